Context: an optimization exercise on an open-source flow, tuned for small area and a short achievable clock period. The choices shown serve that exercise and are no tape-out recipe.
At most, simulation tests tie the RTL to the original design; equivalence was not proved.
Runs are listed by start time; runs that overlapped did not see each other's results, and the first one shown may already differ from the original design.
The series may have gaps, and a smaller design here may also do less where the tests do not look.
Function not checked in runs 2 to 4, 6, 9 to 12, 14 to 21, 34, 35, 38, 39 and 43: the RTL went through the layout flow alone.
The clock port is modelled as an ideal driver, which makes a skipped or thinned clock tree look cheaper than it is; a real chip needs a root buffer or a tree.
Power and IR drop assume default switching activity.

--- constraint.sdc ---
create_clock -name core_clock -period 5.0 [get_ports {clk}]
set_input_delay 1.0000 -clock core_clock [delete_from_list [all_inputs] [get_ports {clk}]]
set_output_delay 1.0000 -clock core_clock [all_outputs]
set_load 0.01 [all_outputs]
--- run.sh ---
#!/bin/bash
# synth_recipe.tcl (not shown) runs the flow's synth.tcl, then flattens the netlist and writes it again
# the make line also repeats each setting of config.mk as NAME=value (left out here)
make -C /OpenROAD-flow-scripts/flow DESIGN_CONFIG=/design/flow/config.mk WORK_HOME=/design/flow/orfs CLKGATE_MAP_FILE= SYNTH_SCRIPT=/design/flow/synth_recipe.tcl finish
--- design.v ---
module unpack(
    input [31:0] A,
    input [31:0] B,
    output sign_A,          
    output sign_B,
    output [7:0] exp_A,     
    output [7:0] exp_B,
    output [23:0] mant_A,   
    output [23:0] mant_B
);
    assign sign_A = A[31];
    assign sign_B = B[31];
    assign exp_A = A[30:23];
    assign exp_B = B[30:23];
    assign mant_A = {1'b1, A[22:0]};
    assign mant_B = {1'b1, B[22:0]};
endmodule
module alignment(
    input sign_A,
    input sign_B,
    input [7:0] exp_A,     
    input [7:0] exp_B,
    input [23:0] mant_A,   
    input [23:0] mant_B,
    output [24:0] mant_A_align,
    output [24:0] mant_B_align,
    output [7:0] exp_common,
    output round_bit
);
    wire [7:0] exp_diff = (exp_A > exp_B) ? (exp_A - exp_B) : (exp_B - exp_A);
    assign round_bit = (exp_A > exp_B) ? mant_B[exp_diff-1] : mant_A[exp_diff-1];
    wire [23:0] mant_A_shifted = (exp_A > exp_B) ? mant_A : (mant_A >> exp_diff);
    wire [23:0] mant_B_shifted = (exp_A > exp_B) ? (mant_B >> exp_diff) : mant_B;
    assign mant_A_align = (sign_A) ? -mant_A_shifted : mant_A_shifted;  
    assign mant_B_align = (sign_B) ? -mant_B_shifted : mant_B_shifted;
    assign exp_common = (exp_A > exp_B) ? exp_A : exp_B;
endmodule
module addition(
    input sign_A,
    input sign_B,
    input [24:0] mant_A_align,
    input [24:0] mant_B_align,
    output [24:0] mant_sum
);
    assign mant_sum = mant_A_align + mant_B_align;
endmodule
module conversion(
    input [24:0] mant_sum,
    output [23:0] mant_conv,
    output sign_norm
);
    assign sign_norm = mant_sum[24];
    assign mant_conv = (mant_sum[24]) ? (-mant_sum[23:0]) : (mant_sum[23:0]);
endmodule
module normalization(
    input [23:0] mant_conv,
    input [7:0] exp_common,
    output reg [23:0] mant_norm,
    output reg [7:0] exp_norm
);
    always @(*) begin
        if (mant_conv[23] == 1) begin
            mant_norm = mant_conv;  
            exp_norm = exp_common;
        end else begin
            mant_norm = mant_conv << 1;
            exp_norm = exp_common - 1;
        end
    end
endmodule
module rounding(
    input [23:0] mant_norm,
    input round_bit,
    output [23:0] mant_rounded
);
    assign mant_rounded = (round_bit === 1) ? mant_norm + 1 : mant_norm;
endmodule
module packing(
    input sign_norm,
    input [7:0] exp_norm,
    input [23:0] mant_rounded,
    output [31:0] sum
);
    assign sum = {sign_norm, exp_norm, mant_rounded[22:0]};
endmodule
module FLP_adder(
    input [31:0] A,
    input [31:0] B,
    output [31:0] sum
);
    wire sign_A, sign_B;
    wire [7:0] exp_A, exp_B, exp_common, exp_norm;
    wire [23:0] mant_A, mant_B;
    wire [24:0] mant_A_align, mant_B_align;
    wire [24:0] mant_sum;
    wire [23:0] mant_conv, mant_rounded;
    wire round_bit, sign_norm;
    unpack unpackAB(
        .A(A), .B(B), .sign_A(sign_A), .sign_B(sign_B), .exp_A(exp_A), .exp_B(exp_B), .mant_A(mant_A), .mant_B(mant_B)
    );
    alignment alignAB(
        .sign_A(sign_A), .sign_B(sign_B), .exp_A(exp_A), .exp_B(exp_B), .mant_A(mant_A), .mant_B(mant_B),
        .mant_A_align(mant_A_align), .mant_B_align(mant_B_align), .exp_common(exp_common), .round_bit(round_bit)
    );
    addition addAB(
        .sign_A(sign_A), .sign_B(sign_B), .mant_A_align(mant_A_align), .mant_B_align(mant_B_align), .mant_sum(mant_sum)
    );
    conversion conv(
        .mant_sum(mant_sum), .mant_conv(mant_conv), .sign_norm(sign_norm)
    );
    wire [23:0] mant_norm;
    normalization normAB(
        .mant_conv(mant_conv), .exp_common(exp_common), .mant_norm(mant_norm), .exp_norm(exp_norm)
    );
    wire [23:0] mant_result = mant_norm;
    wire [7:0] exp_result = exp_norm;
    rounding roundAB(
        .mant_norm(mant_result), .round_bit(round_bit), .mant_rounded(mant_rounded)
    );
    packing packAB(
        .sign_norm(sign_norm), .exp_norm(exp_result), .mant_rounded(mant_rounded), .sum(sum)
    );
endmodule
module D_FF_unpack(
    input sign_A,          
    input sign_B,
    input [7:0] exp_A,     
    input [7:0] exp_B,
    input [23:0] mant_A,   
    input [23:0] mant_B,
    input clk,
    output reg sign_A_out,          
    output reg sign_B_out,
    output reg [7:0] exp_A_out,     
    output reg [7:0] exp_B_out,
    output reg [23:0] mant_A_out,   
    output reg [23:0] mant_B_out
);
    always @( posedge clk) begin
        sign_A_out <= sign_A;
        sign_B_out <= sign_B;
        mant_A_out <= mant_A;
        mant_B_out <= mant_B;
        exp_A_out <= exp_A;
        exp_B_out <= exp_B;
    end
endmodule
module D_FF_align(
    input sign_A,          
    input sign_B,
    input [7:0] exp_common,     
    input [24:0] mant_A_align,   
    input [24:0] mant_B_align,
    input clk,
    output reg sign_A_out,          
    output reg sign_B_out,
    output reg [7:0] exp_common_out,     
    output reg [24:0] mant_A_align_out,   
    output reg [24:0] mant_B_align_out
);
    always @( posedge clk ) begin
        sign_A_out <= sign_A;
        sign_B_out <= sign_B;
        exp_common_out <= exp_common;
        mant_A_align_out <= mant_A_align;
        mant_B_align_out <= mant_B_align;
    end
endmodule
module D_FF_add(
    input sign_A,          
    input sign_B,
    input [7:0] exp_common,     
    input [24:0] mant_sum,   
    input clk,
    output reg sign_A_out,          
    output reg sign_B_out,
    output reg [7:0] exp_common_out,     
    output reg [24:0] mant_sum_out
);
    always @( posedge clk ) begin
        sign_A_out <= sign_A;
        sign_B_out <= sign_B;
        exp_common_out <= exp_common;
        mant_sum_out <= mant_sum;
    end
endmodule
module D_FF_conv (
    input sign_norm,
    input [23:0] mant_conv,
    input [7:0] exp_common,
    input clk,
    output reg sign_norm_out,
    output reg [23:0] mant_conv_out,
    output reg [7:0] exp_common_out
);
    always @( posedge clk ) begin
        sign_norm_out <= sign_norm;
        exp_common_out <= exp_common;
        mant_conv_out <= mant_conv;
    end
endmodule
module D_FF_norm(
    input [23:0] mant_norm,
    input [7:0] exp_norm,
    input sign_norm,
    input clk,
    output reg [23:0] mant_norm_out,
    output reg [7:0] exp_norm_out,
    output reg sign_norm_out
);
    always @( posedge clk ) begin
        mant_norm_out <= mant_norm;
        sign_norm_out <= sign_norm;
        exp_norm_out <= exp_norm;
    end
endmodule
module D_FF_rounding(
    input [23:0] mant_rounded,
    input [7:0] exp_norm,
    input sign_norm,
    input clk,
    output reg [23:0] mant_rounded_out,
    output reg [7:0] exp_norm_out,
    output reg sign_norm_out
);
    always @( posedge clk ) begin
        mant_rounded_out <= mant_rounded;
        sign_norm_out <= sign_norm;
        exp_norm_out <= exp_norm;
    end
endmodule
module FLP_adder_7(
    input [31:0] A,
    input [31:0] B,
    input rst,
    input clk,
    output [31:0] sum
);
    wire sign_A, sign_B;
    wire [7:0] exp_A, exp_B, exp_common, exp_norm, exp_A_out, exp_B_out;
    wire [23:0] mant_A, mant_B;
    wire [24:0] mant_A_align, mant_B_align;
    wire [24:0] mant_sum;
    wire [23:0] mant_conv, mant_rounded, mant_rounded_out;
    wire round_bit, sign_norm;
    wire sign_A_out, sign_B_out;
    wire [23:0] mant_A_out, mant_B_out;
    wire [7:0] exp_common_out, exp_norm_out, exp_common_out_2, exp_common_out_3, exp_norm_out_2;
    wire [24:0] mant_A_align_out, mant_B_align_out;
    wire [23:0] mant_conv_out, mant_norm_out;
    wire sign_norm_out, sign_norm_out_2, sign_norm_out_3;
    wire [24:0] mant_sum_out;
    unpack unpackAB(
        .A(A), .B(B), 
        .sign_A(sign_A), .sign_B(sign_B), .exp_A(exp_A), .exp_B(exp_B), .mant_A(mant_A), .mant_B(mant_B)
    );
    D_FF_unpack pipe1(.sign_A(sign_A), .sign_B(sign_B), .exp_A(exp_A), .exp_B(exp_B), .mant_A(mant_A), .mant_B(mant_B),.clk(clk),
        .sign_A_out(sign_A_out), .sign_B_out(sign_B_out), .exp_A_out(exp_A_out), .exp_B_out(exp_B_out), .mant_A_out(mant_A_out), .mant_B_out(mant_B_out)
    );
    alignment alignAB(
        .sign_A(sign_A_out), .sign_B(sign_B_out), .exp_A(exp_A_out), .exp_B(exp_B_out), .mant_A(mant_A_out), .mant_B(mant_B_out),
        .mant_A_align(mant_A_align), .mant_B_align(mant_B_align), .exp_common(exp_common)
    );
    wire sign_A_out_2, sign_B_out_2;
    D_FF_align pipe2(
        .sign_A(sign_A_out), .sign_B(sign_B_out), .exp_common(exp_common), .mant_A_align(mant_A_align), .mant_B_align(mant_B_align),.clk(clk),
        .sign_A_out(sign_A_out_2), .sign_B_out(sign_B_out_2), .exp_common_out(exp_common_out), .mant_A_align_out(mant_A_align_out), .mant_B_align_out(mant_B_align_out)
    );
    addition addAB(
        .sign_A(sign_A_out_2), .sign_B(sign_B_out_2), .mant_A_align(mant_A_align_out), .mant_B_align(mant_B_align_out), 
        .mant_sum(mant_sum)
    );
    wire sign_A_out_3, sign_B_out_3;
    D_FF_add pipe3(
        .sign_A(sign_A_out_2), .sign_B(sign_B_out_2),.exp_common(exp_common_out),.mant_sum(mant_sum), .clk(clk),
        .sign_A_out(sign_A_out_3), .sign_B_out(sign_B_out_3), .exp_common_out(exp_common_out_2), .mant_sum_out(mant_sum_out)
    );
    conversion conv(
        .mant_sum(mant_sum_out), 
        .mant_conv(mant_conv), .sign_norm(sign_norm)
    );
    wire [23:0] mant_norm;
    D_FF_conv pipe4(
        .sign_norm(sign_norm), .mant_conv(mant_conv), .exp_common(exp_common_out_2), .clk(clk),
        .sign_norm_out(sign_norm_out), .mant_conv_out(mant_conv_out), .exp_common_out(exp_common_out_3)
    );
    normalization normAB(
        .mant_conv(mant_conv_out), .exp_common(exp_common_out_3), 
        .mant_norm(mant_norm), .exp_norm(exp_norm)
    );
    D_FF_norm pipe5(
        .mant_norm(mant_norm), .exp_norm(exp_norm), .sign_norm(sign_norm_out), .clk(clk),
        .mant_norm_out( mant_norm_out), .exp_norm_out(exp_norm_out), .sign_norm_out(sign_norm_out_2)
    );
    wire [23:0] mant_result = mant_norm_out;
    wire [7:0] exp_result = exp_norm_out;
    rounding roundAB(
        .mant_norm(mant_result), .round_bit(1'b0),
        .mant_rounded(mant_rounded)
    );
    D_FF_rounding pipe6(
        .mant_rounded(mant_rounded), .exp_norm(exp_norm_out), .sign_norm(sign_norm_out_2), .clk(clk),
        .mant_rounded_out(mant_rounded_out), .exp_norm_out(exp_norm_out_2), .sign_norm_out(sign_norm_out_3)
    );
    packing packAB(
        .sign_norm(sign_norm_out_3), .exp_norm(exp_norm_out_2), .mant_rounded(mant_rounded_out), 
        .sum(sum)
    );
endmodule
--- config.mk ---
export PLATFORM = sky130hd
export DESIGN_NAME = FLP_adder_7
export DESIGN_NICKNAME = FLP_adder_7
export VERILOG_FILES = /design/flow/design.v
export SDC_FILE = /design/flow/constraint.sdc
export NUM_CORES = 4
export LEC_CHECK = 0
export CAP_MARGIN = 20
export CORE_MARGIN = 2
export CORE_UTILIZATION = 40
export SETUP_SLACK_MARGIN = 3.0
export SLEW_MARGIN = 20
==> results of run 1 <==
registers in the layout (all words and copies together), names as in the netlist, 8 cells and up:
| name | cells |
|---|---|
| pipe2.mant_A_align_out | 25 |
| pipe2.mant_B_align_out | 25 |
| pipe3.mant_sum_out | 25 |
| pipe4.mant_conv_out | 24 |
| pipe1.mant_A_out | 23 |
| pipe1.mant_B_out | 23 |
| pipe5.mant_norm_out | 23 |
| pipe6.mant_rounded_out | 23 |
| pipe1.exp_A_out | 8 |
| pipe1.exp_B_out | 8 |
| pipe2.exp_common_out | 8 |
| pipe3.exp_common_out | 8 |
| pipe4.exp_common_out | 8 |
| pipe5.exp_norm_out | 8 |
| pipe6.exp_norm_out | 8 |
final timing paths:
kind                             startpoint                                     to  slack [ns]  cells after the start
min reg2reg  pipe5.mant_norm_out[2]$_DFF_P_      pipe6.mant_rounded_out[2]$_DFF_P_        0.32                      0
max              pipe1.exp_A_out[0]$_DFF_P_  pipe2.mant_A_align_out[24]$_SDFF_PN0_        0.34                     20
min          pipe5.mant_norm_out[2]$_DFF_P_      pipe6.mant_rounded_out[2]$_DFF_P_        0.32                      0
max reg2reg      pipe1.exp_A_out[0]$_DFF_P_  pipe2.mant_A_align_out[24]$_SDFF_PN0_        0.34                     20
power groups by stage:
stage | sequential (mW) | clock, mW | combinational [mW]
2_1_floorplan | 2.95 | 0 | 2.05
3_3_place_gp | 3.00 | 0 | 2.93
3_5_place_dp | 3.02 | 0 | 2.96
4_1_cts | 2.98 | 2.14 | 3.39
5_1_grt | 3.08 | 2.22 | 4.04
6_report | 3.01 | 2.08 | 3.79
layout make-up:
class                      instances  area (um2)  share of cell area (%)
multi-input combinational       1001        9089                   48.69
clock buffer                      28       658.1                   3.526
timing repair buffer             320        2890                   15.48
tap                              402       503.0                   2.695
inverter                          45       171.4                  0.9184
sequential                       252        5070                   27.16
antenna                            1       2.502                 0.01341
clock inverter                    20       281.5                   1.508
cells in the final DEF, fill, tap and decap left out, types with 25 or more instances in the layout:
| cell | n |
|---|---|
| buf_6 | 62 |
| nor2_1 | 53 |
| clkdlybuf4s50_1 | 64 |
| ha_1 | 32 |
| dfxtp_1 | 232 |
| clkbuf_16 | 26 |
| inv_1 | 36 |
| mux2_2 | 39 |
| mux2i_1 | 50 |
| xnor2_1 | 61 |
| a21oi_1 | 25 |
| nor3_1 | 29 |
| nand2_1 | 110 |
| buf_4 | 151 |
| o21ai_0 | 48 |
| nand3_1 | 41 |
worst max-delay path: cells and delay by family (launching register included):
family          cells  cell delay (ns)
fa+ha+maj           3             0.64
simple gates        3             0.85
flops               1             0.33
buf+inv             4             0.38
compound gates     10             2.35
routing by layer:
metal  GRT usage [%]  part of all wire (%)  vias up
met5               0                     0        -
met1           30.31                    42     5661
li1                -                     -     5591
met4           9.677                   4.3        0
met3           2.934                   6.1      125
met2           38.80                    47      462
metrics by stage:
stage | setup WS (ns) | hold WS (ns) | cells | TNS, ns
after global routing | 0.2166 | 0.3280 | 2068 | 0
after floorplan | 0.4743 | 0.3096 | 1364 | 0
after detailed placement | -0.004683 | 0.3121 | 1890 | -0.004683
after global placement | 0.07124 | 0.3100 | 1890 | 0
final | 0.3408 | 0.3241 | 2069 | 0
after CTS | 0.3340 | 0.3261 | 2003 | 0
kinds of logic after synthesis:
family	after synthesis	synth area share, %
AOI/OAI and AO/OA	360	19.84
muxes	113	10.17
DFF	252	39.50
adders and majority gates	46	4.683
and+or+nand+nor	383	15.34
xor gates and xnor gates	98	6.720
buffers and inverters	112	3.752
repair_timing:
action / CTS / global route
hold buffers: 0 / 0
pin swaps: 67 / 108
gates resized for setup: 197 / 288
endpoints found under the setup margin: 111 / 116
gates cloned: 3 / 0
setup buffers: 62 / 65
==> impl_metrics.env, run 1 <==
export IMPL_status="complete, no violations"
export IMPL_power_per_cell_area_nw_per_um2=476.2
export IMPL_ys_flop_type="dfxtp_1"
export IMPL_max_vdd_ir_drop_mv=0.2939
export IMPL_vias=11840
export IMPL_die_w_um=182.7
export IMPL_rsz0062_at_grt="yes"
export IMPL_avgSynthCellArea_um2=9.364
export IMPL_grt_use_total_pct=23.22
export IMPL_tritoncts="built"
export IMPL_tightest_slew_ns=1.062
export IMPL_route_detailed_drc=0
export IMPL_slew_headroom_pct=29.13
export IMPL_hold_path_class="flop to flop"
export IMPL_num_fill_cells=2606
export IMPL_comb_power_share_pct=42.7
export IMPL_clock_path_buffers=3
export IMPL_io_pins=98
export IMPL_p_switching_mw=3.085
export IMPL_drv_cap=0
export IMPL_rows=65
export IMPL_critPathSlowestCell="or4_4"
export IMPL_p_seq_share_pct=33.9
export IMPL_nets=1758
export IMPL_numCtsBuffers=26
export IMPL_core_area_um2=31470
export IMPL_drt_total_wl_mm=41.26
export IMPL_avgRoutedWirePerCell_um=19.94
export IMPL_clock_power_share_pct=23.4
export IMPL_io_buffers=96
export IMPL_setup_violations_final=0
export IMPL_synth_edf_count=0
export IMPL_placed_area_um2=15060
export IMPL_slew_viol_final=0
export IMPL_synthTopCellsByArea="dfxtp_1 (39%), xnor2_1 (4.9%), mux2i_1 (4.7%)"
export IMPL_fin_skew_ns=0.01112
export IMPL_yosysSeqAreaShare_pct=39.50
export IMPL_period_share_pct=93.18
export IMPL_htree_num_levels=1
export IMPL_clk_pin_slew_worst_paths_ns=0.07
export IMPL_clock_root_buffer="clkbuf_16"
export IMPL_grt_max_degree=33
export IMPL_critical_path_class="flop to flop"
export IMPL_synth_top_area_share_pct=39.50
export IMPL_yosys_warnings=7
export IMPL_cpPeakStageDelay_ns=0.44
export IMPL_synthDistinctLibCells=96
export IMPL_crit_path_cell_trace="inv_2, ha_4, fa_2, nand2b_4, a211o_4, a21oi_4, buf_12, a21oi_4, buf_4, o21ai_4, a31oi_4, o32ai_2, o21a_2, ha_4, inv_2, a221o_1, a211o_1, or4_4, nand3b_4, o41a_1"
export IMPL_crit_path_end_kind="flop"
export IMPL_hpwl_mm=29.01
export IMPL_yosysMostFrequentCell="dfxtp_1"
export IMPL_clock_sinks=252
export IMPL_utilization_pct=59.30
export IMPL_async_flop_share_pct=0
export IMPL_worstPathRequired_ns=5.43
export IMPL_viasPerCell=5.722
export IMPL_die_area_um2=33380
export IMPL_synth_common_cells="dfxtp_1 (252), nand2_1 (122), o21ai_0 (88), xnor2_1 (72), nor2_1 (64)"
export IMPL_dieHeight_um=182.7
export IMPL_grt_pass1_wl_mm=61.08
export IMPL_hold_viol_final=0
export IMPL_timing_fmax_mhz=214.6
export IMPL_grt_pass1_vias=11040
export IMPL_synth_top_cell_by_area="dfxtp_1"
export IMPL_drt_iter0_markers=909
export IMPL_area_delta_synth_final_pct=46.14
export IMPL_synth_seq_cells=252
export IMPL_grt_overflow_total=0
export IMPL_final_area_um2=18670
export IMPL_switching_share_pct=34.71
export IMPL_power_internal_mw=5.803
export IMPL_fin_crit_ns=4.659
export IMPL_drt_first_pass_iters=6
export IMPL_power_total_mw=8.888
export IMPL_antenna_left=0
export IMPL_initial_core_util_pct=40.58
export IMPL_postSynthCellCount=1364
export IMPL_antenna_found_initial=0
export IMPL_drive_above_1_share_pct=39.20
export IMPL_power_leakage_nw=7.524
export IMPL_gp_congestion=0.9561
export IMPL_clock_latency_ns=0.54
export IMPL_crit_path_max_fanout=7
export IMPL_arrival_ns=5.09
export IMPL_cp_start_kind="flop"
export IMPL_netlist_area_um2=12770
export IMPL_synth_fp_nets=1476
==> run 2, diff against run 1 <==
==> design.v (replaced) <==
module FLP_adder(
    input  [31:0] A,
    input  [31:0] B,
    output [31:0] sum
);
    wire        gt   = A[30:23] > B[30:23];
    wire [7:0]  d    = gt ? A[30:23] - B[30:23] : B[30:23] - A[30:23];
    wire [23:0] big  = gt ? {1'b1, A[22:0]} : {1'b1, B[22:0]};
    wire [23:0] sml  = gt ? {1'b1, B[22:0]} : {1'b1, A[22:0]};
    wire        sbig = gt ? A[31] : B[31];
    wire        sub  = A[31] ^ B[31];
    wire [7:0]  ec   = gt ? A[30:23] : B[30:23];
    wire [23:0] shd  = (d > 8'd23) ? 24'd0 : (sml >> d[4:0]);
    wire [24:0] X    = {1'b0, big} + ({1'b0, shd} ^ {25{sub}}) + {24'd0, sub};
    wire        nz   = |X[23:0];
    wire        sgn  = sbig ? (sub ? (~X[24] & nz) : ~(X[24] & nz)) : X[24];
    wire [23:0] C    = X[24] ? (24'd0 - X[23:0]) : X[23:0];
    wire [22:0] M    = C[23] ? C[22:0] : {C[21:0], 1'b0};
    wire [7:0]  e    = C[23] ? ec : ec - 8'd1;
    assign sum = {sgn, e, M};
endmodule
module FLP_adder_7(
    input  [31:0] A,
    input  [31:0] B,
    input         rst,
    input         clk,
    output [31:0] sum
);
    reg [31:0] a1, b1;
    always @(posedge clk) begin
        a1 <= A;
        b1 <= B;
    end
    wire        gt   = a1[30:23] > b1[30:23];
    wire [7:0]  d    = gt ? a1[30:23] - b1[30:23] : b1[30:23] - a1[30:23];
    wire [23:0] sml  = gt ? {1'b1, b1[22:0]} : {1'b1, a1[22:0]};
    wire [23:0] shd  = (d > 8'd23) ? 24'd0 : (sml >> d[4:0]);
    reg [22:0] big2;
    reg [23:0] shd2;
    reg        sbig2, sub2;
    reg [7:0]  ec2;
    always @(posedge clk) begin
        big2  <= gt ? a1[22:0] : b1[22:0];
        shd2  <= shd;
        sbig2 <= gt ? a1[31] : b1[31];
        sub2  <= a1[31] ^ b1[31];
        ec2   <= gt ? a1[30:23] : b1[30:23];
    end
    wire [24:0] X   = {2'b01, big2} + ({1'b0, shd2} ^ {25{sub2}}) + {24'd0, sub2};
    wire        nz  = |X[23:0];
    wire        sgn = sbig2 ? (sub2 ? (~X[24] & nz) : ~(X[24] & nz)) : X[24];
    wire [23:0] C   = X[24] ? (24'd0 - X[23:0]) : X[23:0];
    wire [22:0] M   = C[23] ? C[22:0] : {C[21:0], 1'b0};
    wire [7:0]  e   = C[23] ? ec2 : ec2 - 8'd1;
    reg [31:0] r3, r4, r5, r6;
    always @(posedge clk) begin
        r3 <= {sgn, e, M};
        r4 <= r3;
        r5 <= r4;
        r6 <= r5;
    end
    assign sum = r6;
endmodule
==> run 2 against run 1 <==
Effect of this change: synthesized cell count decreased by 24%; hold slack got worse by 0.0037 ns; count of clock-buffer cells in the layout increased by 9; total power decreased by 9.3%; fmax increased by 17%; non-clock buffer count decreased by 108; largest power group unchanged; highest routed layer unchanged.
==> impl_metrics.env, run 2 <==
export IMPL_status="complete, no violations"
export IMPL_synth_mux_area_share_pct=12.19
export IMPL_postSynthCellCount=1034
export IMPL_period_share_pct=79.75
export IMPL_timing_rr_start="sub2$_DFF_P_"
export IMPL_hold_viol_final=0
export IMPL_gp_congestion=0.8926
export IMPL_clock_latency_ns=0.52
export IMPL_yosysSeqAreaShare_pct=46.46
export IMPL_grt_max_degree=21
export IMPL_synth_compound_area_share_pct=13.29
export IMPL_yosysMostFrequentCell="dfxtp_1"
export IMPL_drv_cap=0
export IMPL_holdWs_ns=0.3204
export IMPL_crit_path_cell_trace="buf_12, xor2_2, ha_2, o21ai_0, a211oi_2, o21a_1, buf_4, o21ai_0, o211ai_1, nand4bb_4, or4b_4, buf_6, a21oi_4, buf_6, nor3_2, a211oi_2, o21ai_1"
export IMPL_drt_total_wl_mm=26.18
export IMPL_yosys_warnings=1
export IMPL_core_area_um2=26210
export IMPL_clk_pin_slew_worst_paths_ns=0.06
export IMPL_io_buffers=96
export IMPL_synth_edf_count=0
export IMPL_grt_pass1_vias=7905
export IMPL_power_per_cell_area_nw_per_um2=521.4
export IMPL_synth_top_area_share_pct=46.46
export IMPL_numCtsBuffers=25
export IMPL_antenna_found_initial=0
export IMPL_grt_use_total_pct=17.54
export IMPL_dp_slack_ns=0.6040
export IMPL_drt_iter0_markers=526
export IMPL_route_detailed_drc=0
export IMPL_arrival_ns=4.38
export IMPL_synth_seq_cells=249
export IMPL_die_w_um=167.8
export IMPL_fin_skew_ns=0.01652
export IMPL_synth_top_cell_by_area="dfxtp_1"
export IMPL_tightest_slew_ns=0.8669
export IMPL_crit_path_max_fanout=7
export IMPL_synthXorXnorAreaFrac_pct=5.865
export IMPL_yosys_area_share_adder_pct=5.224
export IMPL_clock_root_buffer="clkbuf_16"
export IMPL_utilization_pct=58.97
export IMPL_tritoncts="built"
export IMPL_crit_start="sub2$_DFF_P_"
export IMPL_netlist_area_um2=10730
export IMPL_antenna_left=0
export IMPL_die_area_um2=28150
export IMPL_area_delta_synth_final_pct=44.03
export IMPL_critical_path_class="flop to flop"
export IMPL_cpPeakStageDelay_ns=0.60
export IMPL_ff2ff_path_depth=17
export IMPL_nets=1337
export IMPL_synthTopCellsByArea="dfxtp_1 (46%), mux2i_1 (6.6%), ha_1 (4.7%)"
export IMPL_power_leakage_nw=6.182
export IMPL_vias=8044
export IMPL_clock_sinks=249
export IMPL_fin_crit_ns=3.988
export IMPL_busiest_layer="met2"
export IMPL_synth_common_cells="dfxtp_1 (249), nand2_1 (85), mux2i_1 (71), nor2_1 (63), a21oi_1 (49)"
export IMPL_cp_start_kind="flop"
export IMPL_use_met3_pct=2.539
export IMPL_n_antenna_cell=0
export IMPL_grt_overflow_total=0
export IMPL_power_total_mw=8.058
export IMPL_yosys_area_share_simple_pct=13.20
export IMPL_crit_path_end_kind="flop"
export IMPL_layout_cells_most_common="dfxtp_1"
export IMPL_worstPathRequired_ns=5.39
export IMPL_rows=59
export IMPL_hpwl_mm=16.68
export IMPL_viasPerCell=5.088
export IMPL_critPathSlowestCell="or4b_4"
export IMPL_fin_tns_setup_ns=0
export IMPL_layout_common_cells="dfxtp_1 (244), nand2_1 (75), clkdlybuf4s50_1 (64), buf_4 (64), nor2_1 (54)"
export IMPL_synth_fp_nets=1143
export IMPL_slew_viol_final=0
export IMPL_max_vdd_ir_drop_mv=0.2896
export IMPL_met1_usage_pct=21.60
export IMPL_setup_violations_final=0
export IMPL_htree_num_levels=1
export IMPL_hold_depth=0
export IMPL_slew_headroom_pct=42.01
export IMPL_multi_input_area_um2=6915
export IMPL_ys_flop_type="dfxtp_1"
export IMPL_avgRoutedWirePerCell_um=16.56
export IMPL_grt_pass1_wl_mm=40.28
export IMPL_seq_area_um2=4994
export IMPL_drt_first_pass_iters=5
export IMPL_synthDistinctLibCells=96
export IMPL_timing_final_ws_setup_ns=1.012
export IMPL_hold_path_class="flop to flop"
export IMPL_rsz0062_at_grt="yes"
export IMPL_met2_usage_pct=31.32
export IMPL_async_flop_share_pct=0
export IMPL_synth_top_family_by_area="compound AO/OA/AOI/OAI gates"
export IMPL_min_from="r3[20]$_DFF_P_"
export IMPL_timing_fmax_mhz=250.8
export IMPL_clock_path_buffers=3
export IMPL_initial_core_util_pct=40.95
export IMPL_io_pins=98
export IMPL_num_fill_cells=2141
export IMPL_drive_above_1_share_pct=38.28
export IMPL_dieHeight_um=167.8
export IMPL_avgSynthCellArea_um2=10.38
run 2: power by group:
group / switching (mW) / internal (mW)
logic: 1.84 / 1.61
registers: 0.142 / 2.55
clock network: 0.732 / 1.19
total: 2.71 / 5.35
run 2: worst paths after layout:
check | end | slack, ns
hold reg to reg | r4[20]$_DFF_P_ | 0.32
setup / recovery | r3[8]$_DFF_P_ | 1.01
setup reg to reg | r3[8]$_DFF_P_ | 1.01
hold / removal | r4[20]$_DFF_P_ | 0.32
run 2: cells by family after synthesis:
family	Yosys count
adders and majority gates	43
muxes	112
DFF	249
xor gates and xnor gates	71
buffers and inverters	83
and+or+nand+nor	271
AOI/OAI and AO/OA	205
run 2: cell type report:
type	count	area share [%]
inverter	35	0.8501
clock inverter	8	0.8096
timing repair buffer	212	13.71
clock buffer	37	4.858
multi-input combinational	705	44.75
sequential	249	32.31
tap	335	2.712
run 2: timing repair:
action                                  in CTS  in global routing
endpoints found under the hold margin        0                  0
pin swaps                                   57                 66
cloned                                      10                  4
hold buffers                                 0                  0
endpoints found under the setup margin     120                 89
resized for setup                          323                114
setup buffers                               67                 23
run 2: worst max-delay path, delay by kind of cell, from the launching register on:
kind,cells,cell delay (ns)
compound gates,8,1.51
simple gates,3,0.81
buf+inv,4,0.59
fa+ha+maj,1,0.40
flops,1,0.38
xor+xnor,1,0.18
run 2: through the flow:
stage,area [um2],cells
final,15450,1581
after CTS,14610,1554
after global placement,12220,1432
after detailed placement,12220,1432
after floorplan,11140,1034
after global routing,15450,1581
run 2: metal layers:
layer / share of wire (%) / vias up / wire length, um
li1: - / 4062 / -
met4: 3.6 / 0 / 940
met1: 43 / 3720 / 11240
met2: 50 / 202 / 13020
met3: 3.8 / 60 / 982
met5: 0 / - / 0
==> run 3, diff against run 2 <==
--- a/design.v
+++ b/design.v
@@ -27,13 +27,20 @@
     output [31:0] sum
 );
-    reg [31:0] a1, b1;
+    wire        gt = A[30:23] > B[30:23];
+    wire [7:0]  d  = gt ? A[30:23] - B[30:23] : B[30:23] - A[30:23];
+    reg [22:0] big1, sml1;
+    reg [4:0]  sh1;
+    reg        z1, sbig1, sub1;
+    reg [7:0]  ec1;
     always @(posedge clk) begin
-        a1 <= A;
-        b1 <= B;
+        big1  <= gt ? A[22:0] : B[22:0];
+        sml1  <= gt ? B[22:0] : A[22:0];
+        sh1   <= d[4:0];
+        z1    <= d > 8'd23;
+        sbig1 <= gt ? A[31] : B[31];
+        sub1  <= A[31] ^ B[31];
+        ec1   <= gt ? A[30:23] : B[30:23];
     end
-    wire        gt   = a1[30:23] > b1[30:23];
-    wire [7:0]  d    = gt ? a1[30:23] - b1[30:23] : b1[30:23] - a1[30:23];
-    wire [23:0] sml  = gt ? {1'b1, b1[22:0]} : {1'b1, a1[22:0]};
-    wire [23:0] shd  = (d > 8'd23) ? 24'd0 : (sml >> d[4:0]);
+    wire [23:0] shd = z1 ? 24'd0 : ({1'b1, sml1} >> sh1);
     reg [22:0] big2;
     reg [23:0] shd2;
@@ -41,20 +48,28 @@
     reg [7:0]  ec2;
     always @(posedge clk) begin
-        big2  <= gt ? a1[22:0] : b1[22:0];
+        big2  <= big1;
         shd2  <= shd;
-        sbig2 <= gt ? a1[31] : b1[31];
-        sub2  <= a1[31] ^ b1[31];
-        ec2   <= gt ? a1[30:23] : b1[30:23];
+        sbig2 <= sbig1;
+        sub2  <= sub1;
+        ec2   <= ec1;
     end
-    wire [24:0] X   = {2'b01, big2} + ({1'b0, shd2} ^ {25{sub2}}) + {24'd0, sub2};
-    wire        nz  = |X[23:0];
-    wire        sgn = sbig2 ? (sub2 ? (~X[24] & nz) : ~(X[24] & nz)) : X[24];
-    wire [23:0] C   = X[24] ? (24'd0 - X[23:0]) : X[23:0];
+    wire [24:0] X = {2'b01, big2} + ({1'b0, shd2} ^ {25{sub2}}) + {24'd0, sub2};
+    reg [24:0] X3;
+    reg        sbig3, sub3;
+    reg [7:0]  ec3;
+    always @(posedge clk) begin
+        X3    <= X;
+        sbig3 <= sbig2;
+        sub3  <= sub2;
+        ec3   <= ec2;
+    end
+    wire        nz  = |X3[23:0];
+    wire        sgn = sbig3 ? (sub3 ? (~X3[24] & nz) : ~(X3[24] & nz)) : X3[24];
+    wire [23:0] C   = X3[24] ? (24'd0 - X3[23:0]) : X3[23:0];
     wire [22:0] M   = C[23] ? C[22:0] : {C[21:0], 1'b0};
-    wire [7:0]  e   = C[23] ? ec2 : ec2 - 8'd1;
-    reg [31:0] r3, r4, r5, r6;
+    wire [7:0]  e   = C[23] ? ec3 : ec3 - 8'd1;
+    reg [31:0] r4, r5, r6;
     always @(posedge clk) begin
-        r3 <= {sgn, e, M};
-        r4 <= r3;
+        r4 <= {sgn, e, M};
         r5 <= r4;
         r6 <= r5;
--- a/config.mk
+++ b/config.mk
@@ -9,4 +9,4 @@
 export CORE_MARGIN = 2
 export CORE_UTILIZATION = 40
-export SETUP_SLACK_MARGIN = 3.0
+export SETUP_SLACK_MARGIN = 0
 export SLEW_MARGIN = 20
==> run 3 against run 2 <==
Effect of this change: critical path depth shrank 7; combinational power is 46% lower; count of clock-buffer cells in the layout is 5 lower; design area decreased by 21%; register-to-register slack improved by 0.66 ns; sequential share of layout area rose by 8.8 points; non-clock buffer count down 108; die area is 5.2% lower; setup slack gained 0.42 ns; global-route usage fell by 3.5 points; sequential power increased by 9.3%; via count decreased by 17%; largest cell class is now sequential cells.
==> impl_metrics.env, run 3 <==
export IMPL_cts_resized=0
export IMPL_arrival_ns=3.98
export IMPL_grt_use_total_pct=14.01
export IMPL_grt_pass1_vias=6393
export IMPL_clock_root_buffer="clkbuf_16"
export IMPL_die_w_um=163.4
export IMPL_yosys_warnings=1
export IMPL_io_pins=98
export IMPL_hold_viol_final=0
export IMPL_drt_first_pass_iters=4
export IMPL_worstPathRequired_ns=5.40
export IMPL_drt_total_wl_mm=18.39
export IMPL_nets=1153
export IMPL_vias=6693
export IMPL_ys_flop_type="dfxtp_1"
export IMPL_synth_top_area_share_pct=49.27
export IMPL_viasPerCell=4.808
export IMPL_tritoncts="built"
export IMPL_drt_iter0_markers=335
export IMPL_yosysSeqAreaShare_pct=49.27
export IMPL_synthTopCellsByArea="dfxtp_1 (49%), mux2_2 (6.1%), ha_1 (4.8%)"
export IMPL_setup_violations_final=0
export IMPL_period_share_pct=71.41
export IMPL_antenna_found_initial=0
export IMPL_route_detailed_drc=0
export IMPL_area_delta_synth_final_pct=19.76
export IMPL_fin_tns_setup_ns=0
export IMPL_utilization_pct=48.59
export IMPL_seq_area_um2=5006
export IMPL_drv_cap=0
export IMPL_clock_path_buffers=3
export IMPL_slew_headroom_pct=42.60
export IMPL_n_antenna_cell=0
export IMPL_reg_largest_list="r4 x32, r5 x32, r6 x32"
export IMPL_layout_common_cells="dfxtp_1 (249), clkdlybuf4s50_1 (96), nand2_1 (70)"
export IMPL_drive_above_1_share_pct=12.62
export IMPL_antenna_left=0
export IMPL_grt_overflow_total=0
export IMPL_critical_path_class="primary input to flop"
export IMPL_placed_area_um2=11370
export IMPL_rsz0062_at_grt="no"
export IMPL_yosysMostFrequentCell="dfxtp_1"
export IMPL_numCtsBuffers=25
export IMPL_synthDistinctLibCells=66
export IMPL_clk_pin_slew_worst_paths_ns=0.06
export IMPL_hpwl_mm=13.71
export IMPL_fin_skew_ns=0.01919
export IMPL_cp_start_kind="primary input"
export IMPL_synth_common_cells="dfxtp_1 (250), nand2_1 (70), a21oi_1 (63), mux2_2 (55), nor2_1 (50)"
export IMPL_fin_cells=1392
export IMPL_gp_congestion=0.8364
export IMPL_layout_cells_most_common="dfxtp_1"
export IMPL_initial_core_util_pct=40.57
export IMPL_num_fill_cells=2359
export IMPL_power_total_mw=6.552
export IMPL_core_area_um2=25040
export IMPL_clock_sinks=250
export IMPL_crit_path_end_kind="flop"
export IMPL_grt_pass1_wl_mm=30.85
export IMPL_synth_top_cell_by_area="dfxtp_1"
export IMPL_power_leakage_nw=5.002
export IMPL_slew_viol_final=0
export IMPL_fin_crit_ns=3.571
export IMPL_die_area_um2=26680
export IMPL_async_flop_share_pct=0
export IMPL_power_per_cell_area_nw_per_um2=538.6
export IMPL_grt_max_degree=47
export IMPL_synth_edf_count=0
export IMPL_max_vdd_ir_drop_mv=0.2700
export IMPL_final_area_um2=12160
export IMPL_cts_setup_buffers=0
export IMPL_rrSetupSlack_ns=1.67
export IMPL_multi_input_area_um2=4805
export IMPL_ctsHoldBuffers=0
export IMPL_dp_cells=1348
export IMPL_netlist_area_um2=10160
export IMPL_postSynthCellCount=973
export IMPL_status="complete, no violations"
export IMPL_synth_fp_nets=1081
export IMPL_dieHeight_um=163.4
export IMPL_avgRoutedWirePerCell_um=13.21
export IMPL_io_buffers=96
export IMPL_tightest_slew_ns=0.8599
export IMPL_synth_seq_cells=250
export IMPL_htree_num_levels=1
export IMPL_avgSynthCellArea_um2=10.44
export IMPL_clock_latency_ns=0.53
export IMPL_hold_path_class="flop to flop"
export IMPL_timing_fmax_mhz=280.1
export IMPL_rows=58
export IMPL_crit_path_max_fanout=25
-- run 3: cell count changes after synthesis, moves of 12 or more --
cell,change
nor2_1,-13
clkbuf_1,+12
mux2_2,+26
mux2i_1,-37
nor3_1,-21
nand2_1,-15
a21oi_1,+14
a211oi_1,+25
-- run 3: kinds of logic (layout without fill, tap and decap cells) --
family,after synthesis,count (layout),share of synthesized area (%)
adder cells (fa/ha/maj),42,42,5.395
flip-flops,250,250,49.27
AND/OR/NAND/NOR,201,201,9.731
AO/OA/AOI/OAI,210,210,13.35
buffers and inverters,93,182,3.720
multiplexers,100,100,11.81
XOR/XNOR,77,77,6.714
-- run 3: area by class of cell --
type	instances	area share, %
clock buffers	32	5.770
clock inverters	12	0.6377
inverters	34	1.049
multi-input cells	630	39.50
flip-flops and latches	250	41.15
well taps	330	3.394
repair buffers	104	8.496
-- run 3: metal layers --
layer	wire [um]	share of wire, %	global-route usage [%]
met4	459	2.5	4.706
met3	831	4.5	2.285
met2	8164	44	22.75
met1	8936	49	18.98
met5	0	0	0
-- run 3: per-stage QoR --
stage	hold slack [ns]	setup WS (ns)
floorplan	0.3096	1.807
global placement	0.3099	0.9211
detailed placement	0.3121	0.9246
CTS	0.3218	1.449
global route	0.3276	1.210
finish	0.3107	1.429
-- run 3: path summary, 6_finish.rpt --
check	to	depth (start not counted)	startpoint
max	z1$_DFF_P_	10	A[28]
min	r6[15]$_DFF_P_	0	r5[15]$_DFF_P_
max reg2reg	X3[22]$_DFF_P_	9	sub2$_DFF_P_
min reg2reg	r6[15]$_DFF_P_	0	r5[15]$_DFF_P_
-- run 3: worst max-delay path, cell delays in order --
cell             delay (ns)
clkdlybuf4s50_1        0.48
inv_1                  0.06
ha_1                   0.44
a21oi_1                0.13
o21ai_0                0.51
o21ai_4                0.32
a2111oi_0              0.44
a21oi_1                0.11
xor2_1                 0.20
a211o_1                0.27
-- run 3: power by group --
group          total, mW  internal (mW)  switching [mW]  leakage, nW
clock               1.74          0.994           0.743        0.392
combinational       1.88          0.947           0.929         2.51
sequential          2.94           2.59           0.347         2.10
total               6.55           4.53            2.02         5.00
==> run 4, diff against run 3 <==
--- a/config.mk
+++ b/config.mk
@@ -9,4 +9,4 @@
 export CORE_MARGIN = 2
 export CORE_UTILIZATION = 40
-export SETUP_SLACK_MARGIN = 0
+export SETUP_SLACK_MARGIN = 3.0
 export SLEW_MARGIN = 20
==> run 4 against run 3 <==
Effect of this change: total power rose by 18%; design area rose by 19%; largest cell class is now multi-input gates; setup slack improved by 0.86 ns; still clean on timing, DRC and antenna; combinational power rose by 47%; highest routed layer unchanged.
==> impl_metrics.env, run 4 <==
export IMPL_async_flop_share_pct=0
export IMPL_fin_cells=1507
export IMPL_drive_above_1_share_pct=36.62
export IMPL_dp_cells=1345
export IMPL_yosysMostFrequentCell="dfxtp_1"
export IMPL_crit_path_max_fanout=4
export IMPL_tritoncts="built"
export IMPL_synth_top_area_share_pct=49.27
export IMPL_fin_skew_ns=0.01353
export IMPL_crit_path_cell_trace="buf_12, mux2_4, fa_2, a211o_1, buf_6, a211oi_4, o221ai_2, a31oi_2, o21ai_2, buf_4, xor2_1"
export IMPL_worstPathRequired_ns=5.41
export IMPL_clock_sinks=250
export IMPL_period_share_pct=54.30
export IMPL_io_buffers=96
export IMPL_placed_area_um2=11740
export IMPL_status="complete, no violations"
export IMPL_grt_pass1_wl_mm=34.34
export IMPL_synth_common_cells="dfxtp_1 (250), nand2_1 (70), a21oi_1 (63), mux2_2 (55), nor2_1 (50)"
export IMPL_postSynthCellCount=973
export IMPL_yosysSeqAreaShare_pct=49.27
export IMPL_ctsHoldBuffers=0
export IMPL_drt_first_pass_iters=5
export IMPL_rows=58
export IMPL_power_per_cell_area_nw_per_um2=534.6
export IMPL_timing_fmax_mhz=368.3
export IMPL_crit_path_end_kind="flop"
export IMPL_crit_family="compound AO/OA/AOI/OAI gates"
export IMPL_layout_common_cells="dfxtp_1 (231), buf_4 (62), nand2_1 (60)"
export IMPL_vias=7344
export IMPL_clock_root_buffer="clkbuf_16"
export IMPL_avgSynthCellArea_um2=10.44
export IMPL_antenna_left=0
export IMPL_utilization_pct=57.94
export IMPL_timing_final_ws_setup_ns=2.285
export IMPL_netlist_area_um2=10160
export IMPL_num_fill_cells=2077
export IMPL_met1Wirelength_mm=9.654
export IMPL_clock_path_buffers=3
export IMPL_slew_viol_final=0
export IMPL_yosys_warnings=1
export IMPL_hold_path_class="flop to flop"
export IMPL_hold_viol_final=0
export IMPL_clk_pin_slew_worst_paths_ns=0.06
export IMPL_final_area_um2=14510
export IMPL_synthDistinctLibCells=66
export IMPL_max_vdd_ir_drop_mv=0.2893
export IMPL_initial_core_util_pct=40.57
export IMPL_synth_fp_nets=1081
export IMPL_die_area_um2=26680
export IMPL_setup_violations_final=0
export IMPL_avgRoutedWirePerCell_um=14.59
export IMPL_grt_use_total_pct=15.69
export IMPL_crit_buf_inv=3
export IMPL_dieHeight_um=163.4
export IMPL_fin_tns_setup_ns=0
export IMPL_area_delta_synth_final_pct=42.82
export IMPL_rsz0062_at_grt="yes"
export IMPL_power_leakage_nw=6.157
export IMPL_nets=1269
export IMPL_drt_iter0_markers=289
export IMPL_synth_seq_cells=250
export IMPL_top_layer="met4"
export IMPL_clock_latency_ns=0.52
export IMPL_hpwl_mm=13.53
export IMPL_gp_congestion=0.8611
export IMPL_tightest_slew_ns=0.7959
export IMPL_grt_overflow_total=0
export IMPL_grt_max_degree=42
export IMPL_cpPeakStageDelay_ns=0.35
export IMPL_die_w_um=163.4
export IMPL_fin_crit_ns=2.715
export IMPL_dp_slack_ns=1.184
export IMPL_n_antenna_cell=0
export IMPL_met2_wirelength_mm=10.92
export IMPL_slew_headroom_pct=46.94
export IMPL_reg_largest_list="r4 x32, r5 x32, r6 x32"
export IMPL_core_area_um2=25040
export IMPL_numCtsBuffers=27
export IMPL_route_detailed_drc=0
export IMPL_viasPerCell=4.873
export IMPL_route_met3_wl_um=830
export IMPL_synthTopCellsByArea="dfxtp_1 (49%), mux2_2 (6.1%), ha_1 (4.8%)"
export IMPL_arrival_ns=3.12
export IMPL_io_pins=98
export IMPL_cp_start_kind="flop"
export IMPL_synth_edf_count=0
export IMPL_htree_num_levels=1
export IMPL_drv_cap=0
export IMPL_ys_flop_type="dfxtp_1"
export IMPL_drt_total_wl_mm=21.99
export IMPL_antenna_found_initial=0
export IMPL_synth_top_cell_by_area="dfxtp_1"
export IMPL_grt_pass1_vias=6970
export IMPL_layout_cells_most_common="dfxtp_1"
export IMPL_critPathSlowestCell="dfxtp_4"
export IMPL_critical_path_class="flop to flop"
## run 4: changes by cell type in the layout (fill, tap and decap cells not counted), moves of 17 or more
cell             change
buf_6               +40
a21oi_1             -20
mux2_2              -50
clkdlybuf4s50_1     -48
buf_4               +55
dfxtp_1             -18
o21ai_0             -20
mux2_4              +50
buf_2               +34
ha_1                -17
## run 4: per-stage QoR
stage | total power [mW] | hold WS [ns]
after floorplan | 4.405 | 0.3096
after global placement | 4.938 | 0.3096
after detailed placement | 4.963 | 0.3121
after CTS | 7.463 | 0.3098
after global routing | 8.186 | 0.3208
final | 7.755 | 0.3187
## run 4: cell type report
cell class	count	area, um2	area share (%)
Multi-Input combinational cell	633	5822	40.13
Inverter	34	171.4	1.182
Tap cell	330	412.9	2.846
Sequential cell	250	5056	34.85
Timing Repair Buffer	215	2143	14.77
Clock inverter	13	186.4	1.285
Clock buffer	32	714.4	4.925
## run 4: power by group
part / internal [mW] / switching, mW
Clock: 1.22 / 0.755
Sequential: 2.62 / 0.387
Combinational: 1.48 / 1.29
## run 4: worst paths after layout
check | start | end | slack (ns) | cells past startpoint
min | ec1[2]$_DFF_P_ | ec2[2]$_DFF_P_ | 0.32 | 0
max reg2reg | sub2$_DFF_P_ | X3[18]$_DFF_P_ | 2.28 | 11
min reg2reg | ec1[2]$_DFF_P_ | ec2[2]$_DFF_P_ | 0.32 | 0
max | sub2$_DFF_P_ | X3[18]$_DFF_P_ | 2.28 | 11
## run 4: logic make-up after synthesis
group / after synthesis / synth area share [%]
adder cells (fa/ha/maj): 42 / 5.395
buffers and inverters: 93 / 3.720
AO/OA/AOI/OAI: 210 / 13.35
XOR/XNOR: 77 / 6.714
AND/OR/NAND/NOR: 201 / 9.731
flip-flops: 250 / 49.27
multiplexers: 100 / 11.81
## run 4: metal layers
layer  GRT usage, %  vias to the layer above
met5              0                        -
li1               -                     3792
met1          19.59                     3355
met4          4.787                        0
met3          2.387                       44
met2          27.83                      153
## run 4: timing repair
action,in CTS,in global routing
endpoints found under the setup margin,164,122
setup buffers,70,34
pin swaps,65,55
gates resized for setup,321,122
gates cloned,12,1
==> run 5, diff against run 4 <==
--- a/design.v
+++ b/design.v
@@ -29,30 +29,33 @@
     wire        gt = A[30:23] > B[30:23];
     wire [7:0]  d  = gt ? A[30:23] - B[30:23] : B[30:23] - A[30:23];
-    reg [22:0] big1, sml1;
+    reg [22:0] ma1, mb1;
+    reg        sa1, sb1, gt1, z1;
     reg [4:0]  sh1;
-    reg        z1, sbig1, sub1;
     reg [7:0]  ec1;
     always @(posedge clk) begin
-        big1  <= gt ? A[22:0] : B[22:0];
-        sml1  <= gt ? B[22:0] : A[22:0];
-        sh1   <= d[4:0];
-        z1    <= d > 8'd23;
-        sbig1 <= gt ? A[31] : B[31];
-        sub1  <= A[31] ^ B[31];
-        ec1   <= gt ? A[30:23] : B[30:23];
+        ma1 <= A[22:0];
+        mb1 <= B[22:0];
+        sa1 <= A[31];
+        sb1 <= B[31];
+        gt1 <= gt;
+        z1  <= d > 8'd23;
+        sh1 <= d[4:0];
+        ec1 <= gt ? A[30:23] : B[30:23];
     end
-    wire [23:0] shd = z1 ? 24'd0 : ({1'b1, sml1} >> sh1);
+    wire        sub = sa1 ^ sb1;
+    wire [23:0] sml = gt1 ? {1'b1, mb1} : {1'b1, ma1};
+    wire [23:0] shd = z1 ? 24'd0 : (sml >> sh1);
     reg [22:0] big2;
-    reg [23:0] shd2;
+    reg [23:0] shx2;
     reg        sbig2, sub2;
     reg [7:0]  ec2;
     always @(posedge clk) begin
-        big2  <= big1;
-        shd2  <= shd;
-        sbig2 <= sbig1;
-        sub2  <= sub1;
+        big2  <= gt1 ? ma1 : mb1;
+        shx2  <= shd ^ {24{sub}};
+        sbig2 <= gt1 ? sa1 : sb1;
+        sub2  <= sub;
         ec2   <= ec1;
     end
-    wire [24:0] X = {2'b01, big2} + ({1'b0, shd2} ^ {25{sub2}}) + {24'd0, sub2};
+    wire [24:0] X = {2'b01, big2} + {sub2, shx2} + {24'd0, sub2};
     reg [24:0] X3;
     reg        sbig3, sub3;
--- a/config.mk
+++ b/config.mk
@@ -6,4 +6,5 @@
 export NUM_CORES = 4
 export LEC_CHECK = 0
+export ABC_CLOCK_PERIOD_IN_PS = 1400
 export CAP_MARGIN = 20
 export CORE_MARGIN = 2
==> run 5 against run 4 <==
Effect of this change: sequential share of layout area is 0.43 points lower; via count is 6.3% higher; design area is 1.3% higher; sequential power is 2% lower; largest power group is now combinational logic.
==> impl_metrics.env, run 5 <==
export IMPL_n_antenna_cell=0
export IMPL_crit_path_cell_trace="or4_4, or3_4, o31ai_4, buf_12, xor2_4, buf_12, or3_1, a21oi_2, a211oi_1"
export IMPL_avgRoutedWirePerCell_um=16.05
export IMPL_netlist_area_um2=10490
export IMPL_slew_viol_final=0
export IMPL_die_area_um2=27540
export IMPL_die_w_um=166.0
export IMPL_io_pins=98
export IMPL_vias=7808
export IMPL_synth_fp_nets=1104
export IMPL_dieHeight_um=166.0
export IMPL_crit_path_end_kind="flop"
export IMPL_holdWs_ns=0.3179
export IMPL_route_detailed_drc=0
export IMPL_tritoncts="built"
export IMPL_rsz0062_at_grt="yes"
export IMPL_clock_root_buffer="clkbuf_16"
export IMPL_core_area_um2=25910
export IMPL_crit_path_max_fanout=5
export IMPL_synth_top_area_share_pct=47.90
export IMPL_postSynthCellCount=995
export IMPL_dp_slack_ns=1.321
export IMPL_slew_headroom_pct=56.00
export IMPL_critical_path_class="flop to flop"
export IMPL_power_per_cell_area_nw_per_um2=545.1
export IMPL_reg_largest_list="r4 x32, r5 x32, r6 x32"
export IMPL_num_fill_cells=2156
export IMPL_layout_common_cells="dfxtp_1 (237), buf_4 (68), nand2_1 (67)"
export IMPL_final_area_um2=14700
export IMPL_antenna_left=0
export IMPL_synth_top_cell_by_area="dfxtp_1"
export IMPL_critPathSlowestCell="or4_4"
export IMPL_synth_seq_cells=251
export IMPL_numCtsBuffers=26
export IMPL_dp_cells=1375
export IMPL_fin_crit_ns=2.570
export IMPL_power_total_mw=8.013
export IMPL_drt_total_wl_mm=24.58
export IMPL_met1Wirelength_mm=10.78
export IMPL_status="complete, no violations"
export IMPL_timing_final_ws_setup_ns=2.430
export IMPL_area_delta_synth_final_pct=40.11
export IMPL_top_layer="met4"
export IMPL_antenna_found_initial=0
export IMPL_clk_pin_slew_worst_paths_ns=0.06
export IMPL_nets=1285
export IMPL_hpwl_mm=14.99
export IMPL_clock_path_buffers=3
export IMPL_avgSynthCellArea_um2=10.54
export IMPL_drive_above_1_share_pct=38.88
export IMPL_timing_fmax_mhz=389.1
export IMPL_grt_pass1_wl_mm=38.12
export IMPL_fin_skew_ns=0.01497
export IMPL_synth_common_cells="dfxtp_1 (251), nand2_1 (73), a21oi_1 (67), o21ai_0 (49), nor2_1 (47)"
export IMPL_rows=59
export IMPL_io_buffers=96
export IMPL_initial_core_util_pct=40.49
export IMPL_max_vdd_ir_drop_mv=0.3205
export IMPL_fin_cells=1531
export IMPL_cpMostUsedCell="buf_12"
export IMPL_hold_path_class="flop to flop"
export IMPL_cp_start_kind="flop"
export IMPL_clock_latency_ns=0.53
export IMPL_gp_congestion=0.8657
export IMPL_yosysMostFrequentCell="dfxtp_1"
export IMPL_synthDistinctLibCells=64
export IMPL_grt_max_degree=39
export IMPL_grt_overflow_total=0
export IMPL_synth_edf_count=0
export IMPL_drt_iter0_markers=468
export IMPL_hold_viol_final=0
export IMPL_ctsHoldBuffers=0
export IMPL_async_flop_share_pct=0
export IMPL_cpPeakStageDelay_ns=0.54
export IMPL_setup_violations_final=0
export IMPL_grt_pass1_vias=7497
export IMPL_worstPathRequired_ns=5.38
export IMPL_ys_flop_type="dfxtp_1"
export IMPL_htree_num_levels=1
export IMPL_synthTopCellsByArea="dfxtp_1 (48%), mux4_2 (7.3%), ha_1 (4.7%)"
export IMPL_tightest_slew_ns=0.6530
export IMPL_power_leakage_nw=5.945
export IMPL_fin_tns_setup_ns=0
export IMPL_route_met3_wl_mm=1.070
export IMPL_viasPerCell=5.100
export IMPL_placed_area_um2=11980
export IMPL_drt_first_pass_iters=5
export IMPL_clock_sinks=251
export IMPL_drv_cap=0
export IMPL_arrival_ns=2.95
export IMPL_yosys_warnings=1
export IMPL_utilization_pct=56.73
export IMPL_period_share_pct=51.40
export IMPL_grt_use_total_pct=16.64
export IMPL_yosysSeqAreaShare_pct=47.90
export IMPL_met2_wirelength_mm=11.78
export IMPL_layout_cells_most_common="dfxtp_1"
-- run 5: metal layers --
layer,vias to the layer above,GRT usage [%]
li1,3898,-
met1,3591,21.44
met2,250,28.43
met3,69,2.431
met4,0,6.087
met5,-,0
-- run 5: critical path, delay by kind of cell, from the launching register on --
family	cells	cell delay, ns
DFF	1	0.32
buffers and inverters	2	0.33
xor gates and xnor gates	1	0.09
and+or+nand+nor	3	1.24
AOI/OAI and AO/OA	3	0.46
-- run 5: path summary, 6_finish.rpt --
| path | startpoint | endpoint | slack (ns) | cells past startpoint |
|---|---|---|---|---|
| max | X3[13]$_DFF_P_ | r4[11]$_DFF_P_ | 2.43 | 9 |
| min | r5[27]$_DFF_P_ | r6[27]$_DFF_P_ | 0.32 | 0 |
| max reg2reg | X3[13]$_DFF_P_ | r4[11]$_DFF_P_ | 2.43 | 9 |
| min reg2reg | r5[27]$_DFF_P_ | r6[27]$_DFF_P_ | 0.32 | 0 |
-- run 5: logic make-up (layout without fill, tap and decap cells) --
logic type               Yosys count  in the layout  share of synthesized area, %
flip-flops                       251            251                         47.90
AO/OA/AOI/OAI                    215            217                         12.69
AND/OR/NAND/NOR                  214            214                         9.934
multiplexers                     104            104                         14.48
buffers and inverters             97            296                         3.590
XOR/XNOR                          71             71                         5.999
adder cells (fa/ha/maj)           43             43                         5.414
-- run 5: timing repair --
item / 4_1_cts / 5_1_grt
resized for setup: 361 / 95
buffers inserted: 81 / 19
pin swaps: 71 / 60
gates cloned: 7 / 1
setup endpoints to repair: 118 / 86
-- run 5: power breakdown --
| group | leakage [nW] | internal, mW | switching [mW] |
|---|---|---|---|
| Combinational | 3.38 | 1.58 | 1.49 |
| Clock | 0.441 | 1.23 | 0.766 |
| Sequential | 2.12 | 2.62 | 0.329 |
-- run 5: area by class of cell --
class                   instances  area, um2  share of cell area (%)
multi-input cells             649       6068                   41.28
flip-flops and latches        251       5060                   34.42
repair buffers                211       2073                   14.10
clock buffers                  33      718.2                   4.886
well taps                     335      419.2                   2.852
clock inverters                15      193.9                   1.319
inverters                      37      166.4                   1.132
==> run 6, diff against run 5 <==
--- a/design.v
+++ b/design.v
@@ -1,2 +1,32 @@
+module pfx_add #(parameter W = 25) (
+    input  [W-1:0] a,
+    input  [W-1:0] b,
+    input          cin,
+    output [W-1:0] s,
+    output         cout
+);
+    localparam L = $clog2(W + 1);
+    wire [W:0] g [0:L];
+    wire [W:0] p [0:L];
+    assign g[0] = {a & b, cin};
+    assign p[0] = {a ^ b, 1'b0};
+    genvar l, i;
+    generate
+        for (l = 0; l < L; l = l + 1) begin : lvl
+            for (i = 0; i <= W; i = i + 1) begin : bt
+                if ((i >> l) & 1) begin : comb
+                    localparam integer J = ((i >> l) << l) - 1;
+                    assign g[l+1][i] = g[l][i] | (p[l][i] & g[l][J]);
+                    assign p[l+1][i] = p[l][i] & p[l][J];
+                end else begin : pass
+                    assign g[l+1][i] = g[l][i];
+                    assign p[l+1][i] = p[l][i];
+                end
+            end
+        end
+    endgenerate
+    assign s    = p[0][W:1] ^ g[L][W-1:0];
+    assign cout = g[L][W];
+endmodule
 module FLP_adder(
     input  [31:0] A,
@@ -27,6 +57,10 @@
     output [31:0] sum
 );
-    wire        gt = A[30:23] > B[30:23];
-    wire [7:0]  d  = gt ? A[30:23] - B[30:23] : B[30:23] - A[30:23];
+    wire [7:0] dab, dba;
+    wire       ge, le;    
+    pfx_add #(8) sab (.a(A[30:23]), .b(~B[30:23]), .cin(1'b1), .s(dab), .cout(ge));
+    pfx_add #(8) sba (.a(B[30:23]), .b(~A[30:23]), .cin(1'b1), .s(dba), .cout(le));
+    wire       gt = ~le;
+    wire [7:0] d  = gt ? dab : dba;
     reg [22:0] ma1, mb1;
     reg        sa1, sb1, gt1, z1;
@@ -39,5 +73,5 @@
         sb1 <= B[31];
         gt1 <= gt;
-        z1  <= d > 8'd23;
+        z1  <= (|d[7:5]) | (d[4] & d[3]);
         sh1 <= d[4:0];
         ec1 <= gt ? A[30:23] : B[30:23];
@@ -57,5 +91,6 @@
         ec2   <= ec1;
     end
-    wire [24:0] X = {2'b01, big2} + {sub2, shx2} + {24'd0, sub2};
+    wire [24:0] X;
+    pfx_add #(25) add (.a({2'b01, big2}), .b({sub2, shx2}), .cin(sub2), .s(X), .cout());
     reg [24:0] X3;
     reg        sbig3, sub3;
@@ -67,7 +102,15 @@
         ec3   <= ec2;
     end
-    wire        nz  = |X3[23:0];
+    wire [23:0] lo;       
+    assign lo[0] = 1'b0;
+    genvar i;
+    generate
+        for (i = 1; i < 24; i = i + 1) begin : orl
+            assign lo[i] = |X3[i-1:0];
+        end
+    endgenerate
+    wire        nz  = lo[23] | X3[23];
     wire        sgn = sbig3 ? (sub3 ? (~X3[24] & nz) : ~(X3[24] & nz)) : X3[24];
-    wire [23:0] C   = X3[24] ? (24'd0 - X3[23:0]) : X3[23:0];
+    wire [23:0] C   = X3[23:0] ^ (lo & {24{X3[24]}});
     wire [22:0] M   = C[23] ? C[22:0] : {C[21:0], 1'b0};
     wire [7:0]  e   = C[23] ? ec3 : ec3 - 8'd1;
--- a/config.mk
+++ b/config.mk
@@ -6,5 +6,4 @@
 export NUM_CORES = 4
 export LEC_CHECK = 0
-export ABC_CLOCK_PERIOD_IN_PS = 1400
 export CAP_MARGIN = 20
 export CORE_MARGIN = 2
==> run 6 against run 5 <==
Effect of this change: still clean on timing, DRC and antenna; critical path depth up 5; flip-flop and latch count unchanged; first-iteration DRC count down 36%; count of clock-buffer cells in the layout up 3; wire length down 11%; combinational power down about 20%; synthesized area down 3.4%; setup slack worse by 0.36 ns; cell count down 1.4%; critical path type is now primary input to flop; critical endpoint is now z1$_DFF_P_; largest power group is now sequential cells.
==> impl_metrics.env, run 6 <==
export IMPL_synthTopCellsByArea="dfxtp_1 (50%), mux4_2 (5.6%), ha_1 (4.7%)"
export IMPL_io_pins=98
export IMPL_holdWs_ns=0.3227
export IMPL_r2r_end="r4[28]$_DFF_P_"
export IMPL_crit_path_end_kind="flop"
export IMPL_avgRoutedWirePerCell_um=14.43
export IMPL_nets=1274
export IMPL_fin_crit_ns=2.931
export IMPL_drt_total_wl_mm=21.78
export IMPL_ff2ff_path_depth=9
export IMPL_placed_area_um2=11680
export IMPL_die_area_um2=26640
export IMPL_yosysMostFrequentCell="dfxtp_1"
export IMPL_slew_viol_final=0
export IMPL_setup_violations_final=0
export IMPL_grt_pass1_wl_mm=34.24
export IMPL_reg_largest_list="r4 x32, r5 x32, r6 x32"
export IMPL_utilization_pct=56.89
export IMPL_drv_cap=0
export IMPL_power_total_mw=7.327
export IMPL_p_switching_mw=2.363
export IMPL_slew_headroom_pct=45.74
export IMPL_vias=7470
export IMPL_grt_max_degree=54
export IMPL_fin_cells=1509
export IMPL_tritoncts="built"
export IMPL_path_depth=14
export IMPL_period_share_pct=58.63
export IMPL_power_leakage_nw=5.935
export IMPL_numCtsBuffers=26
export IMPL_critical_path_class="primary input to flop"
export IMPL_crit_path_cell_trace="clkdlybuf4s50_1, ha_4, o21ai_2, buf_4, buf_4, buf_4, buf_4, buf_4, buf_4, buf_4, buf_4, a32oi_1, mux2i_1, o211ai_1"
export IMPL_timing_fmax_mhz=341.1
export IMPL_clk_pin_slew_worst_paths_ns=0.06
export IMPL_ys_flop_type="dfxtp_1"
export IMPL_hold_viol_final=0
export IMPL_clock_path_buffers=3
export IMPL_dp_cells=1346
export IMPL_clock_sinks=251
export IMPL_crit_buf_inv=9
export IMPL_grt_overflow_total=0
export IMPL_synth_top_cell_by_area="dfxtp_1"
export IMPL_async_flop_share_pct=0
export IMPL_p_seq_share_pct=40.5
export IMPL_min_from="r4[3]$_DFF_P_"
export IMPL_met1Wirelength_mm=9.899
export IMPL_layout_common_cells="dfxtp_1 (235), buf_4 (75), nand2_1 (59)"
export IMPL_grt_pass1_vias=6927
export IMPL_comb_power_share_pct=33.7
export IMPL_grt_use_total_pct=15.80
export IMPL_hpwl_mm=14.09
export IMPL_critPathSlowestCell="clkdlybuf4s50_1"
export IMPL_rrSetupSlack_ns=2.72
export IMPL_layout_cells_most_common="dfxtp_1"
export IMPL_dieHeight_um=163.2
export IMPL_io_buffers=96
export IMPL_synth_common_cells="dfxtp_1 (251), nand2_1 (86), o21ai_0 (53), nor2_1 (50), inv_1 (43)"
export IMPL_cp_start_kind="primary input"
export IMPL_rows=58
export IMPL_cpPeakStageDelay_ns=0.47
export IMPL_drt_first_pass_iters=4
export IMPL_synth_top_area_share_pct=49.56
export IMPL_yosys_warnings=3
export IMPL_status="complete, no violations"
export IMPL_dp_slack_ns=0.5675
export IMPL_drive_above_1_share_pct=37.91
export IMPL_crit_family="buffers and inverters"
export IMPL_power_per_cell_area_nw_per_um2=514.4
export IMPL_route_detailed_drc=0
export IMPL_switching_share_pct=32.25
export IMPL_postSynthCellCount=956
export IMPL_antenna_left=0
export IMPL_n_antenna_cell=0
export IMPL_crit_start="B[27]"
export IMPL_fin_tns_setup_ns=0
export IMPL_viasPerCell=4.950
export IMPL_endpoint="z1$_DFF_P_"
export IMPL_synth_fp_nets=1069
export IMPL_met2_wirelength_mm=10.41
export IMPL_crit_path_max_fanout=2
export IMPL_netlist_area_um2=10140
export IMPL_hold_path_class="flop to flop"
export IMPL_drt_iter0_markers=299
export IMPL_initial_core_util_pct=40.49
export IMPL_fin_skew_ns=0.01085
export IMPL_arrival_ns=3.33
export IMPL_core_area_um2=25040
export IMPL_clock_power_share_pct=25.8
export IMPL_gp_congestion=0.8518
export IMPL_tightest_slew_ns=0.8109
export IMPL_avgSynthCellArea_um2=10.61
export IMPL_area_delta_synth_final_pct=40.49
export IMPL_clock_root_buffer="clkbuf_16"
export IMPL_yosysSeqAreaShare_pct=49.56
export IMPL_timing_rr_start="X3[19]$_DFF_P_"
export IMPL_final_area_um2=14240
export IMPL_htree_num_levels=1
export IMPL_die_w_um=163.2
export IMPL_timing_final_ws_setup_ns=2.069
export IMPL_max_vdd_ir_drop_mv=0.2645
export IMPL_cpMostUsedCell="buf_4"
export IMPL_clock_latency_ns=0.52
export IMPL_synthDistinctLibCells=66
export IMPL_top_layer="met4"
export IMPL_route_met3_wl_mm=1.013
export IMPL_antenna_found_initial=0
export IMPL_worstPathRequired_ns=5.40
export IMPL_rsz0062_at_grt="yes"
export IMPL_power_internal_mw=4.964
export IMPL_synth_seq_cells=251
export IMPL_synth_edf_count=0
run 6: changes by cell type in the layout (fill, tap and decap cells not counted), sizes merged, moves of 8 or more:
cell    before  now
or3         12    3
o21ai       61   53
a21oi       67   37
nand2       73   86
nor2b        5   14
mux4        34   25
mux2        42   33
xor2        33   25
a21o        16    7
a211oi       8   19
run 6: per-layer routing:
layer | vias up | track usage, %
li1 | 3792 | -
met1 | 3476 | 20.93
met2 | 164 | 26.52
met3 | 38 | 2.616
met4 | 0 | 4.666
met5 | - | 0
run 6: final cells by class:
| class | count | area [um2] |
|---|---|---|
| Clock buffer | 36 | 770.7 |
| Clock inverter | 10 | 91.34 |
| Fill cell | 2133 | 10790 |
| Inverter | 45 | 190.2 |
| Multi-Input combinational cell | 613 | 5707 |
| Sequential cell | 251 | 5057 |
| Tap cell | 330 | 412.9 |
| Timing Repair Buffer | 223 | 2007 |
| Timing Repair inverter | 1 | 7.507 |
run 6: cells by family after synthesis:
group,share of synthesized area [%]
AO/OA/AOI/OAI,12.06
XOR/XNOR,4.838
adder cells (fa/ha/maj),6.467
buffers and inverters,3.591
flip-flops,49.56
multiplexers,12.58
AND/OR/NAND/NOR,10.91
run 6: what timing repair did:
item | CTS | global route
buffers inserted | 85 | 30
gates cloned | 2 | 0
hold buffers | 0 | 0
setup endpoints to repair | 111 | 80
pin swaps | 59 | 62
resized for setup | 297 | 107
run 6: worst min path at each step:
stage | to | slack [ns] | depth (start not counted)
after floorplan | ec2[0]$_DFF_P_ | 0.31 | 0
after global placement | ec2[7]$_DFF_P_ | 0.31 | 0
after detailed placement | ec2[6]$_DFF_P_ | 0.31 | 0
after CTS | r6[9]$_DFF_P_ | 0.32 | 0
after global routing | ec3[5]$_DFF_P_ | 0.33 | 0
final | r5[3]$_DFF_P_ | 0.32 | 0
run 6: power groups by stage:
stage / logic, mW / registers (mW) / clock network, mW
finish: 2.47 / 2.97 / 1.89
global route: 2.70 / 3.04 / 2.03
CTS: 2.22 / 2.96 / 1.95
detailed placement: 1.97 / 3.01 / 0
global placement: 1.95 / 3.00 / 0
floorplan: 1.44 / 2.91 / 0
==> run 7, diff against run 6 <==
==> design.v: back to that of run 5 <==
--- a/config.mk
+++ b/config.mk
@@ -6,4 +6,5 @@
 export NUM_CORES = 4
 export LEC_CHECK = 0
+export ABC_CLOCK_PERIOD_IN_PS = 2000
 export CAP_MARGIN = 20
 export CORE_MARGIN = 2
==> run 7 against run 6 <==
Effect of this change: register-to-register slack worse by 0.29 ns; critical path type is now flop to flop; sequential share of layout area is 1.1 points lower; synthesized cell count is 4.1% higher; total power is 9.4% higher; cell count is 1.5% higher; flip-flop and latch count stayed put; critical endpoint is now r4[11]$_DFF_P_; largest power group is now combinational logic; still clean; via count is 4.5% higher.
==> impl_metrics.env, run 7 <==
export IMPL_status="complete, no violations"
export IMPL_hpwl_mm=14.99
export IMPL_power_leakage_nw=5.945
export IMPL_hold_path_class="flop to flop"
export IMPL_crit_family="simple AND/OR/NAND/NOR gates"
export IMPL_utilization_pct=56.73
export IMPL_critical_path_class="flop to flop"
export IMPL_antenna_left=0
export IMPL_placed_area_um2=11980
export IMPL_viasPerCell=5.100
export IMPL_n_antenna_cell=0
export IMPL_die_area_um2=27540
export IMPL_tightest_slew_ns=0.6530
export IMPL_tritoncts="built"
export IMPL_avgSynthCellArea_um2=10.54
export IMPL_dieHeight_um=166.0
export IMPL_crit_path_end_kind="flop"
export IMPL_layout_cells_most_common="dfxtp_1"
export IMPL_gp_congestion=0.8657
export IMPL_crit_path_max_fanout=5
export IMPL_avgRoutedWirePerCell_um=16.05
export IMPL_period_share_pct=51.40
export IMPL_io_pins=98
export IMPL_reg_largest_list="r4 x32, r5 x32, r6 x32"
export IMPL_timing_fmax_mhz=389.1
export IMPL_initial_core_util_pct=40.49
export IMPL_synth_seq_cells=251
export IMPL_layout_common_cells="dfxtp_1 (237), buf_4 (68), nand2_1 (67)"
export IMPL_ys_flop_type="dfxtp_1"
export IMPL_dp_slack_ns=1.321
export IMPL_numCtsBuffers=26
export IMPL_synthDistinctLibCells=64
export IMPL_grt_max_degree=39
export IMPL_nets=1285
export IMPL_slew_headroom_pct=56.00
export IMPL_grt_pass1_wl_mm=38.12
export IMPL_crit_buf_inv=2
export IMPL_clock_latency_ns=0.53
export IMPL_drt_total_wl_mm=24.58
export IMPL_drive_above_1_share_pct=38.88
export IMPL_crit_path_cell_trace="or4_4, or3_4, o31ai_4, buf_12, xor2_4, buf_12, or3_1, a21oi_2, a211oi_1"
export IMPL_setup_violations_final=0
export IMPL_synth_top_area_share_pct=47.90
export IMPL_slew_viol_final=0
export IMPL_timing_final_ws_setup_ns=2.430
export IMPL_worstPathRequired_ns=5.38
export IMPL_synth_fp_nets=1104
export IMPL_rows=59
export IMPL_hold_viol_final=0
export IMPL_core_area_um2=25910
export IMPL_rsz0062_at_grt="yes"
export IMPL_cpPeakStageDelay_ns=0.54
export IMPL_die_w_um=166.0
export IMPL_yosysSeqAreaShare_pct=47.90
export IMPL_clk_pin_slew_worst_paths_ns=0.06
export IMPL_critPathSlowestCell="or4_4"
export IMPL_clock_sinks=251
export IMPL_arrival_ns=2.95
export IMPL_async_flop_share_pct=0
export IMPL_fin_crit_ns=2.570
export IMPL_htree_num_levels=1
export IMPL_max_vdd_ir_drop_mv=0.3205
export IMPL_drt_first_pass_iters=5
export IMPL_clock_root_buffer="clkbuf_16"
export IMPL_ctsHoldBuffers=0
export IMPL_fin_tns_setup_ns=0
export IMPL_yosysMostFrequentCell="dfxtp_1"
export IMPL_grt_pass1_vias=7497
export IMPL_grt_overflow_total=0
export IMPL_synthTopCellsByArea="dfxtp_1 (48%), mux4_2 (7.3%), ha_1 (4.7%)"
export IMPL_rrSetupSlack_ns=2.43
export IMPL_synth_common_cells="dfxtp_1 (251), nand2_1 (73), a21oi_1 (67), o21ai_0 (49), nor2_1 (47)"
export IMPL_yosys_warnings=1
export IMPL_netlist_area_um2=10490
export IMPL_route_detailed_drc=0
export IMPL_antenna_found_initial=0
export IMPL_power_per_cell_area_nw_per_um2=545.1
export IMPL_drv_cap=0
export IMPL_cp_start_kind="flop"
export IMPL_vias=7808
export IMPL_drt_iter0_markers=468
export IMPL_clock_path_buffers=3
export IMPL_io_buffers=96
export IMPL_area_delta_synth_final_pct=40.11
export IMPL_cpMostUsedCell="buf_12"
export IMPL_grt_use_total_pct=16.64
export IMPL_postSynthCellCount=995
export IMPL_synth_edf_count=0
export IMPL_final_area_um2=14700
export IMPL_synth_top_cell_by_area="dfxtp_1"
export IMPL_fin_skew_ns=0.01497
-- run 7: cell count changes in the layout (fill, tap and decap cells not counted), moves of 8 or more --
cell / change
inv_1: -20
a21o_1: +9
a211oi_1: -10
a21oi_1: +21
nand2_1: +8
buf_6: -8
nand2_2: -15
ha_1: -8
nor2b_1: -8
inv_2: +9
mux4_2: +9
-- run 7: metrics by stage --
stage          total power [mW]  instances  hold slack, ns
4_1_cts                   7.774       1511          0.3176
6_report                  8.013       1531          0.3179
3_3_place_gp              5.184       1375          0.3097
2_1_floorplan             4.603        995          0.3096
3_5_place_dp              5.210       1375          0.3121
5_1_grt                   8.447       1531          0.3249
-- run 7: what timing repair did --
item,CTS,global route
cloned,7,1
pin swaps,71,60
endpoints found under the setup margin,118,86
buffers inserted,81,19
resized for setup,361,95
-- run 7: final cells by class --
cell class                      instances  area, um2
Fill cell                            2156      11210
Multi-Input combinational cell        649       6068
Tap cell                              335      419.2
Sequential cell                       251       5060
Clock buffer                           33      718.2
Inverter                               37      166.4
Timing Repair Buffer                  211       2073
Clock inverter                         15      193.9
-- run 7: logic make-up after synthesis --
family | after synthesis | synth area share (%)
AO/OA/AOI/OAI | 215 | 12.69
XOR/XNOR | 71 | 5.999
adder cells (fa/ha/maj) | 43 | 5.414
buffers and inverters | 97 | 3.590
flip-flops | 251 | 47.90
multiplexers | 104 | 14.48
AND/OR/NAND/NOR | 214 | 9.934
-- run 7: final timing paths --
| check | startpoint | to | depth (start not counted) |
|---|---|---|---|
| max | X3[13]$_DFF_P_ | r4[11]$_DFF_P_ | 9 |
| min | r5[27]$_DFF_P_ | r6[27]$_DFF_P_ | 0 |
| max reg2reg | X3[13]$_DFF_P_ | r4[11]$_DFF_P_ | 9 |
| min reg2reg | r5[27]$_DFF_P_ | r6[27]$_DFF_P_ | 0 |
-- run 7: routing by layer --
metal | global-route usage [%] | up-vias | routed length (um)
met5 | 0 | - | 0
met4 | 6.087 | 0 | 955
met3 | 2.431 | 69 | 1070
met2 | 28.43 | 250 | 11780
met1 | 21.44 | 3591 | 10780
li1 | - | 3898 | -
-- run 7: power by group --
group | switching (mW) | internal [mW] | leakage (nW)
logic | 1.49 | 1.58 | 3.38
registers | 0.329 | 2.62 | 2.12
clock network | 0.766 | 1.23 | 0.441
total | 2.58 | 5.43 | 5.95
==> run 8, diff against run 7 <==
--- a/config.mk
+++ b/config.mk
@@ -6,5 +6,4 @@
 export NUM_CORES = 4
 export LEC_CHECK = 0
-export ABC_CLOCK_PERIOD_IN_PS = 2000
 export CAP_MARGIN = 20
 export CORE_MARGIN = 2
@@ -12,2 +11,3 @@
 export SETUP_SLACK_MARGIN = 3.0
 export SLEW_MARGIN = 20
+export TNS_END_PERCENT = 10
==> run 8 against run 7 <==
Effect of this change: setup slack better by 0.035 ns; count of clock-buffer cells in the layout up 2; die area unchanged; still clean on timing, DRC and antenna; flip-flop and latch count unchanged; largest power group is now sequential cells; cell count down 2.4%; combinational power down 11%; highest routed layer unchanged; synthesized area unchanged; synthesized cell count unchanged; design area down 6.1%.
==> impl_metrics.env, run 8 <==
export IMPL_yosysMostFrequentCell="dfxtp_1"
export IMPL_multi_input_area_um2=5584
export IMPL_initial_core_util_pct=40.49
export IMPL_max_vdd_ir_drop_mv=0.3590
export IMPL_status="complete, no violations"
export IMPL_num_fill_cells=2311
export IMPL_grt_overflow_total=0
export IMPL_clock_latency_ns=0.52
export IMPL_timing_fmax_mhz=394.5
export IMPL_p_switching_mw=2.376
export IMPL_drt_iter0_markers=452
export IMPL_die_w_um=166.0
export IMPL_period_share_pct=50.70
export IMPL_avgRoutedWirePerCell_um=14.78
export IMPL_nets=1249
export IMPL_final_area_um2=13800
export IMPL_seq_area_um2=5047
export IMPL_layout_common_cells="dfxtp_1 (241), clkdlybuf4s50_1 (80), nand2_1 (72)"
export IMPL_fin_skew_ns=0.009565
export IMPL_crit_path_end_kind="flop"
export IMPL_viasPerCell=5.017
export IMPL_antenna_left=0
export IMPL_htree_num_levels=1
export IMPL_clock_sinks=251
export IMPL_rsz0062_at_grt="yes"
export IMPL_n_antenna_cell=0
export IMPL_fin_tns_setup_ns=0
export IMPL_netlist_area_um2=10490
export IMPL_clock_path_buffers=3
export IMPL_synth_top_cell_by_area="dfxtp_1"
export IMPL_route_detailed_drc=0
export IMPL_synthTopCellsByArea="dfxtp_1 (48%), mux4_2 (7.3%), ha_1 (4.7%)"
export IMPL_io_buffers=96
export IMPL_slew_headroom_pct=49.20
export IMPL_setup_violations_final=0
export IMPL_postSynthCellCount=995
export IMPL_ys_flop_type="dfxtp_1"
export IMPL_switching_share_pct=31.51
export IMPL_worstPathRequired_ns=5.39
export IMPL_synth_fp_nets=1104
export IMPL_antenna_found_initial=0
export IMPL_layout_cells_most_common="dfxtp_1"
export IMPL_crit_path_max_fanout=5
export IMPL_rows=59
export IMPL_clock_root_buffer="clkbuf_16"
export IMPL_power_internal_mw=5.166
export IMPL_grt_pass1_wl_mm=34.97
export IMPL_hpwl_mm=14.70
export IMPL_numCtsBuffers=26
export IMPL_power_per_cell_area_nw_per_um2=546.6
export IMPL_yosysSeqAreaShare_pct=47.90
export IMPL_hold_viol_final=0
export IMPL_grt_use_total_pct=15.21
export IMPL_clk_pin_slew_worst_paths_ns=0.06
export IMPL_synth_seq_cells=251
export IMPL_slew_viol_final=0
export IMPL_drt_first_pass_iters=5
export IMPL_synthDistinctLibCells=64
export IMPL_synth_edf_count=0
export IMPL_io_pins=98
export IMPL_async_flop_share_pct=0
export IMPL_vias=7500
export IMPL_dieHeight_um=166.0
export IMPL_comb_power_share_pct=36.0
export IMPL_avgSynthCellArea_um2=10.54
export IMPL_critical_path_class="flop to flop"
export IMPL_grt_max_degree=45
export IMPL_drv_cap=0
export IMPL_gp_congestion=0.8789
export IMPL_yosys_warnings=1
export IMPL_arrival_ns=2.92
export IMPL_fin_crit_ns=2.535
export IMPL_drive_above_1_share_pct=26.55
export IMPL_clock_power_share_pct=24.9
export IMPL_core_area_um2=25910
export IMPL_hold_depth=0
export IMPL_tritoncts="built"
export IMPL_grt_pass1_vias=7058
export IMPL_cp_start_kind="flop"
export IMPL_drt_total_wl_mm=22.09
export IMPL_ctsHoldBuffers=0
export IMPL_p_seq_share_pct=39.1
export IMPL_hold_path_class="flop to flop"
export IMPL_placed_area_um2=11820
export IMPL_die_area_um2=27540
export IMPL_synth_common_cells="dfxtp_1 (251), nand2_1 (73), a21oi_1 (67), o21ai_0 (49), nor2_1 (47)"
export IMPL_tightest_slew_ns=0.7592
export IMPL_reg_largest_list="r4 x32, r5 x32, r6 x32"
export IMPL_ff2ff_path_depth=10
export IMPL_area_delta_synth_final_pct=31.52
export IMPL_power_leakage_nw=5.548
export IMPL_synth_top_area_share_pct=47.90
==> run 8: logic make-up after synthesis <==
family                   count (synthesis)  share of synthesized area [%]
AO/OA/AOI/OAI                          215                          12.69
XOR/XNOR                                71                          5.999
adder cells (fa/ha/maj)                 43                          5.414
buffers and inverters                   97                          3.590
flip-flops                             251                          47.90
multiplexers                           104                          14.48
AND/OR/NAND/NOR                        214                          9.934
==> run 8: layer usage <==
| metal | track usage (%) | routed length, um | up-vias | share of wire, % |
|---|---|---|---|---|
| li1 | - | - | 3821 | - |
| met1 | 20.57 | 10330 | 3392 | 47 |
| met2 | 24.17 | 9908 | 226 | 45 |
| met3 | 2.526 | 991 | 61 | 4.5 |
| met4 | 6.503 | 864 | 0 | 3.9 |
| met5 | 0 | 0 | - | 0 |
==> run 8: layout make-up <==
type,count,area share (%)
inverters,37,1.133
repair buffers,176,12.49
well taps,335,3.038
flip-flops and latches,251,36.58
multi-input cells,648,40.47
clock inverters,13,0.8161
clock buffers,35,5.477
==> run 8: critical path: stages, from the launching register on <==
cell      delay (ns)
dfxtp_4         0.34
or4_4           0.53
or3_4           0.36
o31ai_4         0.22
buf_6           0.15
xnor2_4         0.10
buf_8           0.18
buf_6           0.11
or2_1           0.21
a21oi_2         0.12
a211oi_1        0.06
==> run 8: power by group through the flow <==
stage | clock, mW | combinational [mW] | sequential [mW]
4_1_cts | 1.93 | 2.56 | 2.93
3_3_place_gp | 0 | 2.10 | 2.97
5_1_grt | 2.01 | 2.95 | 3.03
2_1_floorplan | 0 | 1.55 | 2.89
6_report | 1.88 | 2.72 | 2.95
3_5_place_dp | 0 | 2.12 | 2.98
==> run 8: timing repair <==
action | 4_1_cts | 5_1_grt
gates resized for setup | 146 | 50
pin swaps | 38 | 20
setup endpoints to repair | 119 | 117
gates cloned | 4 | 0
buffers inserted | 54 | 12
==> run 8: metrics by stage <==
stage          power [mW]  util [%]  instances  hold WS (ns)  setup slack, ns
2_1_floorplan       4.437         -        995        0.3096            2.293
3_3_place_gp        5.069     45.60       1377        0.3096            1.353
3_5_place_dp        5.100     45.60       1377        0.3121            1.347
4_1_cts             7.420     52.10       1483        0.3207            2.408
5_1_grt             7.982     53.25       1495        0.3275            2.382
6_report            7.543     53.25       1495        0.3231            2.465
==> run 8: path summary, 6_finish.rpt <==
check                   endpoint  slack, ns           start
setup / recovery  r4[11]$_DFF_P_       2.47  X3[11]$_DFF_P_
hold / removal    r6[27]$_DFF_P_       0.32  r5[27]$_DFF_P_
setup reg to reg  r4[11]$_DFF_P_       2.47  X3[11]$_DFF_P_
hold reg to reg   r6[27]$_DFF_P_       0.32  r5[27]$_DFF_P_
==> run 9, diff against run 8 <==
==> design.v (replaced) <==
module pfx_add #(parameter W = 25) (
    input  [W-1:0] a,
    input  [W-1:0] b,
    input          cin,
    output [W-1:0] s,
    output         cout
);
    localparam L = $clog2(W + 1);
    wire [W:0] g [0:L];
    wire [W:0] p [0:L];
    assign g[0] = {a & b, cin};
    assign p[0] = {a ^ b, 1'b0};
    genvar l, i;
    generate
        for (l = 0; l < L; l = l + 1) begin : lvl
            for (i = 0; i <= W; i = i + 1) begin : bt
                if ((i >> l) & 1) begin : comb
                    localparam integer J = ((i >> l) << l) - 1;
                    assign g[l+1][i] = g[l][i] | (p[l][i] & g[l][J]);
                    assign p[l+1][i] = p[l][i] & p[l][J];
                end else begin : pass
                    assign g[l+1][i] = g[l][i];
                    assign p[l+1][i] = p[l][i];
                end
            end
        end
    endgenerate
    assign s    = p[0][W:1] ^ g[L][W-1:0];
    assign cout = g[L][W];
endmodule
module FLP_adder(
    input  [31:0] A,
    input  [31:0] B,
    output [31:0] sum
);
    wire        gt   = A[30:23] > B[30:23];
    wire [7:0]  d    = gt ? A[30:23] - B[30:23] : B[30:23] - A[30:23];
    wire [23:0] big  = gt ? {1'b1, A[22:0]} : {1'b1, B[22:0]};
    wire [23:0] sml  = gt ? {1'b1, B[22:0]} : {1'b1, A[22:0]};
    wire        sbig = gt ? A[31] : B[31];
    wire        sub  = A[31] ^ B[31];
    wire [7:0]  ec   = gt ? A[30:23] : B[30:23];
    wire [23:0] shd  = (d > 8'd23) ? 24'd0 : (sml >> d[4:0]);
    wire [24:0] X    = {1'b0, big} + ({1'b0, shd} ^ {25{sub}}) + {24'd0, sub};
    wire        nz   = |X[23:0];
    wire        sgn  = sbig ? (sub ? (~X[24] & nz) : ~(X[24] & nz)) : X[24];
    wire [23:0] C    = X[24] ? (24'd0 - X[23:0]) : X[23:0];
    wire [22:0] M    = C[23] ? C[22:0] : {C[21:0], 1'b0};
    wire [7:0]  e    = C[23] ? ec : ec - 8'd1;
    assign sum = {sgn, e, M};
endmodule
module FLP_adder_7(
    input  [31:0] A,
    input  [31:0] B,
    input         rst,
    input         clk,
    output [31:0] sum
);
    reg [31:0] a1, b1;
    reg        ge1;
    always @(posedge clk) begin
        a1  <= A;
        b1  <= B;
        ge1 <= A[30:23] >= B[30:23];
    end
    wire [7:0] ebig = ge1 ? a1[30:23] : b1[30:23];
    wire [7:0] esml = ge1 ? b1[30:23] : a1[30:23];
    wire [7:0] d    = ebig - esml;
    reg [22:0] big2, sml2;
    reg [7:0]  d2;
    reg        sbig2, sub2;
    reg [7:0]  ec2;
    always @(posedge clk) begin
        big2  <= ge1 ? a1[22:0] : b1[22:0];
        sml2  <= ge1 ? b1[22:0] : a1[22:0];
        d2    <= d;
        sbig2 <= ge1 ? a1[31] : b1[31];
        sub2  <= a1[31] ^ b1[31];
        ec2   <= ebig;
    end
    wire        z2  = (|d2[7:5]) | (d2[4] & d2[3]);
    wire [23:0] shd = z2 ? 24'd0 : ({1'b1, sml2} >> d2[4:0]);
    reg [22:0] big3;
    reg [23:0] shx3;
    reg        sbig3, sub3;
    reg [7:0]  ec3;
    always @(posedge clk) begin
        big3  <= big2;
        shx3  <= shd ^ {24{sub2}};
        sbig3 <= sbig2;
        sub3  <= sub2;
        ec3   <= ec2;
    end
    wire [24:0] X;
    pfx_add #(25) add (.a({2'b01, big3}), .b({sub3, shx3}), .cin(sub3), .s(X), .cout());
    reg [24:0] X4;
    reg        sbig4, sub4;
    reg [7:0]  ec4;
    always @(posedge clk) begin
        X4    <= X;
        sbig4 <= sbig3;
        sub4  <= sub3;
        ec4   <= ec3;
    end
    wire [23:0] lo;       
    assign lo[0] = 1'b0;
    genvar i;
    generate
        for (i = 1; i < 24; i = i + 1) begin : orl
            assign lo[i] = |X4[i-1:0];
        end
    endgenerate
    wire        nz  = lo[23] | X4[23];
    wire        sgn = sbig4 ? (sub4 ? (~X4[24] & nz) : ~(X4[24] & nz)) : X4[24];
    wire [23:0] C   = X4[23:0] ^ (lo & {24{X4[24]}});
    wire [22:0] M   = C[23] ? C[22:0] : {C[21:0], 1'b0};
    wire [7:0]  e   = C[23] ? ec4 : ec4 - 8'd1;
    reg [31:0] r5, r6;
    always @(posedge clk) begin
        r5 <= {sgn, e, M};
        r6 <= r5;
    end
    assign sum = r6;
endmodule
==> run 9 against run 8 <==
Effect of this change: still clean on timing, DRC and antenna; non-clock buffer count down 39; fmax fell by 2.8%; flip-flop and latch count up 34; sequential power increased by 9.2%; critical path depth is 1 lower; total power increased by 3.4%; sequential share of layout area grew 6.3 points; wire length is 12% lower; setup slack worse by 0.074 ns; first-iteration DRC count is 33% lower; count of clock-buffer cells in the layout grew 3; highest routed layer unchanged.
==> impl_metrics.env, run 9 <==
export IMPL_power_per_cell_area_nw_per_um2=584.4
export IMPL_vias=6799
export IMPL_viasPerCell=4.725
export IMPL_dp_slack_ns=1.980
export IMPL_hold_path_class="flop to flop"
export IMPL_io_buffers=96
export IMPL_rows=59
export IMPL_fin_skew_ns=0.01666
export IMPL_numCtsBuffers=28
export IMPL_tritoncts="built"
export IMPL_synth_seq_cells=285
export IMPL_core_area_um2=25910
export IMPL_p_switching_mw=2.380
export IMPL_dieHeight_um=165.9
export IMPL_worstPathRequired_ns=5.43
export IMPL_drive_above_1_share_pct=19.38
export IMPL_drt_total_wl_mm=19.35
export IMPL_synthTopCellsByArea="dfxtp_1 (54%), mux2_2 (7.2%), ha_1 (4.5%)"
export IMPL_antenna_left=0
export IMPL_route_detailed_drc=0
export IMPL_yosysMostFrequentCell="dfxtp_1"
export IMPL_avgSynthCellArea_um2=10.88
export IMPL_die_area_um2=27510
export IMPL_ctsHoldBuffers=0
export IMPL_grt_pass1_wl_mm=31.28
export IMPL_timing_fmax_mhz=383.3
export IMPL_nets=1193
export IMPL_n_antenna_cell=0
export IMPL_grt_use_total_pct=13.57
export IMPL_clock_path_buffers=3
export IMPL_clock_root_buffer="clkbuf_16"
export IMPL_comb_power_share_pct=30.2
export IMPL_antenna_found_initial=0
export IMPL_synth_fp_nets=1072
export IMPL_arrival_ns=3.04
export IMPL_clock_latency_ns=0.54
export IMPL_slew_viol_final=0
export IMPL_initial_core_util_pct=40.44
export IMPL_synth_top_area_share_pct=54.45
export IMPL_grt_overflow_total=0
export IMPL_cpMostUsedCell="or4_4"
export IMPL_period_share_pct=52.18
export IMPL_clock_sinks=285
export IMPL_netlist_area_um2=10480
export IMPL_critPathSlowestCell="or4_4"
export IMPL_fin_tns_setup_ns=0
export IMPL_hold_viol_final=0
export IMPL_synth_top_cell_by_area="dfxtp_1"
export IMPL_p_seq_share_pct=41.3
export IMPL_yosysSeqAreaShare_pct=54.45
export IMPL_clk_pin_slew_worst_paths_ns=0.07
export IMPL_fin_crit_ns=2.609
export IMPL_htree_num_levels=1
export IMPL_crit_path_end_kind="flop"
export IMPL_synthDistinctLibCells=57
export IMPL_crit_family="simple AND/OR/NAND/NOR gates"
export IMPL_crit_buf_inv=1
export IMPL_power_leakage_nw=5.453
export IMPL_timing_final_ws_setup_ns=2.391
export IMPL_hpwl_mm=13.03
export IMPL_die_w_um=165.9
export IMPL_power_internal_mw=5.416
export IMPL_yosys_warnings=2
export IMPL_drt_first_pass_iters=5
export IMPL_clock_power_share_pct=28.4
export IMPL_tightest_slew_ns=0.8872
export IMPL_cp_start_kind="flop"
export IMPL_crit_path_cell_trace="or4_4, or4_4, o31ai_4, xnor2_2, buf_6, or3_4, nor3_4, nand2_1, xnor2_1"
export IMPL_slew_headroom_pct=40.74
export IMPL_status="complete, no violations"
export IMPL_drv_cap=0
export IMPL_max_vdd_ir_drop_mv=0.2892
export IMPL_setup_violations_final=0
export IMPL_rsz0062_at_grt="yes"
export IMPL_grt_max_degree=49
export IMPL_critical_path_class="flop to flop"
export IMPL_synth_edf_count=0
export IMPL_layout_common_cells="dfxtp_1 (277), clkdlybuf4s50_1 (96), mux2_2 (66)"
export IMPL_crit_path_max_fanout=3
export IMPL_layout_cells_most_common="dfxtp_1"
export IMPL_switching_share_pct=30.53
export IMPL_drt_iter0_markers=305
export IMPL_area_delta_synth_final_pct=27.31
export IMPL_grt_pass1_vias=6404
export IMPL_async_flop_share_pct=0
export IMPL_avgRoutedWirePerCell_um=13.45
export IMPL_gp_congestion=0.8715
export IMPL_rrSetupSlack_ns=2.39
export IMPL_io_pins=98
export IMPL_cpPeakStageDelay_ns=0.53
export IMPL_postSynthCellCount=963
export IMPL_synth_common_cells="dfxtp_1 (285), nand2_1 (68), mux2_2 (67), o21ai_0 (57), nor2_1 (52)"
export IMPL_ys_flop_type="dfxtp_1"
## run 9: cell types whose count changed in the layout (fill, tap and decap cells not counted), moves of 11 or more
| cell | change |
|---|---|
| a211oi_1 | +15 |
| a21oi_1 | -18 |
| buf_4 | -28 |
| clkdlybuf4s50_1 | +16 |
| dfxtp_1 | +36 |
| inv_1 | +12 |
| mux2_2 | +26 |
| mux4_2 | -27 |
| o22ai_1 | +11 |
| xor2_1 | -13 |
## run 9: metrics by stage
stage / hold WS (ns) / instance area [um2] / utilization, % / std cells / power [mW]
floorplan: 0.3096 / 10590 / - / 963 / 4.732
global placement: 0.3109 / 11790 / 45.51 / 1356 / 5.360
detailed placement: 0.3121 / 11790 / 45.51 / 1356 / 5.386
CTS: 0.3235 / 13190 / 50.91 / 1430 / 7.784
global route: 0.3258 / 13340 / 51.48 / 1439 / 8.275
finish: 0.3212 / 13340 / 51.48 / 1439 / 7.797
## run 9: path summary, 6_finish.rpt
check / from / end / depth (start not counted)
setup / recovery: X4[17]$_DFF_P_ / r5[30]$_DFF_P_ / 9
hold / removal: big2[10]$_DFF_P_ / big3[10]$_DFF_P_ / 0
setup reg to reg: X4[17]$_DFF_P_ / r5[30]$_DFF_P_ / 9
hold reg to reg: big2[10]$_DFF_P_ / big3[10]$_DFF_P_ / 0
## run 9: logic make-up (layout without fill, tap and decap cells)
family                   after synthesis  in the layout  synth area share, %
multiplexers                         108            108                11.95
flip-flops                           285            285                54.45
XOR/XNOR                              59             59                4.931
buffers and inverters                 83            224                3.033
adder cells (fa/ha/maj)               43             43                5.493
AND/OR/NAND/NOR                      197            197                8.955
AO/OA/AOI/OAI                        188            188                11.19
## run 9: power groups by stage
stage | registers [mW] | logic (mW) | clock network (mW)
6_report | 3.22 | 2.36 | 2.22
3_5_place_dp | 3.27 | 2.12 | 0
3_3_place_gp | 3.26 | 2.11 | 0
4_1_cts | 3.22 | 2.29 | 2.28
5_1_grt | 3.30 | 2.60 | 2.38
2_1_floorplan | 3.12 | 1.61 | 0
## run 9: what timing repair did
item / 4_1_cts / 5_1_grt
buffers inserted: 22 / 9
resized for setup: 36 / 23
cloned: 2 / 0
setup endpoints to repair: 100 / 103
pin swaps: 18 / 15
## run 9: per-layer routing
| layer | track usage (%) | routed length (um) |
|---|---|---|
| met4 | 4.612 | 518 |
| met1 | 17.51 | 8854 |
| met5 | 0 | 0 |
| met3 | 2.169 | 881 |
| met2 | 23.16 | 9100 |
## run 9: layout make-up
cell class                      count  area, um2
Multi-Input combinational cell    595       4690
Sequential cell                   285       5720
Clock inverter                     12      197.7
Inverter                           37      138.9
Timing Repair Buffer              137       1375
Tap cell                          335      419.2
Fill cell                        2321      12570
Clock buffer                       38      799.5
==> run 10, diff against run 9 <==
==> flow/run.sh (new file) <==
#!/bin/bash
# Standard ORFS layout with smaller input-port buffers and a clock tree
# without dummy loads. Each tool's output goes to its own log under
# orfs/logs; make's output goes to make.log.
set -euo pipefail
here=$(pwd)
bash standard.sh \
  POST_GLOBAL_PLACE_TCL="$here/flow/inbuf.tcl" \
  CTS_ARGS="-sink_clustering_enable -repair_clock_nets -dont_use_dummy_load -sink_clustering_size 24 -sink_clustering_max_diameter 100" \
  finish > make.log 2>&1
==> flow/inbuf.tcl (new file) <==
# After global placement: drive each input port through the smallest buffer.
foreach inst [get_cells input*] {
  replace_cell $inst sky130_fd_sc_hd__buf_1
}
==> standard.sh (new file) <==
#!/bin/bash
# synth_recipe.tcl (not shown) runs the flow's synth.tcl, then flattens the netlist and writes it again
# the make line also repeats each setting of config.mk as NAME=value (left out here)
make -C /OpenROAD-flow-scripts/flow DESIGN_CONFIG=/design/flow/config.mk WORK_HOME=/design/flow/orfs CLKGATE_MAP_FILE= SYNTH_SCRIPT=/design/flow/synth_recipe.tcl "${@:-finish}"
removed: run.sh
==> run 10 against run 9 <==
Effect of this change: still clean on timing, DRC and antenna; global-route usage decreased by 0.31 points; total power decreased by 14%; non-clock buffer count decreased by 2; sequential power about the same; critical path depth unchanged; first-iteration DRC count decreased by 16%; setup slack got worse by 0.0037 ns; hold slack got worse by 0.011 ns; via count decreased by 2.6%; count of clock-buffer cells in the layout decreased by 23; sequential share of layout area increased by 3.9 points; combinational power decreased by 3%; largest power group unchanged.
==> impl_metrics.env, run 10 <==
export IMPL_status="complete, no violations"
export IMPL_synth_common_cells="dfxtp_1 (285), nand2_1 (68), mux2_2 (67), o21ai_0 (57), nor2_1 (52)"
export IMPL_setup_violations_final=0
export IMPL_clock_power_share_pct=17.8
export IMPL_dieHeight_um=165.9
export IMPL_die_area_um2=27510
export IMPL_initial_core_util_pct=40.44
export IMPL_tritoncts="built"
export IMPL_critical_path_class="flop to flop"
export IMPL_hold_path_class="flop to flop"
export IMPL_slew_viol_final=0
export IMPL_synthTopCellsByArea="dfxtp_1 (54%), mux2_2 (7.2%), ha_1 (4.5%)"
export IMPL_utilization_pct=47.16
export IMPL_timing_fmax_mhz=382.7
export IMPL_area_delta_synth_final_pct=16.62
export IMPL_ys_flop_type="dfxtp_1"
export IMPL_rsz0062_at_grt="yes"
export IMPL_grt_overflow_total=0
export IMPL_clock_sinks=285
export IMPL_clock_root_buffer="clkbuf_16"
export IMPL_yosysMostFrequentCell="dfxtp_1"
export IMPL_yosys_warnings=2
export IMPL_slew_headroom_pct=37.62
export IMPL_netlist_area_um2=10480
export IMPL_io_buffers=96
export IMPL_hold_viol_final=0
export IMPL_drt_iter0_markers=256
export IMPL_postSynthCellCount=963
export IMPL_ctsHoldBuffers=0
export IMPL_core_area_um2=25910
export IMPL_tightest_slew_ns=0.9339
export IMPL_synth_top_area_share_pct=54.45
export IMPL_switching_share_pct=32.22
export IMPL_fin_skew_ns=0.02047
export IMPL_fin_crit_ns=2.613
export IMPL_avgSynthCellArea_um2=10.88
export IMPL_viasPerCell=4.722
export IMPL_nets=1178
export IMPL_fin_tns_setup_ns=0
export IMPL_grt_use_total_pct=13.26
export IMPL_worstPathRequired_ns=5.36
export IMPL_synth_fp_nets=1072
export IMPL_num_fill_cells=2437
export IMPL_clock_path_buffers=3
export IMPL_yosysSeqAreaShare_pct=54.45
export IMPL_crit_path_max_fanout=3
export IMPL_antenna_left=0
export IMPL_die_w_um=165.9
export IMPL_period_share_pct=52.26
export IMPL_synthDistinctLibCells=57
export IMPL_power_per_cell_area_nw_per_um2=545.5
export IMPL_clk_pin_slew_worst_paths_ns=0.09
export IMPL_synth_top_cell_by_area="dfxtp_1"
export IMPL_crit_path_end_kind="flop"
export IMPL_p_seq_share_pct=48.0
export IMPL_max_vdd_ir_drop_mv=0.2805
export IMPL_power_internal_mw=4.518
export IMPL_rows=59
export IMPL_cp_start_kind="flop"
export IMPL_synth_seq_cells=285
export IMPL_drive_above_1_share_pct=16.03
export IMPL_antenna_found_initial=0
export IMPL_io_pins=98
export IMPL_htree_num_levels=1
export IMPL_grt_pass1_wl_mm=30.66
export IMPL_comb_power_share_pct=34.1
export IMPL_grt_max_degree=49
export IMPL_drt_total_wl_mm=18.53
export IMPL_drt_first_pass_iters=4
export IMPL_power_leakage_nw=4.957
export IMPL_grt_pass1_vias=6227
export IMPL_route_detailed_drc=0
export IMPL_n_antenna_cell=0
export IMPL_synth_edf_count=0
export IMPL_numCtsBuffers=15
export IMPL_layout_cells_most_common="dfxtp_1"
export IMPL_async_flop_share_pct=0
export IMPL_vias=6620
export IMPL_layout_common_cells="dfxtp_1 (278), mux2_2 (66), nand2_1 (65)"
export IMPL_p_switching_mw=2.148
export IMPL_drv_cap=0
export IMPL_arrival_ns=2.97
export IMPL_avgRoutedWirePerCell_um=13.22
export IMPL_hpwl_mm=13.09
export IMPL_clock_latency_ns=0.48
==> run 10: power by group through the flow <==
| stage | Combinational, mW | Sequential [mW] | Clock, mW |
|---|---|---|---|
| after global placement | 2.11 | 3.26 | 0 |
| after floorplan | 1.61 | 3.12 | 0 |
| after global routing | 2.53 | 3.28 | 1.33 |
| after detailed placement | 2.09 | 3.27 | 0 |
| final | 2.28 | 3.20 | 1.19 |
| after CTS | 2.22 | 3.21 | 1.25 |
==> run 10: cell type report <==
type / instances / area [um2] / area share [%]
clock buffer: 15 / 375.4 / 3.072
timing repair buffer: 135 / 923.4 / 7.556
sequential: 285 / 5719 / 46.80
inverter: 37 / 138.9 / 1.136
tap: 335 / 419.2 / 3.430
multi-input combinational: 595 / 4644 / 38.01
==> run 10: routing by layer <==
metal / track usage [%] / up-vias / share of wire [%]
li1: - / 3526 / -
met1: 17.82 / 2929 / 47
met2: 22.03 / 140 / 46
met3: 2.050 / 25 / 4.4
met4: 4.159 / 0 / 2.3
met5: 0 / - / 0
==> run 10: per-stage QoR <==
step / instance area (um2) / setup WS, ns / hold WS, ns / std cells / total power [mW]
finish: 12220 / 2.387 / 0.3099 / 1402 / 6.666
global route: 12220 / 2.289 / 0.3127 / 1402 / 7.138
CTS: 12100 / 2.267 / 0.3063 / 1395 / 6.680
detailed placement: 11390 / 2.068 / 0.3121 / 1356 / 5.358
global placement: 11790 / 1.940 / 0.3109 / 1356 / 5.360
floorplan: 10590 / 2.476 / 0.3096 / 963 / 4.732
==> run 10: final timing paths <==
kind	from	end	slack (ns)	cells past startpoint
worst min register to register	big2[18]$_DFF_P_	big3[18]$_DFF_P_	0.31	0
worst max register to register	X4[16]$_DFF_P_	r5[30]$_DFF_P_	2.39	9
worst max-delay path	X4[16]$_DFF_P_	r5[30]$_DFF_P_	2.39	9
worst min-delay path	big2[18]$_DFF_P_	big3[18]$_DFF_P_	0.31	0
==> run 10: critical path, cell delays in order, from the launching register on <==
cell	delay, ns
dfxtp_4	0.35
or4_4	0.51
or4_4	0.46
o31ai_4	0.22
xnor2_2	0.11
buf_6	0.15
or3_4	0.36
nor3_4	0.13
nand2_1	0.09
xnor2_1	0.12
==> run 10: logic make-up (layout without fill, tap and decap cells) <==
group	after synthesis	count (layout)	share of synthesized area [%]
fa+ha+maj	43	43	5.493
compound gates	188	188	11.19
buf+inv	83	187	3.033
simple gates	197	197	8.955
mux	108	108	11.95
xor+xnor	59	59	4.931
flops	285	285	54.45
==> run 10: what timing repair did <==
item	CTS	global route
resized for setup	23	20
endpoints found under the setup margin	99	105
gates cloned	2	0
pin swaps	12	11
buffers inserted	22	7
==> run 11, diff against run 10 <==
--- a/design.v
+++ b/design.v
@@ -65,6 +65,7 @@
     end
     wire [7:0] ebig = ge1 ? a1[30:23] : b1[30:23];
-    wire [7:0] esml = ge1 ? b1[30:23] : a1[30:23];
-    wire [7:0] d    = ebig - esml;
+    wire [7:0] dab  = a1[30:23] - b1[30:23];
+    wire [7:0] dba  = b1[30:23] - a1[30:23];
+    wire [7:0] d    = ge1 ? dab : dba;
     reg [22:0] big2, sml2;
     reg [7:0]  d2;
@@ -114,10 +115,17 @@
     wire        sgn = sbig4 ? (sub4 ? (~X4[24] & nz) : ~(X4[24] & nz)) : X4[24];
     wire [23:0] C   = X4[23:0] ^ (lo & {24{X4[24]}});
-    wire [22:0] M   = C[23] ? C[22:0] : {C[21:0], 1'b0};
-    wire [7:0]  e   = C[23] ? ec4 : ec4 - 8'd1;
-    reg [31:0] r5, r6;
+    reg        sgn5;
+    reg [23:0] C5;
+    reg [7:0]  ec5;
     always @(posedge clk) begin
-        r5 <= {sgn, e, M};
-        r6 <= r5;
+        sgn5 <= sgn;
+        C5   <= C;
+        ec5  <= ec4;
+    end
+    wire [22:0] M = C5[23] ? C5[22:0] : {C5[21:0], 1'b0};
+    wire [7:0]  e = C5[23] ? ec5 : ec5 - 8'd1;
+    reg [31:0] r6;
+    always @(posedge clk) begin
+        r6 <= {sgn5, e, M};
     end
     assign sum = r6;
==> run.sh (new file) <==
#!/bin/bash
# synth_recipe.tcl (not shown) runs the flow's synth.tcl, then flattens the netlist and writes it again
# the make line also repeats each setting of config.mk as NAME=value (left out here)
make -C /OpenROAD-flow-scripts/flow DESIGN_CONFIG=/design/flow/config.mk WORK_HOME=/design/flow/orfs CLKGATE_MAP_FILE= SYNTH_SCRIPT=/design/flow/synth_recipe.tcl finish
removed: flow/run.sh
removed: flow/inbuf.tcl
removed: standard.sh
==> run 11 against run 10 <==
Effect of this change: utilization rose by 3.5 points; still clean on timing, DRC and antenna; critical path type unchanged; total power rose by 4.4%; non-clock buffer count fell by 24; largest power group unchanged; first-iteration DRC count rose by 29%; clock power rose by 85%.
==> impl_metrics.env, run 11 <==
export IMPL_critical_path_class="flop to flop"
export IMPL_crit_path_end_kind="flop"
export IMPL_n_antenna_cell=0
export IMPL_power_leakage_nw=5.357
export IMPL_holdPathEnd="big3[2]$_DFF_P_"
export IMPL_grt_use_total_pct=13.50
export IMPL_layout_cells_most_common="dfxtp_1"
export IMPL_hpwl_mm=12.93
export IMPL_cpPeakStageDelay_ns=0.57
export IMPL_drv_cap=0
export IMPL_slew_headroom_pct=50.55
export IMPL_crit_buf_inv=0
export IMPL_drt_iter0_markers=331
export IMPL_synth_common_cells="dfxtp_1 (286), mux2_2 (82), xnor2_1 (54), nand2_1 (53), ha_1 (45)"
export IMPL_power_per_cell_area_nw_per_um2=544.1
export IMPL_postSynthCellCount=871
export IMPL_grt_pass1_vias=6037
export IMPL_antenna_left=0
export IMPL_yosysSeqAreaShare_pct=55.64
export IMPL_htree_num_levels=1
export IMPL_initial_core_util_pct=40.75
export IMPL_netlist_area_um2=10290
export IMPL_numCtsBuffers=30
export IMPL_clock_root_buffer="clkbuf_16"
export IMPL_layout_common_cells="dfxtp_1 (280), mux2_2 (82), clkdlybuf4s50_1 (64)"
export IMPL_drive_above_1_share_pct=19.54
export IMPL_grt_overflow_total=0
export IMPL_arrival_ns=2.76
export IMPL_crit_path_max_fanout=7
export IMPL_critPathSlowestCell="or4_1"
export IMPL_ctsHoldBuffers=0
export IMPL_fin_skew_ns=0.01297
export IMPL_synth_top_area_share_pct=55.64
export IMPL_yosys_warnings=2
export IMPL_synth_fp_nets=989
export IMPL_clock_path_buffers=3
export IMPL_async_flop_share_pct=0
export IMPL_clk_pin_slew_worst_paths_ns=0.06
export IMPL_final_area_um2=12780
export IMPL_fin_tns_setup_ns=0
export IMPL_avgSynthCellArea_um2=11.82
export IMPL_die_w_um=164.4
export IMPL_clock_latency_ns=0.54
export IMPL_area_delta_synth_final_pct=24.23
export IMPL_top_layer="met4"
export IMPL_synth_top_cell_by_area="dfxtp_1"
export IMPL_timing_fmax_mhz=434.4
export IMPL_hold_path_class="flop to flop"
export IMPL_crit_path_cell_trace="or4_1, nor4_2, nand3b_1, or3_4, or3_4, o21ai_2, xnor2_1"
export IMPL_status="complete, no violations"
export IMPL_met2_wirelength_mm=8.304
export IMPL_clock_sinks=286
export IMPL_tightest_slew_ns=0.7408
export IMPL_drt_first_pass_iters=5
export IMPL_setup_violations_final=0
export IMPL_placed_area_um2=11580
export IMPL_fin_crit_ns=2.302
export IMPL_grt_max_degree=50
export IMPL_crit_family="simple AND/OR/NAND/NOR gates"
export IMPL_r2r_end="C5[20]$_DFF_P_"
export IMPL_gp_congestion=0.8942
export IMPL_synth_seq_cells=286
export IMPL_drt_total_wl_mm=18.02
export IMPL_slew_viol_final=0
export IMPL_min_from="big2[2]$_DFF_P_"
export IMPL_rrSetupSlack_ns=2.70
export IMPL_hold_viol_final=0
export IMPL_yosysMostFrequentCell="dfxtp_1"
export IMPL_route_met3_wl_um=764
export IMPL_synth_edf_count=0
export IMPL_period_share_pct=46.04
export IMPL_tritoncts="built"
export IMPL_timing_rr_start="X4[8]$_DFF_P_"
export IMPL_rows=58
export IMPL_route_detailed_drc=0
export IMPL_grt_pass1_wl_mm=29.27
export IMPL_nets=1097
export IMPL_worstPathRequired_ns=5.46
export IMPL_synthDistinctLibCells=53
export IMPL_cp_start_kind="flop"
export IMPL_io_buffers=96
export IMPL_avgRoutedWirePerCell_um=13.52
export IMPL_die_area_um2=27030
export IMPL_max_vdd_ir_drop_mv=0.3342
export IMPL_ff2ff_path_depth=7
export IMPL_holdWs_ns=0.3253
export IMPL_hold_depth=0
export IMPL_synthTopCellsByArea="dfxtp_1 (56%), mux2_2 (9.0%), ha_1 (5.5%)"
export IMPL_vias=6121
export IMPL_dieHeight_um=164.4
export IMPL_viasPerCell=4.592
export IMPL_cpMostUsedCell="or3_4"
export IMPL_reg_largest_list="a1 x32, b1 x32, r6 x32"
export IMPL_ys_flop_type="dfxtp_1"
export IMPL_rsz0062_at_grt="yes"
export IMPL_antenna_found_initial=0
export IMPL_io_pins=98
export IMPL_core_area_um2=25250
export IMPL_met1Wirelength_mm=8.553
run 11: metrics by stage:
| stage | power, mW | cells | setup slack [ns] | util [%] |
|---|---|---|---|---|
| after detailed placement | 4.827 | 1267 | 2.114 | 45.87 |
| after CTS | 6.992 | 1329 | 2.677 | 50.16 |
| after floorplan | 4.265 | 871 | 2.781 | - |
| after global routing | 7.387 | 1333 | 2.592 | 50.62 |
| after global placement | 4.818 | 1267 | 2.137 | 45.87 |
| final | 6.956 | 1333 | 2.698 | 50.62 |
run 11: final cells by class:
type	instances	area, um2
repair buffers	111	1045
multi-input cells	509	4400
fillers	2303	12470
flip-flops and latches	286	5741
clock buffers	41	883.3
clock inverters	15	141.4
well taps	330	412.9
inverters	41	161.4
run 11: power by group:
part | total (mW) | internal (mW) | switching [mW]
registers | 3.14 | 2.82 | 0.318
clock network | 2.20 | 1.34 | 0.856
logic | 1.62 | 0.881 | 0.740
total | 6.96 | 5.04 | 1.91
run 11: worst max path at each step:
stage | from | endpoint | cells after the start
after floorplan | X4[9]$_DFF_P_ | C5[20]$_DFF_P_ | 8
after global placement | d2[0]$_DFF_P_ | shx3[0]$_DFF_P_ | 7
after detailed placement | d2[0]$_DFF_P_ | shx3[4]$_DFF_P_ | 7
after CTS | X4[8]$_DFF_P_ | C5[20]$_DFF_P_ | 7
after global routing | X4[0]$_DFF_P_ | C5[20]$_DFF_P_ | 7
final | X4[8]$_DFF_P_ | C5[20]$_DFF_P_ | 7
run 11: repair_timing:
| item | CTS | global route |
|---|---|---|
| setup buffers | 6 | 4 |
| setup endpoints to repair | 83 | 80 |
| endpoints found under the hold margin | 0 | 0 |
| pin swaps | 1 | 9 |
| gates resized for setup | 47 | 26 |
run 11: cells by family after synthesis:
logic type,share of synthesized area (%)
compound gates,8.219
xor+xnor,6.808
fa+ha+maj,6.833
buf+inv,2.796
flops,55.64
mux,13.35
simple gates,6.359
run 11: worst register-to-register path: cells and delay by family (launching register included):
kind	cells	cell delay (ns)
AND/OR/NAND/NOR	5	1.64
flip-flops	1	0.35
AO/OA/AOI/OAI	1	0.13
XOR/XNOR	1	0.12
run 11: metal layers:
layer | vias up | track usage, %
met4 | 0 | 4.585
li1 | 3209 | -
met2 | 121 | 22.65
met3 | 31 | 2.260
met5 | - | 0
met1 | 2760 | 17.69
==> run 12, diff against run 11 <==
==> flow/run.sh (new file) <==
#!/bin/bash
# Standard ORFS layout with smaller input-port buffers and a clock tree
# without dummy loads. Each tool's output goes to its own log under
# orfs/logs; make's output goes to make.log.
set -euo pipefail
here=$(pwd)
bash standard.sh \
  POST_GLOBAL_PLACE_TCL="$here/flow/inbuf.tcl" \
  CTS_ARGS="-sink_clustering_enable -repair_clock_nets -dont_use_dummy_load -sink_clustering_size 24 -sink_clustering_max_diameter 100" \
  finish > make.log 2>&1
==> flow/inbuf.tcl (new file) <==
# After global placement: drive each input port through the smallest
# buffer, and each output port through a buf_2.
foreach inst [get_cells input*] {
  replace_cell $inst sky130_fd_sc_hd__buf_1
}
foreach inst [get_cells output*] {
  replace_cell $inst sky130_fd_sc_hd__buf_2
}
==> standard.sh (new file) <==
#!/bin/bash
# synth_recipe.tcl (not shown) runs the flow's synth.tcl, then flattens the netlist and writes it again
# the make line also repeats each setting of config.mk as NAME=value (left out here)
make -C /OpenROAD-flow-scripts/flow DESIGN_CONFIG=/design/flow/config.mk WORK_HOME=/design/flow/orfs CLKGATE_MAP_FILE= SYNTH_SCRIPT=/design/flow/synth_recipe.tcl "${@:-finish}"
removed: run.sh
==> run 12 against run 11 <==
Effect of this change: wire length shrank 1.9%; via count shrank 2.9%; count of clock-buffer cells in the layout shrank 26; flip-flop and latch count is the same; synthesized area is the same; sequential power is essentially flat; largest power group unchanged.
==> impl_metrics.env, run 12 <==
export IMPL_hpwl_mm=12.96
export IMPL_fin_skew_ns=0.01532
export IMPL_timing_final_ws_setup_ns=2.690
export IMPL_critical_path_class="flop to flop"
export IMPL_tightest_slew_ns=0.7389
export IMPL_synth_common_cells="dfxtp_1 (286), mux2_2 (82), xnor2_1 (54), nand2_1 (53), ha_1 (45)"
export IMPL_worstPathRequired_ns=5.42
export IMPL_rrSetupSlack_ns=2.69
export IMPL_slew_headroom_pct=50.67
export IMPL_slew_viol_final=0
export IMPL_seq_area_um2=5739
export IMPL_synth_top_cell_by_area="dfxtp_1"
export IMPL_synthTopCellsByArea="dfxtp_1 (56%), mux2_2 (9.0%), ha_1 (5.5%)"
export IMPL_viasPerCell=4.586
export IMPL_grt_use_total_pct=13.22
export IMPL_power_total_mw=5.900
export IMPL_cp_start_kind="flop"
export IMPL_p_seq_share_pct=53.2
export IMPL_vias=5943
export IMPL_grt_pass1_wl_mm=28.63
export IMPL_period_share_pct=46.19
export IMPL_power_internal_mw=4.184
export IMPL_htree_num_levels=1
export IMPL_hold_viol_final=0
export IMPL_utilization_pct=46.12
export IMPL_switching_share_pct=29.09
export IMPL_drt_first_pass_iters=5
export IMPL_reg_largest_list="a1 x32, b1 x32, r6 x32"
export IMPL_io_buffers=96
export IMPL_nets=1086
export IMPL_yosys_warnings=2
export IMPL_power_leakage_nw=4.835
export IMPL_n_antenna_cell=0
export IMPL_clock_path_buffers=3
export IMPL_timing_fmax_mhz=433.0
export IMPL_layout_cells_most_common="dfxtp_1"
export IMPL_layout_common_cells="dfxtp_1 (279), mux2_2 (82), buf_1 (64)"
export IMPL_crit_path_max_fanout=7
export IMPL_status="complete, no violations"
export IMPL_drt_iter0_markers=387
export IMPL_die_w_um=164.4
export IMPL_setup_violations_final=0
export IMPL_avgSynthCellArea_um2=11.82
export IMPL_hold_path_class="flop to flop"
export IMPL_async_flop_share_pct=0
export IMPL_num_fill_cells=2351
export IMPL_ctsHoldBuffers=0
export IMPL_multi_input_area_um2=4407
export IMPL_fin_tns_setup_ns=0
export IMPL_clock_root_buffer="clkbuf_16"
export IMPL_dp_cells=1267
export IMPL_drive_above_1_share_pct=20.19
export IMPL_core_area_um2=25250
export IMPL_synth_seq_cells=286
export IMPL_avgRoutedWirePerCell_um=13.63
export IMPL_comb_power_share_pct=26.6
export IMPL_numCtsBuffers=15
export IMPL_synth_top_area_share_pct=55.64
export IMPL_drv_cap=0
export IMPL_grt_max_degree=50
export IMPL_area_delta_synth_final_pct=13.17
export IMPL_grt_pass1_vias=5724
export IMPL_crit_path_end_kind="flop"
export IMPL_holdWs_ns=0.3177
export IMPL_rows=58
export IMPL_drt_total_wl_mm=17.67
export IMPL_power_per_cell_area_nw_per_um2=506.6
export IMPL_synthDistinctLibCells=53
export IMPL_yosysSeqAreaShare_pct=55.64
export IMPL_clk_pin_slew_worst_paths_ns=0.09
export IMPL_clock_power_share_pct=20.2
export IMPL_max_vdd_ir_drop_mv=0.2190
export IMPL_p_switching_mw=1.716
export IMPL_rsz0062_at_grt="yes"
export IMPL_grt_overflow_total=0
export IMPL_clock_sinks=286
export IMPL_dieHeight_um=164.4
export IMPL_final_area_um2=11650
export IMPL_placed_area_um2=11020
export IMPL_dp_slack_ns=2.147
export IMPL_route_detailed_drc=0
export IMPL_antenna_found_initial=0
export IMPL_netlist_area_um2=10290
export IMPL_io_pins=98
export IMPL_synth_edf_count=0
export IMPL_synth_fp_nets=989
export IMPL_fin_crit_ns=2.310
export IMPL_tritoncts="built"
export IMPL_die_area_um2=27030
export IMPL_ys_flop_type="dfxtp_1"
export IMPL_postSynthCellCount=871
export IMPL_clock_latency_ns=0.49
export IMPL_yosysMostFrequentCell="dfxtp_1"
export IMPL_initial_core_util_pct=40.75
export IMPL_fin_cells=1296
export IMPL_arrival_ns=2.73
export IMPL_antenna_left=0
==> run 12: what timing repair did <==
| action | in CTS | in global routing |
|---|---|---|
| pin swaps | 2 | 14 |
| gates resized for setup | 13 | 26 |
| buffers inserted | 6 | 8 |
| setup endpoints to repair | 49 | 47 |
==> run 12: worst paths after layout <==
check	cells after the start	end	startpoint
max	7	C5[20]$_DFF_P_	X4[2]$_DFF_P_
max reg2reg	7	C5[20]$_DFF_P_	X4[2]$_DFF_P_
min	0	sbig3$_DFF_P_	sbig2$_DFF_P_
min reg2reg	0	sbig3$_DFF_P_	sbig2$_DFF_P_
==> run 12: metal layers <==
metal | track usage, % | routed length [um] | up-vias
met4 | 3.755 | 361 | 0
li1 | - | - | 3148
met5 | 0 | 0 | -
met3 | 1.984 | 788 | 24
met1 | 18.05 | 8426 | 2645
met2 | 21.85 | 8093 | 126
==> run 12: cell families (layout without fill, tap and decap cells) <==
kind of cell	after synthesis	count (layout)	synth area share (%)
fa+ha+maj	52	52	6.833
xor+xnor	80	80	6.808
compound gates	132	132	8.219
buf+inv	76	171	2.796
mux	112	112	13.35
simple gates	133	133	6.359
flops	286	286	55.64
==> run 12: critical path, cell delays in order (launching register included) <==
cell      delay, ns
dfxtp_1        0.34
or4_4          0.58
nor4_4         0.18
nand3b_1       0.15
or3_4          0.39
or3_4          0.35
o21ai_2        0.13
xnor2_1        0.12
==> run 12: cell type report <==
type                       count  share of cell area (%)
multi-input combinational    509                   37.84
timing repair buffer         115                   4.727
inverter                      41                   1.386
sequential                   286                   49.28
clock buffer                  15                   3.223
tap                          330                   3.545
==> run 12: power groups by stage <==
stage          Clock (mW)  Combinational, mW  Sequential (mW)
6_report             1.19               1.57             3.14
5_1_grt              1.33               1.76             3.21
4_1_cts              1.24               1.52             3.14
3_5_place_dp            0               1.48             3.20
3_3_place_gp            0               1.63             3.19
2_1_floorplan           0               1.14             3.13
==> run 13, diff against run 12 <==
--- a/design.v
+++ b/design.v
@@ -1,3 +1,3 @@
-module pfx_add #(parameter W = 25) (
+module pfx_add #(parameter W = 25, parameter L = 5) (
     input  [W-1:0] a,
     input  [W-1:0] b,
@@ -6,5 +6,4 @@
     output         cout
 );
-    localparam L = $clog2(W + 1);
     wire [W:0] g [0:L];
     wire [W:0] p [0:L];
==> run 13 against run 12 <==
Effect of this change: critical path depth stayed put; count of clock-buffer cells in the layout stayed put; setup slack stayed put; first-iteration DRC count stayed put; still clean; utilization stayed put; non-clock buffer count stayed put.
==> impl_metrics.env, run 13 <==
export IMPL_vias=5943
export IMPL_fin_tns_setup_ns=0
export IMPL_met1_usage_pct=18.05
export IMPL_io_buffers=96
export IMPL_antenna_left=0
export IMPL_grt_max_degree=50
export IMPL_grt_overflow_total=0
export IMPL_status="complete, no violations"
export IMPL_synth_seq_cells=286
export IMPL_antenna_found_initial=0
export IMPL_reg_largest_list="a1 x32, b1 x32, r6 x32"
export IMPL_fin_cells=1296
export IMPL_dieHeight_um=164.4
export IMPL_initial_core_util_pct=40.75
export IMPL_drt_total_wl_mm=17.67
export IMPL_nets=1086
export IMPL_crit_path_end_kind="flop"
export IMPL_grt_pass1_wl_mm=28.63
export IMPL_rsz0062_at_grt="yes"
export IMPL_synth_edf_count=0
export IMPL_synthTopCellsByArea="dfxtp_1 (56%), mux2_2 (9.0%), ha_1 (5.5%)"
export IMPL_hold_viol_final=0
export IMPL_die_area_um2=27030
export IMPL_tightest_slew_ns=0.7389
export IMPL_die_w_um=164.4
export IMPL_n_antenna_cell=0
export IMPL_postSynthCellCount=871
export IMPL_power_leakage_nw=4.835
export IMPL_synth_top_area_share_pct=55.64
export IMPL_rows=58
export IMPL_core_area_um2=25250
export IMPL_synthDistinctLibCells=53
export IMPL_hold_path_class="flop to flop"
export IMPL_drv_cap=0
export IMPL_crit_path_cell_trace="or4_4, nor4_4, nand3b_1, or3_4, or3_4, o21ai_2, xnor2_1"
export IMPL_fin_skew_ns=0.01532
export IMPL_timing_fmax_mhz=433.0
export IMPL_critPathSlowestCell="or4_4"
export IMPL_yosysMostFrequentCell="dfxtp_1"
export IMPL_cpPeakStageDelay_ns=0.58
export IMPL_fin_crit_ns=2.310
export IMPL_netlist_area_um2=10290
export IMPL_slew_viol_final=0
export IMPL_grt_pass1_vias=5724
export IMPL_hpwl_mm=12.96
export IMPL_crit_family="simple AND/OR/NAND/NOR gates"
export IMPL_busiest_layer="met2"
export IMPL_dp_cells=1267
export IMPL_crit_path_max_fanout=7
export IMPL_slew_headroom_pct=50.67
export IMPL_cp_start_kind="flop"
export IMPL_yosys_warnings=2
export IMPL_avgSynthCellArea_um2=11.82
export IMPL_route_detailed_drc=0
export IMPL_clk_pin_slew_worst_paths_ns=0.09
export IMPL_layout_common_cells="dfxtp_1 (279), mux2_2 (82), buf_1 (64)"
export IMPL_critical_path_class="flop to flop"
export IMPL_io_pins=98
export IMPL_clock_sinks=286
export IMPL_drt_iter0_markers=387
export IMPL_power_per_cell_area_nw_per_um2=506.6
export IMPL_async_flop_share_pct=0
export IMPL_numCtsBuffers=15
export IMPL_htree_num_levels=1
export IMPL_drive_above_1_share_pct=20.19
export IMPL_drt_first_pass_iters=5
export IMPL_power_total_mw=5.900
export IMPL_synth_top_cell_by_area="dfxtp_1"
export IMPL_synth_common_cells="dfxtp_1 (286), mux2_2 (82), xnor2_1 (54), nand2_1 (53), ha_1 (45)"
export IMPL_layout_cells_most_common="dfxtp_1"
export IMPL_area_delta_synth_final_pct=13.17
export IMPL_grt_use_total_pct=13.22
export IMPL_clock_latency_ns=0.49
export IMPL_clock_path_buffers=3
export IMPL_viasPerCell=4.586
export IMPL_met2_usage_pct=21.85
export IMPL_max_vdd_ir_drop_mv=0.2190
export IMPL_period_share_pct=46.19
export IMPL_synth_fp_nets=989
export IMPL_yosysSeqAreaShare_pct=55.64
export IMPL_use_met3_pct=1.984
export IMPL_arrival_ns=2.73
export IMPL_setup_violations_final=0
export IMPL_avgRoutedWirePerCell_um=13.63
export IMPL_cpMostUsedCell="or3_4"
export IMPL_ys_flop_type="dfxtp_1"
export IMPL_crit_buf_inv=0
export IMPL_worstPathRequired_ns=5.42
export IMPL_clock_root_buffer="clkbuf_16"
export IMPL_tritoncts="built"
run 13: cell counts after synthesis:
No cell type changed its count.
run 13: path summary, 6_finish.rpt:
kind	cells past startpoint	slack [ns]	start	end
min	0	0.32	sbig2$_DFF_P_	sbig3$_DFF_P_
min reg2reg	0	0.32	sbig2$_DFF_P_	sbig3$_DFF_P_
max reg2reg	7	2.69	X4[2]$_DFF_P_	C5[20]$_DFF_P_
max	7	2.69	X4[2]$_DFF_P_	C5[20]$_DFF_P_
run 13: cell type report:
type	count	area, um2
Timing Repair Buffer	115	550.5
Sequential cell	286	5739
Clock buffer	15	375.4
Tap cell	330	412.9
Inverter	41	161.4
Fill cell	2351	13610
Multi-Input combinational cell	509	4407
run 13: cells by family (layout without fill, tap and decap cells):
kind of cell | count (synthesis) | in the layout | share of synthesized area [%]
DFF | 286 | 286 | 55.64
and+or+nand+nor | 133 | 133 | 6.359
AOI/OAI and AO/OA | 132 | 132 | 8.219
muxes | 112 | 112 | 13.35
xor gates and xnor gates | 80 | 80 | 6.808
buffers and inverters | 76 | 171 | 2.796
adders and majority gates | 52 | 52 | 6.833
run 13: stage by stage:
step / cell area [um2] / util [%] / hold slack [ns] / setup WS [ns]
2_1_floorplan: 10310 / - / 0.3096 / 2.781
3_3_place_gp: 11580 / 45.87 / 0.3099 / 2.137
3_5_place_dp: 11020 / 43.65 / 0.3121 / 2.147
4_1_cts: 11490 / 45.48 / 0.3155 / 2.649
5_1_grt: 11650 / 46.12 / 0.3210 / 2.598
6_report: 11650 / 46.12 / 0.3177 / 2.690
run 13: what timing repair did:
| action | CTS | global route |
|---|---|---|
| cloned | 0 | 0 |
| endpoints found under the setup margin | 49 | 47 |
| pin swaps | 2 | 14 |
| hold buffers | 0 | 0 |
| resized for setup | 13 | 26 |
| buffers inserted | 6 | 8 |
run 13: power breakdown:
group          switching (mW)  leakage (nW)  internal (mW)
Combinational           0.741          2.24          0.828
Clock                   0.651         0.185          0.539
Sequential              0.324          2.41           2.82
run 13: routing by layer:
layer	part of all wire, %	vias to the layer above	wire, um
met1	48	2645	8426
met4	2.0	0	361
met3	4.5	24	788
met2	46	126	8093
met5	0	-	0
li1	-	3148	-
run 13: worst register-to-register path, stage by stage, from the launching register on:
cell,delay [ns]
dfxtp_1,0.34
or4_4,0.58
nor4_4,0.18
nand3b_1,0.15
or3_4,0.39
or3_4,0.35
o21ai_2,0.13
xnor2_1,0.12
==> run 14, diff against run 13 <==
--- a/design.v
+++ b/design.v
@@ -27,4 +27,30 @@
     assign s    = p[0][W:1] ^ g[L][W-1:0];
     assign cout = g[L][W];
+endmodule
+module pfx_gp #(parameter W = 25, parameter L = 5) (
+    input  [W-1:0] g,
+    input  [W-1:0] p,
+    output [W-1:0] s
+);
+    wire [W-1:0] gg [0:L];
+    wire [W-1:0] pp [0:L];
+    assign gg[0] = g;
+    assign pp[0] = p;
+    genvar l, i;
+    generate
+        for (l = 0; l < L; l = l + 1) begin : lvl
+            for (i = 0; i < W; i = i + 1) begin : bt
+                if ((i >> l) & 1) begin : comb
+                    localparam integer J = ((i >> l) << l) - 1;
+                    assign gg[l+1][i] = gg[l][i] | (pp[l][i] & gg[l][J]);
+                    assign pp[l+1][i] = pp[l][i] & pp[l][J];
+                end else begin : pass
+                    assign gg[l+1][i] = gg[l][i];
+                    assign pp[l+1][i] = pp[l][i];
+                end
+            end
+        end
+    endgenerate
+    assign s = p ^ {gg[L][W-2:0], 1'b0};
 endmodule
 module FLP_adder(
@@ -81,26 +107,27 @@
     wire        z2  = (|d2[7:5]) | (d2[4] & d2[3]);
     wire [23:0] shd = z2 ? 24'd0 : ({1'b1, sml2} >> d2[4:0]);
-    reg [22:0] big3;
-    reg [23:0] shx3;
-    reg        sbig3, sub3;
-    reg [7:0]  ec3;
+    wire [23:0] ax = {~sub2, big2 ^ {23{sub2}}};
+    reg  [23:0] g3, p3;
+    reg         sbig3, sub3;
+    reg  [7:0]  ec3;
     always @(posedge clk) begin
-        big3  <= big2;
-        shx3  <= shd ^ {24{sub2}};
+        g3    <= ax & shd;
+        p3    <= ax ^ shd;
         sbig3 <= sbig2;
         sub3  <= sub2;
         ec3   <= ec2;
     end
-    wire [24:0] X;
-    pfx_add #(25) add (.a({2'b01, big3}), .b({sub3, shx3}), .cin(sub3), .s(X), .cout());
-    reg [24:0] X4;
+    wire [24:0] Y;
+    pfx_gp #(25) add (.g({1'b0, g3}), .p({sub3, p3}), .s(Y));
+    reg [24:0] Y4;
     reg        sbig4, sub4;
     reg [7:0]  ec4;
     always @(posedge clk) begin
-        X4    <= X;
+        Y4    <= Y;
         sbig4 <= sbig3;
         sub4  <= sub3;
         ec4   <= ec3;
     end
+    wire [24:0] X4 = Y4 ^ {25{sub4}};
     wire [23:0] lo;       
     assign lo[0] = 1'b0;
--- a/config.mk
+++ b/config.mk
@@ -6,4 +6,5 @@
 export NUM_CORES = 4
 export LEC_CHECK = 0
+export ABC_AREA = 1
 export CAP_MARGIN = 20
 export CORE_MARGIN = 2
==> run 14 against run 13 <==
Effect of this change: sequential power decreased by 2%; via count is 28% higher; hold slack better by 0.014 ns; critical path depth rose by 4; die area up 6.7%; design area up 4.9%; wire length increased by 12%; utilization shrank 0.80 points; total power down 0.79%; critical path type unchanged; critical endpoint is now p3[0]$_DFF_P_; largest cell class unchanged; largest power group unchanged; highest routed layer unchanged.
==> impl_metrics.env, run 14 <==
export IMPL_status="complete, no violations"
export IMPL_clock_root_buffer="clkbuf_16"
export IMPL_hold_viol_final=0
export IMPL_period_share_pct=38.96
export IMPL_grt_pass1_vias=7064
export IMPL_nets=1500
export IMPL_comb_power_share_pct=27.0
export IMPL_drt_total_wl_mm=19.81
export IMPL_die_w_um=169.8
export IMPL_clock_path_buffers=3
export IMPL_layout_common_cells="nand2_1 (328), dfxtp_1 (281), inv_1 (123)"
export IMPL_crit_path_end_kind="flop"
export IMPL_clock_sinks=287
export IMPL_tightest_slew_ns=0.4400
export IMPL_avgRoutedWirePerCell_um=11.52
export IMPL_utilization_pct=45.31
export IMPL_cpPeakStageDelay_ns=0.37
export IMPL_antenna_left=0
export IMPL_clk_pin_slew_worst_paths_ns=0.09
export IMPL_timing_fmax_mhz=513.4
export IMPL_async_flop_share_pct=0
export IMPL_drt_first_pass_iters=4
export IMPL_rsz0062_at_grt="yes"
export IMPL_synth_edf_count=0
export IMPL_arrival_ns=2.31
export IMPL_power_per_cell_area_nw_per_um2=479.3
export IMPL_viasPerCell=4.429
export IMPL_cp_start_kind="flop"
export IMPL_power_leakage_nw=5.864
export IMPL_fin_cells=1719
export IMPL_htree_num_levels=1
export IMPL_crit_path_max_fanout=6
export IMPL_antenna_found_initial=0
export IMPL_route_detailed_drc=0
export IMPL_fin_skew_ns=0.01750
export IMPL_p_switching_mw=1.866
export IMPL_numCtsBuffers=15
export IMPL_crit_family="simple AND/OR/NAND/NOR gates"
export IMPL_dieHeight_um=169.8
export IMPL_ys_flop_type="dfxtp_1"
export IMPL_ctsHoldBuffers=0
export IMPL_slew_headroom_pct=70.36
export IMPL_worstPathRequired_ns=5.36
export IMPL_drt_iter0_markers=497
export IMPL_reg_largest_list="a1 x32, b1 x32, r6 x32"
export IMPL_die_area_um2=28830
export IMPL_critPathSlowestCell="dfxtp_4"
export IMPL_grt_overflow_total=0
export IMPL_tritoncts="built"
export IMPL_hold_path_class="flop to flop"
export IMPL_synth_common_cells="nand2_1 (329), dfxtp_1 (287), inv_1 (127), o21ai_0 (111), nor2_1 (68)"
export IMPL_switching_share_pct=31.87
export IMPL_cpMostUsedCell="nor2_1"
export IMPL_power_internal_mw=3.988
export IMPL_synth_top_area_share_pct=52.26
export IMPL_area_delta_synth_final_pct=11.09
export IMPL_io_buffers=96
export IMPL_max_vdd_ir_drop_mv=0.2667
export IMPL_clock_latency_ns=0.49
export IMPL_multi_input_area_um2=4526
export IMPL_fin_crit_ns=1.948
export IMPL_rows=60
export IMPL_drive_above_1_share_pct=9.289
export IMPL_yosysMostFrequentCell="nand2_1"
export IMPL_fin_tns_setup_ns=0
export IMPL_num_fill_cells=2693
export IMPL_netlist_area_um2=10990
export IMPL_p_seq_share_pct=52.8
export IMPL_critical_path_class="flop to flop"
export IMPL_grt_pass1_wl_mm=32.87
export IMPL_clock_power_share_pct=20.2
export IMPL_postSynthCellCount=1289
export IMPL_drv_cap=0
export IMPL_synth_top_cell_by_area="dfxtp_1"
export IMPL_n_antenna_cell=0
export IMPL_seq_area_um2=5763
export IMPL_grt_max_degree=70
export IMPL_crit_buf_inv=1
export IMPL_synthTopCellsByArea="dfxtp_1 (52%), nand2_1 (11%), ha_1 (5.9%)"
export IMPL_synth_fp_nets=1409
export IMPL_slew_viol_final=0
export IMPL_yosys_warnings=2
export IMPL_io_pins=98
export IMPL_crit_path_cell_trace="buf_4, or2_2, o21ai_1, nand2_1, o21ai_0, nand2_1, o21ai_2, nor2_1, nor2_1, nor2_1, ha_1"
export IMPL_avgSynthCellArea_um2=8.528
export IMPL_vias=7613
export IMPL_initial_core_util_pct=40.79
export IMPL_layout_cells_most_common="nand2_1"
export IMPL_yosysSeqAreaShare_pct=52.26
export IMPL_hpwl_mm=14.85
export IMPL_synth_seq_cells=287
export IMPL_synthDistinctLibCells=46
export IMPL_grt_use_total_pct=13.75
export IMPL_setup_violations_final=0
export IMPL_core_area_um2=26950
export IMPL_dp_cells=1683
==> run 14: logic make-up after synthesis <==
kind of cell               share of synthesized area (%)
DFF                                                52.26
buffers and inverters                              6.749
adders and majority gates                          6.283
and+or+nand+nor                                    19.18
muxes                                             0.1821
AOI/OAI and AO/OA                                  9.117
xor gates and xnor gates                           6.226
==> run 14: what timing repair did <==
action	CTS	global route
gates cloned	4	2
setup buffers	3	12
resized for setup	15	34
pin swaps	0	4
endpoints found under the hold margin	0	0
setup endpoints to repair	47	45
==> run 14: final timing paths <==
path                                      from        endpoint  slack [ns]  depth (start not counted)
worst min register to register  ec3[3]$_DFF_P_  ec4[3]$_DFF_P_        0.33                          0
worst max-delay path             d2[0]$_DFF_P_   p3[0]$_DFF_P_        3.05                         11
worst max register to register   d2[0]$_DFF_P_   p3[0]$_DFF_P_        3.05                         11
worst min-delay path            ec3[3]$_DFF_P_  ec4[3]$_DFF_P_        0.33                          0
==> run 14: per-layer routing <==
| layer | vias up | track usage, % | part of all wire, % | wire length [um] |
|---|---|---|---|---|
| met3 | 30 | 1.982 | 3.5 | 702 |
| met1 | 3228 | 18.76 | 50 | 9876 |
| met5 | - | 0 | 0 | 0 |
| li1 | 4227 | - | - | - |
| met4 | 0 | 3.642 | 2.3 | 461 |
| met2 | 128 | 22.86 | 44 | 8771 |
==> run 14: stage by stage <==
| step | cell area (um2) | setup slack [ns] | hold WS [ns] | power [mW] |
|---|---|---|---|---|
| finish | 12210 | 3.052 | 0.3320 | 5.853 |
| global route | 12210 | 2.949 | 0.3387 | 6.302 |
| CTS | 12070 | 2.900 | 0.3329 | 5.886 |
| detailed placement | 11620 | 2.143 | 0.3121 | 4.666 |
| global placement | 12180 | 2.164 | 0.3104 | 4.785 |
| floorplan | 10990 | 3.198 | 0.3096 | 4.248 |
==> run 14: final cells by class <==
type	count	share of cell area (%)
clock buffers	15	3.074
repair buffers	117	4.652
flip-flops and latches	287	47.19
multi-input cells	823	37.06
well taps	341	3.494
inverters	130	4.180
repair inverters	6	0.3484
==> run 14: power by group through the flow <==
stage	Combinational, mW	Clock (mW)	Sequential, mW
3_5_place_dp	1.52	0	3.15
6_report	1.58	1.18	3.09
2_1_floorplan	1.13	0	3.12
5_1_grt	1.82	1.33	3.16
4_1_cts	1.54	1.24	3.10
3_3_place_gp	1.64	0	3.15
==> run 15, diff against run 14 <==
--- a/config.mk
+++ b/config.mk
@@ -6,5 +6,4 @@
 export NUM_CORES = 4
 export LEC_CHECK = 0
-export ABC_AREA = 1
 export CAP_MARGIN = 20
 export CORE_MARGIN = 2
==> run 15 against run 14 <==
Effect of this change: fmax decreased by 11%; via count fell by 12%; setup slack got worse by 0.24 ns; synthesized area is 1.1% lower; register-to-register slack lost 0.24 ns; count of clock-buffer cells in the layout stayed put; utilization increased by 1.3 points; clock power is essentially flat; design area increased by 2.2%; non-clock buffer count increased by 11; combinational power decreased by 13%; critical endpoint is now sgn5$_DFF_P_; largest cell class unchanged.
==> impl_metrics.env, run 15 <==
export IMPL_reg_largest_list="a1 x32, b1 x32, r6 x32"
export IMPL_grt_pass1_wl_mm=30.57
export IMPL_route_detailed_drc=0
export IMPL_layout_cells_most_common="dfxtp_1"
export IMPL_crit_buf_inv=1
export IMPL_crit_family="compound AO/OA/AOI/OAI gates"
export IMPL_synthDistinctLibCells=70
export IMPL_viasPerCell=4.768
export IMPL_tritoncts="built"
export IMPL_crit_path_end_kind="flop"
export IMPL_dieHeight_um=168.9
export IMPL_async_flop_share_pct=0
export IMPL_ys_flop_type="dfxtp_1"
export IMPL_clock_path_buffers=3
export IMPL_ctsHoldBuffers=0
export IMPL_final_area_um2=12490
export IMPL_timing_fmax_mhz=457.2
export IMPL_netlist_area_um2=10870
export IMPL_yosys_warnings=2
export IMPL_met2_wirelength_mm=8.250
export IMPL_power_per_cell_area_nw_per_um2=461.4
export IMPL_timing_rr_start="sub4$_DFF_P_"
export IMPL_htree_num_levels=1
export IMPL_cp_start_kind="flop"
export IMPL_slew_viol_final=0
export IMPL_core_area_um2=26800
export IMPL_io_buffers=96
export IMPL_clock_latency_ns=0.49
export IMPL_postSynthCellCount=953
export IMPL_antenna_left=0
export IMPL_clock_root_buffer="clkbuf_16"
export IMPL_holdPathEnd="Y4[0]$_DFF_P_"
export IMPL_ff2ff_path_depth=7
export IMPL_avgSynthCellArea_um2=11.41
export IMPL_top_layer="met4"
export IMPL_critical_path_class="flop to flop"
export IMPL_met1Wirelength_mm=9.338
export IMPL_grt_pass1_vias=6453
export IMPL_grt_overflow_total=0
export IMPL_placed_area_um2=11610
export IMPL_die_area_um2=28520
export IMPL_synth_edf_count=0
export IMPL_status="complete, no violations"
export IMPL_synth_top_cell_by_area="dfxtp_1"
export IMPL_initial_core_util_pct=40.57
export IMPL_crit_start="sub4$_DFF_P_"
export IMPL_max_vdd_ir_drop_mv=0.2674
export IMPL_worstPathRequired_ns=5.38
export IMPL_grt_max_degree=58
export IMPL_nets=1179
export IMPL_synthTopCellsByArea="dfxtp_1 (53%), mux2_2 (7.6%), ha_1 (6.0%)"
export IMPL_synth_common_cells="dfxtp_1 (287), mux2_2 (73), ha_1 (52), nor2_1 (46), inv_1 (43)"
export IMPL_drive_above_1_share_pct=20.25
export IMPL_dp_slack_ns=2.218
export IMPL_hold_path_class="flop to flop"
export IMPL_hold_viol_final=0
export IMPL_io_pins=98
export IMPL_drt_first_pass_iters=4
export IMPL_rrSetupSlack_ns=2.81
export IMPL_r2r_end="sgn5$_DFF_P_"
export IMPL_cpPeakStageDelay_ns=0.43
export IMPL_rows=60
export IMPL_die_w_um=168.9
export IMPL_rsz0062_at_grt="yes"
export IMPL_synth_fp_nets=1073
export IMPL_arrival_ns=2.57
export IMPL_fin_tns_setup_ns=0
export IMPL_synth_top_area_share_pct=52.84
export IMPL_area_delta_synth_final_pct=14.83
export IMPL_tightest_slew_ns=1.093
export IMPL_hold_depth=0
export IMPL_n_antenna_cell=0
export IMPL_critPathSlowestCell="or4_4"
export IMPL_yosysSeqAreaShare_pct=52.84
export IMPL_numCtsBuffers=15
export IMPL_clk_pin_slew_worst_paths_ns=0.09
export IMPL_clock_sinks=287
export IMPL_avgRoutedWirePerCell_um=13.39
export IMPL_grt_use_total_pct=12.83
export IMPL_drv_cap=0
export IMPL_drt_total_wl_mm=18.71
export IMPL_timing_final_ws_setup_ns=2.813
export IMPL_slew_headroom_pct=27.01
export IMPL_layout_common_cells="dfxtp_1 (279), mux2_2 (73), buf_1 (64)"
export IMPL_power_leakage_nw=5.164
export IMPL_antenna_found_initial=0
export IMPL_yosysMostFrequentCell="dfxtp_1"
export IMPL_setup_violations_final=0
export IMPL_hpwl_mm=13.11
export IMPL_synth_seq_cells=287
export IMPL_route_met3_wl_um=718
export IMPL_min_from="p3[0]$_DFF_P_"
export IMPL_vias=6665
export IMPL_period_share_pct=43.74
export IMPL_crit_path_cell_trace="buf_12, or4_4, o22ai_4, o211ai_4, nor3_4, mux2_4, a31o_1"
export IMPL_fin_crit_ns=2.187
export IMPL_fin_skew_ns=0.01182
export IMPL_drt_iter0_markers=309
export IMPL_crit_path_max_fanout=8
run 15: stage by stage:
step | total power [mW] | hold slack (ns) | util [%] | cells
3_3_place_gp | 4.609 | 0.3105 | 45.41 | 1356
5_1_grt | 6.107 | 0.3371 | 46.59 | 1398
4_1_cts | 5.776 | 0.3259 | 45.73 | 1386
2_1_floorplan | 4.104 | 0.3096 | - | 953
3_5_place_dp | 4.483 | 0.3121 | 43.31 | 1356
6_report | 5.761 | 0.3238 | 46.59 | 1398
run 15: logic make-up after synthesis:
| logic type | share of synthesized area (%) |
|---|---|
| fa+ha+maj | 6.444 |
| compound gates | 9.862 |
| flops | 52.84 |
| xor+xnor | 6.202 |
| buf+inv | 3.061 |
| mux | 13.21 |
| simple gates | 8.378 |
run 15: what timing repair did:
item	in CTS	in global routing
buffers inserted	14	9
cloned	1	3
setup endpoints to repair	70	60
pin swaps	11	11
gates resized for setup	30	21
hold endpoints to repair	0	0
run 15: layout make-up:
type	count	area [um2]
fill	2450	14320
timing repair buffer	128	790.8
clock buffer	15	375.4
sequential	287	5763
tap	341	426.7
multi-input combinational	583	4960
inverter	44	170.2
run 15: worst register-to-register path: cells and delay by family, from the launching register on:
family	cells	cell delay [ns]
DFF	1	0.36
buffers and inverters	1	0.13
AOI/OAI and AO/OA	3	0.67
and+or+nand+nor	2	0.63
muxes	1	0.31
run 15: worst max path at each step:
stage | endpoint | slack, ns | cells past startpoint
2_1_floorplan | ge1$_DFF_P_ | 2.84 | 7
3_3_place_gp | ge1$_DFF_P_ | 2.12 | 9
3_5_place_dp | p3[1]$_DFF_P_ | 2.22 | 5
4_1_cts | sgn5$_DFF_P_ | 2.79 | 7
5_1_grt | d2[7]$_DFF_P_ | 2.71 | 8
6_report | sgn5$_DFF_P_ | 2.81 | 7
run 15: per-layer routing:
layer	global-route usage, %	vias up
met2	20.92	117
met1	17.83	2998
met4	3.336	0
li1	-	3527
met3	1.987	23
met5	0	-
run 15: where the power goes:
part | leakage, nW | internal (mW) | switching (mW)
Sequential | 2.41 | 2.79 | 0.396
Clock | 0.185 | 0.539 | 0.665
Combinational | 2.57 | 0.741 | 0.634
Total | 5.16 | 4.07 | 1.69
==> run 16, diff against run 15 <==
--- a/design.v
+++ b/design.v
@@ -82,27 +82,25 @@
     output [31:0] sum
 );
-    reg [31:0] a1, b1;
-    reg        ge1;
+    wire       ge  = A[30:23] >= B[30:23];
+    wire [7:0] dab = A[30:23] - B[30:23];
+    wire [7:0] dba = B[30:23] - A[30:23];
+    reg [22:0] ma1, mb1;
+    reg        sa1, sb1, ge1;
+    reg [7:0]  d1, ec1;
     always @(posedge clk) begin
-        a1  <= A;
-        b1  <= B;
-        ge1 <= A[30:23] >= B[30:23];
+        ma1 <= A[22:0];
+        mb1 <= B[22:0];
+        sa1 <= A[31];
+        sb1 <= B[31];
+        ge1 <= ge;
+        d1  <= ge ? dab : dba;
+        ec1 <= ge ? A[30:23] : B[30:23];
     end
-    wire [7:0] ebig = ge1 ? a1[30:23] : b1[30:23];
-    wire [7:0] dab  = a1[30:23] - b1[30:23];
-    wire [7:0] dba  = b1[30:23] - a1[30:23];
-    wire [7:0] d    = ge1 ? dab : dba;
-    reg [22:0] big2, sml2;
-    reg [7:0]  d2;
-    reg        sbig2, sub2;
-    reg [7:0]  ec2;
-    always @(posedge clk) begin
-        big2  <= ge1 ? a1[22:0] : b1[22:0];
-        sml2  <= ge1 ? b1[22:0] : a1[22:0];
-        d2    <= d;
-        sbig2 <= ge1 ? a1[31] : b1[31];
-        sub2  <= a1[31] ^ b1[31];
-        ec2   <= ebig;
-    end
+    wire [22:0] big2 = ge1 ? ma1 : mb1;
+    wire [22:0] sml2 = ge1 ? mb1 : ma1;
+    wire        sbig2 = ge1 ? sa1 : sb1;
+    wire        sub2  = sa1 ^ sb1;
+    wire [7:0]  d2    = d1;
+    wire [7:0]  ec2   = ec1;
     wire        z2  = (|d2[7:5]) | (d2[4] & d2[3]);
     wire [23:0] shd = z2 ? 24'd0 : ({1'b1, sml2} >> d2[4:0]);
@@ -151,7 +149,8 @@
     wire [22:0] M = C5[23] ? C5[22:0] : {C5[21:0], 1'b0};
     wire [7:0]  e = C5[23] ? ec5 : ec5 - 8'd1;
-    reg [31:0] r6;
+    reg [31:0] r5, r6;
     always @(posedge clk) begin
-        r6 <= {sgn5, e, M};
+        r5 <= {sgn5, e, M};
+        r6 <= r5;
     end
     assign sum = r6;
--- a/config.mk
+++ b/config.mk
@@ -6,4 +6,5 @@
 export NUM_CORES = 4
 export LEC_CHECK = 0
+export ABC_AREA = 1
 export CAP_MARGIN = 20
 export CORE_MARGIN = 2
==> run 16 against run 15 <==
Effect of this change: still clean; register-to-register slack better by 0.16 ns; sequential power shrank 8.5%; critical path depth increased by 3; cell count grew 20%; flip-flop and latch count shrank 32; non-clock buffer count up 5; first-iteration DRC count up 46%; clock skew up 0.012 ns; fmax increased by 6.7%; global-route usage grew 2.1 points; hold slack improved by 0.0024 ns; combinational power rose by 36%.
==> impl_metrics.env, run 16 <==
export IMPL_grt_pass1_wl_mm=33.04
export IMPL_fin_tns_setup_ns=0
export IMPL_io_buffers=96
export IMPL_grt_use_total_pct=14.91
export IMPL_holdPathEnd="r6[6]$_DFF_P_"
export IMPL_yosys_area_share_adder_pct=5.843
export IMPL_fin_cells=1681
export IMPL_max_vdd_ir_drop_mv=0.2622
export IMPL_rsz0062_at_grt="yes"
export IMPL_rrSetupSlack_ns=2.97
export IMPL_crit_path_cell_trace="buf_2, ha_4, fa_2, o21ai_2, o21ai_2, nand2_4, buf_4, nand2_1, nand2_1, xnor2_1"
export IMPL_synthXorXnorAreaFrac_pct=6.983
export IMPL_core_area_um2=25250
export IMPL_power_per_cell_area_nw_per_um2=484.4
export IMPL_grt_max_degree=63
export IMPL_clock_root_buffer="clkbuf_16"
export IMPL_initial_core_util_pct=40.87
export IMPL_hold_path_class="flop to flop"
export IMPL_vias=7906
export IMPL_critPathSlowestCell="fa_2"
export IMPL_synth_compound_area_share_pct=6.910
export IMPL_nets=1466
export IMPL_arrival_ns=2.44
export IMPL_timing_fmax_mhz=488.1
export IMPL_clock_path_buffers=3
export IMPL_met2_usage_pct=24.53
export IMPL_antenna_found_initial=0
export IMPL_synth_top_cell_by_area="dfxtp_1"
export IMPL_n_antenna_cell=0
export IMPL_power_total_mw=5.865
export IMPL_synthTopCellsByArea="dfxtp_1 (49%), nand2_1 (12%), nand3_1 (7.0%)"
export IMPL_setup_violations_final=0
export IMPL_synth_edf_count=0
export IMPL_crit_path_max_fanout=5
export IMPL_yosysSeqAreaShare_pct=49.46
export IMPL_grt_overflow_total=0
export IMPL_synth_fp_nets=1352
export IMPL_synthDistinctLibCells=40
export IMPL_rows=58
export IMPL_worstPathRequired_ns=5.40
export IMPL_tightest_slew_ns=0.5262
export IMPL_met1_usage_pct=20.22
export IMPL_min_from="r5[6]$_DFF_P_"
export IMPL_drt_total_wl_mm=21.71
export IMPL_avgSynthCellArea_um2=8.330
export IMPL_drive_above_1_share_pct=15.40
export IMPL_numCtsBuffers=14
export IMPL_dieHeight_um=164.6
export IMPL_route_detailed_drc=0
export IMPL_layout_cells_most_common="nand2_1"
export IMPL_use_met3_pct=2.285
export IMPL_io_pins=98
export IMPL_hold_viol_final=0
export IMPL_netlist_area_um2=10320
export IMPL_utilization_pct=47.94
export IMPL_avgRoutedWirePerCell_um=12.92
export IMPL_drv_cap=0
export IMPL_status="complete, no violations"
export IMPL_cp_start_kind="primary input"
export IMPL_clock_latency_ns=0.48
export IMPL_period_share_pct=40.98
export IMPL_die_w_um=164.6
export IMPL_yosysMostFrequentCell="nand2_1"
export IMPL_r2r_end="p3[5]$_DFF_P_"
export IMPL_drt_first_pass_iters=5
export IMPL_htree_num_levels=1
export IMPL_ctsHoldBuffers=0
export IMPL_timing_rr_start="ge1$_DFF_P_"
export IMPL_ys_flop_type="dfxtp_1"
export IMPL_reg_largest_list="r5 x32, r6 x32, Y4 x25"
export IMPL_postSynthCellCount=1239
export IMPL_yosys_warnings=2
export IMPL_slew_headroom_pct=64.92
export IMPL_cpPeakStageDelay_ns=0.41
export IMPL_dp_cells=1624
export IMPL_drt_iter0_markers=450
export IMPL_fin_skew_ns=0.02427
export IMPL_synth_seq_cells=255
export IMPL_viasPerCell=4.703
export IMPL_synth_top_area_share_pct=49.46
export IMPL_crit_path_end_kind="flop"
export IMPL_antenna_left=0
export IMPL_yosys_area_share_simple_pct=24.61
export IMPL_power_leakage_nw=5.694
export IMPL_clk_pin_slew_worst_paths_ns=0.09
export IMPL_hold_depth=0
export IMPL_synth_mux_area_share_pct=0.09698
export IMPL_layout_common_cells="nand2_1 (329), dfxtp_1 (249), nand3_1 (116)"
export IMPL_synth_top_family_by_area="simple AND/OR/NAND/NOR gates"
export IMPL_synth_common_cells="nand2_1 (335), dfxtp_1 (255), nand3_1 (145), inv_1 (99), nor2_1 (53)"
export IMPL_clock_sinks=255
export IMPL_grt_pass1_vias=7013
export IMPL_fin_crit_ns=2.049
export IMPL_slew_viol_final=0
export IMPL_area_delta_synth_final_pct=17.31
export IMPL_async_flop_share_pct=0
export IMPL_critical_path_class="primary input to flop"
export IMPL_ff2ff_path_depth=12
export IMPL_hpwl_mm=14.55
export IMPL_tritoncts="built"
export IMPL_busiest_layer="met2"
export IMPL_die_area_um2=27100
## run 16: cell types whose count changed in the layout (fill, tap and decap cells not counted), moves of 13 or more
cell        previous run  this run
nand2_1               39       329
nand3_1               11       116
mux2_2                73         0
inv_1                 42        91
dfxtp_1              279       249
nand3_2                0        29
nand2_2                0        23
mux4_2                17         0
mux2i_1               17         1
o211ai_1               5        20
clkinvlp_4             0        13
nor2b_1               13         0
## run 16: worst max-delay path by stage
stage	slack, ns	start	cells past startpoint	end
2_1_floorplan	2.69	A[23]	10	d1[4]$_DFF_P_
3_3_place_gp	1.34	A[23]	11	d1[4]$_DFF_P_
3_5_place_dp	1.72	A[23]	11	d1[4]$_DFF_P_
4_1_cts	2.92	d1[0]$_DFF_P_	10	p3[2]$_DFF_P_
5_1_grt	2.88	A[27]	11	d1[3]$_DFF_P_
6_report	2.95	B[23]	10	d1[2]$_DFF_P_
## run 16: repair_timing
item | in CTS | in global routing
gates resized for setup | 36 | 63
setup endpoints to repair | 88 | 68
pin swaps | 5 | 35
hold endpoints to repair | 0 | 0
cloned | 8 | 11
setup buffers | 6 | 18
## run 16: cells by family after synthesis
kind of cell,Yosys count
flops,255
compound gates,126
buf+inv,149
simple gates,583
xor+xnor,78
fa+ha+maj,47
mux,1
## run 16: area by class of cell
type	count	area, um2
fill	2533	13150
sequential	255	5120
multi-input combinational	836	4872
timing repair buffer	133	860.8
inverter	102	416.7
tap	330	412.9
clock buffer	14	350.3
timing repair inverter	11	75.07
## run 16: layer usage
layer  routed length [um]  vias up
met5                    0        -
met4                  706        0
met3                 1202       54
met2                 9838      207
met1                 9964     3462
li1                     -     4183
## run 16: metrics by stage
stage | hold WS, ns | area (um2) | setup slack [ns]
2_1_floorplan | 0.3096 | 10370 | 2.686
3_3_place_gp | 0.3107 | 11540 | 1.337
3_5_place_dp | 0.3121 | 10980 | 1.718
4_1_cts | 0.3268 | 11540 | 2.917
5_1_grt | 0.3197 | 12110 | 2.883
6_report | 0.3262 | 12110 | 2.951
## run 16: where the power goes
| group | switching [mW] | total (mW) | internal [mW] |
|---|---|---|---|
| combinational | 1.12 | 1.86 | 0.739 |
| sequential | 0.274 | 2.91 | 2.64 |
| clock | 0.591 | 1.09 | 0.503 |
| total | 1.99 | 5.87 | 3.88 |
## run 16: critical path, delay by kind of cell
family / cells / cell delay, ns
buffers and inverters: 2 / 0.26
AOI/OAI and AO/OA: 2 / 0.27
and+or+nand+nor: 3 / 0.23
xor gates and xnor gates: 1 / 0.11
adders and majority gates: 2 / 0.57
==> run 17, diff against run 16 <==
--- a/design.v
+++ b/design.v
@@ -105,11 +105,10 @@
     wire        z2  = (|d2[7:5]) | (d2[4] & d2[3]);
     wire [23:0] shd = z2 ? 24'd0 : ({1'b1, sml2} >> d2[4:0]);
-    wire [23:0] ax = {~sub2, big2 ^ {23{sub2}}};
-    reg  [23:0] g3, p3;
+    reg  [23:0] ax3, shd3;
     reg         sbig3, sub3;
     reg  [7:0]  ec3;
     always @(posedge clk) begin
-        g3    <= ax & shd;
-        p3    <= ax ^ shd;
+        ax3   <= {~sub2, big2 ^ {23{sub2}}};
+        shd3  <= shd;
         sbig3 <= sbig2;
         sub3  <= sub2;
@@ -117,5 +116,5 @@
     end
     wire [24:0] Y;
-    pfx_gp #(25) add (.g({1'b0, g3}), .p({sub3, p3}), .s(Y));
+    pfx_gp #(25) add (.g({1'b0, ax3 & shd3}), .p({sub3, ax3 ^ shd3}), .s(Y));
     reg [24:0] Y4;
     reg        sbig4, sub4;
==> run 17 against run 16 <==
Effect of this change: total power shrank 3.0%; hold slack worse by 0.0029 ns; largest power group unchanged; design area decreased by 2.9%; critical path depth is 1 higher; via count shrank 4.8%; sequential share of layout area grew 1.1 points; global-route usage up 0.070 points; count of clock-buffer cells in the layout did not move; sequential power decreased by 3%; combinational power is 4% lower; non-clock buffer count decreased by 15; synthesized cell count decreased by 0.16%.
==> impl_metrics.env, run 17 <==
export IMPL_async_flop_share_pct=0
export IMPL_slew_viol_final=0
export IMPL_yosys_area_share_simple_pct=23.42
export IMPL_grt_pass1_wl_mm=33.01
export IMPL_cpPeakStageDelay_ns=0.39
export IMPL_drt_first_pass_iters=5
export IMPL_core_area_um2=25330
export IMPL_antenna_left=0
export IMPL_route_detailed_drc=0
export IMPL_crit_path_max_fanout=8
export IMPL_period_share_pct=40.26
export IMPL_synth_edf_count=0
export IMPL_synth_common_cells="nand2_1 (300), dfxtp_1 (255), nand3_1 (159), inv_1 (118), a21oi_1 (56)"
export IMPL_synthTopCellsByArea="dfxtp_1 (49%), nand2_1 (11%), nand3_1 (7.7%)"
export IMPL_power_per_cell_area_nw_per_um2=483.6
export IMPL_nets=1440
export IMPL_htree_num_levels=1
export IMPL_power_leakage_nw=5.570
export IMPL_critPathSlowestCell="fa_2"
export IMPL_slew_headroom_pct=46.88
export IMPL_ctsHoldBuffers=0
export IMPL_critical_path_class="primary input to flop"
export IMPL_postSynthCellCount=1237
export IMPL_rows=58
export IMPL_yosysMostFrequentCell="nand2_1"
export IMPL_worstPathRequired_ns=5.35
export IMPL_die_w_um=165.0
export IMPL_io_buffers=96
export IMPL_status="complete, no violations"
export IMPL_fin_tns_setup_ns=0
export IMPL_clock_root_buffer="clkbuf_16"
export IMPL_clock_sinks=255
export IMPL_io_pins=98
export IMPL_max_vdd_ir_drop_mv=0.2853
export IMPL_synth_seq_cells=255
export IMPL_cp_start_kind="primary input"
export IMPL_antenna_found_initial=0
export IMPL_hold_path_class="flop to flop"
export IMPL_synth_top_area_share_pct=49.26
export IMPL_placed_area_um2=11040
export IMPL_final_area_um2=11760
export IMPL_synth_top_family_by_area="simple AND/OR/NAND/NOR gates"
export IMPL_dieHeight_um=165.0
export IMPL_drt_iter0_markers=568
export IMPL_grt_max_degree=60
export IMPL_avgRoutedWirePerCell_um=12.22
export IMPL_synthDistinctLibCells=42
export IMPL_tritoncts="built"
export IMPL_crit_path_cell_trace="buf_8, inv_8, ha_4, fa_2, o21ai_4, o21ai_4, nand2_4, inv_6, nand2_4, nand2_2, xnor2_2"
export IMPL_yosys_warnings=2
export IMPL_layout_cells_most_common="nand2_1"
export IMPL_viasPerCell=4.545
export IMPL_ys_flop_type="dfxtp_1"
export IMPL_fin_skew_ns=0.02477
export IMPL_avgSynthCellArea_um2=8.377
export IMPL_synth_mux_area_share_pct=0.09660
export IMPL_drive_above_1_share_pct=12.22
export IMPL_numCtsBuffers=14
export IMPL_hpwl_mm=15.03
export IMPL_rsz0062_at_grt="yes"
export IMPL_die_area_um2=27210
export IMPL_fin_crit_ns=2.013
export IMPL_clock_latency_ns=0.48
export IMPL_drv_cap=0
export IMPL_arrival_ns=2.36
export IMPL_grt_use_total_pct=14.98
export IMPL_clk_pin_slew_worst_paths_ns=0.09
export IMPL_synth_fp_nets=1349
export IMPL_area_delta_synth_final_pct=13.50
export IMPL_reg_largest_list="r5 x32, r6 x32, Y4 x25"
export IMPL_yosysSeqAreaShare_pct=49.26
export IMPL_hold_viol_final=0
export IMPL_initial_core_util_pct=40.91
export IMPL_yosys_area_share_adder_pct=6.061
export IMPL_vias=7526
export IMPL_grt_overflow_total=0
export IMPL_synthXorXnorAreaFrac_pct=6.955
export IMPL_layout_common_cells="nand2_1 (291), dfxtp_1 (254), nand3_1 (159)"
export IMPL_setup_violations_final=0
export IMPL_synth_compound_area_share_pct=7.281
export IMPL_synth_top_cell_by_area="dfxtp_1"
export IMPL_timing_fmax_mhz=496.8
export IMPL_clock_path_buffers=3
export IMPL_tightest_slew_ns=0.7924
export IMPL_n_antenna_cell=0
export IMPL_grt_pass1_vias=6835
export IMPL_netlist_area_um2=10360
export IMPL_drt_total_wl_mm=20.24
export IMPL_crit_path_end_kind="flop"
run 17: cell count changes after synthesis, sizes merged, moves of 6 or more:
cell | before | now
a21oi | 50 | 56
ha | 45 | 39
inv | 102 | 123
nand2 | 358 | 322
nand3 | 145 | 159
nor2 | 59 | 51
run 17: cell families (layout without fill, tap and decap cells):
kind of cell               Yosys count  in the layout
muxes                                1              1
xor gates and xnor gates            78             78
and+or+nand+nor                    549            551
AOI/OAI and AO/OA                  135            135
buffers and inverters              173            260
adders and majority gates           46             46
DFF                                255            255
run 17: final timing paths:
kind                                startpoint        endpoint  slack (ns)  cells past startpoint
worst min-delay path            ec1[3]$_DFF_P_  ec3[3]$_DFF_P_        0.32                      0
worst max-delay path                     A[23]   d1[2]$_DFF_P_        2.99                     11
worst min register to register  ec1[3]$_DFF_P_  ec3[3]$_DFF_P_        0.32                      0
worst max register to register  ax3[0]$_DFF_P_  Y4[16]$_DFF_P_        3.02                     11
run 17: power breakdown:
part           switching [mW]  internal (mW)  total, mW
logic                    1.09          0.688       1.78
clock network           0.587          0.502       1.09
registers               0.200           2.62       2.82
total                    1.88           3.81       5.69
run 17: through the flow:
step,instances,worst slack [ns],hold WS (ns),total power [mW],utilization (%)
floorplan,1237,2.686,0.3096,4.164,-
finish,1656,2.987,0.3233,5.688,46.44
global placement,1621,1.350,0.3105,4.720,45.81
global route,1656,2.928,0.3359,6.153,46.44
detailed placement,1621,1.684,0.3121,4.597,43.59
CTS,1643,2.918,0.3288,5.726,45.75
run 17: what timing repair did:
item	CTS	global route
setup buffers	6	9
pin swaps	6	14
gates cloned	2	4
gates resized for setup	37	30
endpoints found under the hold margin	0	0
setup endpoints to repair	47	51
run 17: layout make-up:
type,count,area [um2]
Timing Repair Buffer,118,603.1
Clock buffer,14,350.3
Timing Repair inverter,4,27.53
Multi-Input combinational cell,811,4766
Inverter,124,495.5
Tap cell,330,412.9
Fill cell,2500,13570
Sequential cell,255,5106
run 17: worst max-delay path, delay by kind of cell:
family          cells  cell delay (ns)
xor+xnor            1             0.13
buf+inv             3             0.18
fa+ha+maj           2             0.54
simple gates        3             0.23
compound gates      2             0.27
run 17: per-layer routing:
metal / vias to the layer above / share of wire [%] / GRT usage, %
li1: 4113 / - / -
met1: 3238 / 50 / 21.49
met2: 153 / 43 / 23.81
met3: 22 / 4.2 / 2.160
met4: 0 / 1.9 / 3.557
met5: - / 0 / 0
==> run 18, diff against run 17 <==
--- a/design.v
+++ b/design.v
@@ -82,33 +82,36 @@
     output [31:0] sum
 );
-    wire       ge  = A[30:23] >= B[30:23];
-    wire [7:0] dab = A[30:23] - B[30:23];
-    wire [7:0] dba = B[30:23] - A[30:23];
-    reg [22:0] ma1, mb1;
-    reg        sa1, sb1, ge1;
-    reg [7:0]  d1, ec1;
+    reg [31:0] a1, b1;
+    reg        ge1;
     always @(posedge clk) begin
-        ma1 <= A[22:0];
-        mb1 <= B[22:0];
-        sa1 <= A[31];
-        sb1 <= B[31];
-        ge1 <= ge;
-        d1  <= ge ? dab : dba;
-        ec1 <= ge ? A[30:23] : B[30:23];
+        a1  <= A;
+        b1  <= B;
+        ge1 <= A[30:23] >= B[30:23];
     end
-    wire [22:0] big2 = ge1 ? ma1 : mb1;
-    wire [22:0] sml2 = ge1 ? mb1 : ma1;
-    wire        sbig2 = ge1 ? sa1 : sb1;
-    wire        sub2  = sa1 ^ sb1;
-    wire [7:0]  d2    = d1;
-    wire [7:0]  ec2   = ec1;
+    wire [7:0] ebig = ge1 ? a1[30:23] : b1[30:23];
+    wire [7:0] dab  = a1[30:23] - b1[30:23];
+    wire [7:0] dba  = b1[30:23] - a1[30:23];
+    wire [7:0] d    = ge1 ? dab : dba;
+    reg [22:0] big2, sml2;
+    reg [7:0]  d2;
+    reg        sbig2, sub2;
+    reg [7:0]  ec2;
+    always @(posedge clk) begin
+        big2  <= ge1 ? a1[22:0] : b1[22:0];
+        sml2  <= ge1 ? b1[22:0] : a1[22:0];
+        d2    <= d;
+        sbig2 <= ge1 ? a1[31] : b1[31];
+        sub2  <= a1[31] ^ b1[31];
+        ec2   <= ebig;
+    end
     wire        z2  = (|d2[7:5]) | (d2[4] & d2[3]);
     wire [23:0] shd = z2 ? 24'd0 : ({1'b1, sml2} >> d2[4:0]);
-    reg  [23:0] ax3, shd3;
+    wire [23:0] ax = {~sub2, big2 ^ {23{sub2}}};
+    reg  [23:0] g3, p3;
     reg         sbig3, sub3;
     reg  [7:0]  ec3;
     always @(posedge clk) begin
-        ax3   <= {~sub2, big2 ^ {23{sub2}}};
-        shd3  <= shd;
+        g3    <= ax & shd;
+        p3    <= ax ^ shd;
         sbig3 <= sbig2;
         sub3  <= sub2;
@@ -116,5 +119,5 @@
     end
     wire [24:0] Y;
-    pfx_gp #(25) add (.g({1'b0, ax3 & shd3}), .p({sub3, ax3 ^ shd3}), .s(Y));
+    pfx_gp #(25) add (.g({1'b0, g3}), .p({sub3, p3}), .s(Y));
     reg [24:0] Y4;
     reg        sbig4, sub4;
@@ -148,8 +151,7 @@
     wire [22:0] M = C5[23] ? C5[22:0] : {C5[21:0], 1'b0};
     wire [7:0]  e = C5[23] ? ec5 : ec5 - 8'd1;
-    reg [31:0] r5, r6;
+    reg [31:0] r6;
     always @(posedge clk) begin
-        r5 <= {sgn5, e, M};
-        r6 <= r5;
+        r6 <= {sgn5, e, M};
     end
     assign sum = r6;
==> flow/run.sh (replaced) <==
#!/bin/bash
# Standard ORFS layout with smaller input-port buffers and a two-level
# clock tree (root buffers, leaf buffers) without dummy loads. Each tool's output goes to its own log under
# orfs/logs; make's output goes to make.log.
set -euo pipefail
here=$(pwd)
bash standard.sh \
  POST_GLOBAL_PLACE_TCL="$here/flow/inbuf.tcl" \
  POST_CTS_TCL="$here/flow/clk_tree.tcl" \
  CTS_ARGS="-sink_clustering_enable -repair_clock_nets -dont_use_dummy_load -sink_clustering_size 24 -sink_clustering_max_diameter 100" \
  finish > make.log 2>&1
==> flow/clk_tree.tcl (new file) <==
# After CTS: make the clock tree two buffers deep. The leaf clock buffers
# are driven straight from root buffers (the intermediate level is removed),
# and the root is split into up to four copies, each driving the leaf
# buffers nearest to it. Every register still sees root buffer + leaf buffer.
set block [ord::get_db_block]
set root_net [$block findNet clknet_0_clk]
set nroots 4
if { $root_net != "NULL" } {
  # 1. remove the intermediate level
  set mids {}
  foreach it [$root_net getITerms] {
    if { [$it isInputSignal] } {
      set inst [$it getInst]
      if { [string match "sky130_fd_sc_hd__clkbuf*" [[$inst getMaster] getName]] } {
        lappend mids $inst
      }
    }
  }
  foreach inst $mids {
    set onet [[$inst findITerm X] getNet]
    set leaves {}
    set ok 1
    foreach it [$onet getITerms] {
      if { [$it isInputSignal] } {
        lappend leaves $it
        if { ![string match "sky130_fd_sc_hd__clkbuf*" [[[$it getInst] getMaster] getName]] } { set ok 0 }
      }
    }
    if { !$ok } { continue }
    foreach it $leaves {
      $it disconnect
      $it connect $root_net
    }
    puts "clk_tree: removed [$inst getName], [llength $leaves] leaf buffers now on clknet_0_clk"
    [$inst findITerm A] disconnect
    [$inst findITerm X] disconnect
    odb::dbInst_destroy $inst
    odb::dbNet_destroy $onet
  }

  # 2. split the root buffer: group the leaf buffers by angle around their
  # centre, one root buffer per group
  set root_it [lindex [$root_net getITerms] 0]
  set root {}
  set leaves {}
  foreach it [$root_net getITerms] {
    if { [$it isOutputSignal] } { set root [$it getInst] } else { lappend leaves $it }
  }
  set clk_net [[$root findITerm A] getNet]
  set n [llength $leaves]
  set cx 0; set cy 0
  foreach it $leaves {
    set b [[$it getInst] getBBox]
    set cx [expr {$cx + ([$b xMin] + [$b xMax]) / 2.0}]
    set cy [expr {$cy + ([$b yMin] + [$b yMax]) / 2.0}]
  }
  set cx [expr {$cx / $n}]; set cy [expr {$cy / $n}]
  set keyed {}
  foreach it $leaves {
    set b [[$it getInst] getBBox]
    set x [expr {([$b xMin] + [$b xMax]) / 2.0 - $cx}]
    set y [expr {([$b yMin] + [$b yMax]) / 2.0 - $cy}]
    lappend keyed [list [expr {atan2($y, $x)}] $it $x $y]
  }
  set keyed [lsort -real -index 0 $keyed]
  set k [expr {min($nroots, $n)}]
  set master [[$root getMaster] getName]
  set lib_master [$root getMaster]
  for {set g 0} {$g < $k} {incr g} {
    set lo [expr {($g * $n) / $k}]
    set hi [expr {(($g + 1) * $n) / $k - 1}]
    set grp [lrange $keyed $lo $hi]
    set gx 0; set gy 0
    foreach e $grp { set gx [expr {$gx + [lindex $e 2]}]; set gy [expr {$gy + [lindex $e 3]}] }
    set gx [expr {int($cx + $gx / [llength $grp] / 2.0)}]
    set gy [expr {int($cy + $gy / [llength $grp] / 2.0)}]
    if { $g == 0 } {
      set inst $root
      set net $root_net
    } else {
      set inst [odb::dbInst_create $block $lib_master "clkbuf_root_${g}_clk"]
      set net [odb::dbNet_create $block "clknet_root_${g}_clk"]
      $net setSigType CLOCK
      [$inst findITerm A] connect $clk_net
      [$inst findITerm X] connect $net
      foreach e $grp {
        set it [lindex $e 1]
        $it disconnect
        $it connect $net
      }
    }
    $inst setLocation $gx $gy
    $inst setPlacementStatus PLACED
    puts "clk_tree: [$inst getName] drives [llength $grp] leaf buffers"
  }
}
--- a/config.mk
+++ b/config.mk
@@ -10,5 +10,5 @@
 export CORE_MARGIN = 2
 export CORE_UTILIZATION = 40
-export SETUP_SLACK_MARGIN = 3.0
+export SETUP_SLACK_MARGIN = 3.2
 export SLEW_MARGIN = 20
 export TNS_END_PERCENT = 10
==> run 18 against run 17 <==
Effect of this change: the flow now stops in global routing; synthesized cell count grew 4.2%; synthesized area grew 6.1%.
==> impl_metrics.env, run 18 <==
export IMPL_status="stopped before the end"
export IMPL_haltStage="global routing"
export IMPL_error="[ERROR DRT-0073] No access point for clkbuf_0_clk/A (sky130_fd_sc_hd__clkbuf_16)."
export IMPL_die_w_um=169.8
export IMPL_synth_edf_count=0
export IMPL_yosysSeqAreaShare_pct=52.26
export IMPL_dieHeight_um=169.8
export IMPL_synthTopCellsByArea="dfxtp_1 (52%), nand2_1 (11%), ha_1 (5.9%)"
export IMPL_synth_top_family_by_area="simple AND/OR/NAND/NOR gates"
export IMPL_postSynthCellCount=1289
export IMPL_netlist_area_um2=10990
export IMPL_avgSynthCellArea_um2=8.528
export IMPL_yosys_warnings=2
export IMPL_yosys_area_share_adder_pct=6.283
export IMPL_synth_common_cells="nand2_1 (329), dfxtp_1 (287), inv_1 (127), o21ai_0 (111), nor2_1 (68)"
export IMPL_hpwl_mm=14.98
export IMPL_synth_top_area_share_pct=52.26
export IMPL_synth_top_cell_by_area="dfxtp_1"
export IMPL_clock_sinks=287
export IMPL_synth_fp_nets=1409
export IMPL_initial_core_util_pct=40.79
export IMPL_synth_compound_area_share_pct=9.117
export IMPL_ys_flop_type="dfxtp_1"
export IMPL_yosys_area_share_simple_pct=19.18
export IMPL_synthDistinctLibCells=46
export IMPL_synth_mux_area_share_pct=0.1821
export IMPL_async_flop_share_pct=0
export IMPL_yosysMostFrequentCell="nand2_1"
export IMPL_synth_seq_cells=287
export IMPL_synthXorXnorAreaFrac_pct=6.226
export IMPL_rows=60
export IMPL_io_buffers=96
export IMPL_io_pins=98
run 18: cell types whose count changed after synthesis, sizes merged, moves of 7 or more:
cell | before | now
dfxtp | 255 | 287
ha | 39 | 52
nand2 | 322 | 349
nand3 | 159 | 56
nand4 | 8 | 1
nor2 | 51 | 72
o211ai | 17 | 5
o21ai | 51 | 114
or2 | 1 | 10
xnor2 | 41 | 18
xor2 | 37 | 58
run 18: cell families after synthesis:
family                     count (synthesis)
adders and majority gates                 54
muxes                                      2
DFF                                      287
AOI/OAI and AO/OA                        188
and+or+nand+nor                          503
xor gates and xnor gates                  76
buffers and inverters                    179
run 18: through the flow:
stage | std cells | area [um2] | worst slack (ns) | util, %
after floorplan | 1289 | 10990 | 3.206 | -
after global placement | 1683 | 12180 | 2.183 | 45.19
after detailed placement | 1683 | 11620 | 2.162 | 43.11
run 18: worst max path at each step:
stage / from / end / slack (ns) / cells past startpoint
global placement: d2[0]$_DFF_P_ / p3[0]$_DFF_P_ / 2.18 / 10
detailed placement: d2[0]$_DFF_P_ / p3[0]$_DFF_P_ / 2.16 / 10
floorplan: B[24] / ge1$_DFF_P_ / 3.21 / 6
run 18: power groups by stage:
stage	sequential [mW]	combinational [mW]	clock [mW]
detailed placement	3.15	1.52	0
global placement	3.15	1.64	0
floorplan	3.12	1.13	0
==> run 19, diff against run 18 <==
--- a/config.mk
+++ b/config.mk
@@ -10,5 +10,5 @@
 export CORE_MARGIN = 2
 export CORE_UTILIZATION = 40
-export SETUP_SLACK_MARGIN = 3.2
+export SETUP_SLACK_MARGIN = 3.0
 export SLEW_MARGIN = 20
 export TNS_END_PERCENT = 10
==> run 19 against run 18 <==
Effect of this change: the run again fails in global routing; synthesized cell count unchanged; synthesized area stayed put.
==> impl_metrics.env, run 19 <==
export IMPL_haltStage="global routing"
export IMPL_status="stopped before the end"
export IMPL_io_pins=98
export IMPL_yosysSeqAreaShare_pct=52.26
export IMPL_postSynthCellCount=1289
export IMPL_error="[ERROR DRT-0073] No access point for clkbuf_0_clk/A (sky130_fd_sc_hd__clkbuf_16)."
export IMPL_avgSynthCellArea_um2=8.528
export IMPL_io_buffers=96
export IMPL_dieHeight_um=169.8
export IMPL_initial_core_util_pct=40.79
export IMPL_ys_flop_type="dfxtp_1"
export IMPL_yosysMostFrequentCell="nand2_1"
export IMPL_hpwl_mm=14.85
export IMPL_async_flop_share_pct=0
export IMPL_clock_sinks=287
export IMPL_synth_top_cell_by_area="dfxtp_1"
export IMPL_synth_top_area_share_pct=52.26
export IMPL_synth_edf_count=0
export IMPL_netlist_area_um2=10990
export IMPL_synth_common_cells="nand2_1 (329), dfxtp_1 (287), inv_1 (127), o21ai_0 (111), nor2_1 (68)"
export IMPL_placed_area_um2=11620
export IMPL_rows=60
export IMPL_synthTopCellsByArea="dfxtp_1 (52%), nand2_1 (11%), ha_1 (5.9%)"
export IMPL_synth_fp_nets=1409
export IMPL_synth_seq_cells=287
export IMPL_die_w_um=169.8
export IMPL_synthDistinctLibCells=46
export IMPL_yosys_warnings=2
## run 19: cell counts after synthesis
No cell type changed its count.
## run 19: power by group through the flow
stage	logic, mW	registers (mW)	clock network [mW]
after floorplan	1.13	3.12	0
after detailed placement	1.52	3.15	0
after global placement	1.64	3.15	0
## run 19: cells by family after synthesis
| family | after synthesis | synth area share, % |
|---|---|---|
| xor gates and xnor gates | 76 | 6.226 |
| muxes | 2 | 0.1821 |
| DFF | 287 | 52.26 |
| AOI/OAI and AO/OA | 188 | 9.117 |
| and+or+nand+nor | 503 | 19.18 |
| buffers and inverters | 179 | 6.749 |
| adders and majority gates | 54 | 6.283 |
## run 19: how the worst max path moves through the flow
stage / end / slack, ns / cells past startpoint
after floorplan: ge1$_DFF_P_ / 3.20 / 6
after global placement: p3[0]$_DFF_P_ / 2.16 / 10
after detailed placement: p3[8]$_DFF_P_ / 2.14 / 8
## run 19: through the flow
stage               instances  setup slack (ns)
global placement         1683             2.164
floorplan                1289             3.198
detailed placement       1683             2.143
==> run 20, diff against run 19 <==
--- a/flow/clk_tree.tcl
+++ b/flow/clk_tree.tcl
@@ -95,2 +95,7 @@
   }
 }
+
+# legalise the moved and added buffers
+detailed_placement
+check_placement -verbose
+estimate_parasitics -placement
--- a/config.mk
+++ b/config.mk
@@ -10,5 +10,5 @@
 export CORE_MARGIN = 2
 export CORE_UTILIZATION = 40
-export SETUP_SLACK_MARGIN = 3.0
+export SETUP_SLACK_MARGIN = 3.2
 export SLEW_MARGIN = 20
 export TNS_END_PERCENT = 10
==> run 20 against run 19 <==
Effect of this change: the run now finishes clean; synthesized area stayed put; synthesized cell count stayed put.
==> impl_metrics.env, run 20 <==
export IMPL_synth_top_cell_by_area="dfxtp_1"
export IMPL_met1_usage_pct=19.22
export IMPL_drive_above_1_share_pct=11.95
export IMPL_hpwl_mm=14.98
export IMPL_io_buffers=96
export IMPL_cp_start_kind="flop"
export IMPL_grt_overflow_total=0
export IMPL_synth_common_cells="nand2_1 (329), dfxtp_1 (287), inv_1 (127), o21ai_0 (111), nor2_1 (68)"
export IMPL_busiest_layer="met2"
export IMPL_hold_viol_final=0
export IMPL_nets=1503
export IMPL_rrSetupSlack_ns=3.07
export IMPL_worstPathRequired_ns=5.19
export IMPL_postSynthCellCount=1289
export IMPL_clock_latency_ns=0.31
export IMPL_clock_sinks=287
export IMPL_grt_use_total_pct=14.41
export IMPL_crit_path_max_fanout=6
export IMPL_antenna_left=0
export IMPL_hold_path_class="flop to flop"
export IMPL_rsz0062_at_grt="yes"
export IMPL_reg_largest_list="a1 x32, b1 x32, r6 x32"
export IMPL_drv_cap=0
export IMPL_yosysMostFrequentCell="nand2_1"
export IMPL_grt_pass1_wl_mm=33.84
export IMPL_synthDistinctLibCells=46
export IMPL_arrival_ns=2.12
export IMPL_ys_flop_type="dfxtp_1"
export IMPL_max_vdd_ir_drop_mv=0.2647
export IMPL_synth_edf_count=0
export IMPL_n_antenna_cell=0
export IMPL_core_area_um2=26950
export IMPL_utilization_pct=46.20
export IMPL_route_detailed_drc=0
export IMPL_period_share_pct=38.53
export IMPL_timing_final_ws_setup_ns=3.074
export IMPL_clk_pin_slew_worst_paths_ns=0.09
export IMPL_grt_pass1_vias=7227
export IMPL_rows=60
export IMPL_critical_path_class="flop to flop"
export IMPL_status="complete, no violations"
export IMPL_drt_first_pass_iters=6
export IMPL_tightest_slew_ns=0.4833
export IMPL_cpPeakStageDelay_ns=0.38
export IMPL_placed_area_um2=11620
export IMPL_dieHeight_um=169.8
export IMPL_fin_tns_setup_ns=0
export IMPL_area_delta_synth_final_pct=13.27
export IMPL_layout_cells_most_common="nand2_1"
export IMPL_slew_headroom_pct=67.78
export IMPL_drt_total_wl_mm=20.34
export IMPL_die_area_um2=28830
export IMPL_setup_violations_final=0
export IMPL_crit_buf_inv=2
export IMPL_yosys_warnings=2
export IMPL_timing_fmax_mhz=519.1
export IMPL_grt_max_degree=70
export IMPL_synthTopCellsByArea="dfxtp_1 (52%), nand2_1 (11%), ha_1 (5.9%)"
export IMPL_cpMostUsedCell="nor2_1"
export IMPL_avgSynthCellArea_um2=8.528
export IMPL_async_flop_share_pct=0
export IMPL_antenna_found_initial=0
export IMPL_dp_slack_ns=2.162
export IMPL_use_met3_pct=2.472
export IMPL_layout_common_cells="nand2_1 (316), dfxtp_1 (279), inv_1 (122)"
export IMPL_crit_path_cell_trace="buf_12, clkinvlp_4, nand2_1, nand2_1, o21a_1, o21ai_2, nor2_1, nor2_1, nor2_1, ha_1"
export IMPL_vias=7689
export IMPL_synth_fp_nets=1409
export IMPL_crit_path_end_kind="flop"
export IMPL_synth_seq_cells=287
export IMPL_power_per_cell_area_nw_per_um2=478.8
export IMPL_yosysSeqAreaShare_pct=52.26
export IMPL_num_fill_cells=2655
export IMPL_fin_skew_ns=0.01311
export IMPL_synth_top_area_share_pct=52.26
export IMPL_critPathSlowestCell="dfxtp_4"
export IMPL_initial_core_util_pct=40.79
export IMPL_slew_viol_final=0
export IMPL_drt_iter0_markers=423
export IMPL_crit_family="simple AND/OR/NAND/NOR gates"
export IMPL_fin_crit_ns=1.926
export IMPL_met2_usage_pct=24.10
export IMPL_avgRoutedWirePerCell_um=11.81
export IMPL_viasPerCell=4.465
export IMPL_netlist_area_um2=10990
export IMPL_final_area_um2=12450
export IMPL_power_leakage_nw=5.929
export IMPL_io_pins=98
export IMPL_die_w_um=169.8
export IMPL_power_total_mw=5.962
## run 20: final cells by class, without the clock buffers
| cell class | instances | area, um2 | area share (%) |
|---|---|---|---|
| flip-flops and latches | 287 | 5766 | 46.30 |
| repair buffers | 118 | 658.1 | 5.285 |
| plain buffers | 3 | 75.07 | 0.6029 |
| repair inverters | 7 | 50.05 | 0.4019 |
| multi-input cells | 823 | 4636 | 37.23 |
| inverters | 130 | 515.5 | 4.140 |
| well taps | 341 | 426.7 | 3.426 |
## run 20: final timing paths
check	startpoint	endpoint	cells past startpoint
worst max-delay path	d2[0]$_DFF_P_	p3[0]$_DFF_P_	10
worst min-delay path	ec3[3]$_DFF_P_	ec4[3]$_DFF_P_	0
worst min register to register	ec3[3]$_DFF_P_	ec4[3]$_DFF_P_	0
worst max register to register	d2[0]$_DFF_P_	p3[0]$_DFF_P_	10
## run 20: kinds of logic (layout without fill, tap and decap cells)
group                    after synthesis  in the layout  share of synthesized area, %
flip-flops                           287            287                         52.26
buffers and inverters                179            271                         6.749
multiplexers                           2              2                        0.1821
AO/OA/AOI/OAI                        188            188                         9.117
AND/OR/NAND/NOR                      503            503                         19.18
XOR/XNOR                              76             76                         6.226
adder cells (fa/ha/maj)               54             54                         6.283
## run 20: power breakdown
group	total (mW)	switching [mW]	internal, mW
registers	3.10	0.272	2.83
logic	1.65	0.990	0.662
clock network	1.21	0.636	0.576
total	5.96	1.90	4.06
## run 20: worst register-to-register path, delay by kind of cell (launching register included)
family	cells	cell delay, ns
simple gates	5	0.43
buf+inv	2	0.30
flops	1	0.38
compound gates	2	0.39
fa+ha+maj	1	0.30
## run 20: routing by layer
metal	share of wire (%)	up-vias
li1	-	4215
met1	49	3335
met2	45	115
met3	3.6	24
met4	1.9	0
met5	0	-
## run 20: stage by stage
step           std cells  hold slack [ns]
6_report            1722           0.3301
5_1_grt             1722           0.3383
3_5_place_dp        1683           0.3121
3_3_place_gp        1683           0.3097
2_1_floorplan       1289           0.3096
==> run 21, diff against run 20 <==
--- a/config.mk
+++ b/config.mk
@@ -10,5 +10,5 @@
 export CORE_MARGIN = 2
 export CORE_UTILIZATION = 40
-export SETUP_SLACK_MARGIN = 3.2
+export SETUP_SLACK_MARGIN = 3.0
 export SLEW_MARGIN = 20
 export TNS_END_PERCENT = 10
==> run 21 against run 20 <==
Effect of this change: design area down 1.8%; hold slack better by 0.0020 ns; global-route usage down 0.50 points; setup slack worse by 0.018 ns; register-to-register slack worse by 0.02 ns; clock power about the same; wire length down 3.0%; sequential share of layout area up 0.82 points; die area unchanged; clock skew down 0.0015 ns; largest cell class unchanged.
==> impl_metrics.env, run 21 <==
export IMPL_setup_violations_final=0
export IMPL_max_vdd_ir_drop_mv=0.2768
export IMPL_clock_latency_ns=0.31
export IMPL_num_fill_cells=2690
export IMPL_clock_sinks=287
export IMPL_synth_edf_count=0
export IMPL_antenna_left=0
export IMPL_slew_headroom_pct=69.49
export IMPL_cpPeakStageDelay_ns=0.37
export IMPL_hpwl_mm=14.85
export IMPL_min_from="ec3[3]$_DFF_P_"
export IMPL_power_total_mw=5.868
export IMPL_reg_largest_list="a1 x32, b1 x32, r6 x32"
export IMPL_drv_cap=0
export IMPL_fin_crit_ns=1.944
export IMPL_fin_tns_setup_ns=0
export IMPL_status="complete, no violations"
export IMPL_synth_top_area_share_pct=52.26
export IMPL_grt_overflow_total=0
export IMPL_avgSynthCellArea_um2=8.528
export IMPL_power_leakage_nw=5.873
export IMPL_synth_top_cell_by_area="dfxtp_1"
export IMPL_avgRoutedWirePerCell_um=11.47
export IMPL_synth_fp_nets=1409
export IMPL_vias=7669
export IMPL_arrival_ns=2.14
export IMPL_layout_common_cells="nand2_1 (328), dfxtp_1 (281), inv_1 (123)"
export IMPL_hold_path_class="flop to flop"
export IMPL_synthDistinctLibCells=46
export IMPL_rows=60
export IMPL_rsz0062_at_grt="yes"
export IMPL_netlist_area_um2=10990
export IMPL_async_flop_share_pct=0
export IMPL_hold_viol_final=0
export IMPL_clk_pin_slew_worst_paths_ns=0.09
export IMPL_die_w_um=169.8
export IMPL_fin_skew_ns=0.01162
export IMPL_tightest_slew_ns=0.4577
export IMPL_initial_core_util_pct=40.79
export IMPL_timing_fmax_mhz=514.3
export IMPL_grt_pass1_vias=7067
export IMPL_yosysMostFrequentCell="nand2_1"
export IMPL_dieHeight_um=169.8
export IMPL_io_pins=98
export IMPL_crit_path_cell_trace="clkbuf_4, or2_2, o21ai_1, nand2_1, o21ai_0, o21ai_0, nand2_1, nand2_1, nand2_1, nor2_1, ha_1"
export IMPL_route_detailed_drc=0
export IMPL_layout_cells_most_common="nand2_1"
export IMPL_grt_use_total_pct=13.91
export IMPL_worstPathRequired_ns=5.19
export IMPL_die_area_um2=28830
export IMPL_crit_path_max_fanout=6
export IMPL_viasPerCell=4.459
export IMPL_synth_seq_cells=287
export IMPL_synth_common_cells="nand2_1 (329), dfxtp_1 (287), inv_1 (127), o21ai_0 (111), nor2_1 (68)"
export IMPL_antenna_found_initial=0
export IMPL_yosysSeqAreaShare_pct=52.26
export IMPL_cpMostUsedCell="nand2_1"
export IMPL_nets=1501
export IMPL_area_delta_synth_final_pct=11.24
export IMPL_crit_path_end_kind="flop"
export IMPL_crit_start="d2[0]$_DFF_P_"
export IMPL_timing_rr_start="d2[0]$_DFF_P_"
export IMPL_critPathSlowestCell="dfxtp_4"
export IMPL_drt_total_wl_mm=19.73
export IMPL_yosys_warnings=2
export IMPL_core_area_um2=26950
export IMPL_drt_first_pass_iters=5
export IMPL_cp_start_kind="flop"
export IMPL_synthTopCellsByArea="dfxtp_1 (52%), nand2_1 (11%), ha_1 (5.9%)"
export IMPL_n_antenna_cell=0
export IMPL_io_buffers=96
export IMPL_power_per_cell_area_nw_per_um2=479.8
export IMPL_critical_path_class="flop to flop"
export IMPL_grt_pass1_wl_mm=32.75
export IMPL_grt_max_degree=70
export IMPL_period_share_pct=38.89
export IMPL_drt_iter0_markers=451
export IMPL_drive_above_1_share_pct=9.282
export IMPL_postSynthCellCount=1289
export IMPL_slew_viol_final=0
export IMPL_ys_flop_type="dfxtp_1"
==> run 21: path summary, 6_finish.rpt <==
kind / end / cells after the start / slack (ns)
max: p3[2]$_DFF_P_ / 11 / 3.06
min: ec4[3]$_DFF_P_ / 0 / 0.33
max reg2reg: p3[2]$_DFF_P_ / 11 / 3.06
min reg2reg: ec4[3]$_DFF_P_ / 0 / 0.33
==> run 21: metrics by stage <==
| step | instance area [um2] | cells | hold slack [ns] | util (%) | worst slack, ns |
|---|---|---|---|---|---|
| 5_1_grt | 12230 | 1720 | 0.3387 | 45.38 | 2.940 |
| 2_1_floorplan | 10990 | 1289 | 0.3096 | - | 3.198 |
| 3_5_place_dp | 11620 | 1683 | 0.3121 | 43.11 | 2.143 |
| 3_3_place_gp | 12180 | 1683 | 0.3104 | 45.19 | 2.164 |
| 6_report | 12230 | 1720 | 0.3320 | 45.38 | 3.056 |
==> run 21: critical path, delay by kind of cell (launching register included) <==
kind,cells,cell delay (ns)
fa+ha+maj,1,0.28
flops,1,0.37
buf+inv,1,0.17
simple gates,6,0.66
compound gates,3,0.37
==> run 21: cells by family (layout without fill, tap and decap cells) <==
kind of cell | after synthesis | count (layout) | share of synthesized area [%]
muxes | 2 | 2 | 0.1821
buffers and inverters | 179 | 269 | 6.749
xor gates and xnor gates | 76 | 76 | 6.226
adders and majority gates | 54 | 54 | 6.283
AOI/OAI and AO/OA | 188 | 188 | 9.117
and+or+nand+nor | 503 | 503 | 19.18
DFF | 287 | 287 | 52.26
==> run 21: where the power goes <==
group          leakage [nW]  switching [mW]  internal [mW]
logic                  3.26           0.956          0.623
registers              2.41           0.265           2.82
clock network         0.197           0.622          0.576
total                  5.87            1.84           4.02
==> run 21: layout make-up, without the clock buffers <==
cell class	count	area (um2)	area share [%]
buffer	3	75.07	0.6139
sequential	287	5763	47.13
multi-input combinational	823	4522	36.98
timing repair buffer	117	564.3	4.614
timing repair inverter	6	42.54	0.3479
tap	341	426.7	3.489
inverter	130	510.5	4.174
==> run 21: metal layers <==
| metal | wire (um) | part of all wire (%) | track usage [%] | up-vias |
|---|---|---|---|---|
| met5 | 0 | 0 | 0 | - |
| met4 | 372 | 1.9 | 4.348 | 0 |
| met3 | 817 | 4.1 | 2.355 | 31 |
| met2 | 8785 | 45 | 22.80 | 157 |
| met1 | 9752 | 49 | 18.76 | 3256 |
| li1 | - | - | - | 4225 |
==> run 22, diff against run 21 <==
--- a/design.v
+++ b/design.v
@@ -28,8 +28,8 @@
     assign cout = g[L][W];
 endmodule
-module pfx_gp #(parameter W = 25, parameter L = 5) (
+module pfx_carry #(parameter W = 25, parameter L = 5) (
     input  [W-1:0] g,
     input  [W-1:0] p,
-    output [W-1:0] s
+    output [W-1:0] c
 );
     wire [W-1:0] gg [0:L];
@@ -52,5 +52,5 @@
         end
     endgenerate
-    assign s = p ^ {gg[L][W-2:0], 1'b0};
+    assign c = {gg[L][W-2:0], 1'b0};
 endmodule
 module FLP_adder(
@@ -93,12 +93,14 @@
     wire [7:0] dba  = b1[30:23] - a1[30:23];
     wire [7:0] d    = ge1 ? dab : dba;
-    reg [22:0] big2, sml2;
-    reg [7:0]  d2;
+    wire [23:0] sml = ge1 ? {1'b1, b1[22:0]} : {1'b1, a1[22:0]};
+    reg [22:0] big2;
+    reg [23:0] sml2;
+    reg [7:2]  d2;
     reg        sbig2, sub2;
     reg [7:0]  ec2;
     always @(posedge clk) begin
         big2  <= ge1 ? a1[22:0] : b1[22:0];
-        sml2  <= ge1 ? b1[22:0] : a1[22:0];
-        d2    <= d;
+        sml2  <= sml >> d[1:0];
+        d2    <= d[7:2];
         sbig2 <= ge1 ? a1[31] : b1[31];
         sub2  <= a1[31] ^ b1[31];
@@ -106,5 +108,5 @@
     end
     wire        z2  = (|d2[7:5]) | (d2[4] & d2[3]);
-    wire [23:0] shd = z2 ? 24'd0 : ({1'b1, sml2} >> d2[4:0]);
+    wire [23:0] shd = z2 ? 24'd0 : (sml2 >> {d2[4:2], 2'b00});
     wire [23:0] ax = {~sub2, big2 ^ {23{sub2}}};
     reg  [23:0] g3, p3;
@@ -118,16 +120,16 @@
         ec3   <= ec2;
     end
-    wire [24:0] Y;
-    pfx_gp #(25) add (.g({1'b0, g3}), .p({sub3, p3}), .s(Y));
-    reg [24:0] Y4;
+    wire [24:0] c;
+    pfx_carry #(25) add (.g({1'b0, g3}), .p({sub3, p3}), .c(c));
+    wire [24:0] X = {c[24], (p3 ^ {24{sub3}}) ^ c[23:0]};
+    reg [24:0] X4;
     reg        sbig4, sub4;
     reg [7:0]  ec4;
     always @(posedge clk) begin
-        Y4    <= Y;
+        X4    <= X;
         sbig4 <= sbig3;
         sub4  <= sub3;
         ec4   <= ec3;
     end
-    wire [24:0] X4 = Y4 ^ {25{sub4}};
     wire [23:0] lo;       
     assign lo[0] = 1'b0;
--- a/config.mk
+++ b/config.mk
@@ -10,5 +10,5 @@
 export CORE_MARGIN = 2
 export CORE_UTILIZATION = 40
-export SETUP_SLACK_MARGIN = 3.0
+export SETUP_SLACK_MARGIN = 3.25
 export SLEW_MARGIN = 20
-export TNS_END_PERCENT = 10
+export TNS_END_PERCENT = 30
==> run 22 against run 21 <==
Effect of this change: still clean; fmax rose by 2.0%; utilization rose by 0.77 points; first-iteration DRC count rose by 4.4%; largest cell class unchanged; sequential share of layout area fell by 0.82 points.
==> impl_metrics.env, run 22 <==
export IMPL_fin_tns_setup_ns=0
export IMPL_power_total_mw=5.956
export IMPL_crit_buf_inv=6
export IMPL_ys_flop_type="dfxtp_1"
export IMPL_crit_path_end_kind="flop"
export IMPL_period_share_pct=38.13
export IMPL_synth_fp_nets=1356
export IMPL_comb_power_share_pct=25.8
export IMPL_grt_max_degree=52
export IMPL_antenna_found_initial=0
export IMPL_p_seq_share_pct=53.5
export IMPL_clock_sinks=286
export IMPL_hpwl_mm=14.28
export IMPL_switching_share_pct=31.37
export IMPL_netlist_area_um2=10930
export IMPL_hold_path_class="flop to flop"
export IMPL_nets=1453
export IMPL_die_w_um=169.3
export IMPL_drt_iter0_markers=471
export IMPL_yosys_warnings=2
export IMPL_route_detailed_drc=0
export IMPL_holdPathEnd="sbig4$_DFF_P_"
export IMPL_arrival_ns=2.11
export IMPL_cpPeakStageDelay_ns=0.48
export IMPL_grt_use_total_pct=14.05
export IMPL_clk_pin_slew_worst_paths_ns=0.09
export IMPL_power_per_cell_area_nw_per_um2=480.3
export IMPL_setup_violations_final=0
export IMPL_synth_top_area_share_pct=52.37
export IMPL_rsz0062_at_grt="yes"
export IMPL_postSynthCellCount=1241
export IMPL_clock_latency_ns=0.31
export IMPL_antenna_left=0
export IMPL_timing_rr_start="b1[23]$_DFF_P_"
export IMPL_reg_largest_list="a1 x32, b1 x32, r6 x32"
export IMPL_fin_skew_ns=0.01520
export IMPL_slew_viol_final=0
export IMPL_ff2ff_path_depth=10
export IMPL_yosysSeqAreaShare_pct=52.37
export IMPL_io_buffers=96
export IMPL_yosysMostFrequentCell="nand2_1"
export IMPL_power_internal_mw=4.088
export IMPL_avgSynthCellArea_um2=8.809
export IMPL_fin_crit_ns=1.907
export IMPL_crit_start="b1[23]$_DFF_P_"
export IMPL_cp_start_kind="flop"
export IMPL_drive_above_1_share_pct=11.38
export IMPL_slew_headroom_pct=55.63
export IMPL_layout_common_cells="nand2_1 (295), dfxtp_1 (280), inv_1 (112)"
export IMPL_synth_common_cells="nand2_1 (303), dfxtp_1 (286), inv_1 (121), xor2_1 (69), o21ai_0 (59)"
export IMPL_hold_viol_final=0
export IMPL_crit_family="adder cells"
export IMPL_core_area_um2=26880
export IMPL_crit_path_max_fanout=6
export IMPL_dieHeight_um=169.3
export IMPL_synthDistinctLibCells=47
export IMPL_synth_seq_cells=286
export IMPL_synthTopCellsByArea="dfxtp_1 (52%), nand2_1 (10%), xor2_1 (5.5%)"
export IMPL_cpMostUsedCell="inv_2"
export IMPL_viasPerCell=4.483
export IMPL_crit_path_cell_trace="inv_2, ha_4, inv_2, fa_1, inv_2, buf_4, buf_6, o21ai_4, clkbuf_16, o21ai_0"
export IMPL_min_from="sbig3$_DFF_P_"
export IMPL_clock_power_share_pct=20.7
export IMPL_die_area_um2=28670
export IMPL_status="complete, no violations"
export IMPL_synth_edf_count=0
export IMPL_layout_cells_most_common="nand2_1"
export IMPL_hold_depth=0
export IMPL_critical_path_class="flop to flop"
export IMPL_area_delta_synth_final_pct=13.45
export IMPL_timing_fmax_mhz=524.5
export IMPL_avgRoutedWirePerCell_um=11.88
export IMPL_n_antenna_cell=0
export IMPL_r2r_end="sml2[20]$_DFF_P_"
export IMPL_async_flop_share_pct=0
export IMPL_grt_pass1_vias=6951
export IMPL_grt_overflow_total=0
export IMPL_utilization_pct=46.15
export IMPL_tightest_slew_ns=0.6646
export IMPL_rows=60
export IMPL_initial_core_util_pct=40.68
export IMPL_io_pins=98
export IMPL_drv_cap=0
export IMPL_synth_top_cell_by_area="dfxtp_1"
export IMPL_worstPathRequired_ns=5.20
export IMPL_critPathSlowestCell="fa_1"
export IMPL_grt_pass1_wl_mm=32.95
export IMPL_rrSetupSlack_ns=3.09
export IMPL_power_leakage_nw=5.801
export IMPL_drt_total_wl_mm=19.92
export IMPL_p_switching_mw=1.869
export IMPL_vias=7518
export IMPL_max_vdd_ir_drop_mv=0.2457
export IMPL_drt_first_pass_iters=5
==> run 22: power by group through the flow <==
stage	clock [mW]	sequential [mW]	combinational [mW]
2_1_floorplan	0	3.19	1.06
3_3_place_gp	0	3.24	1.52
3_5_place_dp	0	3.25	1.40
5_1_grt	1.36	3.27	1.75
6_report	1.23	3.19	1.54
==> run 22: logic make-up (layout without fill, tap and decap cells) <==
kind of cell	after synthesis	count (layout)	share of synthesized area, %
flip-flops	286	286	52.37
AND/OR/NAND/NOR	457	457	18.13
AO/OA/AOI/OAI	170	171	8.561
adder cells (fa/ha/maj)	49	49	5.746
XOR/XNOR	101	101	8.092
multiplexers	10	10	0.9157
buffers and inverters	168	262	6.181
==> run 22: worst reg2reg max path, delay by kind of cell, from the launching register on <==
| kind | cells | cell delay, ns |
|---|---|---|
| adders and majority gates | 2 | 0.61 |
| DFF | 1 | 0.33 |
| AOI/OAI and AO/OA | 2 | 0.28 |
| buffers and inverters | 6 | 0.59 |
==> run 22: worst max path at each step <==
stage / endpoint / slack, ns / cells past startpoint
2_1_floorplan: ge1$_DFF_P_ / 3.25 / 6
3_3_place_gp: p3[2]$_DFF_P_ / 2.41 / 6
3_5_place_dp: p3[2]$_DFF_P_ / 2.42 / 6
5_1_grt: sml2[2]$_DFF_P_ / 3.03 / 11
6_report: sml2[20]$_DFF_P_ / 3.09 / 10
==> run 22: through the flow <==
step	hold slack, ns	instances	setup WS [ns]	instance area [um2]
2_1_floorplan	0.3096	1241	3.247	10940
5_1_grt	0.3359	1677	3.029	12400
3_3_place_gp	0.3098	1637	2.406	12140
3_5_place_dp	0.3121	1637	2.421	11580
6_report	0.3312	1677	3.093	12400
==> run 22: layout make-up, without the clock buffers <==
cell class | count | area (um2)
Timing Repair inverter | 4 | 30.03
Tap cell | 341 | 426.7
Timing Repair Buffer | 119 | 670.6
Fill cell | 2665 | 14470
Sequential cell | 286 | 5743
Inverter | 123 | 475.5
Buffer | 3 | 75.07
Multi-Input combinational cell | 788 | 4656
==> run 22: per-layer routing <==
metal / vias to the layer above / track usage, % / part of all wire, %
met2: 151 / 22.36 / 43
met5: - / 0 / 0
li1: 4082 / - / -
met3: 38 / 2.752 / 4.7
met1: 3247 / 19.04 / 49
met4: 0 / 5.091 / 2.7
==> run 23, diff against run 22 <==
--- a/config.mk
+++ b/config.mk
@@ -10,5 +10,5 @@
 export CORE_MARGIN = 2
 export CORE_UTILIZATION = 40
-export SETUP_SLACK_MARGIN = 3.25
+export SETUP_SLACK_MARGIN = 3.2
 export SLEW_MARGIN = 20
-export TNS_END_PERCENT = 30
+export TNS_END_PERCENT = 10
==> run 23 against run 22 <==
Effect of this change: hold slack about the same; sequential share of layout area is 0.68 points higher; clock skew grew 0.0014 ns; via count down 1.8%; setup slack improved by 0.019 ns; wire length decreased by 3.0%; clock power is essentially flat; first-iteration DRC count shrank 8.5%; total power decreased by 1.4%; die area is the same; synthesized area is the same; critical path depth is 1 lower; critical endpoint is now sml2[9]$_DFF_P_.
==> impl_metrics.env, run 23 <==
export IMPL_drt_iter0_markers=431
export IMPL_tightest_slew_ns=0.8162
export IMPL_min_from="ec2[5]$_DFF_P_"
export IMPL_antenna_found_initial=0
export IMPL_hold_depth=0
export IMPL_critPathSlowestCell="fa_1"
export IMPL_switching_share_pct=31.05
export IMPL_rows=60
export IMPL_synth_common_cells="nand2_1 (303), dfxtp_1 (286), inv_1 (121), xor2_1 (69), o21ai_0 (59)"
export IMPL_hpwl_mm=14.27
export IMPL_cp_start_kind="flop"
export IMPL_synthTopCellsByArea="dfxtp_1 (52%), nand2_1 (10%), xor2_1 (5.5%)"
export IMPL_synth_fp_nets=1356
export IMPL_clock_power_share_pct=20.7
export IMPL_placed_area_um2=11580
export IMPL_grt_pass1_vias=6696
export IMPL_area_delta_synth_final_pct=11.80
export IMPL_max_vdd_ir_drop_mv=0.2086
export IMPL_power_leakage_nw=5.721
export IMPL_status="complete, no violations"
export IMPL_p_seq_share_pct=54.5
export IMPL_antenna_left=0
export IMPL_synth_edf_count=0
export IMPL_synthDistinctLibCells=47
export IMPL_n_antenna_cell=0
export IMPL_fin_crit_ns=1.888
export IMPL_slew_viol_final=0
export IMPL_p_switching_mw=1.824
export IMPL_clk_pin_slew_worst_paths_ns=0.09
export IMPL_timing_rr_start="b1[23]$_DFF_P_"
export IMPL_die_w_um=169.3
export IMPL_rrSetupSlack_ns=3.11
export IMPL_ff2ff_path_depth=9
export IMPL_vias=7384
export IMPL_hold_viol_final=0
export IMPL_setup_violations_final=0
export IMPL_netlist_area_um2=10930
export IMPL_ys_flop_type="dfxtp_1"
export IMPL_critical_path_class="flop to flop"
export IMPL_route_detailed_drc=0
export IMPL_nets=1444
export IMPL_yosysSeqAreaShare_pct=52.37
export IMPL_postSynthCellCount=1241
export IMPL_die_area_um2=28670
export IMPL_synth_seq_cells=286
export IMPL_initial_core_util_pct=40.68
export IMPL_timing_final_ws_setup_ns=3.112
export IMPL_clock_latency_ns=0.31
export IMPL_drt_first_pass_iters=5
export IMPL_timing_fmax_mhz=529.8
export IMPL_reg_largest_list="a1 x32, b1 x32, r6 x32"
export IMPL_grt_max_degree=50
export IMPL_num_fill_cells=2671
export IMPL_crit_start="b1[23]$_DFF_P_"
export IMPL_dieHeight_um=169.3
export IMPL_crit_path_end_kind="flop"
export IMPL_io_pins=98
export IMPL_cpMostUsedCell="inv_2"
export IMPL_drv_cap=0
export IMPL_yosys_warnings=2
export IMPL_avgSynthCellArea_um2=8.809
export IMPL_core_area_um2=26880
export IMPL_hold_path_class="flop to flop"
export IMPL_clock_sinks=286
export IMPL_async_flop_share_pct=0
export IMPL_drive_above_1_share_pct=9.570
export IMPL_yosysMostFrequentCell="nand2_1"
export IMPL_io_buffers=96
export IMPL_grt_use_total_pct=13.83
export IMPL_drt_total_wl_mm=19.32
export IMPL_rsz0062_at_grt="yes"
export IMPL_synth_top_cell_by_area="dfxtp_1"
export IMPL_layout_cells_most_common="nand2_1"
export IMPL_crit_path_max_fanout=5
export IMPL_layout_common_cells="nand2_1 (301), dfxtp_1 (280), inv_1 (114)"
export IMPL_period_share_pct=37.75
export IMPL_power_internal_mw=4.050
export IMPL_cpPeakStageDelay_ns=0.49
export IMPL_avgRoutedWirePerCell_um=11.58
export IMPL_comb_power_share_pct=24.8
export IMPL_viasPerCell=4.427
export IMPL_power_per_cell_area_nw_per_um2=480.7
export IMPL_fin_skew_ns=0.01660
export IMPL_final_area_um2=12220
export IMPL_worstPathRequired_ns=5.23
export IMPL_synth_top_area_share_pct=52.37
export IMPL_crit_path_cell_trace="inv_2, ha_4, inv_2, fa_1, inv_2, o21ai_4, buf_12, clkinvlp_4, o21ai_0"
export IMPL_grt_overflow_total=0
export IMPL_arrival_ns=2.12
export IMPL_dp_slack_ns=2.353
export IMPL_slew_headroom_pct=45.51
export IMPL_grt_pass1_wl_mm=32.11
export IMPL_fin_tns_setup_ns=0
==> run 23: cell count changes in the layout (fill, tap and decap cells not counted), moves of 4 or more <==
| cell | before | now |
|---|---|---|
| o21ai_0 | 40 | 55 |
| o21ai_1 | 46 | 36 |
| nand2_1 | 295 | 301 |
| nand2_2 | 18 | 13 |
| buf_4 | 13 | 9 |
| o21ai_2 | 6 | 2 |
==> run 23: worst paths after layout <==
kind | endpoint
worst min register to register | ec3[5]$_DFF_P_
worst max register to register | sml2[9]$_DFF_P_
worst max-delay path | sml2[9]$_DFF_P_
worst min-delay path | ec3[5]$_DFF_P_
==> run 23: logic make-up (layout without fill, tap and decap cells) <==
kind of cell / Yosys count / count (layout) / synth area share [%]
AOI/OAI and AO/OA: 170 / 171 / 8.561
xor gates and xnor gates: 101 / 101 / 8.092
adders and majority gates: 49 / 49 / 5.746
buffers and inverters: 168 / 253 / 6.181
DFF: 286 / 286 / 52.37
muxes: 10 / 10 / 0.9157
and+or+nand+nor: 457 / 457 / 18.13
==> run 23: worst max-delay path: cells and delay by family (launching register included) <==
family	cells	cell delay (ns)
DFF	1	0.33
adders and majority gates	2	0.61
buffers and inverters	5	0.48
AOI/OAI and AO/OA	2	0.40
==> run 23: power by group through the flow <==
stage | Clock [mW] | Sequential [mW] | Combinational, mW
finish | 1.22 | 3.20 | 1.46
global route | 1.35 | 3.28 | 1.67
detailed placement | 0 | 3.26 | 1.39
global placement | 0 | 3.26 | 1.50
floorplan | 0 | 3.19 | 1.06
==> run 23: cell type report, without the clock buffers <==
| type | instances | area, um2 | share of cell area (%) |
|---|---|---|---|
| Buffer | 3 | 75.07 | 0.6143 |
| Tap cell | 341 | 426.7 | 3.491 |
| Sequential cell | 286 | 5743 | 46.99 |
| Timing Repair inverter | 4 | 30.03 | 0.2457 |
| Multi-Input combinational cell | 788 | 4593 | 37.58 |
| Inverter | 123 | 475.5 | 3.890 |
| Timing Repair Buffer | 110 | 553.0 | 4.525 |
==> run 23: per-layer routing <==
| metal | GRT usage (%) | part of all wire, % | vias up | wire [um] |
|---|---|---|---|---|
| met2 | 21.81 | 43 | 159 | 8391 |
| li1 | - | - | 4061 | - |
| met1 | 19.45 | 50 | 3140 | 9598 |
| met5 | 0 | 0 | - | 0 |
| met3 | 2.892 | 5.3 | 24 | 1030 |
| met4 | 3.307 | 1.5 | 0 | 297 |
==> run 23: through the flow <==
step                utilization (%)  total power [mW]  hold slack [ns]  cells
detailed placement            43.10             4.649           0.3121   1637
floorplan                         -             4.252           0.3096   1241
finish                        45.47             5.875           0.3314   1668
global route                  45.47             6.305           0.3353   1668
global placement              45.19             4.761           0.3100   1637
==> run 24, diff against run 23 <==
--- a/config.mk
+++ b/config.mk
@@ -9,5 +9,6 @@
 export CAP_MARGIN = 20
 export CORE_MARGIN = 2
-export CORE_UTILIZATION = 40
+export CORE_UTILIZATION = 65
+export PLACE_DENSITY = 0.75
 export SETUP_SLACK_MARGIN = 3.2
 export SLEW_MARGIN = 20
==> run 24 against run 23 <==
Effect of this change: clock skew shrank 0.0041 ns; setup slack worse by 0.048 ns; first-iteration DRC count decreased by 13%; cell count shrank 7.0%; global-route usage up 7.8 points; design area decreased by 0.92%; critical endpoint is now sml2[19]$_DFF_P_; largest cell class unchanged; largest power group unchanged.
==> impl_metrics.env, run 24 <==
export IMPL_status="complete, no violations"
export IMPL_fin_tns_setup_ns=0
export IMPL_tightest_slew_ns=0.6352
export IMPL_busiest_layer="met2"
export IMPL_crit_start="a1[23]$_DFF_P_"
export IMPL_yosysMostFrequentCell="nand2_1"
export IMPL_crit_path_max_fanout=6
export IMPL_synth_fp_nets=1356
export IMPL_avgRoutedWirePerCell_um=12.22
export IMPL_postSynthCellCount=1241
export IMPL_use_met3_pct=3.805
export IMPL_synth_common_cells="nand2_1 (303), dfxtp_1 (286), inv_1 (121), xor2_1 (69), o21ai_0 (59)"
export IMPL_fin_crit_ns=1.936
export IMPL_antenna_found_initial=0
export IMPL_cpPeakStageDelay_ns=0.51
export IMPL_clk_pin_slew_worst_paths_ns=0.09
export IMPL_grt_overflow_total=0
export IMPL_die_w_um=133.7
export IMPL_crit_path_cell_trace="inv_2, ha_4, inv_4, fa_1, nand2_2, o21ai_4, buf_6, buf_8, mux2i_1"
export IMPL_final_area_um2=12110
export IMPL_placed_area_um2=11430
export IMPL_n_antenna_cell=0
export IMPL_drv_cap=0
export IMPL_worstPathRequired_ns=5.22
export IMPL_min_from="ec3[7]$_DFF_P_"
export IMPL_antenna_left=0
export IMPL_grt_pass1_wl_mm=31.33
export IMPL_netlist_area_um2=10930
export IMPL_reg_largest_list="a1 x32, b1 x32, r6 x32"
export IMPL_cp_start_kind="flop"
export IMPL_vias=7568
export IMPL_met2_usage_pct=37.31
export IMPL_hpwl_mm=13.63
export IMPL_synth_top_cell_by_area="dfxtp_1"
export IMPL_dieHeight_um=133.7
export IMPL_dp_slack_ns=2.376
export IMPL_power_total_mw=5.879
export IMPL_clock_sinks=286
export IMPL_io_buffers=96
export IMPL_synthDistinctLibCells=47
export IMPL_synth_top_area_share_pct=52.37
export IMPL_ys_flop_type="dfxtp_1"
export IMPL_drt_iter0_markers=377
export IMPL_initial_core_util_pct=66.15
export IMPL_slew_headroom_pct=57.60
export IMPL_synth_seq_cells=286
export IMPL_drt_total_wl_mm=18.95
export IMPL_fin_skew_ns=0.01253
export IMPL_crit_path_end_kind="flop"
export IMPL_grt_use_total_pct=21.60
export IMPL_arrival_ns=2.16
export IMPL_viasPerCell=4.879
export IMPL_period_share_pct=38.71
export IMPL_route_detailed_drc=0
export IMPL_setup_violations_final=0
export IMPL_timing_fmax_mhz=516.7
export IMPL_rows=47
export IMPL_synthTopCellsByArea="dfxtp_1 (52%), nand2_1 (10%), xor2_1 (5.5%)"
export IMPL_io_pins=98
export IMPL_die_area_um2=17870
export IMPL_avgSynthCellArea_um2=8.809
export IMPL_clock_latency_ns=0.31
export IMPL_critPathSlowestCell="fa_1"
export IMPL_hold_path_class="flop to flop"
export IMPL_max_vdd_ir_drop_mv=0.3636
export IMPL_drt_first_pass_iters=5
export IMPL_grt_max_degree=77
export IMPL_layout_cells_most_common="nand2_1"
export IMPL_timing_rr_start="a1[23]$_DFF_P_"
export IMPL_synth_edf_count=0
export IMPL_yosys_warnings=2
export IMPL_yosysSeqAreaShare_pct=52.37
export IMPL_async_flop_share_pct=0
export IMPL_utilization_pct=73.28
export IMPL_power_per_cell_area_nw_per_um2=485.5
export IMPL_core_area_um2=16520
export IMPL_met1_usage_pct=27.70
export IMPL_nets=1448
export IMPL_drive_above_1_share_pct=10.07
export IMPL_area_delta_synth_final_pct=10.77
export IMPL_layout_common_cells="nand2_1 (301), dfxtp_1 (280), inv_1 (113)"
export IMPL_hold_viol_final=0
export IMPL_rsz0062_at_grt="yes"
export IMPL_critical_path_class="flop to flop"
export IMPL_timing_final_ws_setup_ns=3.064
export IMPL_power_leakage_nw=5.744
export IMPL_slew_viol_final=0
export IMPL_grt_pass1_vias=6932
[run 24: layer usage]
metal	wire length, um	vias to the layer above
li1	-	4090
met1	8726	3271
met2	8913	176
met3	905	31
met4	406	0
met5	0	-
[run 24: cell families after synthesis]
logic type	after synthesis	share of synthesized area, %
AO/OA/AOI/OAI	170	8.561
XOR/XNOR	101	8.092
adder cells (fa/ha/maj)	49	5.746
buffers and inverters	168	6.181
flip-flops	286	52.37
multiplexers	10	0.9157
AND/OR/NAND/NOR	457	18.13
[run 24: path summary, 6_finish.rpt]
kind | endpoint | slack (ns) | depth (start not counted)
max reg2reg | sml2[19]$_DFF_P_ | 3.06 | 9
max | sml2[19]$_DFF_P_ | 3.06 | 9
min reg2reg | ec4[7]$_DFF_P_ | 0.33 | 0
min | ec4[7]$_DFF_P_ | 0.33 | 0
[run 24: cell type report, without the clock buffers]
class	count	area, um2
Buffer	3	75.07
Fill cell	1303	4415
Inverter	123	478.0
Multi-Input combinational cell	789	4614
Sequential cell	286	5741
Tap cell	220	275.3
Timing Repair Buffer	113	570.5
Timing Repair inverter	4	30.03
[run 24: worst max-delay path: cells and delay by family, from the launching register on]
| kind | cells | cell delay [ns] |
|---|---|---|
| AOI/OAI and AO/OA | 1 | 0.11 |
| adders and majority gates | 2 | 0.65 |
| buffers and inverters | 4 | 0.42 |
| DFF | 1 | 0.37 |
| muxes | 1 | 0.21 |
| and+or+nand+nor | 1 | 0.08 |
[run 24: power by group]
part,internal (mW),switching (mW),leakage (nW),total [mW]
clock network,0.576,0.624,0.197,1.20
logic,0.626,0.877,3.14,1.50
registers,2.85,0.322,2.40,3.18
[run 24: stage by stage]
stage                     instances  hold slack (ns)
final                          1551           0.3317
after global placement         1516           0.3099
after floorplan                1241           0.3096
after detailed placement       1516           0.3121
after global routing           1551           0.3383
==> run 25, diff against run 24 <==
--- a/design.v
+++ b/design.v
@@ -96,11 +96,11 @@
     reg [22:0] big2;
     reg [23:0] sml2;
-    reg [7:2]  d2;
+    reg [7:1]  d2;
     reg        sbig2, sub2;
     reg [7:0]  ec2;
     always @(posedge clk) begin
         big2  <= ge1 ? a1[22:0] : b1[22:0];
-        sml2  <= sml >> d[1:0];
-        d2    <= d[7:2];
+        sml2  <= sml >> d[0];
+        d2    <= d[7:1];
         sbig2 <= ge1 ? a1[31] : b1[31];
         sub2  <= a1[31] ^ b1[31];
@@ -108,16 +108,17 @@
     end
     wire        z2  = (|d2[7:5]) | (d2[4] & d2[3]);
-    wire [23:0] shd = z2 ? 24'd0 : (sml2 >> {d2[4:2], 2'b00});
-    wire [23:0] ax = {~sub2, big2 ^ {23{sub2}}};
-    reg  [23:0] g3, p3;
+    wire [23:0] shd = z2 ? 24'd0 : (sml2 >> {d2[4:1], 1'b0});
+    reg  [23:0] ax3, shd3;
     reg         sbig3, sub3;
     reg  [7:0]  ec3;
     always @(posedge clk) begin
-        g3    <= ax & shd;
-        p3    <= ax ^ shd;
+        ax3   <= {~sub2, big2 ^ {23{sub2}}};
+        shd3  <= shd;
         sbig3 <= sbig2;
         sub3  <= sub2;
         ec3   <= ec2;
     end
+    wire [23:0] g3 = ax3 & shd3;
+    wire [23:0] p3 = ax3 ^ shd3;
     wire [24:0] c;
     pfx_carry #(25) add (.g({1'b0, g3}), .p({sub3, p3}), .c(c));
--- a/config.mk
+++ b/config.mk
@@ -9,6 +9,5 @@
 export CAP_MARGIN = 20
 export CORE_MARGIN = 2
-export CORE_UTILIZATION = 65
-export PLACE_DENSITY = 0.75
+export CORE_UTILIZATION = 40
 export SETUP_SLACK_MARGIN = 3.2
 export SLEW_MARGIN = 20
==> run 25 against run 24 <==
Effect of this change: via count is 4.5% lower; fmax is 6.4% higher; synthesized area is 0.31% higher; design area is 0.79% lower; hold slack worse by 0.0042 ns; still clean; die area is 61% higher.
==> impl_metrics.env, run 25 <==
export IMPL_multi_input_area_um2=4424
export IMPL_fin_skew_ns=0.04817
export IMPL_synth_edf_count=0
export IMPL_crit_family="flip-flops"
export IMPL_tightest_slew_ns=0.7748
export IMPL_grt_pass1_wl_mm=30.55
export IMPL_max_vdd_ir_drop_mv=0.2127
export IMPL_hold_viol_final=0
export IMPL_timing_fmax_mhz=549.8
export IMPL_rows=60
export IMPL_grt_max_degree=62
export IMPL_io_buffers=96
export IMPL_min_from="ec3[1]$_DFF_P_"
export IMPL_die_w_um=169.6
export IMPL_core_area_um2=26950
export IMPL_yosysSeqAreaShare_pct=52.40
export IMPL_num_fill_cells=2692
export IMPL_ys_flop_type="dfxtp_1"
export IMPL_reg_largest_list="a1 x32, b1 x32, r6 x32"
export IMPL_area_delta_synth_final_pct=9.562
export IMPL_async_flop_share_pct=0
export IMPL_cp_start_kind="flop"
export IMPL_status="complete, no violations"
export IMPL_crit_path_max_fanout=31
export IMPL_drt_first_pass_iters=5
export IMPL_yosysMostFrequentCell="dfxtp_1"
export IMPL_grt_pass1_vias=6454
export IMPL_arrival_ns=2.02
export IMPL_layout_cells_most_common="dfxtp_1"
export IMPL_seq_area_um2=5756
export IMPL_slew_headroom_pct=48.28
export IMPL_holdPathEnd="ec4[1]$_DFF_P_"
export IMPL_die_area_um2=28750
export IMPL_layout_common_cells="dfxtp_1 (283), nand2_1 (273), inv_1 (138)"
export IMPL_power_per_cell_area_nw_per_um2=477.2
export IMPL_netlist_area_um2=10970
export IMPL_hpwl_mm=14.42
export IMPL_critical_path_class="flop to flop"
export IMPL_rrSetupSlack_ns=3.18
export IMPL_drive_above_1_share_pct=8.207
export IMPL_setup_violations_final=0
export IMPL_clk_pin_slew_worst_paths_ns=0.09
export IMPL_synth_top_cell_by_area="dfxtp_1"
export IMPL_drt_iter0_markers=366
export IMPL_antenna_left=0
export IMPL_clock_sinks=287
export IMPL_synthDistinctLibCells=43
export IMPL_synthTopCellsByArea="dfxtp_1 (52%), nand2_1 (9.3%), xor2_1 (5.5%)"
export IMPL_vias=7224
export IMPL_fin_tns_setup_ns=0
export IMPL_drv_cap=0
export IMPL_fin_crit_ns=1.819
export IMPL_avgSynthCellArea_um2=8.815
export IMPL_hold_path_class="flop to flop"
export IMPL_nets=1433
export IMPL_route_detailed_drc=0
export IMPL_holdWs_ns=0.3275
export IMPL_slew_viol_final=0
export IMPL_rsz0062_at_grt="yes"
export IMPL_synth_seq_cells=287
export IMPL_drt_total_wl_mm=18.46
export IMPL_timing_rr_start="C5[23]$_DFF_P_"
export IMPL_antenna_found_initial=0
export IMPL_grt_use_total_pct=13.10
export IMPL_ff2ff_path_depth=6
export IMPL_cpPeakStageDelay_ns=0.83
export IMPL_initial_core_util_pct=40.69
export IMPL_crit_buf_inv=1
export IMPL_r2r_end="r6[30]$_DFF_P_"
export IMPL_period_share_pct=36.38
export IMPL_clock_latency_ns=0.31
export IMPL_worstPathRequired_ns=5.20
export IMPL_synth_fp_nets=1359
export IMPL_n_antenna_cell=0
export IMPL_synth_common_cells="dfxtp_1 (287), nand2_1 (273), inv_1 (138), o21ai_0 (108), xor2_1 (69)"
export IMPL_critPathSlowestCell="dfxtp_1"
export IMPL_hold_depth=0
export IMPL_viasPerCell=4.360
export IMPL_postSynthCellCount=1244
export IMPL_power_leakage_nw=5.618
export IMPL_io_pins=98
export IMPL_crit_path_cell_trace="buf_4, nor2_1, nand2_1, nor3_2, nor3b_2, xor2_1"
export IMPL_crit_path_end_kind="flop"
export IMPL_avgRoutedWirePerCell_um=11.14
export IMPL_synth_top_area_share_pct=52.40
export IMPL_dieHeight_um=169.6
export IMPL_grt_overflow_total=0
export IMPL_yosys_warnings=2
[run 25: changes by cell type in the layout (fill, tap and decap cells not counted), moves of 7 or more]
cell        previous run  this run
o21ai_0               48       108
o21ai_1               40        11
nand2_1              301       273
inv_1                113       138
nand3_1               51        37
a21oi_1               48        55
buf_4                 12         5
clkinvlp_4             7         0
mux2i_1               10         3
[run 25: worst max path at each step]
stage	start	to	slack, ns	cells past startpoint
3_5_place_dp	d2[1]$_DFF_P_	shd3[3]$_SDFF_PP0_	2.83	7
6_report	C5[23]$_DFF_P_	r6[30]$_DFF_P_	3.18	6
3_3_place_gp	B[24]	ge1$_DFF_P_	2.66	7
5_1_grt	C5[23]$_DFF_P_	r6[30]$_DFF_P_	2.99	6
2_1_floorplan	B[26]	ge1$_DFF_P_	3.24	6
[run 25: power breakdown]
| part | total [mW] | internal (mW) | switching (mW) |
|---|---|---|---|
| logic | 1.39 | 0.564 | 0.830 |
| clock network | 1.24 | 0.610 | 0.633 |
| registers | 3.10 | 2.82 | 0.278 |
| total | 5.73 | 3.99 | 1.74 |
[run 25: routing by layer]
layer  GRT usage [%]  up-vias  share of wire [%]
met5               0        -                  0
met1           18.43     3046                 52
met2           20.37      122                 42
met3           2.519       28                4.0
met4           4.051        0                2.0
li1                -     4028                  -
[run 25: metrics by stage]
step,setup WS [ns],instance area (um2),power (mW),std cells,utilization (%)
floorplan,3.243,10970,4.187,1244,-
finish,3.181,12010,5.733,1657,44.58
global placement,2.657,12140,4.682,1640,45.05
global route,2.987,12010,6.157,1657,44.58
detailed placement,2.835,11580,4.561,1640,42.97
[run 25: cell families after synthesis]
| group | Yosys count | synth area share (%) |
|---|---|---|
| fa+ha+maj | 49 | 5.728 |
| xor+xnor | 101 | 8.067 |
| mux | 3 | 0.2739 |
| simple gates | 408 | 16.10 |
| buf+inv | 191 | 7.257 |
| flops | 287 | 52.40 |
| compound gates | 205 | 10.18 |
[run 25: cell type report, without the clock buffers]
type | instances | area share [%]
Inverter | 145 | 4.530
Timing Repair Buffer | 101 | 3.645
Multi-Input combinational cell | 766 | 36.83
Sequential cell | 287 | 47.91
Tap cell | 341 | 3.551
Buffer | 3 | 0.6249
==> run 26, diff against run 25 <==
--- a/design.v
+++ b/design.v
@@ -83,9 +83,10 @@
 );
     reg [31:0] a1, b1;
-    reg        ge1;
+    reg        ge1, lt1;    
     always @(posedge clk) begin
         a1  <= A;
         b1  <= B;
         ge1 <= A[30:23] >= B[30:23];
+        lt1 <= A[30:23] <  B[30:23];
     end
     wire [7:0] ebig = ge1 ? a1[30:23] : b1[30:23];
@@ -93,5 +94,5 @@
     wire [7:0] dba  = b1[30:23] - a1[30:23];
     wire [7:0] d    = ge1 ? dab : dba;
-    wire [23:0] sml = ge1 ? {1'b1, b1[22:0]} : {1'b1, a1[22:0]};
+    wire [23:0] sml = lt1 ? {1'b1, a1[22:0]} : {1'b1, b1[22:0]};
     reg [22:0] big2;
     reg [23:0] sml2;
@@ -146,12 +147,14 @@
     reg        sgn5;
     reg [23:0] C5;
+    reg        lz5;       
     reg [7:0]  ec5;
     always @(posedge clk) begin
         sgn5 <= sgn;
         C5   <= C;
+        lz5  <= ~C[23];
         ec5  <= ec4;
     end
     wire [22:0] M = C5[23] ? C5[22:0] : {C5[21:0], 1'b0};
-    wire [7:0]  e = C5[23] ? ec5 : ec5 - 8'd1;
+    wire [7:0]  e = lz5 ? ec5 - 8'd1 : ec5;
     reg [31:0] r6;
     always @(posedge clk) begin
==> run 26 against run 25 <==
Effect of this change: cell count unchanged; clock skew up 0.0094 ns; critical path type is now primary input to flop; combinational power about the same; sequential share of layout area about the same; sequential power about the same; global-route usage about the same; fmax up 1.3%; critical path depth up 3; synthesized cell count about the same; utilization up 0.31 points; still clean on timing, DRC and antenna; largest power group unchanged; flip-flop and latch count up 2; via count up 0.55%.
==> impl_metrics.env, run 26 <==
export IMPL_status="complete, no violations"
export IMPL_die_area_um2=28810
export IMPL_synth_seq_cells=289
export IMPL_met1_usage_pct=18.27
export IMPL_drt_first_pass_iters=5
export IMPL_dieHeight_um=169.7
export IMPL_power_leakage_nw=5.709
export IMPL_tightest_slew_ns=0.7567
export IMPL_hold_viol_final=0
export IMPL_layout_common_cells="dfxtp_1 (285), nand2_1 (269), inv_1 (137)"
export IMPL_hold_path_class="flop to flop"
export IMPL_grt_max_degree=51
export IMPL_antenna_found_initial=0
export IMPL_route_detailed_drc=0
export IMPL_drv_cap=0
export IMPL_fin_crit_ns=1.796
export IMPL_drive_above_1_share_pct=8.359
export IMPL_antenna_left=0
export IMPL_rows=60
export IMPL_dp_slack_ns=2.742
export IMPL_synth_common_cells="dfxtp_1 (289), nand2_1 (269), inv_1 (139), o21ai_0 (94), xor2_1 (69)"
export IMPL_netlist_area_um2=10990
export IMPL_synth_edf_count=0
export IMPL_postSynthCellCount=1243
export IMPL_yosysMostFrequentCell="dfxtp_1"
export IMPL_setup_violations_final=0
export IMPL_timing_fmax_mhz=556.7
export IMPL_busiest_layer="met2"
export IMPL_reg_largest_list="a1 x32, b1 x32, r6 x32"
export IMPL_synth_top_area_share_pct=52.65
export IMPL_yosys_warnings=2
export IMPL_layout_cells_most_common="dfxtp_1"
export IMPL_final_area_um2=12100
export IMPL_die_w_um=169.7
export IMPL_period_share_pct=35.93
export IMPL_slew_headroom_pct=49.49
export IMPL_clock_sinks=289
export IMPL_avgRoutedWirePerCell_um=10.98
export IMPL_worstPathRequired_ns=5.21
export IMPL_ys_flop_type="dfxtp_1"
export IMPL_hpwl_mm=13.98
export IMPL_power_total_mw=5.775
export IMPL_async_flop_share_pct=0
export IMPL_synthDistinctLibCells=45
export IMPL_vias=7264
export IMPL_rsz0062_at_grt="yes"
export IMPL_synth_top_cell_by_area="dfxtp_1"
export IMPL_viasPerCell=4.384
export IMPL_n_antenna_cell=0
export IMPL_clock_latency_ns=0.33
export IMPL_io_buffers=96
export IMPL_core_area_um2=26950
export IMPL_max_vdd_ir_drop_mv=0.2464
export IMPL_avgSynthCellArea_um2=8.840
export IMPL_synthTopCellsByArea="dfxtp_1 (53%), nand2_1 (9.2%), xor2_1 (5.5%)"
export IMPL_drt_iter0_markers=398
export IMPL_critical_path_class="primary input to flop"
export IMPL_grt_pass1_vias=6759
export IMPL_fin_skew_ns=0.05758
export IMPL_placed_area_um2=11660
export IMPL_grt_overflow_total=0
export IMPL_grt_use_total_pct=13.10
export IMPL_fin_tns_setup_ns=0
export IMPL_nets=1433
export IMPL_crit_path_end_kind="flop"
export IMPL_clk_pin_slew_worst_paths_ns=0.09
export IMPL_power_per_cell_area_nw_per_um2=477.4
export IMPL_use_met3_pct=2.192
export IMPL_arrival_ns=2.00
export IMPL_met2_usage_pct=20.75
export IMPL_slew_viol_final=0
export IMPL_synth_fp_nets=1358
export IMPL_grt_pass1_wl_mm=31.37
export IMPL_drt_total_wl_mm=18.19
export IMPL_io_pins=98
export IMPL_area_delta_synth_final_pct=10.09
export IMPL_cp_start_kind="primary input"
export IMPL_yosysSeqAreaShare_pct=52.65
export IMPL_crit_path_max_fanout=2
export IMPL_initial_core_util_pct=40.77
export IMPL_timing_final_ws_setup_ns=3.204
==> run 26: cell types whose count changed in the layout (fill, tap and decap cells not counted), moves of 4 or more <==
cell     change
nand2_1      -4
or2_2        -6
o21ai_0     -16
nand3_1      +8
nor2_1       -4
mux2i_1      +4
o21ai_1     +17
==> run 26: critical path, stage by stage <==
cell and delay (ns):
buf_1 0.09, inv_1 0.05, ha_1 0.29, nand2_1 0.09, nor2_1 0.18, nand2_1 0.08
o211ai_1 0.08, inv_1 0.08, o21ai_1 0.07
==> run 26: stage by stage <==
| step | util [%] | std cells | hold WS (ns) |
|---|---|---|---|
| 5_1_grt | 44.88 | 1657 | 0.3375 |
| 3_3_place_gp | 45.33 | 1640 | 0.3098 |
| 2_1_floorplan | - | 1243 | 0.3096 |
| 6_report | 44.88 | 1657 | 0.3285 |
| 3_5_place_dp | 43.25 | 1640 | 0.3121 |
==> run 26: layer usage <==
metal	vias up	wire length, um	share of wire [%]
met1	3072	9316	51
li1	4037	-	-
met5	-	0	0
met2	130	7693	42
met4	0	400	2.2
met3	25	775	4.3
==> run 26: final timing paths <==
path | from | endpoint | slack (ns) | cells after the start
setup / recovery | B[30] | ge1$_DFF_P_ | 3.20 | 9
hold / removal | sbig2$_DFF_P_ | sbig3$_DFF_P_ | 0.33 | 0
setup reg to reg | a1[23]$_DFF_P_ | sml2[9]$_DFF_P_ | 3.29 | 5
hold reg to reg | sbig2$_DFF_P_ | sbig3$_DFF_P_ | 0.33 | 0
==> run 26: layout make-up, without the clock buffers <==
type | instances | area [um2]
buffer | 3 | 75.07
fill | 2585 | 14850
inverter | 147 | 556.8
multi-input combinational | 763 | 4464
sequential | 289 | 5793
tap | 341 | 426.7
timing repair buffer | 100 | 430.4
==> run 26: power breakdown <==
group	total (mW)	switching [mW]	internal, mW
Clock	1.26	0.653	0.611
Sequential	3.12	0.282	2.84
Combinational	1.39	0.828	0.563
Total	5.78	1.76	4.01
==> run 26: logic make-up after synthesis <==
family | Yosys count | share of synthesized area, %
AO/OA/AOI/OAI | 202 | 9.895
XOR/XNOR | 100 | 7.971
adder cells (fa/ha/maj) | 49 | 5.716
flip-flops | 289 | 52.65
multiplexers | 7 | 0.6377
AND/OR/NAND/NOR | 405 | 16.16
buffers and inverters | 191 | 6.969
==> run 27, diff against run 26 <==
--- a/config.mk
+++ b/config.mk
@@ -10,5 +10,5 @@
 export CORE_MARGIN = 2
 export CORE_UTILIZATION = 40
-export SETUP_SLACK_MARGIN = 3.2
+export SETUP_SLACK_MARGIN = 3.3
 export SLEW_MARGIN = 20
-export TNS_END_PERCENT = 10
+export TNS_END_PERCENT = 20
==> run 27 against run 26 <==
Effect of this change: fmax is 3.2% higher; design area is 2.8% higher; global-route usage down 0.11 points; hold slack is essentially flat; synthesized cell count unchanged; synthesized area did not move; flip-flop and latch count unchanged; clock power about the same; largest power group unchanged; utilization rose by 1.3 points; still clean; largest cell class unchanged.
==> impl_metrics.env, run 27 <==
export IMPL_status="complete, no violations"
export IMPL_yosys_area_share_adder_pct=5.716
export IMPL_synth_top_area_share_pct=52.65
export IMPL_crit_path_end_kind="output port"
export IMPL_utilization_pct=46.14
export IMPL_nets=1437
export IMPL_fin_skew_ns=0.06545
export IMPL_clock_sinks=289
export IMPL_clock_latency_ns=0.31
export IMPL_clock_power_share_pct=21.4
export IMPL_slew_viol_final=0
export IMPL_p_switching_mw=1.792
export IMPL_netlist_area_um2=10990
export IMPL_avgSynthCellArea_um2=8.840
export IMPL_grt_max_degree=51
export IMPL_drt_iter0_markers=459
export IMPL_drt_total_wl_mm=18.64
export IMPL_fin_tns_setup_ns=0
export IMPL_dp_cells=1639
export IMPL_antenna_found_initial=0
export IMPL_synthDistinctLibCells=45
export IMPL_max_vdd_ir_drop_mv=0.2085
export IMPL_postSynthCellCount=1243
export IMPL_async_flop_share_pct=0
export IMPL_synth_edf_count=0
export IMPL_grt_use_total_pct=12.99
export IMPL_crit_buf_inv=1
export IMPL_synth_fp_nets=1358
export IMPL_drive_above_1_share_pct=11.67
export IMPL_power_internal_mw=4.063
export IMPL_crit_path_cell_trace="buf_2"
export IMPL_num_fill_cells=2592
export IMPL_cp_start_kind="flop"
export IMPL_die_area_um2=28810
export IMPL_synth_compound_area_share_pct=9.895
export IMPL_power_per_cell_area_nw_per_um2=470.9
export IMPL_power_total_mw=5.855
export IMPL_area_delta_synth_final_pct=13.16
export IMPL_crit_path_max_fanout=1
export IMPL_route_detailed_drc=0
export IMPL_period_share_pct=34.81
export IMPL_cpPeakStageDelay_ns=0.32
export IMPL_grt_overflow_total=0
export IMPL_p_seq_share_pct=53.8
export IMPL_yosysMostFrequentCell="dfxtp_1"
export IMPL_timing_fmax_mhz=574.6
export IMPL_avgRoutedWirePerCell_um=11.22
export IMPL_yosysSeqAreaShare_pct=52.65
export IMPL_yosys_area_share_simple_pct=16.16
export IMPL_synth_mux_area_share_pct=0.6377
export IMPL_synthXorXnorAreaFrac_pct=7.971
export IMPL_layout_common_cells="dfxtp_1 (281), nand2_1 (266), inv_1 (133)"
export IMPL_critical_path_class="flop to output port"
export IMPL_clk_pin_slew_worst_paths_ns=0.09
export IMPL_synthTopCellsByArea="dfxtp_1 (53%), nand2_1 (9.2%), xor2_1 (5.5%)"
export IMPL_grt_pass1_wl_mm=30.99
export IMPL_synth_seq_cells=289
export IMPL_tightest_slew_ns=0.7341
export IMPL_layout_cells_most_common="dfxtp_1"
export IMPL_antenna_left=0
export IMPL_synth_top_cell_by_area="dfxtp_1"
export IMPL_fin_cells=1661
export IMPL_crit_family="flip-flops"
export IMPL_synth_top_family_by_area="simple AND/OR/NAND/NOR gates"
export IMPL_io_buffers=96
export IMPL_viasPerCell=4.435
export IMPL_slew_headroom_pct=51.00
export IMPL_drv_cap=0
export IMPL_rows=60
export IMPL_setup_violations_final=0
export IMPL_comb_power_share_pct=24.7
export IMPL_power_leakage_nw=5.768
export IMPL_switching_share_pct=30.60
export IMPL_worstPathRequired_ns=4.00
export IMPL_n_antenna_cell=0
export IMPL_reg_largest_list="a1 x32, b1 x32, r6 x32"
export IMPL_ys_flop_type="dfxtp_1"
export IMPL_io_pins=98
export IMPL_hold_viol_final=0
export IMPL_grt_pass1_vias=6701
export IMPL_dieHeight_um=169.7
export IMPL_yosys_warnings=2
export IMPL_hpwl_mm=14.03
export IMPL_core_area_um2=26950
export IMPL_initial_core_util_pct=40.77
export IMPL_drt_first_pass_iters=5
export IMPL_vias=7367
export IMPL_die_w_um=169.7
export IMPL_arrival_ns=0.74
export IMPL_fin_crit_ns=1.740
export IMPL_critPathSlowestCell="dfxtp_1"
export IMPL_rsz0062_at_grt="yes"
export IMPL_synth_common_cells="dfxtp_1 (289), nand2_1 (269), inv_1 (139), o21ai_0 (94), xor2_1 (69)"
export IMPL_hold_path_class="flop to flop"
## run 27: power by group through the flow
stage | Clock, mW | Sequential [mW] | Combinational [mW]
global placement | 0 | 3.18 | 1.51
floorplan | 0 | 3.13 | 1.08
detailed placement | 0 | 3.19 | 1.40
global route | 1.40 | 3.22 | 1.66
finish | 1.25 | 3.15 | 1.45
## run 27: metal layers
layer | track usage (%) | up-vias | wire (um) | share of wire, %
li1 | - | 4046 | - | -
met1 | 18.14 | 3183 | 9484 | 51
met2 | 20.60 | 112 | 8096 | 43
met3 | 2.285 | 26 | 704 | 3.8
met4 | 3.865 | 0 | 357 | 1.9
met5 | 0 | - | 0 | 0
## run 27: area by class of cell, without the clock buffers
type                            count  area (um2)  share of cell area (%)
Tap cell                          341       426.7                   3.431
Multi-Input combinational cell    763        4733                   38.07
Sequential cell                   289        5801                   46.65
Timing Repair inverter              1       7.507                 0.06037
Timing Repair Buffer              103       466.7                   3.753
Buffer                              3       75.07                  0.6037
Inverter                          147       574.3                   4.619
## run 27: logic make-up after synthesis
kind of cell	Yosys count
adders and majority gates	49
AOI/OAI and AO/OA	202
muxes	7
buffers and inverters	191
and+or+nand+nor	405
DFF	289
xor gates and xnor gates	100
## run 27: path summary, 6_finish.rpt
kind	from	endpoint	slack [ns]	cells past startpoint
setup / recovery	r6[21]$_DFF_P_	sum[21]	3.26	1
hold / removal	sbig3$_DFF_P_	sbig4$_DFF_P_	0.33	0
setup reg to reg	X4[24]$_DFF_P_	C5[9]$_DFF_P_	3.33	4
hold reg to reg	sbig3$_DFF_P_	sbig4$_DFF_P_	0.33	0
## run 27: per-stage QoR
| stage | area, um2 | worst slack [ns] | hold slack, ns |
|---|---|---|---|
| 5_1_grt | 12430 | 3.192 | 0.3364 |
| 3_5_place_dp | 11700 | 2.778 | 0.3121 |
| 2_1_floorplan | 11060 | 3.248 | 0.3096 |
| 6_report | 12430 | 3.260 | 0.3281 |
| 3_3_place_gp | 12260 | 2.479 | 0.3099 |
==> run 28, diff against run 27 <==
--- a/config.mk
+++ b/config.mk
@@ -10,5 +10,5 @@
 export CORE_MARGIN = 2
 export CORE_UTILIZATION = 40
-export SETUP_SLACK_MARGIN = 3.3
+export SETUP_SLACK_MARGIN = 3.27
 export SLEW_MARGIN = 20
 export TNS_END_PERCENT = 20
==> run 28 against run 27 <==
Effect of this change: utilization decreased by 0.17 points; global-route usage unchanged; register-to-register slack about the same; total power decreased by 0.24%; fmax about the same; via count decreased by 0.15%; design area decreased by 0.37%; first-iteration DRC count decreased by 2.0%; wire length decreased by 0.40%; highest routed layer unchanged.
==> impl_metrics.env, run 28 <==
export IMPL_io_buffers=96
export IMPL_power_total_mw=5.841
export IMPL_worstPathRequired_ns=4.00
export IMPL_critical_path_class="flop to output port"
export IMPL_crit_path_end_kind="output port"
export IMPL_crit_path_cell_trace="buf_2"
export IMPL_yosysSeqAreaShare_pct=52.65
export IMPL_hold_path_class="flop to flop"
export IMPL_die_area_um2=28810
export IMPL_endpoint="sum[21]"
export IMPL_synth_seq_cells=289
export IMPL_rows=60
export IMPL_yosysMostFrequentCell="dfxtp_1"
export IMPL_drv_cap=0
export IMPL_r2r_end="C5[9]$_DFF_P_"
export IMPL_core_area_um2=26950
export IMPL_clock_latency_ns=0.31
export IMPL_slew_viol_final=0
export IMPL_synthTopCellsByArea="dfxtp_1 (53%), nand2_1 (9.2%), xor2_1 (5.5%)"
export IMPL_hold_depth=0
export IMPL_timing_rr_start="X4[24]$_DFF_P_"
export IMPL_vias=7356
export IMPL_fin_tns_setup_ns=0
export IMPL_max_vdd_ir_drop_mv=0.2086
export IMPL_grt_pass1_wl_mm=30.99
export IMPL_synthDistinctLibCells=45
export IMPL_postSynthCellCount=1243
export IMPL_viasPerCell=4.431
export IMPL_p_switching_mw=1.786
export IMPL_antenna_found_initial=0
export IMPL_antenna_left=0
export IMPL_clock_power_share_pct=21.5
export IMPL_die_w_um=169.7
export IMPL_crit_family="flip-flops"
export IMPL_crit_path_max_fanout=1
export IMPL_hpwl_mm=14.03
export IMPL_synth_top_cell_by_area="dfxtp_1"
export IMPL_comb_power_share_pct=24.7
export IMPL_crit_buf_inv=1
export IMPL_fin_skew_ns=0.06591
export IMPL_layout_cells_most_common="dfxtp_1"
export IMPL_io_pins=98
export IMPL_power_per_cell_area_nw_per_um2=471.5
export IMPL_arrival_ns=0.74
export IMPL_timing_fmax_mhz=574.6
export IMPL_setup_violations_final=0
export IMPL_rsz0062_at_grt="yes"
export IMPL_drive_above_1_share_pct=11.14
export IMPL_switching_share_pct=30.58
export IMPL_synth_top_area_share_pct=52.65
export IMPL_num_fill_cells=2599
export IMPL_synth_fp_nets=1358
export IMPL_clk_pin_slew_worst_paths_ns=0.09
export IMPL_grt_overflow_total=0
export IMPL_netlist_area_um2=10990
export IMPL_reg_largest_list="a1 x32, b1 x32, r6 x32"
export IMPL_yosys_warnings=2
export IMPL_grt_use_total_pct=12.99
export IMPL_layout_common_cells="dfxtp_1 (282), nand2_1 (267), inv_1 (134)"
export IMPL_fin_crit_ns=1.740
export IMPL_synth_edf_count=0
export IMPL_crit_start="r6[21]$_DFF_P_"
export IMPL_power_leakage_nw=5.748
export IMPL_synth_common_cells="dfxtp_1 (289), nand2_1 (269), inv_1 (139), o21ai_0 (94), xor2_1 (69)"
export IMPL_grt_pass1_vias=6701
export IMPL_drt_first_pass_iters=5
export IMPL_hold_viol_final=0
export IMPL_slew_headroom_pct=49.99
export IMPL_ys_flop_type="dfxtp_1"
export IMPL_nets=1436
export IMPL_n_antenna_cell=0
export IMPL_avgSynthCellArea_um2=8.840
export IMPL_avgRoutedWirePerCell_um=11.19
export IMPL_status="complete, no violations"
export IMPL_drt_total_wl_mm=18.57
export IMPL_initial_core_util_pct=40.77
export IMPL_cpPeakStageDelay_ns=0.32
export IMPL_path_depth=1
export IMPL_dieHeight_um=169.7
export IMPL_tightest_slew_ns=0.7491
export IMPL_rrSetupSlack_ns=3.32
export IMPL_route_detailed_drc=0
export IMPL_power_internal_mw=4.055
export IMPL_ff2ff_path_depth=4
export IMPL_critPathSlowestCell="dfxtp_1"
export IMPL_cp_start_kind="flop"
export IMPL_grt_max_degree=51
export IMPL_period_share_pct=34.81
export IMPL_async_flop_share_pct=0
export IMPL_area_delta_synth_final_pct=12.74
export IMPL_clock_sinks=289
export IMPL_drt_iter0_markers=450
export IMPL_p_seq_share_pct=53.9
## run 28: cell counts after synthesis
Identical to the previous run, type by type.
## run 28: final cells by class, without the clock buffers
class                      instances  area [um2]  share of cell area, %
tap                              341       426.7                  3.444
sequential                       289        5799                  46.81
buffer                             3       75.07                 0.6060
inverter                         147       574.3                  4.636
timing repair buffer             102       454.2                  3.666
timing repair inverter             1       7.507                0.06060
multi-input combinational        763        4701                  37.95
## run 28: stage by stage
step / hold slack (ns) / setup WS (ns) / cell area [um2] / cells / utilization [%]
after global routing: 0.3364 / 3.192 / 12390 / 1660 / 45.97
after global placement: 0.3099 / 2.479 / 12260 / 1639 / 45.48
final: 0.3275 / 3.260 / 12390 / 1660 / 45.97
after floorplan: 0.3096 / 3.248 / 11060 / 1243 / -
after detailed placement: 0.3121 / 2.778 / 11700 / 1639 / 43.40
## run 28: kinds of logic after synthesis
group	synth area share (%)
mux	0.6377
xor+xnor	7.971
simple gates	16.16
compound gates	9.895
buf+inv	6.969
fa+ha+maj	5.716
flops	52.65
## run 28: power groups by stage
stage | clock (mW) | sequential, mW | combinational, mW
after floorplan | 0 | 3.13 | 1.08
after global placement | 0 | 3.18 | 1.51
after detailed placement | 0 | 3.19 | 1.40
after global routing | 1.40 | 3.21 | 1.65
final | 1.25 | 3.15 | 1.44
## run 28: worst min path at each step
| stage | start | endpoint | slack, ns |
|---|---|---|---|
| global route | ec4[5]$_DFF_P_ | ec5[5]$_DFF_P_ | 0.34 |
| finish | sbig3$_DFF_P_ | sbig4$_DFF_P_ | 0.33 |
| detailed placement | ec4[5]$_DFF_P_ | ec5[5]$_DFF_P_ | 0.31 |
| global placement | ec4[7]$_DFF_P_ | ec5[7]$_DFF_P_ | 0.31 |
| floorplan | ec2[0]$_DFF_P_ | ec3[0]$_DFF_P_ | 0.31 |
## run 28: routing by layer
layer | vias to the layer above | global-route usage, % | part of all wire [%] | wire length, um
met2 | 127 | 20.60 | 43 | 8046
met5 | - | 0 | 0 | 0
met1 | 3159 | 18.14 | 51 | 9425
li1 | 4044 | - | - | -
met4 | 0 | 3.865 | 1.9 | 360
met3 | 26 | 2.285 | 4.0 | 735
==> run 29, diff against run 28 <==
--- a/config.mk
+++ b/config.mk
@@ -12,3 +12,3 @@
 export SETUP_SLACK_MARGIN = 3.27
 export SLEW_MARGIN = 20
-export TNS_END_PERCENT = 20
+export TNS_END_PERCENT = 0
==> run 29 against run 28 <==
Effect of this change: still clean on timing, DRC and antenna; critical path depth is 8 higher; fmax is 5.3% lower; first-iteration DRC count is 12% lower; synthesized cell count stayed put; register-to-register slack worse by 0.04 ns; via count is 0.69% lower; sequential power hardly changed.
==> impl_metrics.env, run 29 <==
export IMPL_viasPerCell=4.411
export IMPL_reg_largest_list="a1 x32, b1 x32, r6 x32"
export IMPL_tightest_slew_ns=0.7342
export IMPL_dieHeight_um=169.7
export IMPL_layout_cells_most_common="dfxtp_1"
export IMPL_antenna_found_initial=0
export IMPL_die_w_um=169.7
export IMPL_status="complete, no violations"
export IMPL_clock_latency_ns=0.31
export IMPL_die_area_um2=28810
export IMPL_drive_above_1_share_pct=8.821
export IMPL_cpMostUsedCell="o21ai_1"
export IMPL_utilization_pct=45.03
export IMPL_dp_slack_ns=2.778
export IMPL_crit_path_end_kind="flop"
export IMPL_drv_cap=0
export IMPL_power_total_mw=5.765
export IMPL_synth_top_area_share_pct=52.65
export IMPL_async_flop_share_pct=0
export IMPL_drt_first_pass_iters=7
export IMPL_slew_viol_final=0
export IMPL_fin_tns_setup_ns=0
export IMPL_postSynthCellCount=1243
export IMPL_seq_area_um2=5794
export IMPL_max_vdd_ir_drop_mv=0.2061
export IMPL_arrival_ns=2.03
export IMPL_yosys_warnings=2
export IMPL_period_share_pct=36.75
export IMPL_n_antenna_cell=0
export IMPL_multi_input_area_um2=4497
export IMPL_synth_seq_cells=289
export IMPL_crit_path_max_fanout=2
export IMPL_holdWs_ns=0.3279
export IMPL_io_pins=98
export IMPL_core_area_um2=26950
export IMPL_area_delta_synth_final_pct=10.45
export IMPL_grt_pass1_wl_mm=30.99
export IMPL_grt_pass1_vias=6701
export IMPL_clock_sinks=289
export IMPL_initial_core_util_pct=40.77
export IMPL_hold_viol_final=0
export IMPL_avgSynthCellArea_um2=8.840
export IMPL_rsz0062_at_grt="yes"
export IMPL_route_detailed_drc=0
export IMPL_yosysSeqAreaShare_pct=52.65
export IMPL_vias=7305
export IMPL_drt_iter0_markers=394
export IMPL_timing_final_ws_setup_ns=3.162
export IMPL_antenna_left=0
export IMPL_grt_overflow_total=0
export IMPL_io_buffers=96
export IMPL_synth_fp_nets=1358
export IMPL_fin_crit_ns=1.838
export IMPL_critical_path_class="primary input to flop"
export IMPL_fin_skew_ns=0.06561
export IMPL_synth_top_cell_by_area="dfxtp_1"
export IMPL_cpPeakStageDelay_ns=0.28
export IMPL_setup_violations_final=0
export IMPL_timing_fmax_mhz=544.2
export IMPL_synth_edf_count=0
export IMPL_hold_path_class="flop to flop"
export IMPL_ys_flop_type="dfxtp_1"
export IMPL_crit_path_cell_trace="buf_1, inv_12, ha_4, a21oi_2, o21ai_1, nand2_1, o211ai_1, inv_1, o21ai_1"
export IMPL_num_fill_cells=2623
export IMPL_netlist_area_um2=10990
export IMPL_cp_start_kind="primary input"
export IMPL_rows=60
export IMPL_synth_common_cells="dfxtp_1 (289), nand2_1 (269), inv_1 (139), o21ai_0 (94), xor2_1 (69)"
export IMPL_yosysMostFrequentCell="dfxtp_1"
export IMPL_power_leakage_nw=5.706
export IMPL_avgRoutedWirePerCell_um=10.98
export IMPL_clk_pin_slew_worst_paths_ns=0.09
export IMPL_critPathSlowestCell="buf_1"
export IMPL_synthDistinctLibCells=45
export IMPL_worstPathRequired_ns=5.20
export IMPL_power_per_cell_area_nw_per_um2=475.0
export IMPL_grt_use_total_pct=12.99
export IMPL_hpwl_mm=14.03
export IMPL_grt_max_degree=51
export IMPL_nets=1432
export IMPL_layout_common_cells="dfxtp_1 (284), nand2_1 (269), inv_1 (135)"
export IMPL_drt_total_wl_mm=18.18
export IMPL_slew_headroom_pct=50.99
export IMPL_synthTopCellsByArea="dfxtp_1 (53%), nand2_1 (9.2%), xor2_1 (5.5%)"
## run 29: path summary, 6_finish.rpt
kind                                      from               to  slack [ns]  depth (start not counted)
worst max-delay path                     B[24]      ge1$_DFF_P_        3.16                          9
worst min-delay path             sbig3$_DFF_P_    sbig4$_DFF_P_        0.33                          0
worst max register to register  a1[23]$_DFF_P_  sml2[9]$_DFF_P_        3.28                          5
worst min register to register   sbig3$_DFF_P_    sbig4$_DFF_P_        0.33                          0
## run 29: layer usage
| metal | track usage [%] | share of wire (%) |
|---|---|---|
| met1 | 18.14 | 51 |
| met2 | 20.60 | 43 |
| met3 | 2.285 | 4.2 |
| met4 | 3.865 | 2.0 |
| met5 | 0 | 0 |
## run 29: cells by family after synthesis
group,Yosys count,share of synthesized area (%)
xor gates and xnor gates,100,7.971
and+or+nand+nor,405,16.16
buffers and inverters,191,6.969
adders and majority gates,49,5.716
AOI/OAI and AO/OA,202,9.895
DFF,289,52.65
muxes,7,0.6377
## run 29: critical path: cells and delay by family
kind | cells | cell delay [ns]
adder cells (fa/ha/maj) | 1 | 0.24
buffers and inverters | 3 | 0.39
AO/OA/AOI/OAI | 4 | 0.33
AND/OR/NAND/NOR | 1 | 0.07
## run 29: power breakdown
group          switching [mW]  internal, mW
registers               0.290          2.84
logic                   0.822         0.563
clock network           0.641         0.609
## run 29: cell type report, without the clock buffers
cell class	count	share of cell area, %
plain buffers	3	0.6186
inverters	147	4.701
multi-input cells	763	37.05
flip-flops and latches	289	47.74
well taps	341	3.515
repair buffers	99	3.485
## run 29: stage by stage
stage               instance area, um2  cells
floorplan                        11060   1243
global placement                 12260   1639
detailed placement               11700   1639
global route                     12140   1656
finish                           12140   1656
==> run 30, diff against run 29 <==
--- a/config.mk
+++ b/config.mk
@@ -12,3 +12,3 @@
 export SETUP_SLACK_MARGIN = 3.27
 export SLEW_MARGIN = 20
-export TNS_END_PERCENT = 0
+export TNS_END_PERCENT = 2
==> run 30 against run 29 <==
Effect of this change: total power did not move; register-to-register slack hardly changed; die area stayed put; design area stayed put; flip-flop and latch count stayed put; wire length unchanged; clock skew stayed put; combinational power barely moved.
==> impl_metrics.env, run 30 <==
export IMPL_status="complete, no violations"
export IMPL_hold_path_class="flop to flop"
export IMPL_grt_use_total_pct=12.99
export IMPL_postSynthCellCount=1243
export IMPL_met1Wirelength_mm=9.256
export IMPL_crit_path_max_fanout=2
export IMPL_power_leakage_nw=5.706
export IMPL_drt_iter0_markers=394
export IMPL_io_pins=98
export IMPL_timing_fmax_mhz=544.2
export IMPL_p_seq_share_pct=54.3
export IMPL_synth_fp_nets=1358
export IMPL_grt_pass1_wl_mm=30.99
export IMPL_synthDistinctLibCells=45
export IMPL_power_total_mw=5.765
export IMPL_avgRoutedWirePerCell_um=10.98
export IMPL_holdWs_ns=0.3279
export IMPL_top_layer="met4"
export IMPL_layout_common_cells="dfxtp_1 (284), nand2_1 (269), inv_1 (135)"
export IMPL_synth_top_area_share_pct=52.65
export IMPL_grt_pass1_vias=6701
export IMPL_tightest_slew_ns=0.7342
export IMPL_area_delta_synth_final_pct=10.45
export IMPL_yosysSeqAreaShare_pct=52.65
export IMPL_drive_above_1_share_pct=8.821
export IMPL_synth_common_cells="dfxtp_1 (289), nand2_1 (269), inv_1 (139), o21ai_0 (94), xor2_1 (69)"
export IMPL_ff2ff_path_depth=5
export IMPL_antenna_found_initial=0
export IMPL_met2_wirelength_mm=7.799
export IMPL_drt_first_pass_iters=7
export IMPL_n_antenna_cell=0
export IMPL_grt_overflow_total=0
export IMPL_r2r_end="sml2[9]$_DFF_P_"
export IMPL_dp_cells=1639
export IMPL_setup_violations_final=0
export IMPL_rows=60
export IMPL_slew_viol_final=0
export IMPL_viasPerCell=4.411
export IMPL_synth_seq_cells=289
export IMPL_dp_slack_ns=2.778
export IMPL_fin_cells=1656
export IMPL_yosysMostFrequentCell="dfxtp_1"
export IMPL_fin_crit_ns=1.838
export IMPL_avgSynthCellArea_um2=8.840
export IMPL_vias=7305
export IMPL_clock_sinks=289
export IMPL_drv_cap=0
export IMPL_async_flop_share_pct=0
export IMPL_io_buffers=96
export IMPL_synthTopCellsByArea="dfxtp_1 (53%), nand2_1 (9.2%), xor2_1 (5.5%)"
export IMPL_antenna_left=0
export IMPL_p_switching_mw=1.753
export IMPL_grt_max_degree=51
export IMPL_dieHeight_um=169.7
export IMPL_min_from="sbig3$_DFF_P_"
export IMPL_rrSetupSlack_ns=3.28
export IMPL_hold_viol_final=0
export IMPL_switching_share_pct=30.41
export IMPL_drt_total_wl_mm=18.18
export IMPL_fin_tns_setup_ns=0
export IMPL_timing_final_ws_setup_ns=3.162
export IMPL_worstPathRequired_ns=5.20
export IMPL_route_detailed_drc=0
export IMPL_critical_path_class="primary input to flop"
export IMPL_slew_headroom_pct=50.99
export IMPL_power_per_cell_area_nw_per_um2=475.0
export IMPL_holdPathEnd="sbig4$_DFF_P_"
export IMPL_ys_flop_type="dfxtp_1"
export IMPL_arrival_ns=2.03
export IMPL_clock_power_share_pct=21.7
export IMPL_hpwl_mm=14.03
export IMPL_core_area_um2=26950
export IMPL_yosys_warnings=2
export IMPL_rsz0062_at_grt="yes"
export IMPL_initial_core_util_pct=40.77
export IMPL_power_internal_mw=4.012
export IMPL_die_area_um2=28810
export IMPL_num_fill_cells=2623
export IMPL_crit_path_end_kind="flop"
export IMPL_die_w_um=169.7
export IMPL_reg_largest_list="a1 x32, b1 x32, r6 x32"
export IMPL_fin_skew_ns=0.06561
export IMPL_max_vdd_ir_drop_mv=0.2061
export IMPL_netlist_area_um2=10990
export IMPL_cp_start_kind="primary input"
export IMPL_clock_latency_ns=0.31
export IMPL_period_share_pct=36.75
export IMPL_timing_rr_start="a1[23]$_DFF_P_"
export IMPL_comb_power_share_pct=24.0
export IMPL_synth_edf_count=0
export IMPL_clk_pin_slew_worst_paths_ns=0.09
export IMPL_layout_cells_most_common="dfxtp_1"
export IMPL_nets=1432
export IMPL_route_met3_wl_um=764
export IMPL_hold_depth=0
export IMPL_synth_top_cell_by_area="dfxtp_1"
-- run 30: cell counts in the layout (fill, tap and decap cells not counted) --
Identical to the previous run, type by type.
-- run 30: per-layer routing --
layer	vias to the layer above	global-route usage (%)
met3	26	2.285
li1	4037	-
met2	126	20.60
met1	3116	18.14
met5	-	0
met4	0	3.865
-- run 30: metrics by stage --
| stage | utilization (%) | area (um2) |
|---|---|---|
| 5_1_grt | 45.03 | 12140 |
| 3_3_place_gp | 45.48 | 12260 |
| 3_5_place_dp | 43.40 | 11700 |
| 6_report | 45.03 | 12140 |
| 2_1_floorplan | - | 11060 |
-- run 30: power groups by stage --
stage               registers (mW)  logic (mW)  clock network [mW]
detailed placement            3.19        1.40                   0
floorplan                     3.13        1.08                   0
global placement              3.18        1.51                   0
global route                  3.19        1.59                1.40
finish                        3.13        1.39                1.25
-- run 30: area by class of cell, without the clock buffers --
class                      count  area (um2)  share of cell area (%)
inverter                     147       570.5                   4.701
buffer                         3       75.07                  0.6186
multi-input combinational    763        4497                   37.05
sequential                   289        5794                   47.74
timing repair buffer          99       422.9                   3.485
tap                          341       426.7                   3.515
-- run 30: how the worst max path moves through the flow --
stage | from | end | slack (ns) | cells past startpoint
floorplan | B[24] | ge1$_DFF_P_ | 3.25 | 8
global placement | B[24] | ge1$_DFF_P_ | 2.48 | 9
detailed placement | d2[1]$_DFF_P_ | shd3[0]$_SDFF_PP0_ | 2.78 | 7
global route | a1[23]$_DFF_P_ | sml2[17]$_DFF_P_ | 3.08 | 5
finish | B[24] | ge1$_DFF_P_ | 3.16 | 9
-- run 30: kinds of logic (layout without fill, tap and decap cells) --
family,count (synthesis),count (layout),share of synthesized area [%]
AOI/OAI and AO/OA,202,202,9.895
adders and majority gates,49,49,5.716
DFF,289,289,52.65
xor gates and xnor gates,100,100,7.971
muxes,7,7,0.6377
buffers and inverters,191,263,6.969
and+or+nand+nor,405,405,16.16
-- run 30: critical path: stages --
cell      delay, ns
buf_1          0.28
inv_12         0.03
ha_4           0.24
a21oi_2        0.11
o21ai_1        0.08
nand2_1        0.07
o211ai_1       0.08
inv_1          0.08
o21ai_1        0.06
==> run 31, diff against run 30 <==
==> flow/run.sh (replaced) <==
#!/bin/bash
# Standard ORFS layout with: ABC mapping from flow/abc.script (registers as
# in the standard synthesis), smaller input-port buffers, and a two-level
# clock tree (root buffers, leaf buffers) without dummy loads. Each tool's
# output goes to its own log under orfs/logs; make's output to make.log.
set -euo pipefail
here=$(pwd)
export FLOW_ABC_SCRIPT="$here/flow/abc.script"
bash standard.sh \
  SYNTH_SCRIPT="$here/flow/synth.tcl" \
  POST_GLOBAL_PLACE_TCL="$here/flow/inbuf.tcl" \
  POST_CTS_TCL="$here/flow/clk_tree.tcl" \
  CTS_ARGS="-sink_clustering_enable -repair_clock_nets -dont_use_dummy_load -sink_clustering_size 24 -sink_clustering_max_diameter 100" \
  finish > make.log 2>&1
==> flow/abc.script (new file) <==
strash
dch
map -B 0.7
topo
stime -c
buffer -c
upsize -c
dnsize -c
==> flow/synth.tcl (new file) <==
# The standard synthesis (synth_recipe.tcl), with ABC's technology
# mapping run from flow/abc.script instead of ORFS's abc_area.script.
proc synth {args} { yosys synth -nofsm -noshare {*}$args }
proc abc {args} {
  set i [lsearch -exact $args -script]
  if { $i >= 0 } { lset args [expr {$i + 1}] $::env(FLOW_ABC_SCRIPT) }
  yosys abc {*}$args
}
source $::env(SCRIPTS_DIR)/synth.tcl
# left out here: clear keep_hierarchy, flatten, clean up, hide names made inside functions, write 1_2_yosys.v
--- a/config.mk
+++ b/config.mk
@@ -12,3 +12,3 @@
 export SETUP_SLACK_MARGIN = 3.27
 export SLEW_MARGIN = 20
-export TNS_END_PERCENT = 2
+export TNS_END_PERCENT = 5
==> run 31 against run 30 <==
Effect of this change: still clean; flip-flop and latch count unchanged; utilization grew 0.45 points; wire length is 4.1% higher; setup slack gained 0.014 ns; sequential share of layout area fell by 0.23 points; first-iteration DRC count is 13% lower; die area shrank 1.2%.
==> impl_metrics.env, run 31 <==
export IMPL_die_w_um=168.7
export IMPL_synth_common_cells="dfxtp_1 (289), nand2_1 (259), inv_1 (127), o21ai_0 (100)"
export IMPL_drt_first_pass_iters=5
export IMPL_hold_path_class="flop to flop"
export IMPL_netlist_area_um2=10850
export IMPL_hold_viol_final=0
export IMPL_num_fill_cells=2650
export IMPL_dp_slack_ns=2.844
export IMPL_io_pins=98
export IMPL_yosysSeqAreaShare_pct=53.31
export IMPL_power_per_cell_area_nw_per_um2=473.5
export IMPL_r2r_end="shd3[16]$_SDFF_PP0_"
export IMPL_period_share_pct=36.48
export IMPL_arrival_ns=1.99
export IMPL_clk_pin_slew_worst_paths_ns=0.06
export IMPL_cp_start_kind="primary input"
export IMPL_synth_seq_cells=289
export IMPL_grt_pass1_vias=6660
export IMPL_antenna_found_initial=0
export IMPL_critPathSlowestCell="buf_1"
export IMPL_p_seq_share_pct=54.0
export IMPL_rrSetupSlack_ns=3.21
export IMPL_synth_mux_area_share_pct=0.4611
export IMPL_async_flop_share_pct=0
export IMPL_synthTopCellsByArea="dfxtp_1 (53%), nand2_1 (9.0%), ha_1 (5.4%)"
export IMPL_nets=1431
export IMPL_yosys_area_share_adder_pct=5.787
export IMPL_drv_cap=0
export IMPL_synth_fp_nets=1348
export IMPL_synth_top_family_by_area="simple AND/OR/NAND/NOR gates"
export IMPL_layout_common_cells="dfxtp_1 (284), nand2_1 (256), inv_1 (121)"
export IMPL_drt_total_wl_mm=18.92
export IMPL_critical_path_class="primary input to flop"
export IMPL_clock_latency_ns=0.32
export IMPL_slew_headroom_pct=54.43
export IMPL_yosys_warnings=2
export IMPL_route_detailed_drc=0
export IMPL_timing_rr_start="d2[3]$_DFF_P_"
export IMPL_die_area_um2=28470
export IMPL_min_from="sgn5$_DFF_P_"
export IMPL_crit_path_end_kind="flop"
export IMPL_p_switching_mw=1.755
export IMPL_core_area_um2=26800
export IMPL_multi_input_area_um2=4526
export IMPL_tightest_slew_ns=0.6825
export IMPL_rows=60
export IMPL_dieHeight_um=168.7
export IMPL_switching_share_pct=30.40
export IMPL_initial_core_util_pct=40.49
export IMPL_reg_largest_list="a1 x32, b1 x32, r6 x32"
export IMPL_n_antenna_cell=0
export IMPL_holdPathEnd="r6[31]$_DFF_P_"
export IMPL_power_internal_mw=4.017
export IMPL_slew_viol_final=0
export IMPL_hpwl_mm=13.96
export IMPL_ys_flop_type="dfxtp_1"
export IMPL_seq_area_um2=5792
export IMPL_worstPathRequired_ns=5.16
export IMPL_avgSynthCellArea_um2=8.802
export IMPL_grt_pass1_wl_mm=30.64
export IMPL_grt_overflow_total=0
export IMPL_fin_skew_ns=0.04655
export IMPL_rsz0062_at_grt="yes"
export IMPL_clock_sinks=289
export IMPL_cpPeakStageDelay_ns=0.28
export IMPL_comb_power_share_pct=24.0
export IMPL_hold_depth=0
export IMPL_fin_tns_setup_ns=0
export IMPL_crit_family="compound AO/OA/AOI/OAI gates"
export IMPL_viasPerCell=4.450
export IMPL_synthXorXnorAreaFrac_pct=7.909
export IMPL_max_vdd_ir_drop_mv=0.2348
export IMPL_crit_path_max_fanout=2
export IMPL_crit_buf_inv=2
export IMPL_ff2ff_path_depth=5
export IMPL_synth_edf_count=0
export IMPL_timing_fmax_mhz=548.3
export IMPL_drt_iter0_markers=344
export IMPL_layout_cells_most_common="dfxtp_1"
export IMPL_setup_violations_final=0
export IMPL_yosys_area_share_simple_pct=15.43
export IMPL_io_buffers=96
export IMPL_clock_power_share_pct=22.0
export IMPL_area_delta_synth_final_pct=12.31
export IMPL_synth_top_area_share_pct=53.31
export IMPL_postSynthCellCount=1233
export IMPL_power_leakage_nw=5.568
export IMPL_synth_top_cell_by_area="dfxtp_1"
export IMPL_antenna_left=0
export IMPL_yosysMostFrequentCell="dfxtp_1"
export IMPL_synth_compound_area_share_pct=10.59
export IMPL_avgRoutedWirePerCell_um=11.43
export IMPL_status="complete, no violations"
export IMPL_cpMostUsedCell="o21ai_1"
export IMPL_grt_max_degree=50
export IMPL_grt_use_total_pct=13.13
export IMPL_timing_final_ws_setup_ns=3.176
export IMPL_drive_above_1_share_pct=8.980
export IMPL_fin_crit_ns=1.824
export IMPL_synthDistinctLibCells=44
export IMPL_vias=7364
export IMPL_crit_path_cell_trace="buf_1, inv_12, ha_4, a21oi_2, o21ai_1, a21oi_1, o21ai_1"
==> run 31: changes by cell type in the layout (fill, tap and decap cells not counted), moves of 5 or more <==
cell	change
nand3b_1	+10
inv_1	-14
nor2_1	+19
nand3_1	-15
ha_4	+5
buf_4	+8
nand2_1	-13
o21ai_1	+11
a21oi_1	+6
==> run 31: cell type report, without the clock buffers <==
class	count	area share (%)
Sequential cell	289	47.52
Multi-Input combinational cell	766	37.13
Inverter	133	4.301
Timing Repair Buffer	107	3.962
Tap cell	341	3.500
Buffer	3	0.6159
Timing Repair inverter	2	0.1026
==> run 31: logic make-up (layout without fill, tap and decap cells) <==
kind of cell,after synthesis,in the layout
AO/OA/AOI/OAI,220,220
XOR/XNOR,98,98
adder cells (fa/ha/maj),49,49
flip-flops,289,289
AND/OR/NAND/NOR,394,394
buffers and inverters,178,259
multiplexers,5,5
==> run 31: routing by layer <==
metal / vias to the layer above / GRT usage [%] / part of all wire (%)
met2: 153 / 20.79 / 44
met3: 26 / 2.993 / 4.7
met4: 0 / 4.085 / 2.0
met1: 3143 / 17.86 / 49
li1: 4042 / - / -
met5: - / 0 / 0
==> run 31: how the worst max path moves through the flow <==
stage	from	to	slack [ns]	cells after the start
6_report	B[24]	ge1$_DFF_P_	3.18	7
2_1_floorplan	B[24]	ge1$_DFF_P_	3.26	6
3_5_place_dp	d2[3]$_DFF_P_	shd3[13]$_SDFF_PP0_	2.84	5
3_3_place_gp	B[24]	ge1$_DFF_P_	2.54	7
5_1_grt	d2[3]$_DFF_P_	shd3[16]$_SDFF_PP0_	3.10	5
==> run 31: metrics by stage <==
step,power [mW],util [%],instance area [um2],hold slack (ns),std cells
floorplan,4.139,-,10930,0.3096,1233
global placement,4.621,45.33,12150,0.3100,1630
detailed placement,4.513,43.24,11590,0.3121,1630
global route,6.165,45.48,12190,0.3363,1655
finish,5.772,45.48,12190,0.3309,1655
==> run 31: worst register-to-register path, cell delays in order (launching register included) <==
cell and delay (ns):
dfxtp_2 0.58, clkinvlp_4 0.40, o21ai_4 0.38, nor2_4 0.10, inv_2 0.14, nor3_1 0.06
==> run 31: power by group through the flow <==
stage          registers, mW  logic [mW]  clock network [mW]
6_report                3.12        1.38                1.27
2_1_floorplan           3.12        1.02                   0
3_3_place_gp            3.16        1.46                   0
5_1_grt                 3.18        1.58                1.40
3_5_place_dp            3.17        1.34                   0
==> run 32, diff against run 31 <==
==> flow/abc.script (replaced) <==
strash
dch
map -B 0.5
topo
stime -c
buffer -c
upsize -c
dnsize -c
==> run 32 against run 31 <==
Effect of this change: synthesized area fell by 0.36%; first-iteration DRC count rose by 24%; sequential power barely moved; utilization fell by 0.36 points; via count fell by 1.0%; flip-flop and latch count did not move; critical path depth did not move; global-route usage barely moved; total power fell by 0.28%; critical path type unchanged; largest power group unchanged; highest routed layer unchanged.
==> impl_metrics.env, run 32 <==
export IMPL_status="complete, no violations"
export IMPL_n_antenna_cell=0
export IMPL_clock_sinks=289
export IMPL_hold_viol_final=0
export IMPL_cpPeakStageDelay_ns=0.28
export IMPL_slew_headroom_pct=59.29
export IMPL_ys_flop_type="dfxtp_1"
export IMPL_clk_pin_slew_worst_paths_ns=0.08
export IMPL_fin_tns_setup_ns=0
export IMPL_power_per_cell_area_nw_per_um2=477.4
export IMPL_critical_path_class="primary input to flop"
export IMPL_grt_pass1_vias=6615
export IMPL_layout_cells_most_common="dfxtp_1"
export IMPL_synthDistinctLibCells=43
export IMPL_yosysSeqAreaShare_pct=53.50
export IMPL_nets=1420
export IMPL_route_detailed_drc=0
export IMPL_reg_largest_list="a1 x32, b1 x32, r6 x32"
export IMPL_grt_max_degree=51
export IMPL_clock_latency_ns=0.32
export IMPL_synth_top_area_share_pct=53.50
export IMPL_crit_buf_inv=2
export IMPL_rows=60
export IMPL_critPathSlowestCell="buf_1"
export IMPL_io_pins=98
export IMPL_antenna_left=0
export IMPL_arrival_ns=1.98
export IMPL_synthXorXnorAreaFrac_pct=7.370
export IMPL_grt_pass1_wl_mm=30.95
export IMPL_core_area_um2=26730
export IMPL_grt_overflow_total=0
export IMPL_cp_start_kind="primary input"
export IMPL_viasPerCell=4.434
export IMPL_synth_top_family_by_area="simple AND/OR/NAND/NOR gates"
export IMPL_synth_edf_count=0
export IMPL_synth_fp_nets=1340
export IMPL_grt_use_total_pct=13.15
export IMPL_io_buffers=96
export IMPL_antenna_found_initial=0
export IMPL_async_flop_share_pct=0
export IMPL_num_fill_cells=2635
export IMPL_die_w_um=168.4
export IMPL_vias=7289
export IMPL_netlist_area_um2=10810
export IMPL_slew_viol_final=0
export IMPL_area_delta_synth_final_pct=11.50
export IMPL_synth_compound_area_share_pct=10.61
export IMPL_yosysMostFrequentCell="dfxtp_1"
export IMPL_power_leakage_nw=5.561
export IMPL_drt_iter0_markers=428
export IMPL_fin_crit_ns=1.814
export IMPL_rrSetupSlack_ns=3.23
export IMPL_yosys_warnings=2
export IMPL_initial_core_util_pct=40.46
export IMPL_crit_path_max_fanout=2
export IMPL_synth_top_cell_by_area="dfxtp_1"
export IMPL_die_area_um2=28370
export IMPL_synth_mux_area_share_pct=0.8330
export IMPL_avgSynthCellArea_um2=8.828
export IMPL_avgRoutedWirePerCell_um=11.19
export IMPL_utilization_pct=45.12
export IMPL_worstPathRequired_ns=5.17
export IMPL_fin_cells=1644
export IMPL_yosys_area_share_simple_pct=15.48
export IMPL_dieHeight_um=168.4
export IMPL_timing_fmax_mhz=551.3
export IMPL_synth_common_cells="dfxtp_1 (289), nand2_1 (276), inv_1 (128), o21ai_0 (124), a21oi_1 (65)"
export IMPL_layout_common_cells="dfxtp_1 (282), nand2_1 (276), inv_1 (120)"
export IMPL_yosys_area_share_adder_pct=5.808
export IMPL_drt_first_pass_iters=6
export IMPL_drive_above_1_share_pct=8.058
export IMPL_synthTopCellsByArea="dfxtp_1 (53%), nand2_1 (9.6%), o21ai_0 (5.7%)"
export IMPL_drt_total_wl_mm=18.39
export IMPL_fin_skew_ns=0.03699
export IMPL_synth_seq_cells=289
export IMPL_crit_path_cell_trace="buf_1, inv_12, ha_4, a21oi_2, o21ai_1, a21oi_1, o21ai_1"
export IMPL_crit_family="compound AO/OA/AOI/OAI gates"
export IMPL_drv_cap=0
export IMPL_dp_cells=1622
export IMPL_cpMostUsedCell="o21ai_1"
export IMPL_postSynthCellCount=1225
export IMPL_tightest_slew_ns=0.6099
export IMPL_max_vdd_ir_drop_mv=0.2366
export IMPL_crit_path_end_kind="flop"
export IMPL_period_share_pct=36.28
export IMPL_rsz0062_at_grt="yes"
export IMPL_hold_path_class="flop to flop"
export IMPL_setup_violations_final=0
export IMPL_hpwl_mm=13.91
==> run 32: final timing paths <==
kind | startpoint | to | cells after the start
hold reg to reg | ec4[6]$_DFF_P_ | ec5[6]$_DFF_P_ | 0
setup reg to reg | b1[23]$_DFF_P_ | d2[4]$_DFF_P_ | 7
setup / recovery | B[24] | ge1$_DFF_P_ | 7
hold / removal | ec4[6]$_DFF_P_ | ec5[6]$_DFF_P_ | 0
==> run 32: power by group <==
part           total [mW]  internal, mW  switching [mW]
sequential           3.13          2.84           0.292
clock                1.26         0.610           0.646
combinational        1.37         0.564           0.802
==> run 32: cell families after synthesis <==
family	after synthesis
compound gates	216
xor+xnor	91
flops	289
simple gates	395
fa+ha+maj	49
buf+inv	176
mux	9
==> run 32: per-layer routing <==
layer  up-vias  GRT usage [%]  part of all wire (%)
li1       4031              -                     -
met1      3088          18.59                    52
met2       143          20.76                    42
met3        27          2.304                   4.3
met4         0          3.598                   1.6
met5         -              0                     0
==> run 32: layout make-up, without the clock buffers <==
class                           count  area, um2  area share (%)
Sequential cell                   289       5802           48.12
Multi-Input combinational cell    760       4418           36.64
Buffer                              3      75.07          0.6226
Timing Repair Buffer              103      452.9           3.756
Tap cell                          341      426.7           3.538
Timing Repair inverter              2      15.01          0.1245
Inverter                          132      518.0           4.296
==> run 32: per-stage QoR <==
stage | cell area, um2 | hold WS, ns | setup slack [ns] | power, mW
floorplan | 10890 | 0.3096 | 3.260 | 4.160
global placement | 12110 | 0.3107 | 2.540 | 4.651
global route | 12060 | 0.3324 | 3.103 | 6.168
detailed placement | 11550 | 0.3121 | 2.612 | 4.543
finish | 12060 | 0.3312 | 3.186 | 5.756
==> run 33, diff against run 32 <==
==> flow/run.sh (replaced) <==
#!/bin/bash
# Standard ORFS layout with smaller input-port buffers and a two-level
# clock tree (root buffers, leaf buffers) without dummy loads. Each tool's output goes to its own log under
# orfs/logs; make's output goes to make.log.
set -euo pipefail
here=$(pwd)
bash standard.sh \
  POST_GLOBAL_PLACE_TCL="$here/flow/inbuf.tcl" \
  POST_CTS_TCL="$here/flow/clk_tree.tcl" \
  CTS_ARGS="-sink_clustering_enable -repair_clock_nets -dont_use_dummy_load -sink_clustering_size 24 -sink_clustering_max_diameter 100" \
  finish > make.log 2>&1
removed: flow/abc.script
removed: flow/synth.tcl
==> run 33 against run 32 <==
Effect of this change: die area up 1.6%; flip-flop and latch count unchanged; hold slack worse by 0.0035 ns; critical endpoint is now sum[21].
==> impl_metrics.env, run 33 <==
export IMPL_status="complete, no violations"
export IMPL_crit_path_end_kind="output port"
export IMPL_antenna_left=0
export IMPL_crit_buf_inv=1
export IMPL_setup_violations_final=0
export IMPL_core_area_um2=26950
export IMPL_synth_edf_count=0
export IMPL_period_share_pct=34.81
export IMPL_synth_fp_nets=1358
export IMPL_cpPeakStageDelay_ns=0.32
export IMPL_drv_cap=0
export IMPL_critPathSlowestCell="dfxtp_1"
export IMPL_avgSynthCellArea_um2=8.840
export IMPL_synth_top_area_share_pct=52.65
export IMPL_grt_overflow_total=0
export IMPL_crit_start="r6[21]$_DFF_P_"
export IMPL_dieHeight_um=169.7
export IMPL_vias=7301
export IMPL_drt_iter0_markers=394
export IMPL_use_met3_pct=2.285
export IMPL_crit_path_cell_trace="buf_2"
export IMPL_fin_tns_setup_ns=0
export IMPL_crit_path_max_fanout=1
export IMPL_clk_pin_slew_worst_paths_ns=0.09
export IMPL_synth_common_cells="dfxtp_1 (289), nand2_1 (269), inv_1 (139), o21ai_0 (94), xor2_1 (69)"
export IMPL_busiest_layer="met2"
export IMPL_fin_crit_ns=1.741
export IMPL_critical_path_class="flop to output port"
export IMPL_power_total_mw=5.772
export IMPL_slew_headroom_pct=50.99
export IMPL_area_delta_synth_final_pct=10.74
export IMPL_synthTopCellsByArea="dfxtp_1 (53%), nand2_1 (9.2%), xor2_1 (5.5%)"
export IMPL_die_area_um2=28810
export IMPL_met1_usage_pct=18.14
export IMPL_yosysMostFrequentCell="dfxtp_1"
export IMPL_layout_cells_most_common="dfxtp_1"
export IMPL_tightest_slew_ns=0.7342
export IMPL_power_leakage_nw=5.704
export IMPL_met2_usage_pct=20.60
export IMPL_hpwl_mm=14.03
export IMPL_io_pins=98
export IMPL_min_from="sbig3$_DFF_P_"
export IMPL_drt_total_wl_mm=18.28
export IMPL_clock_latency_ns=0.31
export IMPL_grt_pass1_vias=6701
export IMPL_clock_sinks=289
export IMPL_arrival_ns=0.74
export IMPL_netlist_area_um2=10990
export IMPL_drive_above_1_share_pct=9.195
export IMPL_ys_flop_type="dfxtp_1"
export IMPL_die_w_um=169.7
export IMPL_timing_fmax_mhz=574.5
export IMPL_layout_common_cells="dfxtp_1 (284), nand2_1 (269), inv_1 (134)"
export IMPL_route_detailed_drc=0
export IMPL_grt_pass1_wl_mm=30.99
export IMPL_cp_start_kind="flop"
export IMPL_rows=60
export IMPL_slew_viol_final=0
export IMPL_drt_first_pass_iters=5
export IMPL_synthDistinctLibCells=45
export IMPL_postSynthCellCount=1243
export IMPL_reg_largest_list="a1 x32, b1 x32, r6 x32"
export IMPL_worstPathRequired_ns=4.00
export IMPL_yosysSeqAreaShare_pct=52.65
export IMPL_io_buffers=96
export IMPL_synth_seq_cells=289
export IMPL_utilization_pct=45.15
export IMPL_avgRoutedWirePerCell_um=11.03
export IMPL_hold_path_class="flop to flop"
export IMPL_antenna_found_initial=0
export IMPL_nets=1433
export IMPL_yosys_warnings=2
export IMPL_rsz0062_at_grt="yes"
export IMPL_power_per_cell_area_nw_per_um2=474.4
export IMPL_timing_rr_start="X4[24]$_DFF_P_"
export IMPL_initial_core_util_pct=40.77
export IMPL_grt_use_total_pct=12.99
export IMPL_grt_max_degree=51
export IMPL_fin_skew_ns=0.06545
export IMPL_viasPerCell=4.406
export IMPL_crit_family="flip-flops"
export IMPL_async_flop_share_pct=0
export IMPL_n_antenna_cell=0
export IMPL_synth_top_cell_by_area="dfxtp_1"
export IMPL_max_vdd_ir_drop_mv=0.2085
export IMPL_hold_viol_final=0
export IMPL_holdWs_ns=0.3277
==> run 33: cell types whose count changed in the layout (fill, tap and decap cells not counted), sizes merged, moves of 4 or more <==
cell / change
nand3: +31
buf: -5
inv: +17
a21oi: -7
xor2: +6
nand3b: -13
nor2: -8
o21bai: +4
==> run 33: kinds of logic after synthesis <==
logic type,synth area share (%)
buffers and inverters,6.969
flip-flops,52.65
AND/OR/NAND/NOR,16.16
multiplexers,0.6377
XOR/XNOR,7.971
adder cells (fa/ha/maj),5.716
AO/OA/AOI/OAI,9.895
==> run 33: worst paths after layout <==
kind | end | slack, ns | cells after the start
setup / recovery | sum[21] | 3.26 | 1
hold / removal | sbig4$_DFF_P_ | 0.33 | 0
setup reg to reg | C5[9]$_DFF_P_ | 3.32 | 4
hold reg to reg | sbig4$_DFF_P_ | 0.33 | 0
==> run 33: per-stage QoR <==
step	setup slack [ns]	cells	cell area, um2
floorplan	3.248	1243	11060
global placement	2.479	1639	12260
detailed placement	2.778	1639	11700
global route	3.136	1657	12170
finish	3.260	1657	12170
==> run 33: final cells by class, without the clock buffers <==
class,count,area [um2]
fill,2619,14780
sequential,289,5797
multi-input combinational,763,4513
inverter,147,574.3
tap,341,426.7
timing repair buffer,99,424.2
buffer,3,75.07
timing repair inverter,1,7.507
==> run 33: report_power, final <==
| part | total [mW] | switching [mW] | internal [mW] |
|---|---|---|---|
| logic | 1.39 | 0.824 | 0.566 |
| registers | 3.13 | 0.290 | 2.84 |
| clock network | 1.25 | 0.643 | 0.609 |
==> run 33: per-layer routing <==
| layer | wire [um] | up-vias |
|---|---|---|
| li1 | - | 4040 |
| met5 | 0 | - |
| met1 | 9386 | 3113 |
| met3 | 719 | 26 |
| met4 | 358 | 0 |
| met2 | 7811 | 122 |
==> run 34, diff against run 33 <==
--- a/design.v
+++ b/design.v
@@ -110,9 +110,10 @@
     wire        z2  = (|d2[7:5]) | (d2[4] & d2[3]);
     wire [23:0] shd = z2 ? 24'd0 : (sml2 >> {d2[4:1], 1'b0});
-    reg  [23:0] ax3, shd3;
+    reg  [22:0] ax3;
+    reg  [23:0] shd3;
     reg         sbig3, sub3;
     reg  [7:0]  ec3;
     always @(posedge clk) begin
-        ax3   <= {~sub2, big2 ^ {23{sub2}}};
+        ax3   <= big2 ^ {23{sub2}};
         shd3  <= shd;
         sbig3 <= sbig2;
@@ -120,6 +121,7 @@
         ec3   <= ec2;
     end
-    wire [23:0] g3 = ax3 & shd3;
-    wire [23:0] p3 = ax3 ^ shd3;
+    wire [23:0] a3 = {~sub3, ax3};    
+    wire [23:0] g3 = a3 & shd3;
+    wire [23:0] p3 = a3 ^ shd3;
     wire [24:0] c;
     pfx_carry #(25) add (.g({1'b0, g3}), .p({sub3, p3}), .c(c));
==> run 34 against run 33 <==
Effect of this change: still clean on timing, DRC and antenna; cell count is 0.18% higher; fmax hardly changed; synthesized area is 1.1% lower; clock power hardly changed; die area is 1.1% lower; hold slack worse by 0.0049 ns; register-to-register slack worse by 0.02 ns; first-iteration DRC count is 12% lower; largest cell class unchanged.
==> impl_metrics.env, run 34 <==
export IMPL_crit_path_cell_trace="buf_2"
export IMPL_antenna_found_initial=0
export IMPL_synth_common_cells="dfxtp_1 (288), nand2_1 (283), inv_1 (141), o21ai_0 (109), xor2_1 (70)"
export IMPL_layout_common_cells="dfxtp_1 (282), nand2_1 (280), inv_1 (133)"
export IMPL_clock_sinks=288
export IMPL_rsz0062_at_grt="yes"
export IMPL_clock_latency_ns=0.32
export IMPL_drive_above_1_share_pct=9.553
export IMPL_core_area_um2=26800
export IMPL_max_vdd_ir_drop_mv=0.2483
export IMPL_drt_first_pass_iters=5
export IMPL_n_antenna_cell=0
export IMPL_grt_overflow_total=0
export IMPL_postSynthCellCount=1245
export IMPL_power_leakage_nw=5.718
export IMPL_die_area_um2=28490
export IMPL_reg_largest_list="a1 x32, b1 x32, r6 x32"
export IMPL_hold_viol_final=0
export IMPL_synth_seq_cells=288
export IMPL_io_buffers=96
export IMPL_grt_pass1_vias=6687
export IMPL_fin_tns_setup_ns=0
export IMPL_synth_edf_count=0
export IMPL_slew_headroom_pct=58.89
export IMPL_hold_path_class="flop to flop"
export IMPL_worstPathRequired_ns=4.00
export IMPL_fin_cells=1660
export IMPL_power_total_mw=5.760
export IMPL_netlist_area_um2=10860
export IMPL_synthDistinctLibCells=40
export IMPL_drt_total_wl_mm=19.03
export IMPL_dieHeight_um=168.8
export IMPL_viasPerCell=4.392
export IMPL_period_share_pct=34.82
export IMPL_synthTopCellsByArea="dfxtp_1 (53%), nand2_1 (9.8%), xor2_1 (5.6%)"
export IMPL_async_flop_share_pct=0
export IMPL_yosys_warnings=2
export IMPL_synth_top_area_share_pct=53.08
export IMPL_io_pins=98
export IMPL_avgSynthCellArea_um2=8.725
export IMPL_setup_violations_final=0
export IMPL_grt_use_total_pct=13.51
export IMPL_tightest_slew_ns=0.6167
export IMPL_crit_path_max_fanout=1
export IMPL_vias=7291
export IMPL_critPathSlowestCell="dfxtp_1"
export IMPL_area_delta_synth_final_pct=12.23
export IMPL_yosysMostFrequentCell="dfxtp_1"
export IMPL_status="complete, no violations"
export IMPL_grt_pass1_wl_mm=31.57
export IMPL_route_detailed_drc=0
export IMPL_initial_core_util_pct=40.53
export IMPL_avgRoutedWirePerCell_um=11.46
export IMPL_dp_cells=1639
export IMPL_drv_cap=0
export IMPL_synth_top_cell_by_area="dfxtp_1"
export IMPL_timing_fmax_mhz=574.4
export IMPL_arrival_ns=0.74
export IMPL_ys_flop_type="dfxtp_1"
export IMPL_die_w_um=168.8
export IMPL_hpwl_mm=14.63
export IMPL_grt_max_degree=51
export IMPL_cp_start_kind="flop"
export IMPL_yosysSeqAreaShare_pct=53.08
export IMPL_cpPeakStageDelay_ns=0.32
export IMPL_power_per_cell_area_nw_per_um2=472.5
export IMPL_rows=60
export IMPL_layout_cells_most_common="dfxtp_1"
export IMPL_fin_crit_ns=1.741
export IMPL_drt_iter0_markers=345
export IMPL_critical_path_class="flop to output port"
export IMPL_slew_viol_final=0
export IMPL_nets=1436
export IMPL_antenna_left=0
export IMPL_crit_family="flip-flops"
export IMPL_fin_skew_ns=0.05153
export IMPL_synth_fp_nets=1360
export IMPL_clk_pin_slew_worst_paths_ns=0.09
export IMPL_crit_buf_inv=1
export IMPL_crit_path_end_kind="output port"
-- run 34: cell types whose count changed after synthesis, sizes merged, moves of 4 or more --
cell   previous run  this run
buf              21        25
nand3            46        40
nor2             53        48
o21ai           124       129
-- run 34: power breakdown --
part | leakage, nW | switching, mW | internal (mW)
Sequential | 2.42 | 0.280 | 2.83
Combinational | 3.09 | 0.822 | 0.575
Clock | 0.209 | 0.642 | 0.610
-- run 34: cell families (layout without fill, tap and decap cells) --
logic type,after synthesis,count (layout),synth area share (%)
AO/OA/AOI/OAI,207,207,9.963
XOR/XNOR,100,100,8.063
adder cells (fa/ha/maj),49,49,5.782
buffers and inverters,194,268,7.153
flip-flops,288,288,53.08
multiplexers,5,5,0.4607
AND/OR/NAND/NOR,402,402,15.50
-- run 34: per-layer routing --
metal | vias to the layer above | GRT usage, % | wire length, um
met5 | - | 0 | 0
met4 | 0 | 4.235 | 331
met3 | 24 | 2.174 | 726
met2 | 123 | 21.77 | 8325
met1 | 3106 | 18.62 | 9642
li1 | 4038 | - | -
-- run 34: worst paths after layout --
kind	start	end	slack (ns)	depth (start not counted)
max	r6[16]$_DFF_P_	sum[16]	3.26	1
min	ec4[0]$_DFF_P_	ec5[0]$_DFF_P_	0.32	0
max reg2reg	shd3[9]$_SDFF_PP0_	X4[24]$_DFF_P_	3.30	11
min reg2reg	ec4[0]$_DFF_P_	ec5[0]$_DFF_P_	0.32	0
-- run 34: layout make-up, without the clock buffers --
type	instances	area [um2]
buffer	3	75.07
multi-input combinational	763	4459
tap	341	426.7
timing repair inverter	1	7.507
inverter	147	570.5
timing repair buffer	103	524.3
sequential	288	5778
fill	2674	14610
-- run 34: metrics by stage --
step	hold slack (ns)	instance area, um2	util, %	setup slack [ns]
after floorplan	0.3096	10940	-	3.248
after global placement	0.3106	12130	45.25	2.475
after detailed placement	0.3121	11570	43.16	2.823
after global routing	0.3260	12190	45.49	3.140
final	0.3228	12190	45.49	3.259
==> run 35, diff against run 34 <==
--- a/config.mk
+++ b/config.mk
@@ -6,5 +6,5 @@
 export NUM_CORES = 4
 export LEC_CHECK = 0
-export ABC_AREA = 1
+export ABC_AREA = 0
 export CAP_MARGIN = 20
 export CORE_MARGIN = 2
==> run 35 against run 34 <==
Effect of this change: total power shrank 1.5%; still clean on timing, DRC and antenna; design area fell by 4.0%; die area shrank 3.5%; combinational power fell by 6%.
==> impl_metrics.env, run 35 <==
export IMPL_status="complete, no violations"
export IMPL_slew_viol_final=0
export IMPL_grt_use_total_pct=12.93
export IMPL_final_area_um2=11700
export IMPL_dp_cells=1279
export IMPL_grt_max_degree=52
export IMPL_worstPathRequired_ns=5.19
export IMPL_critPathSlowestCell="or4_4"
export IMPL_setup_violations_final=0
export IMPL_avgRoutedWirePerCell_um=13.60
export IMPL_viasPerCell=4.616
export IMPL_area_delta_synth_final_pct=11.72
export IMPL_synth_seq_cells=288
export IMPL_crit_path_end_kind="flop"
export IMPL_dp_slack_ns=2.259
export IMPL_route_detailed_drc=0
export IMPL_core_area_um2=25910
export IMPL_rsz0062_at_grt="yes"
export IMPL_yosys_warnings=2
export IMPL_die_w_um=165.8
export IMPL_layout_common_cells="dfxtp_1 (284), buf_1 (64), xnor2_1 (57)"
export IMPL_fin_cells=1301
export IMPL_crit_path_cell_trace="or4_4, or4_4, or4_4, or4_4, nand3_2, o221ai_2"
export IMPL_min_from="ec4[1]$_DFF_P_"
export IMPL_drive_above_1_share_pct=16.87
export IMPL_cpMostUsedCell="or4_4"
export IMPL_clk_pin_slew_worst_paths_ns=0.09
export IMPL_fin_crit_ns=2.499
export IMPL_tightest_slew_ns=0.9629
export IMPL_synth_fp_nets=991
export IMPL_max_vdd_ir_drop_mv=0.3143
export IMPL_holdPathEnd="ec5[1]$_DFF_P_"
export IMPL_drv_cap=0
export IMPL_ys_flop_type="dfxtp_1"
export IMPL_power_leakage_nw=4.855
export IMPL_grt_pass1_vias=5849
export IMPL_placed_area_um2=11210
export IMPL_num_fill_cells=2411
export IMPL_crit_buf_inv=0
export IMPL_io_buffers=96
export IMPL_clock_sinks=288
export IMPL_power_per_cell_area_nw_per_um2=484.6
export IMPL_period_share_pct=49.99
export IMPL_slew_headroom_pct=35.81
export IMPL_synth_common_cells="dfxtp_1 (288), xnor2_1 (57), mux2_2 (56), xor2_1 (49), ha_1 (47)"
export IMPL_async_flop_share_pct=0
export IMPL_rrSetupSlack_ns=2.50
export IMPL_drt_iter0_markers=298
export IMPL_synth_edf_count=0
export IMPL_r2r_end="sgn5$_DFF_P_"
export IMPL_postSynthCellCount=876
export IMPL_cpPeakStageDelay_ns=0.53
export IMPL_synth_top_area_share_pct=55.04
export IMPL_timing_final_ws_setup_ns=2.501
export IMPL_cp_start_kind="flop"
export IMPL_synthDistinctLibCells=50
export IMPL_grt_overflow_total=0
export IMPL_yosysMostFrequentCell="dfxtp_1"
export IMPL_grt_pass1_wl_mm=29.23
export IMPL_crit_family="simple AND/OR/NAND/NOR gates"
export IMPL_n_antenna_cell=0
export IMPL_synthTopCellsByArea="dfxtp_1 (55%), mux2_2 (6.0%), ha_1 (5.6%)"
export IMPL_timing_rr_start="X4[3]$_DFF_P_"
export IMPL_antenna_found_initial=0
export IMPL_fin_tns_setup_ns=0
export IMPL_synth_top_cell_by_area="dfxtp_1"
export IMPL_hold_viol_final=0
export IMPL_drt_first_pass_iters=4
export IMPL_timing_fmax_mhz=400.1
export IMPL_critical_path_class="flop to flop"
export IMPL_antenna_left=0
export IMPL_hpwl_mm=13.22
export IMPL_fin_skew_ns=0.01231
export IMPL_dieHeight_um=165.8
export IMPL_ff2ff_path_depth=6
export IMPL_power_total_mw=5.671
export IMPL_utilization_pct=45.16
export IMPL_yosysSeqAreaShare_pct=55.04
export IMPL_holdWs_ns=0.3292
export IMPL_rows=59
export IMPL_vias=6005
export IMPL_avgSynthCellArea_um2=11.96
export IMPL_layout_cells_most_common="dfxtp_1"
export IMPL_arrival_ns=2.69
export IMPL_die_area_um2=27500
export IMPL_initial_core_util_pct=40.43
export IMPL_clock_latency_ns=0.31
export IMPL_nets=1083
export IMPL_reg_largest_list="a1 x32, b1 x32, r6 x32"
export IMPL_crit_path_max_fanout=6
export IMPL_drt_total_wl_mm=17.69
export IMPL_hold_depth=0
export IMPL_io_pins=98
export IMPL_netlist_area_um2=10480
export IMPL_hold_path_class="flop to flop"
[run 35: final cells by class, without the clock buffers]
cell class              instances  area [um2]  share of cell area (%)
plain buffers                   3       75.07                  0.6415
inverters                      31       116.4                  0.9943
multi-input cells             524        4509                   38.53
flip-flops and latches        288        5771                   49.31
well taps                     335       419.2                   3.582
repair buffers                107       486.7                   4.159
[run 35: kinds of logic (layout without fill, tap and decap cells)]
logic type      count (synthesis)  in the layout  synth area share (%)
flops                         288            288                 55.04
simple gates                  143            143                 6.856
compound gates                121            121                 7.131
mux                           105            105                 13.81
fa+ha+maj                      49             49                 5.996
buf+inv                        64            154                 2.305
xor+xnor                      106            106                 8.863
[run 35: how the worst max path moves through the flow]
stage / startpoint / endpoint / slack [ns] / cells past startpoint
floorplan: X4[3]$_DFF_P_ / sgn5$_DFF_P_ / 2.39 / 7
global placement: X4[0]$_DFF_P_ / sgn5$_DFF_P_ / 2.28 / 6
detailed placement: X4[0]$_DFF_P_ / sgn5$_DFF_P_ / 2.26 / 6
global route: X4[3]$_DFF_P_ / sgn5$_DFF_P_ / 2.45 / 6
finish: X4[3]$_DFF_P_ / sgn5$_DFF_P_ / 2.50 / 6
[run 35: layer usage]
layer / part of all wire [%] / GRT usage (%) / up-vias
met5: 0 / 0 / -
met4: 2.0 / 4.083 / 0
met3: 3.8 / 2.526 / 24
met2: 44 / 20.49 / 97
met1: 50 / 17.88 / 2701
li1: - / - / 3183
[run 35: power by group]
| group | leakage, nW | switching (mW) | internal, mW |
|---|---|---|---|
| clock | 0.197 | 0.634 | 0.576 |
| combinational | 2.24 | 0.607 | 0.707 |
| sequential | 2.42 | 0.331 | 2.82 |
==> run 36, diff against run 35 <==
--- a/design.v
+++ b/design.v
@@ -110,10 +110,9 @@
     wire        z2  = (|d2[7:5]) | (d2[4] & d2[3]);
     wire [23:0] shd = z2 ? 24'd0 : (sml2 >> {d2[4:1], 1'b0});
-    reg  [22:0] ax3;
-    reg  [23:0] shd3;
+    reg  [23:0] ax3, shd3;
     reg         sbig3, sub3;
     reg  [7:0]  ec3;
     always @(posedge clk) begin
-        ax3   <= big2 ^ {23{sub2}};
+        ax3   <= {~sub2, big2 ^ {23{sub2}}};
         shd3  <= shd;
         sbig3 <= sbig2;
@@ -121,7 +120,6 @@
         ec3   <= ec2;
     end
-    wire [23:0] a3 = {~sub3, ax3};    
-    wire [23:0] g3 = a3 & shd3;
-    wire [23:0] p3 = a3 ^ shd3;
+    wire [23:0] g3 = ax3 & shd3;
+    wire [23:0] p3 = ax3 ^ shd3;
     wire [24:0] c;
     pfx_carry #(25) add (.g({1'b0, g3}), .p({sub3, p3}), .c(c));
--- a/config.mk
+++ b/config.mk
@@ -6,8 +6,8 @@
 export NUM_CORES = 4
 export LEC_CHECK = 0
-export ABC_AREA = 0
+export ABC_AREA = 1
 export CAP_MARGIN = 20
 export CORE_MARGIN = 2
-export CORE_UTILIZATION = 40
+export CORE_UTILIZATION = 50
 export SETUP_SLACK_MARGIN = 3.27
 export SLEW_MARGIN = 20
==> run 36 against run 35 <==
Effect of this change: clock power grew 3%; wire length rose by 4.1%; flip-flop and latch count rose by 1; cell count is 23% higher; register-to-register slack improved by 0.78 ns; hold slack better by 0.00079 ns; sequential power hardly changed; still clean on timing, DRC and antenna.
==> impl_metrics.env, run 36 <==
export IMPL_grt_overflow_total=0
export IMPL_clock_sinks=289
export IMPL_rsz0062_at_grt="yes"
export IMPL_die_w_um=152.2
export IMPL_crit_buf_inv=1
export IMPL_final_area_um2=12120
export IMPL_setup_violations_final=0
export IMPL_synth_top_cell_by_area="dfxtp_1"
export IMPL_yosys_warnings=2
export IMPL_timing_rr_start="X4[24]$_DFF_P_"
export IMPL_timing_fmax_mhz=572.9
export IMPL_dp_slack_ns=2.728
export IMPL_ys_flop_type="dfxtp_1"
export IMPL_postSynthCellCount=1243
export IMPL_core_area_um2=21690
export IMPL_synth_seq_cells=289
export IMPL_crit_path_cell_trace="buf_2"
export IMPL_drt_first_pass_iters=5
export IMPL_synth_common_cells="dfxtp_1 (289), nand2_1 (269), inv_1 (139), o21ai_0 (94), xor2_1 (69)"
export IMPL_synth_fp_nets=1358
export IMPL_n_antenna_cell=0
export IMPL_synth_edf_count=0
export IMPL_critPathSlowestCell="dfxtp_1"
export IMPL_route_detailed_drc=0
export IMPL_io_pins=98
export IMPL_fin_crit_ns=1.746
export IMPL_rows=54
export IMPL_drt_total_wl_mm=18.42
export IMPL_tightest_slew_ns=0.7729
export IMPL_arrival_ns=0.75
export IMPL_placed_area_um2=11630
export IMPL_holdWs_ns=0.3300
export IMPL_cp_start_kind="flop"
export IMPL_synthTopCellsByArea="dfxtp_1 (53%), nand2_1 (9.2%), xor2_1 (5.5%)"
export IMPL_yosysSeqAreaShare_pct=52.65
export IMPL_nets=1435
export IMPL_antenna_found_initial=1
export IMPL_layout_common_cells="dfxtp_1 (284), nand2_1 (267), inv_1 (134)"
export IMPL_hold_viol_final=0
export IMPL_fin_skew_ns=0.05583
export IMPL_utilization_pct=55.87
export IMPL_avgRoutedWirePerCell_um=11.53
export IMPL_synthDistinctLibCells=45
export IMPL_hold_path_class="flop to flop"
export IMPL_crit_path_end_kind="output port"
export IMPL_critical_path_class="flop to output port"
export IMPL_crit_family="flip-flops"
export IMPL_slew_viol_final=0
export IMPL_min_from="ec2[0]$_DFF_P_"
export IMPL_async_flop_share_pct=0
export IMPL_fin_tns_setup_ns=0
export IMPL_status="complete, no violations"
export IMPL_grt_pass1_vias=6589
export IMPL_slew_headroom_pct=48.40
export IMPL_cpPeakStageDelay_ns=0.30
export IMPL_drv_cap=0
export IMPL_hpwl_mm=13.89
export IMPL_worstPathRequired_ns=4.00
export IMPL_antenna_left=0
export IMPL_power_per_cell_area_nw_per_um2=476.2
export IMPL_dieHeight_um=152.2
export IMPL_clk_pin_slew_worst_paths_ns=0.09
export IMPL_initial_core_util_pct=50.66
export IMPL_grt_use_total_pct=16.06
export IMPL_clock_latency_ns=0.30
export IMPL_die_area_um2=23180
export IMPL_drt_iter0_markers=332
export IMPL_crit_path_max_fanout=1
export IMPL_avgSynthCellArea_um2=8.840
export IMPL_grt_max_degree=51
export IMPL_max_vdd_ir_drop_mv=0.2743
export IMPL_reg_largest_list="a1 x32, b1 x32, r6 x32"
export IMPL_grt_pass1_wl_mm=31.19
export IMPL_io_buffers=96
export IMPL_netlist_area_um2=10990
export IMPL_power_leakage_nw=5.728
export IMPL_viasPerCell=4.544
export IMPL_layout_cells_most_common="dfxtp_1"
export IMPL_timing_final_ws_setup_ns=3.254
export IMPL_crit_start="r6[7]$_DFF_P_"
export IMPL_vias=7262
export IMPL_period_share_pct=34.91
export IMPL_yosysMostFrequentCell="dfxtp_1"
export IMPL_area_delta_synth_final_pct=10.28
export IMPL_synth_top_area_share_pct=52.65
export IMPL_drive_above_1_share_pct=9.636
## run 36: through the flow
| step | total power, mW | instances |
|---|---|---|
| final | 5.771 | 1598 |
| after global routing | 6.192 | 1598 |
| after detailed placement | 4.573 | 1579 |
| after global placement | 4.698 | 1579 |
| after floorplan | 4.207 | 1243 |
## run 36: where the power goes
group | internal (mW) | leakage (nW) | switching [mW]
clock network | 0.609 | 0.209 | 0.641
registers | 2.84 | 2.43 | 0.278
logic | 0.572 | 3.09 | 0.832
## run 36: path summary, 6_finish.rpt
path | cells past startpoint | end | slack [ns]
worst min register to register | 0 | ec3[0]$_DFF_P_ | 0.33
worst max-delay path | 1 | sum[7] | 3.25
worst max register to register | 4 | C5[9]$_DFF_P_ | 3.28
worst min-delay path | 0 | ec3[0]$_DFF_P_ | 0.33
## run 36: kinds of logic after synthesis
| family | count (synthesis) | share of synthesized area, % |
|---|---|---|
| multiplexers | 7 | 0.6377 |
| AO/OA/AOI/OAI | 202 | 9.895 |
| buffers and inverters | 191 | 6.969 |
| XOR/XNOR | 100 | 7.971 |
| flip-flops | 289 | 52.65 |
| adder cells (fa/ha/maj) | 49 | 5.716 |
| AND/OR/NAND/NOR | 405 | 16.16 |
## run 36: final cells by class, without the clock buffers
class | count | area, um2
Buffer | 3 | 75.07
Inverter | 147 | 574.3
Multi-Input combinational cell | 763 | 4514
Timing Repair Buffer | 101 | 451.7
Fill cell | 1989 | 9570
Timing Repair inverter | 1 | 7.507
Tap cell | 280 | 350.3
Sequential cell | 289 | 5794
## run 36: metal layers
layer | GRT usage, % | vias to the layer above | share of wire (%)
li1 | - | 4044 | -
met1 | 22.98 | 3058 | 51
met2 | 25.18 | 141 | 43
met3 | 2.730 | 19 | 4.4
met4 | 4.495 | 0 | 1.7
met5 | 0 | - | 0
==> run 37, diff against run 36 <==
--- a/flow/run.sh
+++ b/flow/run.sh
@@ -8,4 +8,4 @@
   POST_GLOBAL_PLACE_TCL="$here/flow/inbuf.tcl" \
   POST_CTS_TCL="$here/flow/clk_tree.tcl" \
-  CTS_ARGS="-sink_clustering_enable -repair_clock_nets -dont_use_dummy_load -sink_clustering_size 24 -sink_clustering_max_diameter 100" \
+  CTS_ARGS="-sink_clustering_enable -repair_clock_nets -dont_use_dummy_load -sink_clustering_size 30 -sink_clustering_max_diameter 100" \
   finish > make.log 2>&1
--- a/config.mk
+++ b/config.mk
@@ -9,5 +9,5 @@
 export CAP_MARGIN = 20
 export CORE_MARGIN = 2
-export CORE_UTILIZATION = 50
+export CORE_UTILIZATION = 40
 export SETUP_SLACK_MARGIN = 3.27
 export SLEW_MARGIN = 20
==> run 37 against run 36 <==
Effect of this change: sequential share of layout area shrank 0.19 points; combinational power is essentially flat; setup slack lost 0.015 ns; register-to-register slack gained 0.05 ns; sequential power is essentially flat; hold slack lost 0.026 ns; via count grew 0.69%; design area grew 0.39%; wire length shrank 1.0%; first-iteration DRC count grew 40%; synthesized area is the same; synthesized cell count is the same; largest cell class unchanged.
==> impl_metrics.env, run 37 <==
export IMPL_status="complete, no violations"
export IMPL_drive_above_1_share_pct=9.665
export IMPL_power_leakage_nw=5.701
export IMPL_yosysMostFrequentCell="dfxtp_1"
export IMPL_num_fill_cells=2622
export IMPL_holdWs_ns=0.3039
export IMPL_cpPeakStageDelay_ns=0.33
export IMPL_rows=60
export IMPL_initial_core_util_pct=40.77
export IMPL_async_flop_share_pct=0
export IMPL_crit_buf_inv=1
export IMPL_clock_sinks=289
export IMPL_hpwl_mm=14.03
export IMPL_netlist_area_um2=10990
export IMPL_synth_fp_nets=1358
export IMPL_slew_headroom_pct=51.20
export IMPL_ys_flop_type="dfxtp_1"
export IMPL_avgSynthCellArea_um2=8.840
export IMPL_viasPerCell=4.418
export IMPL_met1_usage_pct=18.11
export IMPL_dp_slack_ns=2.778
export IMPL_synthDistinctLibCells=45
export IMPL_antenna_found_initial=0
export IMPL_period_share_pct=35.21
export IMPL_postSynthCellCount=1243
export IMPL_fin_crit_ns=1.760
export IMPL_crit_family="flip-flops"
export IMPL_fin_cells=1655
export IMPL_clock_latency_ns=0.32
export IMPL_vias=7312
export IMPL_rsz0062_at_grt="yes"
export IMPL_grt_overflow_total=0
export IMPL_slew_viol_final=0
export IMPL_multi_input_area_um2=4552
export IMPL_busiest_layer="met2"
export IMPL_synth_seq_cells=289
export IMPL_arrival_ns=0.76
export IMPL_drt_total_wl_mm=18.24
export IMPL_nets=1431
export IMPL_hold_path_class="flop to flop"
export IMPL_synthTopCellsByArea="dfxtp_1 (53%), nand2_1 (9.2%), xor2_1 (5.5%)"
export IMPL_dp_cells=1639
export IMPL_clk_pin_slew_worst_paths_ns=0.11
export IMPL_fin_skew_ns=0.06267
export IMPL_final_area_um2=12170
export IMPL_use_met3_pct=2.099
export IMPL_n_antenna_cell=0
export IMPL_power_total_mw=5.696
export IMPL_critical_path_class="flop to output port"
export IMPL_area_delta_synth_final_pct=10.71
export IMPL_power_per_cell_area_nw_per_um2=468.2
export IMPL_synth_top_cell_by_area="dfxtp_1"
export IMPL_dieHeight_um=169.7
export IMPL_layout_cells_most_common="dfxtp_1"
export IMPL_critPathSlowestCell="dfxtp_1"
export IMPL_io_buffers=96
export IMPL_crit_path_cell_trace="buf_2"
export IMPL_die_w_um=169.7
export IMPL_cp_start_kind="flop"
export IMPL_layout_common_cells="dfxtp_1 (284), nand2_1 (268), inv_1 (134)"
export IMPL_grt_pass1_wl_mm=30.93
export IMPL_drt_first_pass_iters=5
export IMPL_fin_tns_setup_ns=0
export IMPL_reg_largest_list="a1 x32, b1 x32, r6 x32"
export IMPL_timing_fmax_mhz=568.1
export IMPL_crit_path_max_fanout=1
export IMPL_route_detailed_drc=0
export IMPL_tightest_slew_ns=0.7310
export IMPL_hold_viol_final=0
export IMPL_worstPathRequired_ns=4.00
export IMPL_core_area_um2=26950
export IMPL_timing_final_ws_setup_ns=3.240
export IMPL_antenna_left=0
export IMPL_setup_violations_final=0
export IMPL_placed_area_um2=11700
export IMPL_yosysSeqAreaShare_pct=52.65
export IMPL_grt_use_total_pct=12.93
export IMPL_crit_path_end_kind="output port"
export IMPL_synth_edf_count=0
export IMPL_synth_common_cells="dfxtp_1 (289), nand2_1 (269), inv_1 (139), o21ai_0 (94), xor2_1 (69)"
export IMPL_seq_area_um2=5794
export IMPL_grt_pass1_vias=6686
export IMPL_utilization_pct=45.14
export IMPL_synth_top_area_share_pct=52.65
export IMPL_avgRoutedWirePerCell_um=11.02
export IMPL_drv_cap=0
export IMPL_die_area_um2=28810
export IMPL_yosys_warnings=2
export IMPL_drt_iter0_markers=464
export IMPL_io_pins=98
export IMPL_met2_usage_pct=20.73
export IMPL_grt_max_degree=51
export IMPL_max_vdd_ir_drop_mv=0.2593
==> run 37: cell type report, without the clock buffers <==
type	instances	share of cell area [%]
Buffer	3	0.6171
Inverter	147	4.721
Multi-Input combinational cell	763	37.42
Sequential cell	289	47.63
Tap cell	341	3.507
Timing Repair Buffer	99	3.579
Timing Repair inverter	1	0.06171
==> run 37: cells by family (layout without fill, tap and decap cells) <==
family	count (synthesis)	after routing	share of synthesized area, %
and+or+nand+nor	405	405	16.16
adders and majority gates	49	49	5.716
DFF	289	289	52.65
muxes	7	7	0.6377
buffers and inverters	191	262	6.969
xor gates and xnor gates	100	100	7.971
AOI/OAI and AO/OA	202	202	9.895
==> run 37: final timing paths <==
| kind | cells past startpoint | slack [ns] | start | end |
|---|---|---|---|---|
| worst max-delay path | 1 | 3.24 | r6[24]$_DFF_P_ | sum[24] |
| worst min-delay path | 0 | 0.30 | ec2[7]$_DFF_P_ | ec3[7]$_DFF_P_ |
| worst max register to register | 4 | 3.33 | X4[24]$_DFF_P_ | C5[9]$_DFF_P_ |
| worst min register to register | 0 | 0.30 | ec2[7]$_DFF_P_ | ec3[7]$_DFF_P_ |
==> run 37: report_power, final <==
group	internal (mW)	switching [mW]	total [mW]
Sequential	2.84	0.289	3.13
Combinational	0.570	0.827	1.40
Clock	0.542	0.629	1.17
==> run 37: metal layers <==
metal	share of wire, %	wire, um
met1	50	9164
met2	43	7909
met3	4.8	870
met4	1.6	296
met5	0	0
==> run 38, diff against run 37 <==
--- a/design.v
+++ b/design.v
@@ -1,30 +1,124 @@
-module pfx_add #(parameter W = 25, parameter L = 5) (
-    input  [W-1:0] a,
-    input  [W-1:0] b,
-    input          cin,
-    output [W-1:0] s,
-    output         cout
-);
-    wire [W:0] g [0:L];
-    wire [W:0] p [0:L];
-    assign g[0] = {a & b, cin};
-    assign p[0] = {a ^ b, 1'b0};
-    genvar l, i;
-    generate
-        for (l = 0; l < L; l = l + 1) begin : lvl
-            for (i = 0; i <= W; i = i + 1) begin : bt
-                if ((i >> l) & 1) begin : comb
-                    localparam integer J = ((i >> l) << l) - 1;
-                    assign g[l+1][i] = g[l][i] | (p[l][i] & g[l][J]);
-                    assign p[l+1][i] = p[l][i] & p[l][J];
-                end else begin : pass
-                    assign g[l+1][i] = g[l][i];
-                    assign p[l+1][i] = p[l][i];
-                end
-            end
+module unpack(
+    input [31:0] A,
+    input [31:0] B,
+    output sign_A,          
+    output sign_B,
+    output [7:0] exp_A,     
+    output [7:0] exp_B,
+    output [23:0] mant_A,   
+    output [23:0] mant_B
+);
+    assign sign_A = A[31];
+    assign sign_B = B[31];
+    assign exp_A = A[30:23];
+    assign exp_B = B[30:23];
+    assign mant_A = {1'b1, A[22:0]};
+    assign mant_B = {1'b1, B[22:0]};
+endmodule
+module alignment(
+    input sign_A,
+    input sign_B,
+    input [7:0] exp_A,     
+    input [7:0] exp_B,
+    input [23:0] mant_A,   
+    input [23:0] mant_B,
+    output [24:0] mant_A_align,
+    output [24:0] mant_B_align,
+    output [7:0] exp_common,
+    output round_bit
+);
+    wire [7:0] exp_diff = (exp_A > exp_B) ? (exp_A - exp_B) : (exp_B - exp_A);
+    assign round_bit = (exp_A > exp_B) ? mant_B[exp_diff-1] : mant_A[exp_diff-1];
+    wire [23:0] mant_A_shifted = (exp_A > exp_B) ? mant_A : (mant_A >> exp_diff);
+    wire [23:0] mant_B_shifted = (exp_A > exp_B) ? (mant_B >> exp_diff) : mant_B;
+    assign mant_A_align = (sign_A) ? -mant_A_shifted : mant_A_shifted;  
+    assign mant_B_align = (sign_B) ? -mant_B_shifted : mant_B_shifted;
+    assign exp_common = (exp_A > exp_B) ? exp_A : exp_B;
+endmodule
+module addition(
+    input sign_A,
+    input sign_B,
+    input [24:0] mant_A_align,
+    input [24:0] mant_B_align,
+    output [24:0] mant_sum
+);
+    assign mant_sum = mant_A_align + mant_B_align;
+endmodule
+module conversion(
+    input [24:0] mant_sum,
+    output [23:0] mant_conv,
+    output sign_norm
+);
+    assign sign_norm = mant_sum[24];
+    assign mant_conv = (mant_sum[24]) ? (-mant_sum[23:0]) : (mant_sum[23:0]);
+endmodule
+module normalization(
+    input [23:0] mant_conv,
+    input [7:0] exp_common,
+    output reg [23:0] mant_norm,
+    output reg [7:0] exp_norm
+);
+    always @(*) begin
+        if (mant_conv[23] == 1) begin
+            mant_norm = mant_conv;  
+            exp_norm = exp_common;
+        end else begin
+            mant_norm = mant_conv << 1;
+            exp_norm = exp_common - 1;
         end
-    endgenerate
-    assign s    = p[0][W:1] ^ g[L][W-1:0];
-    assign cout = g[L][W];
+    end
+endmodule
+module rounding(
+    input [23:0] mant_norm,
+    input round_bit,
+    output [23:0] mant_rounded
+);
+    assign mant_rounded = (round_bit === 1) ? mant_norm + 1 : mant_norm;
+endmodule
+module packing(
+    input sign_norm,
+    input [7:0] exp_norm,
+    input [23:0] mant_rounded,
+    output [31:0] sum
+);
+    assign sum = {sign_norm, exp_norm, mant_rounded[22:0]};
+endmodule
+module FLP_adder(
+    input [31:0] A,
+    input [31:0] B,
+    output [31:0] sum
+);
+    wire sign_A, sign_B;
+    wire [7:0] exp_A, exp_B, exp_common, exp_norm;
+    wire [23:0] mant_A, mant_B;
+    wire [24:0] mant_A_align, mant_B_align;
+    wire [24:0] mant_sum;
+    wire [23:0] mant_conv, mant_rounded;
+    wire round_bit, sign_norm;
+    unpack unpackAB(
+        .A(A), .B(B), .sign_A(sign_A), .sign_B(sign_B), .exp_A(exp_A), .exp_B(exp_B), .mant_A(mant_A), .mant_B(mant_B)
+    );
+    alignment alignAB(
+        .sign_A(sign_A), .sign_B(sign_B), .exp_A(exp_A), .exp_B(exp_B), .mant_A(mant_A), .mant_B(mant_B),
+        .mant_A_align(mant_A_align), .mant_B_align(mant_B_align), .exp_common(exp_common), .round_bit(round_bit)
+    );
+    addition addAB(
+        .sign_A(sign_A), .sign_B(sign_B), .mant_A_align(mant_A_align), .mant_B_align(mant_B_align), .mant_sum(mant_sum)
+    );
+    conversion conv(
+        .mant_sum(mant_sum), .mant_conv(mant_conv), .sign_norm(sign_norm)
+    );
+    wire [23:0] mant_norm;
+    normalization normAB(
+        .mant_conv(mant_conv), .exp_common(exp_common), .mant_norm(mant_norm), .exp_norm(exp_norm)
+    );
+    wire [23:0] mant_result = mant_norm;
+    wire [7:0] exp_result = exp_norm;
+    rounding roundAB(
+        .mant_norm(mant_result), .round_bit(round_bit), .mant_rounded(mant_rounded)
+    );
+    packing packAB(
+        .sign_norm(sign_norm), .exp_norm(exp_result), .mant_rounded(mant_rounded), .sum(sum)
+    );
 endmodule
 module pfx_carry #(parameter W = 25, parameter L = 5) (
@@ -54,25 +148,4 @@
     assign c = {gg[L][W-2:0], 1'b0};
 endmodule
-module FLP_adder(
-    input  [31:0] A,
-    input  [31:0] B,
-    output [31:0] sum
-);
-    wire        gt   = A[30:23] > B[30:23];
-    wire [7:0]  d    = gt ? A[30:23] - B[30:23] : B[30:23] - A[30:23];
-    wire [23:0] big  = gt ? {1'b1, A[22:0]} : {1'b1, B[22:0]};
-    wire [23:0] sml  = gt ? {1'b1, B[22:0]} : {1'b1, A[22:0]};
-    wire        sbig = gt ? A[31] : B[31];
-    wire        sub  = A[31] ^ B[31];
-    wire [7:0]  ec   = gt ? A[30:23] : B[30:23];
-    wire [23:0] shd  = (d > 8'd23) ? 24'd0 : (sml >> d[4:0]);
-    wire [24:0] X    = {1'b0, big} + ({1'b0, shd} ^ {25{sub}}) + {24'd0, sub};
-    wire        nz   = |X[23:0];
-    wire        sgn  = sbig ? (sub ? (~X[24] & nz) : ~(X[24] & nz)) : X[24];
-    wire [23:0] C    = X[24] ? (24'd0 - X[23:0]) : X[23:0];
-    wire [22:0] M    = C[23] ? C[22:0] : {C[21:0], 1'b0};
-    wire [7:0]  e    = C[23] ? ec : ec - 8'd1;
-    assign sum = {sgn, e, M};
-endmodule
 module FLP_adder_7(
     input  [31:0] A,
@@ -83,10 +156,9 @@
 );
     reg [31:0] a1, b1;
-    reg        ge1, lt1;    
+    reg        ge1;
     always @(posedge clk) begin
         a1  <= A;
         b1  <= B;
         ge1 <= A[30:23] >= B[30:23];
-        lt1 <= A[30:23] <  B[30:23];
     end
     wire [7:0] ebig = ge1 ? a1[30:23] : b1[30:23];
@@ -94,5 +166,5 @@
     wire [7:0] dba  = b1[30:23] - a1[30:23];
     wire [7:0] d    = ge1 ? dab : dba;
-    wire [23:0] sml = lt1 ? {1'b1, a1[22:0]} : {1'b1, b1[22:0]};
+    wire [23:0] sml = ge1 ? {1'b1, b1[22:0]} : {1'b1, a1[22:0]};
     reg [22:0] big2;
     reg [23:0] sml2;
@@ -147,14 +219,12 @@
     reg        sgn5;
     reg [23:0] C5;
-    reg        lz5;       
     reg [7:0]  ec5;
     always @(posedge clk) begin
         sgn5 <= sgn;
         C5   <= C;
-        lz5  <= ~C[23];
         ec5  <= ec4;
     end
     wire [22:0] M = C5[23] ? C5[22:0] : {C5[21:0], 1'b0};
-    wire [7:0]  e = lz5 ? ec5 - 8'd1 : ec5;
+    wire [7:0]  e = C5[23] ? ec5 : ec5 - 8'd1;
     reg [31:0] r6;
     always @(posedge clk) begin
--- a/flow/run.sh
+++ b/flow/run.sh
@@ -8,4 +8,4 @@
   POST_GLOBAL_PLACE_TCL="$here/flow/inbuf.tcl" \
   POST_CTS_TCL="$here/flow/clk_tree.tcl" \
-  CTS_ARGS="-sink_clustering_enable -repair_clock_nets -dont_use_dummy_load -sink_clustering_size 30 -sink_clustering_max_diameter 100" \
+  CTS_ARGS="-sink_clustering_enable -repair_clock_nets -dont_use_dummy_load -sink_clustering_size 24 -sink_clustering_max_diameter 100" \
   finish > make.log 2>&1
==> run 38 against run 37 <==
Effect of this change: clock power rose by 3%; flip-flop and latch count is 2 lower; wire length grew 2.4%; register-to-register slack worse by 0.06 ns; critical endpoint is now sum[22]; largest power group unchanged.
==> impl_metrics.env, run 38 <==
export IMPL_status="complete, no violations"
export IMPL_hold_viol_final=0
export IMPL_grt_pass1_wl_mm=30.71
export IMPL_power_leakage_nw=5.597
export IMPL_grt_use_total_pct=13.31
export IMPL_core_area_um2=26800
export IMPL_drt_total_wl_mm=18.67
export IMPL_synth_fp_nets=1358
export IMPL_avgRoutedWirePerCell_um=11.27
export IMPL_ff2ff_path_depth=7
export IMPL_rrSetupSlack_ns=3.27
export IMPL_crit_path_end_kind="output port"
export IMPL_reg_largest_list="a1 x32, b1 x32, r6 x32"
export IMPL_fin_crit_ns=1.731
export IMPL_fin_skew_ns=0.01638
export IMPL_max_vdd_ir_drop_mv=0.2284
export IMPL_crit_buf_inv=1
export IMPL_viasPerCell=4.345
export IMPL_r2r_end="shd3[14]$_SDFF_PP0_"
export IMPL_timing_rr_start="d2[4]$_DFF_P_"
export IMPL_crit_family="flip-flops"
export IMPL_drive_above_1_share_pct=7.447
export IMPL_final_area_um2=11970
export IMPL_hold_depth=0
export IMPL_layout_cells_most_common="nand2_1"
export IMPL_grt_overflow_total=0
export IMPL_min_from="ec4[3]$_DFF_P_"
export IMPL_n_antenna_cell=0
export IMPL_synth_seq_cells=287
export IMPL_clk_pin_slew_worst_paths_ns=0.09
export IMPL_cp_start_kind="flop"
export IMPL_route_detailed_drc=0
export IMPL_synthTopCellsByArea="dfxtp_1 (53%), nand2_1 (9.9%), xor2_1 (5.6%)"
export IMPL_netlist_area_um2=10880
export IMPL_hpwl_mm=14.32
export IMPL_arrival_ns=0.73
export IMPL_vias=7199
export IMPL_setup_violations_final=0
export IMPL_power_total_mw=5.687
export IMPL_fin_tns_setup_ns=0
export IMPL_timing_fmax_mhz=577.8
export IMPL_drt_first_pass_iters=5
export IMPL_drt_iter0_markers=330
export IMPL_synth_common_cells="dfxtp_1 (287), nand2_1 (286), inv_1 (140), o21ai_0 (106), xor2_1 (69)"
export IMPL_cpPeakStageDelay_ns=0.30
export IMPL_postSynthCellCount=1243
export IMPL_yosys_warnings=2
export IMPL_avgSynthCellArea_um2=8.751
export IMPL_dieHeight_um=168.9
export IMPL_power_per_cell_area_nw_per_um2=475.1
export IMPL_synth_top_cell_by_area="dfxtp_1"
export IMPL_synthDistinctLibCells=41
export IMPL_layout_common_cells="nand2_1 (286), dfxtp_1 (282), inv_1 (138)"
export IMPL_hold_path_class="flop to flop"
export IMPL_io_buffers=96
export IMPL_rows=60
export IMPL_placed_area_um2=11520
export IMPL_worstPathRequired_ns=4.00
export IMPL_period_share_pct=34.61
export IMPL_clock_sinks=287
export IMPL_synth_top_area_share_pct=52.82
export IMPL_drv_cap=0
export IMPL_yosysSeqAreaShare_pct=52.82
export IMPL_crit_path_max_fanout=1
export IMPL_initial_core_util_pct=40.59
export IMPL_tightest_slew_ns=0.7179
export IMPL_antenna_found_initial=0
export IMPL_crit_path_cell_trace="buf_2"
export IMPL_slew_viol_final=0
export IMPL_clock_latency_ns=0.31
export IMPL_holdPathEnd="ec5[3]$_DFF_P_"
export IMPL_io_pins=98
export IMPL_die_area_um2=28530
export IMPL_yosysMostFrequentCell="dfxtp_1"
export IMPL_grt_pass1_vias=6479
export IMPL_grt_max_degree=102
export IMPL_async_flop_share_pct=0
export IMPL_ys_flop_type="dfxtp_1"
export IMPL_slew_headroom_pct=52.07
export IMPL_area_delta_synth_final_pct=10.04
export IMPL_antenna_left=0
export IMPL_critical_path_class="flop to output port"
export IMPL_rsz0062_at_grt="yes"
export IMPL_synth_edf_count=0
export IMPL_critPathSlowestCell="dfxtp_1"
export IMPL_nets=1433
export IMPL_die_w_um=168.9
-- run 38: changes by cell type in the layout (fill, tap and decap cells not counted), moves of 6 or more --
cell	delta
o21ai_0	+13
nand3_1	-7
ha_1	+6
o21ai_1	-9
nand2_1	+18
-- run 38: layout make-up, without the clock buffers --
class                   count  area, um2
multi-input cells         766       4375
well taps                 341      426.7
repair buffers            101      451.7
plain buffers               3      75.07
inverters                 144      544.3
repair inverters            2      15.01
flip-flops and latches    287       5757
fillers                  2705      14830
-- run 38: worst max-delay path by stage --
stage,from,end,slack (ns),cells past startpoint
after floorplan,B[26],ge1$_DFF_P_,3.27,6
after global placement,B[30],ge1$_DFF_P_,2.68,7
after detailed placement,d2[1]$_DFF_P_,shd3[2]$_SDFF_PP0_,2.71,7
after global routing,d2[4]$_DFF_P_,shd3[14]$_SDFF_PP0_,3.10,7
final,r6[22]$_DFF_P_,sum[22],3.27,1
-- run 38: worst reg2reg max path, cell delays in order (launching register included) --
cell      delay, ns
dfxtp_1        0.54
nand2_1        0.09
nand2_1        0.19
inv_1          0.11
nand2_1        0.28
inv_1          0.18
o211ai_1       0.16
inv_1          0.06
-- run 38: stage by stage --
step	hold slack [ns]	std cells	setup WS, ns	util [%]
final	0.3305	1657	3.269	44.66
after global routing	0.3356	1657	3.099	44.66
after detailed placement	0.3121	1639	2.705	42.98
after global placement	0.3111	1639	2.679	45.07
after floorplan	0.3096	1243	3.273	-
-- run 38: power by group --
part / internal (mW) / switching, mW
clock: 0.576 / 0.631
combinational: 0.561 / 0.838
sequential: 2.82 / 0.261
total: 3.96 / 1.73
-- run 38: cells by family after synthesis --
logic type / share of synthesized area (%)
AOI/OAI and AO/OA: 9.926
xor gates and xnor gates: 8.132
adders and majority gates: 5.774
buffers and inverters: 7.143
DFF: 52.82
muxes: 0.3681
and+or+nand+nor: 15.84
-- run 38: per-layer routing --
metal | up-vias | global-route usage, % | wire length [um] | share of wire (%)
met5 | - | 0 | 0 | 0
met4 | 0 | 3.861 | 327 | 1.8
met3 | 22 | 2.455 | 756 | 4.0
met2 | 121 | 20.97 | 7955 | 43
met1 | 3019 | 18.65 | 9632 | 52
li1 | 4037 | - | - | -
==> run 39, diff against run 38 <==
--- a/design.v
+++ b/design.v
@@ -156,9 +156,10 @@
 );
     reg [31:0] a1, b1;
-    reg        ge1;
+    reg        ge1, lt1;    
     always @(posedge clk) begin
         a1  <= A;
         b1  <= B;
         ge1 <= A[30:23] >= B[30:23];
+        lt1 <= A[30:23] <  B[30:23];
     end
     wire [7:0] ebig = ge1 ? a1[30:23] : b1[30:23];
@@ -166,5 +167,5 @@
     wire [7:0] dba  = b1[30:23] - a1[30:23];
     wire [7:0] d    = ge1 ? dab : dba;
-    wire [23:0] sml = ge1 ? {1'b1, b1[22:0]} : {1'b1, a1[22:0]};
+    wire [23:0] sml = lt1 ? {1'b1, a1[22:0]} : {1'b1, b1[22:0]};
     reg [22:0] big2;
     reg [23:0] sml2;
@@ -219,12 +220,14 @@
     reg        sgn5;
     reg [23:0] C5;
+    reg        lz5;       
     reg [7:0]  ec5;
     always @(posedge clk) begin
         sgn5 <= sgn;
         C5   <= C;
+        lz5  <= ~C[23];
         ec5  <= ec4;
     end
     wire [22:0] M = C5[23] ? C5[22:0] : {C5[21:0], 1'b0};
-    wire [7:0]  e = C5[23] ? ec5 : ec5 - 8'd1;
+    wire [7:0]  e = lz5 ? ec5 - 8'd1 : ec5;
     reg [31:0] r6;
     always @(posedge clk) begin
==> run 39 against run 38 <==
Effect of this change: fmax is 1.7% lower; register-to-register slack lost 0.03 ns; design area is 1.4% higher; critical path type is now flop to flop; highest routed layer unchanged; utilization is 0.39 points higher; largest power group unchanged; critical path depth up 6.
==> impl_metrics.env, run 39 <==
export IMPL_reg_largest_list="a1 x32, b1 x32, r6 x32"
export IMPL_crit_path_max_fanout=27
export IMPL_drv_cap=0
export IMPL_max_vdd_ir_drop_mv=0.2278
export IMPL_postSynthCellCount=1246
export IMPL_worstPathRequired_ns=5.21
export IMPL_arrival_ns=1.97
export IMPL_synth_common_cells="dfxtp_1 (289), nand2_1 (269), inv_1 (145), o21ai_0 (111), xor2_1 (69)"
export IMPL_synthTopCellsByArea="dfxtp_1 (53%), nand2_1 (9.2%), xor2_1 (5.5%)"
export IMPL_slew_headroom_pct=49.07
export IMPL_hpwl_mm=13.98
export IMPL_synth_top_area_share_pct=52.67
export IMPL_n_antenna_cell=0
export IMPL_power_per_cell_area_nw_per_um2=475.5
export IMPL_antenna_found_initial=0
export IMPL_io_pins=98
export IMPL_yosysMostFrequentCell="dfxtp_1"
export IMPL_avgSynthCellArea_um2=8.816
export IMPL_grt_pass1_wl_mm=31.30
export IMPL_grt_max_degree=50
export IMPL_grt_use_total_pct=13.21
export IMPL_antenna_left=0
export IMPL_timing_fmax_mhz=567.7
export IMPL_die_w_um=169.7
export IMPL_timing_rr_start="d2[1]$_DFF_P_"
export IMPL_cpPeakStageDelay_ns=0.62
export IMPL_synth_edf_count=0
export IMPL_min_from="ec4[4]$_DFF_P_"
export IMPL_area_delta_synth_final_pct=10.55
export IMPL_synthDistinctLibCells=40
export IMPL_ys_flop_type="dfxtp_1"
export IMPL_layout_cells_most_common="dfxtp_1"
export IMPL_dp_cells=1643
export IMPL_synth_seq_cells=289
export IMPL_grt_overflow_total=0
export IMPL_crit_path_cell_trace="inv_2, nand2_1, nand2_1, o21ai_0, nor2_1, a31oi_1, a21oi_1"
export IMPL_drt_iter0_markers=359
export IMPL_hold_viol_final=0
export IMPL_drt_total_wl_mm=18.38
export IMPL_cpMostUsedCell="nand2_1"
export IMPL_fin_tns_setup_ns=0
export IMPL_fin_crit_ns=1.761
export IMPL_viasPerCell=4.389
export IMPL_io_buffers=96
export IMPL_grt_pass1_vias=6644
export IMPL_clk_pin_slew_worst_paths_ns=0.09
export IMPL_status="complete, no violations"
export IMPL_rsz0062_at_grt="yes"
export IMPL_vias=7290
export IMPL_initial_core_util_pct=40.76
export IMPL_critical_path_class="flop to flop"
export IMPL_yosysSeqAreaShare_pct=52.67
export IMPL_synth_top_cell_by_area="dfxtp_1"
export IMPL_crit_path_end_kind="flop"
export IMPL_async_flop_share_pct=0
export IMPL_netlist_area_um2=10980
export IMPL_clock_sinks=289
export IMPL_critPathSlowestCell="dfxtp_2"
export IMPL_route_detailed_drc=0
export IMPL_yosys_warnings=2
export IMPL_clock_latency_ns=0.32
export IMPL_rows=60
export IMPL_setup_violations_final=0
export IMPL_slew_viol_final=0
export IMPL_fin_cells=1661
export IMPL_drive_above_1_share_pct=8.712
export IMPL_tightest_slew_ns=0.7629
export IMPL_utilization_pct=45.06
export IMPL_cp_start_kind="flop"
export IMPL_fin_skew_ns=0.04309
export IMPL_synth_fp_nets=1361
export IMPL_nets=1437
export IMPL_hold_path_class="flop to flop"
export IMPL_drt_first_pass_iters=5
export IMPL_dieHeight_um=169.7
export IMPL_period_share_pct=35.23
export IMPL_crit_start="d2[1]$_DFF_P_"
export IMPL_power_leakage_nw=5.716
export IMPL_layout_common_cells="dfxtp_1 (284), nand2_1 (269), inv_1 (140)"
export IMPL_avgRoutedWirePerCell_um=11.07
export IMPL_die_area_um2=28800
export IMPL_core_area_um2=26950
export IMPL_holdWs_ns=0.3315
-- run 39: worst paths after layout --
kind / end / slack [ns] / depth (start not counted)
worst max register to register: shd3[1]$_SDFF_PP0_ / 3.24 / 7
worst min register to register: ec5[4]$_DFF_P_ / 0.33 / 0
worst min-delay path: ec5[4]$_DFF_P_ / 0.33 / 0
worst max-delay path: shd3[1]$_SDFF_PP0_ / 3.24 / 7
-- run 39: critical path, delay by kind of cell (launching register included) --
kind	cells	cell delay [ns]
flops	1	0.62
compound gates	3	0.54
simple gates	3	0.26
buf+inv	1	0.23
-- run 39: per-layer routing --
metal | routed length (um) | track usage (%) | vias up
met2 | 7853 | 20.30 | 132
li1 | - | - | 4042
met3 | 821 | 2.542 | 28
met5 | 0 | 0 | -
met4 | 423 | 4.311 | 0
met1 | 9284 | 18.69 | 3088
-- run 39: power breakdown --
part / internal, mW / switching [mW] / leakage [nW]
Combinational: 0.564 / 0.819 / 3.08
Clock: 0.611 / 0.652 / 0.209
Sequential: 2.84 / 0.289 / 2.43
Total: 4.01 / 1.76 / 5.72
-- run 39: cells by family after synthesis --
group | Yosys count | share of synthesized area [%]
AND/OR/NAND/NOR | 407 | 16.05
flip-flops | 289 | 52.67
AO/OA/AOI/OAI | 203 | 9.910
buffers and inverters | 192 | 7.131
XOR/XNOR | 100 | 7.974
adder cells (fa/ha/maj) | 49 | 5.718
multiplexers | 6 | 0.5468
-- run 39: cell type report, without the clock buffers --
| class | instances | area [um2] |
|---|---|---|
| plain buffers | 3 | 75.07 |
| fillers | 2650 | 14810 |
| inverters | 148 | 574.3 |
| multi-input cells | 765 | 4486 |
| flip-flops and latches | 289 | 5792 |
| well taps | 341 | 426.7 |
| repair buffers | 100 | 431.7 |
| repair inverters | 1 | 7.507 |
-- run 39: metrics by stage --
step	cell area, um2	setup slack (ns)	total power, mW
floorplan	11060	3.248	4.200
global placement	12250	2.477	4.683
detailed placement	11690	2.837	4.576
global route	12140	3.108	6.197
finish	12140	3.239	5.774
==> run 40, diff against run 39 <==
==> design.v: back to that of run 26 <==
--- a/flow/clk_tree.tcl
+++ b/flow/clk_tree.tcl
@@ -96,4 +96,13 @@
 }
 
+# 3. use buf_12 for the root and leaf buffers: lower insertion delay than
+# clkbuf_16 at these loads, with flip-flop clock slew well inside the limit
+foreach inst [$block getInsts] {
+  set name [$inst getName]
+  if { [string match "clkbuf_*_clk" $name] } {
+    replace_cell [get_cells $name] sky130_fd_sc_hd__buf_12
+  }
+}
+
 # legalise the moved and added buffers
 detailed_placement
--- a/config.mk
+++ b/config.mk
@@ -10,5 +10,5 @@
 export CORE_MARGIN = 2
 export CORE_UTILIZATION = 40
-export SETUP_SLACK_MARGIN = 3.27
+export SETUP_SLACK_MARGIN = 3.31
 export SLEW_MARGIN = 20
 export TNS_END_PERCENT = 5
==> run 40 against run 39 <==
Effect of this change: via count increased by 0.53%; synthesized cell count decreased by 0.24%; flip-flop and latch count unchanged; fmax increased by 3.5%; synthesized area about the same; design area decreased by 0.24%; still clean; critical endpoint is now ge1$_DFF_P_; hold slack got worse by 0.0045 ns; wire length decreased by 0.69%; register-to-register slack improved by 0.09 ns; largest cell class unchanged; die area about the same; utilization decreased by 0.11 points; clock power decreased by 6%.
==> impl_metrics.env, run 40 <==
export IMPL_status="complete, no violations"
export IMPL_viasPerCell=4.423
export IMPL_power_per_cell_area_nw_per_um2=472.1
export IMPL_die_area_um2=28810
export IMPL_timing_fmax_mhz=587.6
export IMPL_cp_start_kind="primary input"
export IMPL_grt_pass1_wl_mm=31.03
export IMPL_reg_largest_list="a1 x32, b1 x32, r6 x32"
export IMPL_tightest_slew_ns=0.7339
export IMPL_initial_core_util_pct=40.77
export IMPL_utilization_pct=44.95
export IMPL_drt_total_wl_mm=18.26
export IMPL_die_w_um=169.7
export IMPL_grt_overflow_total=0
export IMPL_synthTopCellsByArea="dfxtp_1 (53%), nand2_1 (9.2%), xor2_1 (5.5%)"
export IMPL_synth_mux_area_share_pct=0.6377
export IMPL_period_share_pct=34.04
export IMPL_clock_latency_ns=0.27
export IMPL_nets=1433
export IMPL_layout_cells_most_common="dfxtp_1"
export IMPL_rsz0062_at_grt="yes"
export IMPL_crit_path_end_kind="flop"
export IMPL_yosys_area_share_simple_pct=16.16
export IMPL_power_leakage_nw=5.676
export IMPL_grt_use_total_pct=12.99
export IMPL_setup_violations_final=0
export IMPL_synth_edf_count=0
export IMPL_hold_path_class="flop to flop"
export IMPL_grt_max_degree=51
export IMPL_dp_cells=1639
export IMPL_max_vdd_ir_drop_mv=0.2117
export IMPL_postSynthCellCount=1243
export IMPL_fin_skew_ns=0.07281
export IMPL_power_total_mw=5.719
export IMPL_drive_above_1_share_pct=9.726
export IMPL_n_antenna_cell=0
export IMPL_fin_tns_setup_ns=0
export IMPL_critPathSlowestCell="ha_4"
export IMPL_slew_viol_final=0
export IMPL_area_delta_synth_final_pct=10.25
export IMPL_synth_top_area_share_pct=52.65
export IMPL_netlist_area_um2=10990
export IMPL_crit_path_max_fanout=2
export IMPL_yosysSeqAreaShare_pct=52.65
export IMPL_avgSynthCellArea_um2=8.840
export IMPL_synth_seq_cells=289
export IMPL_rows=60
export IMPL_synthXorXnorAreaFrac_pct=7.971
export IMPL_cpMostUsedCell="o21ai_1"
export IMPL_fin_crit_ns=1.702
export IMPL_crit_buf_inv=2
export IMPL_layout_common_cells="dfxtp_1 (284), nand2_1 (268), inv_1 (133)"
export IMPL_crit_family="compound AO/OA/AOI/OAI gates"
export IMPL_clk_pin_slew_worst_paths_ns=0.09
export IMPL_arrival_ns=1.85
export IMPL_drt_first_pass_iters=6
export IMPL_yosysMostFrequentCell="dfxtp_1"
export IMPL_slew_headroom_pct=51.00
export IMPL_drv_cap=0
export IMPL_worstPathRequired_ns=5.15
export IMPL_synth_fp_nets=1358
export IMPL_hold_viol_final=0
export IMPL_synth_top_family_by_area="simple AND/OR/NAND/NOR gates"
export IMPL_synth_common_cells="dfxtp_1 (289), nand2_1 (269), inv_1 (139), o21ai_0 (94), xor2_1 (69)"
export IMPL_ys_flop_type="dfxtp_1"
export IMPL_yosys_warnings=2
export IMPL_crit_path_cell_trace="buf_1, ha_4, a21oi_2, o21ai_1, nand2_1, o211ai_1, inv_1, o21ai_1"
export IMPL_critical_path_class="primary input to flop"
export IMPL_route_detailed_drc=0
export IMPL_avgRoutedWirePerCell_um=11.02
export IMPL_antenna_left=0
export IMPL_hpwl_mm=14.03
export IMPL_drt_iter0_markers=440
export IMPL_antenna_found_initial=0
export IMPL_dieHeight_um=169.7
export IMPL_core_area_um2=26950
export IMPL_clock_sinks=289
export IMPL_fin_cells=1657
export IMPL_synth_compound_area_share_pct=9.895
export IMPL_cpPeakStageDelay_ns=0.23
export IMPL_synth_top_cell_by_area="dfxtp_1"
export IMPL_io_buffers=96
export IMPL_async_flop_share_pct=0
export IMPL_yosys_area_share_adder_pct=5.716
export IMPL_synthDistinctLibCells=45
export IMPL_grt_pass1_vias=6723
export IMPL_io_pins=98
export IMPL_vias=7329
run 40: cell types whose count changed after synthesis, sizes merged, moves of 2 or more:
cell	change
buf	-3
clkbuf	+3
inv	-2
nand3	+3
nor2	-4
run 40: area by class of cell, without the clock buffers:
| cell class | count | area (um2) |
|---|---|---|
| Fill cell | 2625 | 14840 |
| Sequential cell | 289 | 5794 |
| Multi-Input combinational cell | 763 | 4534 |
| Inverter | 147 | 574.3 |
| Timing Repair Buffer | 99 | 436.7 |
| Tap cell | 341 | 426.7 |
| Buffer | 3 | 60.06 |
| Timing Repair inverter | 1 | 7.507 |
run 40: metrics by stage:
step                      worst slack [ns]  instance area [um2]  hold WS, ns
after floorplan                      3.248                11060       0.3096
after global placement               2.479                12260       0.3099
after detailed placement             2.778                11700       0.3121
after global routing                 3.134                12110       0.3372
final                                3.298                12110       0.3270
run 40: per-layer routing:
layer | GRT usage [%] | routed length [um] | vias to the layer above | part of all wire [%]
met3 | 2.169 | 687 | 25 | 3.8
met2 | 20.66 | 7854 | 126 | 43
li1 | - | - | 4040 | -
met4 | 3.902 | 368 | 0 | 2.0
met1 | 18.16 | 9347 | 3138 | 51
met5 | 0 | 0 | - | 0
run 40: worst register-to-register path, cell delays in order, from the launching register on:
cell,delay [ns]
dfxtp_1,0.80
inv_1,0.31
nor2_1,0.23
a21oi_1,0.07
xnor2_1,0.15
run 40: worst paths after layout:
| kind | from | end | slack, ns | depth (start not counted) |
|---|---|---|---|---|
| max | A[26] | ge1$_DFF_P_ | 3.30 | 8 |
| min | sbig3$_DFF_P_ | sbig4$_DFF_P_ | 0.33 | 0 |
| max reg2reg | X4[24]$_DFF_P_ | C5[9]$_DFF_P_ | 3.33 | 4 |
| min reg2reg | sbig3$_DFF_P_ | sbig4$_DFF_P_ | 0.33 | 0 |
run 40: report_power, final:
part	switching (mW)	internal [mW]	total, mW
clock network	0.651	0.539	1.19
registers	0.291	2.84	3.13
logic	0.827	0.568	1.40
run 40: cells by family after synthesis:
family,after synthesis
simple gates,405
flops,289
compound gates,202
buf+inv,191
xor+xnor,100
fa+ha+maj,49
mux,7
==> run 41, diff against run 40 <==
--- a/config.mk
+++ b/config.mk
@@ -10,5 +10,5 @@
 export CORE_MARGIN = 2
 export CORE_UTILIZATION = 40
-export SETUP_SLACK_MARGIN = 3.31
+export SETUP_SLACK_MARGIN = 3.27
 export SLEW_MARGIN = 20
 export TNS_END_PERCENT = 5
==> run 41 against run 40 <==
Effect of this change: synthesized area did not move; sequential power barely moved; sequential share of layout area rose by 0.16 points; highest routed layer unchanged; combinational power barely moved; total power fell by 0.11%; cell count did not move; design area fell by 0.33%; critical path type unchanged; largest cell class unchanged; die area did not move; critical endpoint unchanged.
==> impl_metrics.env, run 41 <==
export IMPL_layout_common_cells="dfxtp_1 (284), nand2_1 (269), inv_1 (134)"
export IMPL_power_total_mw=5.712
export IMPL_reg_largest_list="a1 x32, b1 x32, r6 x32"
export IMPL_antenna_left=0
export IMPL_drt_first_pass_iters=5
export IMPL_postSynthCellCount=1243
export IMPL_async_flop_share_pct=0
export IMPL_yosysMostFrequentCell="dfxtp_1"
export IMPL_synth_top_area_share_pct=52.65
export IMPL_slew_headroom_pct=49.95
export IMPL_seq_area_um2=5794
export IMPL_core_area_um2=26950
export IMPL_power_leakage_nw=5.655
export IMPL_io_pins=98
export IMPL_drive_above_1_share_pct=9.043
export IMPL_vias=7326
export IMPL_netlist_area_um2=10990
export IMPL_synth_edf_count=0
export IMPL_avgRoutedWirePerCell_um=11.01
export IMPL_period_share_pct=35.50
export IMPL_multi_input_area_um2=4507
export IMPL_layout_cells_most_common="dfxtp_1"
export IMPL_status="complete, no violations"
export IMPL_cp_start_kind="primary input"
export IMPL_grt_pass1_wl_mm=31.03
export IMPL_fin_tns_setup_ns=0
export IMPL_timing_fmax_mhz=563.3
export IMPL_synth_top_cell_by_area="dfxtp_1"
export IMPL_hold_depth=0
export IMPL_initial_core_util_pct=40.77
export IMPL_max_vdd_ir_drop_mv=0.2116
export IMPL_holdWs_ns=0.3278
export IMPL_synth_seq_cells=289
export IMPL_yosysSeqAreaShare_pct=52.65
export IMPL_clk_pin_slew_worst_paths_ns=0.09
export IMPL_die_w_um=169.7
export IMPL_num_fill_cells=2632
export IMPL_crit_path_max_fanout=2
export IMPL_setup_violations_final=0
export IMPL_avgSynthCellArea_um2=8.840
export IMPL_grt_pass1_vias=6723
export IMPL_synth_fp_nets=1358
export IMPL_holdPathEnd="sbig4$_DFF_P_"
export IMPL_worstPathRequired_ns=5.15
export IMPL_drt_iter0_markers=413
export IMPL_viasPerCell=4.421
export IMPL_ys_flop_type="dfxtp_1"
export IMPL_fin_crit_ns=1.775
export IMPL_arrival_ns=1.92
export IMPL_drt_total_wl_mm=18.24
export IMPL_dp_slack_ns=2.778
export IMPL_timing_rr_start="X4[24]$_DFF_P_"
export IMPL_clock_sinks=289
export IMPL_min_from="sbig3$_DFF_P_"
export IMPL_area_delta_synth_final_pct=9.884
export IMPL_grt_use_total_pct=12.99
export IMPL_rows=60
export IMPL_clock_latency_ns=0.27
export IMPL_hold_path_class="flop to flop"
export IMPL_grt_overflow_total=0
export IMPL_antenna_found_initial=0
export IMPL_synth_common_cells="dfxtp_1 (289), nand2_1 (269), inv_1 (139), o21ai_0 (94), xor2_1 (69)"
export IMPL_dieHeight_um=169.7
export IMPL_nets=1433
export IMPL_timing_final_ws_setup_ns=3.225
export IMPL_synthDistinctLibCells=45
export IMPL_r2r_end="C5[9]$_DFF_P_"
export IMPL_io_buffers=96
export IMPL_route_detailed_drc=0
export IMPL_hpwl_mm=14.03
export IMPL_grt_max_degree=51
export IMPL_tightest_slew_ns=0.7497
export IMPL_die_area_um2=28810
export IMPL_hold_viol_final=0
export IMPL_rrSetupSlack_ns=3.31
export IMPL_slew_viol_final=0
export IMPL_crit_path_end_kind="flop"
export IMPL_synthTopCellsByArea="dfxtp_1 (53%), nand2_1 (9.2%), xor2_1 (5.5%)"
export IMPL_rsz0062_at_grt="yes"
export IMPL_power_per_cell_area_nw_per_um2=473.1
export IMPL_fin_skew_ns=0.07281
export IMPL_n_antenna_cell=0
export IMPL_ff2ff_path_depth=4
export IMPL_drv_cap=0
export IMPL_critical_path_class="primary input to flop"
export IMPL_yosys_warnings=2
## run 41: cell counts after synthesis
No cell type changed its count.
## run 41: final cells by class, without the clock buffers
| class | count | share of cell area, % |
|---|---|---|
| multi-input cells | 763 | 37.33 |
| well taps | 341 | 3.534 |
| flip-flops and latches | 289 | 47.99 |
| inverters | 147 | 4.756 |
| repair buffers | 99 | 3.513 |
| plain buffers | 3 | 0.4974 |
| repair inverters | 1 | 0.06218 |
## run 41: worst max-delay path by stage
stage | cells past startpoint | slack (ns) | start | end
floorplan | 8 | 3.25 | B[24] | ge1$_DFF_P_
global placement | 9 | 2.48 | B[24] | ge1$_DFF_P_
detailed placement | 7 | 2.78 | d2[1]$_DFF_P_ | shd3[0]$_SDFF_PP0_
global route | 9 | 3.13 | ax3[11]$_DFF_P_ | X4[21]$_DFF_P_
finish | 9 | 3.22 | B[24] | ge1$_DFF_P_
## run 41: metal layers
metal	share of wire (%)	vias up	global-route usage (%)
li1	-	4041	-
met1	51	3127	18.16
met2	43	133	20.66
met3	4.0	25	2.169
met4	2.0	0	3.902
met5	0	-	0
## run 41: cells by family after synthesis
| kind of cell | share of synthesized area (%) |
|---|---|
| compound gates | 9.895 |
| buf+inv | 6.969 |
| flops | 52.65 |
| simple gates | 16.16 |
| xor+xnor | 7.971 |
| fa+ha+maj | 5.716 |
| mux | 0.6377 |
## run 41: power breakdown
part           switching (mW)  leakage [nW]  total [mW]  internal (mW)
sequential              0.291          2.43        3.13           2.84
combinational           0.825          3.07        1.39          0.565
clock                   0.651         0.160        1.19          0.539
total                    1.77          5.66        5.71           3.95
## run 41: critical path, stage by stage
cell      delay [ns]
clkbuf_2        0.18
inv_12          0.03
ha_4            0.24
a21oi_2         0.11
o21ai_1         0.08
nand2_1         0.07
o211ai_1        0.08
inv_1           0.08
o21ai_1         0.06
## run 41: per-stage QoR
step,area [um2],utilization [%],std cells
after global routing,12070,44.80,1657
after global placement,12260,45.48,1639
after floorplan,11060,-,1243
after detailed placement,11700,43.40,1639
final,12070,44.80,1657
==> run 42, diff against run 41 <==
--- a/flow/run.sh
+++ b/flow/run.sh
@@ -1,5 +1,6 @@
 #!/bin/bash
 # Standard ORFS layout with smaller input-port buffers and a two-level
-# clock tree (root buffers, leaf buffers) without dummy loads. Each tool's output goes to its own log under
+# clock tree (root buffers, leaf buffers, see clk_tree.tcl) without dummy
+# loads. Each tool's output goes to its own log under
 # orfs/logs; make's output goes to make.log.
 set -euo pipefail
--- a/flow/clk_tree.tcl
+++ b/flow/clk_tree.tcl
@@ -3,4 +3,5 @@
 # and the root is split into up to four copies, each driving the leaf
 # buffers nearest to it. Every register still sees root buffer + leaf buffer.
+# Root and leaf buffers are then buf_12 cells.
 set block [ord::get_db_block]
 set root_net [$block findNet clknet_0_clk]
--- a/config.mk
+++ b/config.mk
@@ -10,5 +10,5 @@
 export CORE_MARGIN = 2
 export CORE_UTILIZATION = 40
-export SETUP_SLACK_MARGIN = 3.27
+export SETUP_SLACK_MARGIN = 3.31
 export SLEW_MARGIN = 20
 export TNS_END_PERCENT = 5
==> run 42 against run 41 <==
Effect of this change: still clean on timing, DRC and antenna; design area rose by 0.33%; first-iteration DRC count rose by 6.5%; via count is essentially flat; hold slack worse by 0.00076 ns; fmax is 4.3% higher; cell count stayed put; flip-flop and latch count unchanged; setup slack improved by 0.073 ns; die area is the same.
==> impl_metrics.env, run 42 <==
export IMPL_yosys_warnings=2
export IMPL_crit_path_max_fanout=2
export IMPL_timing_rr_start="X4[24]$_DFF_P_"
export IMPL_hold_viol_final=0
export IMPL_synth_common_cells="dfxtp_1 (289), nand2_1 (269), inv_1 (139), o21ai_0 (94), xor2_1 (69)"
export IMPL_viasPerCell=4.423
export IMPL_power_per_cell_area_nw_per_um2=472.1
export IMPL_endpoint="ge1$_DFF_P_"
export IMPL_worstPathRequired_ns=5.15
export IMPL_status="complete, no violations"
export IMPL_clk_pin_slew_worst_paths_ns=0.09
export IMPL_async_flop_share_pct=0
export IMPL_slew_headroom_pct=51.00
export IMPL_rrSetupSlack_ns=3.33
export IMPL_avgSynthCellArea_um2=8.840
export IMPL_setup_violations_final=0
export IMPL_drt_iter0_markers=440
export IMPL_route_detailed_drc=0
export IMPL_die_w_um=169.7
export IMPL_area_delta_synth_final_pct=10.25
export IMPL_synth_top_area_share_pct=52.65
export IMPL_synth_edf_count=0
export IMPL_vias=7329
export IMPL_core_area_um2=26950
export IMPL_clock_latency_ns=0.27
export IMPL_netlist_area_um2=10990
export IMPL_timing_fmax_mhz=587.6
export IMPL_synth_seq_cells=289
export IMPL_clock_sinks=289
export IMPL_antenna_found_initial=0
export IMPL_ff2ff_path_depth=4
export IMPL_avgRoutedWirePerCell_um=11.02
export IMPL_grt_pass1_wl_mm=31.03
export IMPL_grt_overflow_total=0
export IMPL_io_pins=98
export IMPL_layout_common_cells="dfxtp_1 (284), nand2_1 (268), inv_1 (133)"
export IMPL_hpwl_mm=14.03
export IMPL_die_area_um2=28810
export IMPL_crit_path_end_kind="flop"
export IMPL_critical_path_class="primary input to flop"
export IMPL_postSynthCellCount=1243
export IMPL_yosysSeqAreaShare_pct=52.65
export IMPL_antenna_left=0
export IMPL_r2r_end="C5[9]$_DFF_P_"
export IMPL_drv_cap=0
export IMPL_period_share_pct=34.04
export IMPL_power_leakage_nw=5.676
export IMPL_fin_crit_ns=1.702
export IMPL_synth_fp_nets=1358
export IMPL_hold_path_class="flop to flop"
export IMPL_cp_start_kind="primary input"
export IMPL_nets=1433
export IMPL_yosysMostFrequentCell="dfxtp_1"
export IMPL_fin_tns_setup_ns=0
export IMPL_tightest_slew_ns=0.7339
export IMPL_io_buffers=96
export IMPL_grt_use_total_pct=12.99
export IMPL_dieHeight_um=169.7
export IMPL_drt_total_wl_mm=18.26
export IMPL_dp_cells=1639
export IMPL_synthDistinctLibCells=45
export IMPL_max_vdd_ir_drop_mv=0.2117
export IMPL_fin_skew_ns=0.07281
export IMPL_grt_pass1_vias=6723
export IMPL_n_antenna_cell=0
export IMPL_arrival_ns=1.85
export IMPL_synthTopCellsByArea="dfxtp_1 (53%), nand2_1 (9.2%), xor2_1 (5.5%)"
export IMPL_drt_first_pass_iters=6
export IMPL_drive_above_1_share_pct=9.726
export IMPL_synth_top_cell_by_area="dfxtp_1"
export IMPL_ys_flop_type="dfxtp_1"
export IMPL_initial_core_util_pct=40.77
export IMPL_layout_cells_most_common="dfxtp_1"
export IMPL_reg_largest_list="a1 x32, b1 x32, r6 x32"
export IMPL_rsz0062_at_grt="yes"
export IMPL_rows=60
export IMPL_slew_viol_final=0
export IMPL_grt_max_degree=51
export IMPL_fin_cells=1657
export IMPL_crit_start="A[26]"
## run 42: cell counts after synthesis
Identical to the previous run, type by type.
## run 42: cell families (layout without fill, tap and decap cells)
family / Yosys count / after routing / share of synthesized area (%)
AND/OR/NAND/NOR: 405 / 405 / 16.16
flip-flops: 289 / 289 / 52.65
AO/OA/AOI/OAI: 202 / 202 / 9.895
buffers and inverters: 191 / 264 / 6.969
XOR/XNOR: 100 / 100 / 7.971
adder cells (fa/ha/maj): 49 / 49 / 5.716
multiplexers: 7 / 7 / 0.6377
## run 42: final cells by class, without the clock buffers
class / instances / area, um2
Buffer: 3 / 60.06
Timing Repair Buffer: 99 / 436.7
Timing Repair inverter: 1 / 7.507
Fill cell: 2625 / 14840
Sequential cell: 289 / 5794
Multi-Input combinational cell: 763 / 4534
Inverter: 147 / 574.3
Tap cell: 341 / 426.7
## run 42: worst min path at each step
stage | start | to | slack, ns | depth (start not counted)
6_report | sbig3$_DFF_P_ | sbig4$_DFF_P_ | 0.33 | 0
3_3_place_gp | ec4[7]$_DFF_P_ | ec5[7]$_DFF_P_ | 0.31 | 0
3_5_place_dp | ec4[5]$_DFF_P_ | ec5[5]$_DFF_P_ | 0.31 | 0
2_1_floorplan | ec2[0]$_DFF_P_ | ec3[0]$_DFF_P_ | 0.31 | 0
5_1_grt | ec4[5]$_DFF_P_ | ec5[5]$_DFF_P_ | 0.34 | 0
## run 42: per-layer routing
metal	vias to the layer above	share of wire (%)	routed length (um)	track usage (%)
met4	0	2.0	368	3.902
met5	-	0	0	0
met2	126	43	7854	20.66
li1	4040	-	-	-
met3	25	3.8	687	2.169
met1	3138	51	9347	18.16
## run 42: metrics by stage
stage	instance area, um2	hold slack (ns)	setup WS, ns	util [%]	power [mW]
final	12110	0.3270	3.298	44.95	5.719
after global routing	12110	0.3372	3.134	44.95	6.130
after detailed placement	11700	0.3121	2.778	43.40	4.583
after global placement	12260	0.3099	2.479	45.48	4.697
after floorplan	11060	0.3096	3.248	-	4.207
## run 42: power by group
part,switching (mW),leakage (nW),internal [mW]
clock network,0.651,0.160,0.539
logic,0.827,3.09,0.568
registers,0.291,2.43,2.84
total,1.77,5.68,3.95
## run 42: worst max-delay path, cell delays in order
cell	delay, ns
buf_1	0.16
ha_4	0.23
a21oi_2	0.10
o21ai_1	0.07
nand2_1	0.07
o211ai_1	0.08
inv_1	0.08
o21ai_1	0.06
==> run 43, diff against run 42 <==
--- a/design.v
+++ b/design.v
@@ -110,9 +110,10 @@
     wire        z2  = (|d2[7:5]) | (d2[4] & d2[3]);
     wire [23:0] shd = z2 ? 24'd0 : (sml2 >> {d2[4:1], 1'b0});
-    reg  [23:0] ax3, shd3;
+    reg  [22:0] ax3;
+    reg  [23:0] shd3;
     reg         sbig3, sub3;
     reg  [7:0]  ec3;
     always @(posedge clk) begin
-        ax3   <= {~sub2, big2 ^ {23{sub2}}};
+        ax3   <= big2 ^ {23{sub2}};
         shd3  <= shd;
         sbig3 <= sbig2;
@@ -120,6 +121,7 @@
         ec3   <= ec2;
     end
-    wire [23:0] g3 = ax3 & shd3;
-    wire [23:0] p3 = ax3 ^ shd3;
+    wire [23:0] a3 = {~sub3, ax3};    
+    wire [23:0] g3 = a3 & shd3;
+    wire [23:0] p3 = a3 ^ shd3;
     wire [24:0] c;
     pfx_carry #(25) add (.g({1'b0, g3}), .p({sub3, p3}), .c(c));
==> run 43 against run 42 <==
Effect of this change: largest power group unchanged; sequential share of layout area fell by 1.2 points; combinational power rose by 5%; hold slack got worse by 0.0063 ns; fmax fell by 1.6%; clock skew fell by 0.012 ns; highest routed layer unchanged; design area rose by 2.5%; flip-flop and latch count fell by 1.
==> impl_metrics.env, run 43 <==
export IMPL_tightest_slew_ns=0.6133
export IMPL_dp_slack_ns=2.823
export IMPL_synthXorXnorAreaFrac_pct=8.063
export IMPL_drt_total_wl_mm=19.25
export IMPL_fin_skew_ns=0.06037
export IMPL_reg_largest_list="a1 x32, b1 x32, r6 x32"
export IMPL_avgSynthCellArea_um2=8.725
export IMPL_synthTopCellsByArea="dfxtp_1 (53%), nand2_1 (9.8%), xor2_1 (5.6%)"
export IMPL_drive_above_1_share_pct=12.08
export IMPL_ys_flop_type="dfxtp_1"
export IMPL_grt_pass1_vias=6687
export IMPL_hold_viol_final=0
export IMPL_clock_sinks=288
export IMPL_avgRoutedWirePerCell_um=11.55
export IMPL_comb_power_share_pct=25.4
export IMPL_hpwl_mm=14.63
export IMPL_timing_fmax_mhz=578.3
export IMPL_hold_path_class="flop to flop"
export IMPL_synth_top_cell_by_area="dfxtp_1"
export IMPL_synth_edf_count=0
export IMPL_grt_pass1_wl_mm=31.57
export IMPL_synthDistinctLibCells=40
export IMPL_synth_seq_cells=288
export IMPL_route_detailed_drc=0
export IMPL_synth_top_area_share_pct=53.08
export IMPL_io_buffers=96
export IMPL_synth_fp_nets=1360
export IMPL_nets=1442
export IMPL_dieHeight_um=168.8
export IMPL_postSynthCellCount=1245
export IMPL_holdWs_ns=0.3207
export IMPL_drt_first_pass_iters=4
export IMPL_power_per_cell_area_nw_per_um2=468.0
export IMPL_yosysSeqAreaShare_pct=53.08
export IMPL_synth_compound_area_share_pct=9.963
export IMPL_crit_path_end_kind="flop"
export IMPL_p_seq_share_pct=54.0
export IMPL_n_antenna_cell=0
export IMPL_layout_common_cells="nand2_1 (276), dfxtp_1 (272), inv_1 (134)"
export IMPL_worstPathRequired_ns=5.11
export IMPL_critPathSlowestCell="ha_4"
export IMPL_max_vdd_ir_drop_mv=0.2412
export IMPL_crit_path_max_fanout=2
export IMPL_rsz0062_at_grt="yes"
export IMPL_grt_overflow_total=0
export IMPL_async_flop_share_pct=0
export IMPL_crit_buf_inv=2
export IMPL_synth_top_family_by_area="simple AND/OR/NAND/NOR gates"
export IMPL_critical_path_class="primary input to flop"
export IMPL_fin_crit_ns=1.729
export IMPL_fin_tns_setup_ns=0
export IMPL_synth_mux_area_share_pct=0.4607
export IMPL_power_internal_mw=4.014
export IMPL_clock_power_share_pct=20.6
export IMPL_viasPerCell=4.430
export IMPL_yosysMostFrequentCell="dfxtp_1"
export IMPL_core_area_um2=26800
export IMPL_yosys_area_share_simple_pct=15.50
export IMPL_status="complete, no violations"
export IMPL_vias=7380
export IMPL_cpPeakStageDelay_ns=0.24
export IMPL_period_share_pct=34.59
export IMPL_fin_cells=1666
export IMPL_crit_path_cell_trace="buf_1, ha_4, a21oi_1, o211ai_1, inv_1, o21ai_1"
export IMPL_switching_share_pct=30.92
export IMPL_clk_pin_slew_worst_paths_ns=0.09
export IMPL_grt_max_degree=51
export IMPL_p_switching_mw=1.796
export IMPL_timing_final_ws_setup_ns=3.271
export IMPL_slew_viol_final=0
export IMPL_crit_family="compound AO/OA/AOI/OAI gates"
export IMPL_antenna_found_initial=0
export IMPL_arrival_ns=1.84
export IMPL_netlist_area_um2=10860
export IMPL_clock_latency_ns=0.28
export IMPL_die_area_um2=28490
export IMPL_synth_common_cells="dfxtp_1 (288), nand2_1 (283), inv_1 (141), o21ai_0 (109), xor2_1 (70)"
export IMPL_power_leakage_nw=5.746
export IMPL_drv_cap=0
export IMPL_antenna_left=0
export IMPL_area_delta_synth_final_pct=14.29
export IMPL_die_w_um=168.8
export IMPL_setup_violations_final=0
export IMPL_utilization_pct=46.33
export IMPL_dp_cells=1639
export IMPL_io_pins=98
export IMPL_initial_core_util_pct=40.53
export IMPL_cp_start_kind="primary input"
export IMPL_yosys_warnings=2
export IMPL_slew_headroom_pct=59.11
export IMPL_grt_use_total_pct=13.52
export IMPL_yosys_area_share_adder_pct=5.782
export IMPL_rows=60
export IMPL_layout_cells_most_common="nand2_1"
export IMPL_drt_iter0_markers=314
[run 43: layout make-up, without the clock buffers]
class                   count  area (um2)
plain buffers               3       60.06
fillers                  2651       14390
inverters                 147       573.1
multi-input cells         763        4683
flip-flops and latches    288        5791
well taps                 341       426.7
repair buffers            109       594.3
repair inverters            1       7.507
[run 43: final timing paths]
| check | depth (start not counted) | end | slack, ns | from |
|---|---|---|---|---|
| max | 6 | ge1$_DFF_P_ | 3.27 | A[30] |
| min reg2reg | 0 | ec5[0]$_DFF_P_ | 0.32 | ec4[0]$_DFF_P_ |
| max reg2reg | 7 | d2[5]$_DFF_P_ | 3.34 | a1[25]$_DFF_P_ |
| min | 0 | ec5[0]$_DFF_P_ | 0.32 | ec4[0]$_DFF_P_ |
[run 43: logic make-up (layout without fill, tap and decap cells)]
kind of cell,after synthesis,in the layout
fa+ha+maj,49,49
compound gates,207,207
flops,288,288
buf+inv,194,274
mux,5,5
xor+xnor,100,100
simple gates,402,402
[run 43: per-stage QoR]
step                power [mW]  area (um2)
finish                   5.810       12420
global route             6.230       12420
floorplan                4.165       10940
global placement         4.666       12130
detailed placement       4.549       11570
[run 43: per-layer routing]
metal  track usage [%]  routed length, um  vias up
li1                  -                  -     4054
met1             18.62               9544     3168
met4             4.235                342        0
met2             21.81               8529      134
met3             2.174                833       24
met5                 0                  0        -
[run 43: power by group through the flow]
stage          logic, mW  registers, mW  clock network (mW)
3_3_place_gp        1.50           3.17                   0
2_1_floorplan       1.06           3.11                   0
6_report            1.47           3.14                1.20
3_5_place_dp        1.38           3.17                   0
5_1_grt             1.69           3.21                1.34
[run 43: worst register-to-register path: stages (launching register included)]
cell	delay (ns)
dfxtp_1	0.36
inv_1	0.05
ha_1	0.38
a21oi_1	0.16
nand2_1	0.10
o21ai_1	0.22
o21ai_0	0.13
xor2_1	0.15
==> run 44, diff against run 43 <==
--- a/design.v
+++ b/design.v
@@ -83,10 +83,9 @@
 );
     reg [31:0] a1, b1;
-    reg        ge1, lt1;    
+    reg        ge1;
     always @(posedge clk) begin
         a1  <= A;
         b1  <= B;
         ge1 <= A[30:23] >= B[30:23];
-        lt1 <= A[30:23] <  B[30:23];
     end
     wire [7:0] ebig = ge1 ? a1[30:23] : b1[30:23];
@@ -94,5 +93,5 @@
     wire [7:0] dba  = b1[30:23] - a1[30:23];
     wire [7:0] d    = ge1 ? dab : dba;
-    wire [23:0] sml = lt1 ? {1'b1, a1[22:0]} : {1'b1, b1[22:0]};
+    wire [23:0] sml = ge1 ? {1'b1, b1[22:0]} : {1'b1, a1[22:0]};
     reg [22:0] big2;
     reg [23:0] sml2;
@@ -110,10 +109,9 @@
     wire        z2  = (|d2[7:5]) | (d2[4] & d2[3]);
     wire [23:0] shd = z2 ? 24'd0 : (sml2 >> {d2[4:1], 1'b0});
-    reg  [22:0] ax3;
-    reg  [23:0] shd3;
+    reg  [23:0] ax3, shd3;
     reg         sbig3, sub3;
     reg  [7:0]  ec3;
     always @(posedge clk) begin
-        ax3   <= big2 ^ {23{sub2}};
+        ax3   <= {~sub2, big2 ^ {23{sub2}}};
         shd3  <= shd;
         sbig3 <= sbig2;
@@ -121,7 +119,6 @@
         ec3   <= ec2;
     end
-    wire [23:0] a3 = {~sub3, ax3};    
-    wire [23:0] g3 = a3 & shd3;
-    wire [23:0] p3 = a3 ^ shd3;
+    wire [23:0] g3 = ax3 & shd3;
+    wire [23:0] p3 = ax3 ^ shd3;
     wire [24:0] c;
     pfx_carry #(25) add (.g({1'b0, g3}), .p({sub3, p3}), .c(c));
@@ -149,14 +146,12 @@
     reg        sgn5;
     reg [23:0] C5;
-    reg        lz5;       
     reg [7:0]  ec5;
     always @(posedge clk) begin
         sgn5 <= sgn;
         C5   <= C;
-        lz5  <= ~C[23];
         ec5  <= ec4;
     end
     wire [22:0] M = C5[23] ? C5[22:0] : {C5[21:0], 1'b0};
-    wire [7:0]  e = lz5 ? ec5 - 8'd1 : ec5;
+    wire [7:0]  e = C5[23] ? ec5 : ec5 - 8'd1;
     reg [31:0] r6;
     always @(posedge clk) begin
==> run 44 against run 43 <==
Effect of this change: sequential share of layout area up 1.3 points; combinational power is 3% lower; register-to-register slack worse by 0.04 ns; clock power about the same; synthesized cell count hardly changed; via count is 1.7% lower; total power down 2.2%; wire length shrank 1.2%; hold slack improved by 0.012 ns; still clean on timing, DRC and antenna.
==> impl_metrics.env, run 44 <==
export IMPL_synth_top_cell_by_area="dfxtp_1"
export IMPL_die_area_um2=28750
export IMPL_crit_family="flip-flops"
export IMPL_route_detailed_drc=0
export IMPL_yosysMostFrequentCell="dfxtp_1"
export IMPL_setup_violations_final=0
export IMPL_avgRoutedWirePerCell_um=11.47
export IMPL_worstPathRequired_ns=4.00
export IMPL_die_w_um=169.6
export IMPL_num_fill_cells=2688
export IMPL_fin_tns_setup_ns=0
export IMPL_hpwl_mm=14.57
export IMPL_synthDistinctLibCells=43
export IMPL_drt_first_pass_iters=6
export IMPL_async_flop_share_pct=0
export IMPL_slew_viol_final=0
export IMPL_power_total_mw=5.684
export IMPL_yosysSeqAreaShare_pct=52.40
export IMPL_rows=60
export IMPL_dp_cells=1640
export IMPL_clock_latency_ns=0.26
export IMPL_dieHeight_um=169.6
export IMPL_slew_headroom_pct=67.36
export IMPL_antenna_left=0
export IMPL_initial_core_util_pct=40.69
export IMPL_drv_cap=0
export IMPL_grt_max_degree=92
export IMPL_drive_above_1_share_pct=9.408
export IMPL_synth_fp_nets=1359
export IMPL_status="complete, no violations"
export IMPL_power_leakage_nw=5.558
export IMPL_cp_start_kind="flop"
export IMPL_hold_path_class="flop to flop"
export IMPL_layout_common_cells="dfxtp_1 (280), nand2_1 (273), inv_1 (133)"
export IMPL_clk_pin_slew_worst_paths_ns=0.09
export IMPL_crit_path_max_fanout=1
export IMPL_n_antenna_cell=0
export IMPL_postSynthCellCount=1244
export IMPL_avgSynthCellArea_um2=8.815
export IMPL_tightest_slew_ns=0.4844
export IMPL_reg_largest_list="a1 x32, b1 x32, r6 x32"
export IMPL_arrival_ns=0.70
export IMPL_synth_common_cells="dfxtp_1 (287), nand2_1 (273), inv_1 (138), o21ai_0 (108), xor2_1 (69)"
export IMPL_area_delta_synth_final_pct=9.482
export IMPL_crit_path_end_kind="output port"
export IMPL_power_per_cell_area_nw_per_um2=473.4
export IMPL_cpPeakStageDelay_ns=0.32
export IMPL_drt_total_wl_mm=19.02
export IMPL_synth_top_area_share_pct=52.40
export IMPL_core_area_um2=26950
export IMPL_timing_fmax_mhz=589.1
export IMPL_viasPerCell=4.374
export IMPL_fin_cells=1659
export IMPL_vias=7256
export IMPL_hold_viol_final=0
export IMPL_fin_crit_ns=1.698
export IMPL_synthTopCellsByArea="dfxtp_1 (52%), nand2_1 (9.3%), xor2_1 (5.5%)"
export IMPL_period_share_pct=33.95
export IMPL_critPathSlowestCell="dfxtp_2"
export IMPL_crit_path_cell_trace="buf_2"
export IMPL_ys_flop_type="dfxtp_1"
export IMPL_grt_use_total_pct=13.64
export IMPL_io_buffers=96
export IMPL_io_pins=98
export IMPL_clock_sinks=287
export IMPL_crit_buf_inv=1
export IMPL_grt_pass1_vias=6661
export IMPL_nets=1435
export IMPL_netlist_area_um2=10970
export IMPL_yosys_warnings=2
export IMPL_grt_overflow_total=0
export IMPL_max_vdd_ir_drop_mv=0.2435
export IMPL_layout_cells_most_common="dfxtp_1"
export IMPL_synth_edf_count=0
export IMPL_rsz0062_at_grt="yes"
export IMPL_synth_seq_cells=287
export IMPL_grt_pass1_wl_mm=31.73
export IMPL_antenna_found_initial=0
export IMPL_critical_path_class="flop to output port"
export IMPL_drt_iter0_markers=394
export IMPL_fin_skew_ns=0.01254
[run 44: changes by cell type after synthesis, sizes merged, moves of 3 or more]
cell,before,now
clkbuf,22,14
nand2,291,286
buf,25,32
a21oi,59,56
nor2,48,57
[run 44: area by class of cell, without the clock buffers]
type / instances / area [um2] / area share, %
plain buffers: 3 / 60.06 / 0.5003
repair buffers: 101 / 455.4 / 3.794
repair inverters: 3 / 22.52 / 0.1876
flip-flops and latches: 287 / 5759 / 47.97
multi-input cells: 766 / 4473 / 37.26
inverters: 145 / 548.0 / 4.565
well taps: 341 / 426.7 / 3.554
[run 44: metrics by stage]
stage	util (%)	instance area [um2]	hold slack [ns]	setup slack [ns]
2_1_floorplan	-	11010	0.3096	3.310
3_3_place_gp	45.20	12180	0.3098	2.713
3_5_place_dp	43.12	11620	0.3121	2.845
5_1_grt	44.55	12010	0.3378	3.134
6_report	44.55	12010	0.3324	3.302
[run 44: metal layers]
| layer | vias to the layer above | routed length (um) | track usage [%] |
|---|---|---|---|
| met3 | 27 | 863 | 3.172 |
| met2 | 126 | 7972 | 20.89 |
| li1 | 4031 | - | - |
| met5 | - | 0 | 0 |
| met1 | 3072 | 9758 | 19.00 |
| met4 | 0 | 428 | 4.459 |
[run 44: logic make-up (layout without fill, tap and decap cells)]
family                   count (synthesis)  after routing  synth area share, %
multiplexers                             3              3               0.2739
AO/OA/AOI/OAI                          205            205                10.18
buffers and inverters                  191            265                7.257
flip-flops                             287            287                52.40
XOR/XNOR                               101            101                8.067
adder cells (fa/ha/maj)                 49             49                5.728
AND/OR/NAND/NOR                        408            408                16.10
[run 44: path summary, 6_finish.rpt]
kind / depth (start not counted) / endpoint / startpoint / slack, ns
setup / recovery: 1 / sum[25] / r6[25]$_DFF_P_ / 3.30
hold / removal: 0 / ec5[2]$_DFF_P_ / ec4[2]$_DFF_P_ / 0.33
setup reg to reg: 7 / d2[5]$_DFF_P_ / a1[25]$_DFF_P_ / 3.30
hold reg to reg: 0 / ec5[2]$_DFF_P_ / ec4[2]$_DFF_P_ / 0.33
[run 44: where the power goes]
part	leakage [nW]	internal [mW]	total, mW	switching [mW]
Clock	0.150	0.510	1.17	0.656
Sequential	2.41	2.82	3.09	0.265
Combinational	2.99	0.573	1.43	0.858
Total	5.56	3.90	5.68	1.78

==> re-timing with driven ports <==
Ports are ideal in the flow. The routed layouts listed here were re-timed in OpenROAD. Step 1, drivers: a clkbuf_16 drives clk and a buf_2 each remaining input, both assumed. Step 2 also shifts input and output timing later by t, the mid clock arrival at the registers, as if the neighbouring blocks saw the same clock. Three values: ideal ports, drivers, drivers and shift; two values: the first two.
| run | t, ns | setup WS [ns] | worst slew at a driven data input, ns | pins driven straight from the clock port |
|---|---|---|---|---|
| run 1 | 0.593 | 0.341 / 0.341 / 0.341 | 0.03 | 1 |
| run 2 | 0.559 | 1.012 / 1.012 / 1.012 | 0.03 | 1 |
| run 3 | 0.565 | 1.429 / 1.449 / 0.884 | 0.03 | 1 |
| run 4 | 0.558 | 2.285 / 2.285 / 1.923 | 0.06 | 1 |
| run 5 | 0.562 | 2.430 / 2.430 / 1.967 | 0.05 | 1 |
| run 6 | 0.562 | 2.069 / 2.063 / 1.501 | 0.06 | 1 |
| run 7 | 0.562 | 2.430 / 2.430 / 1.967 | 0.05 | 1 |
| run 8 | 0.560 | 2.465 / 2.465 / 2.021 | 0.05 | 1 |
| run 9 | 0.581 | 2.391 / 2.391 / 1.956 | 0.03 | 1 |
| run 10 | 0.518 | 2.387 / 2.387 / 2.379 | 0.03 | 1 |
| run 11 | 0.577 | 2.698 / 2.698 / 2.149 | 0.04 | 1 |
| run 12 | 0.521 | 2.690 / 2.690 / 2.525 | 0.03 | 1 |
| run 13 | 0.521 | 2.690 / 2.690 / 2.525 | 0.03 | 1 |
| run 14 | 0.526 | 3.052 / 3.023 / 2.934 | 0.04 | 1 |
| run 15 | 0.526 | 2.813 / 2.813 / 2.490 | 0.03 | 1 |
| run 16 | 0.521 | 2.951 / 2.963 / 2.442 | 0.04 | 1 |
| run 17 | 0.511 | 2.987 / 2.981 / 2.470 | 0.05 | 1 |
| run 20 | 0.386 | 3.074 / 3.074 / 2.936 | 0.03 | 4 |
| run 21 | 0.386 | 3.056 / 3.056 / 2.926 | 0.04 | 4 |
| run 22 | 0.389 | 3.093 / 3.093 / 3.004 | 0.03 | 4 |
| run 23 | 0.386 | 3.112 / 3.112 / 2.980 | 0.03 | 4 |
| run 24 | 0.383 | 3.064 / 3.065 / 2.997 | 0.03 | 4 |
| run 25 | 0.376 | 3.181 / 3.170 / 3.056 | 0.03 | 4 |
| run 26 | 0.377 | 3.204 / 3.162 / 2.882 | 0.03 | 4 |
| run 27 | 0.366 | 3.260 / 3.176 / 3.044 | 0.04 | 4 |
| run 28 | 0.366 | 3.260 / 3.176 / 3.025 | 0.03 | 4 |
| run 29 | 0.366 | 3.162 / 3.175 / 2.861 | 0.03 | 4 |
| run 30 | 0.366 | 3.162 / 3.175 / 2.861 | 0.03 | 4 |
| run 31 | 0.380 | 3.176 / 3.184 / 2.853 | 0.04 | 4 |
| run 32 | 0.378 | 3.186 / 3.174 / 2.866 | 0.03 | 4 |
| run 33 | 0.366 | 3.260 / 3.176 / 2.975 | 0.03 | 4 |
| run 34 | 0.381 | 3.259 / 3.175 / 2.984 | 0.06 | 4 |
| run 35 | 0.385 | 2.501 / 2.501 / 2.501 | 0.03 | 4 |
| run 36 | 0.366 | 3.254 / 3.169 / 3.052 | 0.03 | 4 |
| run 37 | 0.369 | 3.240 / 3.160 / 3.026 | 0.04 | 4 |
| run 38 | 0.381 | 3.269 / 3.185 / 3.050 | 0.04 | 4 |
| run 39 | 0.384 | 3.239 / 3.155 / 2.919 | 0.03 | 4 |
| run 40 | 0.323 | 3.298 / 3.218 / 3.040 | 0.04 | 4 |
| run 41 | 0.323 | 3.225 / 3.218 / 2.971 | 0.03 | 4 |
| run 42 | 0.323 | 3.298 / 3.218 / 3.040 | 0.04 | 4 |
| run 43 | 0.341 | 3.271 / 3.226 / 2.989 | 0.05 | 4 |
| run 44 | 0.346 | 3.302 / 3.211 / 3.074 | 0.03 | 4 |
After both steps every run listed still meets setup and hold. For run 6, which loses most, drivers alone change the setup slack by -0.006 ns; drivers and shift together by -0.568 ns.
